Background: an optimization exercise with open tools, aiming at small area and a short achievable clock period. Do not read the settings as production practice.
RTL that was checked went through simulation tests only; none was proved equivalent to the original.
The runs stand in the order in which they began. Some may have run side by side, so a run need not build on the results above it, and the first need not be the original design.
Some runs may be left out. An edit can pass the tests and still lose a function that they never use.
Function not checked in runs 3 to 14, 24, 26 to 30, 35, 36, 40, 41, 43, 44, 46, 49, 51, 63 and 64: the RTL went through the layout flow alone.
The clock cells of runs 27 to 72 come from the design's own scripts or RTL, not from TritonCTS.
No driver is modelled on the clock port, so clock power and skew are understated where the tree is cut down; a real chip needs a root buffer or a tree.

File: flow/run.sh
#!/bin/bash
# synth_recipe.tcl (not shown) runs the flow's synth.tcl, then flattens the netlist and writes it again
# the make line also repeats each setting of config.mk as NAME=value (left out here)
make -C /OpenROAD-flow-scripts/flow DESIGN_CONFIG=/design/flow/config.mk WORK_HOME=/design/flow/orfs CLKGATE_MAP_FILE= SYNTH_SCRIPT=/design/flow/synth_recipe.tcl finish
File: flow/config.mk
export PLATFORM = sky130hd
export DESIGN_NAME = encoder
export DESIGN_NICKNAME = encoder
export VERILOG_FILES = /design/flow/design.v
export SDC_FILE = /design/flow/constraint.sdc
export NUM_CORES = 8
export LEC_CHECK = 0
export CAP_MARGIN = 20
export CORE_MARGIN = 2
export CORE_UTILIZATION = 40
export SLEW_MARGIN = 20
File: flow/constraint.sdc
create_clock -name core_clock -period 14.0 [get_ports {clk}]
set_input_delay 2.8000 -clock core_clock [delete_from_list [all_inputs] [get_ports {clk}]]
set_output_delay 2.8000 -clock core_clock [all_outputs]
set_load 0.01 [all_outputs]
File: flow/design.v
localparam EGF_ORDER = 8;
localparam logic [EGF_ORDER : 0] EGF_PRI_POL = 9'b100011101;  
localparam RS_COR_CAP = 8;
localparam RS_PAR_LEN = 16;  
localparam RS_COD_LEN = 255;  
localparam RS_MES_LEN = 239;  
localparam logic [(RS_PAR_LEN + 1) * EGF_ORDER - 1 : 0] RS_GEN_POL = {8'b00000001, 8'b01110110, 8'b00110100, 8'b01100111, 8'b00011111, 8'b01101000, 8'b01111110, 8'b10111011, 8'b11101000, 8'b00010001, 8'b00111000, 8'b10110111, 8'b00110001, 8'b01100100, 8'b01010001, 8'b00101100, 8'b01001111};
localparam ENC_SYM_NUM = 4;
localparam logic [RS_PAR_LEN * $clog2(RS_COD_LEN) - 1 : 0] ENC_CON_STA = {8'd239, 8'd240, 8'd241, 8'd242, 8'd243, 8'd244, 8'd245, 8'd246, 8'd247, 8'd248, 8'd249, 8'd250, 8'd251, 8'd252, 8'd253, 8'd254};
localparam SEL_PHA_NUM = 5;
localparam PRO_PHA_NUM = 4;
typedef enum logic [$clog2(SEL_PHA_NUM) - 1 : 0] {
    SEL_IDL,
    SEL_MES,
    SEL_PAR,
    SEL_MTP,
    SEL_PTM
} SEL_PHASE;
typedef enum logic [$clog2(PRO_PHA_NUM) - 1 : 0] {
    PRO_IDL,
    PRO_FIR,
    PRO_NOR,
    PRO_LAS
} PRO_PHASE;
module enc_buffer (
    input clk,
    input rst_n,
    input con_stall,
    input [ENC_SYM_NUM - 1 : 0][EGF_ORDER - 1 : 0] enc_data,
    output logic [2 * ENC_SYM_NUM - 1 : 0][EGF_ORDER - 1 : 0] buf_data
);
    always_ff @(posedge clk) begin
        if (!rst_n) begin
            buf_data <= '0;
        end else if (!con_stall) begin
            buf_data[2 * ENC_SYM_NUM - 1 : ENC_SYM_NUM] <= buf_data[ENC_SYM_NUM - 1 : 0];
            buf_data[ENC_SYM_NUM - 1 : 0] <= enc_data;
        end
    end
endmodule
module enc_controller (
    input clk,
    input rst_n,
    output logic [$clog2(RS_COD_LEN) - 1 : 0] con_counter,
    output logic con_stall,
    output SEL_PHASE sel_phase,
    output logic [$clog2(ENC_SYM_NUM + 1) - 1 : 0] sel_request,
    output logic [$clog2(ENC_SYM_NUM) - 1 : 0] sel_offset,
    output PRO_PHASE pro_phase,
    output logic [$clog2(ENC_SYM_NUM + 1) - 1 : 0] for_request,
    output logic [$clog2(2 * ENC_SYM_NUM - 1) - 1 : 0] for_offset
);
    logic [RS_PAR_LEN - 1 : 0] con_stall_temp;
    logic con_stall_reg;
    logic [$clog2(ENC_SYM_NUM) - 1 : 0] sel_offset_reg;
    logic [$clog2(2 * ENC_SYM_NUM - 1) - 1 : 0] for_offset_reg;
    always_ff @(posedge clk) begin
        if (!rst_n) begin
            con_counter <= '0;
        end else if (con_counter > RS_COD_LEN - ENC_SYM_NUM) begin
            con_counter <= con_counter + ENC_SYM_NUM - RS_COD_LEN;
        end else begin
            con_counter <= con_counter + ENC_SYM_NUM;
        end
    end
    always_ff @(posedge clk) begin
        if (!rst_n) begin
            con_stall_reg <= '0;
        end else begin
            con_stall_reg <= con_stall;
        end
    end
    always_comb begin
        for (int i = 0; i < RS_PAR_LEN; i++) begin
            con_stall_temp[i] = (con_counter == ENC_CON_STA[i * $clog2(RS_COD_LEN) +: $clog2(RS_COD_LEN)]);
        end
        con_stall = |con_stall_temp;
    end
    always_comb begin
        if (con_counter == '0) begin
            sel_phase = SEL_IDL;
        end else if (con_counter < ENC_SYM_NUM) begin
            sel_phase = SEL_PTM;
        end else if (con_counter <= RS_MES_LEN) begin
            sel_phase = SEL_MES;
        end else if (con_counter < RS_MES_LEN + ENC_SYM_NUM) begin
            sel_phase = SEL_MTP;
        end else if (con_counter <= RS_COD_LEN) begin
            sel_phase = SEL_PAR;
        end else begin
            sel_phase = SEL_IDL;
        end
    end
    always_comb begin
        if (sel_phase == SEL_IDL) begin
            sel_request = '0;
        end else if (sel_phase == SEL_MES) begin
            sel_request = ENC_SYM_NUM;
        end else if (sel_phase == SEL_PAR) begin
            sel_request = '0;
        end else if (sel_phase == SEL_MTP) begin
            sel_request = RS_MES_LEN + ENC_SYM_NUM - con_counter;
        end else if (sel_phase == SEL_PTM) begin
            sel_request = con_counter;
        end else begin
            sel_request = '0;
        end
    end
    always_ff @(posedge clk) begin
        if (!rst_n) begin
            sel_offset_reg <= '0;
        end else begin
            sel_offset_reg <= sel_offset;
        end
    end
    always_comb begin
        if (con_counter == ENC_SYM_NUM) begin
            sel_offset = '0;
        end else if (sel_phase == SEL_IDL) begin
            sel_offset = '0;
        end else if (con_stall_reg) begin
            sel_offset = sel_offset_reg - sel_request;
        end else begin
            sel_offset = sel_offset_reg + ENC_SYM_NUM - sel_request;
        end
    end
    always_comb begin
        if (con_counter < RS_MES_LEN % ENC_SYM_NUM) begin
            pro_phase = PRO_IDL;
        end else if (con_counter < ENC_SYM_NUM + RS_MES_LEN % ENC_SYM_NUM) begin
            pro_phase = PRO_FIR;
        end else if (con_counter < RS_MES_LEN) begin
            pro_phase = PRO_NOR;
        end else if (con_counter < RS_MES_LEN + ENC_SYM_NUM) begin
            pro_phase = PRO_LAS;
        end else begin
            pro_phase = PRO_IDL;
        end
    end
    always_comb begin
        if (pro_phase == PRO_IDL) begin
            for_request = '0;
        end else if (pro_phase == PRO_FIR) begin
            for_request = RS_MES_LEN % ENC_SYM_NUM;
        end else if (pro_phase == PRO_NOR) begin
            for_request = ENC_SYM_NUM;
        end else if (pro_phase == PRO_LAS) begin
            for_request = ENC_SYM_NUM;
        end else begin
            for_request = '0;
        end
    end
    always_ff @(posedge clk) begin
        if (!rst_n) begin
            for_offset_reg <= '0;
        end else begin
            for_offset_reg <= for_offset;
        end
    end
    always_comb begin
        if (con_counter == ENC_SYM_NUM) begin
            for_offset = ENC_SYM_NUM - RS_MES_LEN % ENC_SYM_NUM;
        end else if (con_stall_reg) begin
            for_offset = for_offset_reg - for_request;
        end else begin
            for_offset = for_offset_reg + ENC_SYM_NUM - for_request;
        end
    end
endmodule
module enc_formatter (
    input [$clog2(ENC_SYM_NUM + 1) - 1 : 0] for_request,
    input [$clog2(2 * ENC_SYM_NUM - 1) - 1 : 0] for_offset,
    input [ENC_SYM_NUM - 1 : 0][EGF_ORDER - 1 : 0] enc_data,
    input [2 * ENC_SYM_NUM - 1 : 0][EGF_ORDER - 1 : 0] buf_data,
    output logic [ENC_SYM_NUM - 1 : 0][EGF_ORDER - 1 : 0] for_data
);
    logic [3 * ENC_SYM_NUM - 1 : 0][EGF_ORDER - 1 : 0] for_data_temp;
    always_comb begin
        for_data_temp = {buf_data, enc_data};
        for (int i = ENC_SYM_NUM - 1; i >= 0; i --) begin
            if (i >= for_request) begin
                for_data[i] = '0;
            end else begin
                for_data[i] = for_data_temp[i + for_offset];
            end
        end
    end
endmodule
function logic [EGF_ORDER - 1 : 0] egf_mul (
    input [EGF_ORDER - 1 : 0] data_in_0,
    input [EGF_ORDER - 1 : 0] data_in_1
);
    logic redundant_bit;
    logic [EGF_ORDER - 1 : 0] returned_data;
    redundant_bit = '0;
    returned_data = '0;
    for (int i = 0; i < EGF_ORDER; i ++) begin
        redundant_bit = returned_data[EGF_ORDER - 1];
        for (int j = EGF_ORDER - 1; j > 0; j --) begin
            returned_data[j] = returned_data[j - 1] ^ (redundant_bit & EGF_PRI_POL[j]) ^ (data_in_0[j] & data_in_1[EGF_ORDER - i - 1]);
        end
        returned_data[0] = (redundant_bit & EGF_PRI_POL[0]) ^ (data_in_0[0] & data_in_1[EGF_ORDER - i - 1]);
    end
    egf_mul = returned_data;
endfunction
module enc_pro_partly (
    input [RS_MES_LEN % ENC_SYM_NUM - 1 : 0][EGF_ORDER - 1 : 0] for_data,
    output logic [RS_PAR_LEN - 1 : 0][EGF_ORDER - 1 : 0] pro_data_partly
);
    logic [RS_PAR_LEN - 1 : 0][EGF_ORDER - 1 : 0] pro_data_temp;
    always_comb begin
        pro_data_temp = '0;
        for (int i = RS_MES_LEN % ENC_SYM_NUM - 1; i >= 0; i --) begin
            for (int j = RS_PAR_LEN - 1; j > 0; j --) begin
                pro_data_partly[j] = pro_data_temp[j - 1] ^ egf_mul(for_data[i] ^ pro_data_temp[RS_PAR_LEN - 1], RS_GEN_POL[j * EGF_ORDER +: EGF_ORDER]);
            end
            pro_data_partly[0] = egf_mul(for_data[i] ^ pro_data_temp[RS_PAR_LEN - 1], RS_GEN_POL[0 +: EGF_ORDER]);
            for (int j = RS_PAR_LEN - 1; j >= 0; j --) begin
                pro_data_temp[j] = pro_data_partly[j];
            end
        end
    end
endmodule
module enc_pro_fully (
    input [ENC_SYM_NUM - 1 : 0][EGF_ORDER - 1 : 0] for_data,
    input [RS_PAR_LEN - 1 : 0][EGF_ORDER - 1 : 0] pro_data_reg,
    output logic [RS_PAR_LEN - 1 : 0][EGF_ORDER - 1 : 0] pro_data_fully
);
    logic [RS_PAR_LEN - 1 : 0][EGF_ORDER - 1 : 0] pro_data_temp;
    always_comb begin
        pro_data_temp = pro_data_reg;
        for (int i = ENC_SYM_NUM - 1; i >= 0; i --) begin
            for (int j = RS_PAR_LEN - 1; j > 0; j --) begin
                pro_data_fully[j] = pro_data_temp[j - 1] ^ egf_mul(for_data[i] ^ pro_data_temp[RS_PAR_LEN - 1], RS_GEN_POL[j * EGF_ORDER +: EGF_ORDER]);
            end
            pro_data_fully[0] = egf_mul(for_data[i] ^ pro_data_temp[RS_PAR_LEN - 1], RS_GEN_POL[0 +: EGF_ORDER]);
            for (int j = RS_PAR_LEN - 1; j >= 0; j --) begin
                pro_data_temp[j] = pro_data_fully[j];
            end
        end
    end
endmodule
module enc_processor (
    input clk,
    input rst_n,
    input PRO_PHASE pro_phase,
    input [ENC_SYM_NUM - 1 : 0][EGF_ORDER - 1 : 0] for_data,
    output logic [RS_PAR_LEN - 1 : 0][EGF_ORDER - 1 : 0] pro_data
);
    logic [RS_PAR_LEN - 1 : 0][EGF_ORDER - 1 : 0] pro_data_reg;
    logic [RS_PAR_LEN - 1 : 0][EGF_ORDER - 1 : 0] pro_data_partly;
    logic [RS_PAR_LEN - 1 : 0][EGF_ORDER - 1 : 0] pro_data_fully;
    always_ff @(posedge clk) begin
        if (!rst_n) begin
            pro_data_reg <= '0;
        end else begin
            pro_data_reg <= pro_data;
        end
    end
    enc_pro_partly partly (
        .for_data(for_data[RS_MES_LEN % ENC_SYM_NUM - 1 : 0]),
        .pro_data_partly (pro_data_partly)
    );
    enc_pro_fully fully (
        .for_data(for_data),
        .pro_data_reg(pro_data_reg),
        .pro_data_fully(pro_data_fully)
    );
    always_comb begin
        if (pro_phase == PRO_FIR) begin
            pro_data = pro_data_partly;
        end else if (pro_phase == PRO_NOR) begin
            pro_data = pro_data_fully;
        end else if (pro_phase == PRO_LAS) begin
            pro_data = pro_data_fully;
        end else begin
            pro_data = pro_data_reg;
        end
    end
endmodule
module enc_selector (
    input clk,
    input rst_n,
    input SEL_PHASE sel_phase,
    input [$clog2(ENC_SYM_NUM + 1) - 1 : 0] sel_request,
    input [$clog2(ENC_SYM_NUM) - 1 : 0] sel_offset,
    input [ENC_SYM_NUM - 1 : 0][EGF_ORDER - 1 : 0] enc_data,
    input [2 * ENC_SYM_NUM - 1 : 0][EGF_ORDER - 1 : 0] buf_data,
    input PRO_PHASE pro_phase,
    input [RS_PAR_LEN - 1 : 0][EGF_ORDER - 1 : 0] pro_data,
    output logic [ENC_SYM_NUM - 1 : 0][EGF_ORDER - 1 : 0] sel_data
);
    logic [3 * ENC_SYM_NUM - 1 : 0][EGF_ORDER - 1 : 0] sel_data_temp;
    logic [RS_PAR_LEN - 1 : 0][EGF_ORDER - 1 : 0] pro_data_reg;
    logic [RS_PAR_LEN - 1 : 0][EGF_ORDER - 1 : 0] pro_data_shift;
    always_ff @(posedge clk) begin
        if (!rst_n) begin
            pro_data_reg <= '0;
        end else if (pro_phase == PRO_LAS) begin
            for (int i = RS_PAR_LEN - 1; i >= 0; i --) begin
                if (i >= ENC_SYM_NUM - sel_request) begin
                    pro_data_reg[i] <= pro_data[i + sel_request - ENC_SYM_NUM];
                end else begin
                    pro_data_reg[i] <= '0;
                end
            end 
        end else begin
            pro_data_reg <= pro_data_shift;
        end
    end
    always_comb begin
        if (sel_phase == SEL_PAR) begin
            pro_data_shift = '0;
            for (int i = RS_PAR_LEN - 1; i >= ENC_SYM_NUM; i --) begin
                pro_data_shift[i] = pro_data_reg[i - ENC_SYM_NUM];
            end
        end else if (sel_phase == SEL_PTM) begin
            pro_data_shift = '0;
        end else begin
            pro_data_shift = pro_data_reg;
        end
    end
    always_comb begin
        sel_data_temp = {buf_data, enc_data};
        if (sel_phase == SEL_MES) begin
            sel_data = sel_data_temp[ENC_SYM_NUM - 1 + sel_offset -: ENC_SYM_NUM];
        end else if (sel_phase == SEL_PAR) begin
            sel_data = pro_data_reg[RS_PAR_LEN - 1 -: ENC_SYM_NUM];
        end else if (sel_phase == SEL_MTP) begin
            for (int i = ENC_SYM_NUM - 1; i >= 0; i --) begin
                if (i >= ENC_SYM_NUM - sel_request) begin
                    sel_data[i] = sel_data_temp[i + sel_offset + sel_request - ENC_SYM_NUM];
                end else begin
                    sel_data[i] = pro_data[i + sel_request + RS_PAR_LEN - ENC_SYM_NUM];
                end
            end
        end else if (sel_phase == SEL_PTM) begin
            for (int i = ENC_SYM_NUM - 1; i >= 0; i --) begin
                if (i >= sel_request) begin
                    sel_data[i] = pro_data_reg[i + RS_PAR_LEN - ENC_SYM_NUM];
                end else begin
                    sel_data[i] = sel_data_temp[i + sel_offset];
                end
            end
        end else begin
            sel_data = '0;
        end
    end
endmodule
module encoder (
    input clk,
    input rst_n,
    input [ENC_SYM_NUM * EGF_ORDER - 1 : 0] data_in,
    output logic [ENC_SYM_NUM * EGF_ORDER - 1 : 0] data_out
);
    logic [ENC_SYM_NUM - 1 : 0][EGF_ORDER - 1 : 0] enc_data;
    logic [$clog2(RS_COD_LEN) - 1 : 0] con_counter;
    logic con_stall;
    SEL_PHASE sel_phase;
    logic [$clog2(ENC_SYM_NUM + 1) - 1 : 0] sel_request;
    logic [$clog2(ENC_SYM_NUM) - 1 : 0] sel_offset;
    PRO_PHASE pro_phase;
    logic [$clog2(ENC_SYM_NUM + 1) - 1 : 0] for_request;
    logic [$clog2(2 * ENC_SYM_NUM - 1) - 1 : 0] for_offset;
    logic [2 * ENC_SYM_NUM - 1 : 0][EGF_ORDER - 1 : 0] buf_data;
    logic [ENC_SYM_NUM - 1 : 0][EGF_ORDER - 1 : 0] for_data;
    logic [RS_PAR_LEN - 1 : 0][EGF_ORDER - 1 : 0] pro_data;
    logic [ENC_SYM_NUM - 1 : 0][EGF_ORDER - 1 : 0] sel_data;
    enc_controller controller (
        .clk(clk),
        .rst_n(rst_n),
        .con_counter(con_counter),
        .con_stall(con_stall),
        .sel_phase(sel_phase),
        .sel_request(sel_request),
        .sel_offset(sel_offset),
        .pro_phase(pro_phase),
        .for_request(for_request),
        .for_offset(for_offset)
    );
    enc_buffer buffer (
        .clk(clk),
        .rst_n(rst_n),
        .con_stall(con_stall),
        .enc_data(enc_data),
        .buf_data(buf_data)
    );
    enc_formatter formatter (
        .for_request(for_request),
        .for_offset(for_offset),
        .enc_data(enc_data),
        .buf_data(buf_data),
        .for_data(for_data)
    );
    enc_processor processor (
        .clk(clk),
        .rst_n(rst_n),
        .pro_phase(pro_phase),
        .for_data(for_data),
        .pro_data(pro_data)
    );
    enc_selector selector (
        .clk(clk),
        .rst_n(rst_n),
        .sel_phase(sel_phase),
        .sel_request(sel_request),
        .sel_offset(sel_offset),
        .enc_data(enc_data),
        .buf_data(buf_data),
        .pro_phase(pro_phase),
        .pro_data(pro_data),
        .sel_data(sel_data)
    );
    always_ff @(posedge clk) begin
        if (!rst_n) begin
            enc_data <= '0;
        end else if (!con_stall) begin
            for (int i = ENC_SYM_NUM - 1; i >= 0; i --) begin
                enc_data[i] <= data_in[(i + 1) * EGF_ORDER - 1 -: EGF_ORDER];
            end
        end else begin
            enc_data <= enc_data;
        end
    end
    always_ff @(posedge clk) begin
        if (!rst_n) begin
            data_out <= '0;
        end else begin
            for (int i = ENC_SYM_NUM - 1; i >= 0; i --) begin
                data_out[(i + 1) * EGF_ORDER - 1 -: EGF_ORDER] <= sel_data[i];
            end
        end
    end
endmodule
==> results of run 1 <==
## worst max-delay path, delay by kind of cell, from the launching register on
family | cells | cell delay, ns
xor gates and xnor gates | 8 | 4.85
AOI/OAI and AO/OA | 8 | 3.48
adders and majority gates | 3 | 1.59
buffers and inverters | 5 | 1.05
and+or+nand+nor | 4 | 0.98
muxes | 2 | 0.76
DFF | 1 | 0.47
## cells by family after synthesis
logic type	share of synthesized area (%)
mux	11.0
xor+xnor	38.4
compound gates	18.9
fa+ha+maj	1.31
flops	14.4
simple gates	11.6
buf+inv	4.37
## cell usage after synthesis, types with 20 or more instances
cell,count,area share [%]
a221oi_1,51,0.81
o21a_1,32,0.43
ha_1,47,1.1
mux2_2,81,1.6
a221o_1,27,0.49
o21ai_1,33,0.30
dfxtp_1,398,14
o211ai_1,119,1.6
xor2_1,282,4.5
xnor3_1,358,15
and2_1,71,0.80
o221ai_1,61,0.96
a22oi_1,70,0.95
a32oi_1,20,0.32
nand2b_1,36,0.41
buf_1,63,0.43
and3_1,38,0.43
xor3_1,24,1.0
a211o_1,21,0.33
a2bb2oi_1,35,0.55
clkbuf_1,395,2.7
o21ai_0,248,2.2
o31ai_1,25,0.34
nor3_1,68,0.61
xnor2_1,999,16
mux4_2,143,5.8
a211oi_1,36,0.49
mux2i_1,194,3.5
inv_1,49,0.33
buf_2,58,0.52
a21o_1,20,0.27
nand2_1,553,3.7
a22o_1,31,0.49
xnor2_2,31,0.91
a31oi_1,49,0.55
o22ai_1,80,0.90
or3_1,38,0.43
or2_2,40,0.45
nor2_1,440,3.0
a21oi_1,337,3.0
nand3_1,100,0.90
## placed cells by master, fill, tap and decap left out, drive strengths merged, types with 81 or more instances in the layout
cell / Yosys / layout
xnor2: 1045 / 1045
a21oi: 338 / 338
nand2: 554 / 554
o21ai: 282 / 282
o22ai: 84 / 84
o211ai: 119 / 119
nand3: 101 / 101
dfxtp: 398 / 398
buf: 143 / 321
xnor3: 366 / 366
mux4: 143 / 143
mux2: 81 / 81
xor2: 297 / 297
nor2: 442 / 442
mux2i: 196 / 196
## through the flow
step | util (%) | hold slack [ns] | std cells | cell area (um^2) | worst slack [ns]
after global placement | 42.8 | 0.432 | 7811 | 58800 | 1.30
after detailed placement | 42.8 | 0.433 | 7813 | 58900 | 1.32
final | 44.2 | 0.437 | 7925 | 60800 | 0.722
after global routing | 44.2 | 0.468 | 7911 | 60700 | 0.678
after CTS | 44.1 | 0.441 | 7908 | 60700 | 1.31
after floorplan | - | 0.416 | 6174 | 55400 | 4.19
## final timing paths
check	slack, ns	endpoint
hold reg to reg	0.44	selector.pro_data_reg[13]$_SDFFE_PN0P_
hold / removal	0.44	selector.pro_data_reg[13]$_SDFFE_PN0P_
setup / recovery	0.72	selector.pro_data_reg[92]$_SDFFE_PN0P_
setup reg to reg	0.72	selector.pro_data_reg[92]$_SDFFE_PN0P_
## layer usage
metal,global-route usage (%),vias to the layer above,part of all wire [%]
met3,13.8,1067,13
met2,66.9,4617,40
met4,35.9,6,9.9
met1,59.3,26900,37
li1,-,22100,-
met5,0,-,0.011
## layout make-up
type                    count  area, um^2
diodes                     14        35.0
fillers                 13600       76700
clock buffers              77        1550
clock inverters            18         248
well taps                1794        2240
repair buffers            386        3090
multi-input cells        5175       45400
flip-flops and latches    398        7970
inverters                  63         246
==> results.cfg, run 1 <==
[status]
run_status = complete, no violations

[timing]
timing.final.crit_period_ns = 13.28
hold_violations = 0
tns_ns = 0
skew_ns = 0.0899
rsz0062_at_grt = no
slew_headroom_pct = 9.66
setup_violations = 0
fmax_ghz = 0.0753
finalCritPeriodShare_pct = 94.8
tightestPinTransition_ns = 1.35
slew_viol_final = 0

[critical_path]
reg2regPathDepth = 30
cp.arrival_ns = 13.92
worstPathRequired_ns = 14.64
max_stage_delay_ns = 1.12
worstPathMaxFanout = 34
start_kind = register
rr_startpoint = controller.con_counter[2]$_SDFF_PN0_
startpoint = controller.con_counter[2]$_SDFF_PN0_
worst_setup_path_end_kind = register
cp_slowest_cell = fa_4
worstSetupPathType = reg -> reg

[die]
die_height_um = 376
dieArea_um2 = 142000
initial_utilization_pct = 40.3
design.core.area_um2 = 137000
std_cell_rows = 136
ios = 66
die_x_um = 376

[routing]
post_drt_wl_per_cell_um = 43.1
firstDrtPassIters = 7
drt-vias-per-instance = 6.90
vias = 54700
route.detailed.drc = 0
wirelength_um = 341000
ant_nets = 0
drtIter0Drc = 9420

[min_path]
hp-class = reg -> reg
holdPathStages = 2
hp-start = selector.pro_data_reg[13]$_SDFFE_PN0P_

[clock_network]
cts_hold_buf = 0
numCtsBuffers = 52
clkSinkCount = 398
cts_tree = yes
cts_resized = 0
cts_buffer_depth = 3
htreeDepth = 2
clkLatencyLatePin_ns = 0.71
clk_pin_slew_ns = 0.06
root_buffer = clkbuf_16
post-cts-setup-buffer-count = 0

[final_layout]
fin_nets = 6164
area_growth_pct = 9.63
drive_gt1_share_pct = 13.8

[logic_synthesis]
synth_top_flop_cell = dfxtp_1
syn_nets = 6262
synth_area_um2 = 55400
syn_inst = 6174
synth_seq_cells = 398
yosysSeqAreaShare_pct = 14.4
async_reset_ff_share_pct = 0
synth_edf_count = 0
ys_warn_count = 8
avgSynthCellArea_um2 = 8.98
ys_types = 111

[global_route]
grt.overflow.total = 0
antenna_found_initial = 14
grt_pass1_wl_um = 455000
grt_max_degree = 118
grt_pass1_vias = 50000
grt_use_total_pct = 46.9

[place]
dp_hpwl_um = 261000
port_buffers = 65
place.gp.congestion = 1.14

[flow_run]
maxCapViolations = 0
Power of run 1 is not shown: default switching activity piles up to over one toggle a cycle in this logic, so the estimate is an artifact.
==> inputs of run 2 (changes only) <==
==> flow/design.v (replaced) <==
module encoder (
    input clk,
    input rst_n,
    input [31:0] data_in,
    output logic [31:0] data_out
);
    localparam logic [4095:0] MAP = {
        32'he5dd51ce,
        32'h726e2867,
        32'hb9379433,
        32'hdc9b4a19,
        32'h0b10f442,
        32'he0552bef,
        32'h95774439,
        32'hcabba29c,
        32'h33643f6c,
        32'h19b21f36,
        32'h8cd90f1b,
        32'h46ec878d,
        32'h90127caa,
        32'hfbed81b9,
        32'hce92ffb0,
        32'h67c97fd8,
        32'hb12f07c6,
        32'h589703e3,
        32'h2ccb81f1,
        32'h1665c078,
        32'hba1d67fa,
        32'hec2134bb,
        32'hc7bf1d1b,
        32'h635f0e8d,
        32'haa203978,
        32'hd5109c3c,
        32'hea88ce9e,
        32'hf5c467cf,
        32'h50c20a9f,
        32'h0241bc37,
        32'hab80e7e3,
        32'h554073f1,
        32'hca782236,
        32'he53c111b,
        32'h729e088d,
        32'hb9cf84c6,
        32'h169fe0d5,
        32'hc13752dc,
        32'h2ae38bd8,
        32'h95f1456c,
        32'haf44c9de,
        32'hd7a264ef,
        32'heb51b2f7,
        32'h7528d9fb,
        32'h15d02523,
        32'h25acdb4f,
        32'hbd122479,
        32'h5e8992bc,
        32'h81b5eced,
        32'hc0da76f6,
        32'h606d3b7b,
        32'h30b69dbd,
        32'h19eea2b3,
        32'h0dc2bdb4,
        32'h07d4b2b7,
        32'h036ad9db,
        32'h0dfb2547,
        32'h86fd1223,
        32'hc37e8991,
        32'he1bf4448,
        32'hfda487e3,
        32'h732966b6,
        32'h34ef961c,
        32'h1af74b8e,
        32'he0fa1e08,
        32'h707d8f84,
        32'hb83ec7c2,
        32'h5c9f6361,
        32'h4eb5afb8,
        32'hc720c954,
        32'h83ea7a22,
        32'hc1f53d11,
        32'hfcf00e5c,
        32'hfef807ae,
        32'hff7c0357,
        32'h7fbe81ab,
        32'hc32fce09,
        32'h1d676958,
        32'hf2c33a70,
        32'hf9e11db8,
        32'h4c4c4ddd,
        32'h2626a66e,
        32'h9393d337,
        32'h4949699b,
        32'h68687910,
        32'hf8f8f155,
        32'h30303577,
        32'h98989abb,
        32'h8c9a02cc,
        32'h464d0166,
        32'ha3a680b3,
        32'hd1d34059,
        32'he4f32260,
        32'h7ee313fc,
        32'h336b0b32,
        32'h19350599,
        32'h017a3c06,
        32'h803d9e83,
        32'h401ecfc1,
        32'h208fe7e0,
        32'h11bd4f76,
        32'h09249b3d,
        32'h05e8f118,
        32'h02f4780c,
        32'h4f2315ea,
        32'ha7918af5,
        32'h5348c5fa,
        32'h29a4627d,
        32'h5bf124d4,
        32'he25b8780,
        32'h3e8e56aa,
        32'h9f472bd5,
        32'h44ac7ef4,
        32'ha256bf7a,
        32'h512b5f3d,
        32'h28152f1e,
        32'hd026e97b,
        32'hac3f0a49,
        32'h12b3fbd0,
        32'h8959fde8,
        32'hec0e2012,
        32'h76071089,
        32'h3b038844,
        32'h9d81c4a2,
        32'ha2cec243,
        32'hbd6941b3,
        32'hb23a804b,
        32'hd91d4025
    };
    logic [7:0] cnt;
    logic [127:0] par;            
    logic [3:0][7:0] enc;         
    logic [1:0] u;
    logic [5:0] v;
    logic [7:0] cnt_nxt;
    logic acc;
    assign u = cnt[7:6];
    assign v = cnt[5:0];
    assign cnt_nxt = (cnt == 8'd254) ? 8'd0 : cnt + 8'd1;
    assign acc = (cnt_nxt[5:0] < 6'd59) || (cnt_nxt[5:0] == 6'd59 && cnt_nxt[7:6] != 2'd3);
    always_ff @(posedge clk) begin
        if (!rst_n) cnt <= 8'd254;
        else cnt <= cnt_nxt;
    end
    always_ff @(posedge clk) begin
        if (acc) enc <= data_in;
    end
    logic [7:0] dl [0:3];
    logic [7:0] el [0:3];
    logic [7:0] cat [0:7];
    always_comb begin
        for (int s = 0; s < 4; s++) begin
            dl[s] = data_out[31 - 8 * s -: 8];
            el[s] = enc[3 - s];
            cat[s] = dl[s];
            cat[s + 4] = el[s];
        end
    end
    logic [3:0][7:0] slot;
    logic [31:0] fb;              
    logic [127:0] peff;
    logic [127:0] mp;
    logic [127:0] pnew;
    logic en;
    logic first;
    assign first = (v == 6'd0);
    assign en = (v <= 6'd59);
    assign peff = first ? 128'd0 : par;
    always_comb begin
        for (int j = 0; j < 4; j++) begin
            slot[j] = cat[j + 3 - u];
            if (j == 0 && first) slot[j] = 8'd0;
        end
        for (int e = 0; e < 4; e++)
            fb[8 * e +: 8] = en ? (peff[8 * (12 + e) +: 8] ^ slot[3 - e]) : 8'd0;
        for (int b = 0; b < 128; b++)
            mp[b] = ^(fb & MAP[32 * b +: 32]);
        pnew = {peff[95:0], 32'd0} ^ mp;
    end
    always_ff @(posedge clk) begin
        par <= pnew;
    end
    logic [7:0] sw [0:7];
    logic [3:0] msg;
    logic [31:0] dnext;
    always_comb begin
        for (int i = 0; i < 8; i++) begin
            sw[i] = par[8 * (15 - i) +: 8];
            if (i >= 4 && v == 6'd59) sw[i] = pnew[8 * (19 - i) +: 8];
        end
        for (int s = 0; s < 4; s++) begin
            msg[s] = (v <= 6'd58) || (v == 6'd59 && s < 3 - u) || (v == 6'd63 && s >= 3 - u);
            dnext[31 - 8 * s -: 8] = msg[s] ? el[s] : sw[s + u + 1];
        end
    end
    always_ff @(posedge clk) begin
        data_out <= dnext;
    end
endmodule
==> results.cfg, run 2 <==
[clock_network]
root_buffer = clkbuf_16
numCtsBuffers = 17
cts_buffer_depth = 2
cts_resized = 0
clkLatencyLatePin_ns = 0.53
htreeDepth = 4
cts_tree = yes
cts_hold_buf = 0
clkSinkCount = 200
clk_pin_slew_ns = 0.08
post-cts-setup-buffer-count = 0

[critical_path]
rr_startpoint = cnt[6]$_SDFF_PN1_
max_stage_delay_ns = 1.09
worstPathRequired_ns = 14.44
worstSetupPathType = reg -> reg
r2r_slack_ns = 8.22
startpoint = cnt[6]$_SDFF_PN1_
start_kind = register
worst_setup_path_end_kind = register
cp_slowest_cell = xor2_1
cp.arrival_ns = 6.22
worstPathMaxFanout = 66
reg2regPathDepth = 11

[timing]
worst_slack_ns = 8.22
tightestPinTransition_ns = 1.32
skew_ns = 0.0235
hold_violations = 0
rsz0062_at_grt = no
slew_viol_final = 0
finalCritPeriodShare_pct = 41.3
hold-worst-slack_ns = 0.469
setup_violations = 0
timing.final.crit_period_ns = 5.78
slew_headroom_pct = 11.1
fmax_ghz = 0.173
tns_ns = 0

[logic_synthesis]
async_reset_ff_share_pct = 0
synth_area_um2 = 18600
synth_seq_cells = 200
synth_top_flop_cell = dfxtp_1
netlist_top_cells_count = 674 x xnor2_1, 209 x xor2_1, 173 x nand2_1, 168 x dfxtp_1, 76 x nor2_1
yosysMostFrequentCell = xnor2_1
synth_edf_count = 32
yosysSeqAreaShare_pct = 23.2
syn_nets = 1997
ys_types = 86
synth_area_leaders = xnor2_1 32%, dfxtp_1 18%, xor2_1 9.8%
syn_inst = 1960
yosys.area.top_type = xnor2_1
netlist.area_leader.share_pct = 31.7
ys_warn_count = 9
avgSynthCellArea_um2 = 9.50

[routing]
wl_met3_um = 8410
dr_wl_met2_um = 34400
ant_nets = 0
top_layer = met4
firstDrtPassIters = 5
drtIter0Drc = 2137
drt-met1-wl_um = 32700
wirelength_um = 82100
route.detailed.drc = 0
vias = 15000
drt-vias-per-instance = 5.82
post_drt_wl_per_cell_um = 31.8

[die]
ios = 66
initial_utilization_pct = 40.2
dieArea_um2 = 48300
die_height_um = 220
std_cell_rows = 79
die_x_um = 220
design.core.area_um2 = 46300

[final_layout]
fin_area_um2 = 20400
area_growth_pct = 9.37
fin_util_pct = 44.0
drive_gt1_share_pct = 9.72
largest_reg_flops = 128
final_cell_mix = 673 x xnor2_1, 207 x xor2_1, 172 x nand2_1
fin_cells = 2582
fin_nets = 1999
n_antenna_cell = 0
final_common_cell = xnor2_1

[global_route]
grt.overflow.total = 0
grt_util_met3_pct = 7.54
grt_use_total_pct = 34.7
antenna_found_initial = 1
busiest_layer = met2
grt_use_met1_pct = 45.4
grt_pass1_wl_um = 114000
use_met2_pct = 50.8
grt_max_degree = 67

[status]
run_status = complete, no violations

[place]
dp_worst_setup_slack_ns = 8.36
numPlacedInstances = 2550
port_buffers = 65
placed_area_um2 = 19800
place.gp.congestion = 1.07
dp_hpwl_um = 63000

[min_path]
holdPathStages = 2
whs_endpoint = data_out[4]$_DFF_P_
hp-class = reg -> reg
hp-start = enc[4]$_DFFE_PP_

[flow_run]
maxCapViolations = 0
run 2: cells by family (layout without fill, tap and decap cells):
logic type | after synthesis | count (layout) | synth area share (%)
adder cells (fa/ha/maj) | 3 | 3 | 0.202
AND/OR/NAND/NOR | 370 | 370 | 9.10
XOR/XNOR | 952 | 952 | 49.4
flip-flops | 200 | 200 | 23.2
buffers and inverters | 137 | 152 | 3.31
multiplexers | 79 | 79 | 7.18
AO/OA/AOI/OAI | 219 | 219 | 7.62
run 2: layout make-up:
class / count / area, um^2
clock inverters: 12 / 105
inverters: 25 / 93.8
flip-flops and latches: 200 / 4330
fillers: 4487 / 25900
clock buffers: 20 / 458
repair buffers: 95 / 876
multi-input cells: 1623 / 13700
well taps: 607 / 759
run 2: worst max path at each step:
stage                      endpoint  slack (ns)  cells after the start
6_report       data_out[18]$_DFF_P_        8.22                     11
5_1_grt        data_out[18]$_DFF_P_        8.07                     11
4_1_cts        data_out[18]$_DFF_P_        8.31                     11
3_5_place_dp   data_out[18]$_DFF_P_        8.36                     11
3_3_place_gp   data_out[18]$_DFF_P_        8.25                     11
2_1_floorplan      enc[0]$_DFFE_PP_        9.91                     10
run 2: critical path, delay by kind of cell, from the launching register on:
kind	cells	cell delay, ns
AO/OA/AOI/OAI	1	0.16
XOR/XNOR	5	2.30
buffers and inverters	1	0.77
flip-flops	1	0.53
multiplexers	3	1.38
AND/OR/NAND/NOR	1	0.47
Power of run 2 is left out for the same reason.
==> inputs of run 3 (changes only) <==
==> flow/design.v (replaced) <==
module encoder (
    input clk,
    input rst_n,
    input [31:0] data_in,
    output logic [31:0] data_out
);
    logic [7:0] cnt;
    logic [127:0] par;            
    logic [3:0][7:0] enc;         
    logic [1:0] u;
    logic [5:0] v;
    logic [7:0] cnt_nxt;
    logic acc;
    assign u = cnt[7:6];
    assign v = cnt[5:0];
    assign cnt_nxt = (cnt == 8'd254) ? 8'd0 : cnt + 8'd1;
    assign acc = (cnt_nxt[5:0] < 6'd59) || (cnt_nxt[5:0] == 6'd59 && cnt_nxt[7:6] != 2'd3);
    always_ff @(posedge clk) begin
        if (!rst_n) cnt <= 8'd254;
        else cnt <= cnt_nxt;
    end
    always_ff @(posedge clk) begin
        if (acc) enc <= data_in;
    end
    logic [7:0] dl [0:3];
    logic [7:0] el [0:3];
    logic [7:0] cat [0:7];
    always_comb begin
        for (int s = 0; s < 4; s++) begin
            dl[s] = data_out[31 - 8 * s -: 8];
            el[s] = enc[3 - s];
            cat[s] = dl[s];
            cat[s + 4] = el[s];
        end
    end
    logic [3:0][7:0] slot;
    logic [31:0] fb;              
    logic [127:0] peff;
    logic [127:0] mp;
    logic [127:0] pnew;
    logic en;
    logic first;
    assign first = (v == 6'd0);
    assign en = (v <= 6'd59);
    assign peff[127:96] = first ? 32'd0 : par[127:96];
    assign peff[95:64] = par[95:64];
    assign peff[63:0] = (cnt == 8'd254) ? 64'd0 : par[63:0];
    always_comb begin
        for (int j = 0; j < 4; j++) begin
            slot[j] = cat[j + 3 - u];
            if (j == 0 && first) slot[j] = 8'd0;
        end
        for (int e = 0; e < 4; e++)
            fb[8 * e +: 8] = en ? (peff[8 * (12 + e) +: 8] ^ slot[3 - e]) : 8'd0;
        pnew = {peff[95:0], 32'd0} ^ mp;
    end
    always_ff @(posedge clk) begin
        par <= pnew;
    end
    logic [208:0] cx;
    assign cx[0] = fb[4] ^ fb[21];
    assign cx[1] = fb[20] ^ fb[31];
    assign cx[2] = fb[9] ^ fb[23];
    assign cx[3] = fb[6] ^ fb[8];
    assign cx[4] = fb[5] ^ fb[28];
    assign cx[5] = fb[0] ^ fb[18];
    assign cx[6] = fb[7] ^ fb[30];
    assign cx[7] = fb[3] ^ fb[11];
    assign cx[8] = fb[1] ^ fb[19];
    assign cx[9] = fb[16] ^ fb[24];
    assign cx[10] = fb[2] ^ fb[22];
    assign cx[11] = fb[15] ^ fb[25];
    assign cx[12] = fb[17] ^ fb[29];
    assign cx[13] = fb[10] ^ fb[13];
    assign cx[14] = fb[26] ^ fb[27];
    assign cx[15] = fb[14] ^ cx[3];
    assign cx[16] = fb[12] ^ cx[0];
    assign cx[17] = fb[16] ^ cx[2];
    assign cx[18] = fb[10] ^ cx[9];
    assign cx[19] = fb[3] ^ cx[6];
    assign cx[20] = fb[4] ^ fb[12];
    assign cx[21] = cx[1] ^ cx[8];
    assign cx[22] = fb[14] ^ fb[17];
    assign cx[23] = fb[5] ^ cx[13];
    assign cx[24] = cx[5] ^ cx[7];
    assign cx[25] = fb[25] ^ cx[10];
    assign cx[26] = fb[24] ^ cx[4];
    assign cx[27] = fb[8] ^ fb[22];
    assign cx[28] = fb[7] ^ fb[15];
    assign cx[29] = fb[6] ^ cx[1];
    assign cx[30] = fb[27] ^ fb[29];
    assign cx[31] = fb[18] ^ cx[12];
    assign cx[32] = fb[1] ^ cx[11];
    assign cx[33] = fb[13] ^ fb[30];
    assign cx[34] = fb[19] ^ cx[6];
    assign cx[35] = fb[2] ^ cx[2];
    assign cx[36] = fb[12] ^ fb[21];
    assign cx[37] = fb[26] ^ cx[15];
    assign cx[38] = fb[0] ^ fb[4];
    assign cx[39] = fb[9] ^ fb[16];
    assign cx[40] = fb[8] ^ fb[20];
    assign cx[41] = cx[0] ^ cx[4];
    assign cx[42] = cx[3] ^ cx[14];
    assign cx[43] = fb[23] ^ cx[9];
    assign cx[44] = fb[24] ^ cx[5];
    assign cx[45] = fb[28] ^ cx[10];
    assign cx[46] = fb[22] ^ cx[7];
    assign cx[47] = fb[31] ^ cx[8];
    assign cx[48] = fb[11] ^ fb[17];
    assign cx[49] = fb[1] ^ fb[31];
    assign cx[50] = cx[11] ^ cx[19];
    assign cx[51] = fb[19] ^ cx[1];
    assign cx[52] = fb[5] ^ fb[13];
    assign cx[53] = fb[2] ^ fb[9];
    assign cx[54] = fb[15] ^ cx[16];
    assign cx[55] = fb[20] ^ cx[13];
    assign cx[56] = cx[6] ^ cx[7];
    assign cx[57] = fb[3] ^ fb[26];
    assign cx[58] = fb[10] ^ cx[2];
    assign cx[59] = fb[23] ^ cx[18];
    assign cx[60] = fb[27] ^ cx[0];
    assign cx[61] = fb[7] ^ fb[28];
    assign cx[62] = fb[0] ^ cx[20];
    assign cx[63] = fb[18] ^ cx[7];
    assign cx[64] = cx[14] ^ cx[17];
    assign cx[65] = cx[4] ^ cx[16];
    assign cx[66] = fb[21] ^ cx[12];
    assign cx[67] = fb[29] ^ cx[14];
    assign cx[68] = fb[6] ^ cx[11];
    assign cx[69] = cx[4] ^ cx[5];
    assign cx[70] = fb[9] ^ cx[25];
    assign cx[71] = fb[29] ^ cx[37];
    assign cx[72] = fb[10] ^ cx[34];
    assign cx[73] = fb[7] ^ cx[32];
    assign cx[74] = fb[5] ^ fb[26];
    assign cx[75] = fb[25] ^ cx[12];
    assign cx[76] = fb[31] ^ cx[30];
    assign cx[77] = fb[22] ^ cx[5];
    assign cx[78] = cx[8] ^ cx[26];
    assign cx[79] = fb[20] ^ cx[15];
    assign cx[80] = fb[1] ^ fb[27];
    assign cx[81] = fb[27] ^ cx[9];
    assign cx[82] = fb[14] ^ cx[27];
    assign cx[83] = fb[25] ^ cx[13];
    assign cx[84] = fb[3] ^ cx[29];
    assign cx[85] = fb[29] ^ cx[3];
    assign cx[86] = cx[23] ^ cx[28];
    assign cx[87] = cx[0] ^ cx[44];
    assign cx[88] = fb[2] ^ fb[23];
    assign cx[89] = fb[30] ^ cx[22];
    assign cx[90] = fb[4] ^ cx[15];
    assign cx[91] = cx[1] ^ cx[22];
    assign cx[92] = fb[21] ^ cx[31];
    assign cx[93] = cx[2] ^ cx[20];
    assign cx[94] = cx[10] ^ cx[52];
    assign cx[95] = fb[13] ^ cx[61];
    assign cx[96] = fb[25] ^ cx[36];
    assign cx[97] = fb[28] ^ cx[21];
    assign cx[98] = fb[24] ^ cx[8];
    assign cx[99] = fb[13] ^ fb[17];
    assign cx[100] = fb[11] ^ cx[35];
    assign cx[101] = cx[9] ^ cx[41];
    assign cx[102] = cx[15] ^ cx[46];
    assign cx[103] = cx[1] ^ cx[27];
    assign cx[104] = fb[0] ^ cx[55];
    assign cx[105] = fb[8] ^ cx[21];
    assign cx[106] = fb[3] ^ cx[4];
    assign cx[107] = fb[21] ^ cx[58];
    assign cx[108] = fb[22] ^ cx[33];
    assign cx[109] = fb[7] ^ cx[11];
    assign cx[110] = cx[24] ^ cx[39];
    assign cx[111] = fb[26] ^ cx[5];
    assign cx[112] = fb[30] ^ cx[16];
    assign cx[113] = fb[19] ^ cx[50];
    assign cx[114] = fb[6] ^ fb[14];
    assign cx[115] = fb[10] ^ cx[28];
    assign cx[116] = cx[9] ^ cx[29];
    assign cx[117] = fb[2] ^ fb[30];
    assign cx[118] = cx[19] ^ cx[49];
    assign cx[119] = cx[23] ^ cx[32];
    assign cx[120] = fb[26] ^ cx[26];
    assign cx[121] = fb[5] ^ cx[12];
    assign cx[122] = fb[18] ^ cx[19];
    assign cx[123] = fb[11] ^ cx[39];
    assign cx[124] = cx[60] ^ cx[99];
    assign cx[125] = cx[8] ^ cx[25];
    assign cx[126] = fb[18] ^ cx[23];
    assign cx[127] = fb[24] ^ cx[10];
    assign cx[128] = fb[10] ^ cx[7];
    assign cx[129] = fb[1] ^ cx[104];
    assign cx[130] = cx[16] ^ cx[48];
    assign cx[131] = cx[24] ^ cx[34];
    assign cx[132] = fb[23] ^ cx[54];
    assign cx[133] = cx[13] ^ cx[26];
    assign cx[134] = cx[17] ^ cx[74];
    assign cx[135] = cx[5] ^ cx[43];
    assign cx[136] = fb[31] ^ cx[11];
    assign cx[137] = fb[28] ^ cx[38];
    assign cx[138] = fb[16] ^ fb[22];
    assign cx[139] = cx[69] ^ cx[80];
    assign cx[140] = fb[4] ^ cx[47];
    assign cx[141] = fb[31] ^ cx[73];
    assign cx[142] = cx[7] ^ cx[89];
    assign cx[143] = fb[14] ^ cx[14];
    assign cx[144] = fb[6] ^ fb[11];
    assign cx[145] = cx[15] ^ cx[33];
    assign cx[146] = fb[24] ^ fb[27];
    assign cx[147] = cx[53] ^ cx[92];
    assign cx[148] = cx[85] ^ cx[110];
    assign cx[149] = fb[20] ^ cx[131];
    assign cx[150] = cx[17] ^ cx[25];
    assign cx[151] = cx[30] ^ cx[35];
    assign cx[152] = cx[1] ^ cx[20];
    assign cx[153] = cx[10] ^ cx[43];
    assign cx[154] = fb[19] ^ cx[14];
    assign cx[155] = cx[36] ^ cx[98];
    assign cx[156] = fb[21] ^ cx[22];
    assign cx[157] = cx[12] ^ cx[18];
    assign cx[158] = cx[12] ^ cx[46];
    assign cx[159] = fb[1] ^ cx[13];
    assign cx[160] = cx[36] ^ cx[63];
    assign cx[161] = fb[8] ^ cx[14];
    assign cx[162] = fb[24] ^ cx[2];
    assign cx[163] = fb[30] ^ cx[58];
    assign cx[164] = fb[19] ^ cx[17];
    assign cx[165] = cx[51] ^ cx[81];
    assign cx[166] = cx[4] ^ cx[7];
    assign cx[167] = fb[29] ^ cx[42];
    assign cx[168] = cx[12] ^ cx[68];
    assign cx[169] = cx[6] ^ cx[23];
    assign cx[170] = cx[30] ^ cx[39];
    assign cx[171] = fb[0] ^ cx[16];
    assign cx[172] = fb[15] ^ cx[5];
    assign cx[173] = cx[11] ^ cx[103];
    assign cx[174] = fb[9] ^ cx[62];
    assign cx[175] = cx[28] ^ cx[59];
    assign cx[176] = fb[7] ^ cx[106];
    assign cx[177] = cx[2] ^ cx[45];
    assign cx[178] = cx[27] ^ cx[76];
    assign cx[179] = cx[38] ^ cx[56];
    assign cx[180] = fb[17] ^ cx[24];
    assign cx[181] = fb[21] ^ cx[24];
    assign cx[182] = cx[5] ^ cx[40];
    assign cx[183] = cx[6] ^ cx[94];
    assign cx[184] = cx[19] ^ cx[42];
    assign cx[185] = cx[8] ^ cx[101];
    assign cx[186] = fb[23] ^ cx[121];
    assign cx[187] = fb[1] ^ fb[17];
    assign cx[188] = cx[50] ^ cx[78];
    assign cx[189] = fb[28] ^ cx[75];
    assign cx[190] = fb[13] ^ cx[82];
    assign cx[191] = fb[16] ^ cx[111];
    assign cx[192] = cx[33] ^ cx[69];
    assign cx[193] = cx[4] ^ cx[20];
    assign cx[194] = cx[2] ^ cx[77];
    assign cx[195] = cx[93] ^ cx[169];
    assign cx[196] = cx[6] ^ cx[26];
    assign cx[197] = cx[12] ^ cx[65];
    assign cx[198] = cx[40] ^ cx[80];
    assign cx[199] = cx[18] ^ cx[41];
    assign cx[200] = cx[11] ^ cx[56];
    assign cx[201] = cx[18] ^ cx[61];
    assign cx[202] = cx[31] ^ cx[164];
    assign cx[203] = fb[19] ^ cx[18];
    assign cx[204] = fb[4] ^ cx[95];
    assign cx[205] = fb[8] ^ cx[53];
    assign cx[206] = cx[3] ^ cx[17];
    assign cx[207] = cx[29] ^ cx[66];
    assign cx[208] = cx[105] ^ cx[112];
    assign mp[0] = fb[14] ^ cx[69] ^ cx[117] ^ cx[165];
    assign mp[1] = fb[0] ^ fb[3] ^ cx[66] ^ cx[68] ^ cx[97];
    assign mp[2] = fb[0] ^ fb[7] ^ cx[47] ^ cx[67] ^ cx[82] ^ cx[101];
    assign mp[3] = fb[14] ^ cx[47] ^ cx[168] ^ cx[194];
    assign mp[4] = cx[4] ^ cx[49] ^ cx[143] ^ cx[175];
    assign mp[5] = fb[2] ^ fb[11] ^ fb[28] ^ cx[81] ^ cx[168];
    assign mp[6] = fb[12] ^ cx[19] ^ cx[189] ^ cx[191];
    assign mp[7] = cx[14] ^ cx[31] ^ cx[33] ^ cx[140];
    assign mp[8] = fb[12] ^ cx[86] ^ cx[102] ^ cx[165];
    assign mp[9] = cx[11] ^ cx[17] ^ cx[79] ^ cx[95] ^ cx[130];
    assign mp[10] = cx[110] ^ cx[154] ^ cx[207];
    assign mp[11] = fb[15] ^ cx[41] ^ cx[49] ^ cx[145] ^ cx[180];
    assign mp[12] = fb[2] ^ fb[4] ^ cx[40] ^ cx[63] ^ cx[159] ^ cx[170];
    assign mp[13] = fb[0] ^ cx[65] ^ cx[142] ^ cx[203] ^ cx[205];
    assign mp[14] = fb[9] ^ cx[3] ^ cx[31] ^ cx[46] ^ cx[119] ^ cx[152];
    assign mp[15] = fb[26] ^ cx[16] ^ cx[34] ^ cx[100] ^ cx[114] ^ cx[126];
    assign mp[16] = fb[31] ^ cx[5] ^ cx[9] ^ cx[42] ^ cx[48] ^ cx[70] ^ cx[204];
    assign mp[17] = fb[12] ^ fb[25] ^ cx[8] ^ cx[31] ^ cx[58] ^ cx[143] ^ cx[176];
    assign mp[18] = cx[12] ^ cx[39] ^ cx[72] ^ cx[173];
    assign mp[19] = fb[6] ^ fb[28] ^ cx[6] ^ cx[25] ^ cx[43] ^ cx[55] ^ cx[60];
    assign mp[20] = fb[3] ^ cx[52] ^ cx[87] ^ cx[114] ^ cx[151];
    assign mp[21] = fb[10] ^ fb[22] ^ cx[90] ^ cx[188];
    assign mp[22] = fb[29] ^ cx[38] ^ cx[74] ^ cx[100] ^ cx[109] ^ cx[116];
    assign mp[23] = fb[5] ^ cx[18] ^ cx[96] ^ cx[184] ^ cx[187];
    assign mp[24] = fb[13] ^ fb[14] ^ fb[20] ^ fb[23] ^ cx[25] ^ cx[160];
    assign mp[25] = fb[19] ^ fb[24] ^ cx[57] ^ cx[132] ^ cx[190];
    assign mp[26] = fb[5] ^ cx[24] ^ cx[54] ^ cx[146] ^ cx[205];
    assign mp[27] = fb[18] ^ cx[8] ^ cx[79] ^ cx[100] ^ cx[199];
    assign mp[28] = cx[15] ^ cx[86] ^ cx[202];
    assign mp[29] = fb[9] ^ cx[48] ^ cx[72] ^ cx[79] ^ cx[172];
    assign mp[30] = cx[5] ^ cx[21] ^ cx[36] ^ cx[115] ^ cx[123];
    assign mp[31] = cx[10] ^ cx[48] ^ cx[55] ^ cx[155];
    assign mp[32] = fb[3] ^ cx[60] ^ cx[182] ^ cx[201];
    assign mp[33] = fb[9] ^ fb[11] ^ cx[27] ^ cx[75] ^ cx[185];
    assign mp[34] = cx[150] ^ cx[184] ^ cx[197];
    assign mp[35] = cx[108] ^ cx[134] ^ cx[207];
    assign mp[36] = fb[22] ^ cx[43] ^ cx[84] ^ cx[89] ^ cx[137];
    assign mp[37] = cx[87] ^ cx[141] ^ cx[186];
    assign mp[38] = fb[16] ^ fb[18] ^ fb[30] ^ cx[3] ^ cx[74] ^ cx[125];
    assign mp[39] = fb[7] ^ fb[17] ^ cx[35] ^ cx[84] ^ cx[154];
    assign mp[40] = fb[27] ^ cx[2] ^ cx[21] ^ cx[28] ^ cx[62] ^ cx[166];
    assign mp[41] = fb[2] ^ cx[65] ^ cx[85] ^ cx[129];
    assign mp[42] = fb[0] ^ cx[30] ^ cx[45] ^ cx[51] ^ cx[132] ^ cx[145];
    assign mp[43] = fb[11] ^ fb[19] ^ cx[16] ^ cx[30] ^ cx[33] ^ cx[82];
    assign mp[44] = cx[8] ^ cx[81] ^ cx[179] ^ cx[190];
    assign mp[45] = fb[8] ^ cx[4] ^ cx[9] ^ cx[32] ^ cx[35] ^ cx[62] ^ cx[91];
    assign mp[46] = fb[6] ^ cx[57] ^ cx[119] ^ cx[147];
    assign mp[47] = cx[10] ^ cx[14] ^ cx[24] ^ cx[72] ^ cx[90];
    assign mp[48] = cx[56] ^ cx[59] ^ cx[65] ^ cx[178];
    assign mp[49] = fb[31] ^ cx[17] ^ cx[75] ^ cx[108] ^ cx[144] ^ cx[193];
    assign mp[50] = fb[18] ^ fb[28] ^ cx[0] ^ cx[9] ^ cx[14] ^ cx[99] ^ cx[102];
    assign mp[51] = fb[9] ^ cx[89] ^ cx[136] ^ cx[181] ^ cx[203];
    assign mp[52] = fb[23] ^ cx[14] ^ cx[66] ^ cx[182] ^ cx[188];
    assign mp[53] = fb[30] ^ cx[70] ^ cx[87] ^ cx[97] ^ cx[167];
    assign mp[54] = cx[4] ^ cx[19] ^ cx[25] ^ cx[67] ^ cx[105] ^ cx[107];
    assign mp[55] = cx[0] ^ cx[7] ^ cx[29] ^ cx[45] ^ cx[67] ^ cx[163];
    assign mp[56] = fb[11] ^ cx[13] ^ cx[103] ^ cx[112] ^ cx[135];
    assign mp[57] = fb[11] ^ fb[22] ^ cx[22] ^ cx[47] ^ cx[52] ^ cx[96] ^ cx[162];
    assign mp[58] = fb[11] ^ fb[24] ^ cx[0] ^ cx[37] ^ cx[117] ^ cx[136];
    assign mp[59] = cx[0] ^ cx[40] ^ cx[64] ^ cx[126] ^ cx[200];
    assign mp[60] = fb[17] ^ fb[19] ^ cx[64] ^ cx[79] ^ cx[192];
    assign mp[61] = fb[9] ^ fb[27] ^ cx[15] ^ cx[92] ^ cx[97] ^ cx[115];
    assign mp[62] = fb[15] ^ fb[18] ^ fb[21] ^ fb[29] ^ cx[40] ^ cx[45] ^ cx[72] ^ cx[123];
    assign mp[63] = cx[36] ^ cx[51] ^ cx[158] ^ cx[163];
    assign mp[64] = cx[61] ^ cx[63] ^ cx[150] ^ cx[156] ^ cx[198];
    assign mp[65] = fb[10] ^ cx[45] ^ cx[54] ^ cx[57] ^ cx[202];
    assign mp[66] = fb[14] ^ fb[29] ^ cx[6] ^ cx[53] ^ cx[83] ^ cx[185];
    assign mp[67] = cx[49] ^ cx[107] ^ cx[167] ^ cx[172] ^ cx[196];
    assign mp[68] = fb[14] ^ fb[19] ^ fb[30] ^ cx[59] ^ cx[84] ^ cx[92];
    assign mp[69] = cx[34] ^ cx[48] ^ cx[87] ^ cx[173];
    assign mp[70] = cx[21] ^ cx[77] ^ cx[96] ^ cx[134];
    assign mp[71] = fb[17] ^ fb[21] ^ cx[8] ^ cx[42] ^ cx[104] ^ cx[153];
    assign mp[72] = fb[17] ^ cx[98] ^ cx[102] ^ cx[109] ^ cx[171];
    assign mp[73] = fb[20] ^ fb[26] ^ cx[44] ^ cx[73] ^ cx[93] ^ cx[94];
    assign mp[74] = fb[23] ^ cx[20] ^ cx[48] ^ cx[86] ^ cx[127] ^ cx[161];
    assign mp[75] = cx[28] ^ cx[78] ^ cx[124] ^ cx[194];
    assign mp[76] = cx[24] ^ cx[40] ^ cx[88] ^ cx[115] ^ cx[197];
    assign mp[77] = fb[5] ^ cx[8] ^ cx[16] ^ cx[108] ^ cx[148];
    assign mp[78] = fb[6] ^ cx[10] ^ cx[21] ^ cx[22] ^ cx[195];
    assign mp[79] = fb[2] ^ fb[14] ^ cx[29] ^ cx[43] ^ cx[86] ^ cx[181];
    assign mp[80] = fb[2] ^ cx[64] ^ cx[113] ^ cx[193];
    assign mp[81] = cx[12] ^ cx[14] ^ cx[38] ^ cx[84] ^ cx[133];
    assign mp[82] = fb[15] ^ cx[24] ^ cx[35] ^ cx[71] ^ cx[155];
    assign mp[83] = fb[23] ^ cx[27] ^ cx[120] ^ cx[129];
    assign mp[84] = fb[0] ^ cx[54] ^ cx[56] ^ cx[71] ^ cx[78];
    assign mp[85] = cx[30] ^ cx[32] ^ cx[116] ^ cx[174] ^ cx[183];
    assign mp[86] = fb[0] ^ fb[6] ^ cx[83] ^ cx[88] ^ cx[118] ^ cx[120] ^ cx[156];
    assign mp[87] = cx[63] ^ cx[67] ^ cx[90] ^ cx[127] ^ cx[141];
    assign mp[88] = fb[21] ^ cx[1] ^ cx[10] ^ cx[37] ^ cx[59] ^ cx[106];
    assign mp[89] = cx[60] ^ cx[109] ^ cx[158] ^ cx[206];
    assign mp[90] = cx[16] ^ cx[22] ^ cx[53] ^ cx[116] ^ cx[122];
    assign mp[91] = fb[19] ^ fb[20] ^ cx[22] ^ cx[68] ^ cx[88] ^ cx[191] ^ cx[204];
    assign mp[92] = fb[6] ^ fb[27] ^ cx[31] ^ cx[45] ^ cx[47] ^ cx[175];
    assign mp[93] = cx[88] ^ cx[149] ^ cx[189];
    assign mp[94] = fb[29] ^ cx[44] ^ cx[57] ^ cx[208];
    assign mp[95] = fb[5] ^ cx[21] ^ cx[33] ^ cx[60] ^ cx[70];
    assign mp[96] = fb[13] ^ fb[22] ^ cx[37] ^ cx[174] ^ cx[196];
    assign mp[97] = fb[0] ^ cx[15] ^ cx[23] ^ cx[73] ^ cx[76] ^ cx[162];
    assign mp[98] = fb[11] ^ fb[16] ^ cx[10] ^ cx[62] ^ cx[119];
    assign mp[99] = cx[177] ^ cx[179] ^ cx[187];
    assign mp[100] = cx[13] ^ cx[44] ^ cx[71] ^ cx[118] ^ cx[177];
    assign mp[101] = fb[10] ^ fb[14] ^ cx[140] ^ cx[151] ^ cx[200];
    assign mp[102] = fb[15] ^ cx[117] ^ cx[120] ^ cx[128] ^ cx[152];
    assign mp[103] = fb[25] ^ cx[3] ^ cx[7] ^ cx[16] ^ cx[52] ^ cx[76];
    assign mp[104] = cx[70] ^ cx[149] ^ cx[157];
    assign mp[105] = fb[25] ^ fb[26] ^ cx[59] ^ cx[180] ^ cx[208];
    assign mp[106] = fb[16] ^ cx[23] ^ cx[67] ^ cx[118] ^ cx[171];
    assign mp[107] = fb[18] ^ cx[21] ^ cx[83] ^ cx[90] ^ cx[170] ^ cx[176];
    assign mp[108] = fb[14] ^ fb[18] ^ cx[41] ^ cx[57] ^ cx[68] ^ cx[138];
    assign mp[109] = fb[19] ^ cx[28] ^ cx[38] ^ cx[42] ^ cx[138] ^ cx[186];
    assign mp[110] = fb[17] ^ fb[20] ^ cx[6] ^ cx[139] ^ cx[206];
    assign mp[111] = cx[3] ^ cx[47] ^ cx[147] ^ cx[201];
    assign mp[112] = cx[9] ^ cx[34] ^ cx[46] ^ cx[71] ^ cx[83] ^ cx[93];
    assign mp[113] = fb[11] ^ cx[11] ^ cx[91] ^ cx[161] ^ cx[195];
    assign mp[114] = cx[41] ^ cx[113] ^ cx[135] ^ cx[178];
    assign mp[115] = fb[7] ^ fb[12] ^ cx[91] ^ cx[159] ^ cx[166];
    assign mp[116] = fb[8] ^ cx[10] ^ cx[107] ^ cx[111] ^ cx[113];
    assign mp[117] = cx[21] ^ cx[27] ^ cx[38] ^ cx[64] ^ cx[128];
    assign mp[118] = fb[10] ^ cx[26] ^ cx[35] ^ cx[130] ^ cx[198];
    assign mp[119] = cx[70] ^ cx[85] ^ cx[133] ^ cx[160];
    assign mp[120] = fb[2] ^ cx[17] ^ cx[50] ^ cx[51] ^ cx[124];
    assign mp[121] = cx[57] ^ cx[77] ^ cx[91] ^ cx[199];
    assign mp[122] = fb[1] ^ cx[1] ^ cx[148] ^ cx[183];
    assign mp[123] = fb[12] ^ cx[32] ^ cx[55] ^ cx[114] ^ cx[146];
    assign mp[124] = cx[51] ^ cx[64] ^ cx[137] ^ cx[142];
    assign mp[125] = cx[1] ^ cx[54] ^ cx[139] ^ cx[157];
    assign mp[126] = cx[66] ^ cx[125] ^ cx[144] ^ cx[192];
    assign mp[127] = fb[12] ^ cx[21] ^ cx[71] ^ cx[122] ^ cx[153];
    logic [7:0] sw [0:7];
    logic [3:0] msg;
    logic [31:0] dnext;
    always_comb begin
        for (int i = 0; i < 8; i++) begin
            sw[i] = par[8 * (15 - i) +: 8];
            if (i >= 4 && v == 6'd59) sw[i] = pnew[8 * (19 - i) +: 8];
        end
        for (int s = 0; s < 4; s++) begin
            msg[s] = (v <= 6'd58) || (v == 6'd59 && s < 3 - u) || (v == 6'd63 && s >= 3 - u);
            dnext[31 - 8 * s -: 8] = msg[s] ? el[s] : sw[s + u + 1];
        end
    end
    always_ff @(posedge clk) begin
        data_out <= dnext;
    end
endmodule
--- a/flow/config.mk
+++ b/flow/config.mk
@@ -6,6 +6,6 @@
 export NUM_CORES = 8
 export LEC_CHECK = 0
-export CAP_MARGIN = 20
+export CAP_MARGIN = 60
 export CORE_MARGIN = 2
 export CORE_UTILIZATION = 40
-export SLEW_MARGIN = 20
+export SLEW_MARGIN = 60
==> results.cfg, run 3 <==
[timing]
slew_viol_final = 0
setup_violations = 0
slew_headroom_pct = 56.9
finalCritPeriodShare_pct = 37.7
timing.final.crit_period_ns = 5.28
tightestPinTransition_ns = 0.642
tns_ns = 0
worst_slack_ns = 8.72
rsz0062_at_grt = no
hold_violations = 0
skew_ns = 0.0132
fmax_ghz = 0.189

[clock_network]
cts_resized = 0
cts_tree = yes
htreeDepth = 4
clk_pin_slew_ns = 0.08
root_buffer = clkbuf_16
cts_buffer_depth = 2
post-cts-setup-buffer-count = 0
numCtsBuffers = 17
clkSinkCount = 200
cts_hold_buf = 0
clkLatencyLatePin_ns = 0.52

[logic_synthesis]
synthXorXnorAreaFrac_pct = 50.8
synth-simple-area-share_pct = 7.76
ys_warn_count = 9
yosysMostFrequentCell = xnor2_1
syn_nets = 1790
synth_edf_count = 32
synth_top_family_by_area = XOR/XNOR gates
async_reset_ff_share_pct = 0
synth_top_flop_cell = dfxtp_1
synth-compound-area-share_pct = 6.80
ys_types = 70
netlist_top_cells_count = 596 x xnor2_1, 229 x xor2_1, 168 x dfxtp_1, 126 x nand2_1, 92 x nor2_1
netlist.area_leader.share_pct = 30.4
yosysSeqAreaShare_pct = 25.2
muxShareOfSynthArea_pct = 6.83
yosys.area.top_type = xnor2_1
synth_area_um2 = 17200
syn_inst = 1753
synth_seq_cells = 200
synth_area_leaders = xnor2_1 30%, dfxtp_1 20%, xor2_1 12%
synth_fa_ha_area_share_pct = 0.219
avgSynthCellArea_um2 = 9.79

[global_route]
grt_use_total_pct = 32.4
grt_pass1_vias = 13200
antenna_found_initial = 2
grt.overflow.total = 0
grt_max_degree = 71
grt_pass1_wl_um = 99800

[routing]
top_layer = met5
drtIter0Drc = 1931
route.detailed.drc = 0
ant_nets = 0
wirelength_um = 70900
dr_wl_met2_um = 28900
post_drt_wl_per_cell_um = 29.7
drt-vias-per-instance = 5.72
drt-met1-wl_um = 29500
vias = 13600
wl_met3_um = 7120
firstDrtPassIters = 5

[place]
place.gp.congestion = 1.04
dp_worst_setup_slack_ns = 8.65
placed_area_um2 = 19200
dp_hpwl_um = 54200
port_buffers = 65

[critical_path]
worstSetupPathType = reg -> reg
worstPathMaxFanout = 33
worstPathRequired_ns = 14.41
worst_setup_path_end_kind = register
cp.arrival_ns = 5.69
start_kind = register

[final_layout]
n_antenna_cell = 0
area_growth_pct = 15.9
fillers = 4026
ff_latch_area_um2 = 4330
largest_register = par
multiInputGateArea_um2 = 12900
fin_nets = 1868
final_cell_mix = 565 x xnor2_1, 222 x xor2_1, 166 x dfxtp_1
final_common_cell = xnor2_1
drive_gt1_share_pct = 13.7
largest_reg_flops = 128
fin_area_um2 = 19900

[die]
std_cell_rows = 75
ios = 66
die_height_um = 211
die_x_um = 211
design.core.area_um2 = 42100
initial_utilization_pct = 40.7
dieArea_um2 = 44600

[status]
run_status = complete, no violations

[min_path]
hp-class = reg -> reg

[flow_run]
maxCapViolations = 0
-- run 3: layout make-up --
cell class	instances	share of cell area, %
flip-flops and latches	200	21.8
clock inverters	15	0.755
multi-input cells	1459	65.1
inverters	13	0.252
well taps	539	3.39
clock buffers	17	2.14
repair buffers	140	6.56
-- run 3: worst max-delay path, stage by stage, from the launching register on --
cell	delay, ns
dfxtp_4	0.60
buf_12	0.24
buf_4	0.45
mux4_2	0.65
xnor3_1	0.29
nor2_1	0.16
xnor3_1	0.40
nor2_4	0.33
xor2_1	0.51
xnor3_1	0.54
xnor2_1	0.20
mux4_2	0.53
a22oi_1	0.16
o21ai_1	0.08
-- run 3: path summary, 6_finish.rpt --
kind | slack (ns) | to | depth (start not counted) | start
max reg2reg | 8.72 | data_out[4]$_DFF_P_ | 13 | cnt[6]$_SDFF_PN1_
min reg2reg | 0.47 | par[65]$_DFF_P_ | 2 | par[33]$_DFF_P_
max | 8.72 | data_out[4]$_DFF_P_ | 13 | cnt[6]$_SDFF_PN1_
min | 0.47 | par[65]$_DFF_P_ | 2 | par[33]$_DFF_P_
-- run 3: routing by layer --
metal | GRT usage [%] | vias to the layer above
li1 | - | 5928
met1 | 43.8 | 6589
met2 | 45.8 | 877
met3 | 7.29 | 229
met4 | 22.2 | 2
met5 | 0 | -
-- run 3: per-stage QoR --
stage / cells / utilization (%) / hold slack (ns)
final: 2383 / 47.2 / 0.475
after global routing: 2383 / 47.2 / 0.489
after CTS: 2380 / 47.0 / 0.480
after detailed placement: 2348 / 45.6 / 0.467
after global placement: 2332 / 44.1 / 0.462
after floorplan: 1753 / - / 0.439
Power of run 3 is left out for the same reason.
==> inputs of run 4 (changes only) <==
--- a/flow/config.mk
+++ b/flow/config.mk
@@ -6,6 +6,6 @@
 export NUM_CORES = 8
 export LEC_CHECK = 0
-export CAP_MARGIN = 60
+export CAP_MARGIN = 85
 export CORE_MARGIN = 2
 export CORE_UTILIZATION = 40
-export SLEW_MARGIN = 60
+export SLEW_MARGIN = 85
==> results.cfg, run 4 <==
[global_route]
grt_pass1_vias = 17000
grt_pass1_wl_um = 119000
antenna_found_initial = 3
busiest_layer = met2
grt_util_met3_pct = 12.9
grt_use_met1_pct = 47.3
grt_max_degree = 23
grt_use_total_pct = 38.6
use_met2_pct = 54.6
grt.overflow.total = 0

[critical_path]
start_kind = register
worstSetupPathType = reg -> reg
max_stage_delay_ns = 0.78
worstPathMaxFanout = 16
worst_setup_path_end_kind = register
cp_slowest_cell = mux4_4
worstPathRequired_ns = 14.41
reg2regPathDepth = 34
cpMostUsedCell = clkdlybuf4s50_1
cp.arrival_ns = 12.60

[logic_synthesis]
synth_seq_cells = 200
syn_nets = 1790
synth_area_um2 = 17200
synth_top_flop_cell = dfxtp_1
yosysSeqAreaShare_pct = 25.2
yosys.area.top_type = xnor2_1
async_reset_ff_share_pct = 0
ys_warn_count = 9
yosysMostFrequentCell = xnor2_1
synth_area_leaders = xnor2_1 30%, dfxtp_1 20%, xor2_1 12%
avgSynthCellArea_um2 = 9.79
netlist_top_cells_count = 596 x xnor2_1, 229 x xor2_1, 168 x dfxtp_1, 126 x nand2_1, 92 x nor2_1
ys_types = 70
synth_edf_count = 32
syn_inst = 1753
netlist.area_leader.share_pct = 30.4

[final_layout]
ff_latch_area_um2 = 4430
multiInputGateArea_um2 = 19300
largest_register = par
final_cell_mix = 327 x xnor2_2, 215 x xnor2_1, 190 x buf_1
largest_reg_flops = 128
drive_gt1_share_pct = 54.1
fin_nets = 2410
final_common_cell = xnor2_2
area_growth_pct = 74.6
fillers = 2546
fin_util_pct = 71.1

[die]
die_x_um = 211
initial_utilization_pct = 40.7
dieArea_um2 = 44600
die_height_um = 211
std_cell_rows = 75
design.core.area_um2 = 42100
ios = 66

[routing]
wl_met3_um = 14600
drt-met1-wl_um = 32100
dr_wl_met2_um = 38700
vias = 17700
post_drt_wl_per_cell_um = 32.9
drt-vias-per-instance = 6.06
firstDrtPassIters = 8
ant_nets = 0
drtIter0Drc = 2728
top_layer = met5
route.detailed.drc = 0
wirelength_um = 96400

[timing]
skew_ns = 0.0201
tns_ns = 0
fmax_ghz = 0.0820
setup_violations = 0
rsz0062_at_grt = no
hold_violations = 0
timing.final.crit_period_ns = 12.19
worst_slack_ns = 1.81
hold-worst-slack_ns = 0.467
finalCritPeriodShare_pct = 87.1
slew_viol_final = 0
tightestPinTransition_ns = 0.751
slew_headroom_pct = 49.7

[clock_network]
clkSinkCount = 200
htreeDepth = 4
root_buffer = clkbuf_16
clk_pin_slew_ns = 0.08
numCtsBuffers = 17
cts_buffer_depth = 2
cts_hold_buf = 0
post-cts-setup-buffer-count = 0
clkLatencyLatePin_ns = 0.52
cts_tree = yes
cts_resized = 0

[min_path]
holdPathStages = 2
hp-class = reg -> reg

[place]
port_buffers = 65
dp_hpwl_um = 66400
place.gp.congestion = 1.04
dp_worst_setup_slack_ns = 7.56

[flow_run]
maxCapViolations = 0

[status]
run_status = complete, no violations
run 4: worst paths after layout:
path | from | end | slack, ns
worst min register to register | par[33]$_DFF_P_ | par[65]$_DFF_P_ | 0.47
worst max-delay path | cnt[6]$_SDFF_PN1_ | data_out[10]$_DFF_P_ | 1.81
worst max register to register | cnt[6]$_SDFF_PN1_ | data_out[10]$_DFF_P_ | 1.81
worst min-delay path | par[33]$_DFF_P_ | par[65]$_DFF_P_ | 0.47
run 4: layout make-up:
type / count / area share, %
clock inverter: 13 / 0.530
clock buffer: 19 / 1.52
multi-input combinational: 1459 / 64.5
sequential: 200 / 14.8
inverter: 13 / 0.196
tap: 539 / 2.25
antenna: 2 / 0.0167
timing repair buffer: 682 / 16.2
run 4: critical path: cells and delay by family, from the launching register on:
kind                      cells  cell delay [ns]
AOI/OAI and AO/OA             2             0.43
xor gates and xnor gates      5             1.52
buffers and inverters        23             8.75
DFF                           1             0.36
muxes                         1             0.78
and+or+nand+nor               3             0.22
run 4: per-stage QoR:
step / instances / cell area, um^2
2_1_floorplan: 1753 / 17200
6_report: 2927 / 30000
3_5_place_dp: 2841 / 27200
5_1_grt: 2925 / 30000
4_1_cts: 2873 / 27800
3_3_place_gp: 2332 / 18600
run 4: logic make-up after synthesis:
group	count (synthesis)	share of synthesized area [%]
DFF	200	25.2
adders and majority gates	3	0.219
buffers and inverters	94	2.34
AOI/OAI and AO/OA	188	6.80
muxes	74	6.83
and+or+nand+nor	301	7.76
xor gates and xnor gates	893	50.8
Power of run 4 is left out for the same reason.
==> inputs of run 5 (changes only) <==
--- a/flow/design.v
+++ b/flow/design.v
@@ -5,57 +5,61 @@
     output logic [31:0] data_out
 );
-    logic [7:0] cnt;
-    logic [127:0] par;            
-    logic [3:0][7:0] enc;         
-    logic [1:0] u;
-    logic [5:0] v;
+    logic [7:0] cnt;              
     logic [7:0] cnt_nxt;
-    logic acc;
+    logic [1:0] u, un;
+    logic [5:0] v, vn;
+    assign cnt_nxt = (cnt == 8'd254) ? 8'd0 : cnt + 8'd1;
     assign u = cnt[7:6];
     assign v = cnt[5:0];
-    assign cnt_nxt = (cnt == 8'd254) ? 8'd0 : cnt + 8'd1;
-    assign acc = (cnt_nxt[5:0] < 6'd59) || (cnt_nxt[5:0] == 6'd59 && cnt_nxt[7:6] != 2'd3);
+    assign un = cnt_nxt[7:6];
+    assign vn = cnt_nxt[5:0];
     always_ff @(posedge clk) begin
         if (!rst_n) cnt <= 8'd254;
         else cnt <= cnt_nxt;
     end
+    logic ptop;
+    always_ff @(posedge clk) begin
+        if (!rst_n) ptop <= 1'b0;
+        else ptop <= (vn != 6'd0) && (vn <= 6'd59);
+    end
+    logic acc;
+    assign acc = (vn < 6'd59) || (vn == 6'd59 && un != 2'd3);
+    logic [3:0][7:0] enc;         
     always_ff @(posedge clk) begin
         if (acc) enc <= data_in;
     end
-    logic [7:0] dl [0:3];
     logic [7:0] el [0:3];
-    logic [7:0] cat [0:7];
+    logic [7:0] cat [0:7];        
     always_comb begin
         for (int s = 0; s < 4; s++) begin
-            dl[s] = data_out[31 - 8 * s -: 8];
             el[s] = enc[3 - s];
-            cat[s] = dl[s];
-            cat[s + 4] = el[s];
+            cat[s] = enc[3 - s];
+            cat[s + 4] = data_in[31 - 8 * s -: 8];
         end
     end
-    logic [3:0][7:0] slot;
-    logic [31:0] fb;              
+    logic [3:0][7:0] rot;
+    logic [3:0][7:0] rot_d;
+    always_comb begin
+        for (int j = 0; j < 4; j++) begin
+            rot_d[j] = cat[j + 3 - un];
+            if ((j == 0 && vn == 6'd0) || vn > 6'd59 || !rst_n) rot_d[j] = 8'd0;
+        end
+    end
+    always_ff @(posedge clk) begin
+        rot <= rot_d;
+    end
+    logic [127:0] par;            
     logic [127:0] peff;
+    logic [31:0] fb;              
     logic [127:0] mp;
     logic [127:0] pnew;
-    logic en;
-    logic first;
-    assign first = (v == 6'd0);
-    assign en = (v <= 6'd59);
-    assign peff[127:96] = first ? 32'd0 : par[127:96];
+    assign peff[127:96] = ptop ? par[127:96] : 32'd0;
     assign peff[95:64] = par[95:64];
     assign peff[63:0] = (cnt == 8'd254) ? 64'd0 : par[63:0];
     always_comb begin
-        for (int j = 0; j < 4; j++) begin
-            slot[j] = cat[j + 3 - u];
-            if (j == 0 && first) slot[j] = 8'd0;
-        end
         for (int e = 0; e < 4; e++)
-            fb[8 * e +: 8] = en ? (peff[8 * (12 + e) +: 8] ^ slot[3 - e]) : 8'd0;
+            fb[8 * e +: 8] = peff[8 * (12 + e) +: 8] ^ rot[3 - e];
         pnew = {peff[95:0], 32'd0} ^ mp;
     end
-    always_ff @(posedge clk) begin
-        par <= pnew;
-    end
     logic [208:0] cx;
     assign cx[0] = fb[4] ^ fb[21];
@@ -396,15 +400,28 @@
     assign mp[126] = cx[66] ^ cx[125] ^ cx[144] ^ cx[192];
     assign mp[127] = fb[12] ^ cx[21] ^ cx[71] ^ cx[122] ^ cx[153];
-    logic [7:0] sw [0:7];
+    always_ff @(posedge clk) begin
+        par <= pnew;
+    end
     logic [3:0] msg;
+    logic s59;
+    logic [3:0] uoh;
+    logic [7:0] wr [0:3];
+    logic [7:0] wn [0:3];
     logic [31:0] dnext;
     always_comb begin
-        for (int i = 0; i < 8; i++) begin
-            sw[i] = par[8 * (15 - i) +: 8];
-            if (i >= 4 && v == 6'd59) sw[i] = pnew[8 * (19 - i) +: 8];
-        end
+        s59 = (v == 6'd59);
+        for (int i = 0; i < 4; i++) uoh[i] = (u == i);
         for (int s = 0; s < 4; s++) begin
             msg[s] = (v <= 6'd58) || (v == 6'd59 && s < 3 - u) || (v == 6'd63 && s >= 3 - u);
-            dnext[31 - 8 * s -: 8] = msg[s] ? el[s] : sw[s + u + 1];
+            wr[s] = 8'd0;
+            wn[s] = 8'd0;
+            for (int k = 0; k < 4; k++) begin
+                wr[s] = wr[s] | ({8{uoh[k]}} & par[8 * (15 - (s + k + 1)) +: 8]);
+                if (s + k + 1 >= 4)
+                    wn[s] = wn[s] | ({8{uoh[k]}} & pnew[8 * (19 - (s + k + 1)) +: 8]);
+            end
+            dnext[31 - 8 * s -: 8] = ({8{msg[s]}} & el[s])
+                                   | ({8{!msg[s] && s59}} & wn[s])
+                                   | ({8{!msg[s] && !s59}} & wr[s]);
         end
     end
--- a/flow/config.mk
+++ b/flow/config.mk
@@ -6,6 +6,6 @@
 export NUM_CORES = 8
 export LEC_CHECK = 0
-export CAP_MARGIN = 85
+export CAP_MARGIN = 20
 export CORE_MARGIN = 2
 export CORE_UTILIZATION = 40
-export SLEW_MARGIN = 85
+export SLEW_MARGIN = 20
==> results.cfg, run 5 <==
[routing]
ant_nets = 0
vias = 13500
route.detailed.drc = 0
wirelength_um = 70300
drt-vias-per-instance = 5.47
drtIter0Drc = 1760
firstDrtPassIters = 8
post_drt_wl_per_cell_um = 28.4

[global_route]
antenna_found_initial = 0
grt_max_degree = 60
grt_use_total_pct = 29.7
grt.overflow.total = 0
grt_pass1_vias = 13400
grt_pass1_wl_um = 99200

[critical_path]
reg2regPathDepth = 8
worst_setup_path_end_kind = register
max_stage_delay_ns = 1.00
start_kind = register
rr_startpoint = ptop$_SDFF_PN0_
worstPathMaxFanout = 32
path_cells = nand2_1 > xor2_2 > xor3_1 > xnor2_1 > xor2_1 > xnor2_1 > a221oi_1 > nand2_1
cp.arrival_ns = 4.95
cp_slowest_cell = xnor2_1
worstPathRequired_ns = 14.52
r2r_slack_ns = 9.57
worstSetupPathType = reg -> reg
worst_path_dominant_cell_family = XOR/XNOR gates
cp.depth = 8
path_buf_inv = 0
regToRegEndpoint = data_out[8]$_DFF_P_

[place]
dp_worst_setup_slack_ns = 9.28
place.gp.congestion = 1.05
dp_hpwl_um = 54100
port_buffers = 65

[timing]
tns_ns = 0
worst_slack_ns = 9.57
hold_violations = 0
skew_ns = 0.0254
timing.final.crit_period_ns = 4.43
finalCritPeriodShare_pct = 31.6
slew_headroom_pct = 15.5
setup_violations = 0
slew_viol_final = 0
tightestPinTransition_ns = 1.26
fmax_ghz = 0.226
rsz0062_at_grt = no

[min_path]
hp-class = reg -> reg
hp-start = enc[30]$_DFFE_PP_
holdPathStages = 1
whs_endpoint = data_out[30]$_DFF_P_

[final_layout]
area_growth_pct = 13.4
ff_latch_area_um2 = 4990
largest_reg_flops = 128
multiInputGateArea_um2 = 12800
final_cell_mix = 597 x xnor2_1, 236 x nand2_1, 225 x xor2_1
largest_register = par
n_antenna_cell = 0
fillers = 4255
drive_gt1_share_pct = 10.1
fin_nets = 1898
final_common_cell = xnor2_1

[logic_synthesis]
yosysSeqAreaShare_pct = 27.5
synth_edf_count = 32
netlist.area_leader.share_pct = 29.2
ys_types = 64
synth_seq_cells = 233
ys_warn_count = 5
async_reset_ff_share_pct = 0
netlist_top_cells_count = 603 x xnor2_1, 237 x nand2_1, 229 x xor2_1, 201 x dfxtp_1, 52 x nor2_1
yosys.area.top_type = xnor2_1
syn_nets = 1857
synth_top_flop_cell = dfxtp_1
yosysMostFrequentCell = xnor2_1
syn_inst = 1821
synth_area_leaders = xnor2_1 29%, dfxtp_1 22%, xor2_1 11%
synth_area_um2 = 18100
avgSynthCellArea_um2 = 9.95

[die]
std_cell_rows = 77
initial_utilization_pct = 40.7
dieArea_um2 = 47000
die_x_um = 217
die_height_um = 217
design.core.area_um2 = 44500
ios = 66

[clock_network]
clkSinkCount = 233
cts_buffer_depth = 3
numCtsBuffers = 29
post-cts-setup-buffer-count = 0
htreeDepth = 1
clkLatencyLatePin_ns = 0.60
cts_resized = 0
clk_pin_slew_ns = 0.06
root_buffer = clkbuf_16
cts_hold_buf = 0
cts_tree = yes

[flow_run]
maxCapViolations = 0

[status]
run_status = complete, no violations
## run 5: layout make-up
type | count | area share (%)
Clock buffer | 41 | 4.04
Multi-Input combinational cell | 1489 | 62.2
Timing Repair Buffer | 104 | 4.59
Clock inverter | 11 | 1.21
Tap cell | 592 | 3.60
Inverter | 5 | 0.0913
Sequential cell | 233 | 24.3
## run 5: routing by layer
metal	share of wire [%]	global-route usage (%)
met4	6.8	16.9
met2	43	45.4
met3	9.2	4.71
met1	41	39.9
met5	0	0
## run 5: per-stage QoR
step                      utilization, %  area, um^2  instances  hold slack, ns
after floorplan                        -       18100       1821           0.450
after global placement              43.7       19500       2423           0.503
after detailed placement            43.7       19500       2423           0.520
after CTS                           46.2       20500       2475           0.530
after global routing                46.2       20600       2475           0.560
final                               46.2       20600       2475           0.525
## run 5: cell families after synthesis
kind of cell	after synthesis	synth area share [%]
AOI/OAI and AO/OA	146	5.80
xor gates and xnor gates	934	52.0
adders and majority gates	2	0.138
buffers and inverters	99	2.51
DFF	233	27.5
muxes	65	4.20
and+or+nand+nor	342	7.82
## run 5: worst max path at each step
| stage | from | slack, ns | end |
|---|---|---|---|
| after detailed placement | rst_n | 9.28 | rot[4]$_SDFF_PP0_ |
| after global routing | cnt[7]$_SDFF_PN1_ | 9.46 | enc[31]$_DFFE_PP_ |
| after floorplan | rst_n | 10.14 | rot[0]$_SDFF_PP0_ |
| after CTS | data_out[26]$_DFF_P_ | 9.67 | data_out[26] |
| after global placement | rst_n | 9.34 | rot[1]$_SDFF_PP0_ |
| final | ptop$_SDFF_PN0_ | 9.57 | data_out[8]$_DFF_P_ |
Power of run 5 is left out for the same reason.
==> inputs of run 6 (changes only) <==
--- a/flow/config.mk
+++ b/flow/config.mk
@@ -6,6 +6,6 @@
 export NUM_CORES = 8
 export LEC_CHECK = 0
-export CAP_MARGIN = 20
+export CAP_MARGIN = 60
 export CORE_MARGIN = 2
 export CORE_UTILIZATION = 40
-export SLEW_MARGIN = 20
+export SLEW_MARGIN = 60
==> results.cfg, run 6 <==
[status]
run_status = complete, no violations

[flow_run]
maxCapViolations = 0

[final_layout]
largest_reg_flops = 128
largest_register = par
final_common_cell = xnor2_1
final_cell_mix = 562 x xnor2_1, 235 x nand2_1, 207 x xor2_1
fin_util_pct = 48.2
fin_nets = 1915
fin_area_um2 = 21500
fin_cells = 2494
n_antenna_cell = 0
area_growth_pct = 18.4
fillers = 4175
drive_gt1_share_pct = 14.9

[clock_network]
clkSinkCount = 233
htreeDepth = 1
root_buffer = clkbuf_16
cts_tree = yes
cts_resized = 0
clkLatencyLatePin_ns = 0.61
cts_buffer_depth = 3
numCtsBuffers = 29
cts_hold_buf = 0
clk_pin_slew_ns = 0.06
post-cts-setup-buffer-count = 0

[logic_synthesis]
yosys.area.top_type = xnor2_1
synth_top_flop_cell = dfxtp_1
async_reset_ff_share_pct = 0
syn_inst = 1821
yosysMostFrequentCell = xnor2_1
netlist.area_leader.share_pct = 29.2
ys_warn_count = 5
synth_seq_cells = 233
synth_area_leaders = xnor2_1 29%, dfxtp_1 22%, xor2_1 11%
ys_types = 64
yosysSeqAreaShare_pct = 27.5
synth_edf_count = 32
avgSynthCellArea_um2 = 9.95
netlist_top_cells_count = 603 x xnor2_1, 237 x nand2_1, 229 x xor2_1, 201 x dfxtp_1, 52 x nor2_1
synth_area_um2 = 18100
syn_nets = 1857

[routing]
drtIter0Drc = 1612
post_drt_wl_per_cell_um = 28.4
ant_nets = 0
wirelength_um = 70800
drt-vias-per-instance = 5.49
vias = 13700
route.detailed.drc = 0
firstDrtPassIters = 7

[critical_path]
r2r_slack_ns = 10.05
path_cells = clkdlybuf4s50_1
max_stage_delay_ns = 0.56
worstSetupPathType = reg -> out
worstPathRequired_ns = 11.20
startpoint = data_out[26]$_DFF_P_
cp.arrival_ns = 1.52
regToRegEndpoint = data_out[2]$_DFF_P_
worst_path_dominant_cell_family = buffers and inverters
reg2regPathDepth = 8
start_kind = register
path_buf_inv = 1
rr_startpoint = ptop$_SDFF_PN0_
cp_slowest_cell = clkdlybuf4s50_1
worst_setup_path_end_kind = output port
worstPathMaxFanout = 1
crit_path_end = data_out[26]
cp.depth = 1

[global_route]
grt_max_degree = 60
grt_use_total_pct = 30.1
grt_pass1_vias = 13500
grt_pass1_wl_um = 100000
grt.overflow.total = 0
antenna_found_initial = 0

[die]
ios = 66
initial_utilization_pct = 40.7
dieArea_um2 = 47000
design.core.area_um2 = 44500
die_x_um = 217
die_height_um = 217
std_cell_rows = 77

[timing]
timing.final.crit_period_ns = 4.32
tns_ns = 0
skew_ns = 0.0332
rsz0062_at_grt = no
tightestPinTransition_ns = 0.622
slew_headroom_pct = 58.3
setup_violations = 0
fmax_ghz = 0.232
hold-worst-slack_ns = 0.544
hold_violations = 0
worst_slack_ns = 9.68
finalCritPeriodShare_pct = 30.8
slew_viol_final = 0

[place]
port_buffers = 65
placed_area_um2 = 20300
place.gp.congestion = 1.05
dp_hpwl_um = 55200
numPlacedInstances = 2437
dp_worst_setup_slack_ns = 9.52

[min_path]
hp-class = reg -> reg
## run 6: layer usage
layer	vias to the layer above	wire length [um]	track usage, %
met5	-	0	0
met4	0	5240	17.8
met3	226	6260	4.14
met2	812	30200	45.6
met1	6625	29200	40.8
li1	6030	-	-
## run 6: worst min path at each step
stage / from / endpoint / slack (ns) / depth (start not counted)
5_1_grt: enc[26]$_DFFE_PP_ / data_out[26]$_DFF_P_ / 0.57 / 1
6_report: enc[30]$_DFFE_PP_ / data_out[30]$_DFF_P_ / 0.54 / 1
4_1_cts: enc[26]$_DFFE_PP_ / data_out[26]$_DFF_P_ / 0.55 / 1
2_1_floorplan: par[66]$_DFF_P_ / par[98]$_DFF_P_ / 0.45 / 1
3_3_place_gp: enc[30]$_DFFE_PP_ / data_out[30]$_DFF_P_ / 0.50 / 1
3_5_place_dp: enc[30]$_DFFE_PP_ / data_out[30]$_DFF_P_ / 0.53 / 1
## run 6: cells by family after synthesis
group	share of synthesized area, %
buffers and inverters	2.51
multiplexers	4.20
adder cells (fa/ha/maj)	0.138
XOR/XNOR	52.0
AND/OR/NAND/NOR	7.82
AO/OA/AOI/OAI	5.80
flip-flops	27.5
## run 6: area by class of cell
type,count,area [um^2],share of cell area (%)
flip-flops and latches,233,5000,23.3
repair buffers,121,1110,5.17
inverters,5,20.0,0.0933
clock inverters,20,241,1.13
well taps,592,741,3.45
multi-input cells,1489,13600,63.3
clock buffers,34,774,3.61
Power of run 6 is left out for the same reason.
==> inputs of run 7 (changes only) <==
--- a/flow/config.mk
+++ b/flow/config.mk
@@ -6,6 +6,6 @@
 export NUM_CORES = 8
 export LEC_CHECK = 0
-export CAP_MARGIN = 60
+export CAP_MARGIN = 20
 export CORE_MARGIN = 2
-export CORE_UTILIZATION = 40
-export SLEW_MARGIN = 60
+export CORE_UTILIZATION = 70
+export SLEW_MARGIN = 20
==> results.cfg, run 7 <==
[timing]
hold-worst-slack_ns = 0.513
slew_headroom_pct = 13.8
setup_violations = 0
tightestPinTransition_ns = 1.29
rsz0062_at_grt = no
fmax_ghz = 0.225
hold_violations = 0
skew_ns = 0.0218
worst_slack_ns = 9.56
slew_viol_final = 0
finalCritPeriodShare_pct = 31.7
timing.final.crit_period_ns = 4.44
tns_ns = 0

[place]
dp_hpwl_um = 49500
numPlacedInstances = 2161
dp_worst_setup_slack_ns = 9.31
place.gp.congestion = 1.11
placed_area_um2 = 19100
port_buffers = 65

[clock_network]
cts_resized = 0
clkSinkCount = 233
cts_tree = yes
numCtsBuffers = 26
post-cts-setup-buffer-count = 0
cts_buffer_depth = 3
cts_hold_buf = 0
clk_pin_slew_ns = 0.06
clkLatencyLatePin_ns = 0.56
root_buffer = clkbuf_16
htreeDepth = 1

[final_layout]
drive_gt1_share_pct = 9.95
n_antenna_cell = 0
fin_util_pct = 79.2
largest_reg_flops = 128
fin_nets = 1895
final_common_cell = xnor2_1
final_cell_mix = 596 x xnor2_1, 236 x nand2_1, 226 x xor2_1
fin_area_um2 = 20100
area_growth_pct = 10.7
fin_cells = 2209
largest_register = par

[routing]
drtIter0Drc = 2108
vias = 14200
firstDrtPassIters = 8
top_layer = met4
drt-met1-wl_um = 23200
post_drt_wl_per_cell_um = 30.4
drt-vias-per-instance = 6.41
route.detailed.drc = 0
ant_nets = 0
wl_met3_um = 9170
wirelength_um = 67200
dr_wl_met2_um = 27700

[logic_synthesis]
synth_top_flop_cell = dfxtp_1
avgSynthCellArea_um2 = 9.95
ys_warn_count = 5
netlist.area_leader.share_pct = 29.2
synth_edf_count = 32
syn_nets = 1857
async_reset_ff_share_pct = 0
netlist_top_cells_count = 603 x xnor2_1, 237 x nand2_1, 229 x xor2_1, 201 x dfxtp_1, 52 x nor2_1
yosys.area.top_type = xnor2_1
ys_types = 64
yosysMostFrequentCell = xnor2_1
synth_area_leaders = xnor2_1 29%, dfxtp_1 22%, xor2_1 11%
yosysSeqAreaShare_pct = 27.5
synth_seq_cells = 233
syn_inst = 1821
synth_area_um2 = 18100

[die]
design.core.area_um2 = 25300
initial_utilization_pct = 71.5
dieArea_um2 = 27200
die_height_um = 165
die_x_um = 165
std_cell_rows = 58
ios = 66

[status]
run_status = complete, no violations

[critical_path]
worst_path_dominant_cell_family = XOR/XNOR gates
path_cells = buf_4 > nand2_1 > xor2_2 > xor3_1 > xnor2_1 > xnor2_1 > xnor3_1 > a221oi_1 > nand2_1
start_kind = register
worstPathRequired_ns = 14.42
max_stage_delay_ns = 0.89
worstSetupPathType = reg -> reg
r2r_slack_ns = 9.56
cp.arrival_ns = 4.86
worstPathMaxFanout = 81
cp_slowest_cell = xor3_1
path_buf_inv = 1
worst_setup_path_end_kind = register

[global_route]
grt_pass1_wl_um = 95800
grt_pass1_vias = 14000
grt_max_degree = 82
antenna_found_initial = 0
grt.overflow.total = 0
grt_use_total_pct = 50.4

[flow_run]
maxCapViolations = 0

[min_path]
hp-class = reg -> reg
-- run 7: cell counts after synthesis --
No cell type changed its count.
-- run 7: cells by family (layout without fill, tap and decap cells) --
group	after synthesis	in the layout	share of synthesized area (%)
xor gates and xnor gates	934	934	52.0
muxes	65	65	4.20
buffers and inverters	99	157	2.51
AOI/OAI and AO/OA	146	146	5.80
and+or+nand+nor	342	342	7.82
adders and majority gates	2	2	0.138
DFF	233	233	27.5
-- run 7: layer usage --
metal  up-vias  global-route usage (%)
met4         0                    42.4
met3       362                    16.9
met2      1177                    72.9
met5         -                       0
li1       5984                       -
met1      6629                    60.2
-- run 7: path summary, 6_finish.rpt --
path | start | endpoint | cells past startpoint
worst min register to register | enc[26]$_DFFE_PP_ | data_out[26]$_DFF_P_ | 1
worst min-delay path | enc[26]$_DFFE_PP_ | data_out[26]$_DFF_P_ | 1
worst max register to register | ptop$_SDFF_PN0_ | data_out[4]$_DFF_P_ | 9
worst max-delay path | ptop$_SDFF_PN0_ | data_out[4]$_DFF_P_ | 9
-- run 7: area by class of cell --
| type | count | area [um^2] |
|---|---|---|
| clock buffer | 35 | 746 |
| clock inverter | 13 | 166 |
| inverter | 5 | 18.8 |
| timing repair buffer | 104 | 943 |
| sequential | 233 | 4990 |
| fill | 1692 | 5270 |
| tap | 330 | 413 |
| multi-input combinational | 1489 | 12800 |
Power of run 7 is left out for the same reason.
==> inputs of run 8 (changes only) <==
--- a/flow/config.mk
+++ b/flow/config.mk
@@ -8,4 +8,4 @@
 export CAP_MARGIN = 20
 export CORE_MARGIN = 2
-export CORE_UTILIZATION = 70
+export CORE_UTILIZATION = 85
 export SLEW_MARGIN = 20
==> results.cfg, run 8 <==
[status]
run_status = did not finish
lastStage = global routing (5_1_grt)
error = [ERROR GRT-0116] Global routing finished with congestion. Check the congestion regions in the DRC Viewer.

[logic_synthesis]
synth_area_um2 = 18100
netlist.area_leader.share_pct = 29.2
synth_edf_count = 32
ys_types = 64
yosysSeqAreaShare_pct = 27.5
async_reset_ff_share_pct = 0
synth_seq_cells = 233
avgSynthCellArea_um2 = 9.95
synth_top_flop_cell = dfxtp_1
yosysMostFrequentCell = xnor2_1
netlist_top_cells_count = 603 x xnor2_1, 237 x nand2_1, 229 x xor2_1, 201 x dfxtp_1, 52 x nor2_1
synth_area_leaders = xnor2_1 29%, dfxtp_1 22%, xor2_1 11%
yosys.area.top_type = xnor2_1
ys_warn_count = 5
syn_nets = 1857
syn_inst = 1821

[place]
port_buffers = 65
dp_hpwl_um = 48400
place.gp.congestion = 1.21

[die]
ios = 66
std_cell_rows = 53
die_height_um = 150
die_x_um = 150
initial_utilization_pct = 86.5

[clock_network]
clkSinkCount = 233
numCtsBuffers = 25
root_buffer = clkbuf_16
cts_buffer_depth = 3
post-cts-setup-buffer-count = 0
cts_hold_buf = 0
cts_resized = 0
htreeDepth = 1

[global_route]
grt_use_total_pct = 76.7
grt_pass1_vias = 18200
grt_pass1_wl_um = 124000
grt.overflow.total = 21
grt_max_degree = 82
## run 8: cell counts after synthesis
Identical to the previous run, type by type.
## run 8: stage by stage
step	cells	worst slack [ns]	cell area (um^2)	util, %	hold slack (ns)
4_1_cts	2145	9.60	19800	94.5	0.521
3_3_place_gp	2098	9.43	19000	90.5	0.488
2_1_floorplan	1821	10.14	18100	-	0.450
3_5_place_dp	2099	9.32	19000	90.5	0.494
## run 8: logic make-up after synthesis
| group | share of synthesized area (%) |
|---|---|
| compound gates | 5.80 |
| xor+xnor | 52.0 |
| fa+ha+maj | 0.138 |
| buf+inv | 2.51 |
| flops | 27.5 |
| mux | 4.20 |
| simple gates | 7.82 |
## run 8: worst min-delay path by stage
stage	end	slack (ns)
2_1_floorplan	par[98]$_DFF_P_	0.45
3_3_place_gp	data_out[25]$_DFF_P_	0.49
3_5_place_dp	data_out[28]$_DFF_P_	0.49
4_1_cts	data_out[25]$_DFF_P_	0.52
## run 8: layer usage
metal,GRT usage (%),GRT overflow
met5,42.3,0
met4,75.1,11
met3,64.7,0
met2,91.2,10
met1,75.7,0
==> inputs of run 9 (changes only) <==
--- a/flow/config.mk
+++ b/flow/config.mk
@@ -8,4 +8,5 @@
 export CAP_MARGIN = 20
 export CORE_MARGIN = 2
-export CORE_UTILIZATION = 85
+export CORE_UTILIZATION = 70
+export CTS_BUF_LIST = sky130_fd_sc_hd__clkbuf_4 sky130_fd_sc_hd__clkbuf_8
 export SLEW_MARGIN = 20
==> results.cfg, run 9 <==
[final_layout]
area_growth_pct = 10.5
n_antenna_cell = 0
largest_register = par
final_cell_mix = 599 x xnor2_1, 236 x nand2_1, 225 x xor2_1
fillers = 1725
fin_nets = 1911
largest_reg_flops = 128

[global_route]
antenna_found_initial = 2
busiest_layer = met2
grt_use_met1_pct = 59.8
grt_pass1_vias = 14000
grt.overflow.total = 0
use_met2_pct = 72.7
grt_use_total_pct = 50.0
grt_util_met3_pct = 16.6
grt_max_degree = 82
grt_pass1_wl_um = 95100

[routing]
dr_wl_met2_um = 27500
top_layer = met5
wirelength_um = 66900
ant_nets = 0
drt-met1-wl_um = 22700
post_drt_wl_per_cell_um = 29.9
drt-vias-per-instance = 6.39

[critical_path]
r2r_slack_ns = 9.17
regToRegEndpoint = par[27]$_DFF_P_
start_kind = register
rr_startpoint = ptop$_SDFF_PN0_
cp.arrival_ns = 5.18
worstSetupPathType = reg -> reg
worstPathMaxFanout = 81
worst_setup_path_end_kind = register

[logic_synthesis]
async_reset_ff_share_pct = 0
avgSynthCellArea_um2 = 9.95
muxShareOfSynthArea_pct = 4.20
yosysMostFrequentCell = xnor2_1
synth_seq_cells = 233
synth_top_family_by_area = XOR/XNOR gates
netlist_top_cells_count = 603 x xnor2_1, 237 x nand2_1, 229 x xor2_1, 201 x dfxtp_1, 52 x nor2_1
synth_fa_ha_area_share_pct = 0.138
syn_nets = 1857
yosysSeqAreaShare_pct = 27.5
synth-compound-area-share_pct = 5.80
synthXorXnorAreaFrac_pct = 52.0
synth_top_flop_cell = dfxtp_1

[timing]
hold_violations = 0
tns_ns = 0
slew_viol_final = 0
rsz0062_at_grt = no
slew_headroom_pct = 12.6
fmax_ghz = 0.207
setup_violations = 0

[die]
std_cell_rows = 58
initial_utilization_pct = 71.5
dieArea_um2 = 27200
ios = 66

[min_path]
hp-start = enc[26]$_DFFE_PP_
holdPathStages = 1
hp-class = reg -> reg

[place]
dp_hpwl_um = 49500
port_buffers = 65
numPlacedInstances = 2161

[clock_network]
numCtsBuffers = 41
cts_buffer_depth = 3
root_buffer = clkbuf_8
cts_tree = yes
clkLatencyLatePin_ns = 0.57
htreeDepth = 2
cts_resized = 0
clk_pin_slew_ns = 0.07

[status]
run_status = complete, no violations
run 9: cell counts after synthesis:
Identical to the previous run, type by type.
run 9: how the worst max path moves through the flow:
stage                         start                   to  slack, ns  depth (start not counted)
3_3_place_gp                  rst_n    rot[3]$_SDFF_PP0_       9.44                          4
6_report            ptop$_SDFF_PN0_      par[27]$_DFF_P_       9.17                          7
5_1_grt             ptop$_SDFF_PN0_  data_out[4]$_DFF_P_       9.27                         10
2_1_floorplan                 rst_n    rot[0]$_SDFF_PP0_      10.14                          5
3_5_place_dp                  rst_n    rot[3]$_SDFF_PP0_       9.31                          4
4_1_cts        data_out[25]$_DFF_P_         data_out[25]       9.70                          1
run 9: stage by stage:
step / instance area [um^2] / utilization (%) / hold slack [ns]
finish: 20000 / 79.1 / 0.513
global route: 20000 / 79.1 / 0.530
CTS: 20000 / 78.9 / 0.512
detailed placement: 19100 / 75.5 / 0.498
global placement: 19100 / 75.4 / 0.483
floorplan: 18100 / - / 0.450
run 9: area by class of cell:
| class | count | area [um^2] | share of cell area, % |
|---|---|---|---|
| timing repair buffer | 105 | 955 | 4.77 |
| multi-input combinational | 1489 | 12800 | 63.8 |
| sequential | 233 | 4990 | 24.9 |
| clock buffer | 60 | 757 | 3.78 |
| inverter | 5 | 18.8 | 0.0937 |
| tap | 330 | 413 | 2.06 |
| clock inverter | 11 | 114 | 0.569 |
run 9: critical path, cell delays in order (launching register included):
cell	delay, ns
dfxtp_2	0.31
buf_4	0.59
nand2_1	0.22
xor2_2	0.56
xor3_1	1.00
xor2_1	0.80
xor2_1	0.17
xnor2_1	0.91
Power of run 9 is left out for the same reason.
==> inputs of run 10 (changes only) <==
==> flow/flow/run.sh (new file) <==
#!/bin/bash
# Standard layout, with plain buffers on the ports and timing repair aimed
# well below the clock period.
set -euo pipefail
export BUFFER_PORTS_ARGS="-buffer_cell sky130_fd_sc_hd__buf_2"
export SETUP_SLACK_MARGIN=10.5
bash standard.sh > standard.log 2>&1
==> flow/standard.sh (new file) <==
#!/bin/bash
# synth_recipe.tcl (not shown) runs the flow's synth.tcl, then flattens the netlist and writes it again
# the make line also repeats each setting of config.mk as NAME=value (left out here)
make -C /OpenROAD-flow-scripts/flow DESIGN_CONFIG=/design/flow/config.mk WORK_HOME=/design/flow/orfs CLKGATE_MAP_FILE= SYNTH_SCRIPT=/design/flow/synth_recipe.tcl "${@:-finish}"
--- a/flow/config.mk
+++ b/flow/config.mk
@@ -8,5 +8,4 @@
 export CAP_MARGIN = 20
 export CORE_MARGIN = 2
-export CORE_UTILIZATION = 70
-export CTS_BUF_LIST = sky130_fd_sc_hd__clkbuf_4 sky130_fd_sc_hd__clkbuf_8
+export CORE_UTILIZATION = 40
 export SLEW_MARGIN = 20
removed: flow/run.sh
==> results.cfg, run 10 <==
[status]
run_status = complete, no violations

[critical_path]
start_kind = register
worstPathMaxFanout = 1
regToRegEndpoint = data_out[23]$_DFF_P_
startpoint = data_out[25]$_DFF_P_
r2r_slack_ns = 10.49
reg2regPathDepth = 10
path_cells = buf_6
cp.arrival_ns = 1.06
worst_setup_path_end_kind = output port
cp.depth = 1
worstPathRequired_ns = 11.20
max_stage_delay_ns = 0.36
cp_slowest_cell = dfxtp_4
worst_path_dominant_cell_family = flip-flops
worstSetupPathType = reg -> out
rr_startpoint = ptop$_SDFF_PN0_
crit_path_end = data_out[25]
path_buf_inv = 1

[routing]
route.detailed.drc = 0
wirelength_um = 71600
post_drt_wl_per_cell_um = 28.7
ant_nets = 0
firstDrtPassIters = 8
vias = 13800
drtIter0Drc = 1670
drt-vias-per-instance = 5.52

[place]
numPlacedInstances = 2427
place.gp.congestion = 1.02
dp_hpwl_um = 55100
dp_worst_setup_slack_ns = 9.90
port_buffers = 65
placed_area_um2 = 19200

[global_route]
grt_max_degree = 82
grt.overflow.total = 0
grt_pass1_vias = 13400
grt_use_total_pct = 30.2
antenna_found_initial = 0
grt_pass1_wl_um = 101000

[die]
std_cell_rows = 77
die_height_um = 217
die_x_um = 217
ios = 66
initial_utilization_pct = 40.7
dieArea_um2 = 47000
design.core.area_um2 = 44500

[timing]
fmax_ghz = 0.259
setup_violations = 0
tightestPinTransition_ns = 1.19
hold-worst-slack_ns = 0.557
worst_slack_ns = 10.14
timing.final.crit_period_ns = 3.86
slew_viol_final = 0
rsz0062_at_grt = yes
slew_headroom_pct = 20.2
skew_ns = 0.0275
finalCritPeriodShare_pct = 27.6
hold_violations = 0
tns_ns = 0

[final_layout]
final_cell_mix = 593 x xnor2_1, 236 x nand2_1, 222 x xor2_1
n_antenna_cell = 0
fillers = 4274
largest_register = par
fin_area_um2 = 20800
final_common_cell = xnor2_1
area_growth_pct = 14.9
fin_cells = 2493
drive_gt1_share_pct = 16.9
fin_util_pct = 46.8
fin_nets = 1914
largest_reg_flops = 128

[logic_synthesis]
synth_area_leaders = xnor2_1 29%, dfxtp_1 22%, xor2_1 11%
syn_inst = 1821
synth_seq_cells = 233
avgSynthCellArea_um2 = 9.95
syn_nets = 1857
ys_warn_count = 5
synth_top_flop_cell = dfxtp_1
async_reset_ff_share_pct = 0
yosysMostFrequentCell = xnor2_1
ys_types = 64
yosys.area.top_type = xnor2_1
yosysSeqAreaShare_pct = 27.5
netlist.area_leader.share_pct = 29.2
synth_area_um2 = 18100
netlist_top_cells_count = 603 x xnor2_1, 237 x nand2_1, 229 x xor2_1, 201 x dfxtp_1, 52 x nor2_1
synth_edf_count = 32

[clock_network]
clkSinkCount = 233
root_buffer = clkbuf_16
cts_buffer_depth = 3
cts_tree = yes
numCtsBuffers = 29
cts_hold_buf = 0
clk_pin_slew_ns = 0.06
clkLatencyLatePin_ns = 0.61
htreeDepth = 1

[min_path]
hp-start = enc[23]$_DFFE_PP_
hp-class = reg -> reg
whs_endpoint = data_out[23]$_DFF_P_
holdPathStages = 2

[flow_run]
maxCapViolations = 0
## run 10: cell types whose count changed in the layout (fill, tap and decap cells not counted), moves of 11 or more
| cell | change |
|---|---|
| clkbuf_8 | -46 |
| dfxtp_2 | +29 |
| clkdlybuf4s50_1 | -65 |
| dfxtp_1 | -30 |
| clkbuf_16 | +30 |
| buf_2 | +36 |
| buf_6 | +30 |
| buf_4 | +11 |
| clkbuf_4 | -11 |
## run 10: metal layers
metal  part of all wire (%)  vias to the layer above  wire length [um]  track usage [%]
met1                     41                     6710             29600             40.5
met2                     43                      808             30800             45.9
li1                       -                     6022                 -                -
met3                    8.9                      217              6380             5.07
met5                      0                        -                 0                0
met4                    6.7                        0              4800             17.3
## run 10: kinds of logic after synthesis
kind of cell / Yosys count / share of synthesized area (%)
multiplexers: 65 / 4.20
buffers and inverters: 99 / 2.51
XOR/XNOR: 934 / 52.0
AO/OA/AOI/OAI: 146 / 5.80
AND/OR/NAND/NOR: 342 / 7.82
adder cells (fa/ha/maj): 2 / 0.138
flip-flops: 233 / 27.5
## run 10: cell type report
class / count / area, um^2 / share of cell area, %
multi-input cells: 1489 / 13000 / 62.4
flip-flops and latches: 233 / 5030 / 24.2
repair buffers: 120 / 965 / 4.63
clock buffers: 38 / 811 / 3.90
well taps: 592 / 741 / 3.56
clock inverters: 16 / 248 / 1.19
inverters: 5 / 23.8 / 0.114
## run 10: repair_timing
action,4_1_cts,5_1_grt
endpoints found under the setup margin,117,102
cloned,0,0
hold endpoints to repair,0,0
pin swaps,1,2
setup buffers,5,7
resized for setup,66,28
Power of run 10 is left out for the same reason.
==> inputs of run 11 (changes only) <==
--- a/flow/config.mk
+++ b/flow/config.mk
@@ -8,4 +8,4 @@
 export CAP_MARGIN = 20
 export CORE_MARGIN = 2
-export CORE_UTILIZATION = 40
+export CORE_UTILIZATION = 65
 export SLEW_MARGIN = 20
==> results.cfg, run 11 <==
[final_layout]
area_growth_pct = 12.3
final_common_cell = xnor2_1
final_cell_mix = 594 x xnor2_1, 236 x nand2_1, 223 x xor2_1
fillers = 2109
n_antenna_cell = 0
drive_gt1_share_pct = 16.5
ff_latch_area_um2 = 5020

[status]
run_status = complete, no violations

[die]
std_cell_rows = 61
ios = 66
design.core.area_um2 = 27600
die_x_um = 171
dieArea_um2 = 29200
die_height_um = 171

[timing]
tns_ns = 0
finalCritPeriodShare_pct = 27.4
skew_ns = 0.0146
rsz0062_at_grt = yes
setup_violations = 0
fmax_ghz = 0.260
slew_headroom_pct = 21.7
tightestPinTransition_ns = 1.17
timing.final.crit_period_ns = 3.84
slew_viol_final = 0

[place]
place.gp.congestion = 1.07
port_buffers = 65

[critical_path]
cp_slowest_cell = dfxtp_2
max_stage_delay_ns = 0.36
path_cells = buf_6
path_buf_inv = 1
cp.depth = 1
start_kind = register
regToRegEndpoint = par[82]$_DFF_P_
worstPathRequired_ns = 11.20
r2r_slack_ns = 10.48
rr_startpoint = ptop$_SDFF_PN0_
worst_setup_path_end_kind = output port
reg2regPathDepth = 7

[logic_synthesis]
synth_top_flop_cell = dfxtp_1
yosysSeqAreaShare_pct = 27.5
yosys.area.top_type = xnor2_1
synth_seq_cells = 233
netlist_top_cells_count = 603 x xnor2_1, 237 x nand2_1, 229 x xor2_1, 201 x dfxtp_1, 52 x nor2_1
synth-compound-area-share_pct = 5.80
synth_area_leaders = xnor2_1 29%, dfxtp_1 22%, xor2_1 11%
synth_top_family_by_area = XOR/XNOR gates
ys_types = 64
syn_nets = 1857
avgSynthCellArea_um2 = 9.95
synthXorXnorAreaFrac_pct = 52.0
yosysMostFrequentCell = xnor2_1

[clock_network]
cts_tree = yes
clkSinkCount = 233
htreeDepth = 1
clkLatencyLatePin_ns = 0.57
cts_resized = 60
root_buffer = clkbuf_16

[routing]
route.detailed.drc = 0
post_drt_wl_per_cell_um = 30.2
drtIter0Drc = 1696
vias = 14100
ant_nets = 0
firstDrtPassIters = 7
drt-vias-per-instance = 6.19

[global_route]
grt_use_total_pct = 46.8
grt_pass1_vias = 13700
grt.overflow.total = 0
grt_pass1_wl_um = 95800
grt_max_degree = 60

[min_path]
hp-start = enc[27]$_DFFE_PP_
holdPathStages = 1
[run 11: cell counts after synthesis]
Identical to the previous run, type by type.
[run 11: metal layers]
layer	wire [um]	global-route usage [%]
met5	0	0
met4	7020	38.9
met3	7850	11.9
met2	29400	70.6
met1	24300	56.4
[run 11: cells by family (layout without fill, tap and decap cells)]
kind of cell / count (synthesis) / count (layout)
compound gates: 146 / 146
xor+xnor: 934 / 934
fa+ha+maj: 2 / 2
buf+inv: 99 / 171
flops: 233 / 233
mux: 65 / 65
simple gates: 342 / 342
[run 11: how the worst max path moves through the flow]
stage                                     from                   to
final                     data_out[28]$_DFF_P_         data_out[28]
after global routing      data_out[28]$_DFF_P_         data_out[28]
after CTS                 data_out[28]$_DFF_P_         data_out[28]
after detailed placement       ptop$_SDFF_PN0_  data_out[1]$_DFF_P_
after global placement         ptop$_SDFF_PN0_  data_out[4]$_DFF_P_
after floorplan                          rst_n    rot[0]$_SDFF_PP0_
[run 11: per-stage QoR]
step                hold slack (ns)  setup WS, ns  area [um^2]  cells  util [%]
floorplan                     0.450         10.39        18200   1821         -
global placement              0.513          9.74        18900   2207      68.3
detailed placement            0.507          9.64        18900   2207      68.3
CTS                           0.534         10.17        20100   2261      72.6
global route                  0.551         10.16        20300   2271      73.6
finish                        0.523         10.16        20300   2271      73.6
[run 11: layout make-up]
type / count / share of cell area, %
Timing Repair Buffer: 118 / 4.58
Clock buffer: 40 / 3.91
Clock inverter: 8 / 0.424
Sequential cell: 233 / 24.7
Inverter: 5 / 0.0923
Tap cell: 378 / 2.33
Multi-Input combinational cell: 1489 / 64.0
Power of run 11 is left out for the same reason.
==> inputs of run 12 (changes only) <==
--- a/flow/config.mk
+++ b/flow/config.mk
@@ -8,4 +8,6 @@
 export CAP_MARGIN = 20
 export CORE_MARGIN = 2
-export CORE_UTILIZATION = 65
+export CORE_UTILIZATION = 40
+export CTS_CLUSTER_DIAMETER = 100
+export CTS_CLUSTER_SIZE = 20
 export SLEW_MARGIN = 20
==> results.cfg, run 12 <==
[place]
place.gp.congestion = 1.02
dp_hpwl_um = 55100
numPlacedInstances = 2427
dp_worst_setup_slack_ns = 9.90
port_buffers = 65
placed_area_um2 = 19200

[critical_path]
worstPathMaxFanout = 1
regToRegEndpoint = data_out[23]$_DFF_P_
worst_path_dominant_cell_family = flip-flops
worstPathRequired_ns = 11.20
worstSetupPathType = reg -> out
cp_slowest_cell = dfxtp_4
r2r_slack_ns = 10.55
reg2regPathDepth = 10
cp.arrival_ns = 1.02
path_buf_inv = 1
cp.depth = 1
worst_setup_path_end_kind = output port
max_stage_delay_ns = 0.37
start_kind = register
path_cells = buf_6
rr_startpoint = ptop$_SDFF_PN0_

[clock_network]
clk_pin_slew_ns = 0.09
cts_hold_buf = 0
clkLatencyLatePin_ns = 0.54
root_buffer = clkbuf_16
numCtsBuffers = 16
cts_buffer_depth = 3
htreeDepth = 1
cts_tree = yes
post-cts-setup-buffer-count = 5
cts_resized = 68
clkSinkCount = 233

[timing]
worst_slack_ns = 10.18
tns_ns = 0
slew_viol_final = 0
slew_headroom_pct = 23.0
fmax_ghz = 0.262
hold_violations = 0
skew_ns = 0.0257
tightestPinTransition_ns = 1.15
hold-worst-slack_ns = 0.554
timing.final.crit_period_ns = 3.82
rsz0062_at_grt = yes
setup_violations = 0
finalCritPeriodShare_pct = 27.3

[routing]
drtIter0Drc = 1697
ant_nets = 0
post_drt_wl_per_cell_um = 28.9
firstDrtPassIters = 6
wirelength_um = 71100
route.detailed.drc = 0
drt-vias-per-instance = 5.50
vias = 13500

[die]
initial_utilization_pct = 40.7
dieArea_um2 = 47000
std_cell_rows = 77
die_x_um = 217
ios = 66
die_height_um = 217
design.core.area_um2 = 44500

[logic_synthesis]
syn_inst = 1821
avgSynthCellArea_um2 = 9.95
netlist_top_cells_count = 603 x xnor2_1, 237 x nand2_1, 229 x xor2_1, 201 x dfxtp_1, 52 x nor2_1
synth_top_flop_cell = dfxtp_1
synth_area_leaders = xnor2_1 29%, dfxtp_1 22%, xor2_1 11%
yosysSeqAreaShare_pct = 27.5
synth_edf_count = 32
syn_nets = 1857
yosysMostFrequentCell = xnor2_1
ys_types = 64
netlist.area_leader.share_pct = 29.2
async_reset_ff_share_pct = 0
synth_area_um2 = 18100
synth_seq_cells = 233
ys_warn_count = 5
yosys.area.top_type = xnor2_1

[global_route]
grt_pass1_wl_um = 100000
grt_max_degree = 82
grt.overflow.total = 0
grt_use_total_pct = 30.0
antenna_found_initial = 0
grt_pass1_vias = 13200

[final_layout]
fin_area_um2 = 20200
area_growth_pct = 11.6
multiInputGateArea_um2 = 13000
largest_register = par
final_cell_mix = 591 x xnor2_1, 235 x nand2_1, 222 x xor2_1
drive_gt1_share_pct = 15.8
largest_reg_flops = 128
fin_nets = 1896
fillers = 4330
n_antenna_cell = 0
fin_cells = 2459
ff_latch_area_um2 = 5030
final_common_cell = xnor2_1
fin_util_pct = 45.4

[min_path]
hp-start = enc[25]$_DFFE_PP_
holdPathStages = 1
whs_endpoint = data_out[25]$_DFF_P_
hp-class = reg -> reg

[flow_run]
maxCapViolations = 0

[status]
run_status = complete, no violations
==> run 12: cell type report <==
cell class | instances | share of cell area [%]
Multi-Input combinational cell | 1489 | 64.4
Sequential cell | 233 | 24.9
Timing Repair Buffer | 115 | 4.52
Tap cell | 592 | 3.66
Clock buffer | 21 | 2.17
Clock inverter | 4 | 0.229
Inverter | 5 | 0.118
==> run 12: worst max-delay path by stage <==
stage	startpoint	end	slack [ns]
global route	data_out[26]$_DFF_P_	data_out[26]	10.16
global placement	ptop$_SDFF_PN0_	data_out[4]$_DFF_P_	9.98
floorplan	rst_n	rot[0]$_SDFF_PP0_	10.39
CTS	data_out[20]$_DFF_P_	data_out[20]	10.16
detailed placement	ptop$_SDFF_PN0_	data_out[4]$_DFF_P_	9.90
finish	data_out[25]$_DFF_P_	data_out[25]	10.18
==> run 12: cell families (layout without fill, tap and decap cells) <==
group                    count (synthesis)  after routing  share of synthesized area, %
AO/OA/AOI/OAI                          146            146                          5.80
XOR/XNOR                               934            934                          52.0
adder cells (fa/ha/maj)                  2              2                         0.138
buffers and inverters                   99            145                          2.51
flip-flops                             233            233                          27.5
multiplexers                            65             65                          4.20
AND/OR/NAND/NOR                        342            342                          7.82
==> run 12: per-layer routing <==
layer / vias to the layer above / routed length (um) / track usage (%) / share of wire, %
li1: 5966 / - / - / -
met1: 6602 / 29800 / 40.7 / 42
met4: 0 / 4850 / 16.4 / 6.8
met5: - / 0 / 0 / 0
met2: 748 / 30400 / 45.4 / 43
met3: 208 / 6060 / 4.99 / 8.5
Power of run 12 is left out for the same reason.
## Run 13: large edit since run 12, in outline
flow/design.v: 431 -> 814 lines; modules unchanged: 0
  enc_xor2: new, 7 lines
  encoder: edited, 431 -> 807 lines, shown in part
==> module enc_xor2 as of run 13 <==
module enc_xor2 (
    input a,
    input b,
    output y
);
    assign y = a ^ b;
endmodule
==> module encoder as of run 13, first 61 of 807 lines <==
module encoder (
    input clk,
    input rst_n,
    input [31:0] data_in,
    output logic [31:0] data_out
);
    logic [7:0] cnt;              
    logic [7:0] cnt_nxt;
    logic [1:0] u, un;
    logic [5:0] v, vn;
    assign cnt_nxt = (cnt == 8'd254) ? 8'd0 : cnt + 8'd1;
    assign u = cnt[7:6];
    assign v = cnt[5:0];
    assign un = cnt_nxt[7:6];
    assign vn = cnt_nxt[5:0];
    always_ff @(posedge clk) begin
        if (!rst_n) cnt <= 8'd254;
        else cnt <= cnt_nxt;
    end
    logic ptop;
    always_ff @(posedge clk) begin
        if (!rst_n) ptop <= 1'b0;
        else ptop <= (vn != 6'd0) && (vn <= 6'd59);
    end
    logic acc;
    assign acc = (vn < 6'd59) || (vn == 6'd59 && un != 2'd3);
    logic [3:0][7:0] enc;
    always_ff @(posedge clk) begin
        enc[3] <= data_in[31:24];
        if (acc) enc[2:0] <= data_in[23:0];
    end
    logic [7:0] el [0:3];
    logic [7:0] cat [0:7];        
    always_comb begin
        for (int s = 0; s < 4; s++) begin
            el[s] = enc[3 - s];
            cat[s] = enc[3 - s];
            cat[s + 4] = data_in[31 - 8 * s -: 8];
        end
    end
    logic [3:0][7:0] rot;
    logic [3:0][7:0] rot_d;
    always_comb begin
        for (int j = 0; j < 4; j++) begin
            rot_d[j] = cat[j + 3 - un];
            if ((j == 0 && vn == 6'd0) || vn > 6'd59 || !rst_n) rot_d[j] = 8'd0;
        end
    end
    always_ff @(posedge clk) begin
        rot <= rot_d;
    end
    logic [127:0] par;            
    logic [127:0] peff;
    logic [31:0] fb;              
    logic [127:0] mp;
    logic [127:0] pnew;
    assign peff[127:96] = ptop ? par[127:96] : 32'd0;
    assign peff[95:64] = par[95:64];
    assign peff[63:0] = (cnt == 8'd254) ? 64'd0 : par[63:0];
    always_comb begin
        for (int e = 0; e < 4; e++)
--- a/flow/flow/run.sh
+++ b/flow/flow/run.sh
@@ -4,4 +4,4 @@
 set -euo pipefail
 export BUFFER_PORTS_ARGS="-buffer_cell sky130_fd_sc_hd__buf_2"
-export SETUP_SLACK_MARGIN=10.5
+export SETUP_SLACK_MARGIN=10.2
 bash standard.sh > standard.log 2>&1
--- a/flow/config.mk
+++ b/flow/config.mk
@@ -8,6 +8,7 @@
 export CAP_MARGIN = 20
 export CORE_MARGIN = 2
-export CORE_UTILIZATION = 40
+export CORE_UTILIZATION = 65
 export CTS_CLUSTER_DIAMETER = 100
 export CTS_CLUSTER_SIZE = 20
 export SLEW_MARGIN = 20
+export SYNTH_HIERARCHICAL = 1
==> results.cfg, run 13 <==
[routing]
top_layer = met5
route.detailed.drc = 0
wirelength_um = 68500
drt-vias-per-instance = 6.69
post_drt_wl_per_cell_um = 32.7
wl_met3_um = 11000
dr_wl_met2_um = 27500
drtIter0Drc = 2585
vias = 14000
firstDrtPassIters = 18
drt-met1-wl_um = 23200
ant_nets = 0

[die]
dieArea_um2 = 25000
initial_utilization_pct = 66.1
die_x_um = 158
die_height_um = 158
std_cell_rows = 56
design.core.area_um2 = 23400
ios = 66

[logic_synthesis]
synth_edf_count = 24
netlist.area_leader.share_pct = 42.5
async_reset_ff_share_pct = 0
yosysSeqAreaShare_pct = 31.7
synth_area_leaders = xor2_1 43%, dfxtp_1 27%, xnor2_1 5.9%
avgSynthCellArea_um2 = 9.79
ys_warn_count = 10
synth_top_flop_cell = dfxtp_1
synth_seq_cells = 233
netlist_top_cells_count = 751 x xor2_1, 209 x dfxtp_1, 132 x nand2_1, 104 x xnor2_1, 59 x a211oi_1
yosys.area.top_type = xor2_1
yosysMostFrequentCell = xor2_1
synth_area_um2 = 15500
ys_types = 46
syn_nets = 1615
syn_inst = 1579

[final_layout]
largest_reg_flops = 128
largest_register = par
fin_nets = 1801
drive_gt1_share_pct = 24.8
fin_util_pct = 84.8
fin_area_um2 = 19800
fin_cells = 2091
area_growth_pct = 28.3
final_common_cell = xor2_1
final_cell_mix = 642 x xor2_1, 199 x dfxtp_1, 128 x nand2_1
ff_latch_area_um2 = 4920
fillers = 1253
multiInputGateArea_um2 = 12100

[timing]
timing.final.crit_period_ns = 4.47
slew_viol_final = 0
tightestPinTransition_ns = 1.17
fmax_ghz = 0.224
skew_ns = 0.0394
rsz0062_at_grt = yes
worst_slack_ns = 9.53
hold-worst-slack_ns = 0.419
hold_violations = 0
setup_violations = 0
slew_headroom_pct = 21.6
tns_ns = 0
finalCritPeriodShare_pct = 31.9

[place]
place.gp.congestion = 1.01
dp_worst_setup_slack_ns = 8.94
port_buffers = 65
dp_hpwl_um = 41500
placed_area_um2 = 17000
numPlacedInstances = 1963

[critical_path]
worstPathRequired_ns = 14.46
cp.arrival_ns = 4.92
max_stage_delay_ns = 0.78
worstSetupPathType = reg -> reg
start_kind = register
worstPathMaxFanout = 13
cp_slowest_cell = a21oi_1
path_buf_inv = 2
worst_setup_path_end_kind = register
worst_path_dominant_cell_family = XOR/XNOR gates
cpMostUsedCell = xor2_1
path_cells = buf_12 > nand2_1 > xnor2_4 > buf_6 > xor2_2 > xor2_1 > xor2_1 > xor2_1 > xor2_1 > xor2_2 > mux2i_1 > a21oi_1 > mux2_2

[global_route]
grt_use_total_pct = 48.1
grt.overflow.total = 0
grt_pass1_wl_um = 85000
grt_pass1_vias = 12700
grt_max_degree = 79
antenna_found_initial = 4

[clock_network]
htreeDepth = 1
numCtsBuffers = 15
clk_pin_slew_ns = 0.10
cts_buffer_depth = 3
post-cts-setup-buffer-count = 59
clkLatencyLatePin_ns = 0.53
cts_hold_buf = 0
cts_tree = yes
cts_resized = 93
clkSinkCount = 233
root_buffer = clkbuf_16

[min_path]
hp-class = reg -> reg

[flow_run]
maxCapViolations = 0

[status]
run_status = complete, no violations
==> run 13: changes by cell type in the layout (fill, tap and decap cells not counted), sizes merged, moves of 37 or more <==
cell / previous run / this run
xnor2: 622 / 104
xor2: 255 / 751
buf: 115 / 221
nand2: 238 / 133
xnor3: 47 / 0
nor2: 52 / 13
a211oi: 22 / 59
==> run 13: metal layers <==
| metal | GRT usage, % | up-vias |
|---|---|---|
| li1 | - | 5419 |
| met3 | 17.5 | 537 |
| met5 | 0 | - |
| met4 | 27.5 | 12 |
| met1 | 61.6 | 6664 |
| met2 | 69.9 | 1363 |
==> run 13: layout make-up <==
type | instances | share of cell area, %
clock inverters | 3 | 0.221
inverters | 9 | 0.170
repair buffers | 223 | 9.79
flip-flops and latches | 233 | 24.8
well taps | 319 | 2.01
multi-input cells | 1283 | 61.0
diodes | 1 | 0.0126
clock buffers | 20 | 1.99
==> run 13: path summary, 6_finish.rpt <==
path,start,end,slack (ns),cells after the start
max,ptop$_SDFF_PN0_,data_out[22]$_DFF_P_,9.53,13
min,par[5]$_DFF_P_,par[37]$_DFF_P_,0.42,2
max reg2reg,ptop$_SDFF_PN0_,data_out[22]$_DFF_P_,9.53,13
min reg2reg,par[5]$_DFF_P_,par[37]$_DFF_P_,0.42,2
==> run 13: cell families after synthesis <==
group           Yosys count  synth area share (%)
compound gates          155                  7.10
xor+xnor                855                  48.4
fa+ha+maj                 2                 0.162
buf+inv                  63                  2.00
flops                   233                  31.7
mux                      49                  3.98
simple gates            222                  6.59
Power of run 13 is left out for the same reason.
==> inputs of run 14 (changes only) <==
--- a/flow/config.mk
+++ b/flow/config.mk
@@ -9,6 +9,4 @@
 export CORE_MARGIN = 2
 export CORE_UTILIZATION = 65
-export CTS_CLUSTER_DIAMETER = 100
-export CTS_CLUSTER_SIZE = 20
 export SLEW_MARGIN = 20
 export SYNTH_HIERARCHICAL = 1
==> results.cfg, run 14 <==
[critical_path]
cp_slowest_cell = xor2_1
regToRegEndpoint = data_out[16]$_DFF_P_
cp.arrival_ns = 5.39
worstPathMaxFanout = 8
worstSetupPathType = reg -> reg
rr_startpoint = ptop$_SDFF_PN0_
r2r_slack_ns = 9.05
cpMostUsedCell = xor2_1
start_kind = register
max_stage_delay_ns = 0.74
worst_setup_path_end_kind = register
reg2regPathDepth = 15
worst_path_dominant_cell_family = XOR/XNOR gates

[global_route]
grt_use_total_pct = 52.0
grt_util_met3_pct = 27.1
grt_pass1_wl_um = 91200
grt_pass1_vias = 13300
busiest_layer = met2
use_met2_pct = 72.4
grt_use_met1_pct = 62.5
grt_max_degree = 79

[final_layout]
largest_reg_flops = 128
fin_util_pct = 88.5
fin_area_um2 = 20700
drive_gt1_share_pct = 28.9
final_cell_mix = 623 x xor2_1, 180 x dfxtp_1, 134 x buf_4
fin_nets = 1836
largest_register = par
final_common_cell = xor2_1

[place]
placed_area_um2 = 17000
numPlacedInstances = 1963
place.gp.congestion = 1.01
dp_hpwl_um = 41500
port_buffers = 65

[logic_synthesis]
yosysSeqAreaShare_pct = 31.7
netlist.area_leader.share_pct = 42.5
synth_top_flop_cell = dfxtp_1
syn_inst = 1579
syn_nets = 1615
netlist_top_cells_count = 751 x xor2_1, 209 x dfxtp_1, 132 x nand2_1, 104 x xnor2_1, 59 x a211oi_1
ys_types = 46
synth_seq_cells = 233
avgSynthCellArea_um2 = 9.79
yosys.area.top_type = xor2_1

[timing]
slew_viol_final = 0
rsz0062_at_grt = yes
worst_slack_ns = 9.05
tightestPinTransition_ns = 1.19
hold_violations = 0
fmax_ghz = 0.202
slew_headroom_pct = 20.1

[clock_network]
cts_buffer_depth = 3
post-cts-setup-buffer-count = 53
clk_pin_slew_ns = 0.06
clkLatencyLatePin_ns = 0.57
htreeDepth = 1
root_buffer = clkbuf_16
cts_tree = yes

[die]
dieArea_um2 = 25000

[routing]
ant_nets = 0
post_drt_wl_per_cell_um = 37.3
drtIter0Drc = 3278
drt-met1-wl_um = 24600
firstDrtPassIters = 21
drt-vias-per-instance = 7.27
route.detailed.drc = 0

[min_path]
hp-class = reg -> reg
whs_endpoint = par[33]$_DFF_P_
holdPathStages = 2

[flow_run]
maxCapViolations = 0

[status]
run_status = complete, no violations
run 14: changes by cell type in the layout (fill, tap and decap cells not counted), moves of 9 or more:
cell / before / now
buf_2: 63 / 42
buf_4: 112 / 134
buf_6: 19 / 41
clkbuf_16: 16 / 26
clkinv_1: 0 / 9
dfxtp_1: 199 / 180
dfxtp_2: 9 / 25
xor2_1: 642 / 623
xor2_2: 56 / 79
run 14: how the worst max path moves through the flow:
stage / start / end / cells past startpoint
floorplan: ptop$_SDFF_PN0_ / data_out[31]$_DFF_P_ / 13
global placement: ptop$_SDFF_PN0_ / data_out[13]$_DFF_P_ / 13
detailed placement: ptop$_SDFF_PN0_ / data_out[21]$_DFF_P_ / 13
CTS: ptop$_SDFF_PN0_ / data_out[1]$_DFF_P_ / 16
global route: ptop$_SDFF_PN0_ / data_out[16]$_DFF_P_ / 15
finish: ptop$_SDFF_PN0_ / data_out[16]$_DFF_P_ / 15
run 14: kinds of logic (layout without fill, tap and decap cells):
kind of cell | after synthesis | after routing
XOR/XNOR | 855 | 855
flip-flops | 233 | 233
AND/OR/NAND/NOR | 222 | 222
AO/OA/AOI/OAI | 155 | 155
buffers and inverters | 63 | 303
multiplexers | 49 | 49
adder cells (fa/ha/maj) | 2 | 2
other | 0 | 4
run 14: layout make-up:
type	count	area, um^2	area share, %
Antenna cell	4	10.0	0.0483
Clock buffer	29	651	3.14
Clock inverter	17	135	0.652
Inverter	9	33.8	0.163
Multi-Input combinational cell	1283	12300	59.2
Sequential cell	233	4950	23.9
Tap cell	319	399	1.93
Timing Repair Buffer	248	2270	11.0
Power of run 14 is left out for the same reason.
==> run 15: too many edits to list; what changed since run 14 <==
flow/design.v: 814 -> 420 lines; modules unchanged: 0
  encoder: edited, 807 -> 420 lines, shown in part
  removed: enc_xor2
==> module encoder as of run 15, first 61 of 420 lines <==
module encoder (
    input clk,
    input rst_n,
    input [31:0] data_in,
    output logic [31:0] data_out
);
    logic [7:0] cnt;              
    logic [7:0] cnt_nxt;
    logic [1:0] u, un;
    logic [5:0] v, vn;
    assign cnt_nxt = (cnt == 8'd254) ? 8'd0 : cnt + 8'd1;
    assign u = cnt[7:6];
    assign v = cnt[5:0];
    assign un = cnt_nxt[7:6];
    assign vn = cnt_nxt[5:0];
    always_ff @(posedge clk) begin
        if (!rst_n) cnt <= 8'd254;
        else cnt <= cnt_nxt;
    end
    logic ptop;
    always_ff @(posedge clk) begin
        if (!rst_n) ptop <= 1'b0;
        else ptop <= (vn != 6'd0) && (vn <= 6'd59);
    end
    logic acc;
    assign acc = (vn < 6'd59) || (vn == 6'd59 && un != 2'd3);
    logic [3:0][7:0] enc;
    always_ff @(posedge clk) begin
        enc[3] <= data_in[31:24];
        if (acc) enc[2:0] <= data_in[23:0];
    end
    logic [7:0] el [0:3];
    logic [7:0] cat [0:7];        
    always_comb begin
        for (int s = 0; s < 4; s++) begin
            el[s] = enc[3 - s];
            cat[s] = enc[3 - s];
            cat[s + 4] = data_in[31 - 8 * s -: 8];
        end
    end
    logic [3:0][7:0] rot;
    logic [3:0][7:0] rot_d;
    always_comb begin
        for (int j = 0; j < 4; j++) begin
            rot_d[j] = cat[j + 3 - un];
            if ((j == 0 && vn == 6'd0) || vn > 6'd59 || !rst_n) rot_d[j] = 8'd0;
        end
    end
    always_ff @(posedge clk) begin
        rot <= rot_d;
    end
    logic [127:0] par;            
    logic [127:0] peff;
    logic [31:0] fb;              
    logic [127:0] mp;
    logic [127:0] pnew;
    assign peff[127:96] = ptop ? par[127:96] : 32'd0;
    assign peff[95:64] = par[95:64];
    assign peff[63:0] = (cnt == 8'd254) ? 64'd0 : par[63:0];
    always_comb begin
        for (int e = 0; e < 4; e++)
--- a/flow/flow/run.sh
+++ b/flow/flow/run.sh
@@ -4,4 +4,4 @@
 set -euo pipefail
 export BUFFER_PORTS_ARGS="-buffer_cell sky130_fd_sc_hd__buf_2"
-export SETUP_SLACK_MARGIN=10.2
+export SETUP_SLACK_MARGIN=10.5
 bash standard.sh > standard.log 2>&1
--- a/flow/config.mk
+++ b/flow/config.mk
@@ -9,4 +9,5 @@
 export CORE_MARGIN = 2
 export CORE_UTILIZATION = 65
+export CTS_CLUSTER_DIAMETER = 100
+export CTS_CLUSTER_SIZE = 20
 export SLEW_MARGIN = 20
-export SYNTH_HIERARCHICAL = 1
==> results.cfg, run 15 <==
[status]
run_status = complete, no violations

[final_layout]
multiInputGateArea_um2 = 12100
largest_register = par
area_growth_pct = 11.3
fin_nets = 1870
final_cell_mix = 626 x xnor2_1, 251 x xor2_1, 203 x nand2_1
largest_reg_flops = 128
fillers = 1939
n_antenna_cell = 0
drive_gt1_share_pct = 14.7

[critical_path]
max_stage_delay_ns = 0.37
startpoint = data_out[12]$_DFF_P_
rr_startpoint = par[119]$_DFF_P_
r2r_slack_ns = 10.50
cp.arrival_ns = 1.01
path_cells = buf_6
worst_path_dominant_cell_family = flip-flops
path_buf_inv = 1
worstPathRequired_ns = 11.20
cp_slowest_cell = dfxtp_4
crit_path_end = data_out[12]
start_kind = register
regToRegEndpoint = data_out[24]$_DFF_P_
cp.depth = 1

[timing]
tightestPinTransition_ns = 1.24
skew_ns = 0.0219
fmax_ghz = 0.263
tns_ns = 0
timing.final.crit_period_ns = 3.81

[min_path]
hp-class = reg -> reg

[clock_network]
root_buffer = clkbuf_16
cts_resized = 65
numCtsBuffers = 15
clkSinkCount = 233
clkLatencyLatePin_ns = 0.52
clk_pin_slew_ns = 0.09
cts_tree = yes
post-cts-setup-buffer-count = 1

[routing]
drt-vias-per-instance = 6.23
dr_wl_met2_um = 28300
wirelength_um = 64600
post_drt_wl_per_cell_um = 29.7
wl_met3_um = 6850
vias = 13500
top_layer = met4

[global_route]
busiest_layer = met2
grt_max_degree = 89
grt_pass1_vias = 13000
grt.overflow.total = 0

[logic_synthesis]
synth_area_leaders = xnor2_1 33%, dfxtp_1 25%, xor2_1 14%
avgSynthCellArea_um2 = 9.59
ys_types = 57
async_reset_ff_share_pct = 0
syn_nets = 1813
yosysSeqAreaShare_pct = 28.8
synth-compound-area-share_pct = 6.40
synth_seq_cells = 233
muxShareOfSynthArea_pct = 2.25
synth-simple-area-share_pct = 7.02
netlist_top_cells_count = 646 x xnor2_1, 265 x xor2_1, 209 x dfxtp_1, 205 x nand2_1, 58 x clkbuf_1
netlist.area_leader.share_pct = 33.2
synth_top_family_by_area = XOR/XNOR gates

[die]
die_x_um = 166
ios = 66
dieArea_um2 = 27500
initial_utilization_pct = 65.8

[place]
dp_hpwl_um = 48300
port_buffers = 65
placed_area_um2 = 17900
place.gp.congestion = 1.06

[flow_run]
maxCapViolations = 0
## run 15: layout make-up
type                       instances  share of cell area (%)
multi-input combinational       1439                    63.6
sequential                       233                    26.1
timing repair buffer             138                    5.79
tap                              335                    2.21
clock buffer                      20                    2.08
inverter                           7                   0.139
clock inverter                     2                  0.0923
## run 15: worst min path at each step
| stage | startpoint | end | slack (ns) | cells past startpoint |
|---|---|---|---|---|
| 6_report | enc[30]$_DFF_P_ | rot[6]$_SDFF_PP0_ | 0.50 | 2 |
| 5_1_grt | enc[27]$_DFF_P_ | data_out[27]$_DFF_P_ | 0.50 | 1 |
| 4_1_cts | enc[27]$_DFF_P_ | data_out[27]$_DFF_P_ | 0.49 | 1 |
| 3_5_place_dp | enc[27]$_DFF_P_ | data_out[27]$_DFF_P_ | 0.47 | 1 |
| 3_3_place_gp | enc[27]$_DFF_P_ | data_out[27]$_DFF_P_ | 0.47 | 1 |
| 2_1_floorplan | enc[25]$_DFF_P_ | data_out[25]$_DFF_P_ | 0.44 | 2 |
## run 15: per-stage QoR
stage	std cells	utilization (%)	setup slack, ns	hold slack (ns)
after CTS	2167	72.0	10.20	0.495
after detailed placement	2144	69.2	9.59	0.474
after global routing	2174	73.2	10.19	0.505
after global placement	2144	69.2	9.68	0.474
final	2174	73.2	10.19	0.505
after floorplan	1777	-	10.46	0.440
## run 15: worst reg2reg max path: cells and delay by family, from the launching register on
kind	cells	cell delay (ns)
flip-flops	1	0.56
multiplexers	2	0.86
AND/OR/NAND/NOR	1	0.08
XOR/XNOR	6	1.29
buffers and inverters	2	0.60
Power of run 15 is left out for the same reason.
==> inputs of run 16 (changes only) <==
==> flow/flow/run.sh (replaced) <==
#!/bin/bash
# Standard layout, except: the synthesis maps with flow/abc_speed.script,
# the ports get plain buffers, and timing repair aims below the period.
set -euo pipefail
rm -rf scripts_local
cp -r "$FLOW_HOME/scripts" scripts_local
cp flow/abc_speed.script scripts_local/abc_speed.script
export SCRIPTS_DIR=$PWD/scripts_local
export BUFFER_PORTS_ARGS="-buffer_cell sky130_fd_sc_hd__buf_2"
export SETUP_SLACK_MARGIN=10.5
bash standard.sh > standard.log 2>&1
==> flow/flow/abc_speed.script (new file) <==
strash
dch -f
&get -n
&nf -R 1000 -p
&put
topo
stime -c
==> results.cfg, run 16 <==
[status]
run_status = complete, no violations

[routing]
drt-vias-per-instance = 6.79
firstDrtPassIters = 12
top_layer = met5
route.detailed.drc = 0
post_drt_wl_per_cell_um = 32.0
wirelength_um = 63900
drt-met1-wl_um = 20800
vias = 13600

[critical_path]
worstPathRequired_ns = 14.39
cp_slowest_cell = xnor2_1
worst_setup_path_end_kind = register
worstSetupPathType = reg -> reg

[logic_synthesis]
ys_warn_count = 4
yosysMostFrequentCell = xnor2_1
ys_types = 31
synth_fa_ha_area_share_pct = 0.171
syn_nets = 1542
avgSynthCellArea_um2 = 9.72
netlist.area_leader.share_pct = 35.0
synth_top_flop_cell = dfxtp_1
synth-compound-area-share_pct = 8.61
synth_seq_cells = 233
synthXorXnorAreaFrac_pct = 51.0
yosysSeqAreaShare_pct = 33.5

[min_path]
holdPathStages = 2
whs_endpoint = par[88]$_DFF_P_
hp-class = reg -> reg

[global_route]
busiest_layer = met2
grt.overflow.total = 0
use_met2_pct = 77.3
grt_use_total_pct = 49.5
antenna_found_initial = 2
grt_util_met3_pct = 13.4
grt_max_degree = 41
grt_pass1_vias = 12900

[die]
design.core.area_um2 = 22000
ios = 66
die_x_um = 154
n_tap_cell = 280
std_cell_rows = 54

[clock_network]
clkLatencyLatePin_ns = 0.53
clk_pin_slew_ns = 0.10
cts_buffer_depth = 3
cts_tree = yes
clkSinkCount = 233
post-cts-setup-buffer-count = 33
cts_resized = 108

[timing]
setup_violations = 0
slew_headroom_pct = 24.7
tightestPinTransition_ns = 1.12
finalCritPeriodShare_pct = 29.6
timing.final.crit_period_ns = 4.14

[final_layout]
multiInputGateArea_um2 = 11200
largest_class = multi-input combinational cells
nNonClkInverters = 4
seq_cells = 233
drive_gt1_share_pct = 21.0
nonClkBufAreaFrac_pct = 8.36
clkbuf_count = 20
nMultiInputCombCells = 1271
fillers = 1212
fin_nets = 1746
final_cell_mix = 536 x xnor2_1, 198 x xor2_1, 188 x dfxtp_1
largest_register = par
sh_seq_area_pct = 26.7
n_antenna_cell = 2
nNonClkBuffers = 185
largest_reg_flops = 128

[place]
place.gp.congestion = 1.08

[flow_run]
maxCapViolations = 0
## run 16: cell types whose count changed after synthesis, sizes merged, moves of 17 or more
cell / delta
xnor2: -74
clkbuf: -58
a22oi: +51
buf: -40
xnor3: -22
a21oi: -17
a221oi: +21
a222oi: -22
nand2: -58
## run 16: worst max path at each step
stage                            to  slack [ns]  cells past startpoint
6_report       data_out[12]$_DFF_P_        9.86                     12
2_1_floorplan   data_out[7]$_DFF_P_       10.33                     11
3_3_place_gp    data_out[7]$_DFF_P_        9.27                     12
3_5_place_dp   data_out[18]$_DFF_P_        9.34                     11
5_1_grt        data_out[12]$_DFF_P_        9.95                     12
4_1_cts                data_out[29]       10.23                      1
## run 16: cell families (layout without fill, tap and decap cells)
logic type | Yosys count | in the layout
compound gates | 179 | 179
xor+xnor | 853 | 853
fa+ha+maj | 2 | 2
buf+inv | 4 | 211
flops | 233 | 233
mux | 2 | 2
other cells | 0 | 2
simple gates | 233 | 235
## run 16: worst max-delay path: cells and delay by family, from the launching register on
kind | cells | cell delay (ns)
flip-flops | 1 | 0.39
AO/OA/AOI/OAI | 2 | 0.81
buffers and inverters | 3 | 0.79
AND/OR/NAND/NOR | 2 | 0.23
XOR/XNOR | 5 | 1.76
## run 16: metrics by stage
step	worst slack, ns	instances	utilization, %	area, um^2	hold slack (ns)
CTS	10.23	1962	80.7	17700	0.464
floorplan	10.33	1506	-	15100	0.429
global placement	9.27	1907	73.7	16200	0.448
global route	9.95	1995	84.2	18500	0.485
detailed placement	9.34	1907	73.7	16200	0.448
finish	9.86	1997	84.2	18500	0.460
Power of run 16 is left out for the same reason.
==> inputs of run 17 (changes only) <==
==> flow/flow/abc_speed.script (replaced) <==
strash
dch -f
map -a
topo
stime -c
==> results.cfg, run 17 <==
[timing]
tightestPinTransition_ns = 1.32
skew_ns = 0.0195
fmax_ghz = 0.264
worst_slack_ns = 10.22
tns_ns = 0
slew_viol_final = 0
finalCritPeriodShare_pct = 27.0
setup_violations = 0
hold-worst-slack_ns = 0.462
slew_headroom_pct = 11.8
hold_violations = 0
rsz0062_at_grt = yes
timing.final.crit_period_ns = 3.78

[logic_synthesis]
synth_top_flop_cell = dfxtp_1
synth_area_um2 = 15100
netlist_top_cells_count = 556 x xor2_1, 280 x nand2_1, 221 x xnor2_1, 209 x dfxtp_1, 105 x clkinv_1
syn_inst = 1727
ys_types = 26
synth_seq_cells = 233
avgSynthCellArea_um2 = 8.76
synth_edf_count = 24
syn_nets = 1763
netlist.area_leader.share_pct = 32.2
yosys.area.top_type = xor2_1
yosysMostFrequentCell = xor2_1
yosysSeqAreaShare_pct = 32.4
ys_warn_count = 4
synth_area_leaders = xor2_1 32%, dfxtp_1 28%, xnor2_1 13%
async_reset_ff_share_pct = 0

[final_layout]
fin_area_um2 = 18800
largest_reg_flops = 128
largest_register = par
final_common_cell = xor2_1
n_antenna_cell = 0
final_cell_mix = 502 x xor2_1, 236 x nand2_1, 207 x xnor2_1
fin_nets = 1974
area_growth_pct = 24.4
fin_cells = 2229
fin_util_pct = 82.8
drive_gt1_share_pct = 22.6

[clock_network]
numCtsBuffers = 15
cts_tree = yes
root_buffer = clkbuf_16
cts_buffer_depth = 3
clk_pin_slew_ns = 0.08
clkLatencyLatePin_ns = 0.51
cts_hold_buf = 0
htreeDepth = 1
clkSinkCount = 233

[place]
dp_worst_setup_slack_ns = 8.58
numPlacedInstances = 2110
port_buffers = 65
dp_hpwl_um = 43000
placed_area_um2 = 16200
place.gp.congestion = 1.20

[routing]
vias = 14700
firstDrtPassIters = 8
post_drt_wl_per_cell_um = 29.0
wirelength_um = 64500
route.detailed.drc = 0
drtIter0Drc = 2623
drt-vias-per-instance = 6.61
ant_nets = 0

[critical_path]
r2r_slack_ns = 10.33
worst_path_dominant_cell_family = flip-flops
regToRegEndpoint = data_out[22]$_DFF_P_
cp_slowest_cell = dfxtp_1
path_cells = buf_2
cp.arrival_ns = 0.98
rr_startpoint = ptop$_SDFF_PN0_
worstPathMaxFanout = 1
worstSetupPathType = reg -> out
start_kind = register
max_stage_delay_ns = 0.34
path_buf_inv = 1
worstPathRequired_ns = 11.20
startpoint = data_out[0]$_DFF_P_
worst_setup_path_end_kind = output port
reg2regPathDepth = 11

[die]
dieArea_um2 = 24500
die_x_um = 157
ios = 66
std_cell_rows = 55
die_height_um = 157
design.core.area_um2 = 22700
initial_utilization_pct = 66.6

[global_route]
grt_pass1_wl_um = 86700
antenna_found_initial = 0
grt_max_degree = 65
grt_pass1_vias = 13300
grt_use_total_pct = 49.2
grt.overflow.total = 0

[flow_run]
maxCapViolations = 0

[min_path]
whs_endpoint = data_out[24]$_DFF_P_
hp-class = reg -> reg
holdPathStages = 2
hp-start = enc[24]$_DFF_P_

[status]
run_status = complete, no violations
[run 17: kinds of logic after synthesis]
group                    Yosys count  share of synthesized area, %
flip-flops                       233                          32.4
XOR/XNOR                         777                          45.0
AND/OR/NAND/NOR                  383                          10.3
adder cells (fa/ha/maj)            2                         0.165
AO/OA/AOI/OAI                    227                          9.48
buffers and inverters            105                          2.61
[run 17: cell type report]
cell class,instances,area [um^2]
clock buffer,22,402
clock inverter,1,8.76
fill,1317,3900
inverter,105,485
multi-input combinational,1392,11100
sequential,233,4940
tap,285,357
timing repair buffer,190,1540
timing repair inverter,1,6.26
[run 17: what timing repair did]
| item | in CTS | in global routing |
|---|---|---|
| setup endpoints to repair | 241 | 135 |
| pin swaps | 22 | 31 |
| gates resized for setup | 180 | 122 |
| cloned | 1 | 3 |
| setup buffers | 36 | 56 |
[run 17: metal layers]
layer	routed length [um]	vias up	global-route usage [%]
met4	5700	3	30.3
li1	-	5975	-
met5	59	-	0
met3	11300	464	20.1
met2	25000	1511	68.6
met1	22500	6791	63.1
[run 17: worst max path at each step]
stage                     cells past startpoint  slack [ns]                   end
final                                         1       10.22           data_out[0]
after detailed placement                     15        8.58  data_out[21]$_DFF_P_
after global placement                       15        8.64  data_out[21]$_DFF_P_
after floorplan                               6        9.82      enc[0]$_DFFE_PP_
after global routing                          1       10.21           data_out[0]
after CTS                                     1       10.25          data_out[21]
Power of run 17 is left out for the same reason.
==> inputs of run 18 (changes only) <==
--- a/flow/flow/run.sh
+++ b/flow/flow/run.sh
@@ -8,4 +8,4 @@
 export SCRIPTS_DIR=$PWD/scripts_local
 export BUFFER_PORTS_ARGS="-buffer_cell sky130_fd_sc_hd__buf_2"
-export SETUP_SLACK_MARGIN=10.5
+export SETUP_SLACK_MARGIN=10.2
 bash standard.sh > standard.log 2>&1
==> results.cfg, run 18 <==
[status]
run_status = complete, no violations

[routing]
route.detailed.drc = 0
wl_met3_um = 11100
ant_nets = 0
drt-vias-per-instance = 6.54
top_layer = met4
drt-met1-wl_um = 22000
vias = 14400
wirelength_um = 63400
dr_wl_met2_um = 24900
drtIter0Drc = 2714
post_drt_wl_per_cell_um = 28.8
firstDrtPassIters = 10

[logic_synthesis]
syn_nets = 1763
syn_inst = 1727
yosysMostFrequentCell = xor2_1
yosysSeqAreaShare_pct = 32.4
ys_types = 26
avgSynthCellArea_um2 = 8.76
async_reset_ff_share_pct = 0
synth_seq_cells = 233
netlist.area_leader.share_pct = 32.2
synth_top_flop_cell = dfxtp_1
netlist_top_cells_count = 556 x xor2_1, 280 x nand2_1, 221 x xnor2_1, 209 x dfxtp_1, 105 x clkinv_1
ys_warn_count = 4
synth_area_leaders = xor2_1 32%, dfxtp_1 28%, xnor2_1 13%
synth_area_um2 = 15100
yosys.area.top_type = xor2_1
synth_edf_count = 24

[clock_network]
cts_tree = yes
numCtsBuffers = 15
clkSinkCount = 233
cts_resized = 94
clkLatencyLatePin_ns = 0.52
root_buffer = clkbuf_16
htreeDepth = 1
cts_buffer_depth = 3
cts_hold_buf = 0
post-cts-setup-buffer-count = 20
clk_pin_slew_ns = 0.09

[min_path]
hp-class = reg -> reg

[global_route]
grt_util_met3_pct = 19.0
grt_use_total_pct = 50.3
grt_pass1_wl_um = 88100
grt_use_met1_pct = 64.6
use_met2_pct = 71.8
grt_pass1_vias = 13200
antenna_found_initial = 0
grt.overflow.total = 0
grt_max_degree = 68
busiest_layer = met2

[timing]
finalCritPeriodShare_pct = 28.4
skew_ns = 0.0265
timing.final.crit_period_ns = 3.97
rsz0062_at_grt = yes
hold_violations = 0
slew_headroom_pct = 29.5
tns_ns = 0
worst_slack_ns = 10.03
setup_violations = 0
slew_viol_final = 0
tightestPinTransition_ns = 1.05
fmax_ghz = 0.252
hold-worst-slack_ns = 0.471

[critical_path]
worstSetupPathType = reg -> reg
start_kind = register
cp.arrival_ns = 4.36
worst_setup_path_end_kind = register
worstPathRequired_ns = 14.38
worstPathMaxFanout = 28

[flow_run]
maxCapViolations = 0

[final_layout]
fin_nets = 1945
area_growth_pct = 18.7
fin_area_um2 = 18000
fin_util_pct = 79.1
fillers = 1558
n_antenna_cell = 0
largest_reg_flops = 128
fin_cells = 2201
largest_register = par
final_common_cell = xor2_1
drive_gt1_share_pct = 17.9
final_cell_mix = 519 x xor2_1, 241 x nand2_1, 208 x xnor2_1

[die]
initial_utilization_pct = 66.6
std_cell_rows = 55
die_height_um = 157
ios = 66
dieArea_um2 = 24500
die_x_um = 157
design.core.area_um2 = 22700

[place]
dp_hpwl_um = 45000
dp_worst_setup_slack_ns = 8.62
port_buffers = 65
numPlacedInstances = 2114
placed_area_um2 = 16200
place.gp.congestion = 1.24
-- run 18: cells by family (layout without fill, tap and decap cells) --
logic type	count (synthesis)	in the layout	synth area share [%]
flip-flops	233	233	32.4
adder cells (fa/ha/maj)	2	2	0.165
XOR/XNOR	777	777	45.0
buffers and inverters	105	293	2.61
AO/OA/AOI/OAI	227	227	9.48
AND/OR/NAND/NOR	383	384	10.3
-- run 18: final timing paths --
kind	startpoint	endpoint	slack, ns	cells after the start
max	ptop$_SDFF_PN0_	data_out[10]$_DFF_P_	10.03	15
min	enc[24]$_DFF_P_	data_out[24]$_DFF_P_	0.47	2
min reg2reg	enc[24]$_DFF_P_	data_out[24]$_DFF_P_	0.47	2
max reg2reg	ptop$_SDFF_PN0_	data_out[10]$_DFF_P_	10.03	15
-- run 18: final cells by class --
cell class | instances | area [um^2] | area share, %
repair buffers | 164 | 1140 | 6.35
flip-flops and latches | 233 | 4920 | 27.4
clock buffers | 22 | 402 | 2.24
well taps | 285 | 357 | 1.99
inverters | 105 | 444 | 2.47
multi-input cells | 1390 | 10700 | 59.5
clock inverters | 2 | 17.5 | 0.0975
-- run 18: worst max-delay path: stages (launching register included) --
cell      delay, ns
dfxtp_4        0.42
buf_16         0.19
and3_2         0.19
nor2_1         0.14
clkinv_1       0.52
nand2_1        0.37
nand2_4        0.21
nand3_1        0.15
nand2_2        0.16
xor2_4         0.26
xnor2_1        0.16
xor2_1         0.25
xnor2_1        0.22
clkinv_1       0.18
a221oi_1       0.28
a21oi_1        0.11
Power of run 18 is left out for the same reason.
==> inputs of run 19 (changes only) <==
--- a/flow/flow/run.sh
+++ b/flow/flow/run.sh
@@ -8,4 +8,4 @@
 export SCRIPTS_DIR=$PWD/scripts_local
 export BUFFER_PORTS_ARGS="-buffer_cell sky130_fd_sc_hd__buf_2"
-export SETUP_SLACK_MARGIN=10.2
+export SETUP_SLACK_MARGIN=10.0
 bash standard.sh > standard.log 2>&1
==> results.cfg, run 19 <==
[status]
run_status = complete, no violations

[critical_path]
path_buf_inv = 3
worstSetupPathType = reg -> reg
max_stage_delay_ns = 1.02
start_kind = register
worstPathRequired_ns = 14.42
cp_slowest_cell = xor2_1
worst_setup_path_end_kind = register
cp.arrival_ns = 4.44
path_cells = buf_12 > nand2_1 > or2_2 > nand2_1 > buf_4 > clkinv_1 > nand2_1 > nand2_2 > xor2_1 > xor2_1 > xor2_1
worstPathMaxFanout = 55
worst_path_dominant_cell_family = XOR/XNOR gates

[logic_synthesis]
netlist_top_cells_count = 556 x xor2_1, 280 x nand2_1, 221 x xnor2_1, 209 x dfxtp_1, 105 x clkinv_1
synth_top_flop_cell = dfxtp_1
async_reset_ff_share_pct = 0
yosys.area.top_type = xor2_1
yosysMostFrequentCell = xor2_1
ys_types = 26
synth_area_leaders = xor2_1 32%, dfxtp_1 28%, xnor2_1 13%
avgSynthCellArea_um2 = 8.76
ys_warn_count = 4
netlist.area_leader.share_pct = 32.2
synth_seq_cells = 233
synth_area_um2 = 15100
yosysSeqAreaShare_pct = 32.4
syn_nets = 1763
synth_edf_count = 24
syn_inst = 1727

[global_route]
use_met2_pct = 69.9
grt_use_met1_pct = 63.9
grt_util_met3_pct = 17.2
grt_pass1_wl_um = 85800
antenna_found_initial = 0
grt_use_total_pct = 48.8
grt.overflow.total = 0
grt_max_degree = 68
busiest_layer = met2
grt_pass1_vias = 13000

[final_layout]
final_common_cell = xor2_1
largest_reg_flops = 128
multiInputGateArea_um2 = 10300
ff_latch_area_um2 = 4910
largest_register = par
fin_nets = 1898
fin_area_um2 = 17200
n_antenna_cell = 0
final_cell_mix = 535 x xor2_1, 250 x nand2_1, 214 x xnor2_1
fillers = 1713
drive_gt1_share_pct = 13.2
area_growth_pct = 13.6

[place]
dp_hpwl_um = 45100
port_buffers = 65
placed_area_um2 = 16200
place.gp.congestion = 1.21

[timing]
skew_ns = 0.0262
tns_ns = 0
timing.final.crit_period_ns = 4.02
setup_violations = 0
finalCritPeriodShare_pct = 28.7
slew_viol_final = 0
tightestPinTransition_ns = 1.21
hold_violations = 0
rsz0062_at_grt = yes
fmax_ghz = 0.249
slew_headroom_pct = 19.2
hold-worst-slack_ns = 0.474

[clock_network]
clkLatencyLatePin_ns = 0.52
root_buffer = clkbuf_16
clk_pin_slew_ns = 0.10
cts_hold_buf = 0
htreeDepth = 1
clkSinkCount = 233
cts_tree = yes
cts_buffer_depth = 3
numCtsBuffers = 16

[routing]
post_drt_wl_per_cell_um = 28.0
ant_nets = 0
route.detailed.drc = 0
wl_met3_um = 9330
drt-vias-per-instance = 6.38
firstDrtPassIters = 6
vias = 13700
drt-met1-wl_um = 22200
wirelength_um = 60300
top_layer = met4
drtIter0Drc = 2171
dr_wl_met2_um = 23700

[die]
dieArea_um2 = 24500
die_height_um = 157
ios = 66
std_cell_rows = 55
initial_utilization_pct = 66.6
design.core.area_um2 = 22700
die_x_um = 157

[min_path]
hp-class = reg -> reg

[flow_run]
maxCapViolations = 0
==> run 19: timing repair <==
item / 4_1_cts / 5_1_grt
pin swaps: 2 / 5
cloned: 0 / 1
setup endpoints to repair: 88 / 81
buffers inserted: 4 / 6
resized for setup: 53 / 36
==> run 19: layout make-up <==
cell class / count / share of cell area [%]
multi-input combinational: 1390 / 59.9
sequential: 233 / 28.6
timing repair buffer: 116 / 4.20
clock buffer: 23 / 2.61
inverter: 105 / 2.45
tap: 285 / 2.08
clock inverter: 3 / 0.211
==> run 19: cell families (layout without fill, tap and decap cells) <==
family,after synthesis,in the layout,synth area share [%]
adders and majority gates,2,2,0.165
and+or+nand+nor,383,384,10.3
DFF,233,233,32.4
buffers and inverters,105,247,2.61
AOI/OAI and AO/OA,227,227,9.48
xor gates and xnor gates,777,777,45.0
==> run 19: tightest hold or removal path: stages (launching register included) <==
cell and delay, ns:
dfxtp_1 0.33, nand2_1 0.05, o21ai_0 0.07
==> run 19: final timing paths <==
path,from,end,depth (start not counted),slack [ns]
worst max-delay path,ptop$_SDFF_PN0_,par[27]$_DFF_P_,11,9.98
worst max register to register,ptop$_SDFF_PN0_,par[27]$_DFF_P_,11,9.98
worst min-delay path,enc[28]$_DFF_P_,data_out[28]$_DFF_P_,2,0.47
worst min register to register,enc[28]$_DFF_P_,data_out[28]$_DFF_P_,2,0.47
==> run 19: stage by stage <==
stage	worst slack, ns	cells	utilization, %
after floorplan	9.82	1727	-
after global placement	8.67	2118	71.2
after detailed placement	8.68	2118	71.3
after CTS	10.01	2148	74.6
after global routing	9.94	2155	75.6
final	9.98	2155	75.6
Power of run 19 is left out for the same reason.
==> inputs of run 20 (changes only) <==
--- a/flow/flow/run.sh
+++ b/flow/flow/run.sh
@@ -8,4 +8,4 @@
 export SCRIPTS_DIR=$PWD/scripts_local
 export BUFFER_PORTS_ARGS="-buffer_cell sky130_fd_sc_hd__buf_2"
-export SETUP_SLACK_MARGIN=10.0
+export SETUP_SLACK_MARGIN=10.2
 bash standard.sh > standard.log 2>&1
==> flow/flow/abc_speed.script (replaced) <==
strash
dch -f
&get -n
&nf -R 1000 -p
&put
topo
stime -c
==> results.cfg, run 20 <==
[status]
run_status = complete, no violations

[critical_path]
start_kind = register
worstSetupPathType = reg -> reg
path_cells = buf_6 > nand2_1 > xor2_1 > buf_4 > xnor2_2 > xnor2_1 > xnor2_1 > xnor2_1 > a221o_1 > a221oi_1 > nor2_1
cp_slowest_cell = xnor2_1
worstPathMaxFanout = 17
cp.arrival_ns = 4.23
worst_path_dominant_cell_family = XOR/XNOR gates
cpMostUsedCell = xnor2_1
path_buf_inv = 2
max_stage_delay_ns = 1.03
worst_setup_path_end_kind = register
worstPathRequired_ns = 14.38

[timing]
tns_ns = 0
setup_violations = 0
timing.final.crit_period_ns = 3.85
worst_slack_ns = 10.15
finalCritPeriodShare_pct = 27.5
fmax_ghz = 0.259
rsz0062_at_grt = yes
skew_ns = 0.0422
hold_violations = 0
tightestPinTransition_ns = 1.21
slew_viol_final = 0
slew_headroom_pct = 18.4

[die]
initial_utilization_pct = 66.7
die_height_um = 154
ios = 66
die_x_um = 154
std_cell_rows = 54
dieArea_um2 = 23700
design.core.area_um2 = 22000

[logic_synthesis]
yosys.area.top_type = xnor2_1
syn_nets = 1542
async_reset_ff_share_pct = 0
netlist.area_leader.share_pct = 35.0
yosysMostFrequentCell = xnor2_1
synth_area_um2 = 14600
synth_area_leaders = xnor2_1 35%, dfxtp_1 29%, xor2_1 16%
synth_seq_cells = 233
netlist_top_cells_count = 585 x xnor2_1, 268 x xor2_1, 209 x dfxtp_1, 147 x nand2_1, 57 x nor2_1
syn_inst = 1506
yosysSeqAreaShare_pct = 33.5
ys_types = 31
synth_top_flop_cell = dfxtp_1
ys_warn_count = 4
avgSynthCellArea_um2 = 9.72
synth_edf_count = 24

[clock_network]
cts_buffer_depth = 3
cts_tree = yes
root_buffer = clkbuf_16
htreeDepth = 1
cts_hold_buf = 0
clkLatencyLatePin_ns = 0.52
numCtsBuffers = 15
clkSinkCount = 233
clk_pin_slew_ns = 0.08

[global_route]
grt_util_met3_pct = 11.1
grt_use_met1_pct = 60.5
grt.overflow.total = 0
grt_pass1_wl_um = 77000
grt_max_degree = 44
busiest_layer = met2
grt_pass1_vias = 11800
antenna_found_initial = 1
use_met2_pct = 65.7
grt_use_total_pct = 44.3

[final_layout]
fin_nets = 1714
largest_register = par
area_growth_pct = 16.5
n_antenna_cell = 0
largest_reg_flops = 128
fillers = 1580
fin_util_pct = 77.7
ff_latch_area_um2 = 4910
drive_gt1_share_pct = 14.3
multiInputGateArea_um2 = 10400
final_common_cell = xnor2_1
final_cell_mix = 566 x xnor2_1, 234 x xor2_1, 203 x dfxtp_1

[place]
port_buffers = 65
place.gp.congestion = 1.09
dp_hpwl_um = 39500
dp_worst_setup_slack_ns = 9.19

[flow_run]
maxCapViolations = 0

[routing]
vias = 12300
firstDrtPassIters = 6
ant_nets = 0
route.detailed.drc = 0
drtIter0Drc = 1874
post_drt_wl_per_cell_um = 27.1
top_layer = met4
wl_met3_um = 7400
dr_wl_met2_um = 22200
drt-met1-wl_um = 20200
wirelength_um = 53300
drt-vias-per-instance = 6.27

[min_path]
hp-class = reg -> reg
-- run 20: metrics by stage --
step / hold WS [ns] / std cells / cell area (um^2)
global placement: 0.442 / 1913 / 16000
global route: 0.480 / 1963 / 17100
finish: 0.469 / 1963 / 17100
detailed placement: 0.464 / 1914 / 16000
CTS: 0.475 / 1940 / 16700
floorplan: 0.429 / 1506 / 14800
-- run 20: final timing paths --
kind / slack, ns / cells after the start / startpoint / end
min reg2reg: 0.47 / 2 / par[56]$_DFF_P_ / par[88]$_DFF_P_
max reg2reg: 10.15 / 11 / ptop$_SDFF_PN0_ / data_out[11]$_DFF_P_
min: 0.47 / 2 / par[56]$_DFF_P_ / par[88]$_DFF_P_
max: 10.15 / 11 / ptop$_SDFF_PN0_ / data_out[11]$_DFF_P_
-- run 20: logic make-up after synthesis --
| logic type | after synthesis | synth area share (%) |
|---|---|---|
| flops | 233 | 33.5 |
| compound gates | 179 | 8.61 |
| xor+xnor | 853 | 51.0 |
| buf+inv | 4 | 0.103 |
| simple gates | 233 | 6.44 |
| mux | 2 | 0.154 |
| fa+ha+maj | 2 | 0.171 |
-- run 20: final cells by class --
type / count / area share [%]
multi-input cells: 1269 / 60.7
flip-flops and latches: 233 / 28.8
repair buffers: 155 / 5.91
clock buffers: 21 / 2.33
well taps: 280 / 2.05
inverters: 4 / 0.0880
clock inverters: 1 / 0.0514
-- run 20: what timing repair did --
action                     4_1_cts  5_1_grt
pin swaps                        1        6
setup endpoints to repair      131       35
resized for setup               33       21
setup buffers                    4       23
Power of run 20 is left out for the same reason.
==> inputs of run 21 (changes only) <==
==> flow/flow/abc_speed.script (replaced) <==
strash
dch -f
&get -n
&nf -R 1000 -p
&put
topo
stime -c
buffer -c
upsize -c
dnsize -c
==> results.cfg, run 21 <==
[die]
die_height_um = 159
std_cell_rows = 56
initial_utilization_pct = 66.3
die_x_um = 159
design.core.area_um2 = 23500
dieArea_um2 = 25200
ios = 66

[critical_path]
start_kind = register
worstPathRequired_ns = 14.38
worst_setup_path_end_kind = register
path_buf_inv = 2
worst_path_dominant_cell_family = XOR/XNOR gates
worstPathMaxFanout = 32
cp_slowest_cell = xnor2_1
cpMostUsedCell = xnor2_1
cp.arrival_ns = 4.22
max_stage_delay_ns = 0.58
path_cells = buf_6 > nand2_1 > xor2_2 > buf_4 > xor2_4 > xnor2_1 > xnor2_1 > xnor2_1 > xnor2_1 > a221o_1 > a221oi_1 > nor2_1
worstSetupPathType = reg -> reg

[global_route]
grt_pass1_wl_um = 81000
grt_pass1_vias = 12000
grt.overflow.total = 0
grt_use_total_pct = 45.5
antenna_found_initial = 0
grt_max_degree = 65

[timing]
hold-worst-slack_ns = 0.470
tns_ns = 0
finalCritPeriodShare_pct = 27.4
worst_slack_ns = 10.16
tightestPinTransition_ns = 1.21
slew_headroom_pct = 19.3
slew_viol_final = 0
hold_violations = 0
skew_ns = 0.0216
rsz0062_at_grt = yes
setup_violations = 0
fmax_ghz = 0.260
timing.final.crit_period_ns = 3.84

[routing]
drtIter0Drc = 1555
route.detailed.drc = 0
post_drt_wl_per_cell_um = 28.2
ant_nets = 0
drt-vias-per-instance = 6.13
wirelength_um = 56900
firstDrtPassIters = 7
vias = 12400

[clock_network]
root_buffer = clkbuf_16
cts_hold_buf = 0
clkLatencyLatePin_ns = 0.50
cts_tree = yes
cts_buffer_depth = 3
clk_pin_slew_ns = 0.09
post-cts-setup-buffer-count = 29
htreeDepth = 1
cts_resized = 29
numCtsBuffers = 15
clkSinkCount = 233

[final_layout]
drive_gt1_share_pct = 17.3
fin_area_um2 = 17900
fin_nets = 1730
fillers = 1646
final_cell_mix = 559 x xnor2_1, 209 x dfxtp_1, 202 x xor2_1
largest_register = par
final_common_cell = xnor2_1
fin_util_pct = 76.2
fin_cells = 2017
area_growth_pct = 15.1
largest_reg_flops = 128
n_antenna_cell = 0

[flow_run]
maxCapViolations = 0

[status]
run_status = complete, no violations

[logic_synthesis]
ys_types = 42
async_reset_ff_share_pct = 0
synth_area_um2 = 15600
syn_inst = 1564
ys_warn_count = 4
yosysMostFrequentCell = xnor2_1
netlist_top_cells_count = 574 x xnor2_1, 224 x xor2_1, 209 x dfxtp_1, 145 x nand2_1, 57 x nor2_1
synth_area_leaders = xnor2_1 32%, dfxtp_1 27%, xor2_1 13%
netlist.area_leader.share_pct = 32.3
avgSynthCellArea_um2 = 9.94
yosysSeqAreaShare_pct = 31.5
synth_edf_count = 24
yosys.area.top_type = xnor2_1
synth_top_flop_cell = dfxtp_1
syn_nets = 1600
synth_seq_cells = 233

[place]
numPlacedInstances = 1934
dp_worst_setup_slack_ns = 9.01
port_buffers = 65
placed_area_um2 = 16400
dp_hpwl_um = 40600
place.gp.congestion = 1.08

[min_path]
hp-class = reg -> reg
==> run 21: logic make-up (layout without fill, tap and decap cells) <==
kind of cell | Yosys count | in the layout | synth area share, %
simple gates | 233 | 233 | 6.09
mux | 2 | 2 | 0.145
xor+xnor | 853 | 853 | 52.4
fa+ha+maj | 2 | 2 | 0.161
flops | 233 | 233 | 31.5
buf+inv | 62 | 196 | 1.61
compound gates | 179 | 179 | 8.10
==> run 21: layout make-up <==
class                      instances  area (um^2)  area share (%)
multi-input combinational       1269        10900            61.1
clock inverter                     2         35.0           0.196
tap                              319          399            2.23
inverter                           4         15.0          0.0839
clock buffer                      19          390            2.18
timing repair buffer             171         1210            6.77
sequential                       233         4900            27.4
==> run 21: per-layer routing <==
| layer | global-route usage [%] | wire, um |
|---|---|---|
| met5 | 0 | 0 |
| met4 | 36.3 | 5590 |
| met3 | 10.9 | 6270 |
| met2 | 69.7 | 24700 |
| met1 | 54.6 | 20400 |
==> run 21: final timing paths <==
| path | start | end | slack, ns | cells past startpoint |
|---|---|---|---|---|
| worst max-delay path | ptop$_SDFF_PN0_ | data_out[4]$_DFF_P_ | 10.16 | 12 |
| worst max register to register | ptop$_SDFF_PN0_ | data_out[4]$_DFF_P_ | 10.16 | 12 |
| worst min register to register | par[56]$_DFF_P_ | par[88]$_DFF_P_ | 0.47 | 2 |
| worst min-delay path | par[56]$_DFF_P_ | par[88]$_DFF_P_ | 0.47 | 2 |
==> run 21: tightest hold or removal path, stage by stage (launching register included) <==
cell     delay (ns)
dfxtp_1        0.31
nand2_1        0.06
xnor2_1        0.05
Power of run 21 is left out for the same reason.
==> inputs of run 22 (changes only) <==
==> flow/flow/abc_speed.script (replaced) <==
strash
dch -f
&get -n
&nf -R 20 -p
&put
topo
stime -c
buffer -c
upsize -c
dnsize -c
==> results.cfg, run 22 <==
[logic_synthesis]
yosysSeqAreaShare_pct = 31.1
synth_top_flop_cell = dfxtp_1
synth_area_um2 = 15800
async_reset_ff_share_pct = 0
syn_nets = 1600
ys_types = 44
synth_area_leaders = xnor2_1 31%, dfxtp_1 27%, xor2_1 13%
syn_inst = 1564
avgSynthCellArea_um2 = 10.1
netlist_top_cells_count = 551 x xnor2_1, 234 x xor2_1, 209 x dfxtp_1, 150 x nand2_1, 53 x a22oi_1
synth_edf_count = 24
netlist.area_leader.share_pct = 30.6
yosys.area.top_type = xnor2_1
synth_seq_cells = 233
ys_warn_count = 4
yosysMostFrequentCell = xnor2_1

[clock_network]
numCtsBuffers = 15
clkLatencyLatePin_ns = 0.52
htreeDepth = 1
root_buffer = clkbuf_16
cts_hold_buf = 0
cts_resized = 27
clk_pin_slew_ns = 0.09
post-cts-setup-buffer-count = 33
clkSinkCount = 233
cts_buffer_depth = 3
cts_tree = yes

[die]
design.core.area_um2 = 23600
die_height_um = 160
n_tap_cell = 319
die_x_um = 160
std_cell_rows = 56
ios = 66
dieArea_um2 = 25500
initial_utilization_pct = 66.7

[final_layout]
final_cell_mix = 535 x xnor2_1, 216 x xor2_1, 203 x dfxtp_1
final_common_cell = xnor2_1
fin_cells = 2030
largest_reg_flops = 128
drive_gt1_share_pct = 18.6
n_antenna_cell = 0
largest_register = par
clkbuf_count = 20
clock_area_share_pct = 2.27
multi_input_area_share_pct = 60.9
nMultiInputCombCells = 1270
ff_latch_area_um2 = 4910
seq_cells = 233
fin_util_pct = 76.7
sh_seq_area_pct = 27.1
area_growth_pct = 15.0
nonClkBufAreaFrac_pct = 7.40
multiInputGateArea_um2 = 11000
fin_nets = 1742
nNonClkBuffers = 182
fillers = 1713

[routing]
drt-vias-per-instance = 6.02
drtIter0Drc = 1742
firstDrtPassIters = 8
wirelength_um = 54300
route.detailed.drc = 0
ant_nets = 0
post_drt_wl_per_cell_um = 26.8
vias = 12200

[timing]
finalCritPeriodShare_pct = 27.4
slew_headroom_pct = 14.8
tns_ns = 0
fmax_ghz = 0.261
rsz0062_at_grt = yes
tightestPinTransition_ns = 1.27
hold_violations = 0
timing.final.crit_period_ns = 3.84
worst_slack_ns = 10.16
skew_ns = 0.0273
slew_viol_final = 0
setup_violations = 0

[critical_path]
max_stage_delay_ns = 0.61
worstPathMaxFanout = 32
worstPathRequired_ns = 14.38
cp_slowest_cell = xor2_2
cp.arrival_ns = 4.21
path_buf_inv = 2
worst_path_dominant_cell_family = XOR/XNOR gates
worstSetupPathType = reg -> reg
worst_setup_path_end_kind = register
start_kind = register
path_cells = buf_4 > nand2_1 > xor2_2 > buf_4 > xor2_4 > xor2_2 > xor2_2 > xnor2_1 > xor2_1 > xnor2_1 > a221oi_1 > nor2_1
cpMostUsedCell = xor2_2

[global_route]
grt.overflow.total = 0
grt_pass1_vias = 11800
antenna_found_initial = 0
grt_pass1_wl_um = 77400
grt_use_total_pct = 41.4
grt_max_degree = 65

[min_path]
hp-class = reg -> reg

[place]
place.gp.congestion = 1.09
dp_worst_setup_slack_ns = 9.34
port_buffers = 65
dp_hpwl_um = 39300
numPlacedInstances = 1928

[flow_run]
maxCapViolations = 0

[status]
run_status = complete, no violations
==> run 22: changes by cell type after synthesis, sizes merged, moves of 3 or more <==
cell,delta
clkbuf,-4
nand2,+6
xor2,+15
a221o,-3
xnor2,-20
nor2,-5
xnor3,+3
a31oi,+3
buf,+3
==> run 22: path summary, 6_finish.rpt <==
kind,slack (ns),cells past startpoint,startpoint,endpoint
setup / recovery,10.16,12,ptop$_SDFF_PN0_,data_out[4]$_DFF_P_
setup reg to reg,10.16,12,ptop$_SDFF_PN0_,data_out[4]$_DFF_P_
hold / removal,0.46,2,par[6]$_DFF_P_,par[38]$_DFF_P_
hold reg to reg,0.46,2,par[6]$_DFF_P_,par[38]$_DFF_P_
==> run 22: cells by family after synthesis <==
family	after synthesis	share of synthesized area, %
buf+inv	61	1.60
fa+ha+maj	2	0.159
compound gates	179	7.99
mux	2	0.143
xor+xnor	852	52.9
flops	233	31.1
simple gates	235	6.09
==> run 22: layer usage <==
| layer | up-vias | GRT usage (%) | share of wire [%] |
|---|---|---|---|
| li1 | 5337 | - | - |
| met1 | 5811 | 53.9 | 38 |
| met2 | 869 | 63.7 | 44 |
| met3 | 213 | 7.12 | 11 |
| met4 | 0 | 26.9 | 7.1 |
| met5 | - | 0 | 0 |
==> run 22: stage by stage <==
stage	instance area, um^2	hold slack (ns)
after floorplan	15800	0.436
after global routing	18100	0.482
after global placement	16600	0.448
after detailed placement	16600	0.455
after CTS	17600	0.448
final	18100	0.462
Power of run 22 is left out for the same reason.
==> inputs of run 23 (changes only) <==
--- a/flow/flow/run.sh
+++ b/flow/flow/run.sh
@@ -8,4 +8,4 @@
 export SCRIPTS_DIR=$PWD/scripts_local
 export BUFFER_PORTS_ARGS="-buffer_cell sky130_fd_sc_hd__buf_2"
-export SETUP_SLACK_MARGIN=10.2
+export SETUP_SLACK_MARGIN=0
 bash standard.sh > standard.log 2>&1
==> results.cfg, run 23 <==
[status]
run_status = complete, no violations

[clock_network]
clkLatencyLatePin_ns = 0.52
htreeDepth = 1
cts_buffer_depth = 3
numCtsBuffers = 15
cts_hold_buf = 0
root_buffer = clkbuf_16
post-cts-setup-buffer-count = 0
cts_resized = 0
clkSinkCount = 233
clk_pin_slew_ns = 0.09
cts_tree = yes

[timing]
hold_violations = 0
tightestPinTransition_ns = 1.15
slew_viol_final = 0
timing.final.crit_period_ns = 4.46
fmax_ghz = 0.224
slew_headroom_pct = 23.4
setup_violations = 0
skew_ns = 0.0292
tns_ns = 0
finalCritPeriodShare_pct = 31.9
rsz0062_at_grt = no
worst_slack_ns = 9.54
hold-worst-slack_ns = 0.452

[final_layout]
fin_nets = 1662
fin_cells = 1950
fin_util_pct = 72.1
area_growth_pct = 8.12
fin_area_um2 = 17000
drive_gt1_share_pct = 12.7
largest_register = par
final_cell_mix = 549 x xnor2_1, 226 x xor2_1, 209 x dfxtp_1
largest_reg_flops = 128
fillers = 1846
n_antenna_cell = 0
final_common_cell = xnor2_1

[logic_synthesis]
yosysSeqAreaShare_pct = 31.1
yosys.area.top_type = xnor2_1
synth_top_flop_cell = dfxtp_1
synth_area_leaders = xnor2_1 31%, dfxtp_1 27%, xor2_1 13%
syn_nets = 1600
netlist.area_leader.share_pct = 30.6
synth_seq_cells = 233
ys_warn_count = 4
async_reset_ff_share_pct = 0
netlist_top_cells_count = 551 x xnor2_1, 234 x xor2_1, 209 x dfxtp_1, 150 x nand2_1, 53 x a22oi_1
syn_inst = 1564
synth_edf_count = 24
synth_area_um2 = 15800
ys_types = 44
yosysMostFrequentCell = xnor2_1
avgSynthCellArea_um2 = 10.1

[routing]
drtIter0Drc = 1586
route.detailed.drc = 0
post_drt_wl_per_cell_um = 27.0
firstDrtPassIters = 6
vias = 11800
wirelength_um = 52600
drt-vias-per-instance = 6.03
ant_nets = 0

[min_path]
holdPathStages = 2
hp-class = reg -> reg
hp-start = par[6]$_DFF_P_

[place]
placed_area_um2 = 16600
numPlacedInstances = 1928
dp_hpwl_um = 39300
place.gp.congestion = 1.09
port_buffers = 65
dp_worst_setup_slack_ns = 9.34

[critical_path]
worstSetupPathType = reg -> reg
rr_startpoint = ptop$_SDFF_PN0_
startpoint = ptop$_SDFF_PN0_
worstPathRequired_ns = 14.39
start_kind = register
worstPathMaxFanout = 32
cp.arrival_ns = 4.85
worst_setup_path_end_kind = register
reg2regPathDepth = 11

[global_route]
busiest_layer = met2
grt_pass1_wl_um = 76300
grt_max_degree = 65
use_met2_pct = 63.6
grt_use_total_pct = 40.8
grt.overflow.total = 0
grt_use_met1_pct = 53.4
antenna_found_initial = 0
grt_util_met3_pct = 7.27
grt_pass1_vias = 11500

[die]
die_x_um = 160
ios = 66
dieArea_um2 = 25500
std_cell_rows = 56
design.core.area_um2 = 23600
die_height_um = 160
initial_utilization_pct = 66.7

[flow_run]
maxCapViolations = 0
run 23: worst max-delay path, stage by stage (launching register included):
cell and delay, ns:
dfxtp_1 0.31, buf_4 0.32, nand2_1 0.19, xor2_4 0.63, xnor2_2 0.35, xnor2_1 0.63
xor2_1 0.29, xnor2_1 0.59, xnor2_1 0.33, a221o_1 0.39, a221oi_1 0.22, nor2_1 0.07
run 23: logic make-up after synthesis:
group                    synth area share [%]
XOR/XNOR                                 52.9
AND/OR/NAND/NOR                          6.09
flip-flops                               31.1
AO/OA/AOI/OAI                            7.99
buffers and inverters                    1.60
multiplexers                            0.143
adder cells (fa/ha/maj)                 0.159
run 23: worst paths after layout:
| check | to | slack (ns) |
|---|---|---|
| max | data_out[3]$_DFF_P_ | 9.54 |
| min | par[38]$_DFF_P_ | 0.45 |
| max reg2reg | data_out[3]$_DFF_P_ | 9.54 |
| min reg2reg | par[38]$_DFF_P_ | 0.45 |
run 23: routing by layer:
layer	share of wire (%)	up-vias
met5	0	-
met4	7.0	0
met3	10	191
met2	44	818
met1	39	5578
li1	-	5177
run 23: final cells by class:
class | instances | area, um^2 | area share (%)
clock buffers | 20 | 394 | 2.31
clock inverters | 2 | 17.5 | 0.103
inverters | 4 | 15.0 | 0.0882
multi-input cells | 1270 | 10700 | 62.8
flip-flops and latches | 233 | 4900 | 28.8
well taps | 319 | 399 | 2.34
repair buffers | 102 | 603 | 3.54
Power of run 23 is left out for the same reason.
==> inputs of run 24 (changes only) <==
--- a/flow/design.v
+++ b/flow/design.v
@@ -24,5 +24,10 @@
     end
     logic acc;
-    assign acc = (vn < 6'd59) || (vn == 6'd59 && un != 2'd3);
+    logic [7:0] cnt_nxt2;
+    assign cnt_nxt2 = (cnt_nxt == 8'd254) ? 8'd0 : cnt_nxt + 8'd1;
+    always_ff @(posedge clk) begin
+        if (!rst_n) acc <= 1'b1;
+        else acc <= (cnt_nxt2[5:0] < 6'd59) || (cnt_nxt2[5:0] == 6'd59 && cnt_nxt2[7:6] != 2'd3);
+    end
     logic [3:0][7:0] enc;
     always_ff @(posedge clk) begin
@@ -44,5 +49,5 @@
         for (int j = 0; j < 4; j++) begin
             rot_d[j] = cat[j + 3 - un];
-            if ((j == 0 && vn == 6'd0) || vn > 6'd59 || !rst_n) rot_d[j] = 8'd0;
+            if ((j == 0 && vn == 6'd0) || vn > 6'd59) rot_d[j] = 8'd0;
         end
     end
@@ -55,7 +60,11 @@
     logic [127:0] mp;
     logic [127:0] pnew;
+    logic first;
+    always_ff @(posedge clk) begin
+        if (!rst_n) first <= 1'b0;
+        else first <= (vn == 6'd0);
+    end
     assign peff[127:96] = ptop ? par[127:96] : 32'd0;
-    assign peff[95:64] = par[95:64];
-    assign peff[63:0] = (cnt == 8'd254) ? 64'd0 : par[63:0];
+    assign peff[95:0] = first ? 96'd0 : par[95:0];
     always_comb begin
         for (int e = 0; e < 4; e++)
--- a/flow/flow/run.sh
+++ b/flow/flow/run.sh
@@ -8,4 +8,4 @@
 export SCRIPTS_DIR=$PWD/scripts_local
 export BUFFER_PORTS_ARGS="-buffer_cell sky130_fd_sc_hd__buf_2"
-export SETUP_SLACK_MARGIN=0
+export SETUP_SLACK_MARGIN=10.1
 bash standard.sh > standard.log 2>&1
==> flow/flow/abc_speed.script (replaced) <==
strash
dch -f
&get -n
&nf -R 1000 -p
&put
topo
stime -c
==> results.cfg, run 24 <==
[status]
run_status = complete, no violations

[logic_synthesis]
synth_edf_count = 24
ys_types = 35
synth_top_flop_cell = dfxtp_1
synth_area_um2 = 15100
yosys.area.top_type = xnor2_1
syn_inst = 1551
netlist_top_cells_count = 638 x xnor2_1, 217 x xor2_1, 211 x dfxtp_1, 87 x nand2_1, 57 x a22oi_1
synth_area_leaders = xnor2_1 37%, dfxtp_1 28%, xor2_1 13%
synth_seq_cells = 235
async_reset_ff_share_pct = 0
netlist.area_leader.share_pct = 36.9
ys_warn_count = 4
syn_nets = 1590
yosysMostFrequentCell = xnor2_1
avgSynthCellArea_um2 = 9.75
yosysSeqAreaShare_pct = 32.7

[final_layout]
largest_register = par
fin_nets = 1769
area_growth_pct = 16.9
largest_reg_flops = 128
n_antenna_cell = 0
drive_gt1_share_pct = 14.4
final_cell_mix = 619 x xnor2_1, 208 x dfxtp_1, 173 x xor2_1
fillers = 1566
final_common_cell = xnor2_1

[timing]
skew_ns = 0.0238
finalCritPeriodShare_pct = 28.1
rsz0062_at_grt = yes
tns_ns = 0
worst_slack_ns = 10.07
fmax_ghz = 0.255
slew_viol_final = 0
slew_headroom_pct = 15.7
tightestPinTransition_ns = 1.26
timing.final.crit_period_ns = 3.93
setup_violations = 0
hold_violations = 0

[critical_path]
path_cells = nand2_1 > xor2_2 > buf_4 > xnor2_4 > xor2_4 > buf_4 > xor2_2 > xor2_1 > xnor2_1 > a221oi_1 > nor2_1
regToRegEndpoint = data_out[2]$_DFF_P_
max_stage_delay_ns = 0.57
cp_slowest_cell = dfxtp_4
worstSetupPathType = reg -> reg
startpoint = ptop$_SDFF_PN0_
crit_path_end = data_out[2]$_DFF_P_
reg2regPathDepth = 11
worstPathMaxFanout = 32
r2r_slack_ns = 10.07
worstPathRequired_ns = 14.38
worst_setup_path_end_kind = register
cp.arrival_ns = 4.31
rr_startpoint = ptop$_SDFF_PN0_
start_kind = register

[min_path]
whs_endpoint = data_out[26]$_DFF_P_
hp-start = enc[26]$_DFF_P_
holdPathStages = 2
hp-class = reg -> reg

[die]
ios = 66
die_height_um = 157
dieArea_um2 = 24500
die_x_um = 157
initial_utilization_pct = 66.6
std_cell_rows = 55
design.core.area_um2 = 22700

[clock_network]
cts_buffer_depth = 3
clkSinkCount = 235
root_buffer = clkbuf_16
clk_pin_slew_ns = 0.09
htreeDepth = 1
clkLatencyLatePin_ns = 0.53
numCtsBuffers = 15
cts_tree = yes

[routing]
ant_nets = 0
drtIter0Drc = 1719
wirelength_um = 57000
drt-vias-per-instance = 6.33
post_drt_wl_per_cell_um = 28.2
firstDrtPassIters = 9
vias = 12800
route.detailed.drc = 0

[global_route]
grt_pass1_vias = 12300
use_met2_pct = 70.7
grt_use_met1_pct = 56.1
grt_use_total_pct = 46.4
grt.overflow.total = 0
antenna_found_initial = 0
grt_pass1_wl_um = 81300
grt_max_degree = 58
busiest_layer = met2
grt_util_met3_pct = 11.2

[place]
dp_worst_setup_slack_ns = 9.12
place.gp.congestion = 1.16
port_buffers = 65
dp_hpwl_um = 42200

[flow_run]
maxCapViolations = 0
[run 24: worst max-delay path, delay by kind of cell, from the launching register on]
family | cells | cell delay (ns)
flops | 1 | 0.57
xor+xnor | 6 | 1.93
simple gates | 2 | 0.27
compound gates | 1 | 0.49
buf+inv | 2 | 0.50
[run 24: final cells by class]
cell class | count | area [um^2] | share of cell area [%]
multi-input combinational | 1310 | 10900 | 61.4
sequential | 235 | 4950 | 28.0
inverter | 6 | 22.5 | 0.127
tap | 285 | 357 | 2.02
clock inverter | 2 | 15.0 | 0.0849
clock buffer | 21 | 398 | 2.25
timing repair buffer | 162 | 1080 | 6.11
[run 24: metal layers]
layer	wire, um	vias up
met2	24600	1027
met1	20200	6023
met4	5540	0
li1	-	5436
met5	0	-
met3	6650	307
[run 24: cell families (layout without fill, tap and decap cells)]
logic type                 Yosys count  after routing  synth area share, %
DFF                                235            235                 32.7
xor gates and xnor gates           855            855                 49.5
adders and majority gates            5              5                0.414
and+or+nand+nor                    264            264                 8.60
buffers and inverters                6            191                0.149
AOI/OAI and AO/OA                  186            186                 8.63
[run 24: through the flow]
step                cells  cell area, um^2  hold slack [ns]  util, %
floorplan            1551            15300            0.420        -
global placement     1967            16500            0.437     72.7
detailed placement   1968            16500            0.438     72.9
CTS                  1992            17300            0.460     76.0
global route         2021            17700            0.486     77.9
finish               2021            17700            0.472     77.9
[run 24: repair_timing]
action | CTS | global route
buffers inserted | 1 | 28
pin swaps | 2 | 5
resized for setup | 33 | 20
endpoints found under the setup margin | 85 | 25
hold buffers | 0 | 0
Power of run 24 is left out for the same reason.
==> inputs of run 25 (changes only) <==
--- a/flow/design.v
+++ b/flow/design.v
@@ -24,10 +24,5 @@
     end
     logic acc;
-    logic [7:0] cnt_nxt2;
-    assign cnt_nxt2 = (cnt_nxt == 8'd254) ? 8'd0 : cnt_nxt + 8'd1;
-    always_ff @(posedge clk) begin
-        if (!rst_n) acc <= 1'b1;
-        else acc <= (cnt_nxt2[5:0] < 6'd59) || (cnt_nxt2[5:0] == 6'd59 && cnt_nxt2[7:6] != 2'd3);
-    end
+    assign acc = (vn < 6'd59) || (vn == 6'd59 && un != 2'd3);
     logic [3:0][7:0] enc;
     always_ff @(posedge clk) begin
@@ -49,5 +44,5 @@
         for (int j = 0; j < 4; j++) begin
             rot_d[j] = cat[j + 3 - un];
-            if ((j == 0 && vn == 6'd0) || vn > 6'd59) rot_d[j] = 8'd0;
+            if ((j == 0 && vn == 6'd0) || vn > 6'd59 || !rst_n) rot_d[j] = 8'd0;
         end
     end
@@ -60,11 +55,7 @@
     logic [127:0] mp;
     logic [127:0] pnew;
-    logic first;
-    always_ff @(posedge clk) begin
-        if (!rst_n) first <= 1'b0;
-        else first <= (vn == 6'd0);
-    end
     assign peff[127:96] = ptop ? par[127:96] : 32'd0;
-    assign peff[95:0] = first ? 96'd0 : par[95:0];
+    assign peff[95:64] = par[95:64];
+    assign peff[63:0] = (cnt == 8'd254) ? 64'd0 : par[63:0];
     always_comb begin
         for (int e = 0; e < 4; e++)
--- a/flow/flow/run.sh
+++ b/flow/flow/run.sh
@@ -8,4 +8,4 @@
 export SCRIPTS_DIR=$PWD/scripts_local
 export BUFFER_PORTS_ARGS="-buffer_cell sky130_fd_sc_hd__buf_2"
-export SETUP_SLACK_MARGIN=10.1
+export SETUP_SLACK_MARGIN=10.3
 bash standard.sh > standard.log 2>&1
==> results.cfg, run 25 <==
[place]
dp_hpwl_um = 39900
place.gp.congestion = 1.12
port_buffers = 65

[logic_synthesis]
ys_types = 31
yosysSeqAreaShare_pct = 33.5
synth_seq_cells = 233
synth_edf_count = 24
yosysMostFrequentCell = xnor2_1
synth_top_family_by_area = XOR/XNOR gates
synth_top_flop_cell = dfxtp_1
synth_area_leaders = xnor2_1 35%, dfxtp_1 29%, xor2_1 16%
synth_fa_ha_area_share_pct = 0.171
synth-compound-area-share_pct = 8.61
synthXorXnorAreaFrac_pct = 51.0
syn_inst = 1506
syn_nets = 1542
yosys.area.top_type = xnor2_1
synth-simple-area-share_pct = 6.44
netlist.area_leader.share_pct = 35.0
ys_warn_count = 4
avgSynthCellArea_um2 = 9.72
synth_area_um2 = 14600
muxShareOfSynthArea_pct = 0.154
async_reset_ff_share_pct = 0

[final_layout]
fin_nets = 1718
n_antenna_cell = 0
final_cell_mix = 559 x xnor2_1, 217 x xor2_1, 192 x dfxtp_1
drive_gt1_share_pct = 16.7
largest_reg_flops = 128
final_common_cell = xnor2_1
area_growth_pct = 19.7
largest_register = par

[timing]
setup_violations = 0
hold_violations = 0
timing.final.crit_period_ns = 3.77
slew_headroom_pct = 14.6
fmax_ghz = 0.265
rsz0062_at_grt = yes
tightestPinTransition_ns = 1.28
finalCritPeriodShare_pct = 26.9
tns_ns = 0
slew_viol_final = 0

[global_route]
grt_use_total_pct = 45.0
grt_max_degree = 40
busiest_layer = met2
antenna_found_initial = 0
grt_util_met3_pct = 15.8
grt_pass1_vias = 11800
grt_use_met1_pct = 58.6
grt.overflow.total = 0
grt_pass1_wl_um = 77400
use_met2_pct = 66.4

[clock_network]
cts_tree = yes
clkSinkCount = 233
clkLatencyLatePin_ns = 0.52
cts_buffer_depth = 3
numCtsBuffers = 15
root_buffer = clkbuf_16
cts_resized = 71
cts_hold_buf = 0
clk_pin_slew_ns = 0.09
post-cts-setup-buffer-count = 11
htreeDepth = 1

[die]
die_x_um = 154
design.core.area_um2 = 22000
ios = 66
die_height_um = 154
initial_utilization_pct = 66.7
dieArea_um2 = 23700

[critical_path]
max_stage_delay_ns = 0.54
startpoint = ptop$_SDFF_PN0_
worstPathMaxFanout = 17
start_kind = register
r2r_slack_ns = 10.23
cp.arrival_ns = 4.16
regToRegEndpoint = data_out[4]$_DFF_P_
worstPathRequired_ns = 14.39
rr_startpoint = ptop$_SDFF_PN0_
path_cells = buf_6 > nand2_1 > xor2_2 > buf_4 > xor2_2 > buf_4 > xor2_2 > xnor2_1 > xnor2_1 > a221o_1 > a221oi_1 > nor2_1
cp_slowest_cell = xor2_2
worst_path_dominant_cell_family = XOR/XNOR gates
path_buf_inv = 3
worstSetupPathType = reg -> reg
worst_setup_path_end_kind = register
cp.depth = 12
cpMostUsedCell = xor2_2
reg2regPathDepth = 12
crit_path_end = data_out[4]$_DFF_P_

[flow_run]
maxCapViolations = 0

[routing]
post_drt_wl_per_cell_um = 27.9
wirelength_um = 54800
route.detailed.drc = 0
firstDrtPassIters = 6
vias = 12500
ant_nets = 0
drtIter0Drc = 1869
drt-vias-per-instance = 6.35

[min_path]
hp-class = reg -> reg
hp-start = par[43]$_DFF_P_
whs_endpoint = par[75]$_DFF_P_
holdPathStages = 2

[status]
run_status = complete, no violations
run 25: per-stage QoR:
step | cell area (um^2) | hold slack [ns] | instances | setup WS (ns) | util [%]
after global routing | 17500 | 0.481 | 1966 | 10.13 | 79.8
after floorplan | 14900 | 0.429 | 1506 | 10.16 | -
after global placement | 16000 | 0.439 | 1910 | 9.43 | 73.0
after CTS | 17000 | 0.473 | 1942 | 10.24 | 77.5
final | 17500 | 0.470 | 1966 | 10.23 | 79.8
after detailed placement | 16000 | 0.451 | 1910 | 9.23 | 73.0
run 25: layer usage:
metal | vias up | wire length (um)
met5 | - | 0
met4 | 0 | 3740
li1 | 5269 | -
met2 | 1044 | 22800
met1 | 5905 | 20400
met3 | 267 | 7900
run 25: final cells by class:
type                    count  area, um^2  area share (%)
clock buffers              20         394            2.25
clock inverters             1        8.76          0.0500
inverters                   4        15.0          0.0857
multi-input cells        1270       10700            60.9
flip-flops and latches    233        4930            28.1
well taps                 280         350            2.00
repair buffers            158        1150            6.57
run 25: kinds of logic (layout without fill, tap and decap cells):
family                     after synthesis  in the layout
muxes                                    2              2
xor gates and xnor gates               853            853
DFF                                    233            233
AOI/OAI and AO/OA                      179            179
adders and majority gates                2              2
buffers and inverters                    4            183
and+or+nand+nor                        233            234
run 25: worst min-delay path, cell delays in order (launching register included):
cell     delay, ns
dfxtp_1       0.30
nand2_1       0.06
xnor2_1       0.06
Power of run 25 is left out for the same reason.
==> inputs of run 26 (changes only) <==
--- a/flow/design.v
+++ b/flow/design.v
@@ -24,5 +24,10 @@
     end
     logic acc;
-    assign acc = (vn < 6'd59) || (vn == 6'd59 && un != 2'd3);
+    logic [7:0] cnt_nxt2;
+    assign cnt_nxt2 = (cnt_nxt == 8'd254) ? 8'd0 : cnt_nxt + 8'd1;
+    always_ff @(posedge clk) begin
+        if (!rst_n) acc <= 1'b1;
+        else acc <= (cnt_nxt2[5:0] < 6'd59) || (cnt_nxt2[5:0] == 6'd59 && cnt_nxt2[7:6] != 2'd3);
+    end
     logic [3:0][7:0] enc;
     always_ff @(posedge clk) begin
@@ -44,5 +49,5 @@
         for (int j = 0; j < 4; j++) begin
             rot_d[j] = cat[j + 3 - un];
-            if ((j == 0 && vn == 6'd0) || vn > 6'd59 || !rst_n) rot_d[j] = 8'd0;
+            if ((j == 0 && vn == 6'd0) || vn > 6'd59) rot_d[j] = 8'd0;
         end
     end
@@ -55,7 +60,11 @@
     logic [127:0] mp;
     logic [127:0] pnew;
+    logic first;
+    always_ff @(posedge clk) begin
+        if (!rst_n) first <= 1'b0;
+        else first <= (vn == 6'd0);
+    end
     assign peff[127:96] = ptop ? par[127:96] : 32'd0;
-    assign peff[95:64] = par[95:64];
-    assign peff[63:0] = (cnt == 8'd254) ? 64'd0 : par[63:0];
+    assign peff[95:0] = first ? 96'd0 : par[95:0];
     always_comb begin
         for (int e = 0; e < 4; e++)
==> results.cfg, run 26 <==
[logic_synthesis]
netlist.area_leader.share_pct = 36.9
async_reset_ff_share_pct = 0
syn_inst = 1551
yosysSeqAreaShare_pct = 32.7
synth_seq_cells = 235
synth_edf_count = 24
yosysMostFrequentCell = xnor2_1
ys_warn_count = 4
avgSynthCellArea_um2 = 9.75
syn_nets = 1590
ys_types = 35
synth_area_um2 = 15100
netlist_top_cells_count = 638 x xnor2_1, 217 x xor2_1, 211 x dfxtp_1, 87 x nand2_1, 57 x a22oi_1
yosys.area.top_type = xnor2_1
synth_area_leaders = xnor2_1 37%, dfxtp_1 28%, xor2_1 13%
synth_top_flop_cell = dfxtp_1

[clock_network]
clkLatencyLatePin_ns = 0.52
cts_resized = 82
cts_tree = yes
clkSinkCount = 235
numCtsBuffers = 15
post-cts-setup-buffer-count = 12
htreeDepth = 1
cts_buffer_depth = 3
root_buffer = clkbuf_16
clk_pin_slew_ns = 0.09
cts_hold_buf = 0

[timing]
tns_ns = 0
slew_headroom_pct = 25.4
slew_viol_final = 0
rsz0062_at_grt = yes
setup_violations = 0
worst_slack_ns = 10.00
hold-worst-slack_ns = 0.484
tightestPinTransition_ns = 1.12
timing.final.crit_period_ns = 4.00
fmax_ghz = 0.250
hold_violations = 0
skew_ns = 0.0150
finalCritPeriodShare_pct = 28.5

[critical_path]
regToRegEndpoint = data_out[6]$_DFF_P_
reg2regPathDepth = 12
r2r_slack_ns = 10.00
cp.arrival_ns = 4.36
startpoint = ptop$_SDFF_PN0_
worst_setup_path_end_kind = register
start_kind = register
crit_path_end = data_out[6]$_DFF_P_
worstPathMaxFanout = 17
rr_startpoint = ptop$_SDFF_PN0_
worstSetupPathType = reg -> reg
worstPathRequired_ns = 14.36

[final_layout]
n_antenna_cell = 0
area_growth_pct = 21.6
fin_util_pct = 81.0
fin_cells = 2030
drive_gt1_share_pct = 18.5
largest_reg_flops = 128
final_common_cell = xnor2_1
largest_register = par
final_cell_mix = 601 x xnor2_1, 183 x dfxtp_1, 160 x xor2_1
fin_nets = 1779
fin_area_um2 = 18400

[global_route]
grt_pass1_vias = 13200
antenna_found_initial = 0
grt_pass1_wl_um = 88200
grt_use_total_pct = 50.4
grt_max_degree = 59
grt_use_met1_pct = 60.2
use_met2_pct = 75.7
grt_util_met3_pct = 11.8
busiest_layer = met2
grt.overflow.total = 0

[die]
std_cell_rows = 55
die_height_um = 157
initial_utilization_pct = 66.6
ios = 66
die_x_um = 157
dieArea_um2 = 24500
design.core.area_um2 = 22700

[routing]
route.detailed.drc = 0
wirelength_um = 64200
wl_met3_um = 8720
post_drt_wl_per_cell_um = 31.6
drt-met1-wl_um = 21200
drtIter0Drc = 2234
ant_nets = 0
dr_wl_met2_um = 26400
firstDrtPassIters = 13
top_layer = met4
drt-vias-per-instance = 6.78
vias = 13800

[place]
numPlacedInstances = 1967
port_buffers = 65
place.gp.congestion = 1.09
dp_worst_setup_slack_ns = 9.16
dp_hpwl_um = 42800
placed_area_um2 = 16500

[flow_run]
maxCapViolations = 0

[min_path]
hp-start = par[6]$_DFF_P_
hp-class = reg -> reg

[status]
run_status = complete, no violations
## run 26: how the worst min path moves through the flow
stage / endpoint / slack (ns) / cells past startpoint
3_5_place_dp: data_out[31]$_DFF_P_ / 0.47 / 2
4_1_cts: par[46]$_DFF_P_ / 0.49 / 2
3_3_place_gp: data_out[31]$_DFF_P_ / 0.45 / 2
2_1_floorplan: data_out[26]$_DFF_P_ / 0.42 / 2
6_report: par[38]$_DFF_P_ / 0.48 / 2
5_1_grt: par[46]$_DFF_P_ / 0.50 / 2
## run 26: worst max-delay path, stage by stage (launching register included)
cell and delay (ns):
dfxtp_4 0.49, nand2_1 0.16, xor2_1 0.28, buf_4 0.34, xnor2_1 0.16, buf_4 0.35
xor2_2 0.45, xor2_2 0.39, xnor2_1 0.26, xnor2_2 0.20, a22o_1 0.25, a221oi_1 0.31
o21ai_0 0.17
## run 26: cells by family after synthesis
logic type | after synthesis | synth area share [%]
buffers and inverters | 6 | 0.149
XOR/XNOR | 855 | 49.5
AND/OR/NAND/NOR | 264 | 8.60
flip-flops | 235 | 32.7
AO/OA/AOI/OAI | 186 | 8.63
adder cells (fa/ha/maj) | 5 | 0.414
## run 26: cell type report
| cell class | count | area, um^2 |
|---|---|---|
| clock buffer | 21 | 419 |
| clock inverter | 1 | 8.76 |
| fill | 1328 | 4330 |
| inverter | 6 | 22.5 |
| multi-input combinational | 1310 | 11200 |
| sequential | 235 | 4980 |
| tap | 285 | 357 |
| timing repair buffer | 172 | 1350 |
Power of run 26 is left out for the same reason.
==> inputs of run 27 (changes only) <==
==> flow/flow/run.sh (replaced) <==
#!/bin/bash
# Standard layout, except: the synthesis maps with flow/abc_speed.script,
# the clock tree is flow/ctree.tcl's two-level tree, the ports get plain
# buffers, and timing repair aims below the period.
set -euo pipefail
rm -rf scripts_local
cp -r "$FLOW_HOME/scripts" scripts_local
cp flow/abc_speed.script scripts_local/abc_speed.script
sed -i 's|^log_cmd clock_tree_synthesis .*|source $::env(CTREE_TCL)|' scripts_local/cts.tcl
grep -q CTREE_TCL scripts_local/cts.tcl
export CTREE_TCL=$PWD/flow/ctree.tcl
export CTREE_LEAF=20
export SCRIPTS_DIR=$PWD/scripts_local
export BUFFER_PORTS_ARGS="-buffer_cell sky130_fd_sc_hd__buf_2"
export SETUP_SLACK_MARGIN=10.3
bash standard.sh > standard.log 2>&1
==> flow/flow/ctree.tcl (new file) <==
# Two-level clock tree in place of clock_tree_synthesis: the clock port drives
# one buffer per quadrant of the clock sinks, and each of those drives the
# leaf buffers of its quadrant (at most CTREE_LEAF sinks per leaf).
set ct_block [ord::get_db_block]
set ct_dbu [$ct_block getDbUnitsPerMicron]
set ct_buf sky130_fd_sc_hd__clkbuf_16
set ct_leaf [expr {[info exists ::env(CTREE_LEAF)] ? $::env(CTREE_LEAF) : 20}]

proc ct_centroid {pts} {
  set sx 0.0; set sy 0.0
  foreach p $pts { set sx [expr {$sx + [lindex $p 1]}]; set sy [expr {$sy + [lindex $p 2]}] }
  set n [llength $pts]
  return [list [expr {$sx / $n}] [expr {$sy / $n}]]
}
# split {pin x y} items into k near-equal parts along x (idx 1) or y (idx 2)
proc ct_split {pts k idx} {
  set s [lsort -real -index $idx $pts]
  set n [llength $s]
  set out {}
  for {set i 0} {$i < $k} {incr i} {
    lappend out [lrange $s [expr {($n * $i) / $k}] [expr {($n * ($i + 1)) / $k - 1}]]
  }
  return $out
}
proc ct_span {pts idx} {
  set l [lsort -real -index $idx $pts]
  return [expr {[lindex $l end $idx] - [lindex $l 0 $idx]}]
}
proc ct_um {v} { return [expr {$v / double($::ct_dbu)}] }

set ct_sinks {}
foreach p [get_pins -of_objects [get_nets clk]] {
  lassign [[sta::sta_to_db_pin $p] getAvgXY] ok x y
  lappend ct_sinks [list $p $x $y]
}
puts "ctree: [llength $ct_sinks] clock sinks"

set ct_quads {}
foreach half [ct_split $ct_sinks 2 1] {
  foreach q [ct_split $half 2 2] { lappend ct_quads $q }
}
set qi 0
foreach q $ct_quads {
  set nleaf [expr {int(ceil([llength $q] / double($ct_leaf)))}]
  set idx [expr {[ct_span $q 1] > [ct_span $q 2] ? 1 : 2}]
  set leafxy {}
  set li 0
  foreach g [ct_split $q $nleaf $idx] {
    set pins {}
    foreach p $g { lappend pins [lindex $p 0] }
    lassign [ct_centroid $g] cx cy
    set bname "ctree_leaf_${qi}_${li}"
    insert_buffer -buffer_cell $ct_buf -net clk -load_pins $pins \
      -location [list [ct_um $cx] [ct_um $cy]] \
      -buffer_name $bname -net_name "ctree_net_leaf_${qi}_${li}"
    lappend leafxy [list x $cx $cy]
    incr li
  }
  # insert_buffer adds a number to the names: find this quadrant's leaves
  set leafpins {}
  foreach p [get_pins -of_objects [get_nets clk]] {
    if {[string match "ctree_leaf_${qi}_*" [get_full_name $p]]} { lappend leafpins $p }
  }
  lassign [ct_centroid $leafxy] cx cy
  insert_buffer -buffer_cell $ct_buf -net clk -load_pins $leafpins \
    -location [list [ct_um $cx] [ct_um $cy]] \
    -buffer_name "ctree_q_${qi}" -net_name "ctree_net_q_${qi}"
  incr qi
}
foreach net [$ct_block getNets] {
  if {[string match ctree_net_* [$net getName]]} { $net setSigType CLOCK }
}
[$ct_block findNet clk] setSigType CLOCK
set_propagated_clock [all_clocks]
puts "ctree: clock port drives [llength [get_pins -of_objects [get_nets clk]]] pins"
--- a/flow/config.mk
+++ b/flow/config.mk
@@ -9,5 +9,3 @@
 export CORE_MARGIN = 2
 export CORE_UTILIZATION = 65
-export CTS_CLUSTER_DIAMETER = 100
-export CTS_CLUSTER_SIZE = 20
 export SLEW_MARGIN = 20
==> results.cfg, run 27 <==
[die]
initial_utilization_pct = 66.6
die_height_um = 157
std_cell_rows = 55
die_x_um = 157
design.core.area_um2 = 22700
ios = 66
dieArea_um2 = 24500

[final_layout]
area_growth_pct = 19.3
fin_util_pct = 79.4
fin_nets = 1781
largest_register = par
largest_reg_flops = 128
n_antenna_cell = 0
final_cell_mix = 605 x xnor2_1, 208 x dfxtp_1, 162 x xor2_1
final_common_cell = xnor2_1
drive_gt1_share_pct = 16.5

[global_route]
grt_pass1_vias = 12900
grt_util_met3_pct = 11.6
busiest_layer = met2
grt.overflow.total = 0
grt_pass1_wl_um = 86200
grt_max_degree = 59
use_met2_pct = 74.7
antenna_found_initial = 0
grt_use_total_pct = 48.9
grt_use_met1_pct = 59.5

[routing]
top_layer = met4
post_drt_wl_per_cell_um = 29.7
route.detailed.drc = 0
drtIter0Drc = 1869
firstDrtPassIters = 6
wirelength_um = 60200
wl_met3_um = 7640
ant_nets = 0
drt-met1-wl_um = 20700
drt-vias-per-instance = 6.45
vias = 13100
dr_wl_met2_um = 25500

[logic_synthesis]
synth_top_flop_cell = dfxtp_1
synth_area_leaders = xnor2_1 37%, dfxtp_1 28%, xor2_1 13%
async_reset_ff_share_pct = 0
synth_seq_cells = 235
syn_nets = 1590
netlist_top_cells_count = 638 x xnor2_1, 217 x xor2_1, 211 x dfxtp_1, 87 x nand2_1, 57 x a22oi_1
yosysSeqAreaShare_pct = 32.7
yosys.area.top_type = xnor2_1
netlist.area_leader.share_pct = 36.9
synth_edf_count = 24
yosysMostFrequentCell = xnor2_1
syn_inst = 1551
ys_warn_count = 4
avgSynthCellArea_um2 = 9.75
ys_types = 35
synth_area_um2 = 15100

[flow_run]
maxCapViolations = 0

[critical_path]
path_buf_inv = 1
max_stage_delay_ns = 0.89
start_kind = register
cpMostUsedCell = xnor2_1
worstPathRequired_ns = 14.16
worstSetupPathType = reg -> reg
worstPathMaxFanout = 17
path_cells = nand2_1 > xor2_2 > buf_4 > xor2_4 > xnor2_1 > xor2_1 > xnor2_1 > xnor2_2 > a22o_1 > a221oi_1 > o21ai_0
cp.arrival_ns = 4.04
worst_path_dominant_cell_family = XOR/XNOR gates
cp_slowest_cell = xnor2_1
worst_setup_path_end_kind = register

[place]
dp_hpwl_um = 42800
port_buffers = 65
dp_worst_setup_slack_ns = 9.16
place.gp.congestion = 1.09

[timing]
rsz0062_at_grt = yes
setup_violations = 0
skew_ns = 0.0343
timing.final.crit_period_ns = 3.88
tightestPinTransition_ns = 1.36
tns_ns = 0
slew_headroom_pct = 9.07
slew_viol_final = 0
finalCritPeriodShare_pct = 27.7
hold_violations = 0
fmax_ghz = 0.258
worst_slack_ns = 10.12

[status]
run_status = complete, no violations

[clock_network]
cts_hold_buf = 0
clk_pin_slew_ns = 0.11
clkLatencyLatePin_ns = 0.32

[min_path]
hp-class = reg -> reg
run 27: cell counts after synthesis:
No cell type changed its count.
run 27: stage by stage:
step | cells | hold slack, ns | area (um^2)
3_5_place_dp | 1967 | 0.468 | 16500
4_1_cts | 1993 | 0.474 | 17500
6_report | 2025 | 0.465 | 18000
5_1_grt | 2025 | 0.500 | 18000
3_3_place_gp | 1967 | 0.449 | 16500
2_1_floorplan | 1551 | 0.420 | 15300
run 27: cells by family (layout without fill, tap and decap cells):
family	Yosys count	after routing	share of synthesized area [%]
flip-flops	235	235	32.7
AND/OR/NAND/NOR	264	264	8.60
buffers and inverters	6	195	0.149
AO/OA/AOI/OAI	186	186	8.63
XOR/XNOR	855	855	49.5
adder cells (fa/ha/maj)	5	5	0.414
run 27: worst paths after layout:
check,startpoint,end,slack (ns),cells past startpoint
setup / recovery,ptop$_SDFF_PN0_,data_out[6]$_DFF_P_,10.12,11
hold / removal,par[6]$_DFF_P_,par[38]$_DFF_P_,0.47,2
setup reg to reg,ptop$_SDFF_PN0_,data_out[6]$_DFF_P_,10.12,11
hold reg to reg,par[6]$_DFF_P_,par[38]$_DFF_P_,0.47,2
run 27: repair_timing:
action | in CTS | in global routing
pin swaps | 3 | 8
setup buffers | 10 | 32
gates resized for setup | 56 | 33
endpoints found under the setup margin | 101 | 36
run 27: layout make-up, clock buffers not listed:
cell class | instances | area (um^2)
Fill cell | 1406 | 4670
Inverter | 6 | 22.5
Timing Repair Buffer | 173 | 1180
Tap cell | 285 | 357
Sequential cell | 235 | 4950
Multi-Input combinational cell | 1310 | 11100
Power of run 27 is left out for the same reason.
==> inputs of run 28 (changes only) <==
--- a/flow/flow/run.sh
+++ b/flow/flow/run.sh
@@ -13,4 +13,4 @@
 export SCRIPTS_DIR=$PWD/scripts_local
 export BUFFER_PORTS_ARGS="-buffer_cell sky130_fd_sc_hd__buf_2"
-export SETUP_SLACK_MARGIN=10.3
+export SETUP_SLACK_MARGIN=10.5
 bash standard.sh > standard.log 2>&1
==> results.cfg, run 28 <==
[logic_synthesis]
syn_nets = 1590
async_reset_ff_share_pct = 0
yosysMostFrequentCell = xnor2_1
synth_area_leaders = xnor2_1 37%, dfxtp_1 28%, xor2_1 13%
ys_warn_count = 4
synth_seq_cells = 235
synth-simple-area-share_pct = 8.60
netlist.area_leader.share_pct = 36.9
synth_edf_count = 24
muxShareOfSynthArea_pct = 0
synth_top_family_by_area = XOR/XNOR gates
ys_types = 35
synth-compound-area-share_pct = 8.63
synth_fa_ha_area_share_pct = 0.414
synthXorXnorAreaFrac_pct = 49.5
synth_top_flop_cell = dfxtp_1

[clock_network]
cts_hold_buf = 0
clkLatencyLatePin_ns = 0.33
clk_pin_slew_ns = 0.09

[routing]
drtIter0Drc = 2111
route.detailed.drc = 0
ant_nets = 0
dr_wl_met2_um = 27200
firstDrtPassIters = 6
wl_met3_um = 8910
vias = 13800
post_drt_wl_per_cell_um = 31.7

[critical_path]
regToRegEndpoint = data_out[10]$_DFF_P_
rr_startpoint = ptop$_SDFF_PN0_
path_cells = buf_8 > nand2_1 > xor2_2 > buf_4 > xor2_2 > buf_4 > xnor2_4 > xnor2_1 > xnor2_1 > xnor2_1 > a221o_1 > a221oi_1 > nor2_1
crit_path_end = data_out[10]$_DFF_P_
cpMostUsedCell = xnor2_1
cp_slowest_cell = a221oi_1
worstPathMaxFanout = 16
worst_path_dominant_cell_family = XOR/XNOR gates
worstPathRequired_ns = 14.17
max_stage_delay_ns = 0.53
reg2regPathDepth = 13
start_kind = register
cp.arrival_ns = 4.06

[die]
dieArea_um2 = 24500
initial_utilization_pct = 66.6
std_cell_rows = 55
die_x_um = 157
design.core.area_um2 = 22700
die_height_um = 157
ios = 66

[final_layout]
n_antenna_cell = 0
fin_area_um2 = 19200
fin_cells = 2056
largest_reg_flops = 128
final_cell_mix = 587 x xnor2_1, 183 x dfxtp_1, 141 x xor2_1
final_common_cell = xnor2_1

[flow_run]
maxCapViolations = 0

[place]
place.gp.congestion = 1.11
dp_worst_setup_slack_ns = 9.25
port_buffers = 65
numPlacedInstances = 1956

[global_route]
grt_use_total_pct = 50.6
grt_use_met1_pct = 60.8
antenna_found_initial = 1
grt.overflow.total = 0
grt_util_met3_pct = 12.5
busiest_layer = met2
grt_pass1_vias = 13100
grt_max_degree = 61

[timing]
skew_ns = 0.0419
setup_violations = 0
tns_ns = 0
rsz0062_at_grt = yes

[status]
run_status = complete, no violations
[run 28: logic make-up (layout without fill, tap and decap cells)]
family / count (synthesis) / after routing
buffers and inverters: 6 / 226
DFF: 235 / 235
and+or+nand+nor: 264 / 264
AOI/OAI and AO/OA: 186 / 186
xor gates and xnor gates: 855 / 855
adders and majority gates: 5 / 5
[run 28: worst min-delay path: cells and delay by family, from the launching register on]
kind / cells / cell delay (ns)
DFF: 1 / 0.30
and+or+nand+nor: 1 / 0.07
xor gates and xnor gates: 1 / 0.07
[run 28: cell type report, clock buffers not listed]
class                           instances  area, um^2
Multi-Input combinational cell       1310       11700
Sequential cell                       235        4980
Fill cell                            1202        3540
Timing Repair Buffer                  204        1730
Tap cell                              285         357
Inverter                                6        22.5
[run 28: worst min path at each step]
| stage | start | end | slack (ns) | cells after the start |
|---|---|---|---|---|
| after floorplan | enc[26]$_DFF_P_ | data_out[26]$_DFF_P_ | 0.42 | 2 |
| after global placement | par[14]$_DFF_P_ | par[46]$_DFF_P_ | 0.46 | 2 |
| after detailed placement | enc[26]$_DFF_P_ | data_out[26]$_DFF_P_ | 0.45 | 2 |
| after CTS | par[1]$_DFF_P_ | par[33]$_DFF_P_ | 0.49 | 2 |
| after global routing | par[1]$_DFF_P_ | par[33]$_DFF_P_ | 0.51 | 2 |
| final | par[1]$_DFF_P_ | par[33]$_DFF_P_ | 0.48 | 2 |
[run 28: repair_timing]
item                       CTS  global route
buffers inserted            37            47
gates resized for setup    115            90
pin swaps                   13            14
setup endpoints to repair  161            97
Power of run 28 is left out for the same reason.
==> inputs of run 29 (changes only) <==
==> flow/flow/run.sh (replaced) <==
#!/bin/bash
# Standard layout, except: the synthesis maps with flow/abc_speed.script,
# the clock tree is flow/ctree.tcl's two-level tree, the ports get plain
# buffers, timing repair aims below the period, and the wire capacitance
# the placement-stage timing estimates use is scaled up by 1.3 (closer to
# the extracted values).
set -euo pipefail
rm -rf scripts_local
cp -r "$FLOW_HOME/scripts" scripts_local
cp flow/abc_speed.script scripts_local/abc_speed.script
sed -i 's|^log_cmd clock_tree_synthesis .*|source $::env(CTREE_TCL)|' scripts_local/cts.tcl
grep -q CTREE_TCL scripts_local/cts.tcl
python3 - "$FLOW_HOME/platforms/sky130hd/setRC.tcl" 1.3 > setRC_scaled.tcl <<'PY'
import re, sys
s = open(sys.argv[1]).read()
k = float(sys.argv[2])
print(re.sub(r'-capacitance ([0-9.Ee+-]+)', lambda m: '-capacitance %g' % (float(m.group(1)) * k), s))
PY
export LAYER_PARASITICS_FILE=$PWD/setRC_scaled.tcl
export CTREE_TCL=$PWD/flow/ctree.tcl
export CTREE_LEAF=20
export SCRIPTS_DIR=$PWD/scripts_local
export BUFFER_PORTS_ARGS="-buffer_cell sky130_fd_sc_hd__buf_2"
export SETUP_SLACK_MARGIN=10.3
bash standard.sh > standard.log 2>&1
==> results.cfg, run 29 <==
[status]
run_status = complete, no violations

[logic_synthesis]
yosysSeqAreaShare_pct = 32.7
synth_top_family_by_area = XOR/XNOR gates
synth-simple-area-share_pct = 8.60
synth_area_um2 = 15100
yosys.area.top_type = xnor2_1
synth_top_flop_cell = dfxtp_1
ys_types = 35
netlist_top_cells_count = 638 x xnor2_1, 217 x xor2_1, 211 x dfxtp_1, 87 x nand2_1, 57 x a22oi_1
synth_seq_cells = 235
muxShareOfSynthArea_pct = 0
avgSynthCellArea_um2 = 9.75
yosysMostFrequentCell = xnor2_1
async_reset_ff_share_pct = 0
ys_warn_count = 4
synthXorXnorAreaFrac_pct = 49.5
syn_nets = 1590
syn_inst = 1551
netlist.area_leader.share_pct = 36.9
synth_area_leaders = xnor2_1 37%, dfxtp_1 28%, xor2_1 13%
synth_edf_count = 24
synth-compound-area-share_pct = 8.63
synth_fa_ha_area_share_pct = 0.414

[final_layout]
largest_register = par
fin_area_um2 = 19000
final_common_cell = xnor2_1
n_antenna_cell = 0
drive_gt1_share_pct = 20.8
largest_reg_flops = 128
fin_nets = 1804
final_cell_mix = 571 x xnor2_1, 208 x dfxtp_1, 143 x xor2_1
area_growth_pct = 25.8

[routing]
firstDrtPassIters = 6
vias = 13300
ant_nets = 0
wl_met3_um = 7760
dr_wl_met2_um = 26200
top_layer = met4
drt-met1-wl_um = 21100
drtIter0Drc = 1770
route.detailed.drc = 0
post_drt_wl_per_cell_um = 29.8
wirelength_um = 61000
drt-vias-per-instance = 6.51

[die]
die_height_um = 157
die_x_um = 157
dieArea_um2 = 24500
design.core.area_um2 = 22700
ios = 66
std_cell_rows = 55
initial_utilization_pct = 66.6

[critical_path]
max_stage_delay_ns = 0.37
cp.arrival_ns = 0.81
worst_path_dominant_cell_family = flip-flops
start_kind = register
path_buf_inv = 1
worstPathMaxFanout = 1
path_cells = buf_2
worst_setup_path_end_kind = output port
worstSetupPathType = reg -> out
worstPathRequired_ns = 11.20
cp_slowest_cell = dfxtp_1

[place]
place.gp.congestion = 1.11
port_buffers = 65
dp_hpwl_um = 42600
placed_area_um2 = 16700

[global_route]
grt_use_met1_pct = 58.3
grt_max_degree = 58
grt_pass1_vias = 13000
use_met2_pct = 75.1
busiest_layer = met2
grt_util_met3_pct = 11.2
antenna_found_initial = 0
grt_pass1_wl_um = 85900
grt.overflow.total = 0
grt_use_total_pct = 48.3

[timing]
setup_violations = 0
rsz0062_at_grt = yes
fmax_ghz = 0.277
tns_ns = 0
hold_violations = 0
finalCritPeriodShare_pct = 25.8
slew_viol_final = 0
skew_ns = 0.0323
timing.final.crit_period_ns = 3.61
tightestPinTransition_ns = 1.14
slew_headroom_pct = 23.4

[clock_network]
clkLatencyLatePin_ns = 0.32
clk_pin_slew_ns = 0.10
cts_hold_buf = 0

[flow_run]
maxCapViolations = 0

[min_path]
hp-class = reg -> reg
[run 29: worst paths after layout]
| path | depth (start not counted) | slack (ns) | from | to |
|---|---|---|---|---|
| setup / recovery | 1 | 10.39 | data_out[29]$_DFF_P_ | data_out[29] |
| hold / removal | 2 | 0.48 | par[46]$_DFF_P_ | par[78]$_DFF_P_ |
| hold reg to reg | 2 | 0.48 | par[46]$_DFF_P_ | par[78]$_DFF_P_ |
| setup reg to reg | 12 | 10.52 | ptop$_SDFF_PN0_ | data_out[9]$_DFF_P_ |
[run 29: per-stage QoR]
stage | cells | setup slack, ns | util [%] | hold slack (ns)
floorplan | 1551 | 10.33 | - | 0.420
global placement | 1978 | 8.95 | 73.5 | 0.461
detailed placement | 1980 | 9.43 | 73.7 | 0.451
CTS | 2013 | 10.14 | 79.7 | 0.483
global route | 2048 | 10.04 | 83.8 | 0.493
finish | 2048 | 10.39 | 83.8 | 0.478
[run 29: what timing repair did]
item	in CTS	in global routing
hold endpoints to repair	0	0
pin swaps	4	11
setup endpoints to repair	109	65
gates resized for setup	101	84
buffers inserted	17	35
[run 29: area by class of cell, clock buffers not listed]
class	count	area, um^2
Inverter	6	22.5
Tap cell	285	357
Multi-Input combinational cell	1310	11800
Timing Repair Buffer	196	1540
Fill cell	1259	3680
Sequential cell	235	4950
Power of run 29 is left out for the same reason.
==> inputs of run 30 (changes only) <==
--- a/flow/flow/run.sh
+++ b/flow/flow/run.sh
@@ -22,4 +22,4 @@
 export SCRIPTS_DIR=$PWD/scripts_local
 export BUFFER_PORTS_ARGS="-buffer_cell sky130_fd_sc_hd__buf_2"
-export SETUP_SLACK_MARGIN=10.3
+export SETUP_SLACK_MARGIN=10.5
 bash standard.sh > standard.log 2>&1
==> results.cfg, run 30 <==
[timing]
tightestPinTransition_ns = 1.13
finalCritPeriodShare_pct = 26.2
worst_slack_ns = 10.33
rsz0062_at_grt = yes
skew_ns = 0.0492
hold_violations = 0
slew_viol_final = 0
slew_headroom_pct = 23.9
hold-worst-slack_ns = 0.462
setup_violations = 0

[final_layout]
final_cell_mix = 555 x xnor2_1, 182 x dfxtp_1, 131 x xor2_1
final_common_cell = xnor2_1
fin_cells = 2062
fillers = 1145
fin_area_um2 = 19700
largest_register = par
largest_reg_flops = 128
ff_latch_area_um2 = 4980
fin_nets = 1818
drive_gt1_share_pct = 24.5

[routing]
ant_nets = 0
vias = 13300
drtIter0Drc = 1948
drt-vias-per-instance = 6.46
wirelength_um = 62600

[logic_synthesis]
synth-simple-area-share_pct = 8.60
synth_edf_count = 24
yosys.area.top_type = xnor2_1
synth_seq_cells = 235
syn_nets = 1590
synth_top_flop_cell = dfxtp_1
avgSynthCellArea_um2 = 9.75
syn_inst = 1551
synth_fa_ha_area_share_pct = 0.414
ys_types = 35
synthXorXnorAreaFrac_pct = 49.5
synth-compound-area-share_pct = 8.63
synth_top_family_by_area = XOR/XNOR gates
ys_warn_count = 4

[die]
ios = 66
die_height_um = 157
design.core.area_um2 = 22700
die_x_um = 157
initial_utilization_pct = 66.6

[global_route]
grt.overflow.total = 0
antenna_found_initial = 1
grt_max_degree = 57
grt_pass1_wl_um = 82200

[critical_path]
worstPathRequired_ns = 14.18
cp.arrival_ns = 3.85
worstSetupPathType = reg -> reg
path_buf_inv = 3
cp_slowest_cell = dfxtp_4
worst_setup_path_end_kind = register
path_cells = buf_6 > nand2_1 > xor2_1 > buf_4 > xor2_1 > buf_4 > xor2_4 > xor2_1 > xnor2_1 > xnor2_1 > a221o_1 > a221oi_1 > nor2_1
worst_path_dominant_cell_family = XOR/XNOR gates
cpMostUsedCell = xor2_1
regToRegEndpoint = data_out[10]$_DFF_P_
rr_startpoint = ptop$_SDFF_PN0_

[min_path]
hp-class = reg -> reg
whs_endpoint = data_out[28]$_DFF_P_
hp-start = enc[28]$_DFF_P_
holdPathStages = 2

[status]
run_status = complete, no violations

[clock_network]
clk_pin_slew_ns = 0.08
clkLatencyLatePin_ns = 0.34

[place]
port_buffers = 65
dp_worst_setup_slack_ns = 9.45
dp_hpwl_um = 40600
numPlacedInstances = 1968

[flow_run]
maxCapViolations = 0
[run 30: cell counts after synthesis]
No cell type changed its count.
[run 30: worst max path at each step]
stage          cells after the start  slack [ns]            start                   end
6_report                          13       10.33  ptop$_SDFF_PN0_  data_out[10]$_DFF_P_
5_1_grt                           12        9.97  ptop$_SDFF_PN0_   data_out[0]$_DFF_P_
4_1_cts                           11       10.31  ptop$_SDFF_PN0_   data_out[0]$_DFF_P_
3_5_place_dp                      10        9.45  ptop$_SDFF_PN0_  data_out[13]$_DFF_P_
3_3_place_gp                      11        9.16  ptop$_SDFF_PN0_  data_out[23]$_DFF_P_
2_1_floorplan                     10       10.50  ptop$_SDFF_PN0_   data_out[2]$_DFF_P_
[run 30: routing by layer]
layer / routed length (um) / up-vias / global-route usage (%)
met4: 6670 / 0 / 36.0
met2: 26400 / 1175 / 70.6
li1: - / 5494 / -
met1: 20800 / 6276 / 55.8
met5: 0 / - / 0
met3: 8710 / 380 / 12.6
[run 30: repair_timing]
action | in CTS | in global routing
setup buffers | 46 | 32
resized for setup | 145 | 128
pin swaps | 14 | 10
endpoints found under the setup margin | 176 | 109
[run 30: cell families (layout without fill, tap and decap cells)]
family	after synthesis	count (layout)
flops	235	235
xor+xnor	855	855
buf+inv	6	232
simple gates	264	264
compound gates	186	186
fa+ha+maj	5	5
[run 30: area by class of cell, clock buffers not listed]
| class | count | area share, % |
|---|---|---|
| multi-input combinational | 1310 | 61.3 |
| sequential | 235 | 25.3 |
| inverter | 6 | 0.114 |
| timing repair buffer | 210 | 9.40 |
| tap | 285 | 1.81 |
Power of run 30 is left out for the same reason.
==> inputs of run 31 (changes only) <==
--- a/flow/design.v
+++ b/flow/design.v
@@ -24,10 +24,5 @@
     end
     logic acc;
-    logic [7:0] cnt_nxt2;
-    assign cnt_nxt2 = (cnt_nxt == 8'd254) ? 8'd0 : cnt_nxt + 8'd1;
-    always_ff @(posedge clk) begin
-        if (!rst_n) acc <= 1'b1;
-        else acc <= (cnt_nxt2[5:0] < 6'd59) || (cnt_nxt2[5:0] == 6'd59 && cnt_nxt2[7:6] != 2'd3);
-    end
+    assign acc = (vn < 6'd59) || (vn == 6'd59 && un != 2'd3);
     logic [3:0][7:0] enc;
     always_ff @(posedge clk) begin
@@ -49,5 +44,5 @@
         for (int j = 0; j < 4; j++) begin
             rot_d[j] = cat[j + 3 - un];
-            if ((j == 0 && vn == 6'd0) || vn > 6'd59) rot_d[j] = 8'd0;
+            if ((j == 0 && vn == 6'd0) || vn > 6'd59 || !rst_n) rot_d[j] = 8'd0;
         end
     end
@@ -60,11 +55,7 @@
     logic [127:0] mp;
     logic [127:0] pnew;
-    logic first;
-    always_ff @(posedge clk) begin
-        if (!rst_n) first <= 1'b0;
-        else first <= (vn == 6'd0);
-    end
     assign peff[127:96] = ptop ? par[127:96] : 32'd0;
-    assign peff[95:0] = first ? 96'd0 : par[95:0];
+    assign peff[95:64] = par[95:64];
+    assign peff[63:0] = (cnt == 8'd254) ? 64'd0 : par[63:0];
     always_comb begin
         for (int e = 0; e < 4; e++)
--- a/flow/flow/run.sh
+++ b/flow/flow/run.sh
@@ -22,4 +22,4 @@
 export SCRIPTS_DIR=$PWD/scripts_local
 export BUFFER_PORTS_ARGS="-buffer_cell sky130_fd_sc_hd__buf_2"
-export SETUP_SLACK_MARGIN=10.5
+export SETUP_SLACK_MARGIN=10.3
 bash standard.sh > standard.log 2>&1
==> results.cfg, run 31 <==
[final_layout]
drive_gt1_share_pct = 21.6
n_antenna_cell = 0
ff_latch_area_um2 = 4910
area_growth_pct = 26.2
fin_util_pct = 84.1
fin_area_um2 = 18500
final_common_cell = xnor2_1
fillers = 1255
largest_register = par
largest_reg_flops = 128
final_cell_mix = 521 x xnor2_1, 208 x dfxtp_1, 203 x xor2_1
fin_cells = 2014
fin_nets = 1772
multiInputGateArea_um2 = 11200

[clock_network]
clkLatencyLatePin_ns = 0.31
clk_pin_slew_ns = 0.08
cts_hold_buf = 0

[critical_path]
r2r_slack_ns = 10.49
worstPathRequired_ns = 11.20
max_stage_delay_ns = 0.37
regToRegEndpoint = data_out[16]$_DFF_P_
start_kind = register
cp_slowest_cell = dfxtp_1
reg2regPathDepth = 14
startpoint = data_out[3]$_DFF_P_
path_buf_inv = 1
worst_path_dominant_cell_family = flip-flops
cp.arrival_ns = 0.82
path_cells = buf_2
worst_setup_path_end_kind = output port
worstPathMaxFanout = 1
cp.depth = 1
rr_startpoint = ptop$_SDFF_PN0_
worstSetupPathType = reg -> out

[timing]
setup_violations = 0
skew_ns = 0.0294
hold-worst-slack_ns = 0.462
hold_violations = 0
slew_viol_final = 0
finalCritPeriodShare_pct = 25.9
slew_headroom_pct = 37.1
timing.final.crit_period_ns = 3.62
worst_slack_ns = 10.38
tns_ns = 0
rsz0062_at_grt = yes
fmax_ghz = 0.276
tightestPinTransition_ns = 0.941

[flow_run]
maxCapViolations = 0

[logic_synthesis]
ys_types = 31
syn_inst = 1506
netlist_top_cells_count = 585 x xnor2_1, 268 x xor2_1, 209 x dfxtp_1, 147 x nand2_1, 57 x nor2_1
async_reset_ff_share_pct = 0
ys_warn_count = 4
synth_area_leaders = xnor2_1 35%, dfxtp_1 29%, xor2_1 16%
syn_nets = 1542
synth_seq_cells = 233
synth_top_flop_cell = dfxtp_1
yosysSeqAreaShare_pct = 33.5
yosys.area.top_type = xnor2_1
avgSynthCellArea_um2 = 9.72
yosysMostFrequentCell = xnor2_1
synth_edf_count = 24
synth_area_um2 = 14600
netlist.area_leader.share_pct = 35.0

[routing]
ant_nets = 0
top_layer = met4
drt-met1-wl_um = 21000
dr_wl_met2_um = 24100
post_drt_wl_per_cell_um = 29.4
drtIter0Drc = 2355
route.detailed.drc = 0
drt-vias-per-instance = 6.56
firstDrtPassIters = 9
wl_met3_um = 9430
wirelength_um = 59200
vias = 13200

[die]
std_cell_rows = 54
design.core.area_um2 = 22000
initial_utilization_pct = 66.7
die_height_um = 154
die_x_um = 154
ios = 66
dieArea_um2 = 23700

[global_route]
antenna_found_initial = 0
busiest_layer = met2
grt.overflow.total = 0
grt_pass1_wl_um = 81700
grt_max_degree = 39
grt_util_met3_pct = 13.7
grt_pass1_vias = 12300
grt_use_met1_pct = 63.4
use_met2_pct = 70.1
grt_use_total_pct = 47.1

[place]
numPlacedInstances = 1930
dp_hpwl_um = 41400
placed_area_um2 = 16200
place.gp.congestion = 1.08
dp_worst_setup_slack_ns = 9.20
port_buffers = 65

[min_path]
holdPathStages = 2
hp-class = reg -> reg
hp-start = par[14]$_DFF_P_
whs_endpoint = par[46]$_DFF_P_

[status]
run_status = complete, no violations
## run 31: changes by cell type after synthesis, sizes merged, moves of 7 or more
cell,change
a221oi,+7
nand2,+60
nand2b,-46
nor2b,-50
xnor2,-53
xor2,+51
## run 31: timing repair
item / 4_1_cts / 5_1_grt
gates resized for setup: 89 / 84
pin swaps: 6 / 13
setup buffers: 20 / 48
endpoints found under the setup margin: 173 / 81
## run 31: worst max path at each step
stage	endpoint	slack (ns)
after floorplan	data_out[7]$_DFF_P_	10.16
after global placement	data_out[10]$_DFF_P_	8.66
after detailed placement	data_out[2]$_DFF_P_	9.20
after CTS	data_out[5]$_DFF_P_	10.20
after global routing	data_out[2]$_DFF_P_	10.16
final	data_out[3]	10.38
## run 31: cell families (layout without fill, tap and decap cells)
group / after synthesis / in the layout / share of synthesized area (%)
multiplexers: 2 / 2 / 0.154
buffers and inverters: 4 / 232 / 0.103
flip-flops: 233 / 233 / 33.5
XOR/XNOR: 853 / 853 / 51.0
AO/OA/AOI/OAI: 179 / 179 / 8.61
adder cells (fa/ha/maj): 2 / 2 / 0.171
AND/OR/NAND/NOR: 233 / 233 / 6.44
## run 31: area by class of cell, clock buffers not listed
| cell class | instances | share of cell area [%] |
|---|---|---|
| inverters | 4 | 0.0813 |
| multi-input cells | 1269 | 60.7 |
| flip-flops and latches | 233 | 26.6 |
| well taps | 280 | 1.90 |
| repair buffers | 212 | 8.57 |
Power of run 31 is left out for the same reason.
==> inputs of run 32 (changes only) <==
--- a/flow/design.v
+++ b/flow/design.v
@@ -18,11 +18,11 @@
         else cnt <= cnt_nxt;
     end
-    logic ptop;
+    logic acc;
+    logic [7:0] cnt_nxt2;
+    assign cnt_nxt2 = (cnt_nxt == 8'd254) ? 8'd0 : cnt_nxt + 8'd1;
     always_ff @(posedge clk) begin
-        if (!rst_n) ptop <= 1'b0;
-        else ptop <= (vn != 6'd0) && (vn <= 6'd59);
+        if (!rst_n) acc <= 1'b1;
+        else acc <= (cnt_nxt2[5:0] < 6'd59) || (cnt_nxt2[5:0] == 6'd59 && cnt_nxt2[7:6] != 2'd3);
     end
-    logic acc;
-    assign acc = (vn < 6'd59) || (vn == 6'd59 && un != 2'd3);
     logic [3:0][7:0] enc;
     always_ff @(posedge clk) begin
@@ -39,10 +39,18 @@
         end
     end
+    logic [127:0] par;            
+    logic [127:0] peff;
+    logic [31:0] fb;              
+    logic [127:0] mp;
+    logic [127:0] pnew;
     logic [3:0][7:0] rot;
     logic [3:0][7:0] rot_d;
+    logic ptop_n;
     always_comb begin
+        ptop_n = (vn != 6'd0) && (vn <= 6'd59);
         for (int j = 0; j < 4; j++) begin
             rot_d[j] = cat[j + 3 - un];
-            if ((j == 0 && vn == 6'd0) || vn > 6'd59 || !rst_n) rot_d[j] = 8'd0;
+            if ((j == 0 && vn == 6'd0) || vn > 6'd59) rot_d[j] = 8'd0;
+            if (!ptop_n) rot_d[j] = rot_d[j] ^ pnew[8 * (15 - j) +: 8];
         end
     end
@@ -50,12 +58,11 @@
         rot <= rot_d;
     end
-    logic [127:0] par;            
-    logic [127:0] peff;
-    logic [31:0] fb;              
-    logic [127:0] mp;
-    logic [127:0] pnew;
-    assign peff[127:96] = ptop ? par[127:96] : 32'd0;
-    assign peff[95:64] = par[95:64];
-    assign peff[63:0] = (cnt == 8'd254) ? 64'd0 : par[63:0];
+    logic first;
+    always_ff @(posedge clk) begin
+        if (!rst_n) first <= 1'b0;
+        else first <= (vn == 6'd0);
+    end
+    assign peff[127:96] = par[127:96];
+    assign peff[95:0] = first ? 96'd0 : par[95:0];
     always_comb begin
         for (int e = 0; e < 4; e++)
==> results.cfg, run 32 <==
[status]
run_status = complete, no violations

[die]
std_cell_rows = 56
n_tap_cell = 319
initial_utilization_pct = 65.9
dieArea_um2 = 24900
die_height_um = 158
design.core.area_um2 = 23300

[clock_network]
clkLatencyLatePin_ns = 0.32
clk_pin_slew_ns = 0.08
cts_hold_buf = 0

[logic_synthesis]
netlist.area_leader.share_pct = 39.4
synth-simple-area-share_pct = 9.71
synth_area_um2 = 15400
synth_fa_ha_area_share_pct = 0.407
yosysSeqAreaShare_pct = 32.0
synth_area_leaders = xnor2_1 39%, dfxtp_1 27%, xor2_1 11%
avgSynthCellArea_um2 = 9.68
yosys.area.top_type = xnor2_1
synth_top_flop_cell = dfxtp_1
synth_seq_cells = 234
ys_types = 34
syn_nets = 1626
yosysMostFrequentCell = xnor2_1
synth_edf_count = 24

[timing]
hold-worst-slack_ns = 0.464
timing.final.crit_period_ns = 3.60
tns_ns = 0
worst_slack_ns = 10.40
slew_headroom_pct = 28.8
fmax_ghz = 0.278
finalCritPeriodShare_pct = 25.7
rsz0062_at_grt = yes
skew_ns = 0.0342
slew_viol_final = 0

[routing]
drtIter0Drc = 1624
route.detailed.drc = 0
wirelength_um = 53700
vias = 12600
post_drt_wl_per_cell_um = 25.8

[critical_path]
startpoint = data_out[0]$_DFF_P_
r2r_slack_ns = 10.51
cp_slowest_cell = dfxtp_1
worstSetupPathType = reg -> out
worstPathRequired_ns = 11.20
path_buf_inv = 1
max_stage_delay_ns = 0.36
path_cells = buf_2
worst_path_dominant_cell_family = flip-flops
worstPathMaxFanout = 1

[final_layout]
fin_area_um2 = 17800
largest_class = multi-input combinational cells
multi_input_area_share_pct = 62.0
fin_nets = 1803
largest_reg_flops = 128
fillers = 1776
ff_latch_area_um2 = 4930
largest_register = par
n_antenna_cell = 0
drive_gt1_share_pct = 13.9
final_cell_mix = 661 x xnor2_1, 209 x dfxtp_1, 158 x xor2_1
final_common_cell = xnor2_1
seq_cells = 234
area_growth_pct = 16.0

[global_route]
grt_max_degree = 36
grt_pass1_wl_um = 77800
antenna_found_initial = 0
grt.overflow.total = 0

[flow_run]
maxCapViolations = 0

[min_path]
whs_endpoint = data_out[28]$_DFF_P_
holdPathStages = 1
hp-start = enc[28]$_DFF_P_
## run 32: cell types whose count changed after synthesis, moves of 8 or more
| cell | change |
|---|---|
| a222oi_1 | +21 |
| nand2_1 | -36 |
| xnor2_1 | +107 |
| nor2b_1 | +56 |
| o21ai_0 | -11 |
| a22oi_1 | -43 |
| nor2_1 | +21 |
| xor2_1 | -78 |
| nand2b_1 | +40 |
| a31oi_1 | -8 |
## run 32: worst register-to-register path: stages, from the launching register on
cell and delay, ns:
dfxtp_1 0.42, xnor2_1 0.16, buf_4 0.31, xor2_1 0.43, buf_4 0.30, xnor2_1 0.15
buf_4 0.22, xor2_1 0.30, xnor2_1 0.14, xnor2_1 0.16, xnor2_1 0.53, a221oi_1 0.20
nor2_1 0.12
## run 32: kinds of logic (layout without fill, tap and decap cells)
family | count (synthesis) | count (layout)
simple gates | 315 | 315
buf+inv | 4 | 179
xor+xnor | 883 | 883
flops | 234 | 234
fa+ha+maj | 5 | 5
mux | 6 | 6
compound gates | 140 | 140
## run 32: metal layers
metal | global-route usage (%) | share of wire [%] | up-vias
met1 | 54.2 | 37 | 5888
met5 | 0 | 0 | -
met3 | 7.91 | 11 | 239
li1 | - | - | 5513
met4 | 28.4 | 8.5 | 0
met2 | 67.1 | 43 | 935
## run 32: through the flow
step,utilization [%],instances
after floorplan,-,1587
after detailed placement,72.4,2054
final,76.4,2081
after global routing,76.4,2081
after CTS,74.8,2070
after global placement,72.3,2054
## run 32: what timing repair did
item                                    in CTS  in global routing
gates resized for setup                     21                 32
pin swaps                                    0                  1
setup buffers                                0                 11
endpoints found under the setup margin      53                 45
Power of run 32 is left out for the same reason.
==> inputs of run 33 (changes only) <==
--- a/flow/flow/run.sh
+++ b/flow/flow/run.sh
@@ -22,4 +22,4 @@
 export SCRIPTS_DIR=$PWD/scripts_local
 export BUFFER_PORTS_ARGS="-buffer_cell sky130_fd_sc_hd__buf_2"
-export SETUP_SLACK_MARGIN=10.3
+export SETUP_SLACK_MARGIN=10.4
 bash standard.sh > standard.log 2>&1
==> results.cfg, run 33 <==
[status]
run_status = complete, no violations

[global_route]
grt.overflow.total = 0
grt_use_total_pct = 45.4
antenna_found_initial = 1
grt_pass1_vias = 12500
grt_pass1_wl_um = 82300
grt_max_degree = 60

[critical_path]
path_buf_inv = 1
worst_path_dominant_cell_family = flip-flops
worstPathMaxFanout = 1
max_stage_delay_ns = 0.35
start_kind = register
worstSetupPathType = reg -> out
worstPathRequired_ns = 11.20
worst_setup_path_end_kind = output port
path_cells = buf_2
cp_slowest_cell = dfxtp_1
cp.arrival_ns = 0.77

[logic_synthesis]
ys_types = 34
syn_inst = 1587
avgSynthCellArea_um2 = 9.68
netlist.area_leader.share_pct = 39.4
synthXorXnorAreaFrac_pct = 50.4
ys_warn_count = 4
synth_top_family_by_area = XOR/XNOR gates
yosysMostFrequentCell = xnor2_1
netlist_top_cells_count = 692 x xnor2_1, 210 x dfxtp_1, 190 x xor2_1, 111 x nand2_1, 78 x nor2_1
yosysSeqAreaShare_pct = 32.0
synth_seq_cells = 234
syn_nets = 1626
synth_area_leaders = xnor2_1 39%, dfxtp_1 27%, xor2_1 11%
yosys.area.top_type = xnor2_1
synth-simple-area-share_pct = 9.71
async_reset_ff_share_pct = 0
synth-compound-area-share_pct = 6.89
synth_area_um2 = 15400
muxShareOfSynthArea_pct = 0.440
synth_fa_ha_area_share_pct = 0.407
synth_edf_count = 24
synth_top_flop_cell = dfxtp_1

[final_layout]
fin_util_pct = 77.9
final_common_cell = xnor2_1
final_cell_mix = 644 x xnor2_1, 202 x dfxtp_1, 149 x xor2_1
largest_reg_flops = 128
largest_register = par
n_antenna_cell = 0
area_growth_pct = 18.2
drive_gt1_share_pct = 16.2
fillers = 1628
fin_nets = 1805

[timing]
slew_viol_final = 0
timing.final.crit_period_ns = 3.57
tns_ns = 0
skew_ns = 0.0426
hold-worst-slack_ns = 0.478
setup_violations = 0
rsz0062_at_grt = yes
finalCritPeriodShare_pct = 25.5
fmax_ghz = 0.280
worst_slack_ns = 10.43
slew_headroom_pct = 36.3
hold_violations = 0
tightestPinTransition_ns = 0.952

[place]
port_buffers = 65
dp_hpwl_um = 41500
place.gp.congestion = 1.09
dp_worst_setup_slack_ns = 9.78

[routing]
route.detailed.drc = 0
wirelength_um = 56800
firstDrtPassIters = 7
post_drt_wl_per_cell_um = 27.3
drt-vias-per-instance = 6.18
drtIter0Drc = 1783
vias = 12900
ant_nets = 0

[die]
dieArea_um2 = 24900
die_height_um = 158
ios = 66
initial_utilization_pct = 65.9
design.core.area_um2 = 23300
die_x_um = 158
std_cell_rows = 56

[min_path]
hp-class = reg -> reg

[flow_run]
maxCapViolations = 0

[clock_network]
clk_pin_slew_ns = 0.08
clkLatencyLatePin_ns = 0.33
==> run 33: what timing repair did <==
item | CTS | global route
gates resized for setup | 40 | 52
endpoints found under the setup margin | 66 | 69
pin swaps | 0 | 4
hold buffers | 0 | 0
setup buffers | 0 | 8
==> run 33: per-layer routing <==
metal  part of all wire (%)  track usage, %
met5                      0               0
met4                    8.6            30.5
met3                     13            8.27
met2                     43            70.3
met1                     36            57.9
==> run 33: layout make-up, clock buffers not listed <==
class / instances / area (um^2) / area share [%]
multi-input cells: 1349 / 11300 / 62.4
inverters: 4 / 15.0 / 0.0827
repair buffers: 161 / 1080 / 5.94
flip-flops and latches: 234 / 4930 / 27.2
well taps: 319 / 399 / 2.20
==> run 33: worst paths after layout <==
check	cells after the start	slack [ns]	startpoint	end
worst max-delay path	1	10.43	data_out[16]$_DFF_P_	data_out[16]
worst min-delay path	1	0.48	enc[25]$_DFF_P_	data_out[25]$_DFF_P_
worst max register to register	12	10.58	par[98]$_DFF_P_	data_out[15]$_DFF_P_
worst min register to register	1	0.48	enc[25]$_DFF_P_	data_out[25]$_DFF_P_
==> run 33: stage by stage <==
stage	cell area, um^2	std cells
2_1_floorplan	15500	1587
3_3_place_gp	17000	2059
3_5_place_dp	17000	2059
4_1_cts	17700	2075
5_1_grt	18200	2083
6_report	18200	2083
Power of run 33 is left out for the same reason.
==> inputs of run 34 (changes only) <==
--- a/flow/flow/run.sh
+++ b/flow/flow/run.sh
@@ -22,4 +22,4 @@
 export SCRIPTS_DIR=$PWD/scripts_local
 export BUFFER_PORTS_ARGS="-buffer_cell sky130_fd_sc_hd__buf_2"
-export SETUP_SLACK_MARGIN=10.4
+export SETUP_SLACK_MARGIN=10.2
 bash standard.sh > standard.log 2>&1
==> results.cfg, run 34 <==
[critical_path]
path_buf_inv = 1
worstPathRequired_ns = 11.20
start_kind = register
worst_path_dominant_cell_family = flip-flops
worstPathMaxFanout = 1
rr_startpoint = par[112]$_DFF_P_
path_cells = buf_2
worst_setup_path_end_kind = output port
max_stage_delay_ns = 0.36
cp_slowest_cell = dfxtp_1
startpoint = data_out[4]$_DFF_P_
worstSetupPathType = reg -> out
cp.arrival_ns = 0.80

[logic_synthesis]
synth_edf_count = 24
ys_types = 34
yosysMostFrequentCell = xnor2_1
ys_warn_count = 4
netlist.area_leader.share_pct = 39.4
synth_area_um2 = 15400
async_reset_ff_share_pct = 0
netlist_top_cells_count = 692 x xnor2_1, 210 x dfxtp_1, 190 x xor2_1, 111 x nand2_1, 78 x nor2_1
syn_inst = 1587
yosysSeqAreaShare_pct = 32.0
syn_nets = 1626
synth_top_flop_cell = dfxtp_1
yosys.area.top_type = xnor2_1
avgSynthCellArea_um2 = 9.68
synth_seq_cells = 234
synth_area_leaders = xnor2_1 39%, dfxtp_1 27%, xor2_1 11%

[place]
port_buffers = 65
placed_area_um2 = 16900
dp_hpwl_um = 41400
place.gp.congestion = 1.09
dp_worst_setup_slack_ns = 9.76
numPlacedInstances = 2056

[global_route]
grt_pass1_vias = 12600
grt.overflow.total = 0
antenna_found_initial = 0
grt_max_degree = 50
grt_use_total_pct = 44.4
grt_pass1_wl_um = 80400

[min_path]
hp-start = enc[25]$_DFF_P_
hp-class = reg -> reg

[timing]
tightestPinTransition_ns = 1.02
worst_slack_ns = 10.40
fmax_ghz = 0.278
slew_headroom_pct = 32.0
setup_violations = 0
hold-worst-slack_ns = 0.485
hold_violations = 0
tns_ns = 0
finalCritPeriodShare_pct = 25.7
slew_viol_final = 0
rsz0062_at_grt = yes
skew_ns = 0.0376
timing.final.crit_period_ns = 3.60

[flow_run]
maxCapViolations = 0

[routing]
ant_nets = 0
route.detailed.drc = 0
drtIter0Drc = 1712
firstDrtPassIters = 9
vias = 12700
wirelength_um = 55600
post_drt_wl_per_cell_um = 26.8
drt-vias-per-instance = 6.14

[final_layout]
fin_area_um2 = 17700
fin_nets = 1796
final_common_cell = xnor2_1
largest_register = par
final_cell_mix = 659 x xnor2_1, 209 x dfxtp_1, 165 x xor2_1
largest_reg_flops = 128
fin_cells = 2074
fillers = 1750
fin_util_pct = 75.9
area_growth_pct = 15.2
n_antenna_cell = 0
drive_gt1_share_pct = 13.5

[clock_network]
clkLatencyLatePin_ns = 0.32
clk_pin_slew_ns = 0.08

[die]
initial_utilization_pct = 65.9
die_height_um = 158
std_cell_rows = 56
dieArea_um2 = 24900
design.core.area_um2 = 23300
ios = 66
die_x_um = 158

[status]
run_status = complete, no violations
[run 34: cell counts after synthesis]
Identical to the previous run, type by type.
[run 34: cell families (layout without fill, tap and decap cells)]
| group | count (synthesis) | after routing | synth area share (%) |
|---|---|---|---|
| simple gates | 315 | 315 | 9.71 |
| compound gates | 140 | 140 | 6.89 |
| flops | 234 | 234 | 32.0 |
| mux | 6 | 6 | 0.440 |
| buf+inv | 4 | 172 | 0.0977 |
| fa+ha+maj | 5 | 5 | 0.407 |
| xor+xnor | 883 | 883 | 50.4 |
[run 34: what timing repair did]
action                     in CTS  in global routing
setup endpoints to repair      56                 50
pin swaps                       0                  1
setup buffers                   0                  2
hold buffers                    0                  0
resized for setup              14                 32
[run 34: metal layers]
| metal | global-route usage [%] | wire length, um | vias to the layer above |
|---|---|---|---|
| met5 | 0 | 0 | - |
| met3 | 9.14 | 6570 | 266 |
| met1 | 55.1 | 20400 | 5988 |
| li1 | - | - | 5503 |
| met2 | 70.0 | 24300 | 972 |
| met4 | 29.2 | 4350 | 0 |
[run 34: worst paths after layout]
path	endpoint	slack, ns	cells past startpoint
max	data_out[4]	10.40	1
min	data_out[25]$_DFF_P_	0.48	1
max reg2reg	data_out[1]$_DFF_P_	10.49	11
min reg2reg	data_out[25]$_DFF_P_	0.48	1
[run 34: cell type report, clock buffers not listed]
class	count	area [um^2]	area share (%)
timing repair buffer	152	978	5.53
tap	319	399	2.25
multi-input combinational	1349	11000	62.0
inverter	4	15.0	0.0848
sequential	234	4930	27.8
Power of run 34 is left out for the same reason.
==> run 35: too many edits to list; what changed since run 34 <==
flow/design.v: 427 -> 423 lines; modules unchanged: 0
  encoder: edited, 427 -> 423 lines, shown in part
==> module encoder, changes in run 35, first 50 of 675 lines <==
@@ -70,342 +70,338 @@
         pnew = {peff[95:0], 32'd0} ^ mp;
     end
-    logic [208:0] cx;
-    assign cx[0] = fb[4] ^ fb[21];
+    logic [204:0] cx;
+    assign cx[0] = fb[4] ^ fb[8];
     assign cx[1] = fb[20] ^ fb[31];
-    assign cx[2] = fb[9] ^ fb[23];
-    assign cx[3] = fb[6] ^ fb[8];
-    assign cx[4] = fb[5] ^ fb[28];
+    assign cx[2] = fb[3] ^ fb[21];
+    assign cx[3] = fb[9] ^ fb[23];
+    assign cx[4] = fb[1] ^ fb[5];
     assign cx[5] = fb[0] ^ fb[18];
-    assign cx[6] = fb[7] ^ fb[30];
-    assign cx[7] = fb[3] ^ fb[11];
-    assign cx[8] = fb[1] ^ fb[19];
-    assign cx[9] = fb[16] ^ fb[24];
-    assign cx[10] = fb[2] ^ fb[22];
-    assign cx[11] = fb[15] ^ fb[25];
-    assign cx[12] = fb[17] ^ fb[29];
-    assign cx[13] = fb[10] ^ fb[13];
-    assign cx[14] = fb[26] ^ fb[27];
-    assign cx[15] = fb[14] ^ cx[3];
-    assign cx[16] = fb[12] ^ cx[0];
-    assign cx[17] = fb[16] ^ cx[2];
-    assign cx[18] = fb[10] ^ cx[9];
-    assign cx[19] = fb[3] ^ cx[6];
-    assign cx[20] = fb[4] ^ fb[12];
-    assign cx[21] = cx[1] ^ cx[8];
-    assign cx[22] = fb[14] ^ fb[17];
-    assign cx[23] = fb[5] ^ cx[13];
-    assign cx[24] = cx[5] ^ cx[7];
-    assign cx[25] = fb[25] ^ cx[10];
-    assign cx[26] = fb[24] ^ cx[4];
-    assign cx[27] = fb[8] ^ fb[22];
-    assign cx[28] = fb[7] ^ fb[15];
-    assign cx[29] = fb[6] ^ cx[1];
-    assign cx[30] = fb[27] ^ fb[29];
-    assign cx[31] = fb[18] ^ cx[12];
-    assign cx[32] = fb[1] ^ cx[11];
-    assign cx[33] = fb[13] ^ fb[30];
-    assign cx[34] = fb[19] ^ cx[6];
-    assign cx[35] = fb[2] ^ cx[2];
-    assign cx[36] = fb[12] ^ fb[21];
-    assign cx[37] = fb[26] ^ cx[15];
-    assign cx[38] = fb[0] ^ fb[4];
-    assign cx[39] = fb[9] ^ fb[16];
-    assign cx[40] = fb[8] ^ fb[20];
==> results.cfg, run 35 <==
[timing]
tns_ns = 0
timing.final.crit_period_ns = 3.59
hold_violations = 0
rsz0062_at_grt = no
finalCritPeriodShare_pct = 25.7
skew_ns = 0.0313
slew_headroom_pct = 31.0
worst_slack_ns = 10.41
fmax_ghz = 0.278
setup_violations = 0
hold-worst-slack_ns = 0.460
slew_viol_final = 0
tightestPinTransition_ns = 1.03

[logic_synthesis]
ys_warn_count = 4
netlist_top_cells_count = 688 x xnor2_1, 210 x dfxtp_1, 199 x xor2_1, 102 x nand2_1, 71 x nor2_1
synth_area_um2 = 15400
synth_edf_count = 24
synth_area_leaders = xnor2_1 39%, dfxtp_1 27%, xor2_1 11%
synth_top_flop_cell = dfxtp_1
syn_inst = 1595
synth_seq_cells = 234
netlist.area_leader.share_pct = 39.0
ys_types = 36
yosysMostFrequentCell = xnor2_1
async_reset_ff_share_pct = 0
syn_nets = 1634
yosys.area.top_type = xnor2_1
avgSynthCellArea_um2 = 9.68
yosysSeqAreaShare_pct = 31.9

[global_route]
antenna_found_initial = 0
grt_max_degree = 47
grt_pass1_vias = 12600
grt_use_total_pct = 45.5
grt_pass1_wl_um = 82100
grt.overflow.total = 0

[routing]
route.detailed.drc = 0
firstDrtPassIters = 11
drt-vias-per-instance = 6.19
drtIter0Drc = 1954
ant_nets = 0
vias = 13000
post_drt_wl_per_cell_um = 27.4
wirelength_um = 57500

[final_layout]
largest_register = par
fin_area_um2 = 17900
fin_cells = 2097
drive_gt1_share_pct = 13.8
largest_reg_flops = 128
fin_nets = 1819
area_growth_pct = 15.7
final_common_cell = xnor2_1
final_cell_mix = 659 x xnor2_1, 209 x dfxtp_1, 175 x xor2_1
n_antenna_cell = 0
fin_util_pct = 76.3

[die]
die_x_um = 158
design.core.area_um2 = 23400
initial_utilization_pct = 66.0
dieArea_um2 = 25000
ios = 66
die_height_um = 158
std_cell_rows = 56

[critical_path]
worst_setup_path_end_kind = output port
worstSetupPathType = reg -> out
cp_slowest_cell = dfxtp_1
worstPathRequired_ns = 11.20
cp.arrival_ns = 0.79
worstPathMaxFanout = 1
path_cells = buf_2
start_kind = register
path_buf_inv = 1
max_stage_delay_ns = 0.36
worst_path_dominant_cell_family = flip-flops

[status]
run_status = complete, no violations

[clock_network]
cts_hold_buf = 0
clk_pin_slew_ns = 0.09
clkLatencyLatePin_ns = 0.31

[place]
port_buffers = 65
placed_area_um2 = 17100
place.gp.congestion = 1.10
dp_worst_setup_slack_ns = 10.18
dp_hpwl_um = 42200
numPlacedInstances = 2070

[min_path]
hp-class = reg -> reg

[flow_run]
maxCapViolations = 0
## run 35: final timing paths
check,start,endpoint,slack [ns],cells past startpoint
min,enc[27]$_DFF_P_,data_out[27]$_DFF_P_,0.46,2
min reg2reg,enc[27]$_DFF_P_,data_out[27]$_DFF_P_,0.46,2
max,data_out[30]$_DFF_P_,data_out[30],10.41,1
max reg2reg,par[96]$_DFF_P_,data_out[2]$_DFF_P_,10.54,12
## run 35: final cells by class, clock buffers not listed
class | instances | area, um^2
Multi-Input combinational cell | 1357 | 11000
Sequential cell | 234 | 4930
Inverter | 5 | 18.8
Fill cell | 1725 | 5540
Timing Repair Buffer | 166 | 1100
Tap cell | 319 | 399
## run 35: cell families after synthesis
| kind of cell | after synthesis | synth area share [%] |
|---|---|---|
| buffers and inverters | 5 | 0.122 |
| AND/OR/NAND/NOR | 297 | 9.26 |
| adder cells (fa/ha/maj) | 5 | 0.405 |
| AO/OA/AOI/OAI | 166 | 7.83 |
| flip-flops | 234 | 31.9 |
| XOR/XNOR | 888 | 50.5 |
## run 35: per-layer routing
layer  global-route usage [%]  routed length (um)
met1                     56.9               20700
met2                     72.8               25600
met3                     7.06                6370
met4                     30.0                4820
met5                        0                   0
## run 35: timing repair
action / in CTS / in global routing
pin swaps: 0 / 2
setup endpoints to repair: 34 / 44
cloned: 0 / 1
buffers inserted: 0 / 10
gates resized for setup: 12 / 25
Power of run 35 is left out for the same reason.
==> inputs of run 36 (changes only) <==
==> flow/design.v (replaced) <==
module encoder (
    input clk,
    input rst_n,
    input [31:0] data_in,
    output logic [31:0] data_out
);
    logic [7:0] cnt;              
    logic [7:0] cnt_nxt;
    logic [1:0] u, un;
    logic [5:0] v, vn;
    assign cnt_nxt = (cnt == 8'd254) ? 8'd0 : cnt + 8'd1;
    assign u = cnt[7:6];
    assign v = cnt[5:0];
    assign un = cnt_nxt[7:6];
    assign vn = cnt_nxt[5:0];
    always_ff @(posedge clk) begin
        if (!rst_n) cnt <= 8'd254;
        else cnt <= cnt_nxt;
    end
    logic acc;
    logic [7:0] cnt_nxt2;
    assign cnt_nxt2 = (cnt_nxt == 8'd254) ? 8'd0 : cnt_nxt + 8'd1;
    always_ff @(posedge clk) begin
        if (!rst_n) acc <= 1'b1;
        else acc <= (cnt_nxt2[5:0] < 6'd59) || (cnt_nxt2[5:0] == 6'd59 && cnt_nxt2[7:6] != 2'd3);
    end
    logic [3:0][7:0] enc;
    always_ff @(posedge clk) begin
        enc[3] <= data_in[31:24];
        if (acc) enc[2:0] <= data_in[23:0];
    end
    logic [7:0] el [0:3];
    logic [7:0] cat [0:7];        
    always_comb begin
        for (int s = 0; s < 4; s++) begin
            el[s] = enc[3 - s];
            cat[s] = enc[3 - s];
            cat[s + 4] = data_in[31 - 8 * s -: 8];
        end
    end
    logic [127:0] par;            
    logic [127:0] peff;
    logic [31:0] fb;              
    logic [127:0] mp;
    logic [127:0] pnew;
    logic [3:0][7:0] rot;
    logic [3:0][7:0] rot_d;
    logic ptop_n;
    always_comb begin
        ptop_n = (vn != 6'd0) && (vn <= 6'd59);
        for (int j = 0; j < 4; j++) begin
            rot_d[j] = cat[j + 3 - un];
            if ((j == 0 && vn == 6'd0) || vn > 6'd59) rot_d[j] = 8'd0;
            if (!ptop_n) rot_d[j] = rot_d[j] ^ pnew[8 * (15 - j) +: 8];
        end
    end
    always_ff @(posedge clk) begin
        rot <= rot_d;
    end
    logic first;
    always_ff @(posedge clk) begin
        if (!rst_n) first <= 1'b0;
        else first <= (vn == 6'd0);
    end
    assign peff[127:96] = par[127:96];
    assign peff[95:0] = first ? 96'd0 : par[95:0];
    always_comb begin
        for (int e = 0; e < 4; e++)
            fb[8 * e +: 8] = peff[8 * (12 + e) +: 8] ^ rot[3 - e];
        pnew = {peff[95:0], 32'd0} ^ mp;
    end
    logic [211:0] cx;
    assign cx[0] = fb[4] ^ fb[8];
    assign cx[1] = fb[3] ^ fb[21];
    assign cx[2] = fb[20] ^ fb[31];
    assign cx[3] = fb[9] ^ fb[23];
    assign cx[4] = fb[0] ^ fb[18];
    assign cx[5] = fb[5] ^ fb[28];
    assign cx[6] = fb[7] ^ fb[30];
    assign cx[7] = fb[6] ^ fb[29];
    assign cx[8] = fb[1] ^ fb[19];
    assign cx[9] = fb[16] ^ fb[24];
    assign cx[10] = fb[2] ^ fb[22];
    assign cx[11] = fb[15] ^ fb[25];
    assign cx[12] = fb[10] ^ fb[11];
    assign cx[13] = fb[26] ^ fb[27];
    assign cx[14] = fb[12] ^ fb[13];
    assign cx[15] = fb[14] ^ fb[17];
    assign cx[16] = fb[22] ^ cx[0];
    assign cx[17] = fb[16] ^ cx[3];
    assign cx[18] = cx[1] ^ cx[4];
    assign cx[19] = cx[2] ^ cx[7];
    assign cx[20] = fb[21] ^ cx[8];
    assign cx[21] = fb[10] ^ cx[5];
    assign cx[22] = fb[19] ^ cx[6];
    assign cx[23] = fb[5] ^ cx[14];
    assign cx[24] = fb[23] ^ cx[9];
    assign cx[25] = fb[25] ^ cx[10];
    assign cx[26] = fb[7] ^ fb[15];
    assign cx[27] = fb[17] ^ fb[29];
    assign cx[28] = fb[14] ^ fb[24];
    assign cx[29] = fb[6] ^ cx[15];
    assign cx[30] = fb[12] ^ cx[2];
    assign cx[31] = fb[1] ^ cx[11];
    assign cx[32] = fb[18] ^ cx[1];
    assign cx[33] = fb[3] ^ cx[12];
    assign cx[34] = fb[2] ^ fb[4];
    assign cx[35] = fb[17] ^ cx[7];
    assign cx[36] = fb[8] ^ fb[10];
    assign cx[37] = fb[5] ^ fb[13];
    assign cx[38] = fb[2] ^ cx[0];
    assign cx[39] = fb[9] ^ cx[9];
    assign cx[40] = fb[19] ^ fb[30];
    assign cx[41] = cx[6] ^ cx[8];
    assign cx[42] = cx[0] ^ cx[13];
    assign cx[43] = fb[0] ^ fb[4];
    assign cx[44] = fb[9] ^ fb[16];
    assign cx[45] = fb[11] ^ cx[16];
    assign cx[46] = fb[1] ^ cx[6];
    assign cx[47] = fb[20] ^ fb[27];
    assign cx[48] = fb[26] ^ cx[3];
    assign cx[49] = fb[14] ^ fb[27];
    assign cx[50] = fb[11] ^ fb[31];
    assign cx[51] = fb[28] ^ cx[10];
    assign cx[52] = fb[12] ^ cx[5];
    assign cx[53] = cx[11] ^ cx[22];
    assign cx[54] = fb[6] ^ fb[14];
    assign cx[55] = fb[17] ^ fb[24];
    assign cx[56] = fb[26] ^ fb[30];
    assign cx[57] = fb[20] ^ cx[4];
    assign cx[58] = cx[7] ^ cx[28];
    assign cx[59] = fb[7] ^ fb[28];
    assign cx[60] = fb[20] ^ cx[12];
    assign cx[61] = fb[29] ^ fb[31];
    assign cx[62] = fb[0] ^ cx[1];
    assign cx[63] = fb[3] ^ fb[11];
    assign cx[64] = cx[5] ^ cx[20];
    assign cx[65] = fb[13] ^ cx[21];
    assign cx[66] = cx[3] ^ cx[13];
    assign cx[67] = cx[10] ^ cx[23];
    assign cx[68] = fb[21] ^ cx[4];
    assign cx[69] = fb[18] ^ cx[8];
    assign cx[70] = fb[6] ^ fb[17];
    assign cx[71] = fb[4] ^ cx[27];
    assign cx[72] = fb[8] ^ fb[24];
    assign cx[73] = fb[27] ^ cx[26];
    assign cx[74] = fb[13] ^ cx[13];
    assign cx[75] = fb[27] ^ cx[1];
    assign cx[76] = cx[0] ^ cx[18];
    assign cx[77] = cx[15] ^ cx[40];
    assign cx[78] = cx[3] ^ cx[15];
    assign cx[79] = fb[0] ^ cx[16];
    assign cx[80] = cx[12] ^ cx[24];
    assign cx[81] = fb[7] ^ cx[31];
    assign cx[82] = fb[23] ^ fb[26];
    assign cx[83] = fb[6] ^ cx[28];
    assign cx[84] = fb[21] ^ cx[14];
    assign cx[85] = fb[22] ^ cx[2];
    assign cx[86] = cx[5] ^ cx[14];
    assign cx[87] = fb[17] ^ cx[19];
    assign cx[88] = fb[13] ^ cx[4];
    assign cx[89] = cx[21] ^ cx[66];
    assign cx[90] = fb[3] ^ fb[7];
    assign cx[91] = fb[0] ^ fb[20];
    assign cx[92] = fb[22] ^ cx[17];
    assign cx[93] = cx[29] ^ cx[57];
    assign cx[94] = fb[3] ^ cx[41];
    assign cx[95] = cx[40] ^ cx[49];
    assign cx[96] = fb[12] ^ fb[26];
    assign cx[97] = cx[25] ^ cx[42];
    assign cx[98] = fb[23] ^ cx[27];
    assign cx[99] = fb[2] ^ cx[35];
    assign cx[100] = fb[27] ^ cx[37];
    assign cx[101] = fb[1] ^ cx[21];
    assign cx[102] = fb[11] ^ cx[18];
    assign cx[103] = fb[31] ^ cx[36];
    assign cx[104] = cx[38] ^ cx[52];
    assign cx[105] = fb[1] ^ cx[47];
    assign cx[106] = fb[25] ^ cx[65];
    assign cx[107] = cx[10] ^ cx[24];
    assign cx[108] = cx[22] ^ cx[33];
    assign cx[109] = cx[5] ^ cx[30];
    assign cx[110] = fb[25] ^ cx[50];
    assign cx[111] = fb[10] ^ cx[24];
    assign cx[112] = fb[19] ^ cx[26];
    assign cx[113] = cx[14] ^ cx[16];
    assign cx[114] = fb[0] ^ cx[9];
    assign cx[115] = fb[8] ^ fb[15];
    assign cx[116] = cx[13] ^ cx[17];
    assign cx[117] = fb[11] ^ cx[11];
    assign cx[118] = cx[8] ^ cx[11];
    assign cx[119] = fb[9] ^ cx[20];
    assign cx[120] = fb[11] ^ cx[25];
    assign cx[121] = fb[4] ^ fb[30];
    assign cx[122] = fb[2] ^ cx[2];
    assign cx[123] = cx[43] ^ cx[63];
    assign cx[124] = cx[17] ^ cx[32];
    assign cx[125] = cx[6] ^ cx[39];
    assign cx[126] = cx[68] ^ cx[71];
    assign cx[127] = fb[18] ^ cx[54];
    assign cx[128] = fb[24] ^ cx[56];
    assign cx[129] = cx[11] ^ cx[42];
    assign cx[130] = cx[39] ^ cx[77];
    assign cx[131] = fb[8] ^ cx[25];
    assign cx[132] = fb[12] ^ fb[25];
    assign cx[133] = fb[16] ^ cx[13];
    assign cx[134] = fb[18] ^ cx[36];
    assign cx[135] = cx[2] ^ cx[53];
    assign cx[136] = fb[15] ^ fb[27];
    assign cx[137] = cx[16] ^ cx[61];
    assign cx[138] = cx[11] ^ cx[18];
    assign cx[139] = cx[2] ^ cx[33];
    assign cx[140] = cx[3] ^ cx[55];
    assign cx[141] = fb[8] ^ cx[17];
    assign cx[142] = fb[28] ^ cx[6];
    assign cx[143] = cx[30] ^ cx[76];
    assign cx[144] = fb[3] ^ cx[43];
    assign cx[145] = fb[21] ^ cx[56];
    assign cx[146] = fb[5] ^ fb[24];
    assign cx[147] = fb[14] ^ cx[9];
    assign cx[148] = cx[23] ^ cx[110];
    assign cx[149] = fb[10] ^ cx[47];
    assign cx[150] = fb[28] ^ cx[19];
    assign cx[151] = fb[31] ^ cx[46];
    assign cx[152] = cx[33] ^ cx[49];
    assign cx[153] = fb[19] ^ cx[82];
    assign cx[154] = cx[3] ^ cx[58];
    assign cx[155] = cx[4] ^ cx[5];
    assign cx[156] = fb[24] ^ cx[62];
    assign cx[157] = fb[4] ^ fb[26];
    assign cx[158] = fb[4] ^ cx[67];
    assign cx[159] = fb[15] ^ cx[51];
    assign cx[160] = fb[25] ^ cx[27];
    assign cx[161] = cx[29] ^ cx[32];
    assign cx[162] = cx[7] ^ cx[72];
    assign cx[163] = fb[9] ^ cx[12];
    assign cx[164] = cx[12] ^ cx[130];
    assign cx[165] = fb[16] ^ cx[11];
    assign cx[166] = fb[18] ^ cx[33];
    assign cx[167] = cx[18] ^ cx[53];
    assign cx[168] = fb[21] ^ cx[12];
    assign cx[169] = cx[10] ^ cx[42];
    assign cx[170] = cx[46] ^ cx[51];
    assign cx[171] = cx[31] ^ cx[43];
    assign cx[172] = fb[31] ^ cx[69];
    assign cx[173] = cx[64] ^ cx[88];
    assign cx[174] = cx[15] ^ cx[134];
    assign cx[175] = cx[22] ^ cx[115];
    assign cx[176] = cx[29] ^ cx[156];
    assign cx[177] = fb[29] ^ cx[44];
    assign cx[178] = cx[119] ^ cx[150];
    assign cx[179] = cx[3] ^ cx[41];
    assign cx[180] = cx[0] ^ cx[84];
    assign cx[181] = fb[29] ^ cx[89];
    assign cx[182] = cx[100] ^ cx[154];
    assign cx[183] = cx[17] ^ cx[35];
    assign cx[184] = cx[4] ^ cx[44];
    assign cx[185] = cx[1] ^ cx[2];
    assign cx[186] = cx[6] ^ cx[129];
    assign cx[187] = fb[30] ^ cx[29];
    assign cx[188] = fb[8] ^ cx[107];
    assign cx[189] = cx[36] ^ cx[70];
    assign cx[190] = fb[12] ^ cx[102];
    assign cx[191] = cx[34] ^ cx[125];
    assign cx[192] = cx[1] ^ cx[12];
    assign cx[193] = fb[9] ^ cx[31];
    assign cx[194] = cx[39] ^ cx[59];
    assign cx[195] = fb[28] ^ cx[9];
    assign cx[196] = cx[34] ^ cx[48];
    assign cx[197] = cx[18] ^ cx[26];
    assign cx[198] = cx[20] ^ cx[30];
    assign cx[199] = cx[48] ^ cx[58];
    assign cx[200] = fb[7] ^ cx[45];
    assign cx[201] = cx[67] ^ cx[171];
    assign cx[202] = cx[11] ^ cx[83];
    assign cx[203] = cx[69] ^ cx[90];
    assign cx[204] = cx[6] ^ cx[52];
    assign cx[205] = cx[12] ^ cx[26];
    assign cx[206] = fb[22] ^ cx[78];
    assign cx[207] = cx[8] ^ cx[143];
    assign cx[208] = cx[9] ^ cx[85];
    assign cx[209] = cx[1] ^ cx[46];
    assign cx[210] = fb[13] ^ cx[34];
    assign cx[211] = cx[3] ^ cx[123];
    assign mp[0] = cx[9] ^ cx[95] ^ cx[122] ^ cx[155];
    assign mp[1] = fb[28] ^ cx[62] ^ cx[87] ^ cx[118];
    assign mp[2] = fb[7] ^ cx[13] ^ cx[61] ^ cx[64] ^ cx[79] ^ cx[147];
    assign mp[3] = fb[31] ^ cx[4] ^ cx[7] ^ cx[118] ^ cx[206];
    assign mp[4] = fb[14] ^ fb[31] ^ cx[13] ^ cx[24] ^ cx[26] ^ cx[101];
    assign mp[5] = fb[27] ^ cx[99] ^ cx[117] ^ cx[195];
    assign mp[6] = fb[3] ^ fb[16] ^ cx[4] ^ cx[96] ^ cx[142] ^ cx[160];
    assign mp[7] = fb[30] ^ cx[71] ^ cx[74] ^ cx[172];
    assign mp[8] = fb[6] ^ fb[8] ^ cx[23] ^ cx[112] ^ cx[152] ^ cx[208];
    assign mp[9] = fb[20] ^ cx[17] ^ cx[29] ^ cx[59] ^ cx[117] ^ cx[180];
    assign mp[10] = fb[19] ^ cx[13] ^ cx[44] ^ cx[87] ^ cx[102];
    assign mp[11] = fb[1] ^ fb[13] ^ fb[15] ^ cx[5] ^ cx[50] ^ cx[76] ^ cx[187];
    assign mp[12] = fb[13] ^ cx[38] ^ cx[105] ^ cx[166] ^ cx[177];
    assign mp[13] = cx[62] ^ cx[104] ^ cx[164];
    assign mp[14] = cx[16] ^ cx[23] ^ cx[87] ^ cx[166] ^ cx[193];
    assign mp[15] = cx[22] ^ cx[23] ^ cx[127] ^ cx[168] ^ cx[196];
    assign mp[16] = cx[50] ^ cx[70] ^ cx[88] ^ cx[97] ^ cx[194];
    assign mp[17] = cx[15] ^ cx[132] ^ cx[181] ^ cx[203];
    assign mp[18] = cx[27] ^ cx[36] ^ cx[44] ^ cx[53] ^ cx[85];
    assign mp[19] = fb[4] ^ fb[6] ^ fb[13] ^ fb[21] ^ cx[25] ^ cx[47] ^ cx[111] ^ cx[142];
    assign mp[20] = cx[18] ^ cx[34] ^ cx[182];
    assign mp[21] = cx[16] ^ cx[21] ^ cx[94] ^ cx[202];
    assign mp[22] = fb[5] ^ fb[7] ^ cx[19] ^ cx[114] ^ cx[117] ^ cx[196];
    assign mp[23] = fb[5] ^ cx[9] ^ cx[13] ^ cx[132] ^ cx[189] ^ cx[209];
    assign mp[24] = fb[14] ^ fb[20] ^ fb[23] ^ cx[14] ^ cx[32] ^ cx[120];
    assign mp[25] = fb[15] ^ cx[1] ^ cx[28] ^ cx[113] ^ cx[153];
    assign mp[26] = fb[9] ^ cx[38] ^ cx[136] ^ cx[146] ^ cx[190];
    assign mp[27] = cx[3] ^ cx[9] ^ cx[38] ^ cx[60] ^ cx[64] ^ cx[127];
    assign mp[28] = cx[7] ^ cx[17] ^ cx[37] ^ cx[112] ^ cx[174];
    assign mp[29] = cx[93] ^ cx[163] ^ cx[175];
    assign mp[30] = cx[184] ^ cx[198] ^ cx[205];
    assign mp[31] = cx[10] ^ cx[14] ^ cx[20] ^ cx[55] ^ cx[60];
    assign mp[32] = cx[9] ^ cx[59] ^ cx[76] ^ cx[149];
    assign mp[33] = cx[39] ^ cx[45] ^ cx[64] ^ cx[160];
    assign mp[34] = cx[1] ^ cx[97] ^ cx[183] ^ cx[204];
    assign mp[35] = cx[37] ^ cx[87] ^ cx[92] ^ cx[145];
    assign mp[36] = fb[28] ^ cx[24] ^ cx[85] ^ cx[144] ^ cx[187];
    assign mp[37] = fb[23] ^ fb[31] ^ cx[81] ^ cx[126] ^ cx[146];
    assign mp[38] = fb[5] ^ fb[6] ^ fb[16] ^ cx[56] ^ cx[69] ^ cx[131];
    assign mp[39] = fb[19] ^ cx[66] ^ cx[70] ^ cx[90] ^ cx[122];
    assign mp[40] = cx[8] ^ cx[73] ^ cx[109] ^ cx[211];
    assign mp[41] = cx[7] ^ cx[38] ^ cx[84] ^ cx[91] ^ cx[101];
    assign mp[42] = fb[0] ^ fb[23] ^ cx[19] ^ cx[95] ^ cx[159] ^ cx[180];
    assign mp[43] = fb[29] ^ cx[45] ^ cx[84] ^ cx[95];
    assign mp[44] = fb[13] ^ cx[45] ^ cx[49] ^ cx[94] ^ cx[114];
    assign mp[45] = cx[31] ^ cx[38] ^ cx[78] ^ cx[109] ^ cx[114];
    assign mp[46] = fb[10] ^ fb[26] ^ cx[32] ^ cx[37] ^ cx[99] ^ cx[193];
    assign mp[47] = cx[4] ^ cx[54] ^ cx[108] ^ cx[169];
    assign mp[48] = cx[75] ^ cx[80] ^ cx[137] ^ cx[204];
    assign mp[49] = cx[35] ^ cx[86] ^ cx[92] ^ cx[110] ^ cx[121];
    assign mp[50] = cx[45] ^ cx[74] ^ cx[161] ^ cx[195];
    assign mp[51] = fb[31] ^ cx[138] ^ cx[164];
    assign mp[52] = fb[20] ^ cx[5] ^ cx[13] ^ cx[41] ^ cx[72] ^ cx[98] ^ cx[138];
    assign mp[53] = fb[24] ^ fb[30] ^ cx[4] ^ cx[97] ^ cx[178];
    assign mp[54] = cx[41] ^ cx[131] ^ cx[181] ^ cx[185];
    assign mp[55] = cx[19] ^ cx[51] ^ cx[66] ^ cx[121] ^ cx[192];
    assign mp[56] = fb[30] ^ cx[2] ^ cx[68] ^ cx[80] ^ cx[113];
    assign mp[57] = fb[24] ^ cx[20] ^ cx[148] ^ cx[206];
    assign mp[58] = cx[38] ^ cx[50] ^ cx[145] ^ cx[202];
    assign mp[59] = cx[37] ^ cx[60] ^ cx[124] ^ cx[186];
    assign mp[60] = cx[5] ^ cx[40] ^ cx[74] ^ cx[93] ^ cx[141];
    assign mp[61] = cx[73] ^ cx[174] ^ cx[178];
    assign mp[62] = fb[18] ^ fb[21] ^ cx[51] ^ cx[60] ^ cx[175] ^ cx[177];
    assign mp[63] = fb[22] ^ cx[3] ^ cx[27] ^ cx[30] ^ cx[40] ^ cx[192];
    assign mp[64] = fb[8] ^ cx[15] ^ cx[59] ^ cx[105] ^ cx[120] ^ cx[124];
    assign mp[65] = fb[10] ^ fb[19] ^ cx[71] ^ cx[96] ^ cx[124] ^ cx[159];
    assign mp[66] = fb[14] ^ fb[29] ^ cx[20] ^ cx[106] ^ cx[191];
    assign mp[67] = fb[15] ^ cx[68] ^ cx[89] ^ cx[151] ^ cx[162];
    assign mp[68] = cx[19] ^ cx[32] ^ cx[77] ^ cx[111];
    assign mp[69] = cx[45] ^ cx[55] ^ cx[68] ^ cx[135];
    assign mp[70] = fb[5] ^ fb[25] ^ fb[26] ^ cx[4] ^ cx[92] ^ cx[198];
    assign mp[71] = cx[20] ^ cx[74] ^ cx[91] ^ cx[107] ^ cx[189];
    assign mp[72] = fb[12] ^ cx[118] ^ cx[176] ^ cx[200];
    assign mp[73] = fb[24] ^ cx[48] ^ cx[57] ^ cx[81] ^ cx[158];
    assign mp[74] = fb[23] ^ cx[42] ^ cx[55] ^ cx[67] ^ cx[205];
    assign mp[75] = fb[4] ^ fb[22] ^ cx[73] ^ cx[140] ^ cx[173];
    assign mp[76] = cx[60] ^ cx[98] ^ cx[104] ^ cx[197];
    assign mp[77] = fb[30] ^ cx[7] ^ cx[8] ^ cx[18] ^ cx[23] ^ cx[44] ^ cx[45];
    assign mp[78] = fb[10] ^ cx[2] ^ cx[29] ^ cx[158] ^ cx[179];
    assign mp[79] = cx[37] ^ cx[54] ^ cx[80] ^ cx[122] ^ cx[197];
    assign mp[80] = fb[3] ^ cx[34] ^ cx[52] ^ cx[53] ^ cx[116];
    assign mp[81] = cx[13] ^ cx[19] ^ cx[55] ^ cx[65] ^ cx[144];
    assign mp[82] = fb[2] ^ cx[8] ^ cx[115] ^ cx[190] ^ cx[199];
    assign mp[83] = fb[1] ^ fb[22] ^ cx[65] ^ cx[72] ^ cx[82] ^ cx[91];
    assign mp[84] = fb[11] ^ fb[15] ^ fb[26] ^ cx[0] ^ cx[41] ^ cx[52] ^ cx[58] ^ cx[62];
    assign mp[85] = fb[27] ^ cx[19] ^ cx[125] ^ cx[201];
    assign mp[86] = fb[2] ^ cx[82] ^ cx[106] ^ cx[151] ^ cx[176];
    assign mp[87] = fb[3] ^ fb[18] ^ cx[50] ^ cx[58] ^ cx[81] ^ cx[169];
    assign mp[88] = fb[26] ^ cx[21] ^ cx[54] ^ cx[185] ^ cx[188];
    assign mp[89] = cx[11] ^ cx[75] ^ cx[183] ^ cx[200];
    assign mp[90] = cx[30] ^ cx[161] ^ cx[191];
    assign mp[91] = cx[59] ^ cx[93] ^ cx[153] ^ cx[165] ^ cx[210];
    assign mp[92] = cx[35] ^ cx[51] ^ cx[73] ^ cx[111] ^ cx[172];
    assign mp[93] = fb[2] ^ fb[25] ^ fb[28] ^ cx[22] ^ cx[57] ^ cx[63] ^ cx[98];
    assign mp[94] = fb[29] ^ cx[128] ^ cx[207];
    assign mp[95] = cx[2] ^ cx[25] ^ cx[100] ^ cx[119] ^ cx[121];
    assign mp[96] = fb[9] ^ fb[26] ^ cx[6] ^ cx[79] ^ cx[83] ^ cx[86];
    assign mp[97] = fb[0] ^ cx[81] ^ cx[103] ^ cx[182];
    assign mp[98] = fb[16] ^ cx[12] ^ cx[201];
    assign mp[99] = fb[17] ^ cx[170] ^ cx[211];
    assign mp[100] = fb[3] ^ cx[88] ^ cx[103] ^ cx[170] ^ cx[199];
    assign mp[101] = cx[11] ^ cx[34] ^ cx[61] ^ cx[152] ^ cx[179];
    assign mp[102] = fb[15] ^ cx[33] ^ cx[34] ^ cx[109] ^ cx[128];
    assign mp[103] = cx[0] ^ cx[7] ^ cx[75] ^ cx[148];
    assign mp[104] = cx[25] ^ cx[27] ^ cx[39] ^ cx[57] ^ cx[108];
    assign mp[105] = fb[17] ^ fb[25] ^ cx[56] ^ cx[80] ^ cx[207];
    assign mp[106] = fb[10] ^ cx[23] ^ cx[43] ^ cx[61] ^ cx[133] ^ cx[209];
    assign mp[107] = cx[0] ^ cx[19] ^ cx[44] ^ cx[49] ^ cx[106] ^ cx[203];
    assign mp[108] = fb[22] ^ cx[5] ^ cx[32] ^ cx[54] ^ cx[157] ^ cx[165];
    assign mp[109] = fb[5] ^ fb[23] ^ cx[35] ^ cx[79] ^ cx[112] ^ cx[133];
    assign mp[110] = cx[46] ^ cx[47] ^ cx[70] ^ cx[141] ^ cx[155];
    assign mp[111] = fb[18] ^ cx[20] ^ cx[99] ^ cx[103] ^ cx[194];
    assign mp[112] = fb[25] ^ cx[7] ^ cx[48] ^ cx[108] ^ cx[113] ^ cx[147];
    assign mp[113] = cx[2] ^ cx[12] ^ cx[23] ^ cx[78] ^ cx[186];
    assign mp[114] = fb[27] ^ cx[5] ^ cx[24] ^ cx[137] ^ cx[167];
    assign mp[115] = fb[1] ^ fb[7] ^ cx[15] ^ cx[86] ^ cx[139];
    assign mp[116] = cx[10] ^ cx[36] ^ cx[48] ^ cx[167];
    assign mp[117] = cx[8] ^ cx[79] ^ cx[116] ^ cx[139];
    assign mp[118] = cx[104] ^ cx[105] ^ cx[140] ^ cx[168];
    assign mp[119] = cx[25] ^ cx[32] ^ cx[86] ^ cx[162] ^ cx[163];
    assign mp[120] = fb[17] ^ cx[17] ^ cx[75] ^ cx[135] ^ cx[210];
    assign mp[121] = cx[15] ^ cx[18] ^ cx[21] ^ cx[157] ^ cx[208];
    assign mp[122] = fb[8] ^ cx[10] ^ cx[19] ^ cx[37] ^ cx[46] ^ cx[63] ^ cx[184];
    assign mp[123] = cx[14] ^ cx[31] ^ cx[83] ^ cx[149];
    assign mp[124] = fb[28] ^ cx[2] ^ cx[77] ^ cx[116] ^ cx[123];
    assign mp[125] = cx[9] ^ cx[30] ^ cx[101] ^ cx[126] ^ cx[136];
    assign mp[126] = fb[30] ^ cx[35] ^ cx[120] ^ cx[173];
    assign mp[127] = fb[14] ^ fb[18] ^ cx[19] ^ cx[94] ^ cx[96] ^ cx[188];
    always_ff @(posedge clk) begin
        par <= pnew;
    end
    logic [3:0] msg;
    logic [7:0] tw [0:19];
    logic [31:0] dnext;
    always_comb begin
        for (int i = 0; i < 4; i++) tw[i] = par[8 * (15 - i) +: 8];
        for (int i = 0; i < 16; i++) tw[i + 4] = pnew[8 * (15 - i) +: 8];
        for (int s = 0; s < 4; s++) begin
            msg[s] = (v <= 6'd58) || (v == 6'd59 && s < 3 - u) || (v == 6'd63 && s >= 3 - u);
            dnext[31 - 8 * s -: 8] = msg[s] ? el[s] : tw[s + u + 1];
        end
    end
    always_ff @(posedge clk) begin
        data_out <= dnext;
    end
endmodule
==> results.cfg, run 36 <==
[min_path]
holdPathStages = 2
hp-class = reg -> reg
hp-start = enc[31]$_DFF_P_

[logic_synthesis]
netlist.area_leader.share_pct = 38.9
muxShareOfSynthArea_pct = 0
yosys.area.top_type = xnor2_1
synth_area_leaders = xnor2_1 39%, dfxtp_1 27%, xor2_1 11%
ys_types = 34
syn_inst = 1591
async_reset_ff_share_pct = 0
ys_warn_count = 4
synth-simple-area-share_pct = 9.35
yosysSeqAreaShare_pct = 32.1
synth_edf_count = 24
avgSynthCellArea_um2 = 9.65
synth-compound-area-share_pct = 7.87
synthXorXnorAreaFrac_pct = 50.0
synth_top_flop_cell = dfxtp_1
synth_top_family_by_area = XOR/XNOR gates
synth_fa_ha_area_share_pct = 0.408
yosysMostFrequentCell = xnor2_1
synth_area_um2 = 15300
netlist_top_cells_count = 681 x xnor2_1, 210 x dfxtp_1, 187 x xor2_1, 97 x nand2_1, 71 x nor2_1
synth_seq_cells = 234
syn_nets = 1630

[timing]
slew_viol_final = 0
setup_violations = 0
tightestPinTransition_ns = 1.00
rsz0062_at_grt = yes
tns_ns = 0
finalCritPeriodShare_pct = 25.8
fmax_ghz = 0.277
slew_headroom_pct = 32.7
timing.final.crit_period_ns = 3.62
hold_violations = 0
skew_ns = 0.0302

[routing]
firstDrtPassIters = 7
wirelength_um = 57200
wl_met3_um = 6660
route.detailed.drc = 0
dr_wl_met2_um = 24700
ant_nets = 0
drt-met1-wl_um = 20800
top_layer = met4
drt-vias-per-instance = 6.18
post_drt_wl_per_cell_um = 27.5
drtIter0Drc = 1913
vias = 12900

[final_layout]
final_cell_mix = 654 x xnor2_1, 209 x dfxtp_1, 171 x xor2_1
drive_gt1_share_pct = 12.7
ff_latch_area_um2 = 4930
fin_nets = 1804
largest_register = par
area_growth_pct = 14.4
fin_area_um2 = 17600
multiInputGateArea_um2 = 10800
fillers = 1747
final_common_cell = xnor2_1
largest_reg_flops = 128

[place]
place.gp.congestion = 1.10
dp_hpwl_um = 42700
port_buffers = 65
placed_area_um2 = 16900

[global_route]
antenna_found_initial = 1
grt_max_degree = 54
grt_pass1_wl_um = 81800
grt_use_total_pct = 45.5
use_met2_pct = 71.1
grt_util_met3_pct = 8.92
grt_use_met1_pct = 56.3
busiest_layer = met2
grt.overflow.total = 0
grt_pass1_vias = 12500

[die]
initial_utilization_pct = 65.8
die_height_um = 158
ios = 66
dieArea_um2 = 24900
std_cell_rows = 56
design.core.area_um2 = 23300
die_x_um = 158

[critical_path]
reg2regPathDepth = 12
rr_startpoint = par[112]$_DFF_P_
path_buf_inv = 1
worstPathMaxFanout = 1
worst_setup_path_end_kind = output port
worst_path_dominant_cell_family = flip-flops
path_cells = buf_2
regToRegEndpoint = data_out[1]$_DFF_P_
cp.depth = 1
startpoint = data_out[11]$_DFF_P_
r2r_slack_ns = 10.50
crit_path_end = data_out[11]
cp_slowest_cell = dfxtp_1
cp.arrival_ns = 0.82
start_kind = register
worstSetupPathType = reg -> out
max_stage_delay_ns = 0.37
worstPathRequired_ns = 11.20

[clock_network]
cts_resized = 7
clkLatencyLatePin_ns = 0.31
post-cts-setup-buffer-count = 0
cts_hold_buf = 0
clk_pin_slew_ns = 0.08

[status]
run_status = complete, no violations

[flow_run]
maxCapViolations = 0
## run 36: cell families after synthesis
kind of cell,Yosys count
buffers and inverters,13
AO/OA/AOI/OAI,170
AND/OR/NAND/NOR,298
XOR/XNOR,871
adder cells (fa/ha/maj),5
flip-flops,234
## run 36: through the flow
stage / util (%) / instances / hold slack (ns) / setup WS (ns)
final: 75.2 / 2083 / 0.485 / 10.38
after global routing: 75.2 / 2082 / 0.513 / 10.09
after CTS: 74.3 / 2082 / 0.488 / 10.24
after detailed placement: 72.3 / 2066 / 0.443 / 10.12
after global placement: 72.2 / 2065 / 0.438 / 9.27
after floorplan: - / 1591 / 0.420 / 10.22
## run 36: worst min path at each step
stage / endpoint
3_5_place_dp: data_out[31]$_DFF_P_
3_3_place_gp: data_out[31]$_DFF_P_
6_report: data_out[31]$_DFF_P_
2_1_floorplan: data_out[25]$_DFF_P_
5_1_grt: par[83]$_DFF_P_
4_1_cts: par[83]$_DFF_P_
## run 36: layout make-up, clock buffers not listed
cell class,instances,area share (%)
multi-input cells,1344,61.3
well taps,319,2.27
repair buffers,156,5.77
flip-flops and latches,234,28.1
inverters,13,0.278
diodes,1,0.0143
## run 36: tightest hold or removal path, delay by kind of cell, from the launching register on
| kind | cells | cell delay, ns |
|---|---|---|
| AO/OA/AOI/OAI | 1 | 0.06 |
| flip-flops | 1 | 0.32 |
| AND/OR/NAND/NOR | 1 | 0.05 |
Power of run 36 is left out for the same reason.
==> inputs of run 37 (changes only) <==
==> flow/design.v: back to that of run 32 <==
--- a/flow/config.mk
+++ b/flow/config.mk
@@ -8,4 +8,4 @@
 export CAP_MARGIN = 20
 export CORE_MARGIN = 2
-export CORE_UTILIZATION = 65
+export CORE_UTILIZATION = 72
 export SLEW_MARGIN = 20
==> results.cfg, run 37 <==
[status]
run_status = complete, no violations

[die]
n_tap_cell = 275
dieArea_um2 = 22500
die_height_um = 150
std_cell_rows = 53
die_x_um = 150
ios = 66
design.core.area_um2 = 21000
initial_utilization_pct = 73.3

[global_route]
antenna_found_initial = 0
grt_pass1_wl_um = 82100
grt_use_total_pct = 49.4
grt.overflow.total = 0
grt_pass1_vias = 13100
grt_max_degree = 68

[logic_synthesis]
synth_area_um2 = 15400
netlist_top_cells_count = 692 x xnor2_1, 210 x dfxtp_1, 190 x xor2_1, 111 x nand2_1, 78 x nor2_1
yosysSeqAreaShare_pct = 32.0
async_reset_ff_share_pct = 0
netlist.area_leader.share_pct = 39.4
ys_warn_count = 4
synth_seq_cells = 234
ys_types = 34
syn_inst = 1587
yosys.area.top_type = xnor2_1
avgSynthCellArea_um2 = 9.68
syn_nets = 1626
yosysMostFrequentCell = xnor2_1
synth_area_leaders = xnor2_1 39%, dfxtp_1 27%, xor2_1 11%
synth_edf_count = 24
synth_top_flop_cell = dfxtp_1

[critical_path]
path_buf_inv = 1
worst_path_dominant_cell_family = flip-flops
cp_slowest_cell = dfxtp_1
start_kind = register
r2r_slack_ns = 10.45
path_cells = buf_2
cp.arrival_ns = 0.85
worstSetupPathType = reg -> out
worst_setup_path_end_kind = output port
worstPathRequired_ns = 11.20
max_stage_delay_ns = 0.40
worstPathMaxFanout = 1

[final_layout]
fin_nets = 1807
nNonClkInverters = 4
fin_area_um2 = 17600
fin_cells = 2041
largest_register = par
sh_seq_area_pct = 27.9
multi_input_area_share_pct = 61.7
largest_class = multi-input combinational cells
n_antenna_cell = 0
drive_gt1_share_pct = 13.4
area_growth_pct = 14.7
final_cell_mix = 668 x xnor2_1, 209 x dfxtp_1, 167 x xor2_1
nMultiInputCombCells = 1349
ff_latch_area_um2 = 4930
seq_cells = 234
fillers = 1229
multiInputGateArea_um2 = 10900
fin_util_pct = 84.1
final_common_cell = xnor2_1
largest_reg_flops = 128

[routing]
drt-vias-per-instance = 6.60
vias = 13500
ant_nets = 0
wirelength_um = 56600
route.detailed.drc = 0
firstDrtPassIters = 8
drtIter0Drc = 2264
post_drt_wl_per_cell_um = 27.7

[timing]
slew_viol_final = 0
tightestPinTransition_ns = 1.08
hold-worst-slack_ns = 0.498
worst_slack_ns = 10.35
slew_headroom_pct = 28.0
skew_ns = 0.0203
setup_violations = 0
finalCritPeriodShare_pct = 26.1
timing.final.crit_period_ns = 3.65
hold_violations = 0
tns_ns = 0
rsz0062_at_grt = yes
fmax_ghz = 0.274

[clock_network]
cts_hold_buf = 0
clk_pin_slew_ns = 0.09
post-cts-setup-buffer-count = 0
clkLatencyLatePin_ns = 0.31
cts_resized = 11

[min_path]
hp-class = reg -> reg

[place]
place.gp.congestion = 1.17
port_buffers = 65
numPlacedInstances = 2021
dp_hpwl_um = 41600
dp_worst_setup_slack_ns = 9.85
placed_area_um2 = 16900

[flow_run]
maxCapViolations = 0
==> run 37: cell count changes in the layout (fill, tap and decap cells not counted), moves of 6 or more <==
| cell | before | now |
|---|---|---|
| a21oi_1 | 44 | 37 |
| xnor2_1 | 654 | 668 |
| mux2_1 | 0 | 6 |
| nor2b_1 | 44 | 57 |
| clkinv_1 | 13 | 4 |
| nand2_1 | 96 | 110 |
| nand2b_1 | 56 | 42 |
| a21boi_0 | 6 | 0 |
| o21ai_0 | 24 | 11 |
| buf_4 | 90 | 96 |
==> run 37: worst paths after layout <==
path / from / end / cells after the start
max: data_out[16]$_DFF_P_ / data_out[16] / 1
min: enc[25]$_DFF_P_ / data_out[25]$_DFF_P_ / 1
max reg2reg: par[105]$_DFF_P_ / data_out[4]$_DFF_P_ / 11
min reg2reg: enc[25]$_DFF_P_ / data_out[25]$_DFF_P_ / 1
==> run 37: per-layer routing <==
layer | global-route usage [%] | vias up | part of all wire [%]
li1 | - | 5519 | -
met1 | 64.8 | 6312 | 35
met2 | 74.6 | 1291 | 41
met3 | 13.2 | 357 | 16
met4 | 26.2 | 0 | 7.8
met5 | 0 | - | 0
==> run 37: logic make-up (layout without fill, tap and decap cells) <==
logic type                 after synthesis  after routing  synth area share (%)
xor gates and xnor gates               883            883                  50.4
adders and majority gates                5              5                 0.407
AOI/OAI and AO/OA                      140            140                  6.89
and+or+nand+nor                        315            315                  9.71
muxes                                    6              6                 0.440
buffers and inverters                    4            183                0.0977
DFF                                    234            234                  32.0
Power of run 37 is left out for the same reason.
==> inputs of run 38 (changes only) <==
--- a/flow/config.mk
+++ b/flow/config.mk
@@ -6,6 +6,6 @@
 export NUM_CORES = 8
 export LEC_CHECK = 0
-export CAP_MARGIN = 20
+export CAP_MARGIN = 5
 export CORE_MARGIN = 2
-export CORE_UTILIZATION = 72
-export SLEW_MARGIN = 20
+export CORE_UTILIZATION = 65
+export SLEW_MARGIN = 5
==> results.cfg, run 38 <==
[min_path]
whs_endpoint = data_out[29]$_DFF_P_
hp-class = reg -> reg
hp-start = enc[29]$_DFF_P_
holdPathStages = 2

[logic_synthesis]
synth_edf_count = 24
synthXorXnorAreaFrac_pct = 50.4
ys_warn_count = 4
muxShareOfSynthArea_pct = 0.440
synth_fa_ha_area_share_pct = 0.407
avgSynthCellArea_um2 = 9.68
synth-compound-area-share_pct = 6.89
yosysSeqAreaShare_pct = 32.0
synth_top_flop_cell = dfxtp_1
async_reset_ff_share_pct = 0
yosys.area.top_type = xnor2_1
yosysMostFrequentCell = xnor2_1
synth_area_leaders = xnor2_1 39%, dfxtp_1 27%, xor2_1 11%
synth_seq_cells = 234
netlist_top_cells_count = 692 x xnor2_1, 210 x dfxtp_1, 190 x xor2_1, 111 x nand2_1, 78 x nor2_1
synth_top_family_by_area = XOR/XNOR gates
syn_inst = 1587
syn_nets = 1626
ys_types = 34
netlist.area_leader.share_pct = 39.4
synth-simple-area-share_pct = 9.71
synth_area_um2 = 15400

[routing]
drtIter0Drc = 1815
wl_met3_um = 6780
route.detailed.drc = 0
dr_wl_met2_um = 24700
wirelength_um = 55900
drt-met1-wl_um = 20100
firstDrtPassIters = 10
drt-vias-per-instance = 6.18
ant_nets = 0
post_drt_wl_per_cell_um = 26.9
top_layer = met4
vias = 12800

[timing]
hold_violations = 0
tightestPinTransition_ns = 1.17
finalCritPeriodShare_pct = 25.7
fmax_ghz = 0.278
slew_viol_final = 0
skew_ns = 0.0412
setup_violations = 0
slew_headroom_pct = 21.4
rsz0062_at_grt = yes
timing.final.crit_period_ns = 3.59
tns_ns = 0

[die]
ios = 66
std_cell_rows = 56
die_height_um = 158
die_x_um = 158
dieArea_um2 = 24900
design.core.area_um2 = 23300
initial_utilization_pct = 65.9

[clock_network]
cts_hold_buf = 0
clk_pin_slew_ns = 0.08
clkLatencyLatePin_ns = 0.33

[global_route]
grt_use_total_pct = 44.6
grt_util_met3_pct = 8.71
use_met2_pct = 70.6
grt_max_degree = 50
grt_pass1_wl_um = 80900
grt.overflow.total = 0
grt_pass1_vias = 12600
grt_use_met1_pct = 56.0
busiest_layer = met2
antenna_found_initial = 0

[critical_path]
worstPathMaxFanout = 1
path_buf_inv = 1
worstSetupPathType = reg -> out
cp.arrival_ns = 0.79
worst_setup_path_end_kind = output port
max_stage_delay_ns = 0.36
worst_path_dominant_cell_family = flip-flops
rr_startpoint = rot[7]$_DFF_P_
worstPathRequired_ns = 11.20
path_cells = buf_2
start_kind = register
r2r_slack_ns = 10.47
regToRegEndpoint = data_out[9]$_DFF_P_
cp_slowest_cell = dfxtp_1
reg2regPathDepth = 10

[final_layout]
final_common_cell = xnor2_1
drive_gt1_share_pct = 13.8
area_growth_pct = 15.6
fin_cells = 2078
largest_reg_flops = 128
multiInputGateArea_um2 = 11000
largest_register = par
n_antenna_cell = 0
fin_nets = 1800
ff_latch_area_um2 = 4930
fillers = 1665
final_cell_mix = 659 x xnor2_1, 209 x dfxtp_1, 165 x xor2_1

[place]
dp_hpwl_um = 41400
place.gp.congestion = 1.09
port_buffers = 65
numPlacedInstances = 2056

[flow_run]
maxCapViolations = 0

[status]
run_status = complete, no violations
-- run 38: cell counts after synthesis --
Identical to the previous run, type by type.
-- run 38: repair_timing --
action                     CTS  global route
setup endpoints to repair   57            50
gates resized for setup     18            37
buffers inserted             0             6
pin swaps                    0             1
-- run 38: how the worst max path moves through the flow --
stage / start / slack [ns] / to / cells past startpoint
floorplan: par[114]$_DFF_P_ / 10.21 / data_out[2]$_DFF_P_ / 9
global placement: par[117]$_DFF_P_ / 9.78 / data_out[0]$_DFF_P_ / 10
detailed placement: rot[17]$_DFF_P_ / 9.83 / data_out[4]$_DFF_P_ / 10
CTS: rot[6]$_DFF_P_ / 10.15 / data_out[4]$_DFF_P_ / 11
global route: rot[7]$_DFF_P_ / 10.10 / data_out[9]$_DFF_P_ / 10
finish: data_out[4]$_DFF_P_ / 10.41 / data_out[4] / 1
-- run 38: cell type report, clock buffers not listed --
| cell class | instances | area share (%) |
|---|---|---|
| Timing Repair Buffer | 156 | 5.75 |
| Tap cell | 319 | 2.25 |
| Inverter | 4 | 0.0845 |
| Multi-Input combinational cell | 1349 | 62.0 |
| Sequential cell | 234 | 27.7 |
-- run 38: through the flow --
stage	utilization, %	setup WS [ns]	area (um^2)	hold WS [ns]
floorplan	-	10.21	15400	0.429
global placement	72.4	9.78	16900	0.451
detailed placement	72.4	9.83	16900	0.463
CTS	74.7	10.15	17400	0.494
global route	76.2	10.10	17800	0.524
finish	76.2	10.41	17800	0.481
Power of run 38 is left out for the same reason.
==> inputs of run 39 (changes only) <==
--- a/flow/config.mk
+++ b/flow/config.mk
@@ -6,6 +6,6 @@
 export NUM_CORES = 8
 export LEC_CHECK = 0
-export CAP_MARGIN = 5
+export CAP_MARGIN = 20
 export CORE_MARGIN = 2
-export CORE_UTILIZATION = 65
-export SLEW_MARGIN = 5
+export CORE_UTILIZATION = 78
+export SLEW_MARGIN = 20
==> results.cfg, run 39 <==
[die]
die_height_um = 144
die_x_um = 144
dieArea_um2 = 20800
std_cell_rows = 51
ios = 66
design.core.area_um2 = 19400
initial_utilization_pct = 79.2

[critical_path]
worstSetupPathType = reg -> reg
reg2regPathDepth = 11
cp.depth = 11
start_kind = register
worst_path_dominant_cell_family = XOR/XNOR gates
worst_setup_path_end_kind = register
cpMostUsedCell = xnor2_1
max_stage_delay_ns = 0.80
worstPathRequired_ns = 14.18
cp.arrival_ns = 4.17
path_buf_inv = 2
worstPathMaxFanout = 9
cp_slowest_cell = xnor2_1
path_cells = xor2_1 > buf_4 > xor2_1 > buf_4 > xnor2_1 > xnor2_1 > xnor2_1 > xnor2_1 > xnor2_1 > a221oi_1 > nor2_1

[timing]
tightestPinTransition_ns = 1.04
tns_ns = 0
slew_headroom_pct = 30.4
hold_violations = 0
finalCritPeriodShare_pct = 28.5
worst_slack_ns = 10.01
timing.final.crit_period_ns = 3.99
slew_viol_final = 0
rsz0062_at_grt = yes
hold-worst-slack_ns = 0.499
fmax_ghz = 0.251
setup_violations = 0
skew_ns = 0.0199

[place]
port_buffers = 65
placed_area_um2 = 16700
numPlacedInstances = 1996
dp_hpwl_um = 39300
place.gp.congestion = 1.21
dp_worst_setup_slack_ns = 9.90

[final_layout]
fin_area_um2 = 17600
area_growth_pct = 14.7
final_cell_mix = 669 x xnor2_1, 208 x dfxtp_1, 165 x xor2_1
fin_nets = 1798
largest_reg_flops = 128
drive_gt1_share_pct = 13.1
largest_register = par
fin_cells = 2023
fillers = 829
final_common_cell = xnor2_1
fin_util_pct = 90.8

[clock_network]
clk_pin_slew_ns = 0.09
clkLatencyLatePin_ns = 0.31
cts_hold_buf = 0

[routing]
wirelength_um = 60100
route.detailed.drc = 0
post_drt_wl_per_cell_um = 29.7
firstDrtPassIters = 12
vias = 14200
drtIter0Drc = 2778
drt-vias-per-instance = 7.02
ant_nets = 0

[global_route]
grt_use_total_pct = 54.0
grt_pass1_wl_um = 82400
grt_pass1_vias = 13200
grt_max_degree = 59
grt.overflow.total = 0
antenna_found_initial = 1

[logic_synthesis]
syn_nets = 1626
yosysSeqAreaShare_pct = 32.0
yosysMostFrequentCell = xnor2_1
netlist.area_leader.share_pct = 39.4
syn_inst = 1587
ys_types = 34
synth_top_flop_cell = dfxtp_1
synth_seq_cells = 234
ys_warn_count = 4
avgSynthCellArea_um2 = 9.68
synth_area_leaders = xnor2_1 39%, dfxtp_1 27%, xor2_1 11%
async_reset_ff_share_pct = 0
yosys.area.top_type = xnor2_1
synth_area_um2 = 15400
synth_edf_count = 24
netlist_top_cells_count = 692 x xnor2_1, 210 x dfxtp_1, 190 x xor2_1, 111 x nand2_1, 78 x nor2_1

[min_path]
holdPathStages = 1
hp-class = reg -> reg

[flow_run]
maxCapViolations = 0

[status]
run_status = complete, no violations
-- run 39: metal layers --
layer	GRT usage, %	vias to the layer above	share of wire [%]
met5	0	-	0.13
met4	33.4	2	10
met3	23.2	588	18
met2	78.4	1610	39
met1	65.9	6499	33
li1	-	5509	-
-- run 39: area by class of cell, clock buffers not listed --
cell class | count | area (um^2) | area share [%]
repair buffers | 154 | 1010 | 5.73
diodes | 1 | 2.50 | 0.0142
well taps | 265 | 332 | 1.88
flip-flops and latches | 234 | 4930 | 28.0
multi-input cells | 1349 | 10900 | 62.1
inverters | 4 | 15.0 | 0.0852
-- run 39: kinds of logic after synthesis --
group                    after synthesis  share of synthesized area [%]
XOR/XNOR                             883                           50.4
AND/OR/NAND/NOR                      315                           9.71
flip-flops                           234                           32.0
AO/OA/AOI/OAI                        140                           6.89
multiplexers                           6                          0.440
adder cells (fa/ha/maj)                5                          0.407
buffers and inverters                  4                         0.0977
-- run 39: worst paths after layout --
kind | from | slack, ns | end
worst max-delay path | par[101]$_DFF_P_ | 10.01 | data_out[11]$_DFF_P_
worst min register to register | enc[28]$_DFF_P_ | 0.50 | data_out[28]$_DFF_P_
worst min-delay path | enc[28]$_DFF_P_ | 0.50 | data_out[28]$_DFF_P_
worst max register to register | par[101]$_DFF_P_ | 10.01 | data_out[11]$_DFF_P_
-- run 39: repair_timing --
| action | 4_1_cts | 5_1_grt |
|---|---|---|
| pin swaps | 0 | 3 |
| resized for setup | 18 | 31 |
| endpoints found under the setup margin | 73 | 55 |
| buffers inserted | 0 | 9 |
Power of run 39 is left out for the same reason.
==> inputs of run 40 (changes only) <==
--- a/flow/design.v
+++ b/flow/design.v
@@ -48,8 +48,8 @@
     logic ptop_n;
     always_comb begin
-        ptop_n = (vn != 6'd0) && (vn <= 6'd59);
+        ptop_n = (vn != 6'd0) && (vn <= 6'd59) && rst_n;
         for (int j = 0; j < 4; j++) begin
             rot_d[j] = cat[j + 3 - un];
-            if ((j == 0 && vn == 6'd0) || vn > 6'd59) rot_d[j] = 8'd0;
+            if ((j == 0 && vn == 6'd0) || vn > 6'd59 || !rst_n) rot_d[j] = 8'd0;
             if (!ptop_n) rot_d[j] = rot_d[j] ^ pnew[8 * (15 - j) +: 8];
         end
@@ -58,11 +58,11 @@
         rot <= rot_d;
     end
-    logic first;
+    logic clr;
     always_ff @(posedge clk) begin
-        if (!rst_n) first <= 1'b0;
-        else first <= (vn == 6'd0);
+        if (!rst_n) clr <= 1'b1;
+        else clr <= (cnt_nxt == 8'd254);
     end
-    assign peff[127:96] = par[127:96];
-    assign peff[95:0] = first ? 96'd0 : par[95:0];
+    assign peff[127:64] = par[127:64];
+    assign peff[63:0] = clr ? 64'd0 : par[63:0];
     always_comb begin
         for (int e = 0; e < 4; e++)
--- a/flow/flow/run.sh
+++ b/flow/flow/run.sh
@@ -20,4 +20,6 @@
 export CTREE_TCL=$PWD/flow/ctree.tcl
 export CTREE_LEAF=20
+export CTREE_BUF_LEAF=sky130_fd_sc_hd__clkbuf_16
+export CTREE_BUF_TOP=sky130_fd_sc_hd__clkbuf_16
 export SCRIPTS_DIR=$PWD/scripts_local
 export BUFFER_PORTS_ARGS="-buffer_cell sky130_fd_sc_hd__buf_2"
--- a/flow/flow/ctree.tcl
+++ b/flow/flow/ctree.tcl
@@ -4,5 +4,6 @@
 set ct_block [ord::get_db_block]
 set ct_dbu [$ct_block getDbUnitsPerMicron]
-set ct_buf sky130_fd_sc_hd__clkbuf_16
+set ct_buf_leaf [expr {[info exists ::env(CTREE_BUF_LEAF)] ? $::env(CTREE_BUF_LEAF) : "sky130_fd_sc_hd__clkbuf_16"}]
+set ct_buf_top [expr {[info exists ::env(CTREE_BUF_TOP)] ? $::env(CTREE_BUF_TOP) : "sky130_fd_sc_hd__clkbuf_16"}]
 set ct_leaf [expr {[info exists ::env(CTREE_LEAF)] ? $::env(CTREE_LEAF) : 20}]
 
@@ -51,5 +52,5 @@
     lassign [ct_centroid $g] cx cy
     set bname "ctree_leaf_${qi}_${li}"
-    insert_buffer -buffer_cell $ct_buf -net clk -load_pins $pins \
+    insert_buffer -buffer_cell $ct_buf_leaf -net clk -load_pins $pins \
       -location [list [ct_um $cx] [ct_um $cy]] \
       -buffer_name $bname -net_name "ctree_net_leaf_${qi}_${li}"
@@ -62,6 +63,7 @@
     if {[string match "ctree_leaf_${qi}_*" [get_full_name $p]]} { lappend leafpins $p }
   }
+  if {$li == 1} { incr qi; continue }
   lassign [ct_centroid $leafxy] cx cy
-  insert_buffer -buffer_cell $ct_buf -net clk -load_pins $leafpins \
+  insert_buffer -buffer_cell $ct_buf_top -net clk -load_pins $leafpins \
     -location [list [ct_um $cx] [ct_um $cy]] \
     -buffer_name "ctree_q_${qi}" -net_name "ctree_net_q_${qi}"
--- a/flow/config.mk
+++ b/flow/config.mk
@@ -8,4 +8,4 @@
 export CAP_MARGIN = 20
 export CORE_MARGIN = 2
-export CORE_UTILIZATION = 78
+export CORE_UTILIZATION = 65
 export SLEW_MARGIN = 20
==> results.cfg, run 40 <==
[status]
run_status = complete, no violations

[logic_synthesis]
ys_types = 33
yosys.area.top_type = xnor2_1
netlist_top_cells_count = 661 x xnor2_1, 226 x xor2_1, 210 x dfxtp_1, 114 x nand2_1, 67 x nor2_1
yosysMostFrequentCell = xnor2_1
synth_seq_cells = 234
synth_top_flop_cell = dfxtp_1
synth_area_leaders = xnor2_1 38%, dfxtp_1 28%, xor2_1 13%
syn_nets = 1602
yosysSeqAreaShare_pct = 32.4
syn_inst = 1563
async_reset_ff_share_pct = 0
synth_area_um2 = 15200
synth_edf_count = 24
avgSynthCellArea_um2 = 9.73
netlist.area_leader.share_pct = 38.1
ys_warn_count = 4

[min_path]
hp-start = enc[28]$_DFF_P_
hp-class = reg -> reg

[timing]
hold_violations = 0
finalCritPeriodShare_pct = 26.1
tns_ns = 0
rsz0062_at_grt = yes
tightestPinTransition_ns = 1.13
setup_violations = 0
slew_headroom_pct = 24.3
fmax_ghz = 0.274
slew_viol_final = 0
timing.final.crit_period_ns = 3.65
skew_ns = 0.0313

[die]
design.core.area_um2 = 22800
std_cell_rows = 55
initial_utilization_pct = 66.8
dieArea_um2 = 24600
die_height_um = 157
ios = 66
die_x_um = 157

[final_layout]
area_growth_pct = 15.4
largest_register = par
fin_nets = 1789
final_cell_mix = 635 x xnor2_1, 211 x xor2_1, 209 x dfxtp_1
final_common_cell = xnor2_1
largest_reg_flops = 128
n_antenna_cell = 0
drive_gt1_share_pct = 13.6
fin_cells = 2061

[critical_path]
regToRegEndpoint = data_out[1]$_DFF_P_
reg2regPathDepth = 12
cp.arrival_ns = 3.86
worstPathRequired_ns = 14.22
r2r_slack_ns = 10.49
worstSetupPathType = in -> reg
cp_slowest_cell = or2_4
worst_setup_path_end_kind = register
cp.depth = 6
max_stage_delay_ns = 0.34
rr_startpoint = par[115]$_DFF_P_
path_cells = buf_2 > o21ai_2 > buf_12 > or2_4 > nand2_1 > xnor2_1
worstPathMaxFanout = 29
start_kind = input pin
worst_path_dominant_cell_family = simple AND/OR/NAND/NOR gates
startpoint = rst_n
crit_path_end = rot[17]$_DFF_P_
path_buf_inv = 2

[global_route]
grt.overflow.total = 0
grt_use_total_pct = 44.6
grt_pass1_vias = 12500
antenna_found_initial = 0
grt_pass1_wl_um = 79800
grt_max_degree = 44

[routing]
drt-vias-per-instance = 6.15
wirelength_um = 55100
drt-met1-wl_um = 19800
firstDrtPassIters = 6
wl_met3_um = 7280
top_layer = met4
vias = 12700
ant_nets = 0
post_drt_wl_per_cell_um = 26.8
dr_wl_met2_um = 23700
drtIter0Drc = 1582
route.detailed.drc = 0

[clock_network]
cts_hold_buf = 0
clk_pin_slew_ns = 0.08
post-cts-setup-buffer-count = 0
clkLatencyLatePin_ns = 0.32
cts_resized = 15

[place]
dp_hpwl_um = 40800
place.gp.congestion = 1.06
port_buffers = 65
numPlacedInstances = 2032

[flow_run]
maxCapViolations = 0
run 40: how the worst min path moves through the flow:
stage                                 endpoint  slack, ns  cells after the start
after CTS                 data_out[28]$_DFF_P_       0.48                      1
after global routing      data_out[25]$_DFF_P_       0.49                      1
after global placement    data_out[25]$_DFF_P_       0.45                      1
final                     data_out[28]$_DFF_P_       0.47                      1
after floorplan           data_out[25]$_DFF_P_       0.43                      1
after detailed placement  data_out[28]$_DFF_P_       0.45                      1
run 40: logic make-up after synthesis:
kind of cell,after synthesis,share of synthesized area [%]
simple gates,284,8.63
compound gates,143,6.94
mux,6,0.444
buf+inv,4,0.0987
xor+xnor,887,51.1
fa+ha+maj,5,0.411
flops,234,32.4
run 40: per-layer routing:
layer / track usage (%) / vias to the layer above
met5: 0 / -
met4: 29.0 / 0
met3: 12.2 / 290
met2: 68.6 / 967
met1: 54.9 / 5929
li1: - / 5480
run 40: stage by stage:
stage / cell area (um^2) / setup slack, ns / utilization, % / hold WS (ns)
after CTS: 17200 / 10.20 / 75.6 / 0.483
after floorplan: 15300 / 10.23 / - / 0.429
after global placement: 16700 / 9.64 / 73.4 / 0.451
after detailed placement: 16700 / 9.74 / 73.4 / 0.454
final: 17500 / 10.35 / 77.0 / 0.471
after global routing: 17500 / 10.14 / 77.0 / 0.493
run 40: layout make-up, clock buffers not listed:
| cell class | count | area [um^2] |
|---|---|---|
| sequential | 234 | 4930 |
| timing repair buffer | 166 | 1110 |
| inverter | 4 | 15.0 |
| fill | 1670 | 5230 |
| tap | 313 | 392 |
| multi-input combinational | 1328 | 10700 |
Power of run 40 is left out for the same reason.
--- run 41: outline of the changes from run 40 ---
flow/design.v: 427 -> 430 lines; modules unchanged: 0
  encoder: edited, 427 -> 430 lines, shown in part
==> module encoder, changes in run 41, first 50 of 678 lines <==
@@ -70,342 +70,345 @@
         pnew = {peff[95:0], 32'd0} ^ mp;
     end
-    logic [208:0] cx;
-    assign cx[0] = fb[4] ^ fb[21];
-    assign cx[1] = fb[20] ^ fb[31];
-    assign cx[2] = fb[9] ^ fb[23];
-    assign cx[3] = fb[6] ^ fb[8];
-    assign cx[4] = fb[5] ^ fb[28];
-    assign cx[5] = fb[0] ^ fb[18];
+    logic [211:0] cx;
+    assign cx[0] = fb[4] ^ fb[8];
+    assign cx[1] = fb[3] ^ fb[21];
+    assign cx[2] = fb[20] ^ fb[31];
+    assign cx[3] = fb[9] ^ fb[23];
+    assign cx[4] = fb[0] ^ fb[18];
+    assign cx[5] = fb[5] ^ fb[28];
     assign cx[6] = fb[7] ^ fb[30];
-    assign cx[7] = fb[3] ^ fb[11];
+    assign cx[7] = fb[6] ^ fb[29];
     assign cx[8] = fb[1] ^ fb[19];
     assign cx[9] = fb[16] ^ fb[24];
     assign cx[10] = fb[2] ^ fb[22];
     assign cx[11] = fb[15] ^ fb[25];
-    assign cx[12] = fb[17] ^ fb[29];
-    assign cx[13] = fb[10] ^ fb[13];
-    assign cx[14] = fb[26] ^ fb[27];
-    assign cx[15] = fb[14] ^ cx[3];
-    assign cx[16] = fb[12] ^ cx[0];
-    assign cx[17] = fb[16] ^ cx[2];
-    assign cx[18] = fb[10] ^ cx[9];
-    assign cx[19] = fb[3] ^ cx[6];
-    assign cx[20] = fb[4] ^ fb[12];
-    assign cx[21] = cx[1] ^ cx[8];
-    assign cx[22] = fb[14] ^ fb[17];
-    assign cx[23] = fb[5] ^ cx[13];
-    assign cx[24] = cx[5] ^ cx[7];
+    assign cx[12] = fb[10] ^ fb[11];
+    assign cx[13] = fb[26] ^ fb[27];
+    assign cx[14] = fb[12] ^ fb[13];
+    assign cx[15] = fb[14] ^ fb[17];
+    assign cx[16] = fb[22] ^ cx[0];
+    assign cx[17] = fb[16] ^ cx[3];
+    assign cx[18] = cx[1] ^ cx[4];
+    assign cx[19] = cx[2] ^ cx[7];
+    assign cx[20] = fb[21] ^ cx[8];
+    assign cx[21] = fb[10] ^ cx[5];
+    assign cx[22] = fb[19] ^ cx[6];
+    assign cx[23] = fb[5] ^ cx[14];
+    assign cx[24] = fb[23] ^ cx[9];
==> results.cfg, run 41 <==
[status]
run_status = complete, no violations

[place]
port_buffers = 65
dp_hpwl_um = 39600
place.gp.congestion = 1.07

[routing]
route.detailed.drc = 0
dr_wl_met2_um = 23300
post_drt_wl_per_cell_um = 26.6
drtIter0Drc = 1709
drt-met1-wl_um = 19600
wirelength_um = 53200
firstDrtPassIters = 8
wl_met3_um = 5830

[timing]
slew_viol_final = 0
tightestPinTransition_ns = 1.03
hold_violations = 0
skew_ns = 0.0411
tns_ns = 0
finalCritPeriodShare_pct = 26.1
slew_headroom_pct = 30.7
timing.final.crit_period_ns = 3.65

[min_path]
holdPathStages = 2
hp-start = enc[29]$_DFF_P_
hp-class = reg -> reg

[critical_path]
cp_slowest_cell = or2_4
worst_setup_path_end_kind = register
startpoint = rst_n
worstSetupPathType = in -> reg
reg2regPathDepth = 12
regToRegEndpoint = data_out[5]$_DFF_P_
max_stage_delay_ns = 0.30
cp.depth = 5
cp.arrival_ns = 3.83
worst_path_dominant_cell_family = simple AND/OR/NAND/NOR gates
r2r_slack_ns = 10.41
worstPathRequired_ns = 14.17
worstPathMaxFanout = 14
rr_startpoint = rot[7]$_DFF_P_

[logic_synthesis]
ys_types = 34
ys_warn_count = 4
avgSynthCellArea_um2 = 9.73
synth_area_leaders = xnor2_1 38%, dfxtp_1 28%, xor2_1 12%
synth_top_flop_cell = dfxtp_1
netlist_top_cells_count = 657 x xnor2_1, 213 x xor2_1, 210 x dfxtp_1, 105 x nand2_1, 65 x nor2_1
synth_seq_cells = 234
netlist.area_leader.share_pct = 38.1
yosysMostFrequentCell = xnor2_1

[final_layout]
nMultiInputCombCells = 1315
multiInputGateArea_um2 = 10600
sh_seq_area_pct = 28.6
largest_reg_flops = 128
seq_cells = 234
n_antenna_cell = 0
ff_latch_area_um2 = 4930
multi_input_area_share_pct = 61.5
drive_gt1_share_pct = 12.6
nNonClkInverters = 4
area_growth_pct = 14.1
final_common_cell = xnor2_1

[clock_network]
clkLatencyLatePin_ns = 0.32
post-cts-setup-buffer-count = 0
clk_pin_slew_ns = 0.08

[die]
n_tap_cell = 285
std_cell_rows = 55
die_x_um = 156
dieArea_um2 = 24400
die_height_um = 156

[global_route]
grt_pass1_wl_um = 76900
grt_pass1_vias = 12000
grt_max_degree = 65
grt_use_total_pct = 43.0
grt.overflow.total = 0
## run 41: cell types whose count changed after synthesis, moves of 4 or more
| cell | previous run | this run |
|---|---|---|
| nor2b_1 | 41 | 50 |
| xor2_1 | 226 | 213 |
| nand2b_1 | 29 | 22 |
| a21oi_1 | 42 | 49 |
| o21ai_0 | 11 | 19 |
| a21boi_0 | 0 | 7 |
| xnor2_1 | 661 | 657 |
| mux2_1 | 6 | 0 |
| nand2_1 | 114 | 105 |
## run 41: metrics by stage
stage          hold slack [ns]  setup WS (ns)  instance area, um^2
6_report                 0.474          10.35                17200
4_1_cts                  0.483          10.19                17000
3_5_place_dp             0.444           9.68                16500
3_3_place_gp             0.457           9.23                16400
2_1_floorplan            0.420          10.26                15100
5_1_grt                  0.503          10.06                17200
## run 41: logic make-up (layout without fill, tap and decap cells)
| group | after synthesis | after routing | synth area share (%) |
|---|---|---|---|
| buf+inv | 4 | 164 | 0.0995 |
| flops | 234 | 234 | 32.6 |
| xor+xnor | 871 | 871 | 50.7 |
| simple gates | 274 | 276 | 8.49 |
| fa+ha+maj | 5 | 5 | 0.415 |
| compound gates | 163 | 163 | 7.69 |
## run 41: per-layer routing
| layer | vias to the layer above | GRT usage (%) |
|---|---|---|
| li1 | 5416 | - |
| met1 | 5739 | 54.0 |
| met2 | 931 | 67.8 |
| met3 | 229 | 6.95 |
| met4 | 0 | 29.9 |
| met5 | - | 0 |
## run 41: tightest hold or removal path: stages, from the launching register on
cell     delay (ns)
dfxtp_1        0.34
nand2_1        0.05
o21ai_0        0.06
Power of run 41 is left out for the same reason.
==> inputs of run 42 (changes only) <==
==> flow/design.v: back to that of run 32 <==
==> flow/flow/abc_speed.script (replaced) <==
strash
&get -n
&dch -f
&nf -R 1000 -p
&put
topo
stime -c
==> results.cfg, run 42 <==
[status]
run_status = complete, no violations

[routing]
route.detailed.drc = 0
ant_nets = 0
wirelength_um = 55200
vias = 12800
firstDrtPassIters = 9
drtIter0Drc = 2321
drt-vias-per-instance = 6.24
post_drt_wl_per_cell_um = 26.9

[timing]
slew_viol_final = 0
tns_ns = 0
fmax_ghz = 0.277
rsz0062_at_grt = yes
hold_violations = 0
hold-worst-slack_ns = 0.482
timing.final.crit_period_ns = 3.61
slew_headroom_pct = 33.4
tightestPinTransition_ns = 0.995
skew_ns = 0.0273
finalCritPeriodShare_pct = 25.8
setup_violations = 0

[clock_network]
clk_pin_slew_ns = 0.08
clkLatencyLatePin_ns = 0.32

[global_route]
grt_max_degree = 54
grt_pass1_wl_um = 79500
grt.overflow.total = 0
grt_pass1_vias = 12300
antenna_found_initial = 0
grt_use_total_pct = 44.3

[logic_synthesis]
ys_types = 29
synth_area_leaders = xnor2_1 39%, dfxtp_1 28%, xor2_1 12%
synth_area_um2 = 15200
netlist.area_leader.share_pct = 38.8
netlist_top_cells_count = 675 x xnor2_1, 210 x dfxtp_1, 204 x xor2_1, 81 x nand2_1
synth_edf_count = 24
ys_warn_count = 4
async_reset_ff_share_pct = 0
yosysMostFrequentCell = xnor2_1
yosysSeqAreaShare_pct = 32.4
yosys.area.top_type = xnor2_1
synth_top_flop_cell = dfxtp_1
avgSynthCellArea_um2 = 9.79
syn_nets = 1594
synth_seq_cells = 234
syn_inst = 1555

[critical_path]
max_stage_delay_ns = 0.37
worstPathMaxFanout = 1
path_buf_inv = 1
cp_slowest_cell = dfxtp_1
rr_startpoint = par[113]$_DFF_P_
worst_setup_path_end_kind = output port
worstSetupPathType = reg -> out
r2r_slack_ns = 10.42
cp.arrival_ns = 0.81
worst_path_dominant_cell_family = flip-flops
startpoint = data_out[11]$_DFF_P_
start_kind = register
worstPathRequired_ns = 11.20
path_cells = buf_2

[final_layout]
n_antenna_cell = 0
largest_reg_flops = 128
ff_latch_area_um2 = 4930
multiInputGateArea_um2 = 10900
area_growth_pct = 16.8
fin_nets = 1777
final_cell_mix = 642 x xnor2_1, 209 x dfxtp_1, 175 x xor2_1
drive_gt1_share_pct = 14.6
fillers = 1618
final_common_cell = xnor2_1
largest_register = par
fin_util_pct = 77.8

[min_path]
hp-start = enc[27]$_DFF_P_
hp-class = reg -> reg

[place]
port_buffers = 65
place.gp.congestion = 1.09
dp_hpwl_um = 40500

[die]
ios = 66
design.core.area_um2 = 22800
dieArea_um2 = 24700
initial_utilization_pct = 66.6
die_x_um = 157
std_cell_rows = 55
die_height_um = 157

[flow_run]
maxCapViolations = 0
## run 42: repair_timing
action                     4_1_cts  5_1_grt
pin swaps                        3        5
setup endpoints to repair       71       37
gates resized for setup         26       37
hold buffers                     0        0
buffers inserted                 3       11
## run 42: kinds of logic (layout without fill, tap and decap cells)
family / Yosys count / in the layout / share of synthesized area [%]
AO/OA/AOI/OAI: 165 / 165 / 7.87
XOR/XNOR: 880 / 880 / 50.7
adder cells (fa/ha/maj): 5 / 5 / 0.411
buffers and inverters: 8 / 189 / 0.197
flip-flops: 234 / 234 / 32.4
AND/OR/NAND/NOR: 263 / 263 / 8.44
## run 42: final timing paths
path | to | cells after the start
max reg2reg | data_out[20]$_DFF_P_ | 10
max | data_out[11] | 1
min | rot[3]$_DFF_P_ | 2
min reg2reg | rot[3]$_DFF_P_ | 2
## run 42: layer usage
layer  up-vias  track usage (%)  wire length [um]
li1       5457                -                 -
met1      6040             59.9             20900
met2      1053             67.5             23200
met3       237             9.97              7370
met4         0             20.8              3720
met5         -                0                 0
## run 42: final cells by class, clock buffers not listed
cell class,instances,share of cell area [%]
inverters,8,0.169
multi-input cells,1313,61.6
repair buffers,165,6.11
well taps,313,2.20
flip-flops and latches,234,27.7
## run 42: metrics by stage
step                      cells  setup WS [ns]  area (um^2)
after floorplan            1555          10.17        15300
after global placement     2019           9.52        16800
after detailed placement   2019           9.54        16800
after CTS                  2038          10.20        17400
after global routing       2049          10.10        17800
final                      2049          10.39        17800
Power of run 42 is left out for the same reason.
==> inputs of run 43 (changes only) <==
==> flow/design.v: back to that of run 36 <==
==> results.cfg, run 43 <==
[die]
std_cell_rows = 55
design.core.area_um2 = 22800
die_height_um = 157
dieArea_um2 = 24500
initial_utilization_pct = 66.5
ios = 66
die_x_um = 157

[timing]
finalCritPeriodShare_pct = 25.5
hold_violations = 0
skew_ns = 0.0313
slew_viol_final = 0
rsz0062_at_grt = no
fmax_ghz = 0.280
tightestPinTransition_ns = 0.984
slew_headroom_pct = 34.1
tns_ns = 0
setup_violations = 0
timing.final.crit_period_ns = 3.57

[clock_network]
cts_hold_buf = 0
clkLatencyLatePin_ns = 0.31
post-cts-setup-buffer-count = 0
clk_pin_slew_ns = 0.10
cts_resized = 16

[global_route]
grt_util_met3_pct = 8.70
use_met2_pct = 70.1
grt_pass1_wl_um = 79400
grt_use_total_pct = 44.5
grt_pass1_vias = 12300
grt_use_met1_pct = 56.1
antenna_found_initial = 0
busiest_layer = met2
grt_max_degree = 43
grt.overflow.total = 0

[critical_path]
worst_setup_path_end_kind = output port
r2r_slack_ns = 10.49
worstSetupPathType = reg -> out
path_cells = buf_2
start_kind = register
cp_slowest_cell = dfxtp_1
path_buf_inv = 1
worstPathMaxFanout = 1
cp.arrival_ns = 0.77
worst_path_dominant_cell_family = flip-flops
max_stage_delay_ns = 0.34
worstPathRequired_ns = 11.20

[routing]
top_layer = met4
post_drt_wl_per_cell_um = 26.9
wl_met3_um = 6670
wirelength_um = 54900
vias = 12600
drt-met1-wl_um = 20000
drtIter0Drc = 1800
route.detailed.drc = 0
dr_wl_met2_um = 23800
drt-vias-per-instance = 6.15
firstDrtPassIters = 9
ant_nets = 0

[logic_synthesis]
syn_inst = 1547
syn_nets = 1586
synth_area_um2 = 15100
synth_top_flop_cell = dfxtp_1
ys_warn_count = 4
synth_seq_cells = 234
avgSynthCellArea_um2 = 9.79
synth_area_leaders = xnor2_1 39%, dfxtp_1 28%, xor2_1 12%
yosysSeqAreaShare_pct = 32.5
netlist_top_cells_count = 671 x xnor2_1, 210 x dfxtp_1, 200 x xor2_1, 85 x nand2_1, 60 x nor2_1
synth_edf_count = 24
ys_types = 27
yosys.area.top_type = xnor2_1
async_reset_ff_share_pct = 0
yosysMostFrequentCell = xnor2_1
netlist.area_leader.share_pct = 38.8

[final_layout]
largest_reg_flops = 128
area_growth_pct = 15.7
largest_register = par
drive_gt1_share_pct = 14.1
fillers = 1628
fin_nets = 1769
final_common_cell = xnor2_1
n_antenna_cell = 0
final_cell_mix = 639 x xnor2_1, 209 x dfxtp_1, 182 x xor2_1

[place]
place.gp.congestion = 1.11
port_buffers = 65
dp_hpwl_um = 40800

[status]
run_status = complete, no violations

[min_path]
hp-class = reg -> reg

[flow_run]
maxCapViolations = 0
[run 43: path summary, 6_finish.rpt]
| kind | cells after the start | endpoint | startpoint |
|---|---|---|---|
| setup / recovery | 1 | data_out[24] | data_out[24]$_DFF_P_ |
| hold / removal | 2 | par[34]$_DFF_P_ | par[2]$_DFF_P_ |
| setup reg to reg | 11 | data_out[1]$_DFF_P_ | rot[1]$_DFF_P_ |
| hold reg to reg | 2 | par[34]$_DFF_P_ | par[2]$_DFF_P_ |
[run 43: cell families after synthesis]
group,after synthesis,share of synthesized area (%)
xor gates and xnor gates,872,50.5
DFF,234,32.5
and+or+nand+nor,265,8.49
buffers and inverters,11,0.273
AOI/OAI and AO/OA,160,7.79
adders and majority gates,5,0.413
[run 43: cell type report, clock buffers not listed]
type                            instances  area (um^2)  area share, %
Tap cell                              313          392           2.23
Sequential cell                       234         4930           28.1
Inverter                               11         41.3          0.236
Timing Repair Buffer                  165         1080           6.14
Multi-Input combinational cell       1302        10700           61.0
[run 43: per-stage QoR]
step | cell area [um^2] | hold WS (ns) | util (%) | instances | worst slack [ns]
after floorplan | 15200 | 0.451 | - | 1547 | 10.21
after CTS | 17300 | 0.469 | 75.9 | 2035 | 10.20
after detailed placement | 16700 | 0.468 | 73.5 | 2019 | 10.10
final | 17500 | 0.462 | 76.9 | 2041 | 10.43
after global routing | 17500 | 0.529 | 76.9 | 2041 | 10.17
after global placement | 16700 | 0.459 | 73.5 | 2019 | 9.23
Power of run 43 is left out for the same reason.
==> inputs of run 44 (changes only) <==
--- a/flow/flow/run.sh
+++ b/flow/flow/run.sh
@@ -24,4 +24,4 @@
 export SCRIPTS_DIR=$PWD/scripts_local
 export BUFFER_PORTS_ARGS="-buffer_cell sky130_fd_sc_hd__buf_2"
-export SETUP_SLACK_MARGIN=10.2
+export SETUP_SLACK_MARGIN=10.25
 bash standard.sh > standard.log 2>&1
==> flow/flow/abc_speed.script (replaced) <==
strash
dch -f
&get -n
&nf -R 1000 -p
&put
topo
stime -c
==> results.cfg, run 44 <==
[status]
run_status = complete, no violations

[global_route]
grt.overflow.total = 0
grt_max_degree = 54
grt_pass1_vias = 12300
grt_use_total_pct = 44.3
grt_pass1_wl_um = 79400
antenna_found_initial = 0

[critical_path]
path_buf_inv = 1
max_stage_delay_ns = 0.36
cp.arrival_ns = 0.78
worstPathRequired_ns = 11.20
worstSetupPathType = reg -> out
worst_setup_path_end_kind = output port
start_kind = register
worst_path_dominant_cell_family = flip-flops
path_cells = buf_2
rr_startpoint = par[96]$_DFF_P_
startpoint = data_out[30]$_DFF_P_
cp_slowest_cell = dfxtp_1
worstPathMaxFanout = 1

[logic_synthesis]
synth_top_flop_cell = dfxtp_1
yosysMostFrequentCell = xnor2_1
synth-compound-area-share_pct = 7.87
synth_top_family_by_area = XOR/XNOR gates
netlist.area_leader.share_pct = 38.9
syn_inst = 1591
synth-simple-area-share_pct = 9.35
yosysSeqAreaShare_pct = 32.1
muxShareOfSynthArea_pct = 0
synth_seq_cells = 234
yosys.area.top_type = xnor2_1
async_reset_ff_share_pct = 0
netlist_top_cells_count = 681 x xnor2_1, 210 x dfxtp_1, 187 x xor2_1, 97 x nand2_1, 71 x nor2_1
avgSynthCellArea_um2 = 9.65
ys_types = 34
synth_area_leaders = xnor2_1 39%, dfxtp_1 27%, xor2_1 11%
ys_warn_count = 4
synthXorXnorAreaFrac_pct = 50.0
synth_fa_ha_area_share_pct = 0.408
syn_nets = 1630
synth_edf_count = 24
synth_area_um2 = 15300

[min_path]
hp-class = reg -> reg
hp-start = enc[26]$_DFF_P_

[routing]
ant_nets = 0
route.detailed.drc = 0
firstDrtPassIters = 7
drt-vias-per-instance = 5.98
drtIter0Drc = 1537
post_drt_wl_per_cell_um = 26.5
vias = 12400
wirelength_um = 55100

[final_layout]
fin_cells = 2080
largest_register = par
drive_gt1_share_pct = 12.3
fillers = 1777
fin_util_pct = 75.1
fin_area_um2 = 17500
final_common_cell = xnor2_1
final_cell_mix = 654 x xnor2_1, 209 x dfxtp_1, 175 x xor2_1
fin_nets = 1802
n_antenna_cell = 0
largest_reg_flops = 128
area_growth_pct = 14.1

[timing]
worst_slack_ns = 10.42
rsz0062_at_grt = yes
setup_violations = 0
tns_ns = 0
finalCritPeriodShare_pct = 25.6
hold_violations = 0
tightestPinTransition_ns = 0.954
timing.final.crit_period_ns = 3.58
slew_headroom_pct = 36.1
fmax_ghz = 0.279
slew_viol_final = 0
hold-worst-slack_ns = 0.456
skew_ns = 0.0253

[place]
dp_worst_setup_slack_ns = 9.79
port_buffers = 65
dp_hpwl_um = 41400
place.gp.congestion = 1.06
placed_area_um2 = 16900
numPlacedInstances = 2063

[die]
die_height_um = 158
initial_utilization_pct = 65.8
std_cell_rows = 56
design.core.area_um2 = 23300
ios = 66
dieArea_um2 = 24900
die_x_um = 158

[clock_network]
cts_resized = 8
post-cts-setup-buffer-count = 0
clk_pin_slew_ns = 0.08
clkLatencyLatePin_ns = 0.31
cts_hold_buf = 0

[flow_run]
maxCapViolations = 0
-- run 44: cell types whose count changed in the layout (fill, tap and decap cells not counted), sizes merged, moves of 11 or more --
| cell | change |
|---|---|
| buf | -11 |
| nand2 | +12 |
| a221oi | +25 |
| a31oi | -35 |
| a222oi | -19 |
| nor2 | +11 |
| xor2 | -13 |
| o21ai | +24 |
-- run 44: worst reg2reg max path, cell delays in order (launching register included) --
cell	delay, ns
dfxtp_1	0.41
xnor2_1	0.14
buf_4	0.28
xor2_1	0.17
buf_4	0.27
xor2_2	0.41
buf_4	0.25
xor2_1	0.35
xnor2_1	0.21
xnor2_1	0.27
xnor2_2	0.13
a221oi_1	0.36
nor2_1	0.07
-- run 44: final timing paths --
check	depth (start not counted)	slack (ns)	end
max	1	10.42	data_out[30]
min	2	0.46	data_out[26]$_DFF_P_
max reg2reg	12	10.56	data_out[9]$_DFF_P_
min reg2reg	2	0.46	data_out[26]$_DFF_P_
-- run 44: layout make-up, clock buffers not listed --
| class | count | area [um^2] | area share [%] |
|---|---|---|---|
| Multi-Input combinational cell | 1344 | 10700 | 61.3 |
| Sequential cell | 234 | 4930 | 28.1 |
| Inverter | 13 | 48.8 | 0.279 |
| Timing Repair Buffer | 154 | 997 | 5.69 |
| Tap cell | 319 | 399 | 2.28 |
-- run 44: layer usage --
metal,up-vias,track usage [%],routed length [um]
li1,5532,-,-
met1,5754,54.1,19900
met2,901,71.0,24400
met3,251,8.81,6190
met4,0,29.1,4670
met5,-,0,0
Power of run 44 is left out for the same reason.
==> run 45: too many edits to list; what changed since run 44 <==
flow/design.v: 430 -> 427 lines; modules unchanged: 0
  encoder: edited, 430 -> 427 lines, shown in part
==> module encoder, changes in run 45, first 49 of 689 lines <==
@@ -52,5 +52,5 @@
             rot_d[j] = cat[j + 3 - un];
             if ((j == 0 && vn == 6'd0) || vn > 6'd59) rot_d[j] = 8'd0;
-            if (!ptop_n) rot_d[j] = rot_d[j] ^ pnew[8 * (15 - j) +: 8];
+            if (ptop_n) rot_d[j] = rot_d[j] ^ pnew[8 * (15 - j) +: 8];
         end
     end
@@ -67,348 +67,345 @@
     always_comb begin
         for (int e = 0; e < 4; e++)
-            fb[8 * e +: 8] = peff[8 * (12 + e) +: 8] ^ rot[3 - e];
+            fb[8 * e +: 8] = rot[3 - e];
         pnew = {peff[95:0], 32'd0} ^ mp;
     end
-    logic [211:0] cx;
-    assign cx[0] = fb[4] ^ fb[8];
-    assign cx[1] = fb[3] ^ fb[21];
-    assign cx[2] = fb[20] ^ fb[31];
-    assign cx[3] = fb[9] ^ fb[23];
-    assign cx[4] = fb[0] ^ fb[18];
-    assign cx[5] = fb[5] ^ fb[28];
+    logic [208:0] cx;
+    assign cx[0] = fb[4] ^ fb[21];
+    assign cx[1] = fb[20] ^ fb[31];
+    assign cx[2] = fb[9] ^ fb[23];
+    assign cx[3] = fb[6] ^ fb[8];
+    assign cx[4] = fb[5] ^ fb[28];
+    assign cx[5] = fb[0] ^ fb[18];
     assign cx[6] = fb[7] ^ fb[30];
-    assign cx[7] = fb[6] ^ fb[29];
+    assign cx[7] = fb[3] ^ fb[11];
     assign cx[8] = fb[1] ^ fb[19];
     assign cx[9] = fb[16] ^ fb[24];
     assign cx[10] = fb[2] ^ fb[22];
     assign cx[11] = fb[15] ^ fb[25];
-    assign cx[12] = fb[10] ^ fb[11];
-    assign cx[13] = fb[26] ^ fb[27];
-    assign cx[14] = fb[12] ^ fb[13];
-    assign cx[15] = fb[14] ^ fb[17];
-    assign cx[16] = fb[22] ^ cx[0];
-    assign cx[17] = fb[16] ^ cx[3];
-    assign cx[18] = cx[1] ^ cx[4];
-    assign cx[19] = cx[2] ^ cx[7];
-    assign cx[20] = fb[21] ^ cx[8];
-    assign cx[21] = fb[10] ^ cx[5];
-    assign cx[22] = fb[19] ^ cx[6];
-    assign cx[23] = fb[5] ^ cx[14];
-    assign cx[24] = fb[23] ^ cx[9];
+    assign cx[12] = fb[17] ^ fb[29];
--- a/flow/flow/run.sh
+++ b/flow/flow/run.sh
@@ -24,4 +24,4 @@
 export SCRIPTS_DIR=$PWD/scripts_local
 export BUFFER_PORTS_ARGS="-buffer_cell sky130_fd_sc_hd__buf_2"
-export SETUP_SLACK_MARGIN=10.25
+export SETUP_SLACK_MARGIN=10.2
 bash standard.sh > standard.log 2>&1
==> results.cfg, run 45 <==
[status]
run_status = complete, no violations

[global_route]
grt.overflow.total = 0
grt_use_total_pct = 43.9
grt_max_degree = 43
grt_pass1_wl_um = 78100
antenna_found_initial = 1
grt_pass1_vias = 11900

[die]
initial_utilization_pct = 66.3
design.core.area_um2 = 22600
ios = 66
die_x_um = 156
die_height_um = 156
dieArea_um2 = 24300
std_cell_rows = 55

[logic_synthesis]
syn_nets = 1574
synth_edf_count = 24
synth_area_leaders = xnor2_1 39%, dfxtp_1 27%, xor2_1 10%
synth_top_flop_cell = dfxtp_1
ys_types = 39
netlist.area_leader.share_pct = 39.2
ys_warn_count = 4
avgSynthCellArea_um2 = 9.77
yosysSeqAreaShare_pct = 31.8
netlist_top_cells_count = 672 x xnor2_1, 202 x dfxtp_1, 177 x xor2_1, 61 x nand2b_1
synth_seq_cells = 226
yosysMostFrequentCell = xnor2_1
async_reset_ff_share_pct = 0
yosys.area.top_type = xnor2_1
synth_area_um2 = 15000
syn_inst = 1535

[critical_path]
path_buf_inv = 1
cp.arrival_ns = 0.79
worstPathMaxFanout = 1
worst_path_dominant_cell_family = flip-flops
max_stage_delay_ns = 0.35
cp_slowest_cell = dfxtp_1
worstPathRequired_ns = 11.20
worst_setup_path_end_kind = output port
worstSetupPathType = reg -> out
path_cells = buf_2
start_kind = register

[routing]
wirelength_um = 54300
drt-vias-per-instance = 6.37
ant_nets = 0
firstDrtPassIters = 8
route.detailed.drc = 0
vias = 12600
drtIter0Drc = 2171
post_drt_wl_per_cell_um = 27.5

[clock_network]
clkLatencyLatePin_ns = 0.32
cts_hold_buf = 0
clk_pin_slew_ns = 0.08

[timing]
fmax_ghz = 0.279
tns_ns = 0
skew_ns = 0.0352
slew_headroom_pct = 27.5
finalCritPeriodShare_pct = 25.6
tightestPinTransition_ns = 1.08
timing.final.crit_period_ns = 3.59
hold-worst-slack_ns = 0.474
rsz0062_at_grt = yes
slew_viol_final = 0
setup_violations = 0
hold_violations = 0

[final_layout]
final_cell_mix = 659 x xnor2_1, 196 x dfxtp_1, 164 x xor2_1
drive_gt1_share_pct = 11.7
fillers = 1703
multiInputGateArea_um2 = 10500
n_antenna_cell = 0
final_common_cell = xnor2_1
area_growth_pct = 12.8
largest_reg_flops = 120
fin_nets = 1732
largest_register = par
ff_latch_area_um2 = 4770

[place]
place.gp.congestion = 1.10
dp_hpwl_um = 40600
port_buffers = 65

[flow_run]
maxCapViolations = 0

[min_path]
hp-class = reg -> reg
-- run 45: final timing paths --
kind	start	endpoint	slack [ns]	depth (start not counted)
min	enc[29]$_DFF_P_	data_out[29]$_DFF_P_	0.47	1
min reg2reg	enc[29]$_DFF_P_	data_out[29]$_DFF_P_	0.47	1
max	data_out[3]$_DFF_P_	data_out[3]	10.41	1
max reg2reg	rot[15]$_DFF_P_	data_out[4]$_DFF_P_	10.51	9
-- run 45: metal layers --
layer  track usage [%]  part of all wire (%)  up-vias
li1                  -                     -     5366
met1              60.3                    38     5917
met2              64.0                    41     1070
met3              11.6                    15      234
met4              21.1                   6.2        0
met5                 0                     0        -
-- run 45: kinds of logic after synthesis --
group,after synthesis,synth area share [%]
xor+xnor,849,49.6
buf+inv,12,0.300
simple gates,238,8.31
flops,226,31.8
fa+ha+maj,5,0.417
compound gates,205,9.66
-- run 45: final cells by class, clock buffers not listed --
cell class              instances  share of cell area [%]
well taps                     285                    2.11
flip-flops and latches        226                    28.2
inverters                      12                   0.266
multi-input cells            1297                    61.8
repair buffers                140                    5.27
-- run 45: per-stage QoR --
step,area (um^2),instances,utilization (%),setup WS (ns)
CTS,16800,1975,74.2,10.20
finish,16900,1976,74.8,10.41
floorplan,15000,1535,-,10.23
global route,16900,1976,74.8,10.13
detailed placement,16400,1959,72.2,9.97
global placement,16300,1958,72.0,8.61
-- run 45: what timing repair did --
action                                 in CTS  in global routing
setup buffers                               0                  1
setup endpoints to repair                  18                 49
endpoints found under the hold margin       0                  0
gates resized for setup                     6                 19
pin swaps                                   0                  1
Power of run 45 is left out for the same reason.
==> inputs of run 46 (changes only) <==
--- a/flow/design.v
+++ b/flow/design.v
@@ -56,13 +56,14 @@
     end
     always_ff @(posedge clk) begin
-        rot <= rot_d;
+        if (!rst_n) rot <= '0;
+        else rot <= rot_d;
     end
-    logic first;
+    logic clr;
     always_ff @(posedge clk) begin
-        if (!rst_n) first <= 1'b0;
-        else first <= (vn == 6'd0);
+        if (!rst_n) clr <= 1'b1;
+        else clr <= (cnt_nxt == 8'd254);
     end
-    assign peff[127:96] = par[127:96];
-    assign peff[95:0] = first ? 96'd0 : par[95:0];
+    assign peff[127:64] = par[127:64];
+    assign peff[63:0] = clr ? 64'd0 : par[63:0];
     always_comb begin
         for (int e = 0; e < 4; e++)
--- a/flow/flow/run.sh
+++ b/flow/flow/run.sh
@@ -24,4 +24,4 @@
 export SCRIPTS_DIR=$PWD/scripts_local
 export BUFFER_PORTS_ARGS="-buffer_cell sky130_fd_sc_hd__buf_2"
-export SETUP_SLACK_MARGIN=10.2
+export SETUP_SLACK_MARGIN=10.25
 bash standard.sh > standard.log 2>&1
==> results.cfg, run 46 <==
[final_layout]
multiInputGateArea_um2 = 10400
area_growth_pct = 13.5
fin_util_pct = 74.9
fillers = 1661
fin_area_um2 = 16900
largest_register = par
ff_latch_area_um2 = 4780
drive_gt1_share_pct = 12.6
final_common_cell = xnor2_1
final_cell_mix = 616 x xnor2_1, 193 x dfxtp_1, 174 x xor2_1
largest_reg_flops = 120
fin_nets = 1710

[critical_path]
worstPathMaxFanout = 1
worstPathRequired_ns = 11.20
worst_path_dominant_cell_family = flip-flops
path_cells = buf_2
startpoint = data_out[1]$_DFF_P_
cp.arrival_ns = 0.80
max_stage_delay_ns = 0.37
cp_slowest_cell = dfxtp_1
worstSetupPathType = reg -> out
rr_startpoint = rot[21]$_SDFF_PN0_
start_kind = register
path_buf_inv = 1
worst_setup_path_end_kind = output port

[logic_synthesis]
netlist_top_cells_count = 636 x xnor2_1, 202 x dfxtp_1, 189 x xor2_1, 83 x nand2_1, 71 x a22oi_1
synth_area_um2 = 14900
yosysMostFrequentCell = xnor2_1
synth_top_flop_cell = dfxtp_1
synth_seq_cells = 226
synth_area_leaders = xnor2_1 37%, dfxtp_1 27%, xor2_1 11%
async_reset_ff_share_pct = 0
netlist.area_leader.share_pct = 37.5
yosys.area.top_type = xnor2_1
ys_warn_count = 4
yosysSeqAreaShare_pct = 32.1
synth_edf_count = 24
ys_types = 37
syn_inst = 1518
avgSynthCellArea_um2 = 9.79
syn_nets = 1557

[timing]
tightestPinTransition_ns = 1.05
timing.final.crit_period_ns = 3.60
slew_headroom_pct = 29.6
fmax_ghz = 0.277
setup_violations = 0
slew_viol_final = 0
rsz0062_at_grt = yes
tns_ns = 0
skew_ns = 0.0333
hold_violations = 0
finalCritPeriodShare_pct = 25.7

[global_route]
antenna_found_initial = 1
grt_max_degree = 48
grt_pass1_wl_um = 79200
busiest_layer = met2
grt_pass1_vias = 12200
grt_util_met3_pct = 10.1
use_met2_pct = 71.9
grt_use_total_pct = 44.8
grt.overflow.total = 0
grt_use_met1_pct = 54.6

[die]
die_x_um = 155
std_cell_rows = 55
ios = 66
die_height_um = 155
dieArea_um2 = 24100
design.core.area_um2 = 22500
initial_utilization_pct = 66.0

[routing]
vias = 12500
firstDrtPassIters = 7
route.detailed.drc = 0
drtIter0Drc = 1696
wirelength_um = 55200
drt-vias-per-instance = 6.38
drt-met1-wl_um = 19800
top_layer = met4
wl_met3_um = 6380
ant_nets = 0
dr_wl_met2_um = 24500
post_drt_wl_per_cell_um = 28.2

[min_path]
hp-class = reg -> reg
hp-start = enc[28]$_DFF_P_

[place]
port_buffers = 65
placed_area_um2 = 16200
dp_hpwl_um = 41400
place.gp.congestion = 1.12

[status]
run_status = complete, no violations

[clock_network]
cts_hold_buf = 0
clk_pin_slew_ns = 0.08
clkLatencyLatePin_ns = 0.32

[flow_run]
maxCapViolations = 0
## run 46: area by class of cell, clock buffers not listed
type | count | share of cell area [%]
Multi-Input combinational cell | 1283 | 61.9
Inverter | 10 | 0.237
Sequential cell | 226 | 28.3
Antenna cell | 1 | 0.0148
Timing Repair Buffer | 134 | 5.02
Tap cell | 285 | 2.11
## run 46: path summary, 6_finish.rpt
path / cells after the start / slack (ns) / endpoint
max: 1 / 10.40 / data_out[1]
min reg2reg: 2 / 0.47 / data_out[28]$_DFF_P_
min: 2 / 0.47 / data_out[28]$_DFF_P_
max reg2reg: 9 / 10.45 / data_out[2]$_DFF_P_
## run 46: what timing repair did
action | in CTS | in global routing
pin swaps | 0 | 1
buffers inserted | 0 | 0
gates resized for setup | 20 | 26
cloned | 0 | 1
endpoints found under the setup margin | 60 | 52
## run 46: kinds of logic after synthesis
family / Yosys count / share of synthesized area, %
xor+xnor: 825 / 48.6
simple gates: 214 / 6.95
compound gates: 237 / 11.6
mux: 1 / 0.0758
buf+inv: 10 / 0.253
flops: 226 / 32.1
fa+ha+maj: 5 / 0.421
## run 46: tightest hold or removal path, cell delays in order, from the launching register on
cell	delay, ns
dfxtp_1	0.34
nand2_1	0.05
o21ai_0	0.06
## run 46: stage by stage
step           std cells  hold slack [ns]  setup slack, ns
2_1_floorplan       1518            0.426            10.25
3_3_place_gp        1936            0.447             9.60
3_5_place_dp        1937            0.445             9.73
4_1_cts             1953            0.476            10.20
5_1_grt             1954            0.493            10.06
6_report            1955            0.468            10.40
Power of run 46 is left out for the same reason.
==> inputs of run 47 (changes only) <==
==> flow/design.v (replaced) <==
module encoder (
    input clk,
    input rst_n,
    input [31:0] data_in,
    output logic [31:0] data_out
);
    logic [7:0] cnt;              
    logic [7:0] cnt_nxt;
    logic [1:0] u, un;
    logic [5:0] v, vn;
    assign cnt_nxt = (cnt == 8'd254) ? 8'd0 : cnt + 8'd1;
    assign u = cnt[7:6];
    assign v = cnt[5:0];
    assign un = cnt_nxt[7:6];
    assign vn = cnt_nxt[5:0];
    always_ff @(posedge clk) begin
        if (!rst_n) cnt <= 8'd254;
        else cnt <= cnt_nxt;
    end
    logic acc;
    logic [7:0] cnt_nxt2;
    assign cnt_nxt2 = (cnt_nxt == 8'd254) ? 8'd0 : cnt_nxt + 8'd1;
    always_ff @(posedge clk) begin
        if (!rst_n) acc <= 1'b1;
        else acc <= (cnt_nxt2[5:0] < 6'd59) || (cnt_nxt2[5:0] == 6'd59 && cnt_nxt2[7:6] != 2'd3);
    end
    logic [3:0][7:0] enc;
    always_ff @(posedge clk) begin
        enc[3] <= data_in[31:24];
        if (acc) enc[2:0] <= data_in[23:0];
    end
    logic [7:0] el [0:3];
    logic [7:0] cat [0:7];        
    always_comb begin
        for (int s = 0; s < 4; s++) begin
            el[s] = enc[3 - s];
            cat[s] = enc[3 - s];
            cat[s + 4] = data_in[31 - 8 * s -: 8];
        end
    end
    logic [127:0] par;            
    logic [127:0] peff;
    logic [31:0] fb;              
    logic [127:0] mp;
    logic [127:0] pnew;
    logic [3:0][7:0] rot;
    logic [3:0][7:0] rot_d;
    logic ptop_n;
    always_comb begin
        ptop_n = (vn != 6'd0) && (vn <= 6'd59);
        for (int j = 0; j < 4; j++) begin
            rot_d[j] = cat[j + 3 - un];
            if ((j == 0 && vn == 6'd0) || vn > 6'd59) rot_d[j] = 8'd0;
            if (ptop_n) rot_d[j] = rot_d[j] ^ pnew[8 * (15 - j) +: 8];
        end
    end
    always_ff @(posedge clk) begin
        if (!rst_n) rot <= '0;
        else rot <= rot_d;
    end
    logic clr;
    always_ff @(posedge clk) begin
        if (!rst_n) clr <= 1'b1;
        else clr <= (cnt_nxt == 8'd254);
    end
    assign peff[127:64] = par[127:64];
    assign peff[63:0] = clr ? 64'd0 : par[63:0];
    always_comb begin
        for (int e = 0; e < 4; e++)
            fb[8 * e +: 8] = rot[3 - e];
        pnew = {peff[95:0], 32'd0} ^ mp;
    end
    logic [211:0] cx;
    assign cx[0] = fb[4] ^ fb[8];
    assign cx[1] = fb[3] ^ fb[21];
    assign cx[2] = fb[20] ^ fb[31];
    assign cx[3] = fb[9] ^ fb[23];
    assign cx[4] = fb[0] ^ fb[18];
    assign cx[5] = fb[5] ^ fb[28];
    assign cx[6] = fb[7] ^ fb[30];
    assign cx[7] = fb[6] ^ fb[29];
    assign cx[8] = fb[1] ^ fb[19];
    assign cx[9] = fb[16] ^ fb[24];
    assign cx[10] = fb[2] ^ fb[22];
    assign cx[11] = fb[15] ^ fb[25];
    assign cx[12] = fb[10] ^ fb[11];
    assign cx[13] = fb[26] ^ fb[27];
    assign cx[14] = fb[12] ^ fb[13];
    assign cx[15] = fb[14] ^ fb[17];
    assign cx[16] = fb[22] ^ cx[0];
    assign cx[17] = fb[16] ^ cx[3];
    assign cx[18] = cx[1] ^ cx[4];
    assign cx[19] = cx[2] ^ cx[7];
    assign cx[20] = fb[21] ^ cx[8];
    assign cx[21] = fb[10] ^ cx[5];
    assign cx[22] = fb[19] ^ cx[6];
    assign cx[23] = fb[5] ^ cx[14];
    assign cx[24] = fb[23] ^ cx[9];
    assign cx[25] = fb[25] ^ cx[10];
    assign cx[26] = fb[7] ^ fb[15];
    assign cx[27] = fb[17] ^ fb[29];
    assign cx[28] = fb[14] ^ fb[24];
    assign cx[29] = fb[6] ^ cx[15];
    assign cx[30] = fb[12] ^ cx[2];
    assign cx[31] = fb[1] ^ cx[11];
    assign cx[32] = fb[18] ^ cx[1];
    assign cx[33] = fb[3] ^ cx[12];
    assign cx[34] = fb[2] ^ fb[4];
    assign cx[35] = fb[17] ^ cx[7];
    assign cx[36] = fb[8] ^ fb[10];
    assign cx[37] = fb[5] ^ fb[13];
    assign cx[38] = fb[2] ^ cx[0];
    assign cx[39] = fb[9] ^ cx[9];
    assign cx[40] = fb[19] ^ fb[30];
    assign cx[41] = cx[6] ^ cx[8];
    assign cx[42] = cx[0] ^ cx[13];
    assign cx[43] = fb[0] ^ fb[4];
    assign cx[44] = fb[9] ^ fb[16];
    assign cx[45] = fb[11] ^ cx[16];
    assign cx[46] = fb[1] ^ cx[6];
    assign cx[47] = fb[20] ^ fb[27];
    assign cx[48] = fb[26] ^ cx[3];
    assign cx[49] = fb[14] ^ fb[27];
    assign cx[50] = fb[11] ^ fb[31];
    assign cx[51] = fb[28] ^ cx[10];
    assign cx[52] = fb[12] ^ cx[5];
    assign cx[53] = cx[11] ^ cx[22];
    assign cx[54] = fb[6] ^ fb[14];
    assign cx[55] = fb[17] ^ fb[24];
    assign cx[56] = fb[26] ^ fb[30];
    assign cx[57] = fb[20] ^ cx[4];
    assign cx[58] = cx[7] ^ cx[28];
    assign cx[59] = fb[7] ^ fb[28];
    assign cx[60] = fb[20] ^ cx[12];
    assign cx[61] = fb[29] ^ fb[31];
    assign cx[62] = fb[0] ^ cx[1];
    assign cx[63] = fb[3] ^ fb[11];
    assign cx[64] = cx[5] ^ cx[20];
    assign cx[65] = fb[13] ^ cx[21];
    assign cx[66] = cx[3] ^ cx[13];
    assign cx[67] = cx[10] ^ cx[23];
    assign cx[68] = fb[21] ^ cx[4];
    assign cx[69] = fb[18] ^ cx[8];
    assign cx[70] = fb[6] ^ fb[17];
    assign cx[71] = fb[4] ^ cx[27];
    assign cx[72] = fb[8] ^ fb[24];
    assign cx[73] = fb[27] ^ cx[26];
    assign cx[74] = fb[13] ^ cx[13];
    assign cx[75] = fb[27] ^ cx[1];
    assign cx[76] = cx[0] ^ cx[18];
    assign cx[77] = cx[15] ^ cx[40];
    assign cx[78] = cx[3] ^ cx[15];
    assign cx[79] = fb[0] ^ cx[16];
    assign cx[80] = cx[12] ^ cx[24];
    assign cx[81] = fb[7] ^ cx[31];
    assign cx[82] = fb[23] ^ fb[26];
    assign cx[83] = fb[6] ^ cx[28];
    assign cx[84] = fb[21] ^ cx[14];
    assign cx[85] = fb[22] ^ cx[2];
    assign cx[86] = cx[5] ^ cx[14];
    assign cx[87] = fb[17] ^ cx[19];
    assign cx[88] = fb[13] ^ cx[4];
    assign cx[89] = cx[21] ^ cx[66];
    assign cx[90] = fb[3] ^ fb[7];
    assign cx[91] = fb[0] ^ fb[20];
    assign cx[92] = fb[22] ^ cx[17];
    assign cx[93] = cx[29] ^ cx[57];
    assign cx[94] = fb[3] ^ cx[41];
    assign cx[95] = cx[40] ^ cx[49];
    assign cx[96] = fb[12] ^ fb[26];
    assign cx[97] = cx[25] ^ cx[42];
    assign cx[98] = fb[23] ^ cx[27];
    assign cx[99] = fb[2] ^ cx[35];
    assign cx[100] = fb[27] ^ cx[37];
    assign cx[101] = fb[1] ^ cx[21];
    assign cx[102] = fb[11] ^ cx[18];
    assign cx[103] = fb[31] ^ cx[36];
    assign cx[104] = cx[38] ^ cx[52];
    assign cx[105] = fb[1] ^ cx[47];
    assign cx[106] = fb[25] ^ cx[65];
    assign cx[107] = cx[10] ^ cx[24];
    assign cx[108] = cx[22] ^ cx[33];
    assign cx[109] = cx[5] ^ cx[30];
    assign cx[110] = fb[25] ^ cx[50];
    assign cx[111] = fb[10] ^ cx[24];
    assign cx[112] = fb[19] ^ cx[26];
    assign cx[113] = cx[14] ^ cx[16];
    assign cx[114] = fb[0] ^ cx[9];
    assign cx[115] = fb[8] ^ fb[15];
    assign cx[116] = cx[13] ^ cx[17];
    assign cx[117] = fb[11] ^ cx[11];
    assign cx[118] = cx[8] ^ cx[11];
    assign cx[119] = fb[9] ^ cx[20];
    assign cx[120] = fb[11] ^ cx[25];
    assign cx[121] = fb[4] ^ fb[30];
    assign cx[122] = fb[2] ^ cx[2];
    assign cx[123] = cx[43] ^ cx[63];
    assign cx[124] = cx[17] ^ cx[32];
    assign cx[125] = cx[6] ^ cx[39];
    assign cx[126] = cx[68] ^ cx[71];
    assign cx[127] = fb[18] ^ cx[54];
    assign cx[128] = fb[24] ^ cx[56];
    assign cx[129] = cx[11] ^ cx[42];
    assign cx[130] = cx[39] ^ cx[77];
    assign cx[131] = fb[8] ^ cx[25];
    assign cx[132] = fb[12] ^ fb[25];
    assign cx[133] = fb[16] ^ cx[13];
    assign cx[134] = fb[18] ^ cx[36];
    assign cx[135] = cx[2] ^ cx[53];
    assign cx[136] = fb[15] ^ fb[27];
    assign cx[137] = cx[16] ^ cx[61];
    assign cx[138] = cx[11] ^ cx[18];
    assign cx[139] = cx[2] ^ cx[33];
    assign cx[140] = cx[3] ^ cx[55];
    assign cx[141] = fb[8] ^ cx[17];
    assign cx[142] = fb[28] ^ cx[6];
    assign cx[143] = cx[30] ^ cx[76];
    assign cx[144] = fb[3] ^ cx[43];
    assign cx[145] = fb[21] ^ cx[56];
    assign cx[146] = fb[5] ^ fb[24];
    assign cx[147] = fb[14] ^ cx[9];
    assign cx[148] = cx[23] ^ cx[110];
    assign cx[149] = fb[10] ^ cx[47];
    assign cx[150] = fb[28] ^ cx[19];
    assign cx[151] = fb[31] ^ cx[46];
    assign cx[152] = cx[33] ^ cx[49];
    assign cx[153] = fb[19] ^ cx[82];
    assign cx[154] = cx[3] ^ cx[58];
    assign cx[155] = cx[4] ^ cx[5];
    assign cx[156] = fb[24] ^ cx[62];
    assign cx[157] = fb[4] ^ fb[26];
    assign cx[158] = fb[4] ^ cx[67];
    assign cx[159] = fb[15] ^ cx[51];
    assign cx[160] = fb[25] ^ cx[27];
    assign cx[161] = cx[29] ^ cx[32];
    assign cx[162] = cx[7] ^ cx[72];
    assign cx[163] = fb[9] ^ cx[12];
    assign cx[164] = cx[12] ^ cx[130];
    assign cx[165] = fb[16] ^ cx[11];
    assign cx[166] = fb[18] ^ cx[33];
    assign cx[167] = cx[18] ^ cx[53];
    assign cx[168] = fb[21] ^ cx[12];
    assign cx[169] = cx[10] ^ cx[42];
    assign cx[170] = cx[46] ^ cx[51];
    assign cx[171] = cx[31] ^ cx[43];
    assign cx[172] = fb[31] ^ cx[69];
    assign cx[173] = cx[64] ^ cx[88];
    assign cx[174] = cx[15] ^ cx[134];
    assign cx[175] = cx[22] ^ cx[115];
    assign cx[176] = cx[29] ^ cx[156];
    assign cx[177] = fb[29] ^ cx[44];
    assign cx[178] = cx[119] ^ cx[150];
    assign cx[179] = cx[3] ^ cx[41];
    assign cx[180] = cx[0] ^ cx[84];
    assign cx[181] = fb[29] ^ cx[89];
    assign cx[182] = cx[100] ^ cx[154];
    assign cx[183] = cx[17] ^ cx[35];
    assign cx[184] = cx[4] ^ cx[44];
    assign cx[185] = cx[1] ^ cx[2];
    assign cx[186] = cx[6] ^ cx[129];
    assign cx[187] = fb[30] ^ cx[29];
    assign cx[188] = fb[8] ^ cx[107];
    assign cx[189] = cx[36] ^ cx[70];
    assign cx[190] = fb[12] ^ cx[102];
    assign cx[191] = cx[34] ^ cx[125];
    assign cx[192] = cx[1] ^ cx[12];
    assign cx[193] = fb[9] ^ cx[31];
    assign cx[194] = cx[39] ^ cx[59];
    assign cx[195] = fb[28] ^ cx[9];
    assign cx[196] = cx[34] ^ cx[48];
    assign cx[197] = cx[18] ^ cx[26];
    assign cx[198] = cx[20] ^ cx[30];
    assign cx[199] = cx[48] ^ cx[58];
    assign cx[200] = fb[7] ^ cx[45];
    assign cx[201] = cx[67] ^ cx[171];
    assign cx[202] = cx[11] ^ cx[83];
    assign cx[203] = cx[69] ^ cx[90];
    assign cx[204] = cx[6] ^ cx[52];
    assign cx[205] = cx[12] ^ cx[26];
    assign cx[206] = fb[22] ^ cx[78];
    assign cx[207] = cx[8] ^ cx[143];
    assign cx[208] = cx[9] ^ cx[85];
    assign cx[209] = cx[1] ^ cx[46];
    assign cx[210] = fb[13] ^ cx[34];
    assign cx[211] = cx[3] ^ cx[123];
    assign mp[0] = cx[9] ^ cx[95] ^ cx[122] ^ cx[155];
    assign mp[1] = fb[28] ^ cx[62] ^ cx[87] ^ cx[118];
    assign mp[2] = fb[7] ^ cx[13] ^ cx[61] ^ cx[64] ^ cx[79] ^ cx[147];
    assign mp[3] = fb[31] ^ cx[4] ^ cx[7] ^ cx[118] ^ cx[206];
    assign mp[4] = fb[14] ^ fb[31] ^ cx[13] ^ cx[24] ^ cx[26] ^ cx[101];
    assign mp[5] = fb[27] ^ cx[99] ^ cx[117] ^ cx[195];
    assign mp[6] = fb[3] ^ fb[16] ^ cx[4] ^ cx[96] ^ cx[142] ^ cx[160];
    assign mp[7] = fb[30] ^ cx[71] ^ cx[74] ^ cx[172];
    assign mp[8] = fb[6] ^ fb[8] ^ cx[23] ^ cx[112] ^ cx[152] ^ cx[208];
    assign mp[9] = fb[20] ^ cx[17] ^ cx[29] ^ cx[59] ^ cx[117] ^ cx[180];
    assign mp[10] = fb[19] ^ cx[13] ^ cx[44] ^ cx[87] ^ cx[102];
    assign mp[11] = fb[1] ^ fb[13] ^ fb[15] ^ cx[5] ^ cx[50] ^ cx[76] ^ cx[187];
    assign mp[12] = fb[13] ^ cx[38] ^ cx[105] ^ cx[166] ^ cx[177];
    assign mp[13] = cx[62] ^ cx[104] ^ cx[164];
    assign mp[14] = cx[16] ^ cx[23] ^ cx[87] ^ cx[166] ^ cx[193];
    assign mp[15] = cx[22] ^ cx[23] ^ cx[127] ^ cx[168] ^ cx[196];
    assign mp[16] = cx[50] ^ cx[70] ^ cx[88] ^ cx[97] ^ cx[194];
    assign mp[17] = cx[15] ^ cx[132] ^ cx[181] ^ cx[203];
    assign mp[18] = cx[27] ^ cx[36] ^ cx[44] ^ cx[53] ^ cx[85];
    assign mp[19] = fb[4] ^ fb[6] ^ fb[13] ^ fb[21] ^ cx[25] ^ cx[47] ^ cx[111] ^ cx[142];
    assign mp[20] = cx[18] ^ cx[34] ^ cx[182];
    assign mp[21] = cx[16] ^ cx[21] ^ cx[94] ^ cx[202];
    assign mp[22] = fb[5] ^ fb[7] ^ cx[19] ^ cx[114] ^ cx[117] ^ cx[196];
    assign mp[23] = fb[5] ^ cx[9] ^ cx[13] ^ cx[132] ^ cx[189] ^ cx[209];
    assign mp[24] = fb[14] ^ fb[20] ^ fb[23] ^ cx[14] ^ cx[32] ^ cx[120];
    assign mp[25] = fb[15] ^ cx[1] ^ cx[28] ^ cx[113] ^ cx[153];
    assign mp[26] = fb[9] ^ cx[38] ^ cx[136] ^ cx[146] ^ cx[190];
    assign mp[27] = cx[3] ^ cx[9] ^ cx[38] ^ cx[60] ^ cx[64] ^ cx[127];
    assign mp[28] = cx[7] ^ cx[17] ^ cx[37] ^ cx[112] ^ cx[174];
    assign mp[29] = cx[93] ^ cx[163] ^ cx[175];
    assign mp[30] = cx[184] ^ cx[198] ^ cx[205];
    assign mp[31] = cx[10] ^ cx[14] ^ cx[20] ^ cx[55] ^ cx[60];
    assign mp[32] = cx[9] ^ cx[59] ^ cx[76] ^ cx[149];
    assign mp[33] = cx[39] ^ cx[45] ^ cx[64] ^ cx[160];
    assign mp[34] = cx[1] ^ cx[97] ^ cx[183] ^ cx[204];
    assign mp[35] = cx[37] ^ cx[87] ^ cx[92] ^ cx[145];
    assign mp[36] = fb[28] ^ cx[24] ^ cx[85] ^ cx[144] ^ cx[187];
    assign mp[37] = fb[23] ^ fb[31] ^ cx[81] ^ cx[126] ^ cx[146];
    assign mp[38] = fb[5] ^ fb[6] ^ fb[16] ^ cx[56] ^ cx[69] ^ cx[131];
    assign mp[39] = fb[19] ^ cx[66] ^ cx[70] ^ cx[90] ^ cx[122];
    assign mp[40] = cx[8] ^ cx[73] ^ cx[109] ^ cx[211];
    assign mp[41] = cx[7] ^ cx[38] ^ cx[84] ^ cx[91] ^ cx[101];
    assign mp[42] = fb[0] ^ fb[23] ^ cx[19] ^ cx[95] ^ cx[159] ^ cx[180];
    assign mp[43] = fb[29] ^ cx[45] ^ cx[84] ^ cx[95];
    assign mp[44] = fb[13] ^ cx[45] ^ cx[49] ^ cx[94] ^ cx[114];
    assign mp[45] = cx[31] ^ cx[38] ^ cx[78] ^ cx[109] ^ cx[114];
    assign mp[46] = fb[10] ^ fb[26] ^ cx[32] ^ cx[37] ^ cx[99] ^ cx[193];
    assign mp[47] = cx[4] ^ cx[54] ^ cx[108] ^ cx[169];
    assign mp[48] = cx[75] ^ cx[80] ^ cx[137] ^ cx[204];
    assign mp[49] = cx[35] ^ cx[86] ^ cx[92] ^ cx[110] ^ cx[121];
    assign mp[50] = cx[45] ^ cx[74] ^ cx[161] ^ cx[195];
    assign mp[51] = fb[31] ^ cx[138] ^ cx[164];
    assign mp[52] = fb[20] ^ cx[5] ^ cx[13] ^ cx[41] ^ cx[72] ^ cx[98] ^ cx[138];
    assign mp[53] = fb[24] ^ fb[30] ^ cx[4] ^ cx[97] ^ cx[178];
    assign mp[54] = cx[41] ^ cx[131] ^ cx[181] ^ cx[185];
    assign mp[55] = cx[19] ^ cx[51] ^ cx[66] ^ cx[121] ^ cx[192];
    assign mp[56] = fb[30] ^ cx[2] ^ cx[68] ^ cx[80] ^ cx[113];
    assign mp[57] = fb[24] ^ cx[20] ^ cx[148] ^ cx[206];
    assign mp[58] = cx[38] ^ cx[50] ^ cx[145] ^ cx[202];
    assign mp[59] = cx[37] ^ cx[60] ^ cx[124] ^ cx[186];
    assign mp[60] = cx[5] ^ cx[40] ^ cx[74] ^ cx[93] ^ cx[141];
    assign mp[61] = cx[73] ^ cx[174] ^ cx[178];
    assign mp[62] = fb[18] ^ fb[21] ^ cx[51] ^ cx[60] ^ cx[175] ^ cx[177];
    assign mp[63] = fb[22] ^ cx[3] ^ cx[27] ^ cx[30] ^ cx[40] ^ cx[192];
    assign mp[64] = fb[8] ^ cx[15] ^ cx[59] ^ cx[105] ^ cx[120] ^ cx[124];
    assign mp[65] = fb[10] ^ fb[19] ^ cx[71] ^ cx[96] ^ cx[124] ^ cx[159];
    assign mp[66] = fb[14] ^ fb[29] ^ cx[20] ^ cx[106] ^ cx[191];
    assign mp[67] = fb[15] ^ cx[68] ^ cx[89] ^ cx[151] ^ cx[162];
    assign mp[68] = cx[19] ^ cx[32] ^ cx[77] ^ cx[111];
    assign mp[69] = cx[45] ^ cx[55] ^ cx[68] ^ cx[135];
    assign mp[70] = fb[5] ^ fb[25] ^ fb[26] ^ cx[4] ^ cx[92] ^ cx[198];
    assign mp[71] = cx[20] ^ cx[74] ^ cx[91] ^ cx[107] ^ cx[189];
    assign mp[72] = fb[12] ^ cx[118] ^ cx[176] ^ cx[200];
    assign mp[73] = fb[24] ^ cx[48] ^ cx[57] ^ cx[81] ^ cx[158];
    assign mp[74] = fb[23] ^ cx[42] ^ cx[55] ^ cx[67] ^ cx[205];
    assign mp[75] = fb[4] ^ fb[22] ^ cx[73] ^ cx[140] ^ cx[173];
    assign mp[76] = cx[60] ^ cx[98] ^ cx[104] ^ cx[197];
    assign mp[77] = fb[30] ^ cx[7] ^ cx[8] ^ cx[18] ^ cx[23] ^ cx[44] ^ cx[45];
    assign mp[78] = fb[10] ^ cx[2] ^ cx[29] ^ cx[158] ^ cx[179];
    assign mp[79] = cx[37] ^ cx[54] ^ cx[80] ^ cx[122] ^ cx[197];
    assign mp[80] = fb[3] ^ cx[34] ^ cx[52] ^ cx[53] ^ cx[116];
    assign mp[81] = cx[13] ^ cx[19] ^ cx[55] ^ cx[65] ^ cx[144];
    assign mp[82] = fb[2] ^ cx[8] ^ cx[115] ^ cx[190] ^ cx[199];
    assign mp[83] = fb[1] ^ fb[22] ^ cx[65] ^ cx[72] ^ cx[82] ^ cx[91];
    assign mp[84] = fb[11] ^ fb[15] ^ fb[26] ^ cx[0] ^ cx[41] ^ cx[52] ^ cx[58] ^ cx[62];
    assign mp[85] = fb[27] ^ cx[19] ^ cx[125] ^ cx[201];
    assign mp[86] = fb[2] ^ cx[82] ^ cx[106] ^ cx[151] ^ cx[176];
    assign mp[87] = fb[3] ^ fb[18] ^ cx[50] ^ cx[58] ^ cx[81] ^ cx[169];
    assign mp[88] = fb[26] ^ cx[21] ^ cx[54] ^ cx[185] ^ cx[188];
    assign mp[89] = cx[11] ^ cx[75] ^ cx[183] ^ cx[200];
    assign mp[90] = cx[30] ^ cx[161] ^ cx[191];
    assign mp[91] = cx[59] ^ cx[93] ^ cx[153] ^ cx[165] ^ cx[210];
    assign mp[92] = cx[35] ^ cx[51] ^ cx[73] ^ cx[111] ^ cx[172];
    assign mp[93] = fb[2] ^ fb[25] ^ fb[28] ^ cx[22] ^ cx[57] ^ cx[63] ^ cx[98];
    assign mp[94] = fb[29] ^ cx[128] ^ cx[207];
    assign mp[95] = cx[2] ^ cx[25] ^ cx[100] ^ cx[119] ^ cx[121];
    assign mp[96] = fb[9] ^ fb[26] ^ cx[6] ^ cx[79] ^ cx[83] ^ cx[86];
    assign mp[97] = fb[0] ^ cx[81] ^ cx[103] ^ cx[182];
    assign mp[98] = fb[16] ^ cx[12] ^ cx[201];
    assign mp[99] = fb[17] ^ cx[170] ^ cx[211];
    assign mp[100] = fb[3] ^ cx[88] ^ cx[103] ^ cx[170] ^ cx[199];
    assign mp[101] = cx[11] ^ cx[34] ^ cx[61] ^ cx[152] ^ cx[179];
    assign mp[102] = fb[15] ^ cx[33] ^ cx[34] ^ cx[109] ^ cx[128];
    assign mp[103] = cx[0] ^ cx[7] ^ cx[75] ^ cx[148];
    assign mp[104] = cx[25] ^ cx[27] ^ cx[39] ^ cx[57] ^ cx[108];
    assign mp[105] = fb[17] ^ fb[25] ^ cx[56] ^ cx[80] ^ cx[207];
    assign mp[106] = fb[10] ^ cx[23] ^ cx[43] ^ cx[61] ^ cx[133] ^ cx[209];
    assign mp[107] = cx[0] ^ cx[19] ^ cx[44] ^ cx[49] ^ cx[106] ^ cx[203];
    assign mp[108] = fb[22] ^ cx[5] ^ cx[32] ^ cx[54] ^ cx[157] ^ cx[165];
    assign mp[109] = fb[5] ^ fb[23] ^ cx[35] ^ cx[79] ^ cx[112] ^ cx[133];
    assign mp[110] = cx[46] ^ cx[47] ^ cx[70] ^ cx[141] ^ cx[155];
    assign mp[111] = fb[18] ^ cx[20] ^ cx[99] ^ cx[103] ^ cx[194];
    assign mp[112] = fb[25] ^ cx[7] ^ cx[48] ^ cx[108] ^ cx[113] ^ cx[147];
    assign mp[113] = cx[2] ^ cx[12] ^ cx[23] ^ cx[78] ^ cx[186];
    assign mp[114] = fb[27] ^ cx[5] ^ cx[24] ^ cx[137] ^ cx[167];
    assign mp[115] = fb[1] ^ fb[7] ^ cx[15] ^ cx[86] ^ cx[139];
    assign mp[116] = cx[10] ^ cx[36] ^ cx[48] ^ cx[167];
    assign mp[117] = cx[8] ^ cx[79] ^ cx[116] ^ cx[139];
    assign mp[118] = cx[104] ^ cx[105] ^ cx[140] ^ cx[168];
    assign mp[119] = cx[25] ^ cx[32] ^ cx[86] ^ cx[162] ^ cx[163];
    assign mp[120] = fb[17] ^ cx[17] ^ cx[75] ^ cx[135] ^ cx[210];
    assign mp[121] = cx[15] ^ cx[18] ^ cx[21] ^ cx[157] ^ cx[208];
    assign mp[122] = fb[8] ^ cx[10] ^ cx[19] ^ cx[37] ^ cx[46] ^ cx[63] ^ cx[184];
    assign mp[123] = cx[14] ^ cx[31] ^ cx[83] ^ cx[149];
    assign mp[124] = fb[28] ^ cx[2] ^ cx[77] ^ cx[116] ^ cx[123];
    assign mp[125] = cx[9] ^ cx[30] ^ cx[101] ^ cx[126] ^ cx[136];
    assign mp[126] = fb[30] ^ cx[35] ^ cx[120] ^ cx[173];
    assign mp[127] = fb[14] ^ fb[18] ^ cx[19] ^ cx[94] ^ cx[96] ^ cx[188];
    always_ff @(posedge clk) begin
        par <= pnew;
    end
    logic [3:0] msg;
    logic [7:0] tw [0:19];
    logic [31:0] dnext;
    always_comb begin
        for (int i = 0; i < 4; i++) tw[i] = par[8 * (15 - i) +: 8];
        for (int i = 0; i < 16; i++) tw[i + 4] = pnew[8 * (15 - i) +: 8];
        for (int s = 0; s < 4; s++) begin
            msg[s] = (v <= 6'd58) || (v == 6'd59 && s < 3 - u) || (v == 6'd63 && s >= 3 - u);
            dnext[31 - 8 * s -: 8] = msg[s] ? el[s] : tw[s + u + 1];
        end
    end
    always_ff @(posedge clk) begin
        data_out <= dnext;
    end
endmodule
==> results.cfg, run 47 <==
[critical_path]
crit_path_end = data_out[2]
max_stage_delay_ns = 0.33
rr_startpoint = rot[19]$_SDFF_PN0_
regToRegEndpoint = data_out[0]$_DFF_P_
cp_slowest_cell = dfxtp_1
worstPathRequired_ns = 11.20
worstPathMaxFanout = 1
worst_setup_path_end_kind = output port
cp.arrival_ns = 0.78
path_buf_inv = 1
r2r_slack_ns = 10.50
startpoint = data_out[2]$_DFF_P_
path_cells = buf_2
worst_path_dominant_cell_family = flip-flops
reg2regPathDepth = 9
worstSetupPathType = reg -> out
cp.depth = 1
start_kind = register

[logic_synthesis]
syn_nets = 1546
synth_seq_cells = 226
netlist.area_leader.share_pct = 36.5
synth_top_flop_cell = dfxtp_1
muxShareOfSynthArea_pct = 0.364
async_reset_ff_share_pct = 0
synthXorXnorAreaFrac_pct = 48.5
synth_edf_count = 24
yosysSeqAreaShare_pct = 32.2
netlist_top_cells_count = 616 x xnor2_1, 202 x dfxtp_1, 202 x xor2_1, 68 x a22oi_1, 62 x nand2_1
synth_top_family_by_area = XOR/XNOR gates
synth-simple-area-share_pct = 6.69
synth-compound-area-share_pct = 11.3
avgSynthCellArea_um2 = 9.81
synth_fa_ha_area_share_pct = 0.423
synth_area_um2 = 14800
syn_inst = 1507
ys_warn_count = 4
synth_area_leaders = xnor2_1 36%, dfxtp_1 27%, xor2_1 12%
ys_types = 42
yosysMostFrequentCell = xnor2_1
yosys.area.top_type = xnor2_1

[timing]
finalCritPeriodShare_pct = 25.5
tightestPinTransition_ns = 1.07
setup_violations = 0
slew_viol_final = 0
tns_ns = 0
fmax_ghz = 0.280
skew_ns = 0.0313
rsz0062_at_grt = yes
slew_headroom_pct = 28.5
timing.final.crit_period_ns = 3.58
worst_slack_ns = 10.42
hold_violations = 0

[die]
initial_utilization_pct = 65.7
dieArea_um2 = 24000
ios = 66
die_height_um = 155
die_x_um = 155
design.core.area_um2 = 22500
std_cell_rows = 55

[routing]
route.detailed.drc = 0
wirelength_um = 53400
firstDrtPassIters = 7
post_drt_wl_per_cell_um = 27.3
drt-vias-per-instance = 6.33
ant_nets = 0
drtIter0Drc = 1902
vias = 12400

[global_route]
grt.overflow.total = 0
grt_pass1_vias = 11900
grt_use_total_pct = 44.0
grt_max_degree = 40
grt_pass1_wl_um = 77600
antenna_found_initial = 0

[place]
dp_worst_setup_slack_ns = 9.78
place.gp.congestion = 1.08
numPlacedInstances = 1938
port_buffers = 65
dp_hpwl_um = 40000

[status]
run_status = complete, no violations

[min_path]
hp-start = enc[25]$_DFF_P_
hp-class = reg -> reg
whs_endpoint = data_out[25]$_DFF_P_
holdPathStages = 2

[clock_network]
clk_pin_slew_ns = 0.10
clkLatencyLatePin_ns = 0.32

[final_layout]
drive_gt1_share_pct = 12.1
final_common_cell = xnor2_1
multiInputGateArea_um2 = 10200
fillers = 1742
n_antenna_cell = 0
fin_cells = 1957
fin_nets = 1713
largest_reg_flops = 120
area_growth_pct = 13.1
final_cell_mix = 602 x xnor2_1, 198 x dfxtp_1, 192 x xor2_1
ff_latch_area_um2 = 4770
largest_register = par

[flow_run]
maxCapViolations = 0
[run 47: changes by cell type in the layout (fill, tap and decap cells not counted), moves of 7 or more]
cell / change
nand2_1: -21
buf_4: +14
xnor2_1: -14
a21oi_1: +21
a211oi_1: +12
a22o_1: -7
xor2_1: +18
a311oi_1: -9
nor2b_1: +8
o21ai_0: -9
clkinv_1: +9
[run 47: layout make-up, clock buffers not listed]
| class | instances | area share, % |
|---|---|---|
| repair buffers | 148 | 5.75 |
| well taps | 285 | 2.13 |
| flip-flops and latches | 226 | 28.5 |
| multi-input cells | 1263 | 60.8 |
| inverters | 19 | 0.441 |
[run 47: stage by stage]
| step | area, um^2 | hold WS, ns | utilization [%] |
|---|---|---|---|
| floorplan | 14800 | 0.417 | - |
| global placement | 16100 | 0.436 | 71.7 |
| detailed placement | 16100 | 0.442 | 71.7 |
| CTS | 16600 | 0.463 | 73.6 |
| global route | 16700 | 0.488 | 74.3 |
| finish | 16700 | 0.452 | 74.3 |
[run 47: repair_timing]
| action | 4_1_cts | 5_1_grt |
|---|---|---|
| setup endpoints to repair | 44 | 38 |
| setup buffers | 0 | 1 |
| hold buffers | 0 | 0 |
| gates resized for setup | 6 | 19 |
| cloned | 1 | 0 |
| pin swaps | 1 | 1 |
[run 47: routing by layer]
layer | wire, um | vias to the layer above | global-route usage (%)
met5 | 0 | - | 0
met4 | 2600 | 0 | 17.8
met3 | 7800 | 187 | 11.7
met2 | 22500 | 972 | 66.5
met1 | 20500 | 5877 | 60.0
li1 | - | 5361 | -
Power of run 47 is left out for the same reason.
==> inputs of run 48 (changes only) <==
==> flow/design.v: back to that of run 45 <==
--- a/flow/flow/run.sh
+++ b/flow/flow/run.sh
@@ -24,4 +24,4 @@
 export SCRIPTS_DIR=$PWD/scripts_local
 export BUFFER_PORTS_ARGS="-buffer_cell sky130_fd_sc_hd__buf_2"
-export SETUP_SLACK_MARGIN=10.25
+export SETUP_SLACK_MARGIN=10.2
 bash standard.sh > standard.log 2>&1
==> flow/flow/abc_speed.script (replaced) <==
strash
&get -n
&dch -f
&nf -R 1000 -p
&put
topo
stime -c
==> results.cfg, run 48 <==
[timing]
rsz0062_at_grt = yes
timing.final.crit_period_ns = 3.59
tns_ns = 0
finalCritPeriodShare_pct = 25.6
setup_violations = 0
hold_violations = 0
tightestPinTransition_ns = 0.967
fmax_ghz = 0.279
slew_headroom_pct = 35.3
slew_viol_final = 0
skew_ns = 0.0286

[final_layout]
fin_cells = 1976
final_common_cell = xnor2_1
fillers = 1669
final_cell_mix = 668 x xnor2_1, 196 x dfxtp_1, 168 x xor2_1
ff_latch_area_um2 = 4770
drive_gt1_share_pct = 11.7
area_growth_pct = 13.0
largest_reg_flops = 120
fin_nets = 1732
multiInputGateArea_um2 = 10200
fin_area_um2 = 16700
n_antenna_cell = 0
largest_register = par

[die]
initial_utilization_pct = 65.9
design.core.area_um2 = 22500
dieArea_um2 = 24000
die_height_um = 155
ios = 66
std_cell_rows = 55
die_x_um = 155

[routing]
firstDrtPassIters = 14
drtIter0Drc = 2095
wirelength_um = 53200
ant_nets = 0
post_drt_wl_per_cell_um = 26.9
route.detailed.drc = 0
drt-vias-per-instance = 6.33
vias = 12500

[global_route]
grt_pass1_vias = 11900
antenna_found_initial = 0
grt_use_total_pct = 43.4
grt_max_degree = 48
grt_pass1_wl_um = 77000
grt.overflow.total = 0

[critical_path]
worstPathRequired_ns = 14.15
startpoint = rot[9]$_DFF_P_
cp.arrival_ns = 3.74
worst_setup_path_end_kind = register
rr_startpoint = rot[9]$_DFF_P_
start_kind = register
worstSetupPathType = reg -> reg
worstPathMaxFanout = 7

[logic_synthesis]
synth_area_um2 = 14800
yosysSeqAreaShare_pct = 32.2
avgSynthCellArea_um2 = 9.73
synth_seq_cells = 226
ys_types = 28
synth_edf_count = 24
netlist_top_cells_count = 675 x xnor2_1, 202 x dfxtp_1, 176 x xor2_1, 92 x nand2_1, 58 x nand2b_1
syn_inst = 1523
yosys.area.top_type = xnor2_1
synth_area_leaders = xnor2_1 40%, dfxtp_1 27%, xor2_1 10%
ys_warn_count = 4
async_reset_ff_share_pct = 0
syn_nets = 1562
netlist.area_leader.share_pct = 39.9
yosysMostFrequentCell = xnor2_1
synth_top_flop_cell = dfxtp_1

[place]
port_buffers = 65
place.gp.congestion = 1.08
numPlacedInstances = 1959
placed_area_um2 = 16200
dp_hpwl_um = 39700

[clock_network]
cts_hold_buf = 0
clkLatencyLatePin_ns = 0.31
post-cts-setup-buffer-count = 0
clk_pin_slew_ns = 0.10
cts_resized = 7

[min_path]
hp-class = reg -> reg
hp-start = par[19]$_DFF_P_

[status]
run_status = complete, no violations

[flow_run]
maxCapViolations = 0
==> run 48: cell families after synthesis <==
family	synth area share, %
simple gates	8.85
flops	32.2
compound gates	8.05
fa+ha+maj	0.422
xor+xnor	50.3
buf+inv	0.228
==> run 48: area by class of cell, clock buffers not listed <==
type                    count  share of cell area, %
multi-input cells        1288                   60.9
flip-flops and latches    226                   28.5
repair buffers            152                   5.83
well taps                 285                   2.13
inverters                   9                  0.202
==> run 48: worst max-delay path, cell delays in order, from the launching register on <==
cell and delay (ns):
dfxtp_1 0.61, buf_4 0.32, xnor2_1 0.20, buf_4 0.25, xor2_1 0.39, xor2_1 0.29, xor2_1 0.46, xnor2_2 0.27
nor2_1 0.09, a211oi_1 0.56
==> run 48: final timing paths <==
path                endpoint  slack [ns]  cells after the start
min          par[51]$_DFF_P_        0.48                      2
max           rot[4]$_DFF_P_       10.41                      9
max reg2reg   rot[4]$_DFF_P_       10.41                      9
min reg2reg  par[51]$_DFF_P_        0.48                      2
==> run 48: through the flow <==
step | setup WS [ns] | utilization (%) | hold slack (ns)
finish | 10.41 | 74.4 | 0.478
global route | 10.08 | 74.4 | 0.493
CTS | 10.21 | 74.1 | 0.493
detailed placement | 9.40 | 72.1 | 0.478
global placement | 8.70 | 72.1 | 0.466
floorplan | 10.35 | - | 0.449
==> run 48: routing by layer <==
layer  GRT usage [%]  up-vias  share of wire, %
li1                -     5337                 -
met1            58.6     5965                37
met2            66.3      996                43
met3            8.97      218                14
met4            21.3        0               6.4
met5               0        -                 0
Power of run 48 is left out for the same reason.
==> inputs of run 49 (changes only) <==
--- a/flow/design.v
+++ b/flow/design.v
@@ -56,13 +56,14 @@
     end
     always_ff @(posedge clk) begin
-        rot <= rot_d;
+        if (!rst_n) rot <= '0;
+        else rot <= rot_d;
     end
-    logic first;
+    logic clr;
     always_ff @(posedge clk) begin
-        if (!rst_n) first <= 1'b0;
-        else first <= (vn == 6'd0);
+        if (!rst_n) clr <= 1'b1;
+        else clr <= (cnt_nxt == 8'd254);
     end
-    assign peff[127:96] = par[127:96];
-    assign peff[95:0] = first ? 96'd0 : par[95:0];
+    assign peff[127:64] = par[127:64];
+    assign peff[63:0] = clr ? 64'd0 : par[63:0];
     always_comb begin
         for (int e = 0; e < 4; e++)
--- a/flow/flow/run.sh
+++ b/flow/flow/run.sh
@@ -24,4 +24,4 @@
 export SCRIPTS_DIR=$PWD/scripts_local
 export BUFFER_PORTS_ARGS="-buffer_cell sky130_fd_sc_hd__buf_2"
-export SETUP_SLACK_MARGIN=10.2
+export SETUP_SLACK_MARGIN=10.25
 bash standard.sh > standard.log 2>&1
==> results.cfg, run 49 <==
[logic_synthesis]
syn_nets = 1548
ys_warn_count = 4
syn_inst = 1509
avgSynthCellArea_um2 = 9.77
netlist.area_leader.share_pct = 37.4
synth_area_leaders = xnor2_1 37%, dfxtp_1 27%, xor2_1 12%
yosysMostFrequentCell = xnor2_1
synthXorXnorAreaFrac_pct = 49.0
synth_edf_count = 24
synth_area_um2 = 14700
synth_top_flop_cell = dfxtp_1
synth-simple-area-share_pct = 7.61
synth-compound-area-share_pct = 10.4
yosys.area.top_type = xnor2_1
ys_types = 33
synth_fa_ha_area_share_pct = 0.424
netlist_top_cells_count = 630 x xnor2_1, 202 x dfxtp_1, 195 x xor2_1, 79 x nand2_1, 69 x nor2_1
async_reset_ff_share_pct = 0
synth_top_family_by_area = XOR/XNOR gates
muxShareOfSynthArea_pct = 0
synth_seq_cells = 226
yosysSeqAreaShare_pct = 32.3

[final_layout]
largest_register = par
drive_gt1_share_pct = 13.0
final_common_cell = xnor2_1
largest_reg_flops = 120
area_growth_pct = 13.7
final_cell_mix = 614 x xnor2_1, 191 x dfxtp_1, 184 x xor2_1
fin_nets = 1715
n_antenna_cell = 0

[die]
std_cell_rows = 55
ios = 66
die_height_um = 155
design.core.area_um2 = 22400
die_x_um = 155
initial_utilization_pct = 65.7
dieArea_um2 = 23900

[timing]
setup_violations = 0
timing.final.crit_period_ns = 3.61
tightestPinTransition_ns = 1.00
rsz0062_at_grt = yes
finalCritPeriodShare_pct = 25.8
hold_violations = 0
tns_ns = 0
slew_headroom_pct = 32.6
skew_ns = 0.0320
fmax_ghz = 0.277
slew_viol_final = 0

[critical_path]
path_cells = buf_2 > a222oi_1 > a21boi_1 > o21ai_0 > o211a_1
max_stage_delay_ns = 0.32
r2r_slack_ns = 10.57
worst_path_dominant_cell_family = compound AO/OA/AOI/OAI gates
start_kind = input pin
cp.arrival_ns = 3.80
cp_slowest_cell = a21boi_1
path_buf_inv = 1
regToRegEndpoint = data_out[9]$_DFF_P_
worst_setup_path_end_kind = register
crit_path_end = rot[24]$_SDFF_PN0_
cp.depth = 5
reg2regPathDepth = 10
worstSetupPathType = in -> reg
rr_startpoint = rot[10]$_SDFF_PN0_
worstPathRequired_ns = 14.19
worstPathMaxFanout = 4
startpoint = data_in[24]

[place]
port_buffers = 65
place.gp.congestion = 1.08
dp_hpwl_um = 39100

[global_route]
antenna_found_initial = 0
grt_pass1_vias = 11800
grt_use_total_pct = 43.5
grt_pass1_wl_um = 77100
grt.overflow.total = 0
grt_max_degree = 39

[min_path]
hp-start = par[33]$_DFF_P_
whs_endpoint = par[65]$_DFF_P_
hp-class = reg -> reg
holdPathStages = 2

[clock_network]
clk_pin_slew_ns = 0.08
post-cts-setup-buffer-count = 0
clkLatencyLatePin_ns = 0.32

[routing]
drt-vias-per-instance = 6.30
drtIter0Drc = 2097
ant_nets = 0
vias = 12300
wirelength_um = 52700
route.detailed.drc = 0
post_drt_wl_per_cell_um = 26.9
firstDrtPassIters = 9

[flow_run]
maxCapViolations = 0

[status]
run_status = complete, no violations
[run 49: cell count changes after synthesis, moves of 6 or more]
cell / delta
xor2_1: +19
a222oi_1: -7
nand2_1: -13
nand2b_1: -20
a22oi_1: +22
a311oi_1: +11
nor2_1: +12
xnor2_1: -45
nor2b_1: -9
o211a_1: +6
[run 49: stage by stage]
stage | worst slack (ns) | hold slack, ns | instance area (um^2) | utilization [%] | instances
floorplan | 10.26 | 0.460 | 14700 | - | 1509
detailed placement | 9.75 | 0.477 | 16100 | 71.8 | 1943
CTS | 10.26 | 0.500 | 16600 | 74.0 | 1959
global placement | 9.58 | 0.475 | 16100 | 71.7 | 1943
finish | 10.39 | 0.487 | 16800 | 74.7 | 1959
global route | 10.19 | 0.509 | 16800 | 74.7 | 1959
[run 49: per-layer routing]
layer,share of wire (%),up-vias,global-route usage (%),wire length (um)
met2,42,923,65.7,22200
li1,-,5380,-,-
met1,39,5843,60.6,20300
met4,6.0,0,19.6,3180
met3,13,200,8.13,7010
met5,0,-,0,0
[run 49: timing repair]
action,in CTS,in global routing
gates resized for setup,17,26
endpoints found under the hold margin,0,0
setup endpoints to repair,49,48
cloned,0,0
hold buffers,0,0
[run 49: cell families after synthesis]
group           count (synthesis)
simple gates                  241
flops                         226
buf+inv                         8
fa+ha+maj                       5
compound gates                204
xor+xnor                      825
[run 49: final cells by class, clock buffers not listed]
cell class	instances	area, um^2
Timing Repair Buffer	149	956
Sequential cell	226	4780
Fill cell	1742	5680
Tap cell	285	357
Inverter	8	32.5
Multi-Input combinational cell	1275	10200
Power of run 49 is left out for the same reason.
==> inputs of run 50 (changes only) <==
==> flow/design.v: back to that of run 47 <==
==> results.cfg, run 50 <==
[critical_path]
worstPathRequired_ns = 11.20
worstPathMaxFanout = 1
cp.arrival_ns = 0.78
cp_slowest_cell = dfxtp_1
regToRegEndpoint = data_out[13]$_DFF_P_
path_buf_inv = 1
r2r_slack_ns = 10.55
reg2regPathDepth = 9
path_cells = buf_2
worst_path_dominant_cell_family = flip-flops
start_kind = register
max_stage_delay_ns = 0.35
worst_setup_path_end_kind = output port
rr_startpoint = rot[9]$_SDFF_PN0_
worstSetupPathType = reg -> out

[die]
ios = 66
die_height_um = 154
design.core.area_um2 = 22000
initial_utilization_pct = 66.7
die_x_um = 154
dieArea_um2 = 23700
std_cell_rows = 54

[routing]
vias = 12300
wirelength_um = 50900
ant_nets = 0
drtIter0Drc = 1950
route.detailed.drc = 0
post_drt_wl_per_cell_um = 26.3
firstDrtPassIters = 8
drt-vias-per-instance = 6.36

[logic_synthesis]
synth_area_um2 = 14600
synth_top_flop_cell = dfxtp_1
netlist.area_leader.share_pct = 37.1
yosysMostFrequentCell = xnor2_1
ys_types = 29
syn_nets = 1540
synth_area_leaders = xnor2_1 37%, dfxtp_1 28%, xor2_1 12%
yosysSeqAreaShare_pct = 32.5
yosys.area.top_type = xnor2_1
syn_inst = 1501
netlist_top_cells_count = 620 x xnor2_1, 202 x dfxtp_1, 197 x xor2_1, 123 x nand2_1, 57 x a31oi_1
synth_edf_count = 24
synth_seq_cells = 226
async_reset_ff_share_pct = 0
ys_warn_count = 4
avgSynthCellArea_um2 = 9.75

[min_path]
whs_endpoint = par[79]$_DFF_P_
hp-class = reg -> reg
holdPathStages = 2
hp-start = par[47]$_DFF_P_

[timing]
tns_ns = 0
hold_violations = 0
fmax_ghz = 0.279
slew_headroom_pct = 32.3
slew_viol_final = 0
finalCritPeriodShare_pct = 25.6
worst_slack_ns = 10.42
setup_violations = 0
timing.final.crit_period_ns = 3.58
skew_ns = 0.0201
tightestPinTransition_ns = 1.01
hold-worst-slack_ns = 0.494
rsz0062_at_grt = no

[global_route]
antenna_found_initial = 1
grt_pass1_vias = 11700
grt_max_degree = 50
grt_use_total_pct = 42.1
grt.overflow.total = 0
grt_pass1_wl_um = 74500

[final_layout]
drive_gt1_share_pct = 11.9
area_growth_pct = 12.8
final_common_cell = xnor2_1
fin_area_um2 = 16500
fin_util_pct = 75.2
fin_cells = 1939
n_antenna_cell = 0
largest_reg_flops = 120
final_cell_mix = 601 x xnor2_1, 195 x dfxtp_1, 191 x xor2_1
fin_nets = 1700
largest_register = par

[clock_network]
clkLatencyLatePin_ns = 0.30
cts_hold_buf = 0
post-cts-setup-buffer-count = 0
clk_pin_slew_ns = 0.09

[status]
run_status = complete, no violations

[place]
port_buffers = 65
dp_worst_setup_slack_ns = 9.88
numPlacedInstances = 1923
place.gp.congestion = 1.11
dp_hpwl_um = 37900
placed_area_um2 = 15900

[flow_run]
maxCapViolations = 0
run 50: area by class of cell, clock buffers not listed:
class	instances	area [um^2]
fill	1661	5440
multi-input combinational	1271	10100
tap	280	350
timing repair buffer	142	906
inverter	4	15.0
sequential	226	4770
run 50: worst max path at each step:
stage / slack, ns / to / start / cells after the start
2_1_floorplan: 10.37 / rot[0]$_SDFF_PN0_ / cnt[6]$_SDFF_PN1_ / 8
3_3_place_gp: 9.81 / rot[6]$_SDFF_PN0_ / rst_n / 3
3_5_place_dp: 9.88 / rot[0]$_SDFF_PN0_ / rst_n / 3
4_1_cts: 10.26 / data_out[13]$_DFF_P_ / rot[28]$_SDFF_PN0_ / 9
5_1_grt: 10.27 / data_out[13]$_DFF_P_ / rot[9]$_SDFF_PN0_ / 9
6_report: 10.42 / data_out[31] / data_out[31]$_DFF_P_ / 1
run 50: repair_timing:
action	in CTS	in global routing
gates resized for setup	9	19
gates cloned	0	0
setup endpoints to repair	28	48
run 50: cell families (layout without fill, tap and decap cells):
logic type	Yosys count	in the layout	share of synthesized area, %
xor gates and xnor gates	817	817	48.9
adders and majority gates	5	5	0.427
buffers and inverters	4	162	0.103
AOI/OAI and AO/OA	189	189	9.91
and+or+nand+nor	260	260	8.14
DFF	226	226	32.5
run 50: metal layers:
metal | vias to the layer above | part of all wire (%) | wire [um] | GRT usage (%)
met5 | - | 0.026 | 13 | 0
met2 | 892 | 43 | 21700 | 64.4
li1 | 5330 | - | - | -
met1 | 5907 | 38 | 19400 | 56.2
met3 | 206 | 14 | 7020 | 11.8
met4 | 2 | 5.4 | 2730 | 17.0
Power of run 50 is left out for the same reason.
==> inputs of run 51 (changes only) <==
--- a/flow/design.v
+++ b/flow/design.v
@@ -56,14 +56,13 @@
     end
     always_ff @(posedge clk) begin
-        if (!rst_n) rot <= '0;
-        else rot <= rot_d;
+        rot <= rot_d;
     end
-    logic clr;
+    logic first;
     always_ff @(posedge clk) begin
-        if (!rst_n) clr <= 1'b1;
-        else clr <= (cnt_nxt == 8'd254);
+        if (!rst_n) first <= 1'b0;
+        else first <= (vn == 6'd0);
     end
-    assign peff[127:64] = par[127:64];
-    assign peff[63:0] = clr ? 64'd0 : par[63:0];
+    assign peff[127:96] = par[127:96];
+    assign peff[95:0] = first ? 96'd0 : par[95:0];
     always_comb begin
         for (int e = 0; e < 4; e++)
==> results.cfg, run 51 <==
[critical_path]
worst_setup_path_end_kind = output port
cp_slowest_cell = dfxtp_1
path_buf_inv = 1
worstPathMaxFanout = 1
worst_path_dominant_cell_family = flip-flops
max_stage_delay_ns = 0.35
start_kind = register
path_cells = buf_2
worstSetupPathType = reg -> out
cp.depth = 1
cp.arrival_ns = 0.78
worstPathRequired_ns = 11.20
reg2regPathDepth = 10

[final_layout]
largest_reg_flops = 120
fin_area_um2 = 16600
n_antenna_cell = 0
final_common_cell = xnor2_1
area_growth_pct = 12.8
fin_nets = 1725
drive_gt1_share_pct = 11.6
largest_register = par
final_cell_mix = 641 x xnor2_1, 197 x dfxtp_1, 182 x xor2_1

[die]
dieArea_um2 = 23900
initial_utilization_pct = 65.7
die_height_um = 155
ios = 66
std_cell_rows = 55
die_x_um = 155
design.core.area_um2 = 22400

[global_route]
grt_util_met3_pct = 9.27
use_met2_pct = 64.3
grt_max_degree = 97
busiest_layer = met2
grt_use_total_pct = 42.5
grt_pass1_wl_um = 75100
antenna_found_initial = 0
grt.overflow.total = 0
grt_use_met1_pct = 58.1
grt_pass1_vias = 11400

[logic_synthesis]
ys_warn_count = 4
syn_nets = 1556
synth_top_flop_cell = dfxtp_1
synth_top_family_by_area = XOR/XNOR gates
avgSynthCellArea_um2 = 9.72
ys_types = 32
muxShareOfSynthArea_pct = 0
synth_edf_count = 24
syn_inst = 1517
synth_area_leaders = xnor2_1 39%, dfxtp_1 27%, xor2_1 11%
synth-simple-area-share_pct = 8.76
synthXorXnorAreaFrac_pct = 49.8
yosysSeqAreaShare_pct = 32.3
synth-compound-area-share_pct = 8.42
synth_seq_cells = 226
yosys.area.top_type = xnor2_1
synth_area_um2 = 14700
netlist_top_cells_count = 653 x xnor2_1, 202 x dfxtp_1, 185 x xor2_1, 86 x nand2_1, 58 x nor2_1
async_reset_ff_share_pct = 0
yosysMostFrequentCell = xnor2_1
synth_fa_ha_area_share_pct = 0.424
netlist.area_leader.share_pct = 38.8

[timing]
rsz0062_at_grt = yes
tightestPinTransition_ns = 1.02
slew_viol_final = 0
hold_violations = 0
slew_headroom_pct = 31.5
setup_violations = 0
fmax_ghz = 0.279
tns_ns = 0
finalCritPeriodShare_pct = 25.6
timing.final.crit_period_ns = 3.58
skew_ns = 0.0289

[clock_network]
cts_hold_buf = 0
cts_resized = 5
clk_pin_slew_ns = 0.08
clkLatencyLatePin_ns = 0.31
post-cts-setup-buffer-count = 0

[routing]
drt-met1-wl_um = 20100
vias = 12100
dr_wl_met2_um = 21700
post_drt_wl_per_cell_um = 26.4
wirelength_um = 51900
drtIter0Drc = 1989
wl_met3_um = 6750
route.detailed.drc = 0
top_layer = met4
drt-vias-per-instance = 6.15
ant_nets = 0
firstDrtPassIters = 11

[place]
placed_area_um2 = 16200
port_buffers = 65
place.gp.congestion = 1.08
dp_hpwl_um = 38200

[min_path]
holdPathStages = 2
hp-class = reg -> reg

[flow_run]
maxCapViolations = 0

[status]
run_status = complete, no violations
-- run 51: changes by cell type in the layout (fill, tap and decap cells not counted), moves of 7 or more --
cell	delta
clkinv_1	+9
nand2b_1	+28
a22o_1	-26
xor2_1	-9
buf_4	+7
a31oi_1	-27
nor2_1	+8
a21oi_1	+23
xnor2_1	+40
nand2_1	-36
-- run 51: layout make-up, clock buffers not listed --
type | instances | area, um^2
multi-input combinational | 1278 | 10100
sequential | 226 | 4770
timing repair buffer | 151 | 983
inverter | 13 | 48.8
fill | 1687 | 5800
tap | 285 | 357
-- run 51: tightest hold or removal path, delay by kind of cell, from the launching register on --
| kind | cells | cell delay (ns) |
|---|---|---|
| XOR/XNOR | 1 | 0.07 |
| flip-flops | 1 | 0.30 |
| AND/OR/NAND/NOR | 1 | 0.07 |
-- run 51: metrics by stage --
stage	setup WS (ns)	cells	hold slack, ns	util, %
floorplan	10.34	1517	0.449	-
global placement	10.08	1953	0.464	72.0
detailed placement	10.28	1953	0.469	72.0
CTS	10.24	1969	0.484	73.9
global route	10.07	1969	0.511	74.1
finish	10.42	1969	0.479	74.1
-- run 51: path summary, 6_finish.rpt --
| check | slack, ns | start | to |
|---|---|---|---|
| setup / recovery | 10.42 | data_out[1]$_DFF_P_ | data_out[1] |
| hold reg to reg | 0.48 | par[57]$_DFF_P_ | par[89]$_DFF_P_ |
| hold / removal | 0.48 | par[57]$_DFF_P_ | par[89]$_DFF_P_ |
| setup reg to reg | 10.60 | rot[23]$_DFF_P_ | data_out[2]$_DFF_P_ |
Power of run 51 is left out for the same reason.
==> inputs of run 52 (changes only) <==
--- a/flow/design.v
+++ b/flow/design.v
@@ -56,13 +56,14 @@
     end
     always_ff @(posedge clk) begin
-        rot <= rot_d;
+        if (!rst_n) rot <= '0;
+        else rot <= rot_d;
     end
-    logic first;
+    logic clr;
     always_ff @(posedge clk) begin
-        if (!rst_n) first <= 1'b0;
-        else first <= (vn == 6'd0);
+        if (!rst_n) clr <= 1'b1;
+        else clr <= (cnt_nxt == 8'd254);
     end
-    assign peff[127:96] = par[127:96];
-    assign peff[95:0] = first ? 96'd0 : par[95:0];
+    assign peff[127:64] = par[127:64];
+    assign peff[63:0] = clr ? 64'd0 : par[63:0];
     always_comb begin
         for (int e = 0; e < 4; e++)
--- a/flow/flow/run.sh
+++ b/flow/flow/run.sh
@@ -3,5 +3,5 @@
 # the clock tree is flow/ctree.tcl's two-level tree, the ports get plain
 # buffers, timing repair aims below the period, and the wire capacitance
-# the placement-stage timing estimates use is scaled up by 1.3 (closer to
+# the placement-stage timing estimates use is scaled up by 1.2 (closer to
 # the extracted values).
 set -euo pipefail
@@ -11,5 +11,5 @@
 sed -i 's|^log_cmd clock_tree_synthesis .*|source $::env(CTREE_TCL)|' scripts_local/cts.tcl
 grep -q CTREE_TCL scripts_local/cts.tcl
-python3 - "$FLOW_HOME/platforms/sky130hd/setRC.tcl" 1.3 > setRC_scaled.tcl <<'PY'
+python3 - "$FLOW_HOME/platforms/sky130hd/setRC.tcl" 1.2 > setRC_scaled.tcl <<'PY'
 import re, sys
 s = open(sys.argv[1]).read()
==> results.cfg, run 52 <==
[status]
run_status = complete, no violations

[global_route]
grt_use_total_pct = 42.5
antenna_found_initial = 0
grt_pass1_vias = 11500
grt_max_degree = 65
grt_pass1_wl_um = 75100
grt.overflow.total = 0

[critical_path]
reg2regPathDepth = 7
worst_setup_path_end_kind = output port
cp.depth = 1
cp.arrival_ns = 0.80
rr_startpoint = rot[6]$_SDFF_PN0_
worstPathRequired_ns = 11.20
crit_path_end = data_out[7]
max_stage_delay_ns = 0.37
path_cells = buf_2
worstSetupPathType = reg -> out
start_kind = register
worstPathMaxFanout = 1
cp_slowest_cell = dfxtp_1
r2r_slack_ns = 10.43
worst_path_dominant_cell_family = flip-flops
regToRegEndpoint = data_out[4]$_DFF_P_
path_buf_inv = 1
startpoint = data_out[7]$_DFF_P_

[routing]
vias = 12300
top_layer = met4
ant_nets = 0
route.detailed.drc = 0
drtIter0Drc = 1952
post_drt_wl_per_cell_um = 26.6
dr_wl_met2_um = 21300
drt-met1-wl_um = 19600
wirelength_um = 51500
wl_met3_um = 7380
firstDrtPassIters = 10
drt-vias-per-instance = 6.36

[min_path]
hp-class = reg -> reg
whs_endpoint = par[79]$_DFF_P_
hp-start = par[47]$_DFF_P_
holdPathStages = 2

[logic_synthesis]
ys_types = 29
syn_nets = 1540
synth_area_leaders = xnor2_1 37%, dfxtp_1 28%, xor2_1 12%
netlist.area_leader.share_pct = 37.1
synth_top_flop_cell = dfxtp_1
netlist_top_cells_count = 620 x xnor2_1, 202 x dfxtp_1, 197 x xor2_1, 123 x nand2_1, 57 x a31oi_1
ys_warn_count = 4
async_reset_ff_share_pct = 0
avgSynthCellArea_um2 = 9.75
synth_seq_cells = 226
yosysMostFrequentCell = xnor2_1
synth_area_um2 = 14600
yosysSeqAreaShare_pct = 32.5
synth_edf_count = 24
syn_inst = 1501
yosys.area.top_type = xnor2_1

[die]
dieArea_um2 = 23700
std_cell_rows = 54
initial_utilization_pct = 66.7
die_x_um = 154
die_height_um = 154
design.core.area_um2 = 22000
ios = 66

[place]
place.gp.congestion = 1.14
port_buffers = 65
dp_hpwl_um = 38200

[final_layout]
n_antenna_cell = 0
final_cell_mix = 603 x xnor2_1, 199 x dfxtp_1, 194 x xor2_1
fin_nets = 1702
largest_register = par
drive_gt1_share_pct = 11.4
final_common_cell = xnor2_1
area_growth_pct = 12.7
largest_reg_flops = 120
fillers = 1620

[timing]
finalCritPeriodShare_pct = 25.7
tightestPinTransition_ns = 1.15
hold-worst-slack_ns = 0.485
setup_violations = 0
fmax_ghz = 0.277
slew_viol_final = 0
tns_ns = 0
hold_violations = 0
rsz0062_at_grt = no
slew_headroom_pct = 23.0
skew_ns = 0.0260
timing.final.crit_period_ns = 3.60

[flow_run]
maxCapViolations = 0

[clock_network]
clkLatencyLatePin_ns = 0.31
clk_pin_slew_ns = 0.08
[run 52: timing repair]
item | 4_1_cts | 5_1_grt
endpoints found under the setup margin | 11 | 21
hold buffers | 0 | 0
buffers inserted | 0 | 0
hold endpoints to repair | 0 | 0
resized for setup | 4 | 15
[run 52: routing by layer]
| metal | track usage, % | up-vias |
|---|---|---|
| met5 | 0 | - |
| met4 | 18.4 | 0 |
| met3 | 11.8 | 210 |
| met2 | 62.9 | 1002 |
| met1 | 58.2 | 5787 |
| li1 | - | 5340 |
[run 52: cell type report, clock buffers not listed]
type                    instances  area (um^2)  share of cell area, %
well taps                     280          350                   2.12
inverters                       4         15.0                 0.0910
flip-flops and latches        226         4770                   28.9
multi-input cells            1271        10000                   60.8
repair buffers                144          933                   5.66
[run 52: through the flow]
step                      util [%]  area [um^2]  worst slack (ns)  std cells
after global routing          75.2        16500             10.23       1941
final                         75.2        16500             10.40       1941
after CTS                     74.6        16400             10.26       1940
after global placement        72.6        15900              9.86       1924
after floorplan                  -        14600             10.37       1501
after detailed placement      72.6        15900              9.87       1924
[run 52: cells by family after synthesis]
group	after synthesis	share of synthesized area (%)
xor gates and xnor gates	817	48.9
and+or+nand+nor	260	8.14
DFF	226	32.5
AOI/OAI and AO/OA	189	9.91
adders and majority gates	5	0.427
buffers and inverters	4	0.103
[run 52: worst reg2reg max path, delay by kind of cell, from the launching register on]
kind | cells | cell delay, ns
flops | 1 | 0.77
xor+xnor | 5 | 2.24
compound gates | 2 | 0.46
Power of run 52 is left out for the same reason.
==> inputs of run 53 (changes only) <==
--- a/flow/flow/run.sh
+++ b/flow/flow/run.sh
@@ -3,5 +3,5 @@
 # the clock tree is flow/ctree.tcl's two-level tree, the ports get plain
 # buffers, timing repair aims below the period, and the wire capacitance
-# the placement-stage timing estimates use is scaled up by 1.2 (closer to
+# the placement-stage timing estimates use is scaled up by 1.3 (closer to
 # the extracted values).
 set -euo pipefail
@@ -11,5 +11,5 @@
 sed -i 's|^log_cmd clock_tree_synthesis .*|source $::env(CTREE_TCL)|' scripts_local/cts.tcl
 grep -q CTREE_TCL scripts_local/cts.tcl
-python3 - "$FLOW_HOME/platforms/sky130hd/setRC.tcl" 1.2 > setRC_scaled.tcl <<'PY'
+python3 - "$FLOW_HOME/platforms/sky130hd/setRC.tcl" 1.3 > setRC_scaled.tcl <<'PY'
 import re, sys
 s = open(sys.argv[1]).read()
@@ -24,4 +24,4 @@
 export SCRIPTS_DIR=$PWD/scripts_local
 export BUFFER_PORTS_ARGS="-buffer_cell sky130_fd_sc_hd__buf_2"
-export SETUP_SLACK_MARGIN=10.25
+export SETUP_SLACK_MARGIN=10.35
 bash standard.sh > standard.log 2>&1
==> results.cfg, run 53 <==
[routing]
drt-met1-wl_um = 19300
drtIter0Drc = 1922
post_drt_wl_per_cell_um = 26.5
top_layer = met4
wirelength_um = 51600
ant_nets = 0
vias = 12300
firstDrtPassIters = 9
wl_met3_um = 7470
drt-vias-per-instance = 6.33
route.detailed.drc = 0
dr_wl_met2_um = 21900

[final_layout]
fin_nets = 1707
fin_area_um2 = 16700
largest_reg_flops = 120
n_antenna_cell = 0
fillers = 1633
final_cell_mix = 597 x xnor2_1, 193 x dfxtp_1, 188 x xor2_1
fin_cells = 1946
drive_gt1_share_pct = 13.0
final_common_cell = xnor2_1
area_growth_pct = 14.1
largest_register = par

[logic_synthesis]
netlist.area_leader.share_pct = 37.1
yosysMostFrequentCell = xnor2_1
yosys.area.top_type = xnor2_1
synth_area_leaders = xnor2_1 37%, dfxtp_1 28%, xor2_1 12%
synth_seq_cells = 226
yosysSeqAreaShare_pct = 32.5
syn_inst = 1501
avgSynthCellArea_um2 = 9.75
ys_types = 29
syn_nets = 1540
netlist_top_cells_count = 620 x xnor2_1, 202 x dfxtp_1, 197 x xor2_1, 123 x nand2_1, 57 x a31oi_1
synth_top_flop_cell = dfxtp_1
synth_edf_count = 24
async_reset_ff_share_pct = 0
synth_area_um2 = 14600
ys_warn_count = 4

[global_route]
grt_util_met3_pct = 11.6
grt_pass1_vias = 11800
antenna_found_initial = 0
grt_max_degree = 50
use_met2_pct = 64.6
grt_use_total_pct = 42.1
grt_use_met1_pct = 56.5
busiest_layer = met2
grt_pass1_wl_um = 74600
grt.overflow.total = 0

[die]
ios = 66
dieArea_um2 = 23700
design.core.area_um2 = 22000
die_x_um = 154
initial_utilization_pct = 66.7
die_height_um = 154
std_cell_rows = 54

[timing]
tns_ns = 0
slew_viol_final = 0
hold_violations = 0
finalCritPeriodShare_pct = 25.6
skew_ns = 0.0253
rsz0062_at_grt = yes
slew_headroom_pct = 35.2
setup_violations = 0
tightestPinTransition_ns = 0.965
timing.final.crit_period_ns = 3.58
fmax_ghz = 0.279

[place]
port_buffers = 65
numPlacedInstances = 1923
dp_hpwl_um = 37900
placed_area_um2 = 15900
place.gp.congestion = 1.11

[clock_network]
post-cts-setup-buffer-count = 0
clkLatencyLatePin_ns = 0.31
clk_pin_slew_ns = 0.09
cts_hold_buf = 0
cts_resized = 17

[critical_path]
r2r_slack_ns = 10.62
cp_slowest_cell = dfxtp_1
start_kind = register
worst_setup_path_end_kind = output port
worstPathMaxFanout = 1
worstSetupPathType = reg -> out
max_stage_delay_ns = 0.35
worstPathRequired_ns = 11.20
worst_path_dominant_cell_family = flip-flops
path_cells = buf_2
path_buf_inv = 1
cp.arrival_ns = 0.78

[flow_run]
maxCapViolations = 0

[min_path]
hp-class = reg -> reg

[status]
run_status = complete, no violations
==> run 53: cell count changes in the layout (fill, tap and decap cells not counted), sizes merged <==
cell | previous run | this run
buf | 144 | 149
==> run 53: final cells by class, clock buffers not listed <==
cell class	count	area, um^2	share of cell area [%]
tap	280	350	2.10
multi-input combinational	1271	10200	60.8
timing repair buffer	149	1010	6.02
sequential	226	4780	28.6
inverter	4	15.0	0.0898
==> run 53: path summary, 6_finish.rpt <==
| check | start | endpoint | depth (start not counted) |
|---|---|---|---|
| hold / removal | par[47]$_DFF_P_ | par[79]$_DFF_P_ | 2 |
| setup / recovery | data_out[31]$_DFF_P_ | data_out[31] | 1 |
| setup reg to reg | rot[8]$_SDFF_PN0_ | data_out[15]$_DFF_P_ | 9 |
| hold reg to reg | par[47]$_DFF_P_ | par[79]$_DFF_P_ | 2 |
==> run 53: stage by stage <==
stage / util, % / hold WS (ns) / worst slack [ns]
2_1_floorplan: - / 0.460 / 10.37
3_3_place_gp: 72.6 / 0.469 / 9.81
3_5_place_dp: 72.6 / 0.483 / 9.88
4_1_cts: 74.9 / 0.501 / 10.33
5_1_grt: 76.1 / 0.519 / 10.28
6_report: 76.1 / 0.495 / 10.42
==> run 53: cell families after synthesis <==
logic type	after synthesis	share of synthesized area, %
AOI/OAI and AO/OA	189	9.91
xor gates and xnor gates	817	48.9
adders and majority gates	5	0.427
buffers and inverters	4	0.103
DFF	226	32.5
and+or+nand+nor	260	8.14
Power of run 53 is left out for the same reason.
==> inputs of run 54 (changes only) <==
--- a/flow/flow/run.sh
+++ b/flow/flow/run.sh
@@ -21,7 +21,7 @@
 export CTREE_LEAF=20
 export CTREE_BUF_LEAF=sky130_fd_sc_hd__clkbuf_16
-export CTREE_BUF_TOP=sky130_fd_sc_hd__clkbuf_16
+export CTREE_BUF_TOP=sky130_fd_sc_hd__clkbuf_8
 export SCRIPTS_DIR=$PWD/scripts_local
 export BUFFER_PORTS_ARGS="-buffer_cell sky130_fd_sc_hd__buf_2"
-export SETUP_SLACK_MARGIN=10.35
+export SETUP_SLACK_MARGIN=10.2
 bash standard.sh > standard.log 2>&1
==> results.cfg, run 54 <==
[timing]
finalCritPeriodShare_pct = 25.7
hold_violations = 0
skew_ns = 0.0257
timing.final.crit_period_ns = 3.60
fmax_ghz = 0.278
tns_ns = 0
rsz0062_at_grt = no
slew_headroom_pct = 31.7
tightestPinTransition_ns = 1.02
setup_violations = 0
slew_viol_final = 0

[global_route]
grt.overflow.total = 0
antenna_found_initial = 1
grt_pass1_vias = 11700
grt_use_total_pct = 41.9
grt_max_degree = 50
grt_pass1_wl_um = 74000

[critical_path]
worstPathRequired_ns = 11.20
startpoint = data_out[31]$_DFF_P_
worst_setup_path_end_kind = output port
worst_path_dominant_cell_family = flip-flops
path_buf_inv = 1
crit_path_end = data_out[31]
cp.arrival_ns = 0.80
r2r_slack_ns = 10.52
regToRegEndpoint = data_out[1]$_DFF_P_
cp_slowest_cell = dfxtp_1
cp.depth = 1
worstPathMaxFanout = 1
rr_startpoint = rot[23]$_SDFF_PN0_
worstSetupPathType = reg -> out
start_kind = register
max_stage_delay_ns = 0.35
reg2regPathDepth = 8
path_cells = buf_2

[final_layout]
fin_cells = 1939
final_common_cell = xnor2_1
fin_nets = 1700
final_cell_mix = 604 x xnor2_1, 196 x dfxtp_1, 191 x xor2_1
largest_reg_flops = 120
largest_register = par
area_growth_pct = 12.4
drive_gt1_share_pct = 11.6
n_antenna_cell = 0

[place]
port_buffers = 65
place.gp.congestion = 1.11
numPlacedInstances = 1923
dp_hpwl_um = 37900

[die]
die_height_um = 154
initial_utilization_pct = 66.7
ios = 66
die_x_um = 154
dieArea_um2 = 23700
std_cell_rows = 54
design.core.area_um2 = 22000

[logic_synthesis]
async_reset_ff_share_pct = 0
ys_types = 29
syn_inst = 1501
synth_seq_cells = 226
avgSynthCellArea_um2 = 9.75
netlist.area_leader.share_pct = 37.1
synth_top_flop_cell = dfxtp_1
ys_warn_count = 4
synth_area_um2 = 14600
synth_edf_count = 24
syn_nets = 1540
synth_area_leaders = xnor2_1 37%, dfxtp_1 28%, xor2_1 12%
yosysMostFrequentCell = xnor2_1
yosysSeqAreaShare_pct = 32.5
netlist_top_cells_count = 620 x xnor2_1, 202 x dfxtp_1, 197 x xor2_1, 123 x nand2_1, 57 x a31oi_1
yosys.area.top_type = xnor2_1

[min_path]
hp-start = par[47]$_DFF_P_
hp-class = reg -> reg
holdPathStages = 2
whs_endpoint = par[79]$_DFF_P_

[routing]
wirelength_um = 50800
route.detailed.drc = 0
drt-vias-per-instance = 6.36
ant_nets = 0
vias = 12300
drtIter0Drc = 2027
firstDrtPassIters = 10
post_drt_wl_per_cell_um = 26.2

[clock_network]
clkLatencyLatePin_ns = 0.33
clk_pin_slew_ns = 0.09

[status]
run_status = complete, no violations

[flow_run]
maxCapViolations = 0
-- run 54: cell counts after synthesis --
Identical to the previous run, type by type.
-- run 54: repair_timing --
action / 4_1_cts / 5_1_grt
buffers inserted: 0 / 0
endpoints found under the setup margin: 23 / 37
hold buffers: 0 / 0
resized for setup: 8 / 15
endpoints found under the hold margin: 0 / 0
-- run 54: cell families (layout without fill, tap and decap cells) --
group / count (synthesis) / after routing / share of synthesized area [%]
flops: 226 / 226 / 32.5
xor+xnor: 817 / 817 / 48.9
buf+inv: 4 / 162 / 0.103
compound gates: 189 / 189 / 9.91
simple gates: 260 / 260 / 8.14
fa+ha+maj: 5 / 5 / 0.427
-- run 54: metrics by stage --
stage / util [%] / instance area (um^2) / hold WS [ns] / setup slack, ns
6_report: 74.9 / 16400 / 0.494 / 10.40
5_1_grt: 74.9 / 16400 / 0.511 / 10.21
4_1_cts: 74.5 / 16400 / 0.502 / 10.22
3_5_place_dp: 72.6 / 15900 / 0.483 / 9.88
3_3_place_gp: 72.6 / 15900 / 0.469 / 9.81
2_1_floorplan: - / 14600 / 0.460 / 10.37
-- run 54: routing by layer --
layer	vias up	wire length [um]	global-route usage, %
li1	5328	-	-
met1	5866	19400	56.4
met2	922	21400	64.5
met3	221	7150	10.9
met4	2	2800	16.2
met5	-	10	0
-- run 54: cell type report, clock buffers not listed --
class | count | area, um^2
flip-flops and latches | 226 | 4770
inverters | 4 | 15.0
repair buffers | 142 | 906
fillers | 1667 | 5510
multi-input cells | 1271 | 10100
well taps | 280 | 350
Power of run 54 is left out for the same reason.
==> inputs of run 55 (changes only) <==
--- a/flow/flow/run.sh
+++ b/flow/flow/run.sh
@@ -21,5 +21,5 @@
 export CTREE_LEAF=20
 export CTREE_BUF_LEAF=sky130_fd_sc_hd__clkbuf_16
-export CTREE_BUF_TOP=sky130_fd_sc_hd__clkbuf_8
+export CTREE_BUF_TOP=sky130_fd_sc_hd__clkbuf_16
 export SCRIPTS_DIR=$PWD/scripts_local
 export BUFFER_PORTS_ARGS="-buffer_cell sky130_fd_sc_hd__buf_2"
--- a/flow/config.mk
+++ b/flow/config.mk
@@ -8,4 +8,4 @@
 export CAP_MARGIN = 20
 export CORE_MARGIN = 2
-export CORE_UTILIZATION = 65
+export CORE_UTILIZATION = 70
 export SLEW_MARGIN = 20
==> results.cfg, run 55 <==
[place]
dp_worst_setup_slack_ns = 9.92
place.gp.congestion = 1.11
port_buffers = 65
dp_hpwl_um = 37700
placed_area_um2 = 15900
numPlacedInstances = 1912

[final_layout]
drive_gt1_share_pct = 11.3
final_cell_mix = 605 x xnor2_1, 198 x dfxtp_1, 193 x xor2_1
ff_latch_area_um2 = 4770
largest_register = par
fin_util_pct = 80.9
final_common_cell = xnor2_1
fin_cells = 1929
area_growth_pct = 12.5
multiInputGateArea_um2 = 10100
fin_area_um2 = 16500
fillers = 1368
fin_nets = 1699
largest_reg_flops = 120

[critical_path]
worstPathMaxFanout = 1
r2r_slack_ns = 10.42
start_kind = register
path_cells = buf_2
startpoint = data_out[7]$_DFF_P_
regToRegEndpoint = rot[10]$_SDFF_PN0_
worstPathRequired_ns = 11.20
cp.arrival_ns = 0.79
worstSetupPathType = reg -> out
reg2regPathDepth = 9
rr_startpoint = rot[28]$_SDFF_PN0_
cp_slowest_cell = dfxtp_1
worst_path_dominant_cell_family = flip-flops
max_stage_delay_ns = 0.35
path_buf_inv = 1
worst_setup_path_end_kind = output port

[logic_synthesis]
synth_edf_count = 24
yosysMostFrequentCell = xnor2_1
netlist_top_cells_count = 620 x xnor2_1, 202 x dfxtp_1, 197 x xor2_1, 123 x nand2_1, 57 x a31oi_1
ys_warn_count = 4
yosysSeqAreaShare_pct = 32.5
yosys.area.top_type = xnor2_1
async_reset_ff_share_pct = 0
synth_seq_cells = 226
ys_types = 29
netlist.area_leader.share_pct = 37.1
syn_inst = 1501
synth_area_leaders = xnor2_1 37%, dfxtp_1 28%, xor2_1 12%
syn_nets = 1540
avgSynthCellArea_um2 = 9.75
synth_area_um2 = 14600
synth_top_flop_cell = dfxtp_1

[flow_run]
maxCapViolations = 0

[routing]
vias = 12700
firstDrtPassIters = 10
wirelength_um = 52500
post_drt_wl_per_cell_um = 27.2
route.detailed.drc = 0
ant_nets = 0
drtIter0Drc = 2471
drt-vias-per-instance = 6.60

[global_route]
grt_pass1_vias = 12300
antenna_found_initial = 2
grt_pass1_wl_um = 77400
grt_use_total_pct = 47.2
grt.overflow.total = 0
grt_max_degree = 50

[timing]
finalCritPeriodShare_pct = 25.7
skew_ns = 0.0239
slew_viol_final = 0
hold-worst-slack_ns = 0.493
worst_slack_ns = 10.41
tightestPinTransition_ns = 1.01
setup_violations = 0
hold_violations = 0
timing.final.crit_period_ns = 3.59
rsz0062_at_grt = yes
fmax_ghz = 0.278
slew_headroom_pct = 32.1
tns_ns = 0

[min_path]
hp-class = reg -> reg
whs_endpoint = par[79]$_DFF_P_
holdPathStages = 2
hp-start = par[47]$_DFF_P_

[die]
die_x_um = 149
dieArea_um2 = 22100
die_height_um = 149
std_cell_rows = 52
initial_utilization_pct = 71.9
design.core.area_um2 = 20400
ios = 66

[clock_network]
clk_pin_slew_ns = 0.09
clkLatencyLatePin_ns = 0.31
cts_hold_buf = 0

[status]
run_status = complete, no violations
run 55: cell types whose count changed in the layout (fill, tap and decap cells not counted), sizes merged:
| cell | change |
|---|---|
| buf | -1 |
| diode | +1 |
run 55: cells by family after synthesis:
logic type	after synthesis	share of synthesized area, %
AND/OR/NAND/NOR	260	8.14
XOR/XNOR	817	48.9
buffers and inverters	4	0.103
adder cells (fa/ha/maj)	5	0.427
flip-flops	226	32.5
AO/OA/AOI/OAI	189	9.91
run 55: area by class of cell, clock buffers not listed:
class | instances | share of cell area (%)
multi-input cells | 1271 | 61.0
flip-flops and latches | 226 | 28.9
repair buffers | 141 | 5.45
well taps | 270 | 2.05
inverters | 4 | 0.0911
diodes | 1 | 0.0152
run 55: worst max-delay path by stage:
stage,end,slack [ns],cells past startpoint
floorplan,rot[0]$_SDFF_PN0_,10.37,8
global placement,rot[4]$_SDFF_PN0_,9.90,3
detailed placement,rot[2]$_SDFF_PN0_,9.92,3
CTS,rot[10]$_SDFF_PN0_,10.06,9
global route,rot[10]$_SDFF_PN0_,10.05,9
finish,data_out[7],10.41,1
run 55: metal layers:
metal	routed length (um)	global-route usage [%]
met2	21800	70.2
met3	7920	13.6
met1	19100	62.6
met4	3750	24.3
met5	0	0
run 55: repair_timing:
item | 4_1_cts | 5_1_grt
endpoints found under the hold margin | 0 | 0
pin swaps | 0 | 1
resized for setup | 5 | 13
setup buffers | 0 | 0
setup endpoints to repair | 27 | 20
gates cloned | 0 | 0
Power of run 55 is left out for the same reason.
==> inputs of run 56 (changes only) <==
--- a/flow/flow/run.sh
+++ b/flow/flow/run.sh
@@ -3,5 +3,5 @@
 # the clock tree is flow/ctree.tcl's two-level tree, the ports get plain
 # buffers, timing repair aims below the period, and the wire capacitance
-# the placement-stage timing estimates use is scaled up by 1.3 (closer to
+# the placement-stage timing estimates use is scaled up by 1.4 (closer to
 # the extracted values).
 set -euo pipefail
@@ -11,5 +11,5 @@
 sed -i 's|^log_cmd clock_tree_synthesis .*|source $::env(CTREE_TCL)|' scripts_local/cts.tcl
 grep -q CTREE_TCL scripts_local/cts.tcl
-python3 - "$FLOW_HOME/platforms/sky130hd/setRC.tcl" 1.3 > setRC_scaled.tcl <<'PY'
+python3 - "$FLOW_HOME/platforms/sky130hd/setRC.tcl" 1.4 > setRC_scaled.tcl <<'PY'
 import re, sys
 s = open(sys.argv[1]).read()
--- a/flow/config.mk
+++ b/flow/config.mk
@@ -8,4 +8,4 @@
 export CAP_MARGIN = 20
 export CORE_MARGIN = 2
-export CORE_UTILIZATION = 70
+export CORE_UTILIZATION = 65
 export SLEW_MARGIN = 20
==> results.cfg, run 56 <==
[clock_network]
clkLatencyLatePin_ns = 0.30
clk_pin_slew_ns = 0.09

[die]
die_x_um = 154
initial_utilization_pct = 66.7
std_cell_rows = 54
ios = 66
die_height_um = 154
dieArea_um2 = 23700
design.core.area_um2 = 22000

[routing]
firstDrtPassIters = 9
vias = 12400
wirelength_um = 51000
drtIter0Drc = 1929
route.detailed.drc = 0
post_drt_wl_per_cell_um = 26.2
drt-vias-per-instance = 6.35
ant_nets = 0

[logic_synthesis]
synth_area_um2 = 14600
synth_area_leaders = xnor2_1 37%, dfxtp_1 28%, xor2_1 12%
syn_nets = 1540
ys_warn_count = 4
syn_inst = 1501
yosys.area.top_type = xnor2_1
synth_seq_cells = 226
yosysSeqAreaShare_pct = 32.5
avgSynthCellArea_um2 = 9.75
netlist.area_leader.share_pct = 37.1
synth_edf_count = 24
netlist_top_cells_count = 620 x xnor2_1, 202 x dfxtp_1, 197 x xor2_1, 123 x nand2_1, 57 x a31oi_1
synth_top_flop_cell = dfxtp_1
ys_types = 29
async_reset_ff_share_pct = 0
yosysMostFrequentCell = xnor2_1

[critical_path]
worstSetupPathType = in -> reg
worstPathRequired_ns = 14.17
worstPathMaxFanout = 35
cp_slowest_cell = a31oi_2
cp.arrival_ns = 3.79
r2r_slack_ns = 10.54
max_stage_delay_ns = 0.39
rr_startpoint = rot[28]$_SDFF_PN0_
worst_path_dominant_cell_family = buffers and inverters
path_buf_inv = 2
path_cells = buf_2 > buf_4 > nand2_1 > a31oi_2
startpoint = rst_n
worst_setup_path_end_kind = register
start_kind = input pin

[timing]
finalCritPeriodShare_pct = 25.9
slew_headroom_pct = 32.9
timing.final.crit_period_ns = 3.62
fmax_ghz = 0.276
setup_violations = 0
rsz0062_at_grt = yes
skew_ns = 0.0232
tns_ns = 0
hold_violations = 0
tightestPinTransition_ns = 0.999
slew_viol_final = 0

[final_layout]
area_growth_pct = 13.2
largest_reg_flops = 120
n_antenna_cell = 0
largest_register = par
drive_gt1_share_pct = 12.2
final_common_cell = xnor2_1
fin_nets = 1708
final_cell_mix = 603 x xnor2_1, 195 x dfxtp_1, 191 x xor2_1

[global_route]
antenna_found_initial = 2
grt.overflow.total = 0
grt_use_total_pct = 42.1
grt_max_degree = 50
grt_pass1_wl_um = 74600
grt_pass1_vias = 11700

[place]
dp_hpwl_um = 37800
port_buffers = 65
place.gp.congestion = 1.16

[min_path]
hp-class = reg -> reg
hp-start = par[47]$_DFF_P_

[status]
run_status = complete, no violations

[flow_run]
maxCapViolations = 0
-- run 56: cell counts after synthesis --
No cell type changed its count.
-- run 56: timing repair --
item                                    CTS  global route
gates resized for setup                  10            13
pin swaps                                 0             0
hold buffers                              0             0
endpoints found under the setup margin   11            34
buffers inserted                          0             0
-- run 56: cell type report, clock buffers not listed --
| type | count | area [um^2] |
|---|---|---|
| fill | 1624 | 5390 |
| inverter | 4 | 15.0 |
| multi-input combinational | 1271 | 10100 |
| sequential | 226 | 4770 |
| tap | 280 | 350 |
| timing repair buffer | 150 | 963 |
-- run 56: per-layer routing --
metal  vias up  GRT usage (%)  wire, um
met4         0           19.7      3320
met1      5848           56.7     19400
met2       925           61.5     20900
met5         -              0         0
li1       5351              -         -
met3       244           13.4      7380
-- run 56: through the flow --
stage               util [%]  std cells  hold slack [ns]  cell area [um^2]  setup WS, ns
floorplan                  -       1501            0.460             14600         10.37
global placement        72.9       1931            0.469             16000          9.49
detailed placement      72.9       1931            0.476             16000         10.06
CTS                     75.0       1947            0.496             16500         10.18
global route            75.5       1947            0.533             16600         10.09
finish                  75.5       1947            0.489             16600         10.38
-- run 56: logic make-up after synthesis --
family / after synthesis / synth area share [%]
xor+xnor: 817 / 48.9
simple gates: 260 / 8.14
flops: 226 / 32.5
compound gates: 189 / 9.91
fa+ha+maj: 5 / 0.427
buf+inv: 4 / 0.103
-- run 56: final timing paths --
path                                            to  cells past startpoint
worst max-delay path            rot[17]$_SDFF_PN0_                      4
worst max register to register  rot[14]$_SDFF_PN0_                     10
worst min-delay path               par[79]$_DFF_P_                      2
worst min register to register     par[79]$_DFF_P_                      2
Power of run 56 is left out for the same reason.
==> inputs of run 57 (changes only) <==
--- a/flow/flow/run.sh
+++ b/flow/flow/run.sh
@@ -3,5 +3,5 @@
 # the clock tree is flow/ctree.tcl's two-level tree, the ports get plain
 # buffers, timing repair aims below the period, and the wire capacitance
-# the placement-stage timing estimates use is scaled up by 1.4 (closer to
+# the placement-stage timing estimates use is scaled up by 1.3 (closer to
 # the extracted values).
 set -euo pipefail
@@ -11,5 +11,5 @@
 sed -i 's|^log_cmd clock_tree_synthesis .*|source $::env(CTREE_TCL)|' scripts_local/cts.tcl
 grep -q CTREE_TCL scripts_local/cts.tcl
-python3 - "$FLOW_HOME/platforms/sky130hd/setRC.tcl" 1.4 > setRC_scaled.tcl <<'PY'
+python3 - "$FLOW_HOME/platforms/sky130hd/setRC.tcl" 1.3 > setRC_scaled.tcl <<'PY'
 import re, sys
 s = open(sys.argv[1]).read()
@@ -24,4 +24,4 @@
 export SCRIPTS_DIR=$PWD/scripts_local
 export BUFFER_PORTS_ARGS="-buffer_cell sky130_fd_sc_hd__buf_2"
-export SETUP_SLACK_MARGIN=10.2
+export SETUP_SLACK_MARGIN=10.15
 bash standard.sh > standard.log 2>&1
--- a/flow/config.mk
+++ b/flow/config.mk
@@ -9,3 +9,4 @@
 export CORE_MARGIN = 2
 export CORE_UTILIZATION = 65
+export GPL_TIMING_DRIVEN = 0
 export SLEW_MARGIN = 20
==> results.cfg, run 57 <==
[routing]
drtIter0Drc = 2012
ant_nets = 0
wirelength_um = 51600
route.detailed.drc = 0
post_drt_wl_per_cell_um = 27.1
firstDrtPassIters = 13
drt-vias-per-instance = 6.47
vias = 12300

[critical_path]
regToRegEndpoint = data_out[23]$_DFF_P_
start_kind = register
reg2regPathDepth = 8
worstSetupPathType = reg -> reg
cp.arrival_ns = 3.78
startpoint = rot[31]$_SDFF_PN0_
rr_startpoint = rot[31]$_SDFF_PN0_
worst_setup_path_end_kind = register
worstPathMaxFanout = 8
crit_path_end = data_out[23]$_DFF_P_
worstPathRequired_ns = 14.16
r2r_slack_ns = 10.39

[logic_synthesis]
yosys.area.top_type = xnor2_1
synth_edf_count = 24
yosysMostFrequentCell = xnor2_1
avgSynthCellArea_um2 = 9.75
async_reset_ff_share_pct = 0
synth_top_flop_cell = dfxtp_1
synth_area_leaders = xnor2_1 37%, dfxtp_1 28%, xor2_1 12%
syn_nets = 1540
netlist_top_cells_count = 620 x xnor2_1, 202 x dfxtp_1, 197 x xor2_1, 123 x nand2_1, 57 x a31oi_1
ys_warn_count = 4
synth_area_um2 = 14600
yosysSeqAreaShare_pct = 32.5
netlist.area_leader.share_pct = 37.1
syn_inst = 1501
ys_types = 29
synth_seq_cells = 226

[final_layout]
drive_gt1_share_pct = 14.0
fin_nets = 1663
area_growth_pct = 16.1
final_cell_mix = 583 x xnor2_1, 173 x xor2_1, 172 x dfxtp_1
fillers = 1568
largest_register = par
multiInputGateArea_um2 = 10600
final_common_cell = xnor2_1
ff_latch_area_um2 = 4810
largest_reg_flops = 120
n_antenna_cell = 0

[min_path]
hp-start = par[47]$_DFF_P_
holdPathStages = 2
hp-class = reg -> reg
whs_endpoint = par[79]$_DFF_P_

[timing]
tns_ns = 0
slew_headroom_pct = 29.9
hold_violations = 0
tightestPinTransition_ns = 1.04
fmax_ghz = 0.277
timing.final.crit_period_ns = 3.62
skew_ns = 0.0287
slew_viol_final = 0
rsz0062_at_grt = yes
finalCritPeriodShare_pct = 25.8
setup_violations = 0

[global_route]
grt_pass1_vias = 11600
grt_pass1_wl_um = 75300
grt_max_degree = 50
grt.overflow.total = 0
grt_use_total_pct = 42.8
antenna_found_initial = 1

[status]
run_status = complete, no violations

[die]
design.core.area_um2 = 22000
ios = 66
die_x_um = 154
std_cell_rows = 54
dieArea_um2 = 23700
die_height_um = 154
initial_utilization_pct = 66.7

[flow_run]
maxCapViolations = 0

[place]
port_buffers = 65
dp_hpwl_um = 38000
place.gp.congestion = 1.07

[clock_network]
clk_pin_slew_ns = 0.09
clkLatencyLatePin_ns = 0.31
cts_hold_buf = 0
## run 57: cell counts after synthesis
Identical to the previous run, type by type.
## run 57: worst max-delay path, cell delays in order (launching register included)
cell and delay, ns:
dfxtp_2 0.60, xor2_2 0.46, buf_8 0.22, xor2_2 0.56
xor2_2 0.30, xnor2_1 0.50, xnor2_2 0.23, a222oi_1 0.43
a31oi_1 0.17
## run 57: stage by stage
stage                     instance area (um^2)  hold slack (ns)  cells  util [%]  worst slack (ns)
after global routing                     17000            0.517   1902      77.4             10.08
after CTS                                16700            0.500   1888      76.2             10.13
after floorplan                          14600            0.460   1501         -             10.37
after detailed placement                 16100            0.483   1872      73.5              9.77
final                                    17000            0.486   1902      77.4             10.39
after global placement                   15300            0.472   1846      69.8              7.64
## run 57: routing by layer
metal,wire length (um),GRT usage [%]
met1,19300,57.9
met2,22100,65.4
met3,7030,9.92
met4,3200,18.9
met5,0,0
## run 57: final cells by class, clock buffers not listed
type	count	area share (%)
Timing Repair Buffer	105	5.07
Inverter	4	0.0884
Tap cell	280	2.06
Sequential cell	226	28.3
Multi-Input combinational cell	1271	62.1
## run 57: cells by family (layout without fill, tap and decap cells)
logic type,after synthesis,after routing,synth area share (%)
xor+xnor,817,817,48.9
simple gates,260,260,8.14
flops,226,226,32.5
compound gates,189,189,9.91
fa+ha+maj,5,5,0.427
buf+inv,4,125,0.103
## run 57: repair_timing
item / in CTS / in global routing
buffers inserted: 0 / 14
pin swaps: 0 / 3
setup endpoints to repair: 62 / 54
gates resized for setup: 45 / 21
Power of run 57 is left out for the same reason.
==> inputs of run 58 (changes only) <==
--- a/flow/flow/run.sh
+++ b/flow/flow/run.sh
@@ -21,7 +21,7 @@
 export CTREE_LEAF=20
 export CTREE_BUF_LEAF=sky130_fd_sc_hd__clkbuf_16
-export CTREE_BUF_TOP=sky130_fd_sc_hd__clkbuf_16
+export CTREE_BUF_TOP=sky130_fd_sc_hd__clkbuf_8
 export SCRIPTS_DIR=$PWD/scripts_local
 export BUFFER_PORTS_ARGS="-buffer_cell sky130_fd_sc_hd__buf_2"
-export SETUP_SLACK_MARGIN=10.15
+export SETUP_SLACK_MARGIN=10.25
 bash standard.sh > standard.log 2>&1
==> results.cfg, run 58 <==
[critical_path]
path_buf_inv = 1
worst_path_dominant_cell_family = XOR/XNOR gates
startpoint = rot[31]$_SDFF_PN0_
worstSetupPathType = reg -> reg
cp_slowest_cell = dfxtp_2
cp.arrival_ns = 3.77
regToRegEndpoint = data_out[23]$_DFF_P_
start_kind = register
worstPathMaxFanout = 8
worstPathRequired_ns = 14.18
crit_path_end = data_out[23]$_DFF_P_
max_stage_delay_ns = 0.60
worst_setup_path_end_kind = register
cp.depth = 8
cpMostUsedCell = xor2_2
path_cells = xor2_2 > buf_8 > xor2_2 > xor2_2 > xnor2_1 > xnor2_2 > a222oi_1 > a31oi_1
rr_startpoint = rot[31]$_SDFF_PN0_
reg2regPathDepth = 8
r2r_slack_ns = 10.42

[final_layout]
final_cell_mix = 580 x xnor2_1, 171 x xor2_1, 171 x dfxtp_1
drive_gt1_share_pct = 14.8
fin_nets = 1668
final_common_cell = xnor2_1
area_growth_pct = 16.5
largest_reg_flops = 120
fillers = 1550
largest_register = par

[routing]
route.detailed.drc = 0
wirelength_um = 52000
drtIter0Drc = 2172
ant_nets = 0
drt-met1-wl_um = 19600
post_drt_wl_per_cell_um = 27.3
top_layer = met5
drt-vias-per-instance = 6.48
vias = 12400
dr_wl_met2_um = 22300
firstDrtPassIters = 10
wl_met3_um = 6990

[clock_network]
clk_pin_slew_ns = 0.09
clkLatencyLatePin_ns = 0.34

[die]
die_height_um = 154
dieArea_um2 = 23700
initial_utilization_pct = 66.7
die_x_um = 154
design.core.area_um2 = 22000
std_cell_rows = 54
ios = 66

[place]
port_buffers = 65
place.gp.congestion = 1.07
dp_hpwl_um = 38000

[timing]
fmax_ghz = 0.279
timing.final.crit_period_ns = 3.58
skew_ns = 0.0347
slew_headroom_pct = 31.5
tightestPinTransition_ns = 1.02
rsz0062_at_grt = yes
tns_ns = 0
slew_viol_final = 0
finalCritPeriodShare_pct = 25.6
setup_violations = 0
hold_violations = 0

[global_route]
grt_max_degree = 50
grt_pass1_wl_um = 75300
busiest_layer = met2
grt_use_met1_pct = 58.2
grt_use_total_pct = 42.8
use_met2_pct = 66.4
grt_pass1_vias = 11600
grt.overflow.total = 0
grt_util_met3_pct = 9.19
antenna_found_initial = 2

[logic_synthesis]
synth_fa_ha_area_share_pct = 0.427
ys_warn_count = 4
netlist_top_cells_count = 620 x xnor2_1, 202 x dfxtp_1, 197 x xor2_1, 123 x nand2_1, 57 x a31oi_1
ys_types = 29
synth_area_um2 = 14600
synthXorXnorAreaFrac_pct = 48.9
yosysSeqAreaShare_pct = 32.5
synth_top_family_by_area = XOR/XNOR gates
netlist.area_leader.share_pct = 37.1
synth_seq_cells = 226
synth_area_leaders = xnor2_1 37%, dfxtp_1 28%, xor2_1 12%
muxShareOfSynthArea_pct = 0
syn_nets = 1540
async_reset_ff_share_pct = 0
yosys.area.top_type = xnor2_1
synth_top_flop_cell = dfxtp_1
yosysMostFrequentCell = xnor2_1
syn_inst = 1501
synth-compound-area-share_pct = 9.91
synth_edf_count = 24
synth-simple-area-share_pct = 8.14
avgSynthCellArea_um2 = 9.75

[flow_run]
maxCapViolations = 0

[status]
run_status = complete, no violations

[min_path]
whs_endpoint = par[79]$_DFF_P_
hp-start = par[47]$_DFF_P_
holdPathStages = 2
hp-class = reg -> reg
## run 58: layout make-up, clock buffers not listed
type                       instances  area, um^2  area share (%)
antenna                            1        2.50          0.0147
inverter                           4        15.0          0.0880
multi-input combinational       1272       10600            62.3
sequential                       226        4810            28.2
tap                              280         350            2.05
timing repair buffer             109         903            5.30
## run 58: what timing repair did
item,in CTS,in global routing
pin swaps,1,5
resized for setup,55,21
gates cloned,0,1
endpoints found under the setup margin,71,53
setup buffers,2,16
hold buffers,0,0
## run 58: cell families (layout without fill, tap and decap cells)
family,after synthesis,count (layout)
adders and majority gates,5,5
other,0,1
DFF,226,226
xor gates and xnor gates,817,817
AOI/OAI and AO/OA,189,189
buffers and inverters,4,129
and+or+nand+nor,260,261
## run 58: metrics by stage
stage,hold slack [ns],util [%],area (um^2),instances,setup slack [ns]
2_1_floorplan,0.460,-,14600,1501,10.37
5_1_grt,0.517,77.7,17100,1907,10.15
3_3_place_gp,0.472,69.8,15300,1846,7.64
3_5_place_dp,0.483,73.5,16100,1872,9.77
4_1_cts,0.499,76.4,16800,1890,10.25
6_report,0.488,77.7,17100,1908,10.42
## run 58: worst reg2reg max path, stage by stage (launching register included)
cell and delay, ns:
dfxtp_2 0.60, xor2_2 0.47, buf_8 0.22, xor2_2 0.53
xor2_2 0.27, xnor2_1 0.49, xnor2_2 0.23, a222oi_1 0.46
a31oi_1 0.18
Power of run 58 is left out for the same reason.
==> inputs of run 59 (changes only) <==
--- a/flow/flow/run.sh
+++ b/flow/flow/run.sh
@@ -1,6 +1,7 @@
 #!/bin/bash
 # Standard layout, except: the synthesis maps with flow/abc_speed.script,
-# the clock tree is flow/ctree.tcl's two-level tree, the ports get plain
-# buffers, timing repair aims below the period, and the wire capacitance
+# the clock tree is flow/ctree.tcl's two-level tree, the input ports get
+# buf_1 and the output ports buf_2 buffers, timing repair aims below the
+# period, and the wire capacitance
 # the placement-stage timing estimates use is scaled up by 1.3 (closer to
 # the extracted values).
@@ -23,5 +24,6 @@
 export CTREE_BUF_TOP=sky130_fd_sc_hd__clkbuf_8
 export SCRIPTS_DIR=$PWD/scripts_local
-export BUFFER_PORTS_ARGS="-buffer_cell sky130_fd_sc_hd__buf_2"
-export SETUP_SLACK_MARGIN=10.25
+sed -i "s/^    buffer_ports {\*}\[env_var_or_empty BUFFER_PORTS_ARGS\]/    buffer_ports -inputs -buffer_cell sky130_fd_sc_hd__buf_1\n    buffer_ports -outputs -buffer_cell sky130_fd_sc_hd__buf_2/" scripts_local/global_place.tcl
+grep -q "buffer_ports -outputs" scripts_local/global_place.tcl
+export SETUP_SLACK_MARGIN=10.15
 bash standard.sh > standard.log 2>&1
--- a/flow/config.mk
+++ b/flow/config.mk
@@ -9,4 +9,3 @@
 export CORE_MARGIN = 2
 export CORE_UTILIZATION = 65
-export GPL_TIMING_DRIVEN = 0
 export SLEW_MARGIN = 20
==> results.cfg, run 59 <==
[final_layout]
fin_util_pct = 74.8
largest_reg_flops = 120
final_cell_mix = 610 x xnor2_1, 198 x dfxtp_1, 194 x xor2_1
fin_nets = 1711
fillers = 1698
fin_area_um2 = 16400
largest_register = par
fin_cells = 1950
area_growth_pct = 12.1
final_common_cell = xnor2_1
drive_gt1_share_pct = 9.52
n_antenna_cell = 0

[flow_run]
maxCapViolations = 0

[logic_synthesis]
synth_top_flop_cell = dfxtp_1
synth_area_leaders = xnor2_1 37%, dfxtp_1 28%, xor2_1 12%
yosysMostFrequentCell = xnor2_1
yosys.area.top_type = xnor2_1
syn_nets = 1540
synth_edf_count = 24
ys_warn_count = 4
synth_seq_cells = 226
async_reset_ff_share_pct = 0
syn_inst = 1501
netlist_top_cells_count = 620 x xnor2_1, 202 x dfxtp_1, 197 x xor2_1, 123 x nand2_1, 57 x a31oi_1
ys_types = 29
yosysSeqAreaShare_pct = 32.5
avgSynthCellArea_um2 = 9.75
netlist.area_leader.share_pct = 37.1
synth_area_um2 = 14600

[critical_path]
worstSetupPathType = in -> reg
worstPathRequired_ns = 14.22
worstPathMaxFanout = 35
worst_setup_path_end_kind = register
cp.arrival_ns = 3.84
start_kind = input pin

[die]
initial_utilization_pct = 66.7
design.core.area_um2 = 22000
dieArea_um2 = 23700
ios = 66
die_height_um = 154
die_x_um = 154
std_cell_rows = 54

[timing]
worst_slack_ns = 10.38
slew_headroom_pct = 31.5
setup_violations = 0
hold-worst-slack_ns = 0.490
hold_violations = 0
timing.final.crit_period_ns = 3.62
tightestPinTransition_ns = 1.02
fmax_ghz = 0.276
finalCritPeriodShare_pct = 25.8
slew_viol_final = 0
tns_ns = 0
rsz0062_at_grt = yes
skew_ns = 0.0270

[global_route]
use_met2_pct = 61.7
busiest_layer = met2
grt_pass1_wl_um = 74400
grt_use_total_pct = 42.5
grt_util_met3_pct = 15.4
grt_use_met1_pct = 56.4
grt.overflow.total = 0
grt_pass1_vias = 11700
grt_max_degree = 50
antenna_found_initial = 0

[routing]
drt-met1-wl_um = 19500
wirelength_um = 51200
vias = 12200
firstDrtPassIters = 10
post_drt_wl_per_cell_um = 26.2
route.detailed.drc = 0
top_layer = met4
wl_met3_um = 7490
drtIter0Drc = 1922
dr_wl_met2_um = 20800
ant_nets = 0
drt-vias-per-instance = 6.26

[clock_network]
clkLatencyLatePin_ns = 0.33
cts_hold_buf = 0
post-cts-setup-buffer-count = 0
clk_pin_slew_ns = 0.08

[place]
placed_area_um2 = 16000
port_buffers = 65
numPlacedInstances = 1934
place.gp.congestion = 1.12
dp_hpwl_um = 37800
dp_worst_setup_slack_ns = 10.01

[min_path]
hp-class = reg -> reg

[status]
run_status = complete, no violations
## run 59: cell counts after synthesis
Identical to the previous run, type by type.
## run 59: repair_timing
action                                 in CTS  in global routing
gates resized for setup                     3                  7
endpoints found under the hold margin       0                  0
cloned                                      0                  0
setup endpoints to repair                  26                 21
## run 59: layout make-up, clock buffers not listed
| class | count | area (um^2) | share of cell area [%] |
|---|---|---|---|
| flip-flops and latches | 226 | 4770 | 29.1 |
| well taps | 280 | 350 | 2.13 |
| inverters | 4 | 15.0 | 0.0914 |
| multi-input cells | 1271 | 9980 | 60.8 |
| repair buffers | 153 | 945 | 5.75 |
## run 59: logic make-up after synthesis
logic type      synth area share (%)
flops                           32.5
simple gates                    8.14
buf+inv                        0.103
fa+ha+maj                      0.427
xor+xnor                        48.9
compound gates                  9.91
## run 59: final timing paths
| kind | startpoint | to | slack, ns | depth (start not counted) |
|---|---|---|---|---|
| setup / recovery | rst_n | rot[4]$_SDFF_PN0_ | 10.38 | 4 |
| hold / removal | par[47]$_DFF_P_ | par[79]$_DFF_P_ | 0.49 | 2 |
| setup reg to reg | rot[28]$_SDFF_PN0_ | data_out[5]$_DFF_P_ | 10.51 | 8 |
| hold reg to reg | par[47]$_DFF_P_ | par[79]$_DFF_P_ | 0.49 | 2 |
## run 59: critical path, cell delays in order
cell and delay, ns:
buf_1 0.07, buf_4 0.36, nand2_1 0.31, a211oi_1 0.27
Power of run 59 is left out for the same reason.
==> inputs of run 60 (changes only) <==
==> flow/flow/run.sh (replaced) <==
#!/bin/bash
# Standard layout, except: the synthesis maps with flow/abc_speed.script,
# the clock tree is flow/ctree.tcl's two-level tree, the ports get plain
# buffers, timing repair aims below the period, and the wire capacitance
# the placement-stage timing estimates use is scaled up by 1.3 (closer to
# the extracted values).
set -euo pipefail
rm -rf scripts_local
cp -r "$FLOW_HOME/scripts" scripts_local
cp flow/abc_speed.script scripts_local/abc_speed.script
sed -i 's|^log_cmd clock_tree_synthesis .*|source $::env(CTREE_TCL)|' scripts_local/cts.tcl
grep -q CTREE_TCL scripts_local/cts.tcl
python3 - "$FLOW_HOME/platforms/sky130hd/setRC.tcl" 1.3 > setRC_scaled.tcl <<'PY'
import re, sys
s = open(sys.argv[1]).read()
k = float(sys.argv[2])
print(re.sub(r'-capacitance ([0-9.Ee+-]+)', lambda m: '-capacitance %g' % (float(m.group(1)) * k), s))
PY
export LAYER_PARASITICS_FILE=$PWD/setRC_scaled.tcl
export CTREE_TCL=$PWD/flow/ctree.tcl
export CTREE_LEAF=20
export CTREE_BUF_LEAF=sky130_fd_sc_hd__clkbuf_16
export CTREE_BUF_TOP=sky130_fd_sc_hd__clkbuf_16
export SCRIPTS_DIR=$PWD/scripts_local
export BUFFER_PORTS_ARGS="-buffer_cell sky130_fd_sc_hd__buf_2"
export SETUP_SLACK_MARGIN=10.15
bash standard.sh > standard.log 2>&1
==> results.cfg, run 60 <==
[final_layout]
sh_seq_area_pct = 28.9
nNonClkInverters = 4
nMultiInputCombCells = 1271
fin_nets = 1700
final_cell_mix = 604 x xnor2_1, 197 x dfxtp_1, 192 x xor2_1
seq_cells = 226
multi_input_area_share_pct = 60.9
n_antenna_cell = 0
area_growth_pct = 12.6
largest_class = multi-input combinational cells
multiInputGateArea_um2 = 10000
final_common_cell = xnor2_1
largest_register = par
largest_reg_flops = 120
ff_latch_area_um2 = 4770
drive_gt1_share_pct = 11.5
fillers = 1666

[timing]
timing.final.crit_period_ns = 3.59
setup_violations = 0
hold_violations = 0
tns_ns = 0
tightestPinTransition_ns = 0.997
finalCritPeriodShare_pct = 25.6
skew_ns = 0.0255
fmax_ghz = 0.279
rsz0062_at_grt = no
slew_viol_final = 0
slew_headroom_pct = 33.1

[routing]
drt-vias-per-instance = 6.38
route.detailed.drc = 0
wirelength_um = 51100
firstDrtPassIters = 10
vias = 12400
post_drt_wl_per_cell_um = 26.4
dr_wl_met2_um = 21600
drtIter0Drc = 1869
ant_nets = 0
top_layer = met5
drt-met1-wl_um = 19500
wl_met3_um = 7140

[min_path]
holdPathStages = 2
hp-class = reg -> reg
whs_endpoint = par[79]$_DFF_P_
hp-start = par[47]$_DFF_P_

[critical_path]
worstSetupPathType = reg -> out
path_buf_inv = 1
reg2regPathDepth = 8
rr_startpoint = rot[26]$_SDFF_PN0_
r2r_slack_ns = 10.54
max_stage_delay_ns = 0.35
worstPathRequired_ns = 11.20
cp_slowest_cell = dfxtp_1
start_kind = register
worst_path_dominant_cell_family = flip-flops
worstPathMaxFanout = 1
regToRegEndpoint = data_out[14]$_DFF_P_
path_cells = buf_2
worst_setup_path_end_kind = output port
cp.arrival_ns = 0.79

[global_route]
antenna_found_initial = 1
grt_pass1_vias = 11700
grt_max_degree = 50
busiest_layer = met2
grt_pass1_wl_um = 74400
grt.overflow.total = 0
grt_util_met3_pct = 11.2
grt_use_total_pct = 42.0
use_met2_pct = 64.3
grt_use_met1_pct = 56.7

[logic_synthesis]
yosys.area.top_type = xnor2_1
synth_seq_cells = 226
ys_types = 29
synth_top_flop_cell = dfxtp_1
netlist_top_cells_count = 620 x xnor2_1, 202 x dfxtp_1, 197 x xor2_1, 123 x nand2_1, 57 x a31oi_1
syn_nets = 1540
async_reset_ff_share_pct = 0
ys_warn_count = 4
syn_inst = 1501
synth_area_leaders = xnor2_1 37%, dfxtp_1 28%, xor2_1 12%
netlist.area_leader.share_pct = 37.1
synth_edf_count = 24
yosysSeqAreaShare_pct = 32.5
synth_area_um2 = 14600
avgSynthCellArea_um2 = 9.75
yosysMostFrequentCell = xnor2_1

[status]
run_status = complete, no violations

[die]
ios = 66
die_height_um = 154
n_tap_cell = 280
die_x_um = 154
initial_utilization_pct = 66.7
std_cell_rows = 54
dieArea_um2 = 23700
design.core.area_um2 = 22000

[place]
dp_hpwl_um = 37900
place.gp.congestion = 1.11
port_buffers = 65

[clock_network]
cts_hold_buf = 0
clkLatencyLatePin_ns = 0.31
cts_resized = 7
post-cts-setup-buffer-count = 0
clk_pin_slew_ns = 0.09

[flow_run]
maxCapViolations = 0
run 60: cell counts after synthesis:
No cell type changed its count.
run 60: logic make-up (layout without fill, tap and decap cells):
kind of cell / Yosys count / count (layout) / share of synthesized area [%]
buffers and inverters: 4 / 162 / 0.103
AND/OR/NAND/NOR: 260 / 260 / 8.14
adder cells (fa/ha/maj): 5 / 5 / 0.427
flip-flops: 226 / 226 / 32.5
XOR/XNOR: 817 / 817 / 48.9
AO/OA/AOI/OAI: 189 / 189 / 9.91
run 60: worst max-delay path by stage:
stage                          endpoint  cells past startpoint                 start  slack (ns)
floorplan             rot[0]$_SDFF_PN0_                      8     cnt[6]$_SDFF_PN1_       10.37
global placement      rot[6]$_SDFF_PN0_                      3                 rst_n        9.81
detailed placement    rot[0]$_SDFF_PN0_                      3                 rst_n        9.88
CTS                  rot[14]$_SDFF_PN0_                     10     rot[4]$_SDFF_PN0_       10.20
global route        data_out[7]$_DFF_P_                      8    rot[30]$_SDFF_PN0_       10.04
finish                     data_out[31]                      1  data_out[31]$_DFF_P_       10.41
run 60: stage by stage:
stage / instances / utilization [%] / instance area, um^2 / worst slack [ns] / hold slack, ns
4_1_cts: 1939 / 74.6 / 16400 / 10.20 / 0.501
6_report: 1939 / 75.1 / 16500 / 10.41 / 0.493
2_1_floorplan: 1501 / - / 14600 / 10.37 / 0.460
3_3_place_gp: 1923 / 72.6 / 15900 / 9.81 / 0.469
3_5_place_dp: 1923 / 72.6 / 15900 / 9.88 / 0.483
5_1_grt: 1939 / 75.1 / 16500 / 10.04 / 0.522
Power of run 60 is left out for the same reason.
==> inputs of run 61 (changes only) <==
--- a/flow/config.mk
+++ b/flow/config.mk
@@ -9,3 +9,4 @@
 export CORE_MARGIN = 2
 export CORE_UTILIZATION = 65
+export PLACE_DENSITY = 0.75
 export SLEW_MARGIN = 20
==> results.cfg, run 61 <==
[logic_synthesis]
netlist.area_leader.share_pct = 37.1
avgSynthCellArea_um2 = 9.75
yosysSeqAreaShare_pct = 32.5
ys_types = 29
syn_inst = 1501
yosys.area.top_type = xnor2_1
synth_seq_cells = 226
synth_edf_count = 24
synth_top_flop_cell = dfxtp_1
yosysMostFrequentCell = xnor2_1
async_reset_ff_share_pct = 0
netlist_top_cells_count = 620 x xnor2_1, 202 x dfxtp_1, 197 x xor2_1, 123 x nand2_1, 57 x a31oi_1
ys_warn_count = 4
synth_area_um2 = 14600
syn_nets = 1540
synth_area_leaders = xnor2_1 37%, dfxtp_1 28%, xor2_1 12%

[final_layout]
fillers = 1679
final_cell_mix = 604 x xnor2_1, 199 x dfxtp_1, 192 x xor2_1
fin_util_pct = 75.0
ff_latch_area_um2 = 4770
fin_nets = 1698
area_growth_pct = 12.5
multiInputGateArea_um2 = 10000
largest_register = par
final_common_cell = xnor2_1
largest_reg_flops = 120
drive_gt1_share_pct = 11.3

[critical_path]
r2r_slack_ns = 10.52
path_buf_inv = 1
rr_startpoint = rot[29]$_SDFF_PN0_
cp_slowest_cell = dfxtp_1
worst_setup_path_end_kind = output port
start_kind = register
max_stage_delay_ns = 0.36
startpoint = data_out[7]$_DFF_P_
cp.arrival_ns = 0.79
reg2regPathDepth = 12
worstPathMaxFanout = 1
worst_path_dominant_cell_family = flip-flops
path_cells = buf_2
worstSetupPathType = reg -> out
worstPathRequired_ns = 11.20
regToRegEndpoint = rot[19]$_SDFF_PN0_

[routing]
wirelength_um = 50800
firstDrtPassIters = 9
drt-vias-per-instance = 6.31
drt-met1-wl_um = 19700
ant_nets = 0
route.detailed.drc = 0
top_layer = met4
vias = 12200
dr_wl_met2_um = 21100
post_drt_wl_per_cell_um = 26.2
wl_met3_um = 7150
drtIter0Drc = 1986

[die]
die_x_um = 154
die_height_um = 154
initial_utilization_pct = 66.7
design.core.area_um2 = 22000
ios = 66
dieArea_um2 = 23700
std_cell_rows = 54

[min_path]
hp-start = par[47]$_DFF_P_
holdPathStages = 2
hp-class = reg -> reg
whs_endpoint = par[79]$_DFF_P_

[place]
port_buffers = 65
dp_hpwl_um = 37700
place.gp.congestion = 1.11

[global_route]
grt_pass1_vias = 11600
antenna_found_initial = 1
use_met2_pct = 62.1
grt_max_degree = 65
grt_util_met3_pct = 11.1
grt_use_total_pct = 41.9
grt_pass1_wl_um = 74200
grt.overflow.total = 0
busiest_layer = met2
grt_use_met1_pct = 58.0

[timing]
setup_violations = 0
timing.final.crit_period_ns = 3.59
rsz0062_at_grt = no
skew_ns = 0.0288
tightestPinTransition_ns = 1.02
tns_ns = 0
slew_viol_final = 0
slew_headroom_pct = 31.5
fmax_ghz = 0.279
hold-worst-slack_ns = 0.481
hold_violations = 0
finalCritPeriodShare_pct = 25.6

[clock_network]
clk_pin_slew_ns = 0.08
clkLatencyLatePin_ns = 0.31
cts_hold_buf = 0

[status]
run_status = complete, no violations

[flow_run]
maxCapViolations = 0
[run 61: worst max path at each step]
| stage | endpoint | cells after the start |
|---|---|---|
| CTS | rot[13]$_SDFF_PN0_ | 9 |
| finish | data_out[7] | 1 |
| global route | data_out[9]$_DFF_P_ | 11 |
| floorplan | rot[0]$_SDFF_PN0_ | 8 |
| detailed placement | rot[0]$_SDFF_PN0_ | 3 |
| global placement | rot[0]$_SDFF_PN0_ | 3 |
[run 61: layout make-up, clock buffers not listed]
type                       count  area share, %
inverter                       4         0.0911
multi-input combinational   1271           61.0
sequential                   226           28.9
tap                          280           2.13
timing repair buffer         140           5.41
antenna                        1         0.0152
[run 61: logic make-up after synthesis]
logic type               after synthesis  share of synthesized area, %
XOR/XNOR                             817                          48.9
AND/OR/NAND/NOR                      260                          8.14
flip-flops                           226                          32.5
AO/OA/AOI/OAI                        189                          9.91
adder cells (fa/ha/maj)                5                         0.427
buffers and inverters                  4                         0.103
[run 61: per-stage QoR]
step	instances	instance area (um^2)	worst slack [ns]
floorplan	1501	14600	10.37
global placement	1921	15900	9.84
detailed placement	1921	15900	9.90
CTS	1937	16400	10.18
global route	1937	16500	10.15
finish	1938	16500	10.41
[run 61: what timing repair did]
action	in CTS	in global routing
gates resized for setup	7	14
endpoints found under the setup margin	24	30
setup buffers	0	0
[run 61: tightest hold or removal path: stages (launching register included)]
cell	delay (ns)
dfxtp_1	0.30
nand2b_1	0.07
xnor2_1	0.07
Power of run 61 is left out for the same reason.
==> inputs of run 62 (changes only) <==
--- a/flow/config.mk
+++ b/flow/config.mk
@@ -9,4 +9,4 @@
 export CORE_MARGIN = 2
 export CORE_UTILIZATION = 65
-export PLACE_DENSITY = 0.75
+export PLACE_DENSITY = 0.85
 export SLEW_MARGIN = 20
==> results.cfg, run 62 <==
[critical_path]
cp.arrival_ns = 0.80
path_buf_inv = 1
worst_setup_path_end_kind = output port
cp_slowest_cell = dfxtp_1
start_kind = register
max_stage_delay_ns = 0.37
worstSetupPathType = reg -> out
path_cells = buf_2
worstPathRequired_ns = 11.20
worstPathMaxFanout = 1
worst_path_dominant_cell_family = flip-flops

[final_layout]
fin_cells = 1942
fin_area_um2 = 16500
n_antenna_cell = 0
fillers = 1649
drive_gt1_share_pct = 11.3
area_growth_pct = 12.7
final_common_cell = xnor2_1
largest_reg_flops = 120
fin_nets = 1703
final_cell_mix = 606 x xnor2_1, 199 x dfxtp_1, 194 x xor2_1
fin_util_pct = 75.1
largest_register = par

[timing]
worst_slack_ns = 10.40
slew_headroom_pct = 31.6
tightestPinTransition_ns = 1.02
hold-worst-slack_ns = 0.482
hold_violations = 0
fmax_ghz = 0.278
tns_ns = 0
finalCritPeriodShare_pct = 25.7
timing.final.crit_period_ns = 3.60
slew_viol_final = 0
rsz0062_at_grt = yes
setup_violations = 0
skew_ns = 0.0303

[logic_synthesis]
async_reset_ff_share_pct = 0
avgSynthCellArea_um2 = 9.75
yosys.area.top_type = xnor2_1
synth_top_flop_cell = dfxtp_1
ys_warn_count = 4
syn_inst = 1501
synth_area_um2 = 14600
netlist_top_cells_count = 620 x xnor2_1, 202 x dfxtp_1, 197 x xor2_1, 123 x nand2_1, 57 x a31oi_1
ys_types = 29
synth_seq_cells = 226
syn_nets = 1540
synth_edf_count = 24
netlist.area_leader.share_pct = 37.1
yosysMostFrequentCell = xnor2_1
yosysSeqAreaShare_pct = 32.5
synth_area_leaders = xnor2_1 37%, dfxtp_1 28%, xor2_1 12%

[routing]
post_drt_wl_per_cell_um = 26.9
drt-met1-wl_um = 20000
top_layer = met4
ant_nets = 0
vias = 12300
wirelength_um = 52200
drtIter0Drc = 2293
route.detailed.drc = 0
drt-vias-per-instance = 6.36
wl_met3_um = 6910
dr_wl_met2_um = 21800
firstDrtPassIters = 8

[die]
die_x_um = 154
ios = 66
initial_utilization_pct = 66.7
design.core.area_um2 = 22000
die_height_um = 154
std_cell_rows = 54
dieArea_um2 = 23700

[global_route]
grt_max_degree = 50
use_met2_pct = 64.3
grt_pass1_vias = 11800
grt_use_total_pct = 43.3
antenna_found_initial = 0
grt_util_met3_pct = 10.2
grt.overflow.total = 0
busiest_layer = met2
grt_pass1_wl_um = 76400
grt_use_met1_pct = 59.1

[place]
dp_hpwl_um = 38600
place.gp.congestion = 1.10
placed_area_um2 = 16000
dp_worst_setup_slack_ns = 9.86
port_buffers = 65
numPlacedInstances = 1926

[clock_network]
clk_pin_slew_ns = 0.08
post-cts-setup-buffer-count = 0
clkLatencyLatePin_ns = 0.31

[flow_run]
maxCapViolations = 0

[min_path]
hp-class = reg -> reg

[status]
run_status = complete, no violations
-- run 62: cell count changes in the layout (fill, tap and decap cells not counted), sizes merged --
cell / before / now
buf: 140 / 145
diode: 1 / 0
-- run 62: worst paths after layout --
check | startpoint | depth (start not counted) | slack, ns | end
max | data_out[7]$_DFF_P_ | 1 | 10.40 | data_out[7]
min reg2reg | par[37]$_DFF_P_ | 2 | 0.48 | par[69]$_DFF_P_
min | par[37]$_DFF_P_ | 2 | 0.48 | par[69]$_DFF_P_
max reg2reg | rot[28]$_SDFF_PN0_ | 11 | 10.46 | rot[10]$_SDFF_PN0_
-- run 62: layout make-up, clock buffers not listed --
class / count / area, um^2 / area share [%]
flip-flops and latches: 226 / 4770 / 28.9
well taps: 280 / 350 / 2.12
multi-input cells: 1271 / 10000 / 60.8
inverters: 4 / 15.0 / 0.0910
repair buffers: 145 / 928 / 5.63
-- run 62: timing repair --
| action | 4_1_cts | 5_1_grt |
|---|---|---|
| resized for setup | 4 | 8 |
| hold buffers | 0 | 0 |
| setup endpoints to repair | 16 | 21 |
-- run 62: cells by family (layout without fill, tap and decap cells) --
| group | after synthesis | after routing | synth area share (%) |
|---|---|---|---|
| and+or+nand+nor | 260 | 260 | 8.14 |
| xor gates and xnor gates | 817 | 817 | 48.9 |
| buffers and inverters | 4 | 165 | 0.103 |
| adders and majority gates | 5 | 5 | 0.427 |
| DFF | 226 | 226 | 32.5 |
| AOI/OAI and AO/OA | 189 | 189 | 9.91 |
Power of run 62 is left out for the same reason.
## Run 63: large edit since run 62, in outline
flow/design.v: 431 -> 442 lines; modules unchanged: 0
  encoder: edited, 431 -> 442 lines, shown in part
==> module encoder, changes in run 63, first 50 of 631 lines <==
@@ -71,5 +71,5 @@
         pnew = {peff[95:0], 32'd0} ^ mp;
     end
-    logic [211:0] cx;
+    logic [222:0] cx;
     assign cx[0] = fb[4] ^ fb[8];
     assign cx[1] = fb[3] ^ fb[21];
@@ -107,309 +107,320 @@
     assign cx[33] = fb[3] ^ cx[12];
     assign cx[34] = fb[2] ^ fb[4];
-    assign cx[35] = fb[17] ^ cx[7];
-    assign cx[36] = fb[8] ^ fb[10];
-    assign cx[37] = fb[5] ^ fb[13];
-    assign cx[38] = fb[2] ^ cx[0];
-    assign cx[39] = fb[9] ^ cx[9];
-    assign cx[40] = fb[19] ^ fb[30];
-    assign cx[41] = cx[6] ^ cx[8];
-    assign cx[42] = cx[0] ^ cx[13];
-    assign cx[43] = fb[0] ^ fb[4];
-    assign cx[44] = fb[9] ^ fb[16];
-    assign cx[45] = fb[11] ^ cx[16];
+    assign cx[35] = fb[19] ^ fb[30];
+    assign cx[36] = fb[17] ^ cx[7];
+    assign cx[37] = fb[9] ^ cx[9];
+    assign cx[38] = fb[5] ^ fb[13];
+    assign cx[39] = fb[2] ^ cx[0];
+    assign cx[40] = fb[8] ^ fb[10];
+    assign cx[41] = cx[0] ^ cx[13];
+    assign cx[42] = cx[6] ^ cx[8];
+    assign cx[43] = fb[9] ^ fb[16];
+    assign cx[44] = fb[11] ^ fb[28];
+    assign cx[45] = fb[0] ^ fb[4];
     assign cx[46] = fb[1] ^ cx[6];
-    assign cx[47] = fb[20] ^ fb[27];
-    assign cx[48] = fb[26] ^ cx[3];
-    assign cx[49] = fb[14] ^ fb[27];
-    assign cx[50] = fb[11] ^ fb[31];
-    assign cx[51] = fb[28] ^ cx[10];
-    assign cx[52] = fb[12] ^ cx[5];
-    assign cx[53] = cx[11] ^ cx[22];
-    assign cx[54] = fb[6] ^ fb[14];
-    assign cx[55] = fb[17] ^ fb[24];
-    assign cx[56] = fb[26] ^ fb[30];
-    assign cx[57] = fb[20] ^ cx[4];
-    assign cx[58] = cx[7] ^ cx[28];
-    assign cx[59] = fb[7] ^ fb[28];
-    assign cx[60] = fb[20] ^ cx[12];
-    assign cx[61] = fb[29] ^ fb[31];
-    assign cx[62] = fb[0] ^ cx[1];
-    assign cx[63] = fb[3] ^ fb[11];
--- a/flow/config.mk
+++ b/flow/config.mk
@@ -9,4 +9,3 @@
 export CORE_MARGIN = 2
 export CORE_UTILIZATION = 65
-export PLACE_DENSITY = 0.85
 export SLEW_MARGIN = 20
==> results.cfg, run 63 <==
[logic_synthesis]
synth_top_family_by_area = XOR/XNOR gates
synth_area_um2 = 14600
avgSynthCellArea_um2 = 9.75
syn_nets = 1532
synth-simple-area-share_pct = 8.36
ys_types = 33
yosys.area.top_type = xnor2_1
synth_area_leaders = xnor2_1 37%, dfxtp_1 28%, xor2_1 11%
synth_fa_ha_area_share_pct = 0.430
ys_warn_count = 4
synth-compound-area-share_pct = 10.1
netlist_top_cells_count = 622 x xnor2_1, 202 x dfxtp_1, 180 x xor2_1, 133 x nand2_1, 48 x a31oi_1
syn_inst = 1493

[routing]
firstDrtPassIters = 9
route.detailed.drc = 0
drtIter0Drc = 2047
ant_nets = 0

[timing]
hold_violations = 0
rsz0062_at_grt = no
tightestPinTransition_ns = 1.05
skew_ns = 0.0256
slew_viol_final = 0
slew_headroom_pct = 29.4
setup_violations = 0
hold-worst-slack_ns = 0.481

[critical_path]
cp.depth = 1
worstPathRequired_ns = 11.20
cp.arrival_ns = 0.81
regToRegEndpoint = data_out[7]$_DFF_P_
rr_startpoint = rot[8]$_SDFF_PN0_
worst_path_dominant_cell_family = flip-flops
worstSetupPathType = reg -> out
worstPathMaxFanout = 1
start_kind = register
reg2regPathDepth = 9
cp_slowest_cell = dfxtp_1
max_stage_delay_ns = 0.36

[clock_network]
post-cts-setup-buffer-count = 0
clkLatencyLatePin_ns = 0.31
cts_hold_buf = 0

[final_layout]
fin_nets = 1683
sh_seq_area_pct = 29.1
largest_reg_flops = 120
multiInputGateArea_um2 = 10000
drive_gt1_share_pct = 11.5
n_antenna_cell = 0
final_common_cell = xnor2_1
fillers = 1643
ff_latch_area_um2 = 4770
largest_class = multi-input combinational cells
fin_cells = 1922
final_cell_mix = 604 x xnor2_1, 195 x dfxtp_1, 173 x xor2_1
seq_cells = 226
fin_area_um2 = 16400
fin_util_pct = 74.9

[die]
dieArea_um2 = 23600
die_height_um = 154
die_x_um = 154
initial_utilization_pct = 66.5
std_cell_rows = 54

[place]
port_buffers = 65
dp_worst_setup_slack_ns = 9.74
dp_hpwl_um = 38200
placed_area_um2 = 15900

[min_path]
holdPathStages = 2
hp-start = par[51]$_DFF_P_
hp-class = reg -> reg
whs_endpoint = par[83]$_DFF_P_

[flow_run]
maxCapViolations = 0

[status]
run_status = complete, no violations

[global_route]
grt_pass1_vias = 11700
==> run 63: cell count changes after synthesis, moves of 5 or more <==
cell      change
a221oi_1      +8
a222oi_1      -5
a22o_1        +5
a31oi_1       -9
nand2_1      +10
nor2_1        -6
nor2b_1       -5
o21ai_0       +6
xor2_1       -17
==> run 63: repair_timing <==
action                                 CTS  global route
endpoints found under the hold margin    0             0
gates resized for setup                  8            14
pin swaps                                0             0
setup endpoints to repair               18            31
==> run 63: worst min-delay path, delay by kind of cell (launching register included) <==
kind / cells / cell delay [ns]
xor+xnor: 1 / 0.07
simple gates: 1 / 0.07
flops: 1 / 0.30
==> run 63: metal layers <==
metal / track usage [%] / part of all wire [%]
met1: 59.2 / 38
met5: 0 / 0
met2: 64.3 / 42
met4: 20.7 / 6.6
met3: 9.67 / 14
==> run 63: worst max-delay path by stage <==
stage / to / slack, ns / startpoint
2_1_floorplan: rot[15]$_SDFF_PN0_ / 10.30 / cnt[6]$_SDFF_PN1_
3_3_place_gp: data_out[2]$_DFF_P_ / 9.38 / rot[30]$_SDFF_PN0_
3_5_place_dp: rot[6]$_SDFF_PN0_ / 9.74 / rst_n
4_1_cts: rot[6]$_SDFF_PN0_ / 10.22 / rst_n
5_1_grt: data_out[23]$_DFF_P_ / 10.16 / rot[14]$_SDFF_PN0_
6_report: data_out[6] / 10.39 / data_out[6]$_DFF_P_
==> run 63: cell families after synthesis <==
family / count (synthesis)
AO/OA/AOI/OAI: 191
XOR/XNOR: 802
adder cells (fa/ha/maj): 5
buffers and inverters: 4
flip-flops: 226
AND/OR/NAND/NOR: 265
Power of run 63 is left out for the same reason.
==> inputs of run 64 (changes only) <==
--- a/flow/config.mk
+++ b/flow/config.mk
@@ -9,3 +9,4 @@
 export CORE_MARGIN = 2
 export CORE_UTILIZATION = 65
+export PLACE_DENSITY = 0.75
 export SLEW_MARGIN = 20
==> results.cfg, run 64 <==
[critical_path]
start_kind = register
rr_startpoint = rot[28]$_SDFF_PN0_
max_stage_delay_ns = 0.35
reg2regPathDepth = 8
worst_setup_path_end_kind = output port
crit_path_end = data_out[5]
cp.depth = 1
path_cells = buf_2
path_buf_inv = 1
regToRegEndpoint = rot[27]$_SDFF_PN0_
worst_path_dominant_cell_family = flip-flops
r2r_slack_ns = 10.49
cp.arrival_ns = 0.79
cp_slowest_cell = dfxtp_1
worstPathRequired_ns = 11.20
worstPathMaxFanout = 1
worstSetupPathType = reg -> out
startpoint = data_out[5]$_DFF_P_

[logic_synthesis]
syn_inst = 1493
ys_types = 33
avgSynthCellArea_um2 = 9.75
synth-simple-area-share_pct = 8.36
synth_area_um2 = 14600
yosysMostFrequentCell = xnor2_1
netlist.area_leader.share_pct = 37.4
yosysSeqAreaShare_pct = 32.7
synth_seq_cells = 226
muxShareOfSynthArea_pct = 0
synth_edf_count = 24
synth_area_leaders = xnor2_1 37%, dfxtp_1 28%, xor2_1 11%
synthXorXnorAreaFrac_pct = 48.3
async_reset_ff_share_pct = 0
syn_nets = 1532
synth_top_flop_cell = dfxtp_1
ys_warn_count = 4
synth_top_family_by_area = XOR/XNOR gates
netlist_top_cells_count = 622 x xnor2_1, 202 x dfxtp_1, 180 x xor2_1, 133 x nand2_1, 48 x a31oi_1
yosys.area.top_type = xnor2_1
synth-compound-area-share_pct = 10.1
synth_fa_ha_area_share_pct = 0.430

[routing]
drtIter0Drc = 1758
post_drt_wl_per_cell_um = 26.5
drt-vias-per-instance = 6.31
route.detailed.drc = 0
wirelength_um = 51300
ant_nets = 0
vias = 12200
firstDrtPassIters = 9

[clock_network]
cts_hold_buf = 0
clk_pin_slew_ns = 0.08
clkLatencyLatePin_ns = 0.31

[global_route]
busiest_layer = met2
grt_util_met3_pct = 13.3
grt.overflow.total = 0
use_met2_pct = 64.1
grt_use_met1_pct = 56.4
grt_use_total_pct = 42.5
antenna_found_initial = 0
grt_max_degree = 50
grt_pass1_wl_um = 75000
grt_pass1_vias = 11700

[flow_run]
maxCapViolations = 0

[final_layout]
largest_register = par
final_cell_mix = 607 x xnor2_1, 198 x dfxtp_1, 171 x xor2_1
drive_gt1_share_pct = 12.0
final_common_cell = xnor2_1
fin_nets = 1694
largest_reg_flops = 120
area_growth_pct = 13.1
n_antenna_cell = 0

[timing]
slew_headroom_pct = 34.2
tns_ns = 0
skew_ns = 0.0254
setup_violations = 0
fmax_ghz = 0.278
timing.final.crit_period_ns = 3.59
finalCritPeriodShare_pct = 25.7
slew_viol_final = 0
hold_violations = 0
tightestPinTransition_ns = 0.979
rsz0062_at_grt = no

[die]
dieArea_um2 = 23600
initial_utilization_pct = 66.5
std_cell_rows = 54
die_x_um = 154
die_height_um = 154
ios = 66
design.core.area_um2 = 21900

[status]
run_status = complete, no violations

[place]
dp_hpwl_um = 37900
port_buffers = 65
place.gp.congestion = 1.17

[min_path]
whs_endpoint = par[46]$_DFF_P_
hp-start = par[14]$_DFF_P_
holdPathStages = 2
hp-class = reg -> reg
-- run 64: what timing repair did --
item	CTS	global route
buffers inserted	0	0
setup endpoints to repair	7	21
endpoints found under the hold margin	0	0
gates resized for setup	4	14
-- run 64: routing by layer --
layer,vias to the layer above,part of all wire (%)
met5,-,0
met4,0,5.8
met3,190,14
met2,906,42
met1,5794,38
li1,5306,-
-- run 64: cell families (layout without fill, tap and decap cells) --
family,after synthesis,after routing
xor gates and xnor gates,802,802
and+or+nand+nor,265,265
DFF,226,226
AOI/OAI and AO/OA,191,191
adders and majority gates,5,5
buffers and inverters,4,164
-- run 64: area by class of cell, clock buffers not listed --
cell class / count / area (um^2)
timing repair buffer: 144 / 922
multi-input combinational: 1263 / 10000
inverter: 4 / 15.0
tap: 280 / 350
sequential: 226 / 4770
fill: 1649 / 5430
-- run 64: per-stage QoR --
stage	hold WS (ns)	std cells	worst slack, ns	util [%]	cell area (um^2)
6_report	0.481	1933	10.41	75.2	16500
3_3_place_gp	0.467	1916	9.29	72.8	15900
4_1_cts	0.486	1933	10.19	74.8	16400
3_5_place_dp	0.470	1917	10.09	72.9	16000
2_1_floorplan	0.460	1493	10.30	-	14600
5_1_grt	0.514	1933	10.18	75.2	16500
Power of run 64 is left out for the same reason.
## Run 65: large edit since run 64, in outline
flow/design.v: 442 -> 445 lines; modules unchanged: 0
  encoder: edited, 442 -> 445 lines, shown in part
==> module encoder as of run 65, first 58 of 445 lines <==
module encoder (
    input clk,
    input rst_n,
    input [31:0] data_in,
    output logic [31:0] data_out
);
    logic [7:0] cnt;              
    logic [7:0] cnt_nxt;
    logic [1:0] u, un;
    logic [5:0] v, vn;
    assign cnt_nxt = (cnt == 8'd254) ? 8'd0 : cnt + 8'd1;
    assign u = cnt[7:6];
    assign v = cnt[5:0];
    assign un = cnt_nxt[7:6];
    assign vn = cnt_nxt[5:0];
    always_ff @(posedge clk) begin
        if (!rst_n) cnt <= 8'd254;
        else cnt <= cnt_nxt;
    end
    logic acc;
    logic [7:0] cnt_nxt2;
    assign cnt_nxt2 = (cnt_nxt == 8'd254) ? 8'd0 : cnt_nxt + 8'd1;
    always_ff @(posedge clk) begin
        if (!rst_n) acc <= 1'b1;
        else acc <= (cnt_nxt2[5:0] < 6'd59) || (cnt_nxt2[5:0] == 6'd59 && cnt_nxt2[7:6] != 2'd3);
    end
    logic [3:0][7:0] enc;
    always_ff @(posedge clk) begin
        enc[3] <= data_in[31:24];
        if (acc) enc[2:0] <= data_in[23:0];
    end
    logic [7:0] el [0:3];
    logic [7:0] cat [0:7];        
    always_comb begin
        for (int s = 0; s < 4; s++) begin
            el[s] = enc[3 - s];
            cat[s] = enc[3 - s];
            cat[s + 4] = data_in[31 - 8 * s -: 8];
        end
    end
    logic [127:0] par;            
    logic [127:0] peff;
    logic [31:0] fb;              
    logic [127:0] mp;
    logic [127:0] pnew;
    logic [3:0][7:0] rot;
    logic [3:0][7:0] rot_d;
    logic ptop_n;
    always_comb begin
        ptop_n = (vn != 6'd0) && (vn <= 6'd59);
        for (int j = 0; j < 4; j++) begin
            rot_d[j] = cat[j + 3 - un];
            if ((j == 0 && vn == 6'd0) || vn > 6'd59) rot_d[j] = 8'd0;
            if (ptop_n) rot_d[j] = rot_d[j] ^ pnew[8 * (15 - j) +: 8];
        end
    end
    always_ff @(posedge clk) begin
        if (!rst_n) rot <= '0;
--- a/flow/config.mk
+++ b/flow/config.mk
@@ -9,4 +9,3 @@
 export CORE_MARGIN = 2
 export CORE_UTILIZATION = 65
-export PLACE_DENSITY = 0.75
 export SLEW_MARGIN = 20
==> results.cfg, run 65 <==
[clock_network]
post-cts-setup-buffer-count = 0
cts_hold_buf = 0
clkLatencyLatePin_ns = 0.31

[timing]
timing.final.crit_period_ns = 3.57
skew_ns = 0.0310
fmax_ghz = 0.280
tightestPinTransition_ns = 1.02
slew_headroom_pct = 31.9
worst_slack_ns = 10.43
hold_violations = 0
slew_viol_final = 0
tns_ns = 0

[critical_path]
r2r_slack_ns = 10.43
regToRegEndpoint = data_out[18]$_DFF_P_
path_cells = buf_4 > xor2_1 > buf_4 > xnor2_1 > xnor2_1 > xnor2_1 > xnor2_1 > xnor2_1 > a221oi_1 > o21ai_0
cpMostUsedCell = xnor2_1
start_kind = register
worstPathRequired_ns = 14.22
worstSetupPathType = reg -> reg
max_stage_delay_ns = 0.71
reg2regPathDepth = 10
worst_setup_path_end_kind = register
cp_slowest_cell = xor2_1

[logic_synthesis]
avgSynthCellArea_um2 = 9.89
async_reset_ff_share_pct = 0
synth_area_leaders = xnor2_1 38%, dfxtp_1 28%, xor2_1 11%
synth_top_flop_cell = dfxtp_1
netlist.area_leader.share_pct = 37.6
synthXorXnorAreaFrac_pct = 48.4
yosysSeqAreaShare_pct = 32.9
synth_fa_ha_area_share_pct = 0.432
ys_warn_count = 4
synth-simple-area-share_pct = 7.60
synth-compound-area-share_pct = 10.5
synth_seq_cells = 226
yosys.area.top_type = xnor2_1

[routing]
wirelength_um = 50700
firstDrtPassIters = 9
route.detailed.drc = 0
wl_met3_um = 5640
top_layer = met4
drt-met1-wl_um = 18600
drtIter0Drc = 1721
post_drt_wl_per_cell_um = 26.7
dr_wl_met2_um = 22100

[place]
port_buffers = 65
dp_worst_setup_slack_ns = 9.71
dp_hpwl_um = 37100
numPlacedInstances = 1884

[global_route]
grt_use_met1_pct = 54.1
grt_pass1_vias = 11700
grt_use_total_pct = 42.3
busiest_layer = met2
grt_util_met3_pct = 7.85
grt_pass1_wl_um = 74500

[final_layout]
largest_reg_flops = 120
largest_register = par
final_common_cell = xnor2_1
drive_gt1_share_pct = 12.0
area_growth_pct = 13.2
n_antenna_cell = 0
fin_cells = 1901
fillers = 1671

[die]
dieArea_um2 = 23500
initial_utilization_pct = 66.3
die_height_um = 153
design.core.area_um2 = 21800
die_x_um = 153

[status]
run_status = complete, no violations

[min_path]
holdPathStages = 2
whs_endpoint = data_out[31]$_DFF_P_
[run 65: cell types whose count changed in the layout (fill, tap and decap cells not counted), moves of 4 or more]
cell and delta:
a22o_1 -24, a22oi_1 +23, a311oi_1 +23, a31oi_1 -22, buf_4 -4, nand2_1 -30
nand2b_1 +5, nor2b_1 -4
[run 65: layout make-up, clock buffers not listed]
type / instances / area, um^2 / share of cell area [%]
well taps: 280 / 350 / 2.14
multi-input cells: 1233 / 9940 / 60.7
repair buffers: 140 / 892 / 5.45
inverters: 6 / 25.0 / 0.153
flip-flops and latches: 226 / 4770 / 29.1
[run 65: how the worst max path moves through the flow]
stage,cells after the start,start,to
after floorplan,3,rst_n,acc$_SDFF_PN1_
after global placement,4,rst_n,acc$_SDFF_PN1_
after detailed placement,4,rst_n,acc$_SDFF_PN1_
after CTS,9,rot[10]$_SDFF_PN0_,data_out[22]$_DFF_P_
after global routing,10,cnt[7]$_SDFF_PN1_,rot[5]$_SDFF_PN0_
final,10,rot[26]$_SDFF_PN0_,data_out[18]$_DFF_P_
[run 65: metrics by stage]
step | hold slack, ns | cell area (um^2)
6_report | 0.485 | 16400
5_1_grt | 0.535 | 16400
4_1_cts | 0.496 | 16200
3_5_place_dp | 0.475 | 15800
3_3_place_gp | 0.469 | 15800
2_1_floorplan | 0.460 | 14500
[run 65: worst max-delay path: cells and delay by family (launching register included)]
kind | cells | cell delay [ns]
AOI/OAI and AO/OA | 2 | 0.39
buffers and inverters | 2 | 0.60
DFF | 1 | 0.35
xor gates and xnor gates | 6 | 2.15
Power of run 65 is left out for the same reason.
==> inputs of run 66 (changes only) <==
==> flow/flow/abc_speed.script (replaced) <==
strash
&get -n
&dch -f
&nf -R 1000 -p -E 50
&put
topo
stime -c
==> results.cfg, run 66 <==
[status]
run_status = complete, no violations

[routing]
ant_nets = 0
route.detailed.drc = 0
firstDrtPassIters = 10
drt-vias-per-instance = 6.18
wirelength_um = 49400
drtIter0Drc = 1757
vias = 11700
post_drt_wl_per_cell_um = 26.1

[clock_network]
cts_hold_buf = 0
clk_pin_slew_ns = 0.09
clkLatencyLatePin_ns = 0.31

[logic_synthesis]
async_reset_ff_share_pct = 0
netlist.area_leader.share_pct = 37.1
syn_inst = 1461
yosys.area.top_type = xnor2_1
synth_area_leaders = xnor2_1 37%, dfxtp_1 28%, xor2_1 11%
yosysSeqAreaShare_pct = 33.0
synth_top_flop_cell = dfxtp_1
netlist_top_cells_count = 612 x xnor2_1, 202 x dfxtp_1, 189 x xor2_1, 94 x nand2_1, 55 x nor2_1
avgSynthCellArea_um2 = 9.89
synth_seq_cells = 226
synth_edf_count = 24
ys_warn_count = 4
yosysMostFrequentCell = xnor2_1
synth_area_um2 = 14500
ys_types = 34
syn_nets = 1500

[timing]
worst_slack_ns = 10.42
finalCritPeriodShare_pct = 25.6
slew_viol_final = 0
fmax_ghz = 0.279
rsz0062_at_grt = yes
hold_violations = 0
tns_ns = 0
setup_violations = 0
hold-worst-slack_ns = 0.485
skew_ns = 0.0276
tightestPinTransition_ns = 0.985
timing.final.crit_period_ns = 3.58
slew_headroom_pct = 33.8

[die]
initial_utilization_pct = 66.2
dieArea_um2 = 23400
design.core.area_um2 = 21800
ios = 66
die_height_um = 153
std_cell_rows = 54
n_tap_cell = 280
die_x_um = 153

[final_layout]
largest_reg_flops = 120
fin_area_um2 = 16300
largest_class = multi-input combinational cells
n_antenna_cell = 0
area_growth_pct = 12.7
multi_input_area_share_pct = 60.5
drive_gt1_share_pct = 11.7
seq_cells = 226
fin_nets = 1654
multiInputGateArea_um2 = 9860
nNonClkInverters = 14
ff_latch_area_um2 = 4770
largest_register = par
fillers = 1651
final_cell_mix = 593 x xnor2_1, 198 x dfxtp_1, 185 x xor2_1
nMultiInputCombCells = 1221
sh_seq_area_pct = 29.3
final_common_cell = xnor2_1

[place]
dp_hpwl_um = 36000
placed_area_um2 = 15700
port_buffers = 65
place.gp.congestion = 1.09
dp_worst_setup_slack_ns = 9.55

[critical_path]
worstSetupPathType = reg -> out
path_cells = buf_2
start_kind = register
worst_path_dominant_cell_family = flip-flops
cp_slowest_cell = dfxtp_1
cp.depth = 1
path_buf_inv = 1
reg2regPathDepth = 9
max_stage_delay_ns = 0.36
worst_setup_path_end_kind = output port
worstPathMaxFanout = 1
worstPathRequired_ns = 11.20
cp.arrival_ns = 0.78

[global_route]
grt_max_degree = 43
antenna_found_initial = 1
grt.overflow.total = 0
grt_use_total_pct = 41.3
grt_pass1_vias = 11400
grt_pass1_wl_um = 72700

[min_path]
hp-class = reg -> reg
holdPathStages = 2

[flow_run]
maxCapViolations = 0
==> run 66: cells by family after synthesis <==
kind of cell,share of synthesized area [%]
DFF,33.0
and+or+nand+nor,7.47
xor gates and xnor gates,48.5
AOI/OAI and AO/OA,10.2
adders and majority gates,0.433
buffers and inverters,0.364
==> run 66: per-layer routing <==
layer | wire length (um) | GRT usage, % | share of wire (%) | up-vias
met4 | 4000 | 24.9 | 8.1 | 0
met1 | 18600 | 55.0 | 38 | 5421
met2 | 21100 | 63.1 | 43 | 825
met3 | 5630 | 6.89 | 11 | 219
met5 | 0 | 0 | 0 | -
li1 | - | - | - | 5241
==> run 66: timing repair <==
item | CTS | global route
endpoints found under the setup margin | 42 | 39
resized for setup | 5 | 21
setup buffers | 0 | 0
==> run 66: metrics by stage <==
step	std cells	utilization (%)
6_report	1893	74.7
5_1_grt	1893	74.7
4_1_cts	1893	74.0
3_5_place_dp	1877	72.0
3_3_place_gp	1877	72.0
2_1_floorplan	1461	-
==> run 66: worst reg2reg max path: cells and delay by family (launching register included) <==
kind	cells	cell delay [ns]
xor+xnor	5	1.66
flops	1	0.81
compound gates	3	0.61
buf+inv	1	0.29
==> run 66: path summary, 6_finish.rpt <==
kind,start,end,slack (ns)
setup / recovery,data_out[16]$_DFF_P_,data_out[16],10.42
setup reg to reg,rot[10]$_SDFF_PN0_,data_out[14]$_DFF_P_,10.53
hold reg to reg,par[29]$_DFF_P_,par[61]$_DFF_P_,0.49
hold / removal,par[29]$_DFF_P_,par[61]$_DFF_P_,0.49
Power of run 66 is left out for the same reason.
==> inputs of run 67 (changes only) <==
--- a/flow/flow/run.sh
+++ b/flow/flow/run.sh
@@ -24,4 +24,4 @@
 export SCRIPTS_DIR=$PWD/scripts_local
 export BUFFER_PORTS_ARGS="-buffer_cell sky130_fd_sc_hd__buf_2"
-export SETUP_SLACK_MARGIN=10.15
+export SETUP_SLACK_MARGIN=10.1
 bash standard.sh > standard.log 2>&1
==> results.cfg, run 67 <==
[global_route]
grt_util_met3_pct = 6.89
grt.overflow.total = 0
busiest_layer = met2
use_met2_pct = 63.1
grt_pass1_vias = 11400
grt_pass1_wl_um = 72700
grt_max_degree = 43
antenna_found_initial = 1
grt_use_met1_pct = 55.0
grt_use_total_pct = 41.3

[routing]
drtIter0Drc = 1818
wl_met3_um = 6020
ant_nets = 0
dr_wl_met2_um = 21200
top_layer = met4
route.detailed.drc = 0
vias = 11800
wirelength_um = 49500
drt-met1-wl_um = 18500
firstDrtPassIters = 9
post_drt_wl_per_cell_um = 26.2
drt-vias-per-instance = 6.22

[timing]
hold-worst-slack_ns = 0.484
finalCritPeriodShare_pct = 25.6
slew_headroom_pct = 34.8
worst_slack_ns = 10.42
hold_violations = 0
rsz0062_at_grt = no
fmax_ghz = 0.279
slew_viol_final = 0
timing.final.crit_period_ns = 3.58
tightestPinTransition_ns = 0.971
tns_ns = 0
setup_violations = 0
skew_ns = 0.0283

[final_layout]
largest_register = par
ff_latch_area_um2 = 4770
area_growth_pct = 12.5
final_common_cell = xnor2_1
multiInputGateArea_um2 = 9830
n_antenna_cell = 0
largest_reg_flops = 120
drive_gt1_share_pct = 11.5
fin_nets = 1654
final_cell_mix = 596 x xnor2_1, 198 x dfxtp_1, 185 x xor2_1
fillers = 1659

[critical_path]
path_cells = buf_2
start_kind = register
worstPathMaxFanout = 1
worstSetupPathType = reg -> out
worstPathRequired_ns = 11.20
cp_slowest_cell = dfxtp_1
cp.arrival_ns = 0.78
max_stage_delay_ns = 0.36
worst_setup_path_end_kind = output port
path_buf_inv = 1
worst_path_dominant_cell_family = flip-flops

[die]
std_cell_rows = 54
ios = 66
die_x_um = 153
initial_utilization_pct = 66.2
design.core.area_um2 = 21800
die_height_um = 153
dieArea_um2 = 23400

[logic_synthesis]
async_reset_ff_share_pct = 0
syn_inst = 1461
yosysMostFrequentCell = xnor2_1
avgSynthCellArea_um2 = 9.89
yosys.area.top_type = xnor2_1
netlist_top_cells_count = 612 x xnor2_1, 202 x dfxtp_1, 189 x xor2_1, 94 x nand2_1, 55 x nor2_1
synth_edf_count = 24
netlist.area_leader.share_pct = 37.1
synth_seq_cells = 226
ys_types = 34
ys_warn_count = 4
yosysSeqAreaShare_pct = 33.0
synth_top_flop_cell = dfxtp_1
synth_area_leaders = xnor2_1 37%, dfxtp_1 28%, xor2_1 11%
syn_nets = 1500
synth_area_um2 = 14500

[status]
run_status = complete, no violations

[clock_network]
post-cts-setup-buffer-count = 0
clk_pin_slew_ns = 0.09
cts_hold_buf = 0
clkLatencyLatePin_ns = 0.31

[place]
place.gp.congestion = 1.09
port_buffers = 65
dp_worst_setup_slack_ns = 9.55
dp_hpwl_um = 36000

[flow_run]
maxCapViolations = 0

[min_path]
hp-class = reg -> reg
## run 67: kinds of logic (layout without fill, tap and decap cells)
group / after synthesis / count (layout) / share of synthesized area, %
buffers and inverters: 14 / 166 / 0.364
AO/OA/AOI/OAI: 182 / 182 / 10.2
XOR/XNOR: 801 / 801 / 48.5
AND/OR/NAND/NOR: 233 / 233 / 7.47
flip-flops: 226 / 226 / 33.0
adder cells (fa/ha/maj): 5 / 5 / 0.433
## run 67: path summary, 6_finish.rpt
check,start,endpoint,slack [ns],cells past startpoint
max,data_out[16]$_DFF_P_,data_out[16],10.42,1
min,par[29]$_DFF_P_,par[61]$_DFF_P_,0.48,2
max reg2reg,rot[10]$_SDFF_PN0_,data_out[14]$_DFF_P_,10.42,9
min reg2reg,par[29]$_DFF_P_,par[61]$_DFF_P_,0.48,2
## run 67: per-stage QoR
stage | utilization [%] | instance area [um^2] | std cells
global route | 74.5 | 16300 | 1893
global placement | 72.0 | 15700 | 1877
detailed placement | 72.0 | 15700 | 1877
CTS | 74.0 | 16100 | 1893
finish | 74.5 | 16300 | 1893
floorplan | - | 14500 | 1461
## run 67: layout make-up, clock buffers not listed
type / count / share of cell area (%)
flip-flops and latches: 226 / 29.3
multi-input cells: 1221 / 60.4
well taps: 280 / 2.15
repair buffers: 136 / 5.28
inverters: 14 / 0.339
## run 67: timing repair
action / in CTS / in global routing
resized for setup: 5 / 17
cloned: 0 / 0
setup endpoints to repair: 39 / 34
Power of run 67 is left out for the same reason.
==> inputs of run 68 (changes only) <==
--- a/flow/flow/run.sh
+++ b/flow/flow/run.sh
@@ -24,4 +24,4 @@
 export SCRIPTS_DIR=$PWD/scripts_local
 export BUFFER_PORTS_ARGS="-buffer_cell sky130_fd_sc_hd__buf_2"
-export SETUP_SLACK_MARGIN=10.1
+export SETUP_SLACK_MARGIN=10.3
 bash standard.sh > standard.log 2>&1
==> results.cfg, run 68 <==
[status]
run_status = complete, no violations

[clock_network]
cts_hold_buf = 0
clkLatencyLatePin_ns = 0.31
clk_pin_slew_ns = 0.09

[final_layout]
fillers = 1592
multiInputGateArea_um2 = 10100
final_cell_mix = 585 x xnor2_1, 195 x dfxtp_1, 174 x xor2_1
largest_reg_flops = 120
fin_cells = 1905
largest_register = par
fin_util_pct = 76.1
n_antenna_cell = 0
fin_nets = 1666
fin_area_um2 = 16600
area_growth_pct = 15.0
ff_latch_area_um2 = 4770
final_common_cell = xnor2_1
drive_gt1_share_pct = 13.8

[routing]
vias = 12000
firstDrtPassIters = 11
ant_nets = 0
post_drt_wl_per_cell_um = 27.5
drt-vias-per-instance = 6.31
route.detailed.drc = 0
drtIter0Drc = 1977
wirelength_um = 52300

[logic_synthesis]
synth_top_flop_cell = dfxtp_1
netlist.area_leader.share_pct = 37.1
ys_types = 34
synth_seq_cells = 226
yosysMostFrequentCell = xnor2_1
ys_warn_count = 4
netlist_top_cells_count = 612 x xnor2_1, 202 x dfxtp_1, 189 x xor2_1, 94 x nand2_1, 55 x nor2_1
syn_inst = 1461
synth_edf_count = 24
yosys.area.top_type = xnor2_1
async_reset_ff_share_pct = 0
syn_nets = 1500
synth_area_leaders = xnor2_1 37%, dfxtp_1 28%, xor2_1 11%
avgSynthCellArea_um2 = 9.89
synth_area_um2 = 14500
yosysSeqAreaShare_pct = 33.0

[timing]
setup_violations = 0
hold-worst-slack_ns = 0.482
rsz0062_at_grt = yes
finalCritPeriodShare_pct = 26.6
slew_headroom_pct = 30.2
worst_slack_ns = 10.27
slew_viol_final = 0
timing.final.crit_period_ns = 3.73
skew_ns = 0.0279
tightestPinTransition_ns = 1.04
fmax_ghz = 0.268
hold_violations = 0
tns_ns = 0

[global_route]
grt_use_total_pct = 43.5
antenna_found_initial = 0
grt_pass1_wl_um = 75800
grt.overflow.total = 0
grt_max_degree = 43
grt_pass1_vias = 11800

[critical_path]
worstPathMaxFanout = 3
cp_slowest_cell = a311oi_1
cp.arrival_ns = 3.89
max_stage_delay_ns = 0.49
path_buf_inv = 1
worst_path_dominant_cell_family = compound AO/OA/AOI/OAI gates
worstSetupPathType = in -> reg
start_kind = input pin
worstPathRequired_ns = 14.16
worst_setup_path_end_kind = register
path_cells = buf_2 > a22o_1 > a221o_1 > a311oi_1

[die]
ios = 66
die_height_um = 153
initial_utilization_pct = 66.2
dieArea_um2 = 23400
die_x_um = 153
design.core.area_um2 = 21800
std_cell_rows = 54

[flow_run]
maxCapViolations = 0

[place]
dp_worst_setup_slack_ns = 9.94
place.gp.congestion = 1.07
placed_area_um2 = 15800
dp_hpwl_um = 38900
port_buffers = 65
numPlacedInstances = 1881

[min_path]
hp-class = reg -> reg
## run 68: cell counts after synthesis
No cell type changed its count.
## run 68: area by class of cell, clock buffers not listed
class	count	area share (%)
well taps	280	2.11
inverters	14	0.361
flip-flops and latches	226	28.7
multi-input cells	1221	60.6
repair buffers	148	5.84
## run 68: kinds of logic (layout without fill, tap and decap cells)
family / after synthesis / in the layout / synth area share, %
xor+xnor: 801 / 801 / 48.5
simple gates: 233 / 233 / 7.47
flops: 226 / 226 / 33.0
compound gates: 182 / 182 / 10.2
buf+inv: 14 / 178 / 0.364
fa+ha+maj: 5 / 5 / 0.433
## run 68: path summary, 6_finish.rpt
kind | start | to | slack (ns) | cells after the start
worst min register to register | par[29]$_DFF_P_ | par[61]$_DFF_P_ | 0.48 | 2
worst max register to register | rot[22]$_SDFF_PN0_ | data_out[12]$_DFF_P_ | 10.59 | 8
worst min-delay path | par[29]$_DFF_P_ | par[61]$_DFF_P_ | 0.48 | 2
worst max-delay path | data_in[21] | rot[21]$_SDFF_PN0_ | 10.27 | 4
## run 68: timing repair
item | in CTS | in global routing
buffers inserted | 0 | 8
setup endpoints to repair | 46 | 50
resized for setup | 21 | 31
endpoints found under the hold margin | 0 | 0
pin swaps | 0 | 2
## run 68: routing by layer
layer  GRT usage (%)  wire, um
met1            56.1     19300
met2            65.1     22000
met3            9.44      6530
met4            29.9      4480
met5               0         0
## run 68: tightest hold or removal path, stage by stage, from the launching register on
cell,delay [ns]
dfxtp_1,0.31
nand2b_1,0.07
xnor2_1,0.06
Power of run 68 is left out for the same reason.
==> inputs of run 69 (changes only) <==
--- a/flow/flow/run.sh
+++ b/flow/flow/run.sh
@@ -24,4 +24,4 @@
 export SCRIPTS_DIR=$PWD/scripts_local
 export BUFFER_PORTS_ARGS="-buffer_cell sky130_fd_sc_hd__buf_2"
-export SETUP_SLACK_MARGIN=10.3
+export SETUP_SLACK_MARGIN=10.15
 bash standard.sh > standard.log 2>&1
--- a/flow/config.mk
+++ b/flow/config.mk
@@ -9,3 +9,4 @@
 export CORE_MARGIN = 2
 export CORE_UTILIZATION = 65
+export PLACE_DENSITY = 0.75
 export SLEW_MARGIN = 20
==> results.cfg, run 69 <==
[die]
initial_utilization_pct = 66.2
die_x_um = 153
die_height_um = 153
dieArea_um2 = 23400
std_cell_rows = 54
design.core.area_um2 = 21800
ios = 66

[logic_synthesis]
yosysMostFrequentCell = xnor2_1
synth_seq_cells = 226
netlist_top_cells_count = 612 x xnor2_1, 202 x dfxtp_1, 189 x xor2_1, 94 x nand2_1, 55 x nor2_1
yosysSeqAreaShare_pct = 33.0
synth_area_leaders = xnor2_1 37%, dfxtp_1 28%, xor2_1 11%
avgSynthCellArea_um2 = 9.89
ys_types = 34
yosys.area.top_type = xnor2_1
netlist.area_leader.share_pct = 37.1
synth_edf_count = 24
ys_warn_count = 4
syn_nets = 1500
syn_inst = 1461
synth_area_um2 = 14500
async_reset_ff_share_pct = 0
synth_top_flop_cell = dfxtp_1

[global_route]
grt_max_degree = 45
grt.overflow.total = 0
grt_pass1_wl_um = 74900
grt_pass1_vias = 11700
grt_use_total_pct = 42.5
antenna_found_initial = 0

[final_layout]
largest_register = par
fin_util_pct = 75.2
largest_reg_flops = 120
final_cell_mix = 590 x xnor2_1, 198 x dfxtp_1, 177 x xor2_1
fin_cells = 1895
drive_gt1_share_pct = 12.4
n_antenna_cell = 0
final_common_cell = xnor2_1
fin_area_um2 = 16400
fin_nets = 1656
area_growth_pct = 13.5

[clock_network]
cts_hold_buf = 0
clk_pin_slew_ns = 0.10
post-cts-setup-buffer-count = 0
clkLatencyLatePin_ns = 0.32

[routing]
ant_nets = 0
firstDrtPassIters = 9
post_drt_wl_per_cell_um = 27.0
vias = 12000
drt-vias-per-instance = 6.33
route.detailed.drc = 0
drtIter0Drc = 1680
wirelength_um = 51100

[critical_path]
max_stage_delay_ns = 0.33
worst_setup_path_end_kind = output port
worstPathMaxFanout = 1
worstSetupPathType = reg -> out
path_cells = buf_2
start_kind = register
worst_path_dominant_cell_family = flip-flops
path_buf_inv = 1
r2r_slack_ns = 10.51
worstPathRequired_ns = 11.20
cp_slowest_cell = dfxtp_1
cp.arrival_ns = 0.75

[timing]
slew_headroom_pct = 32.1
hold-worst-slack_ns = 0.490
setup_violations = 0
skew_ns = 0.0371
hold_violations = 0
worst_slack_ns = 10.45
rsz0062_at_grt = no
finalCritPeriodShare_pct = 25.3
timing.final.crit_period_ns = 3.55
tns_ns = 0
tightestPinTransition_ns = 1.01
fmax_ghz = 0.282
slew_viol_final = 0

[place]
numPlacedInstances = 1879
port_buffers = 65
place.gp.congestion = 1.08
dp_worst_setup_slack_ns = 9.43
dp_hpwl_um = 37500
placed_area_um2 = 15700

[min_path]
hp-class = reg -> reg

[flow_run]
maxCapViolations = 0

[status]
run_status = complete, no violations
[run 69: cell types whose count changed in the layout (fill, tap and decap cells not counted), sizes merged]
| cell | change |
|---|---|
| buf | -9 |
| clkbuf | -1 |
[run 69: path summary, 6_finish.rpt]
path                  startpoint             endpoint  cells after the start
max          data_out[7]$_DFF_P_          data_out[7]                      1
max reg2reg    rot[1]$_SDFF_PN0_  data_out[2]$_DFF_P_                      9
min reg2reg      par[29]$_DFF_P_      par[61]$_DFF_P_                      2
min              par[29]$_DFF_P_      par[61]$_DFF_P_                      2
[run 69: final cells by class, clock buffers not listed]
type                            instances  area [um^2]
Inverter                               14         55.1
Multi-Input combinational cell       1221         9950
Tap cell                              280          350
Timing Repair Buffer                  138          877
Sequential cell                       226         4770
Fill cell                            1605         5420
[run 69: cell families (layout without fill, tap and decap cells)]
kind of cell               after synthesis  count (layout)  synth area share [%]
xor gates and xnor gates               801             801                  48.5
and+or+nand+nor                        233             233                  7.47
DFF                                    226             226                  33.0
AOI/OAI and AO/OA                      182             182                  10.2
buffers and inverters                   14             168                 0.364
adders and majority gates                5               5                 0.433
[run 69: what timing repair did]
item | CTS | global route
gates resized for setup | 13 | 25
setup endpoints to repair | 40 | 40
endpoints found under the hold margin | 0 | 0
[run 69: routing by layer]
layer / GRT usage [%] / up-vias / wire (um)
met3: 8.96 / 243 / 5910
li1: - / 5238 / -
met2: 65.0 / 878 / 21900
met1: 55.2 / 5644 / 19200
met4: 26.0 / 0 / 4100
met5: 0 / - / 0
Power of run 69 is left out for the same reason.
==> inputs of run 70 (changes only) <==
--- a/flow/flow/run.sh
+++ b/flow/flow/run.sh
@@ -25,3 +25,4 @@
 export BUFFER_PORTS_ARGS="-buffer_cell sky130_fd_sc_hd__buf_2"
 export SETUP_SLACK_MARGIN=10.15
+export GPL_KEEP_OVERFLOW=0
 bash standard.sh > standard.log 2>&1
--- a/flow/config.mk
+++ b/flow/config.mk
@@ -9,4 +9,3 @@
 export CORE_MARGIN = 2
 export CORE_UTILIZATION = 65
-export PLACE_DENSITY = 0.75
 export SLEW_MARGIN = 20
==> results.cfg, run 70 <==
[die]
die_x_um = 153
design.core.area_um2 = 21800
initial_utilization_pct = 66.2
std_cell_rows = 54
ios = 66
dieArea_um2 = 23400
die_height_um = 153

[final_layout]
final_cell_mix = 576 x xnor2_1, 172 x dfxtp_1, 160 x xor2_1
drive_gt1_share_pct = 14.3
largest_register = par
largest_reg_flops = 120
n_antenna_cell = 0
fin_util_pct = 76.7
area_growth_pct = 15.9
final_common_cell = xnor2_1
fin_nets = 1617

[global_route]
busiest_layer = met2
grt_use_total_pct = 42.9
grt_pass1_vias = 11800
grt_max_degree = 37
grt_pass1_wl_um = 75200
grt_use_met1_pct = 53.9
use_met2_pct = 66.4
antenna_found_initial = 0
grt.overflow.total = 0
grt_util_met3_pct = 10.2

[clock_network]
cts_hold_buf = 0
clk_pin_slew_ns = 0.08
clkLatencyLatePin_ns = 0.32

[logic_synthesis]
synth_seq_cells = 226
synth_top_flop_cell = dfxtp_1
synth_edf_count = 24
async_reset_ff_share_pct = 0
synth-compound-area-share_pct = 10.2
synth_fa_ha_area_share_pct = 0.433
yosysSeqAreaShare_pct = 33.0
yosys.area.top_type = xnor2_1
netlist_top_cells_count = 612 x xnor2_1, 202 x dfxtp_1, 189 x xor2_1, 94 x nand2_1, 55 x nor2_1
syn_nets = 1500
yosysMostFrequentCell = xnor2_1
synth_area_um2 = 14500
synth_area_leaders = xnor2_1 37%, dfxtp_1 28%, xor2_1 11%
netlist.area_leader.share_pct = 37.1
muxShareOfSynthArea_pct = 0
ys_types = 34
ys_warn_count = 4
syn_inst = 1461
synth_top_family_by_area = XOR/XNOR gates
avgSynthCellArea_um2 = 9.89
synthXorXnorAreaFrac_pct = 48.5
synth-simple-area-share_pct = 7.47

[timing]
rsz0062_at_grt = yes
tns_ns = 0
timing.final.crit_period_ns = 3.60
tightestPinTransition_ns = 0.978
skew_ns = 0.0375
slew_viol_final = 0
setup_violations = 0
slew_headroom_pct = 34.3
hold_violations = 0
finalCritPeriodShare_pct = 25.7
fmax_ghz = 0.277

[critical_path]
worst_path_dominant_cell_family = flip-flops
path_buf_inv = 1
cp.arrival_ns = 0.80
rr_startpoint = rot[3]$_SDFF_PN0_
path_cells = buf_2
start_kind = register
cp.depth = 1
regToRegEndpoint = data_out[1]$_DFF_P_
worstPathRequired_ns = 11.20
worstSetupPathType = reg -> out
cp_slowest_cell = dfxtp_1
r2r_slack_ns = 10.49
worst_setup_path_end_kind = output port
reg2regPathDepth = 9
worstPathMaxFanout = 1
max_stage_delay_ns = 0.37

[routing]
post_drt_wl_per_cell_um = 27.6
drtIter0Drc = 1553
route.detailed.drc = 0
wirelength_um = 51300
firstDrtPassIters = 10
vias = 12000
ant_nets = 0
top_layer = met4
wl_met3_um = 6100
drt-vias-per-instance = 6.46
dr_wl_met2_um = 22300
drt-met1-wl_um = 18600

[place]
dp_hpwl_um = 37800
port_buffers = 65
place.gp.congestion = 1.06

[status]
run_status = complete, no violations

[min_path]
hp-start = par[56]$_DFF_P_
hp-class = reg -> reg
whs_endpoint = par[88]$_DFF_P_
holdPathStages = 2

[flow_run]
maxCapViolations = 0
[run 70: cell count changes in the layout (fill, tap and decap cells not counted), sizes merged]
cell	previous run	this run
buf	138	97
clkinv	13	12
clkinvlp	0	1
nor2	55	57
[run 70: final cells by class, clock buffers not listed]
type / instances / area, um^2
Fill cell: 1551 / 5070
Inverter: 14 / 58.8
Multi-Input combinational cell: 1223 / 10400
Sequential cell: 226 / 4810
Tap cell: 280 / 350
Timing Repair Buffer: 97 / 741
[run 70: what timing repair did]
action                     CTS  global route
setup endpoints to repair   75            58
buffers inserted             2             5
pin swaps                    3             1
resized for setup           48            34
gates cloned                 2             0
[run 70: worst max-delay path by stage]
| stage | from | end | slack (ns) |
|---|---|---|---|
| detailed placement | rot[28]$_SDFF_PN0_ | rot[9]$_SDFF_PN0_ | 9.52 |
| CTS | rot[2]$_SDFF_PN0_ | rot[9]$_SDFF_PN0_ | 10.12 |
| finish | data_out[16]$_DFF_P_ | data_out[16] | 10.40 |
| floorplan | rst_n | acc$_SDFF_PN1_ | 10.25 |
| global route | rot[30]$_SDFF_PN0_ | data_out[26]$_DFF_P_ | 10.10 |
| global placement | rot[27]$_SDFF_PN0_ | data_out[9]$_DFF_P_ | 7.24 |
[run 70: stage by stage]
step	hold slack, ns	area [um^2]	setup slack (ns)	std cells
6_report	0.496	16700	10.40	1856
5_1_grt	0.527	16700	10.10	1856
4_1_cts	0.507	16500	10.12	1851
3_5_place_dp	0.485	15900	9.52	1831
3_3_place_gp	0.465	15100	7.24	1806
2_1_floorplan	0.460	14500	10.25	1461
Power of run 70 is left out for the same reason.
==> inputs of run 71 (changes only) <==
--- a/flow/flow/run.sh
+++ b/flow/flow/run.sh
@@ -19,10 +19,9 @@
 export LAYER_PARASITICS_FILE=$PWD/setRC_scaled.tcl
 export CTREE_TCL=$PWD/flow/ctree.tcl
-export CTREE_LEAF=20
+export CTREE_LEAF=14
 export CTREE_BUF_LEAF=sky130_fd_sc_hd__clkbuf_16
 export CTREE_BUF_TOP=sky130_fd_sc_hd__clkbuf_16
 export SCRIPTS_DIR=$PWD/scripts_local
 export BUFFER_PORTS_ARGS="-buffer_cell sky130_fd_sc_hd__buf_2"
-export SETUP_SLACK_MARGIN=10.15
-export GPL_KEEP_OVERFLOW=0
+export SETUP_SLACK_MARGIN=10.25
 bash standard.sh > standard.log 2>&1
==> results.cfg, run 71 <==
[routing]
wirelength_um = 49700
drt-vias-per-instance = 6.22
post_drt_wl_per_cell_um = 26.2
vias = 11800
firstDrtPassIters = 9
dr_wl_met2_um = 21400
top_layer = met4
wl_met3_um = 5920
drt-met1-wl_um = 18300
ant_nets = 0
drtIter0Drc = 1626
route.detailed.drc = 0

[die]
design.core.area_um2 = 21800
die_x_um = 153
dieArea_um2 = 23400
die_height_um = 153
initial_utilization_pct = 66.2
ios = 66
std_cell_rows = 54

[clock_network]
post-cts-setup-buffer-count = 0
clkLatencyLatePin_ns = 0.31
cts_hold_buf = 0
cts_resized = 12
clk_pin_slew_ns = 0.07

[global_route]
grt_max_degree = 43
antenna_found_initial = 1
grt_util_met3_pct = 7.49
grt_pass1_wl_um = 73100
grt.overflow.total = 0
grt_pass1_vias = 11500
grt_use_total_pct = 41.6
busiest_layer = met2
use_met2_pct = 63.1
grt_use_met1_pct = 54.8

[final_layout]
largest_register = par
area_growth_pct = 14.1
largest_reg_flops = 120
n_antenna_cell = 0
fillers = 1622
final_cell_mix = 591 x xnor2_1, 195 x dfxtp_1, 183 x xor2_1
fin_nets = 1660
final_common_cell = xnor2_1
drive_gt1_share_pct = 12.5

[min_path]
hp-class = reg -> reg
hp-start = par[29]$_DFF_P_

[logic_synthesis]
syn_nets = 1500
synth_edf_count = 24
synth_top_flop_cell = dfxtp_1
yosysMostFrequentCell = xnor2_1
ys_warn_count = 4
synth_seq_cells = 226
netlist.area_leader.share_pct = 37.1
ys_types = 34
synth_area_um2 = 14500
async_reset_ff_share_pct = 0
yosys.area.top_type = xnor2_1
yosysSeqAreaShare_pct = 33.0
syn_inst = 1461
synth_area_leaders = xnor2_1 37%, dfxtp_1 28%, xor2_1 11%
avgSynthCellArea_um2 = 9.89
netlist_top_cells_count = 612 x xnor2_1, 202 x dfxtp_1, 189 x xor2_1, 94 x nand2_1, 55 x nor2_1

[flow_run]
maxCapViolations = 0

[critical_path]
r2r_slack_ns = 10.56
crit_path_end = data_out[16]
worstSetupPathType = reg -> out
regToRegEndpoint = data_out[14]$_DFF_P_
path_cells = buf_2
reg2regPathDepth = 10
start_kind = register
cp_slowest_cell = dfxtp_1
max_stage_delay_ns = 0.35
cp.arrival_ns = 0.79
cp.depth = 1
worst_setup_path_end_kind = output port
worst_path_dominant_cell_family = flip-flops
startpoint = data_out[16]$_DFF_P_
rr_startpoint = rot[18]$_SDFF_PN0_
worstPathMaxFanout = 1
path_buf_inv = 1
worstPathRequired_ns = 11.20

[timing]
fmax_ghz = 0.279
hold_violations = 0
timing.final.crit_period_ns = 3.59
skew_ns = 0.0222
finalCritPeriodShare_pct = 25.6
setup_violations = 0
slew_headroom_pct = 37.3
tightestPinTransition_ns = 0.934
rsz0062_at_grt = no
tns_ns = 0
slew_viol_final = 0

[place]
port_buffers = 65
place.gp.congestion = 1.09
dp_hpwl_um = 36000

[status]
run_status = complete, no violations
run 71: cells by family after synthesis:
kind of cell / Yosys count / share of synthesized area (%)
buffers and inverters: 14 / 0.364
xor gates and xnor gates: 801 / 48.5
AOI/OAI and AO/OA: 182 / 10.2
DFF: 226 / 33.0
adders and majority gates: 5 / 0.433
and+or+nand+nor: 233 / 7.47
run 71: cell type report, clock buffers not listed:
cell class,count,area [um^2],area share [%]
multi-input cells,1221,9890,60.0
flip-flops and latches,226,4770,29.0
repair buffers,136,862,5.23
well taps,280,350,2.12
inverters,14,60.1,0.364
run 71: through the flow:
stage               hold WS, ns  instances  util, %  cell area (um^2)  setup slack [ns]
finish                    0.481       1899     75.5             16500             10.41
CTS                       0.487       1899     74.9             16300             10.26
global placement          0.468       1877     72.0             15700              9.39
floorplan                 0.460       1461        -             14500             10.25
global route              0.508       1899     75.5             16500             10.25
detailed placement        0.472       1877     72.0             15700              9.55
run 71: how the worst min path moves through the flow:
| stage | end | slack [ns] | depth (start not counted) |
|---|---|---|---|
| 2_1_floorplan | par[88]$_DFF_P_ | 0.46 | 2 |
| 3_3_place_gp | par[61]$_DFF_P_ | 0.47 | 2 |
| 3_5_place_dp | par[61]$_DFF_P_ | 0.47 | 2 |
| 4_1_cts | par[61]$_DFF_P_ | 0.49 | 2 |
| 5_1_grt | par[35]$_DFF_P_ | 0.51 | 2 |
| 6_report | par[61]$_DFF_P_ | 0.48 | 2 |
Power of run 71 is left out for the same reason.
==> inputs of run 72 (changes only) <==
--- a/flow/flow/run.sh
+++ b/flow/flow/run.sh
@@ -19,5 +19,5 @@
 export LAYER_PARASITICS_FILE=$PWD/setRC_scaled.tcl
 export CTREE_TCL=$PWD/flow/ctree.tcl
-export CTREE_LEAF=14
+export CTREE_LEAF=20
 export CTREE_BUF_LEAF=sky130_fd_sc_hd__clkbuf_16
 export CTREE_BUF_TOP=sky130_fd_sc_hd__clkbuf_16
--- a/flow/config.mk
+++ b/flow/config.mk
@@ -9,3 +9,4 @@
 export CORE_MARGIN = 2
 export CORE_UTILIZATION = 65
+export PLACE_DENSITY = 0.75
 export SLEW_MARGIN = 20
==> results.cfg, run 72 <==
[critical_path]
cp_slowest_cell = a2111oi_1
cp.arrival_ns = 3.70
worst_setup_path_end_kind = register
worst_path_dominant_cell_family = compound AO/OA/AOI/OAI gates
worstPathMaxFanout = 26
worstSetupPathType = in -> reg
path_buf_inv = 2
start_kind = input pin
worstPathRequired_ns = 14.15
max_stage_delay_ns = 0.35
path_cells = buf_2 > inv_4 > a2111oi_1 > o21ai_0

[routing]
drt-vias-per-instance = 6.34
wl_met3_um = 6040
wirelength_um = 51100
route.detailed.drc = 0
ant_nets = 0
dr_wl_met2_um = 22100
drt-met1-wl_um = 19100
post_drt_wl_per_cell_um = 27.0
drtIter0Drc = 1862
firstDrtPassIters = 8
vias = 12000
top_layer = met4

[timing]
slew_viol_final = 0
skew_ns = 0.0395
slew_headroom_pct = 30.9
setup_violations = 0
finalCritPeriodShare_pct = 25.3
hold_violations = 0
timing.final.crit_period_ns = 3.55
rsz0062_at_grt = yes
fmax_ghz = 0.282
tightestPinTransition_ns = 1.03
tns_ns = 0

[logic_synthesis]
synth_top_family_by_area = XOR/XNOR gates
syn_nets = 1500
netlist.area_leader.share_pct = 37.1
synthXorXnorAreaFrac_pct = 48.5
synth_fa_ha_area_share_pct = 0.433
ys_types = 34
synth-simple-area-share_pct = 7.47
synth_edf_count = 24
muxShareOfSynthArea_pct = 0
synth-compound-area-share_pct = 10.2
yosys.area.top_type = xnor2_1
synth_seq_cells = 226
ys_warn_count = 4
netlist_top_cells_count = 612 x xnor2_1, 202 x dfxtp_1, 189 x xor2_1, 94 x nand2_1, 55 x nor2_1
yosysMostFrequentCell = xnor2_1
async_reset_ff_share_pct = 0
synth_top_flop_cell = dfxtp_1
avgSynthCellArea_um2 = 9.89
synth_area_um2 = 14500
syn_inst = 1461
synth_area_leaders = xnor2_1 37%, dfxtp_1 28%, xor2_1 11%
yosysSeqAreaShare_pct = 33.0

[final_layout]
largest_reg_flops = 120
final_common_cell = xnor2_1
area_growth_pct = 13.8
largest_register = par
fin_nets = 1656
multiInputGateArea_um2 = 9990
final_cell_mix = 588 x xnor2_1, 197 x dfxtp_1, 175 x xor2_1
drive_gt1_share_pct = 12.8
n_antenna_cell = 0
fillers = 1589
ff_latch_area_um2 = 4770

[die]
ios = 66
design.core.area_um2 = 21800
die_x_um = 153
dieArea_um2 = 23400
initial_utilization_pct = 66.2
std_cell_rows = 54
die_height_um = 153

[place]
dp_hpwl_um = 37500
place.gp.congestion = 1.08
port_buffers = 65

[status]
run_status = complete, no violations

[global_route]
grt_max_degree = 45
grt_pass1_vias = 11800
grt_pass1_wl_um = 75000
antenna_found_initial = 0
grt.overflow.total = 0
grt_use_total_pct = 42.6

[clock_network]
clk_pin_slew_ns = 0.10
clkLatencyLatePin_ns = 0.32
cts_hold_buf = 0

[flow_run]
maxCapViolations = 0

[min_path]
hp-class = reg -> reg
-- run 72: cell counts after synthesis --
No cell type changed its count.
-- run 72: metal layers --
metal	track usage, %	up-vias
li1	-	5239
met1	55.5	5597
met2	66.4	939
met3	8.28	231
met4	24.0	0
met5	0	-
-- run 72: final timing paths --
check,endpoint,slack (ns),depth (start not counted),start
min reg2reg,par[61]$_DFF_P_,0.49,2,par[29]$_DFF_P_
min,par[61]$_DFF_P_,0.49,2,par[29]$_DFF_P_
max,acc$_SDFF_PN1_,10.45,4,rst_n
max reg2reg,data_out[16]$_DFF_P_,10.55,11,rot[19]$_SDFF_PN0_
-- run 72: what timing repair did --
action	CTS	global route
gates resized for setup	20	26
hold endpoints to repair	0	0
endpoints found under the setup margin	50	45
buffers inserted	0	0
-- run 72: layout make-up, clock buffers not listed --
type / instances / share of cell area (%)
inverters: 14 / 0.335
repair buffers: 138 / 5.37
well taps: 280 / 2.13
multi-input cells: 1221 / 60.7
flip-flops and latches: 226 / 29.0
-- run 72: metrics by stage --
step	hold WS (ns)	setup WS [ns]	util [%]	area [um^2]	std cells
floorplan	0.460	10.25	-	14500	1461
global placement	0.466	9.38	72.1	15700	1879
detailed placement	0.476	9.43	72.2	15700	1879
CTS	0.500	10.09	74.6	16300	1895
global route	0.530	10.18	75.4	16500	1895
finish	0.493	10.45	75.4	16500	1895
-- run 72: cells by family (layout without fill, tap and decap cells) --
group | Yosys count | in the layout
AOI/OAI and AO/OA | 182 | 182
xor gates and xnor gates | 801 | 801
adders and majority gates | 5 | 5
buffers and inverters | 14 | 168
DFF | 226 | 226
and+or+nand+nor | 233 | 233
Power of run 72 is left out for the same reason.

-- port drivers added, routing unchanged --
In the flow no input, the clock included, has a driving cell. The finished layouts below were timed again as built, in two steps. Step 1: set_driving_cell puts a clkbuf_16 on clk and a buf_2 on each other input, an assumption about the parent block. Step 2 times the ports against the registers' clock, not the clock port: input delays grow and output delays shrink by t, the midpoint of the rising clock arrivals with the driver on. a / b / c = ideal ports / drivers / drivers and shift; a / b = the first two.
run | shift t [ns] | setup WS [ns] | worst setup path at the end | clock arrival spread, ns | slew at the worst register clock pin (ns)
run 1 | 0.743 | 0.722 / 0.722 / 0.722 | register to register | 0.090 / 0.090 | 0.07 / 0.07
run 2 | 0.570 | 8.223 / 8.223 / 8.223 | register to register | 0.026 / 0.026 | 0.09 / 0.09
run 3 | 0.572 | 8.720 / 8.720 / 8.720 | register to register | 0.014 / 0.014 | 0.09 / 0.09
run 4 | 0.573 | 1.810 / 1.810 / 1.810 | register to register | 0.021 / 0.021 | 0.08 / 0.08
run 5 | 0.639 | 9.574 / 9.574 / 9.393 | input to register | 0.025 / 0.025 | 0.06 / 0.06
run 6 | 0.649 | 9.684 / 9.624 / 9.451 | input to register | 0.033 / 0.033 | 0.07 / 0.07
run 7 | 0.607 | 9.562 / 9.562 / 9.301 | input to register | 0.023 / 0.023 | 0.08 / 0.08
run 9 | 0.609 | 9.166 / 9.166 / 9.166 | register to register | 0.029 / 0.028 | 0.07 / 0.07
run 10 | 0.655 | 10.139 / 10.078 / 10.008 | input to register | 0.028 / 0.027 | 0.07 / 0.07
run 11 | 0.623 | 10.158 / 10.102 / 9.948 | input to register | 0.015 / 0.014 | 0.07 / 0.07
run 12 | 0.583 | 10.182 / 10.123 / 10.022 | input to register | 0.026 / 0.026 | 0.10 / 0.10
run 13 | 0.557 | 9.534 / 9.534 / 9.534 | register to register | 0.042 / 0.042 | 0.10 / 0.10
run 14 | 0.609 | 9.046 / 9.046 / 9.046 | register to register | 0.033 / 0.033 | 0.08 / 0.08
run 15 | 0.569 | 10.194 / 10.139 / 10.076 | input to register | 0.022 / 0.022 | 0.10 / 0.10
run 16 | 0.571 | 9.861 / 9.861 / 9.861 | register to register | 0.022 / 0.023 | 0.10 / 0.10
run 17 | 0.552 | 10.217 / 10.166 / 10.014 | input to register | 0.019 / 0.020 | 0.09 / 0.09
run 18 | 0.559 | 10.026 / 10.026 / 9.864 | input to register | 0.028 / 0.027 | 0.09 / 0.09
run 19 | 0.561 | 9.983 / 9.983 / 9.652 | input to register | 0.027 / 0.027 | 0.10 / 0.10
run 20 | 0.553 | 10.146 / 10.146 / 9.846 | input to register | 0.042 / 0.042 | 0.11 / 0.11
run 21 | 0.540 | 10.159 / 10.157 / 9.842 | input to register | 0.022 / 0.022 | 0.10 / 0.10
run 22 | 0.557 | 10.163 / 10.163 / 9.939 | input to register | 0.028 / 0.027 | 0.09 / 0.09
run 23 | 0.554 | 9.536 / 9.536 / 9.307 | input to register | 0.030 / 0.029 | 0.09 / 0.09
run 24 | 0.567 | 10.072 / 10.072 / 10.072 | register to register | 0.024 / 0.023 | 0.09 / 0.09
run 25 | 0.551 | 10.231 / 10.188 / 9.990 | input to register | 0.037 / 0.038 | 0.10 / 0.10
run 26 | 0.560 | 10.003 / 10.003 / 10.003 | register to register | 0.017 / 0.016 | 0.09 / 0.09
run 27 | 0.421 | 10.124 / 10.124 / 10.124 | register to register | 0.035 / 0.034 | 0.11 / 0.11
run 28 | 0.428 | 10.107 / 10.107 / 10.107 | register to register | 0.043 / 0.043 | 0.11 / 0.11
run 29 | 0.418 | 10.389 / 10.274 / 10.429 | input to register | 0.033 / 0.032 | 0.10 / 0.10
run 30 | 0.432 | 10.327 / 10.321 / 10.327 | register to register | 0.049 / 0.049 | 0.11 / 0.11
run 31 | 0.421 | 10.380 / 10.259 / 10.137 | input to register | 0.029 / 0.030 | 0.10 / 0.10
run 32 | 0.417 | 10.401 / 10.286 / 10.311 | input to register | 0.034 / 0.034 | 0.10 / 0.10
run 33 | 0.413 | 10.427 / 10.318 / 10.204 | input to register | 0.042 / 0.043 | 0.11 / 0.11
run 34 | 0.420 | 10.403 / 10.289 / 10.291 | input to register | 0.038 / 0.038 | 0.10 / 0.10
run 35 | 0.410 | 10.405 / 10.293 / 10.281 | input to register | 0.032 / 0.032 | 0.09 / 0.09
run 36 | 0.412 | 10.385 / 10.271 / 10.275 | input to register | 0.030 / 0.030 | 0.09 / 0.09
run 37 | 0.422 | 10.348 / 10.227 / 10.208 | input to register | 0.021 / 0.021 | 0.09 / 0.09
run 38 | 0.419 | 10.408 / 10.294 / 10.297 | input to register | 0.042 / 0.041 | 0.10 / 0.10
run 39 | 0.430 | 10.012 / 10.012 / 10.012 | register to register | 0.020 / 0.021 | 0.10 / 0.10
run 40 | 0.408 | 10.353 / 10.310 / 10.033 | input to register | 0.032 / 0.032 | 0.10 / 0.10
run 41 | 0.411 | 10.345 / 10.305 / 10.024 | input to register | 0.042 / 0.042 | 0.10 / 0.10
run 42 | 0.419 | 10.389 / 10.272 / 10.299 | input to register | 0.028 / 0.027 | 0.10 / 0.10
run 43 | 0.411 | 10.430 / 10.317 / 10.267 | input to register | 0.031 / 0.031 | 0.10 / 0.10
run 44 | 0.407 | 10.415 / 10.305 / 10.218 | input to register | 0.026 / 0.026 | 0.10 / 0.10
run 45 | 0.424 | 10.413 / 10.289 / 10.146 | input to register | 0.035 / 0.036 | 0.11 / 0.11
run 46 | 0.416 | 10.395 / 10.279 / 10.152 | input to register | 0.034 / 0.034 | 0.10 / 0.10
run 47 | 0.426 | 10.425 / 10.299 / 10.292 | input to register | 0.031 / 0.032 | 0.10 / 0.10
run 48 | 0.420 | 10.414 / 10.296 / 10.121 | input to register | 0.029 / 0.029 | 0.10 / 0.10
run 49 | 0.420 | 10.390 / 10.319 / 10.071 | input to register | 0.032 / 0.032 | 0.10 / 0.10
run 50 | 0.414 | 10.419 / 10.299 / 10.131 | input to register | 0.021 / 0.020 | 0.09 / 0.09
run 51 | 0.419 | 10.420 / 10.296 / 10.164 | input to register | 0.029 / 0.029 | 0.10 / 0.10
run 52 | 0.409 | 10.396 / 10.284 / 10.124 | input to register | 0.026 / 0.026 | 0.10 / 0.10
run 53 | 0.418 | 10.415 / 10.295 / 10.113 | input to register | 0.025 / 0.026 | 0.09 / 0.09
run 54 | 0.424 | 10.398 / 10.293 / 10.123 | input to register | 0.026 / 0.026 | 0.10 / 0.10
run 55 | 0.420 | 10.405 / 10.285 / 10.129 | input to register | 0.024 / 0.024 | 0.10 / 0.10
run 56 | 0.414 | 10.381 / 10.282 / 10.062 | input to register | 0.023 / 0.023 | 0.09 / 0.09
run 57 | 0.407 | 10.385 / 10.332 / 10.101 | input to register | 0.031 / 0.032 | 0.09 / 0.09
run 58 | 0.415 | 10.416 / 10.328 / 10.085 | input to register | 0.035 / 0.035 | 0.09 / 0.09
run 59 | 0.427 | 10.383 / 10.295 / 10.038 | input to register | 0.028 / 0.027 | 0.10 / 0.10
run 60 | 0.417 | 10.414 / 10.295 / 10.130 | input to register | 0.025 / 0.025 | 0.10 / 0.10
run 61 | 0.416 | 10.411 / 10.290 / 10.118 | input to register | 0.029 / 0.029 | 0.09 / 0.09
run 62 | 0.413 | 10.403 / 10.288 / 10.108 | input to register | 0.030 / 0.031 | 0.10 / 0.10
run 63 | 0.413 | 10.391 / 10.274 / 10.086 | input to register | 0.026 / 0.027 | 0.10 / 0.10
run 64 | 0.412 | 10.406 / 10.291 / 10.106 | input to register | 0.027 / 0.028 | 0.09 / 0.09
run 65 | 0.410 | 10.432 / 10.330 / 10.178 | input to register | 0.032 / 0.032 | 0.10 / 0.10
run 66 | 0.404 | 10.420 / 10.310 / 10.155 | input to register | 0.029 / 0.029 | 0.09 / 0.09
run 67 | 0.405 | 10.419 / 10.309 / 10.150 | input to register | 0.030 / 0.030 | 0.09 / 0.09
run 68 | 0.411 | 10.270 / 10.298 / 9.959 | input to register | 0.028 / 0.027 | 0.09 / 0.09
run 69 | 0.411 | 10.451 / 10.340 / 10.136 | input to register | 0.038 / 0.037 | 0.10 / 0.10
run 70 | 0.416 | 10.396 / 10.279 / 10.136 | input to register | 0.039 / 0.037 | 0.10 / 0.10
run 71 | 0.408 | 10.410 / 10.299 / 10.135 | input to register | 0.023 / 0.023 | 0.08 / 0.08
run 72 | 0.411 | 10.454 / 10.348 / 10.131 | input to register | 0.040 / 0.039 | 0.10 / 0.10
After both steps every run listed still meets setup and hold. The setup slack of run 59, which loses most, moves by -0.088 ns with the drivers and by -0.345 ns with both steps.
